Source: an optimization exercise on an open RTL-to-GDS flow (aim: small area and a short achievable clock period). Production flows keep margins and buffers that such runs may drop. At most, simulation tests tie the RTL to the original design; equivalence was not proved. Runs are listed by start time; runs that overlapped did not see each other's results, and the first one shown may already differ from the original design. The series may have gaps, and a smaller design here may also do less where the tests do not look. The RTL of runs 1, 3 to 8, 13 to 19, 27 to 30, 32 to 35 and 37 to 40 was laid out without a check of its function. In runs 24 to 48 the design's own scripts or RTL, not TritonCTS, make the clock network. The flow treats the clock pin as an ideal source. Dropping or thinning the clock tree relies on that and would not hold on a real chip. Power figures rest on the tool's default switching activity, not on a simulated workload.

## run.sh

```bash
#!/bin/bash
# synth_recipe.tcl (not shown) runs the flow's synth.tcl, then flattens the netlist and writes it again
# the make line also repeats each setting of config.mk as NAME=value (left out here)
make -C /OpenROAD-flow-scripts/flow DESIGN_CONFIG=/design/flow/config.mk WORK_HOME=/design/flow/orfs CLKGATE_MAP_FILE= SYNTH_SCRIPT=/design/flow/synth_recipe.tcl finish
```

## constraint.sdc

```tcl
create_clock -name core_clock -period 13.5 [get_ports {clk}]
set_input_delay 2.7000 -clock core_clock [delete_from_list [all_inputs] [get_ports {clk}]]
set_output_delay 2.7000 -clock core_clock [all_outputs]
set_load 0.01 [all_outputs]
```

## design.v

```verilog
module full_adder(input a,b,cin,
                  output sum,co);
assign sum=a^b^cin;
assign co=((a&b)||(b&cin)||(cin&a));                 
endmodule
module half_adder(input a,
                  input b,
                  output sum,
                  output carry);
assign sum=a^b;
assign carry=a&b;
endmodule
module mux2_1(input a,b,sel,
              output y);
assign y=sel?b:a;
endmodule
module adder_4bit(input [3:0]a,b,
                  input cin,
                  output [3:0]sum,
                  output co);
wire s1,c1,s2,c2,s3,c3,s4,s11,s44,c4,c11,s22,c22,s33,c33,c44;
full_adder f1(a[0],b[0],1'b0,s1,c1);
full_adder f2(a[1],b[1],c1,s2,c2);
full_adder f3(a[2],b[2],c2,s3,c3);
full_adder f4(a[3],b[3],c3,s4,c4);
full_adder f5(a[0],b[0],1'b1,s11,c11);
full_adder f6(a[1],b[1],c11,s22,c22);
full_adder f7(a[2],b[2],c22,s33,c33);
full_adder f8(a[3],b[3],c33,s44,c44);
mux2_1 m1(s1,s11,cin,sum[0]);
mux2_1 m2(s2,s22,cin,sum[1]);
mux2_1 m3(s3,s33,cin,sum[2]);
mux2_1 m4(s4,s44,cin,sum[3]);
mux2_1 m5(c4,c44,cin,co);
endmodule
module adder_6bit(input [5:0]a,b,
                  input cin,
                  output [5:0]sum,
                  output co);
wire s1,s2,s3,s4,s5,s6,c1,c2,c3,c4,c5,c6;
wire s11,s22,s33,s44,s55,s66,c11,c22,c33,c44,c55,c66;
full_adder f1(a[0],b[0],1'b0,s1,c1);
full_adder f2(a[1],b[1],c1,s2,c2);
full_adder f3(a[2],b[2],c2,s3,c3);
full_adder f4(a[3],b[3],c3,s4,c4);
full_adder f5(a[4],b[4],c4,s5,c5);
full_adder f6(a[5],b[5],c5,s6,c6);
full_adder f7(a[0],b[0],1'b1,s11,c11);
full_adder f8(a[1],b[1],c11,s22,c22);
full_adder f9(a[2],b[2],c22,s33,c33);
full_adder f10(a[3],b[3],c33,s44,c44);
full_adder f11(a[4],b[4],c44,s55,c55);
full_adder f12(a[5],b[5],c55,s66,c66);
mux2_1 m1(s1,s11,cin,sum[0]);
mux2_1 m2(s2,s22,cin,sum[1]);
mux2_1 m3(s3,s33,cin,sum[2]);
mux2_1 m4(s4,s44,cin,sum[3]);
mux2_1 m5(s5,s55,cin,sum[4]);
mux2_1 m6(s6,s66,cin,sum[5]);
mux2_1 m7(c6,c66,cin,co);
endmodule
module adder_8bit(input [7:0] a,b,
                   input cin,
                   output [7:0] sum,
                   output co);
wire s1,s2,s3,s4,s5,s6,s7,s8,c1,c2,c3,c4,c5,c6,c7,c8;
wire s11,s22,s33,s44,s55,s66,s77,s88,c11,c22,c33,c44,c55,c66,c77,c88;
full_adder f10(a[0],b[0],1'b0,s1,c1);
full_adder f20(a[1],b[1],c1,s2,c2);
full_adder f30(a[2],b[2],c2,s3,c3);
full_adder f40(a[3],b[3],c3,s4,c4);
full_adder f50(a[4],b[4],c4,s5,c5);
full_adder f60(a[5],b[5],c5,s6,c6);
full_adder f70(a[6],b[6],c6,s7,c7);
full_adder f80(a[7],b[7],c7,s8,c8);
full_adder f11(a[0],b[0],1'b1,s11,c11);
full_adder f22(a[1],b[1],c11,s22,c22);
full_adder f33(a[2],b[2],c22,s33,c33);
full_adder f44(a[3],b[3],c33,s44,c44);
full_adder f55(a[4],b[4],c44,s55,c55);
full_adder f66(a[5],b[5],c55,s66,c66);
full_adder f77(a[6],b[6],c66,s77,c77);
full_adder f88(a[7],b[7],c77,s88,c88);
mux2_1 m1(s1,s11,cin,sum[0]);
mux2_1 m2(s2,s22,cin,sum[1]);
mux2_1 m3(s3,s33,cin,sum[2]);
mux2_1 m4(s4,s44,cin,sum[3]);
mux2_1 m5(s5,s55,cin,sum[4]);
mux2_1 m6(s6,s66,cin,sum[5]);
mux2_1 m7(s7,s77,cin,sum[6]);
mux2_1 m8(s8,s88,cin,sum[7]);
mux2_1 m9(c8,c88,cin,co);
endmodule
module adder_12bit(input [11:0] a,b,
                   input cin,
                   output [11:0] sum,
                   output co);
wire s1,s2,s3,s4,s5,s6,s7,s8,s9,s10,s11a,s12,c1,c2,c3,c4,c5,c6,c7,c8,c9,c10,c11a,c12;
wire s11,s22,s33,s44,s55,s66,s77,s88,s99,s1010,s1111,s1212;
wire c11,c22,c33,c44,c55,c66,c77,c88,c99,c1010,c1111,c1212;
full_adder f10(a[0],b[0],1'b0,s1,c1);
full_adder f20(a[1],b[1],c1,s2,c2);
full_adder f30(a[2],b[2],c2,s3,c3);
full_adder f40(a[3],b[3],c3,s4,c4);
full_adder f50(a[4],b[4],c4,s5,c5);
full_adder f60(a[5],b[5],c5,s6,c6);
full_adder f70(a[6],b[6],c6,s7,c7);
full_adder f80(a[7],b[7],c7,s8,c8);
full_adder f90(a[8],b[8],c8,s9,c9);
full_adder f100(a[9],b[9],c9,s10,c10);
full_adder f110(a[10],b[10],c10,s11a,c11a);
full_adder f120(a[11],b[11],c11a,s12,c12);
full_adder f11(a[0],b[0],1'b1,s11,c11);
full_adder f22(a[1],b[1],c11,s22,c22);
full_adder f33(a[2],b[2],c22,s33,c33);
full_adder f44(a[3],b[3],c33,s44,c44);
full_adder f55(a[4],b[4],c44,s55,c55);
full_adder f66(a[5],b[5],c55,s66,c66);
full_adder f77(a[6],b[6],c66,s77,c77);
full_adder f88(a[7],b[7],c77,s88,c88);
full_adder f99(a[8],b[8],c88,s99,c99);
full_adder f1010(a[9],b[9],c99,s1010,c1010);
full_adder f1111(a[10],b[10],c1010,s1111,c1111);
full_adder f1212(a[11],b[11],c1111,s1212,c1212);
mux2_1 m1(s1,s11,cin,sum[0]);
mux2_1 m2(s2,s22,cin,sum[1]);
mux2_1 m3(s3,s33,cin,sum[2]);
mux2_1 m4(s4,s44,cin,sum[3]);
mux2_1 m5(s5,s55,cin,sum[4]);
mux2_1 m6(s6,s66,cin,sum[5]);
mux2_1 m7(s7,s77,cin,sum[6]);
mux2_1 m8(s8,s88,cin,sum[7]);
mux2_1 m9(s9,s99,cin,sum[8]);
mux2_1 m10(s10,s1010,cin,sum[9]);
mux2_1 m11(s11a,s1111,cin,sum[10]);
mux2_1 m12(s12,s1212,cin,sum[11]);
mux2_1 m13(c12,c1212,cin,co);
endmodule
module adder_16bit(input [15:0] a,b,
                   input cin,
                   output [15:0] sum,
                   output co);
wire s1,s2,s3,s4,s5,s6,s7,s8,s9,s10,s11a,s12,s13,s14,s15,s16;
wire c1,c2,c3,c4,c5,c6,c7,c8,c9,c10,c11a,c12,c13,c14,c15,c16;
wire s11,s22,s33,s44,s55,s66,s77,s88,s99,s1010,s1111,s1212,s1313,s1414,s1515,s1616;
wire c11,c22,c33,c44,c55,c66,c77,c88,c99,c1010,c1111,c1212,c1313,c1414,c1515,c1616;
full_adder f10(a[0],b[0],1'b0,s1,c1);
full_adder f20(a[1],b[1],c1,s2,c2);
full_adder f30(a[2],b[2],c2,s3,c3);
full_adder f40(a[3],b[3],c3,s4,c4);
full_adder f50(a[4],b[4],c4,s5,c5);
full_adder f60(a[5],b[5],c5,s6,c6);
full_adder f70(a[6],b[6],c6,s7,c7);
full_adder f80(a[7],b[7],c7,s8,c8);
full_adder f90(a[8],b[8],c8,s9,c9);
full_adder f100(a[9],b[9],c9,s10,c10);
full_adder f110(a[10],b[10],c10,s11a,c11a);
full_adder f120(a[11],b[11],c11a,s12,c12);
full_adder f130(a[12],b[12],c12,s13,c13);
full_adder f140(a[13],b[13],c13,s14,c14);
full_adder f150(a[14],b[14],c14,s15,c15);
full_adder f160(a[15],b[15],c15,s16,c16);
full_adder f11(a[0],b[0],1'b1,s11,c11);
full_adder f22(a[1],b[1],c11,s22,c22);
full_adder f33(a[2],b[2],c22,s33,c33);
full_adder f44(a[3],b[3],c33,s44,c44);
full_adder f55(a[4],b[4],c44,s55,c55);
full_adder f66(a[5],b[5],c55,s66,c66);
full_adder f77(a[6],b[6],c66,s77,c77);
full_adder f88(a[7],b[7],c77,s88,c88);
full_adder f99(a[8],b[8],c88,s99,c99);
full_adder f1010(a[9],b[9],c99,s1010,c1010);
full_adder f1111(a[10],b[10],c1010,s1111,c1111);
full_adder f1212(a[11],b[11],c1111,s1212,c1212);
full_adder f1313(a[12],b[12],c1212,s1313,c1313);
full_adder f1414(a[13],b[13],c1313,s1414,c1414);
full_adder f1515(a[14],b[14],c1414,s1515,c1515);
full_adder f1616(a[15],b[15],c1515,s1616,c1616);
mux2_1 m1(s1,s11,cin,sum[0]);
mux2_1 m2(s2,s22,cin,sum[1]);
mux2_1 m3(s3,s33,cin,sum[2]);
mux2_1 m4(s4,s44,cin,sum[3]);
mux2_1 m5(s5,s55,cin,sum[4]);
mux2_1 m6(s6,s66,cin,sum[5]);
mux2_1 m7(s7,s77,cin,sum[6]);
mux2_1 m8(s8,s88,cin,sum[7]);
mux2_1 m9(s9,s99,cin,sum[8]);
mux2_1 m10(s10,s1010,cin,sum[9]);
mux2_1 m11(s11a,s1111,cin,sum[10]);
mux2_1 m12(s12,s1212,cin,sum[11]);
mux2_1 m13(s13,s1313,cin,sum[12]);
mux2_1 m14(s14,s1414,cin,sum[13]);
mux2_1 m15(s15,s1515,cin,sum[14]);
mux2_1 m16(s16,s1616,cin,sum[15]);
mux2_1 m17(c16,c1616,cin,co);
endmodule
module adder_24bit(input [23:0] a,b,
                   input cin,
                   output [23:0] sum,
                   output co);
wire s1,s2,s3,s4,s5,s6,s7,s8,s9,s10,s11a,s12;
wire s13,s14,s15,s16,s17,s18,s19,s20,s21,s222,s23,s24;
wire c1,c2,c3,c4,c5,c6,c7,c8,c9,c10,c11a,c12;
wire c13,c14,c15,c16,c17,c18,c19,c20,c21,c222,c23,c24;
wire s11,s22,s33,s44,s55,s66,s77,s88,s99,s1010,s1111,s1212;
wire s1313,s1414,s1515,s1616,s1717,s1818,s1919,s2020,s2121,s2222,s2323,s2424;
wire c11,c22,c33,c44,c55,c66,c77,c88,c99,c1010,c1111,c1212;
wire c1313,c1414,c1515,c1616,c1717,c1818,c1919,c2020,c2121,c2222,c2323,c2424;
full_adder f10(a[0],b[0],1'b0,s1,c1);
full_adder f20(a[1],b[1],c1,s2,c2);
full_adder f30(a[2],b[2],c2,s3,c3);
full_adder f40(a[3],b[3],c3,s4,c4);
full_adder f50(a[4],b[4],c4,s5,c5);
full_adder f60(a[5],b[5],c5,s6,c6);
full_adder f70(a[6],b[6],c6,s7,c7);
full_adder f80(a[7],b[7],c7,s8,c8);
full_adder f90(a[8],b[8],c8,s9,c9);
full_adder f100(a[9],b[9],c9,s10,c10);
full_adder f110(a[10],b[10],c10,s11a,c11a);
full_adder f120(a[11],b[11],c11a,s12,c12);
full_adder f130(a[12],b[12],c12,s13,c13);
full_adder f140(a[13],b[13],c13,s14,c14);
full_adder f150(a[14],b[14],c14,s15,c15);
full_adder f160(a[15],b[15],c15,s16,c16);
full_adder f170(a[16],b[16],c16,s17,c17);
full_adder f180(a[17],b[17],c17,s18,c18);
full_adder f190(a[18],b[18],c18,s19,c19);
full_adder f200(a[19],b[19],c19,s20,c20);
full_adder f210(a[20],b[20],c20,s21,c21);
full_adder f220(a[21],b[21],c21,s222,c222);
full_adder f230(a[22],b[22],c222,s23,c23);
full_adder f240(a[23],b[23],c23,s24,c24);
full_adder f11(a[0],b[0],1'b1,s11,c11);
full_adder f22(a[1],b[1],c11,s22,c22);
full_adder f33(a[2],b[2],c22,s33,c33);
full_adder f44(a[3],b[3],c33,s44,c44);
full_adder f55(a[4],b[4],c44,s55,c55);
full_adder f66(a[5],b[5],c55,s66,c66);
full_adder f77(a[6],b[6],c66,s77,c77);
full_adder f88(a[7],b[7],c77,s88,c88);
full_adder f99(a[8],b[8],c88,s99,c99);
full_adder f1010(a[9],b[9],c99,s1010,c1010);
full_adder f1111(a[10],b[10],c1010,s1111,c1111);
full_adder f1212(a[11],b[11],c1111,s1212,c1212);
full_adder f1313(a[12],b[12],c1212,s1313,c1313);
full_adder f1414(a[13],b[13],c1313,s1414,c1414);
full_adder f1515(a[14],b[14],c1414,s1515,c1515);
full_adder f1616(a[15],b[15],c1515,s1616,c1616);
full_adder f1717(a[16],b[16],c1616,s1717,c1717);
full_adder f1818(a[17],b[17],c1717,s1818,c1818);
full_adder f1919(a[18],b[18],c1818,s1919,c1919);
full_adder f2020(a[19],b[19],c1919,s2020,c2020);
full_adder f2121(a[20],b[20],c2020,s2121,c2121);
full_adder f2222(a[21],b[21],c2121,s2222,c2222);
full_adder f2323(a[22],b[22],c2222,s2323,c2323);
full_adder f2424(a[23],b[23],c2323,s2424,c2424);
mux2_1 m1(s1,s11,cin,sum[0]);
mux2_1 m2(s2,s22,cin,sum[1]);
mux2_1 m3(s3,s33,cin,sum[2]);
mux2_1 m4(s4,s44,cin,sum[3]);
mux2_1 m5(s5,s55,cin,sum[4]);
mux2_1 m6(s6,s66,cin,sum[5]);
mux2_1 m7(s7,s77,cin,sum[6]);
mux2_1 m8(s8,s88,cin,sum[7]);
mux2_1 m9(s9,s99,cin,sum[8]);
mux2_1 m10(s10,s1010,cin,sum[9]);
mux2_1 m11(s11a,s1111,cin,sum[10]);
mux2_1 m12(s12,s1212,cin,sum[11]);
mux2_1 m13(s13,s1313,cin,sum[12]);
mux2_1 m14(s14,s1414,cin,sum[13]);
mux2_1 m15(s15,s1515,cin,sum[14]);
mux2_1 m16(s16,s1616,cin,sum[15]);
mux2_1 m17(s17,s1717,cin,sum[16]);
mux2_1 m18(s18,s1818,cin,sum[17]);
mux2_1 m19(s19,s1919,cin,sum[18]);
mux2_1 m20(s20,s2020,cin,sum[19]);
mux2_1 m21(s21,s2121,cin,sum[20]);
mux2_1 m22(s222,s2222,cin,sum[21]);
mux2_1 m23(s23,s2323,cin,sum[22]);
mux2_1 m24(s24,s2424,cin,sum[23]);
mux2_1 m25(c24,c2424,cin,co);
endmodule
module mul_2x2(input clk,
               input [1:0]a,b,
               output [3:0]out);           
reg [1:0]clk_a,clk_b;
wire [3:0]temp;
always @(posedge clk)
 begin
  clk_a<=a;
  clk_b<=b;
 end
assign out[0]=clk_a[0]&clk_b[0];
assign temp[0]=clk_a[0]&clk_b[1];
assign temp[1]=clk_a[1]&clk_b[0];
assign temp[2]=clk_a[1]&clk_b[1];
half_adder h1(temp[0],temp[1],out[1],temp[3]);
half_adder h2(temp[3],temp[2],out[2],out[3]);
endmodule
module mul_4x4(input clk,
               input [3:0]a,
               input [3:0]b,
               output [7:0]c);
wire [3:0]q0,q1,q2,q3,q4;
wire [5:0]q5,q6;		
wire [3:0]temp1;
wire [5:0]temp2,temp3,temp4;
reg [3:0]clk_a,clk_b;
always @(posedge clk)
begin
 clk_a<=a;
 clk_b<=b;
end
mul_2x2 m1(clk,clk_a[1:0],clk_b[1:0],q0[3:0]);
mul_2x2 m2(clk,clk_a[3:2],clk_b[1:0],q1[3:0]);
mul_2x2 m3(clk,clk_a[1:0],clk_b[3:2],q2[3:0]);
mul_2x2 m4(clk,clk_a[3:2],clk_b[3:2],q3[3:0]);
assign temp1 ={2'b00,q0[3:2]};
adder_4bit a1(q1[3:0],temp1,1'b0,q4,);
assign temp2 ={2'b00,q2[3:0]};
assign temp3 ={q3[3:0],2'b00};
adder_6bit a2(temp2,temp3,1'b0,q5,);
assign temp4={2'b00,q4[3:0]};
adder_6bit a3(temp4,q5,1'b0,q6,);
assign c[1:0]=q0[1:0];
assign c[7:2]=q6[5:0];
endmodule
module mul_8x8(input clk,
               input [7:0] a,b,
               output [15:0]c);
wire [7:0]q0,q1,q2,q3,q4;
wire [11:0]q5,q6;	
wire [7:0]temp1;
wire [11:0]temp2,temp3,temp4;
reg [7:0]clk_a,clk_b;
always @(posedge clk)
begin
 clk_a<=a;
 clk_b<=b;
end
mul_4x4 mu1(clk,clk_a[3:0],clk_b[3:0],q0[7:0]);
mul_4x4 mu2(clk,clk_a[7:4],clk_b[3:0],q1[7:0]);
mul_4x4 mu3(clk,clk_a[3:0],clk_b[7:4],q2[7:0]);
mul_4x4 mu4(clk,clk_a[7:4],clk_b[7:4],q3[7:0]);
assign temp1 ={4'b0000,q0[7:4]};
adder_8bit a1(q1[7:0],temp1,1'b0,q4,);
assign temp2 ={4'b0000,q2[7:0]};
assign temp3 ={q3[7:0],4'b0000};
adder_12bit a2(temp2,temp3,1'b0,q5,);
assign temp4={4'b0000,q4[7:0]};
adder_12bit a3(temp4,q5,1'b0,q6,);
assign c[3:0]=q0[3:0];
assign c[15:4]=q6[11:0];
endmodule    
module mul_16x16(input clk,
                 input [15:0]a,
                 input [15:0]b,
                 output [31:0]c);
reg [15:0]clk_a,clk_b;
reg [31:0]p1,p2,p3;
always @(posedge clk)
 begin
  clk_a<=a;
  clk_b<=b;
  p1<=clk_a*clk_b;
  p2<=p1;
  p3<=p2;
 end
assign c=p3;
endmodule
module accumulator(input clk,en,clr,
                   input [31:0]a,
                   output [39:0]c);
reg [39:0]acc;
always @(posedge clk)
 begin
  if (clr)
   acc <= 40'b0;
  else if (en)
  begin 
   acc <= acc + {8'b0,a};
  end
 end
assign c = acc;
endmodule
module mac_unit(input clk,en,clr,
                input [15:0]a,b,
                output [39:0]c);
wire [31:0]temp1;
mul_16x16 m1(clk,a,b,temp1);
accumulator a1(clk,en,clr,temp1,c);
endmodule
```

## config.mk

```make
export PLATFORM = sky130hd
export DESIGN_NAME = mac_unit
export DESIGN_NICKNAME = mac_unit
export VERILOG_FILES = /design/flow/design.v
export SDC_FILE = /design/flow/constraint.sdc
export NUM_CORES = 4
export LEC_CHECK = 0
export CAP_MARGIN = 20
export CORE_MARGIN = 2
export CORE_UTILIZATION = 40
export SLEW_MARGIN = 20
```

==> flow_metrics.env, run 1 <==
export IMPL_io_pins=75
export IMPL_drc=0
export IMPL_cp_slowest_stage_delay_ps=730
export IMPL_critPathMaxFanout=16
export IMPL_gp_congestion=0.876
export IMPL_ys_warn_count=2
export IMPL_synthCells=1500
export IMPL_max_slew_margin_pct=49.1
export IMPL_synth_distinct_cells=64
export IMPL_dr_pass1_iters=5
export IMPL_power_total_mw=4.46
export IMPL_cpLargestDelayFamily="adder cells"
export IMPL_synthArstFlopShare_pct=0
export IMPL_status="timing/DRC/antenna clean"
export IMPL_cts_setup_buffers=0
export IMPL_grt_max_degree=45
export IMPL_path_buf_inv=3
export IMPL_worstMarginPinSlew_ps=763
export IMPL_dp_hpwl_um=24300
export IMPL_clkSinkCount=168
export IMPL_die_w_um=192
export IMPL_via_count=9800
export IMPL_cp_end_kind="flip-flop"
export IMPL_fin_ws_ps=7270
export IMPL_place_ws_ps=7270
export IMPL_port_buffers=74
export IMPL_crit_slowest_cell="dfxtp_1"
export IMPL_coreArea_um2=35300
export IMPL_cts_inserted_buffers=17
export IMPL_clk_path_buf_depth=2
export IMPL_rows=69
export IMPL_cpMostUsedCell="fa_1"
export IMPL_fin_util_pct=45.2
export IMPL_hold_path_class="flip-flop to flip-flop"
export IMPL_critPathLaunchType="flip-flop"
export IMPL_finalClockSkew_ps=17.1
export IMPL_worstSkewPairLatency_ps=450
export IMPL_met3_usage_pct=2.35
export IMPL_max_freq_ghz=0.161
export IMPL_synthFlopType="dfxtp_1"
export IMPL_report_final_slew_viol_count=0
export IMPL_cap_violations=0
export IMPL_clk_pin_slew_ps=90
export IMPL_htreeDepth=4
export IMPL_ant_nets=0
export IMPL_grtUsageTotal_pct=17.6
export IMPL_totalWireLength_um=30800
export IMPL_start_util_pct=40.3
export IMPL_antenna_found_initial=0
export IMPL_p_leak_nw=7.62
export IMPL_nets=1909
export IMPL_cellPowerDensity_nw_per_um2=280
export IMPL_root_buffer="clkbuf_16"
export IMPL_use_met1_pct=24.9
export IMPL_rsz0062_at_grt="false"
export IMPL_grt_overflow=0
export IMPL_worst_ep_required_time_ps=13870
export IMPL_cts_hold_fix_buffers=0
export IMPL_cts_tree="done"
export IMPL_n_antenna_cell=0
export IMPL_grt_pass1_wl_um=51300
export IMPL_fin_crit_sh_pct=46.1
export IMPL_die_y_um=192
export IMPL_synthesis_area_um2=14200
export IMPL_drt_iter0_drc=471
export IMPL_hold_viol=0
export IMPL_wl_per_cell_um=15.3
export IMPL_grt_util_met2_pct=28.1
export IMPL_cp_data_arrival_time_ps=6600
export IMPL_synth_edff_count=0
export IMPL_setup_tns_ps=0
export IMPL_synth_seq_area_share_pct=23.7
export IMPL_die_area_um2=37100
export IMPL_ir_drop_v=0.000220
export IMPL_setup_violations=0
export IMPL_via_per_inst=4.86
export IMPL_reg2reg_slack_ps=7270
export IMPL_cts_resized=0
export IMPL_drive_gt1_share_pct=3.21
export IMPL_first_global_vias=10200
export IMPL_syn_area_per_cell_um2=9.47
export IMPL_grt_busiest_layer="met2"
export IMPL_critPathKind="flip-flop to flip-flop"
export IMPL_synth_seq_cells=168
export IMPL_syn_to_final_growth_pct=12.2
export IMPL_path_cells="nand2_1 > fa_1 > fa_1 > fa_1 > inv_1 > fa_1 > fa_1 > inv_1 > fa_1 > inv_1 > ha_1 > a21o_1 > a21oi_1 > o21ai_0 > a41o_1 > a21oi_2 > o211ai_1 > a311o_1 > a21oi_1 > xnor2_1"
export IMPL_timing_final_crit_period_ps=6230
-- per-stage QoR --
step | hold WS [ps] | area, um^2 | cells
after floorplan | 310 | 14200 | 1500
after global placement | 310 | 15300 | 1985
after detailed placement | 312 | 15300 | 1985
after CTS | 317 | 15900 | 2017
after global routing | 325 | 15900 | 2017
final | 316 | 15900 | 2017
-- registers in the layout, summed over array words and instances, names as in the netlist --
signal and cells:
a1.acc 40, m1.p1 32, m1.p2 32, m1.p3 32, m1.clk_a 16, m1.clk_b 16
-- path summary, 6_finish.rpt --
| kind | from | to | cells after the start |
|---|---|---|---|
| max | m1.clk_a[12] | m1.p1[30] | 20 |
| min | m1.p2[14] | m1.p3[14] | 0 |
| max reg2reg | m1.clk_a[12] | m1.p1[30] | 20 |
| min reg2reg | m1.p2[14] | m1.p3[14] | 0 |
-- worst register-to-register path: stages (launching register included) --
cell      delay, ps
dfxtp_1         730
nand2_1         170
fa_1            550
fa_1            530
fa_1            520
inv_1            50
fa_1            490
fa_1            500
inv_1            50
fa_1            470
inv_1            40
ha_1            360
a21o_1          210
a21oi_1         120
o21ai_0          90
a41o_1          250
a21oi_2         230
o211ai_1        190
a311o_1         300
a21oi_1         170
xnor2_1         130
-- synthesized netlist by cell type, types with 16 or more instances --
cell type,count,area [um^2]
nor2_1,81,304
fa_1,195,3900
inv_1,242,908
a21o_1,26,195
nand2_1,157,589
a21oi_1,62,310
o21ai_1,16,80.1
dfxtp_1,168,3360
xnor2_1,45,394
xor2_1,17,149
ha_1,136,1700
clkbuf_1,41,154
and2_1,132,826
-- routing by layer --
layer  share of wire [%]  wire [um]
met1                  49      15100
met3                 4.1       1270
met5                   0          0
met2                  45      13800
met4                 1.8        561
-- area by class of cell --
class                           count  area (um^2)
Fill cell                        3399        19400
Multi-Input combinational cell   1036         9700
Sequential cell                   168         3360
Inverter                          243          926
Timing Repair Buffer               77          763
Tap cell                          461          577
Clock buffer                       17          425
Clock inverter                     15          199
-- cell usage in the layout (no fill, tap or decap), types with 4 or more instances in the layout --
| master | count |
|---|---|
| nand2b_1 | 8 |
| nor3_1 | 14 |
| mux2i_1 | 14 |
| clkdlybuf4s50_1 | 74 |
| inv_6 | 4 |
| nand3_1 | 14 |
| o211ai_1 | 7 |
| xor2_1 | 17 |
| xnor2_1 | 45 |
| nand2_1 | 157 |
| dfxtp_1 | 168 |
| inv_8 | 5 |
| clkbuf_16 | 17 |
| nor2b_1 | 7 |
| o21ai_0 | 14 |
| a21o_1 | 26 |
| a21oi_1 | 62 |
| and2_1 | 132 |
| and3_1 | 5 |
| a211oi_1 | 11 |
| nor2_1 | 81 |
| ha_1 | 136 |
| o21a_1 | 5 |
| nand4_1 | 8 |
| o21ai_1 | 16 |
| inv_1 | 242 |
| o21bai_1 | 11 |
| or3_1 | 4 |
| fa_1 | 195 |
-- kinds of logic (layout without fill, tap and decap cells) --
group	count (synthesis)	in the layout	share of synthesized area, %
xor gates and xnor gates	62	62	3.82
and+or+nand+nor	438	438	15.0
adders and majority gates	331	331	39.4
DFF	168	168	23.7
muxes	14	14	0.986
AOI/OAI and AO/OA	191	191	8.98
buffers and inverters	296	352	8.12
-- power breakdown --
group | switching (mW) | internal [mW]
combinational | 1.72 | 1.42
sequential | 0.0904 | 0.713
clock | 0.234 | 0.284
total | 2.05 | 2.41
==> run 2, diff against run 1 <==
--- a/design.v
+++ b/design.v
@@ -358,11 +358,13 @@
                  output [31:0]c);
 reg [15:0]clk_a,clk_b;
-reg [31:0]p1,p2,p3;
+reg [23:0]pl,ph;
+reg [31:0]p2,p3;
 always @(posedge clk)
  begin
   clk_a<=a;
   clk_b<=b;
-  p1<=clk_a*clk_b;
-  p2<=p1;
+  pl<=clk_a*clk_b[7:0];
+  ph<=clk_a*clk_b[15:8];
+  p2<={8'b0,pl}+{ph,8'b0};
   p3<=p2;
  end
==> run 2 against run 1 <==
Maximum frequency rose by 20%. Via count increased by 4.9%. Global-route usage fell by 0.63 points. Critical endpoint is now m1.ph[20]. Total power shrank 21%. Clock power up 3%. Still clean on timing, DRC and antenna. Combinational power is 32% lower. Clock skew down 6.2 ps. Sequential power rose by 8.1%. Final area increased by 4.0%.
==> flow_metrics.env, run 2 <==
export IMPL_grt_max_degree=43
export IMPL_largest_register="a1.acc"
export IMPL_cts_resized=0
export IMPL_whs_ps=321
export IMPL_ant_nets=0
export IMPL_synth_seq_area_share_pct=24.9
export IMPL_n_antenna_cell=0
export IMPL_root_buffer="clkbuf_16"
export IMPL_start_util_pct=40.5
export IMPL_port_buffers=74
export IMPL_via_count=10300
export IMPL_cts_inserted_buffers=17
export IMPL_nets=1951
export IMPL_synth_area_top_cells="dfxtp_1, fa_1, ha_1, and2_1, inv_1"
export IMPL_final_cell_mix="and2_1, inv_1, dfxtp_1"
export IMPL_die_w_um=196
export IMPL_clkSinkCount=184
export IMPL_r2r_cells=17
export IMPL_first_global_vias=10700
export IMPL_via_per_inst=4.92
export IMPL_crit_slowest_cell="dfxtp_1"
export IMPL_path_cells="and2_1 > fa_1 > fa_1 > fa_1 > inv_1 > fa_1 > inv_1 > ha_1 > a21oi_1 > o21ai_0 > nand2_1 > o31a_1 > o21ai_1 > o311ai_0 > nand2b_1 > a21oi_1 > xnor2_1"
export IMPL_critPathLaunch="m1.clk_a[6]"
export IMPL_max_slew_margin_pct=38.6
export IMPL_yosysMostFrequentCell="and2_1"
export IMPL_layout_commonest_cell="and2_1"
export IMPL_grt_overflow=0
export IMPL_worstMarginPinSlew_ps=922
export IMPL_finalClockSkew_ps=10.9
export IMPL_dp_hpwl_um=25200
export IMPL_cts_setup_buffers=0
export IMPL_syn_to_final_growth_pct=12.0
export IMPL_wl_per_cell_um=14.9
export IMPL_io_pins=75
export IMPL_timing_final_crit_period_ps=5170
export IMPL_r2r_start="m1.clk_a[6]"
export IMPL_critPathLaunchType="flip-flop"
export IMPL_totalWireLength_um=31200
export IMPL_synth_distinct_cells=62
export IMPL_final_area_um2=16600
export IMPL_clk_path_buf_depth=2
export IMPL_placed_cells=2059
export IMPL_synth_common_cells="and2_1, inv_1, dfxtp_1"
export IMPL_cts_hold_fix_buffers=0
export IMPL_synthArstFlopShare_pct=0
export IMPL_cp_end_kind="flip-flop"
export IMPL_reg2reg_slack_ps=8330
export IMPL_cellPowerDensity_nw_per_um2=214
export IMPL_die_area_um2=38600
export IMPL_r2r_end="m1.ph[20]"
export IMPL_rows=70
export IMPL_worstSkewPairLatency_ps=460
export IMPL_cp_slowest_stage_delay_ps=650
export IMPL_syn_area_per_cell_um2=9.46
export IMPL_htreeDepth=4
export IMPL_drive_gt1_share_pct=3.45
export IMPL_n_fill_cell=3514
export IMPL_cts_tree="done"
export IMPL_antenna_found_initial=0
export IMPL_die_y_um=196
export IMPL_rsz0062_at_grt="false"
export IMPL_critPathMaxFanout=16
export IMPL_fin_cells=2091
export IMPL_synthesis_area_um2=14800
export IMPL_synthFlopType="dfxtp_1"
export IMPL_synth_top_cell_by_area="dfxtp_1"
export IMPL_max_freq_ghz=0.193
export IMPL_hold_viol=0
export IMPL_largest_reg_flops=40
export IMPL_setup_violations=0
export IMPL_drt_iter0_drc=297
export IMPL_cpMostUsedCell="fa_1"
export IMPL_cp_data_arrival_time_ps=5560
export IMPL_endpoint="m1.ph[20]"
export IMPL_worst_ep_required_time_ps=13890
export IMPL_hold_path_class="flip-flop to flip-flop"
export IMPL_clk_pin_slew_ps=80
export IMPL_largestRegisters="a1.acc x40, m1.p2 x32, m1.p3 x32"
export IMPL_synth_seq_cells=184
export IMPL_ir_drop_v=0.000116
export IMPL_synthCells=1564
export IMPL_setup_tns_ps=0
export IMPL_cap_violations=0
export IMPL_fin_crit_sh_pct=38.3
export IMPL_status="timing/DRC/antenna clean"
export IMPL_gp_congestion=0.846
export IMPL_report_final_slew_viol_count=0
export IMPL_critPathKind="flip-flop to flip-flop"
export IMPL_fin_ws_ps=8330
export IMPL_synth_top_area_share_pct=24.9
export IMPL_placed_area_um2=15900
export IMPL_coreArea_um2=36500
export IMPL_grtUsageTotal_pct=16.9
export IMPL_place_ws_ps=8360
export IMPL_synth_edff_count=0
export IMPL_drc=0
export IMPL_p_leak_nw=7.79
export IMPL_ys_warn_count=2
export IMPL_dr_pass1_iters=5
export IMPL_grt_pass1_wl_um=52500
==> run 2: worst min-delay path by stage <==
stage / from / to / depth (start not counted)
floorplan: m1.pl[0] / m1.p2[0] / 0
global placement: m1.p2[15] / m1.p3[15] / 0
detailed placement: m1.pl[3] / m1.p2[3] / 0
CTS: m1.p2[6] / m1.p3[6] / 0
global route: m1.pl[1] / m1.p2[1] / 0
finish: m1.p2[10] / m1.p3[10] / 0
==> run 2: cells by family after synthesis <==
| group | share of synthesized area, % |
|---|---|
| and+or+nand+nor | 17.1 |
| buffers and inverters | 6.70 |
| xor gates and xnor gates | 4.85 |
| muxes | 1.56 |
| adders and majority gates | 34.5 |
| DFF | 24.9 |
| AOI/OAI and AO/OA | 10.4 |
==> run 2: critical path: cells and delay by family, from the launching register on <==
kind | cells | cell delay (ps)
xor+xnor | 1 | 130
fa+ha+maj | 5 | 2250
simple gates | 3 | 480
flops | 1 | 650
buf+inv | 2 | 90
compound gates | 6 | 1520
==> run 2: metal layers <==
| layer | up-vias | track usage, % | share of wire (%) |
|---|---|---|---|
| li1 | 5125 | - | - |
| met1 | 4967 | 21.7 | 47 |
| met2 | 162 | 29.7 | 48 |
| met3 | 29 | 2.70 | 3.5 |
| met4 | 0 | 4.52 | 1.6 |
| met5 | - | 0 | 0 |
==> run 2: cell type report <==
| type | instances | area, um^2 | share of cell area (%) |
|---|---|---|---|
| Clock buffer | 17 | 425 | 2.57 |
| Clock inverter | 15 | 216 | 1.31 |
| Inverter | 213 | 800 | 4.82 |
| Multi-Input combinational cell | 1119 | 10100 | 61.1 |
| Sequential cell | 184 | 3680 | 22.2 |
| Tap cell | 468 | 586 | 3.53 |
| Timing Repair Buffer | 75 | 743 | 4.48 |
==> run 2: where the power goes <==
group	total, mW	switching [mW]	internal, mW
logic	2.14	1.19	0.955
clock network	0.533	0.270	0.263
registers	0.868	0.107	0.761
==> run 2: per-stage QoR <==
step	total power [mW]	utilization, %
2_1_floorplan	2.49	-
3_3_place_gp	2.98	43.6
3_5_place_dp	3.03	43.6
4_1_cts	3.58	45.4
5_1_grt	3.88	45.4
6_report	3.55	45.4
## Run 3: large edit since run 2, in outline
design.v: 394 -> 1087 lines; modules unchanged: 14
  mul_16x16: edited, 18 -> 711 lines, not shown
==> run 3 against run 2 <==
Critical path type is now primary input to flip-flop. Maximum frequency grew 20%. Largest cell class unchanged. Cell count shrank 3.5%. Register-to-register slack better by 1200 ps. Final area down 2.7%. Critical path depth shrank 13. Highest routed layer unchanged. First-iteration DRC count increased by 97%. Total power shrank 11%. Clock power up 0.8%. Routed wire length grew 3.3%.
==> flow_metrics.env, run 3 <==
export IMPL_status="timing/DRC/antenna clean"
export IMPL_synth_area_top_cells="dfxtp_1, fa_1, and2_1, ha_1, inv_1"
export IMPL_grt_pass1_wl_um=54100
export IMPL_crit_slowest_cell="or4_1"
export IMPL_multiInputGateArea_um2=9380
export IMPL_grt_util_met2_pct=28.7
export IMPL_worstSkewPairLatency_ps=450
export IMPL_syn_to_final_growth_pct=12.2
export IMPL_antenna_found_initial=0
export IMPL_rsz0062_at_grt="false"
export IMPL_hold_viol=0
export IMPL_grt_busiest_layer="met2"
export IMPL_worstMarginPinSlew_ps=943
export IMPL_syn_area_per_cell_um2=9.57
export IMPL_cts_inserted_buffers=17
export IMPL_grtUsageTotal_pct=17.9
export IMPL_timing_final_crit_period_ps=4320
export IMPL_cts_tree="done"
export IMPL_report_final_slew_viol_count=0
export IMPL_die_y_um=194
export IMPL_wl_per_cell_um=15.9
export IMPL_use_met1_pct=25.1
export IMPL_hp_start="m1.s2[0]"
export IMPL_htreeDepth=4
export IMPL_met3_usage_pct=3.03
export IMPL_die_w_um=194
export IMPL_synthCells=1502
export IMPL_hold_path_class="flip-flop to flip-flop"
export IMPL_drt_iter0_drc=585
export IMPL_clock_power_share_pct=17.1
export IMPL_worst_ep_required_time_ps=13880
export IMPL_gp_congestion=0.852
export IMPL_synth_edff_count=0
export IMPL_cts_setup_buffers=0
export IMPL_finalClockSkew_ps=11.7
export IMPL_layout_commonest_cell="inv_1"
export IMPL_rows=69
export IMPL_ir_drop_v=0.000111
export IMPL_synth_distinct_cells=67
export IMPL_cts_hold_fix_buffers=0
export IMPL_largest_reg_flops=61
export IMPL_regArea_um2=3940
export IMPL_synth_top_cell_by_area="dfxtp_1"
export IMPL_grt_overflow=0
export IMPL_ys_warn_count=2
export IMPL_synthesis_area_um2=14400
export IMPL_synth_common_cells="inv_1, dfxtp_1, fa_1"
export IMPL_clkSinkCount=197
export IMPL_power_switching_mw=1.34
export IMPL_via_per_inst=4.97
export IMPL_clk_pin_slew_ps=90
export IMPL_clk_path_buf_depth=2
export IMPL_whs_ps=324
export IMPL_cp_slowest_stage_delay_ps=650
export IMPL_io_pins=75
export IMPL_share_seq_of_total_power_pct=29.1
export IMPL_setup_violations=0
export IMPL_critPathLaunch="en"
export IMPL_root_buffer="clkbuf_16"
export IMPL_drc=0
export IMPL_dp_hpwl_um=24300
export IMPL_drive_gt1_share_pct=2.83
export IMPL_power_frac_comb_pct=53.8
export IMPL_r2r_start="m1.rb[15]"
export IMPL_critPathKind="primary input to flip-flop"
export IMPL_dr_pass1_iters=5
export IMPL_cp_data_arrival_time_ps=4700
export IMPL_p_leak_nw=7.44
export IMPL_synth_seq_area_share_pct=27.4
export IMPL_largestRegisters="m1.s2 x61, a1.acc x40"
export IMPL_critPathMaxFanout=38
export IMPL_start_util_pct=40.5
export IMPL_die_area_um2=37500
export IMPL_grt_max_degree=53
export IMPL_largest_register="m1.s2"
export IMPL_cellPowerDensity_nw_per_um2=195
export IMPL_first_global_vias=10500
export IMPL_synth_seq_cells=197
export IMPL_cap_violations=0
export IMPL_critPathLaunchType="primary input"
export IMPL_max_freq_ghz=0.231
export IMPL_ant_nets=0
export IMPL_nets=1853
export IMPL_cts_resized=0
export IMPL_n_antenna_cell=0
export IMPL_setup_tns_ps=0
export IMPL_synthArstFlopShare_pct=0
export IMPL_internal_power_mw=1.81
export IMPL_path_cells="buf_2 > inv_1 > or4_1 > a21oi_1"
export IMPL_swShare_pct=42.6
export IMPL_port_buffers=74
export IMPL_totalWireLength_um=32200
export IMPL_synth_top_area_share_pct=27.4
export IMPL_fin_crit_sh_pct=32.0
export IMPL_coreArea_um2=35500
export IMPL_via_count=10000
export IMPL_n_fill_cell=3345
export IMPL_max_slew_margin_pct=37.1
export IMPL_cp_end_kind="flip-flop"
export IMPL_yosysMostFrequentCell="inv_1"
export IMPL_synthFlopType="dfxtp_1"
export IMPL_final_cell_mix="inv_1, fa_1, dfxtp_1"
[run 3: cell types whose count changed after synthesis, moves of 6 or more]
cell | previous run | this run
fa_1 | 170 | 197
or2_2 | 7 | 1
a21oi_1 | 87 | 65
dfxtp_1 | 184 | 197
xnor2_1 | 57 | 29
xor2_1 | 25 | 13
nand2b_1 | 10 | 4
o21bai_1 | 12 | 6
inv_1 | 213 | 230
nand2_1 | 84 | 147
ha_1 | 136 | 77
and2_1 | 218 | 162
a211oi_1 | 7 | 13
[run 3: routing by layer]
layer | up-vias | share of wire, % | wire (um)
met5 | - | 0 | 0
met4 | 0 | 1.4 | 437
met3 | 27 | 4.1 | 1330
met2 | 212 | 45 | 14500
met1 | 4934 | 49 | 15900
li1 | 4865 | - | -
[run 3: path summary, 6_finish.rpt]
path	slack, ps	cells after the start	end
setup / recovery	9180	4	a1.acc[32]
hold reg to reg	320	0	m1.p3[0]
setup reg to reg	9520	10	m1.s2[32]
hold / removal	320	0	m1.p3[0]
[run 3: metrics by stage]
stage	cell area [um^2]	utilization (%)	std cells	total power, mW	worst slack, ps
4_1_cts	16100	45.5	2018	3.18	9200
6_report	16100	45.5	2018	3.15	9180
5_1_grt	16100	45.5	2018	3.45	9040
2_1_floorplan	14400	-	1502	2.17	9660
3_3_place_gp	15500	43.7	1986	2.60	8690
3_5_place_dp	15500	43.7	1986	2.63	8720
[run 3: area by class of cell]
| type | instances | area share (%) |
|---|---|---|
| repair buffers | 74 | 4.53 |
| clock buffers | 17 | 2.64 |
| flip-flops and latches | 197 | 24.4 |
| multi-input cells | 1023 | 58.1 |
| inverters | 231 | 5.38 |
| well taps | 461 | 3.58 |
| clock inverters | 15 | 1.30 |
[run 3: critical path, delay by kind of cell]
kind | cells | cell delay [ps]
AOI/OAI and AO/OA | 1 | 140
and+or+nand+nor | 1 | 650
buffers and inverters | 2 | 1200
[run 3: logic make-up (layout without fill, tap and decap cells)]
logic type / Yosys count / count (layout) / synth area share, %
buffers and inverters: 282 / 337 / 7.37
flip-flops: 197 / 197 / 27.4
AO/OA/AOI/OAI: 217 / 217 / 10.3
multiplexers: 22 / 22 / 1.57
XOR/XNOR: 42 / 42 / 2.56
AND/OR/NAND/NOR: 468 / 468 / 16.6
adder cells (fa/ha/maj): 274 / 274 / 34.1
[run 3: power groups by stage]
| stage | Combinational (mW) | Clock, mW | Sequential, mW |
|---|---|---|---|
| 2_1_floorplan | 1.28 | 0 | 0.891 |
| 3_3_place_gp | 1.66 | 0 | 0.933 |
| 3_5_place_dp | 1.70 | 0 | 0.933 |
| 4_1_cts | 1.71 | 0.553 | 0.919 |
| 5_1_grt | 1.93 | 0.576 | 0.939 |
| 6_report | 1.69 | 0.537 | 0.916 |
==> run 4, diff against run 3 <==
--- a/design.v
+++ b/design.v
@@ -358,5 +358,5 @@
                  output [31:0]c);
 reg [15:0]ra,rb;
-reg [60:0]s2;
+reg [87:0]s2;
 reg [31:0]p3,p4;
 wire s1, c2;
@@ -906,152 +906,179 @@
 assign s363 = (ra[13] & rb[15]) ^ (ra[14] & rb[14]) ^ (ra[15] & rb[13]);
 assign c364 = ((ra[13] & rb[15]) & (ra[14] & rb[14])) | ((ra[13] & rb[15]) & (ra[15] & rb[13])) | ((ra[14] & rb[14]) & (ra[15] & rb[13]));
+wire [87:0]s2_d;
+assign s2_d[0] = (ra[0] & rb[0]);
+assign s2_d[1] = (ra[0] & rb[1]);
+assign s2_d[2] = (ra[1] & rb[0]);
+assign s2_d[3] = (ra[0] & rb[2]);
+assign s2_d[4] = (ra[1] & rb[1]);
+assign s2_d[5] = (ra[2] & rb[0]);
+assign s2_d[6] = s313;
+assign s2_d[7] = (ra[2] & rb[1]);
+assign s2_d[8] = (ra[3] & rb[0]);
+assign s2_d[9] = c314;
+assign s2_d[10] = s315;
+assign s2_d[11] = s221;
+assign s2_d[12] = c316;
+assign s2_d[13] = s317;
+assign s2_d[14] = s223;
+assign s2_d[15] = c318;
+assign s2_d[16] = s319;
+assign s2_d[17] = s229;
+assign s2_d[18] = c320;
+assign s2_d[19] = s321;
+assign s2_d[20] = s233;
+assign s2_d[21] = c322;
+assign s2_d[22] = s323;
+assign s2_d[23] = s237;
+assign s2_d[24] = c324;
+assign s2_d[25] = s325;
+assign s2_d[26] = s241;
+assign s2_d[27] = c326;
+assign s2_d[28] = s327;
+assign s2_d[29] = s245;
+assign s2_d[30] = c328;
+assign s2_d[31] = s329;
+assign s2_d[32] = s249;
+assign s2_d[33] = c330;
+assign s2_d[34] = s331;
+assign s2_d[35] = s253;
+assign s2_d[36] = c332;
+assign s2_d[37] = s333;
+assign s2_d[38] = s257;
+assign s2_d[39] = c334;
+assign s2_d[40] = s335;
+assign s2_d[41] = s261;
+assign s2_d[42] = c336;
+assign s2_d[43] = s337;
+assign s2_d[44] = s265;
+assign s2_d[45] = c338;
+assign s2_d[46] = s339;
+assign s2_d[47] = s269;
+assign s2_d[48] = c340;
+assign s2_d[49] = s341;
+assign s2_d[50] = s273;
+assign s2_d[51] = c342;
+assign s2_d[52] = s343;
+assign s2_d[53] = s277;
+assign s2_d[54] = c344;
+assign s2_d[55] = s345;
+assign s2_d[56] = s281;
+assign s2_d[57] = c346;
+assign s2_d[58] = s347;
+assign s2_d[59] = s285;
+assign s2_d[60] = c348;
+assign s2_d[61] = s349;
+assign s2_d[62] = c286;
+assign s2_d[63] = c350;
+assign s2_d[64] = s351;
+assign s2_d[65] = s293;
+assign s2_d[66] = c352;
+assign s2_d[67] = s353;
+assign s2_d[68] = s297;
+assign s2_d[69] = c354;
+assign s2_d[70] = s355;
+assign s2_d[71] = s301;
+assign s2_d[72] = c356;
+assign s2_d[73] = s357;
+assign s2_d[74] = c302;
+assign s2_d[75] = c358;
+assign s2_d[76] = s359;
+assign s2_d[77] = s309;
+assign s2_d[78] = c360;
+assign s2_d[79] = s361;
+assign s2_d[80] = c310;
+assign s2_d[81] = c362;
+assign s2_d[82] = s363;
+assign s2_d[83] = c312;
+assign s2_d[84] = c364;
+assign s2_d[85] = (ra[14] & rb[15]);
+assign s2_d[86] = (ra[15] & rb[14]);
+assign s2_d[87] = (ra[15] & rb[15]);
 wire s365, c366;
-assign s365 = (ra[0] & rb[2]) ^ (ra[1] & rb[1]);
-assign c366 = (ra[0] & rb[2]) & (ra[1] & rb[1]);
+assign s365 = s2[3] ^ s2[4];
+assign c366 = s2[3] & s2[4];
 wire s367, c368;
-assign s367 = (ra[2] & rb[1]) ^ (ra[3] & rb[0]) ^ s313;
-assign c368 = ((ra[2] & rb[1]) & (ra[3] & rb[0])) | ((ra[2] & rb[1]) & s313) | ((ra[3] & rb[0]) & s313);
+assign s367 = s2[6] ^ s2[7] ^ s2[8];
+assign c368 = (s2[6] & s2[7]) | (s2[6] & s2[8]) | (s2[7] & s2[8]);
 wire s369, c370;
-assign s369 = c314 ^ s221 ^ s315;
-assign c370 = (c314 & s221) | (c314 & s315) | (s221 & s315);
+assign s369 = s2[9] ^ s2[10] ^ s2[11];
+assign c370 = (s2[9] & s2[10]) | (s2[9] & s2[11]) | (s2[10] & s2[11]);
 wire s371, c372;
-assign s371 = c316 ^ s223 ^ s317;
-assign c372 = (c316 & s223) | (c316 & s317) | (s223 & s317);
+assign s371 = s2[12] ^ s2[13] ^ s2[14];
+assign c372 = (s2[12] & s2[13]) | (s2[12] & s2[14]) | (s2[13] & s2[14]);
 wire s373, c374;
-assign s373 = c318 ^ s229 ^ s319;
-assign c374 = (c318 & s229) | (c318 & s319) | (s229 & s319);
+assign s373 = s2[15] ^ s2[16] ^ s2[17];
+assign c374 = (s2[15] & s2[16]) | (s2[15] & s2[17]) | (s2[16] & s2[17]);
 wire s375, c376;
-assign s375 = c320 ^ s233 ^ s321;
-assign c376 = (c320 & s233) | (c320 & s321) | (s233 & s321);
+assign s375 = s2[18] ^ s2[19] ^ s2[20];
+assign c376 = (s2[18] & s2[19]) | (s2[18] & s2[20]) | (s2[19] & s2[20]);
 wire s377, c378;
-assign s377 = s237 ^ c322 ^ s323;
-assign c378 = (s237 & c322) | (s237 & s323) | (c322 & s323);
+assign s377 = s2[21] ^ s2[22] ^ s2[23];
+assign c378 = (s2[21] & s2[22]) | (s2[21] & s2[23]) | (s2[22] & s2[23]);
 wire s379, c380;
-assign s379 = s241 ^ c324 ^ s325;
-assign c380 = (s241 & c324) | (s241 & s325) | (c324 & s325);
+assign s379 = s2[24] ^ s2[25] ^ s2[26];
+assign c380 = (s2[24] & s2[25]) | (s2[24] & s2[26]) | (s2[25] & s2[26]);
 wire s381, c382;
-assign s381 = c326 ^ s245 ^ s327;
-assign c382 = (c326 & s245) | (c326 & s327) | (s245 & s327);
+assign s381 = s2[27] ^ s2[28] ^ s2[29];
+assign c382 = (s2[27] & s2[28]) | (s2[27] & s2[29]) | (s2[28] & s2[29]);
 wire s383, c384;
-assign s383 = s249 ^ c328 ^ s329;
-assign c384 = (s249 & c328) | (s249 & s329) | (c328 & s329);
+assign s383 = s2[30] ^ s2[31] ^ s2[32];
+assign c384 = (s2[30] & s2[31]) | (s2[30] & s2[32]) | (s2[31] & s2[32]);
 wire s385, c386;
-assign s385 = s253 ^ c330 ^ s331;
-assign c386 = (s253 & c330) | (s253 & s331) | (c330 & s331);
+assign s385 = s2[33] ^ s2[34] ^ s2[35];
+assign c386 = (s2[33] & s2[34]) | (s2[33] & s2[35]) | (s2[34] & s2[35]);
 wire s387, c388;
-assign s387 = s257 ^ c332 ^ s333;
-assign c388 = (s257 & c332) | (s257 & s333) | (c332 & s333);
+assign s387 = s2[36] ^ s2[37] ^ s2[38];
+assign c388 = (s2[36] & s2[37]) | (s2[36] & s2[38]) | (s2[37] & s2[38]);
 wire s389, c390;
-assign s389 = s261 ^ c334 ^ s335;
-assign c390 = (s261 & c334) | (s261 & s335) | (c334 & s335);
+assign s389 = s2[39] ^ s2[40] ^ s2[41];
+assign c390 = (s2[39] & s2[40]) | (s2[39] & s2[41]) | (s2[40] & s2[41]);
 wire s391, c392;
-assign s391 = c336 ^ s265 ^ s337;
-assign c392 = (c336 & s265) | (c336 & s337) | (s265 & s337);
+assign s391 = s2[42] ^ s2[43] ^ s2[44];
+assign c392 = (s2[42] & s2[43]) | (s2[42] & s2[44]) | (s2[43] & s2[44]);
 wire s393, c394;
-assign s393 = s269 ^ c338 ^ s339;
-assign c394 = (s269 & c338) | (s269 & s339) | (c338 & s339);
+assign s393 = s2[45] ^ s2[46] ^ s2[47];
+assign c394 = (s2[45] & s2[46]) | (s2[45] & s2[47]) | (s2[46] & s2[47]);
 wire s395, c396;
-assign s395 = s273 ^ c340 ^ s341;
-assign c396 = (s273 & c340) | (s273 & s341) | (c340 & s341);
+assign s395 = s2[48] ^ s2[49] ^ s2[50];
+assign c396 = (s2[48] & s2[49]) | (s2[48] & s2[50]) | (s2[49] & s2[50]);
 wire s397, c398;
-assign s397 = s277 ^ c342 ^ s343;
-assign c398 = (s277 & c342) | (s277 & s343) | (c342 & s343);
+assign s397 = s2[51] ^ s2[52] ^ s2[53];
+assign c398 = (s2[51] & s2[52]) | (s2[51] & s2[53]) | (s2[52] & s2[53]);
 wire s399, c400;
-assign s399 = s281 ^ c344 ^ s345;
-assign c400 = (s281 & c344) | (s281 & s345) | (c344 & s345);
+assign s399 = s2[54] ^ s2[55] ^ s2[56];
+assign c400 = (s2[54] & s2[55]) | (s2[54] & s2[56]) | (s2[55] & s2[56]);
 wire s401, c402;
-assign s401 = s285 ^ c346 ^ s347;
-assign c402 = (s285 & c346) | (s285 & s347) | (c346 & s347);
+assign s401 = s2[57] ^ s2[58] ^ s2[59];
+assign c402 = (s2[57] & s2[58]) | (s2[57] & s2[59]) | (s2[58] & s2[59]);
 wire s403, c404;
-assign s403 = s349 ^ c286 ^ c348;
-assign c404 = (s349 & c286) | (s349 & c348) | (c286 & c348);
+assign s403 = s2[60] ^ s2[61] ^ s2[62];
+assign c404 = (s2[60] & s2[61]) | (s2[60] & s2[62]) | (s2[61] & s2[62]);
 wire s405, c406;
-assign s405 = s293 ^ c350 ^ s351;
-assign c406 = (s293 & c350) | (s293 & s351) | (c350 & s351);
+assign s405 = s2[63] ^ s2[64] ^ s2[65];
+assign c406 = (s2[63] & s2[64]) | (s2[63] & s2[65]) | (s2[64] & s2[65]);
 wire s407, c408;
-assign s407 = s297 ^ c352 ^ s353;
-assign c408 = (s297 & c352) | (s297 & s353) | (c352 & s353);
+assign s407 = s2[66] ^ s2[67] ^ s2[68];
+assign c408 = (s2[66] & s2[67]) | (s2[66] & s2[68]) | (s2[67] & s2[68]);
 wire s409, c410;
-assign s409 = s301 ^ c354 ^ s355;
-assign c410 = (s301 & c354) | (s301 & s355) | (c354 & s355);
+assign s409 = s2[69] ^ s2[70] ^ s2[71];
+assign c410 = (s2[69] & s2[70]) | (s2[69] & s2[71]) | (s2[70] & s2[71]);
 wire s411, c412;
-assign s411 = s357 ^ c302 ^ c356;
-assign c412 = (s357 & c302) | (s357 & c356) | (c302 & c356);
+assign s411 = s2[72] ^ s2[73] ^ s2[74];
+assign c412 = (s2[72] & s2[73]) | (s2[72] & s2[74]) | (s2[73] & s2[74]);
 wire s413, c414;
-assign s413 = s309 ^ c358 ^ s359;
-assign c414 = (s309 & c358) | (s309 & s359) | (c358 & s359);
+assign s413 = s2[75] ^ s2[76] ^ s2[77];
+assign c414 = (s2[75] & s2[76]) | (s2[75] & s2[77]) | (s2[76] & s2[77]);
 wire s415, c416;
-assign s415 = s361 ^ c310 ^ c360;
-assign c416 = (s361 & c310) | (s361 & c360) | (c310 & c360);
+assign s415 = s2[78] ^ s2[79] ^ s2[80];
+assign c416 = (s2[78] & s2[79]) | (s2[78] & s2[80]) | (s2[79] & s2[80]);
 wire s417, c418;
-assign s417 = s363 ^ c312 ^ c362;
-assign c418 = (s363 & c312) | (s363 & c362) | (c312 & c362);
+assign s417 = s2[81] ^ s2[82] ^ s2[83];
+assign c418 = (s2[81] & s2[82]) | (s2[81] & s2[83]) | (s2[82] & s2[83]);
 wire s419, c420;
-assign s419 = (ra[14] & rb[15]) ^ (ra[15] & rb[14]) ^ c364;
-assign c420 = ((ra[14] & rb[15]) & (ra[15] & rb[14])) | ((ra[14] & rb[15]) & c364) | ((ra[15] & rb[14]) & c364);
-wire [60:0]s2_d;
-assign s2_d[0] = (ra[0] & rb[0]);
-assign s2_d[1] = (ra[0] & rb[1]);
-assign s2_d[2] = (ra[1] & rb[0]);
-assign s2_d[3] = s365;
-assign s2_d[4] = (ra[2] & rb[0]);
-assign s2_d[5] = c366;
-assign s2_d[6] = s367;
-assign s2_d[7] = c368;
-assign s2_d[8] = s369;
-assign s2_d[9] = c370;
-assign s2_d[10] = s371;
-assign s2_d[11] = c372;
-assign s2_d[12] = s373;
-assign s2_d[13] = c374;
-assign s2_d[14] = s375;
-assign s2_d[15] = c376;
-assign s2_d[16] = s377;
-assign s2_d[17] = c378;
-assign s2_d[18] = s379;
-assign s2_d[19] = c380;
-assign s2_d[20] = s381;
-assign s2_d[21] = c382;
-assign s2_d[22] = s383;
-assign s2_d[23] = c384;
-assign s2_d[24] = s385;
-assign s2_d[25] = c386;
-assign s2_d[26] = s387;
-assign s2_d[27] = c388;
-assign s2_d[28] = s389;
-assign s2_d[29] = c390;
-assign s2_d[30] = s391;
-assign s2_d[31] = c392;
-assign s2_d[32] = s393;
-assign s2_d[33] = c394;
-assign s2_d[34] = s395;
-assign s2_d[35] = c396;
-assign s2_d[36] = s397;
-assign s2_d[37] = c398;
-assign s2_d[38] = s399;
-assign s2_d[39] = c400;
-assign s2_d[40] = s401;
-assign s2_d[41] = c402;
-assign s2_d[42] = s403;
-assign s2_d[43] = c404;
-assign s2_d[44] = s405;
-assign s2_d[45] = c406;
-assign s2_d[46] = s407;
-assign s2_d[47] = c408;
-assign s2_d[48] = s409;
-assign s2_d[49] = c410;
-assign s2_d[50] = s411;
-assign s2_d[51] = c412;
-assign s2_d[52] = s413;
-assign s2_d[53] = c414;
-assign s2_d[54] = s415;
-assign s2_d[55] = c416;
-assign s2_d[56] = s417;
-assign s2_d[57] = c418;
-assign s2_d[58] = s419;
-assign s2_d[59] = c420;
-assign s2_d[60] = (ra[15] & rb[15]);
-wire [31:0]x3 = {1'b0, s2[59], s2[57], s2[55], s2[53], s2[51], s2[49], s2[47], s2[45], s2[43], s2[41], s2[39], s2[37], s2[35], s2[33], s2[31], s2[29], s2[27], s2[25], s2[23], s2[21], s2[19], s2[17], s2[15], s2[13], s2[11], s2[9], s2[7], s2[5], s2[3], s2[1], s2[0]};
-wire [31:0]y3 = {1'b0, s2[60], s2[58], s2[56], s2[54], s2[52], s2[50], s2[48], s2[46], s2[44], s2[42], s2[40], s2[38], s2[36], s2[34], s2[32], s2[30], s2[28], s2[26], s2[24], s2[22], s2[20], s2[18], s2[16], s2[14], s2[12], s2[10], s2[8], s2[6], s2[4], s2[2], 1'b0};
+assign s419 = s2[84] ^ s2[85] ^ s2[86];
+assign c420 = (s2[84] & s2[85]) | (s2[84] & s2[86]) | (s2[85] & s2[86]);
+wire [31:0]x3 = {c420, c418, c416, c414, c412, c410, c408, c406, c404, c402, c400, c398, c396, c394, c392, c390, c388, c386, c384, c382, c380, c378, c376, c374, c372, c370, c368, c366, s365, s2[1], s2[0]};
+wire [31:0]y3 = {s2[87], s419, s417, s415, s413, s411, s409, s407, s405, s403, s401, s399, s397, s395, s393, s391, s389, s387, s385, s383, s381, s379, s377, s375, s373, s371, s369, s367, s2[5], s2[2], 1'b0};
 always @(posedge clk)
  begin
==> run 4 against run 3 <==
Clock skew grew 7.5 ps. First-iteration DRC count shrank 5.5%. Die area grew 2.3%. Non-clock buffer count grew 3. Clock power grew 38%. Critical path type is now flip-flop to primary output. Area after synthesis grew 2.4%. Combinational power grew 16%. Clock-buffer cell count grew 17. Final area grew 3.9%. Critical endpoint is now c[32].
==> flow_metrics.env, run 4 <==
export IMPL_first_global_vias=10300
export IMPL_final_cell_mix="dfxtp_1, fa_1, inv_1"
export IMPL_multiInputGateArea_um2=9300
export IMPL_power_switching_mw=1.50
export IMPL_rows=70
export IMPL_drive_gt1_share_pct=4.61
export IMPL_yosysMostFrequentCell="dfxtp_1"
export IMPL_max_slew_margin_pct=45.5
export IMPL_grt_max_degree=58
export IMPL_clock_power_share_pct=19.9
export IMPL_die_y_um=196
export IMPL_worstSkewPairLatency_ps=560
export IMPL_cp_end_kind="primary output"
export IMPL_wl_per_cell_um=16.2
export IMPL_die_w_um=196
export IMPL_drc=0
export IMPL_swShare_pct=40.2
export IMPL_fin_crit_sh_pct=32.0
export IMPL_synthCells=1488
export IMPL_ant_nets=0
export IMPL_critPathMaxFanout=9
export IMPL_cap_violations=0
export IMPL_hold_path_class="flip-flop to flip-flop"
export IMPL_clk_pin_slew_ps=60
export IMPL_syn_area_per_cell_um2=9.89
export IMPL_n_fill_cell=3457
export IMPL_via_count=10100
export IMPL_setup_violations=0
export IMPL_drt_iter0_drc=553
export IMPL_synth_edff_count=0
export IMPL_internal_power_mw=2.23
export IMPL_final_area_um2=16800
export IMPL_critPathKind="flip-flop to primary output"
export IMPL_synth_common_cells="dfxtp_1, fa_1, inv_1"
export IMPL_cts_setup_buffers=0
export IMPL_path_buf_inv=1
export IMPL_setup_tns_ps=0
export IMPL_status="timing/DRC/antenna clean"
export IMPL_hold_viol=0
export IMPL_synth_seq_area_share_pct=30.5
export IMPL_n_antenna_cell=0
export IMPL_worstMarginPinSlew_ps=816
export IMPL_largestRegisters="m1.s2 x88, a1.acc x40"
export IMPL_cp_slowest_stage_delay_ps=590
export IMPL_cpLargestDelayFamily="buffers and inverters"
export IMPL_dp_hpwl_um=23800
export IMPL_cts_inserted_buffers=27
export IMPL_grtUsageTotal_pct=17.6
export IMPL_worst_ep_required_time_ps=10800
export IMPL_p_leak_nw=7.62
export IMPL_grt_overflow=0
export IMPL_cts_tree="done"
export IMPL_clk_path_buf_depth=3
export IMPL_layout_commonest_cell="dfxtp_1"
export IMPL_synthArstFlopShare_pct=0
export IMPL_synthFlopType="dfxtp_1"
export IMPL_synthesis_area_um2=14700
export IMPL_regArea_um2=4480
export IMPL_cellPowerDensity_nw_per_um2=223
export IMPL_path_cells="clkdlybuf4s50_1"
export IMPL_finalClockSkew_ps=19.2
export IMPL_synth_distinct_cells=64
export IMPL_clkSinkCount=224
export IMPL_synth_area_top_cells="dfxtp_1, fa_1, and2_1, ha_1, inv_1"
export IMPL_io_pins=75
export IMPL_grt_pass1_wl_um=54300
export IMPL_largest_register="m1.s2"
export IMPL_ys_warn_count=2
export IMPL_placed_area_um2=15800
export IMPL_syn_to_final_growth_pct=13.9
export IMPL_via_per_inst=4.96
export IMPL_nets=1849
export IMPL_synth_seq_cells=224
export IMPL_totalWireLength_um=32900
export IMPL_report_final_slew_viol_count=0
export IMPL_antenna_found_initial=0
export IMPL_synth_top_area_share_pct=30.5
export IMPL_htreeDepth=1
export IMPL_root_buffer="clkbuf_16"
export IMPL_die_area_um2=38400
export IMPL_rsz0062_at_grt="false"
export IMPL_fin_util_pct=46.0
export IMPL_power_frac_comb_pct=52.5
export IMPL_critPathLaunchType="flip-flop"
export IMPL_gp_congestion=0.840
export IMPL_share_seq_of_total_power_pct=27.6
export IMPL_crit_slowest_cell="clkdlybuf4s50_1"
export IMPL_ir_drop_v=0.000121
export IMPL_largest_reg_flops=88
export IMPL_dr_pass1_iters=5
export IMPL_power_total_mw=3.73
export IMPL_timing_final_crit_period_ps=4320
export IMPL_cts_hold_fix_buffers=0
export IMPL_cp_data_arrival_time_ps=1620
export IMPL_cts_resized=0
export IMPL_max_freq_ghz=0.231
export IMPL_port_buffers=74
export IMPL_start_util_pct=40.4
export IMPL_synth_top_cell_by_area="dfxtp_1"
export IMPL_coreArea_um2=36400
run 4: cell type report:
type / count / area share [%]
Timing Repair Buffer: 77 / 4.49
Clock buffer: 34 / 4.43
Clock inverter: 16 / 1.07
Sequential cell: 224 / 26.7
Multi-Input combinational cell: 1016 / 55.4
Inverter: 194 / 4.34
Tap cell: 468 / 3.49
run 4: kinds of logic (layout without fill, tap and decap cells):
group / Yosys count / after routing / synth area share [%]
AO/OA/AOI/OAI: 206 / 206 / 9.03
adder cells (fa/ha/maj): 274 / 274 / 33.3
multiplexers: 26 / 26 / 1.81
AND/OR/NAND/NOR: 463 / 463 / 16.2
flip-flops: 224 / 224 / 30.5
buffers and inverters: 248 / 321 / 6.41
XOR/XNOR: 47 / 47 / 2.80
run 4: worst paths after layout:
check | depth (start not counted) | from | slack, ps | to
worst max-delay path | 1 | a1.acc[32] | 9180 | c[32]
worst min-delay path | 0 | m1.p3[19] | 320 | m1.p4[19]
worst max register to register | 7 | m1.rb[14] | 9880 | m1.s2[46]
worst min register to register | 0 | m1.p3[19] | 320 | m1.p4[19]
run 4: routing by layer:
layer | global-route usage, % | vias to the layer above | part of all wire, %
met5 | 0 | - | 0
met4 | 4.99 | 0 | 2.2
met3 | 3.09 | 55 | 5.9
met2 | 28.0 | 250 | 45
met1 | 24.7 | 4907 | 47
li1 | - | 4852 | -
run 4: metrics by stage:
step           hold WS [ps]  cells  setup slack, ps
3_5_place_dp            312   1979             8930
3_3_place_gp            310   1979             8920
6_report                318   2029             9180
5_1_grt                 328   2029             9130
2_1_floorplan           310   1488             9700
4_1_cts                 320   2029             9160
run 4: power groups by stage:
stage	Clock [mW]	Sequential (mW)	Combinational (mW)
after floorplan	0	1.01	1.50
after global placement	0	1.04	1.93
after detailed placement	0	1.05	1.95
after CTS	0.766	1.03	1.97
after global routing	0.793	1.06	2.23
final	0.743	1.03	1.96
==> run 5: too many edits to list; what changed since run 4 <==
design.v: 1114 -> 877 lines; modules unchanged: 14
  mul_16x16: edited, 738 -> 501 lines, not shown
--- a/config.mk
+++ b/config.mk
@@ -10,2 +10,4 @@
 export CORE_UTILIZATION = 40
 export SLEW_MARGIN = 20
+export SYNTH_HIERARCHICAL = 1
+export SYNTH_MINIMUM_KEEP_SIZE = 0
==> run 5 against run 4 <==
Final area shrank 7.0%. Via count is 6.2% lower. Critical path type is now primary input to flip-flop. Area after synthesis down 5.6%.
==> flow_metrics.env, run 5 <==
export IMPL_status="timing/DRC/antenna clean"
export IMPL_largestRegisters="m1.s2 x61, a1.acc x40"
export IMPL_cp_end_kind="flip-flop"
export IMPL_fin_crit_sh_pct=31.7
export IMPL_synth_area_top_cells="dfxtp_1, fa_1, and2_1, ha_1, a21oi_1"
export IMPL_syn_to_final_growth_pct=12.2
export IMPL_hold_path_class="flip-flop to flip-flop"
export IMPL_n_antenna_cell=0
export IMPL_whs_ps=329
export IMPL_drc=0
export IMPL_synth_seq_area_share_pct=28.4
export IMPL_cp_slowest_stage_delay_ps=460
export IMPL_synth_compound_area_share_pct=10.3
export IMPL_first_global_vias=10100
export IMPL_io_pins=75
export IMPL_grt_max_degree=43
export IMPL_max_slew_margin_pct=45.3
export IMPL_clk_pin_slew_ps=70
export IMPL_critPathKind="primary input to flip-flop"
export IMPL_synthCells=1307
export IMPL_synth_top_area_share_pct=28.4
export IMPL_largest_register="m1.s2"
export IMPL_synth_top_family_by_area="adder cells"
export IMPL_clkSinkCount=197
export IMPL_crit_slowest_cell="clkdlybuf4s50_1"
export IMPL_drt_iter0_drc=564
export IMPL_finalClockSkew_ps=15.1
export IMPL_port_buffers=74
export IMPL_dr_pass1_iters=5
export IMPL_synth_seq_cells=197
export IMPL_synth_top_cell_by_area="dfxtp_1"
export IMPL_worstMarginPinSlew_ps=820
export IMPL_totalWireLength_um=31800
export IMPL_synth_simple_area_share_pct=19.0
export IMPL_worstSkewPairLatency_ps=460
export IMPL_cellPowerDensity_nw_per_um2=208
export IMPL_cpLargestDelayFamily="buffers and inverters"
export IMPL_cp_data_arrival_time_ps=4620
export IMPL_synthesis_area_um2=13900
export IMPL_timing_final_crit_period_ps=4290
export IMPL_synthAdderAreaFrac_pct=35.3
export IMPL_antenna_found_initial=0
export IMPL_p_leak_nw=6.61
export IMPL_max_freq_ghz=0.233
export IMPL_die_y_um=190
export IMPL_yosysMostFrequentCell="and2_1"
export IMPL_grtUsageTotal_pct=18.7
export IMPL_rows=68
export IMPL_ir_drop_v=0.000131
export IMPL_coreArea_um2=34400
export IMPL_drive_gt1_share_pct=3.89
export IMPL_via_count=9436
export IMPL_synth_common_cells="and2_1, dfxtp_1, fa_1"
export IMPL_synth_mux_area_share_pct=1.75
export IMPL_gp_congestion=0.860
export IMPL_wl_per_cell_um=17.5
export IMPL_die_area_um2=36300
export IMPL_cts_inserted_buffers=17
export IMPL_cts_hold_fix_buffers=0
export IMPL_power_total_mw=3.24
export IMPL_path_cells="clkdlybuf4s50_1 > buf_4 > nand3_1 > nor4_1 > mux2_1"
export IMPL_dp_hpwl_um=23900
export IMPL_setup_tns_ps=0
export IMPL_cts_setup_buffers=0
export IMPL_nets=1657
export IMPL_grt_overflow=0
export IMPL_worst_ep_required_time_ps=13840
export IMPL_critPathLaunchType="primary input"
export IMPL_syn_area_per_cell_um2=10.6
export IMPL_start_util_pct=40.4
export IMPL_via_per_inst=5.20
export IMPL_clk_path_buf_depth=2
export IMPL_synthFlopType="dfxtp_1"
export IMPL_cts_resized=0
export IMPL_synthArstFlopShare_pct=0
export IMPL_die_w_um=190
export IMPL_rsz0062_at_grt="false"
export IMPL_cap_violations=0
export IMPL_htreeDepth=4
export IMPL_ant_nets=0
export IMPL_fin_util_pct=45.4
export IMPL_largest_reg_flops=61
export IMPL_layout_commonest_cell="and2_1"
export IMPL_setup_violations=0
export IMPL_synth_distinct_cells=66
export IMPL_synth_xor_area_share_pct=3.28
export IMPL_report_final_slew_viol_count=0
export IMPL_path_buf_inv=2
export IMPL_root_buffer="clkbuf_16"
export IMPL_critPathMaxFanout=33
export IMPL_grt_pass1_wl_um=52800
export IMPL_final_cell_mix="and2_1, fa_1, dfxtp_1"
export IMPL_ys_warn_count=8
export IMPL_synth_edff_count=0
export IMPL_hold_viol=0
export IMPL_cts_tree="done"
[run 5: cell types whose count changed in the layout (fill, tap and decap cells not counted), sizes merged, moves of 5 or more]
cell and change:
inv -172, and2 +99, nand2 -70, dfxtp -27
clkbuf -17, a21o -8, nor2 -8, o21a -6
xor2 +6, a31oi +5, nand2b -5, o22ai +5
[run 5: metrics by stage]
step / worst slack (ps) / instances / cell area (um^2)
after global placement: 8800 / 1784 / 15000
final: 9210 / 1816 / 15600
after floorplan: 9590 / 1307 / 13900
after CTS: 9240 / 1816 / 15600
after detailed placement: 8770 / 1784 / 15000
after global routing: 9110 / 1816 / 15600
[run 5: final cells by class]
class / count / area, um^2
clock buffer: 17 / 425
sequential: 197 / 3940
tap: 455 / 569
inverter: 15 / 56.3
multi-input combinational: 1041 / 9680
timing repair buffer: 76 / 756
clock inverter: 15 / 158
fill: 3221 / 18800
[run 5: worst register-to-register path, cell delays in order, from the launching register on]
cell	delay [ps]
dfxtp_1	740
and2_1	260
fa_1	420
fa_1	530
fa_1	460
fa_1	400
fa_1	530
fa_1	450
[run 5: final timing paths]
path / from / slack [ps] / end / cells after the start
worst max register to register: m1.rb[15] / 9580 / m1.s2[32] / 7
worst min-delay path: m1.p3[16] / 330 / m1.p4[16] / 0
worst min register to register: m1.p3[16] / 330 / m1.p4[16] / 0
worst max-delay path: en / 9210 / a1.acc[39] / 5
[run 5: power breakdown]
group          leakage [nW]  switching [mW]  internal [mW]  total [mW]
Sequential             1.65           0.110          0.801       0.911
Combinational          4.67            1.02          0.789        1.81
Clock                 0.293           0.252          0.264       0.516
Total                  6.61            1.38           1.85        3.24
[run 5: per-module statistics from Yosys (local to each module, per instance), a selection]
module,area (um^2),cells inside,flip-flops and latches,copies in the design
full_adder,20.0,1,0,195
accumulator,3110,384,40,1
half_adder,12.5,1,0,15
mul_16x16,6700,713,157,1
[run 5: logic make-up after synthesis]
logic type	Yosys count
simple gates	477
flops	197
mux	24
xor+xnor	52
compound gates	214
fa+ha+maj	274
buf+inv	69
[run 5: per-layer routing]
metal	track usage, %	part of all wire [%]	up-vias
met2	30.9	47	202
met3	2.96	3.9	39
met5	0	0	-
met4	6.44	2.1	0
met1	24.9	47	4709
li1	-	-	4486
==> run 6, diff against run 5 <==
--- a/design.v
+++ b/design.v
@@ -358,5 +358,5 @@
                  output [31:0]c);
 reg [15:0]ra,rb;
-reg [60:0]s2;
+reg [87:0]s2;
 reg [31:0]p3,p4;
 wire s1, c2;
@@ -724,124 +724,151 @@
 wire s363, c364;
 full_adder fa364((ra[13] & rb[15]), (ra[14] & rb[14]), (ra[15] & rb[13]), s363, c364);
+wire [87:0]s2_d;
+assign s2_d[0] = (ra[0] & rb[0]);
+assign s2_d[1] = (ra[0] & rb[1]);
+assign s2_d[2] = (ra[1] & rb[0]);
+assign s2_d[3] = (ra[0] & rb[2]);
+assign s2_d[4] = (ra[1] & rb[1]);
+assign s2_d[5] = (ra[2] & rb[0]);
+assign s2_d[6] = s313;
+assign s2_d[7] = (ra[2] & rb[1]);
+assign s2_d[8] = (ra[3] & rb[0]);
+assign s2_d[9] = c314;
+assign s2_d[10] = s315;
+assign s2_d[11] = s221;
+assign s2_d[12] = c316;
+assign s2_d[13] = s317;
+assign s2_d[14] = s223;
+assign s2_d[15] = c318;
+assign s2_d[16] = s319;
+assign s2_d[17] = s229;
+assign s2_d[18] = c320;
+assign s2_d[19] = s321;
+assign s2_d[20] = s233;
+assign s2_d[21] = c322;
+assign s2_d[22] = s323;
+assign s2_d[23] = s237;
+assign s2_d[24] = c324;
+assign s2_d[25] = s325;
+assign s2_d[26] = s241;
+assign s2_d[27] = c326;
+assign s2_d[28] = s327;
+assign s2_d[29] = s245;
+assign s2_d[30] = c328;
+assign s2_d[31] = s329;
+assign s2_d[32] = s249;
+assign s2_d[33] = c330;
+assign s2_d[34] = s331;
+assign s2_d[35] = s253;
+assign s2_d[36] = c332;
+assign s2_d[37] = s333;
+assign s2_d[38] = s257;
+assign s2_d[39] = c334;
+assign s2_d[40] = s335;
+assign s2_d[41] = s261;
+assign s2_d[42] = c336;
+assign s2_d[43] = s337;
+assign s2_d[44] = s265;
+assign s2_d[45] = c338;
+assign s2_d[46] = s339;
+assign s2_d[47] = s269;
+assign s2_d[48] = c340;
+assign s2_d[49] = s341;
+assign s2_d[50] = s273;
+assign s2_d[51] = c342;
+assign s2_d[52] = s343;
+assign s2_d[53] = s277;
+assign s2_d[54] = c344;
+assign s2_d[55] = s345;
+assign s2_d[56] = s281;
+assign s2_d[57] = c346;
+assign s2_d[58] = s347;
+assign s2_d[59] = s285;
+assign s2_d[60] = c348;
+assign s2_d[61] = s349;
+assign s2_d[62] = c286;
+assign s2_d[63] = c350;
+assign s2_d[64] = s351;
+assign s2_d[65] = s293;
+assign s2_d[66] = c352;
+assign s2_d[67] = s353;
+assign s2_d[68] = s297;
+assign s2_d[69] = c354;
+assign s2_d[70] = s355;
+assign s2_d[71] = s301;
+assign s2_d[72] = c356;
+assign s2_d[73] = s357;
+assign s2_d[74] = c302;
+assign s2_d[75] = c358;
+assign s2_d[76] = s359;
+assign s2_d[77] = s309;
+assign s2_d[78] = c360;
+assign s2_d[79] = s361;
+assign s2_d[80] = c310;
+assign s2_d[81] = c362;
+assign s2_d[82] = s363;
+assign s2_d[83] = c312;
+assign s2_d[84] = c364;
+assign s2_d[85] = (ra[14] & rb[15]);
+assign s2_d[86] = (ra[15] & rb[14]);
+assign s2_d[87] = (ra[15] & rb[15]);
 wire s365, c366;
-half_adder ha366((ra[0] & rb[2]), (ra[1] & rb[1]), s365, c366);
+half_adder ha366(s2[3], s2[4], s365, c366);
 wire s367, c368;
-full_adder fa368((ra[2] & rb[1]), (ra[3] & rb[0]), s313, s367, c368);
+full_adder fa368(s2[6], s2[7], s2[8], s367, c368);
 wire s369, c370;
-full_adder fa370(c314, s221, s315, s369, c370);
+full_adder fa370(s2[9], s2[10], s2[11], s369, c370);
 wire s371, c372;
-full_adder fa372(c316, s223, s317, s371, c372);
+full_adder fa372(s2[12], s2[13], s2[14], s371, c372);
 wire s373, c374;
-full_adder fa374(c318, s229, s319, s373, c374);
+full_adder fa374(s2[15], s2[16], s2[17], s373, c374);
 wire s375, c376;
-full_adder fa376(c320, s233, s321, s375, c376);
+full_adder fa376(s2[18], s2[19], s2[20], s375, c376);
 wire s377, c378;
-full_adder fa378(s237, c322, s323, s377, c378);
+full_adder fa378(s2[21], s2[22], s2[23], s377, c378);
 wire s379, c380;
-full_adder fa380(s241, c324, s325, s379, c380);
+full_adder fa380(s2[24], s2[25], s2[26], s379, c380);
 wire s381, c382;
-full_adder fa382(c326, s245, s327, s381, c382);
+full_adder fa382(s2[27], s2[28], s2[29], s381, c382);
 wire s383, c384;
-full_adder fa384(s249, c328, s329, s383, c384);
+full_adder fa384(s2[30], s2[31], s2[32], s383, c384);
 wire s385, c386;
-full_adder fa386(s253, c330, s331, s385, c386);
+full_adder fa386(s2[33], s2[34], s2[35], s385, c386);
 wire s387, c388;
-full_adder fa388(s257, c332, s333, s387, c388);
+full_adder fa388(s2[36], s2[37], s2[38], s387, c388);
 wire s389, c390;
-full_adder fa390(s261, c334, s335, s389, c390);
+full_adder fa390(s2[39], s2[40], s2[41], s389, c390);
 wire s391, c392;
-full_adder fa392(c336, s265, s337, s391, c392);
+full_adder fa392(s2[42], s2[43], s2[44], s391, c392);
 wire s393, c394;
-full_adder fa394(s269, c338, s339, s393, c394);
+full_adder fa394(s2[45], s2[46], s2[47], s393, c394);
 wire s395, c396;
-full_adder fa396(s273, c340, s341, s395, c396);
+full_adder fa396(s2[48], s2[49], s2[50], s395, c396);
 wire s397, c398;
-full_adder fa398(s277, c342, s343, s397, c398);
+full_adder fa398(s2[51], s2[52], s2[53], s397, c398);
 wire s399, c400;
-full_adder fa400(s281, c344, s345, s399, c400);
+full_adder fa400(s2[54], s2[55], s2[56], s399, c400);
 wire s401, c402;
-full_adder fa402(s285, c346, s347, s401, c402);
+full_adder fa402(s2[57], s2[58], s2[59], s401, c402);
 wire s403, c404;
-full_adder fa404(s349, c286, c348, s403, c404);
+full_adder fa404(s2[60], s2[61], s2[62], s403, c404);
 wire s405, c406;
-full_adder fa406(s293, c350, s351, s405, c406);
+full_adder fa406(s2[63], s2[64], s2[65], s405, c406);
 wire s407, c408;
-full_adder fa408(s297, c352, s353, s407, c408);
+full_adder fa408(s2[66], s2[67], s2[68], s407, c408);
 wire s409, c410;
-full_adder fa410(s301, c354, s355, s409, c410);
+full_adder fa410(s2[69], s2[70], s2[71], s409, c410);
 wire s411, c412;
-full_adder fa412(s357, c302, c356, s411, c412);
+full_adder fa412(s2[72], s2[73], s2[74], s411, c412);
 wire s413, c414;
-full_adder fa414(s309, c358, s359, s413, c414);
+full_adder fa414(s2[75], s2[76], s2[77], s413, c414);
 wire s415, c416;
-full_adder fa416(s361, c310, c360, s415, c416);
+full_adder fa416(s2[78], s2[79], s2[80], s415, c416);
 wire s417, c418;
-full_adder fa418(s363, c312, c362, s417, c418);
+full_adder fa418(s2[81], s2[82], s2[83], s417, c418);
 wire s419, c420;
-full_adder fa420((ra[14] & rb[15]), (ra[15] & rb[14]), c364, s419, c420);
-wire [60:0]s2_d;
-assign s2_d[0] = (ra[0] & rb[0]);
-assign s2_d[1] = (ra[0] & rb[1]);
-assign s2_d[2] = (ra[1] & rb[0]);
-assign s2_d[3] = s365;
-assign s2_d[4] = (ra[2] & rb[0]);
-assign s2_d[5] = c366;
-assign s2_d[6] = s367;
-assign s2_d[7] = c368;
-assign s2_d[8] = s369;
-assign s2_d[9] = c370;
-assign s2_d[10] = s371;
-assign s2_d[11] = c372;
-assign s2_d[12] = s373;
-assign s2_d[13] = c374;
-assign s2_d[14] = s375;
-assign s2_d[15] = c376;
-assign s2_d[16] = s377;
-assign s2_d[17] = c378;
-assign s2_d[18] = s379;
-assign s2_d[19] = c380;
-assign s2_d[20] = s381;
-assign s2_d[21] = c382;
-assign s2_d[22] = s383;
-assign s2_d[23] = c384;
-assign s2_d[24] = s385;
-assign s2_d[25] = c386;
-assign s2_d[26] = s387;
-assign s2_d[27] = c388;
-assign s2_d[28] = s389;
-assign s2_d[29] = c390;
-assign s2_d[30] = s391;
-assign s2_d[31] = c392;
-assign s2_d[32] = s393;
-assign s2_d[33] = c394;
-assign s2_d[34] = s395;
-assign s2_d[35] = c396;
-assign s2_d[36] = s397;
-assign s2_d[37] = c398;
-assign s2_d[38] = s399;
-assign s2_d[39] = c400;
-assign s2_d[40] = s401;
-assign s2_d[41] = c402;
-assign s2_d[42] = s403;
-assign s2_d[43] = c404;
-assign s2_d[44] = s405;
-assign s2_d[45] = c406;
-assign s2_d[46] = s407;
-assign s2_d[47] = c408;
-assign s2_d[48] = s409;
-assign s2_d[49] = c410;
-assign s2_d[50] = s411;
-assign s2_d[51] = c412;
-assign s2_d[52] = s413;
-assign s2_d[53] = c414;
-assign s2_d[54] = s415;
-assign s2_d[55] = c416;
-assign s2_d[56] = s417;
-assign s2_d[57] = c418;
-assign s2_d[58] = s419;
-assign s2_d[59] = c420;
-assign s2_d[60] = (ra[15] & rb[15]);
-wire [31:0]x3 = {1'b0, s2[59], s2[57], s2[55], s2[53], s2[51], s2[49], s2[47], s2[45], s2[43], s2[41], s2[39], s2[37], s2[35], s2[33], s2[31], s2[29], s2[27], s2[25], s2[23], s2[21], s2[19], s2[17], s2[15], s2[13], s2[11], s2[9], s2[7], s2[5], s2[3], s2[1], s2[0]};
-wire [31:0]y3 = {1'b0, s2[60], s2[58], s2[56], s2[54], s2[52], s2[50], s2[48], s2[46], s2[44], s2[42], s2[40], s2[38], s2[36], s2[34], s2[32], s2[30], s2[28], s2[26], s2[24], s2[22], s2[20], s2[18], s2[16], s2[14], s2[12], s2[10], s2[8], s2[6], s2[4], s2[2], 1'b0};
+full_adder fa420(s2[84], s2[85], s2[86], s419, c420);
+wire [31:0]x3 = {c420, c418, c416, c414, c412, c410, c408, c406, c404, c402, c400, c398, c396, c394, c392, c390, c388, c386, c384, c382, c380, c378, c376, c374, c372, c370, c368, c366, s365, s2[1], s2[0]};
+wire [31:0]y3 = {s2[87], s419, s417, s415, s413, s411, s409, s407, s405, s403, s401, s399, s397, s395, s393, s391, s389, s387, s385, s383, s381, s379, s377, s375, s373, s371, s369, s367, s2[5], s2[2], 1'b0};
 always @(posedge clk)
  begin
==> run 6 against run 5 <==
Sequential share of layout area is 2.1 points higher. First-iteration DRC count shrank 20%. Die area up 3.8%. Via count rose by 2.1%. Clock power grew 26%. Sequential cell count rose by 27. Largest power group unchanged. Total power rose by 22%. Maximum frequency is 1.0% higher. Cell count increased by 2.6%.
==> flow_metrics.env, run 6 <==
export IMPL_n_antenna_cell=0
export IMPL_via_per_inst=5.17
export IMPL_reg2reg_slack_ps=10060
export IMPL_syn_to_final_growth_pct=13.3
export IMPL_wl_per_cell_um=17.9
export IMPL_path_depth=1
export IMPL_synth_area_top_cells="dfxtp_1, fa_1, and2_1, ha_1, a21oi_1"
export IMPL_htreeDepth=1
export IMPL_ant_nets=0
export IMPL_endpoint="c[34]"
export IMPL_fin_cells=1864
export IMPL_critPathLaunch="a1.acc[34]"
export IMPL_setup_violations=0
export IMPL_finalClockSkew_ps=19.9
export IMPL_drt_iter0_drc=451
export IMPL_totalWireLength_um=33300
export IMPL_grt_util_met2_pct=30.1
export IMPL_clkSinkCount=224
export IMPL_worstSkewPairLatency_ps=530
export IMPL_ys_warn_count=8
export IMPL_cap_violations=0
export IMPL_synth_seq_area_share_pct=31.1
export IMPL_synth_seq_cells=224
export IMPL_placed_cells=1818
export IMPL_final_cell_mix="and2_1, dfxtp_1, fa_1"
export IMPL_critPathKind="flip-flop to primary output"
export IMPL_synth_distinct_cells=66
export IMPL_grtUsageTotal_pct=17.9
export IMPL_r2r_start="m1.rb[13]"
export IMPL_cts_inserted_buffers=25
export IMPL_first_global_vias=10300
export IMPL_critPathMaxFanout=7
export IMPL_synth_edff_count=0
export IMPL_cp_slowest_stage_delay_ps=580
export IMPL_cts_resized=0
export IMPL_synthesis_area_um2=14400
export IMPL_clk_path_buf_depth=3
export IMPL_coreArea_um2=35600
export IMPL_via_count=9630
export IMPL_setup_tns_ps=0
export IMPL_synthFlopType="dfxtp_1"
export IMPL_cpLargestDelayFamily="buffers and inverters"
export IMPL_drive_gt1_share_pct=4.70
export IMPL_status="timing/DRC/antenna clean"
export IMPL_die_y_um=194
export IMPL_r2r_end="m1.s2[46]"
export IMPL_path_buf_inv=1
export IMPL_rows=69
export IMPL_worst_ep_required_time_ps=10800
export IMPL_io_pins=75
export IMPL_hold_viol=0
export IMPL_max_freq_ghz=0.236
export IMPL_layout_commonest_cell="and2_1"
export IMPL_largest_register="m1.s2"
export IMPL_clk_pin_slew_ps=60
export IMPL_worstMarginPinSlew_ps=814
export IMPL_synth_top_cell_by_area="dfxtp_1"
export IMPL_die_w_um=194
export IMPL_crit_slowest_cell="clkdlybuf4s50_1"
export IMPL_placed_area_um2=15600
export IMPL_critPathLaunchType="flip-flop"
export IMPL_syn_area_per_cell_um2=10.8
export IMPL_largest_reg_flops=88
export IMPL_p_leak_nw=6.93
export IMPL_synth_top_area_share_pct=31.1
export IMPL_grt_max_degree=43
export IMPL_timing_final_crit_period_ps=4240
export IMPL_synth_common_cells="and2_1, dfxtp_1, fa_1"
export IMPL_dp_hpwl_um=25000
export IMPL_drc=0
export IMPL_ir_drop_v=0.000148
export IMPL_cts_hold_fix_buffers=0
export IMPL_path_cells="clkdlybuf4s50_1"
export IMPL_nets=1693
export IMPL_grt_pass1_wl_um=54600
export IMPL_die_area_um2=37600
export IMPL_cts_setup_buffers=0
export IMPL_yosysMostFrequentCell="and2_1"
export IMPL_port_buffers=74
export IMPL_final_area_um2=16400
export IMPL_cp_end_kind="primary output"
export IMPL_cellPowerDensity_nw_per_um2=242
export IMPL_rsz0062_at_grt="false"
export IMPL_met3_usage_pct=2.35
export IMPL_hold_path_class="flip-flop to flip-flop"
export IMPL_root_buffer="clkbuf_16"
export IMPL_dr_pass1_iters=5
export IMPL_cp_data_arrival_time_ps=1540
export IMPL_r2r_cells=6
export IMPL_start_util_pct=40.6
export IMPL_synthArstFlopShare_pct=0
export IMPL_power_total_mw=3.95
export IMPL_max_slew_margin_pct=45.3
export IMPL_fin_crit_sh_pct=31.4
export IMPL_gp_congestion=0.836
export IMPL_grt_busiest_layer="met2"
export IMPL_report_final_slew_viol_count=0
export IMPL_grt_overflow=0
export IMPL_largestRegisters="m1.s2 x88, a1.acc x40"
export IMPL_synthCells=1334
export IMPL_use_met1_pct=24.1
export IMPL_antenna_found_initial=0
export IMPL_cts_tree="done"
## run 6: changes by cell type in the layout (fill, tap and decap cells not counted)
cell / change
inv_6: -4
clkinv_2: +6
clkbuf_16: +8
clkbuf_8: +2
dfxtp_1: +27
clkbuf_1: +2
inv_8: -5
buf_4: +1
clkinvlp_4: +5
## run 6: worst min-delay path by stage
stage	start	endpoint	slack, ps	cells after the start
floorplan	m1.s2[0]	m1.p3[0]	310	0
global route	m1.p3[7]	m1.p4[7]	330	0
finish	m1.p3[5]	m1.p4[5]	320	0
detailed placement	m1.p3[14]	m1.p4[14]	310	0
global placement	m1.p3[21]	m1.p4[21]	310	0
CTS	m1.p3[5]	m1.p4[5]	320	0
## run 6: where the power goes
group | internal, mW | switching (mW)
Sequential | 0.901 | 0.132
Combinational | 0.954 | 1.32
Clock | 0.372 | 0.279
Total | 2.23 | 1.73
## run 6: per-module statistics from Yosys, one instance, submodules excluded, excerpt
| module | flip-flops and latches | cells | area (um^2) |
|---|---|---|---|
| accumulator | 40 | 384 | 3110 |
| full_adder | 0 | 1 | 20.0 |
| half_adder | 0 | 1 | 12.5 |
| mul_16x16 | 184 | 740 | 7240 |
## run 6: per-stage QoR
step	worst slack (ps)	util [%]	hold slack, ps
3_5_place_dp	8740	43.8	312
4_1_cts	9230	46.0	324
5_1_grt	9180	46.0	328
3_3_place_gp	8790	43.8	310
2_1_floorplan	9590	-	310
6_report	9260	46.0	317
## run 6: cell families after synthesis
group	Yosys count	share of synthesized area [%]
XOR/XNOR	52	3.15
multiplexers	24	1.68
adder cells (fa/ha/maj)	274	34.0
AO/OA/AOI/OAI	214	9.96
buffers and inverters	69	1.88
flip-flops	224	31.1
AND/OR/NAND/NOR	477	18.3
## run 6: per-layer routing
layer | wire, um | vias up
li1 | - | 4598
met1 | 15700 | 4801
met2 | 15700 | 182
met3 | 1110 | 49
met4 | 740 | 0
met5 | 0 | -
## run 6: area by class of cell
class / count / area [um^2]
clock buffers: 29 / 661
clock inverters: 17 / 134
fillers: 3369 / 19200
inverters: 15 / 56.3
multi-input cells: 1041 / 9680
flip-flops and latches: 224 / 4480
well taps: 461 / 577
repair buffers: 77 / 763
==> run 7, diff against run 6 <==
==> design.v: back to that of run 5 <==
==> flow/run.sh (new file) <==
#!/bin/bash
# Standard layout with plain buf_1 port buffers; ORFS keeps each step's log under orfs/logs.
export BUFFER_PORTS_ARGS="-buffer_cell sky130_fd_sc_hd__buf_1"
bash standard.sh > standard.log 2>&1
==> standard.sh (new file) <==
#!/bin/bash
# synth_recipe.tcl (not shown) runs the flow's synth.tcl, then flattens the netlist and writes it again
# the make line also repeats each setting of config.mk as NAME=value (left out here)
make -C /OpenROAD-flow-scripts/flow DESIGN_CONFIG=/design/flow/config.mk WORK_HOME=/design/flow/orfs CLKGATE_MAP_FILE= SYNTH_SCRIPT=/design/flow/synth_recipe.tcl "${@:-finish}"
removed: run.sh
==> run 7 against run 6 <==
Still clean. Clock skew decreased by 7.0 ps. Critical path depth increased by 3. Cell count decreased by 2.6%. Non-clock buffer count fell by 2. Worst hold slack improved by 9.9 ps. Sequential cell count down 27. Critical endpoint is now a1.acc[39]. Largest power group unchanged. Highest routed layer unchanged.
==> flow_metrics.env, run 7 <==
export IMPL_whs_endpoint="m1.p4[7]"
export IMPL_power_total_mw=3.17
export IMPL_port_buffers=74
export IMPL_cts_tree="done"
export IMPL_root_buffer="clkbuf_16"
export IMPL_syn_to_final_growth_pct=8.83
export IMPL_r2r_start="m1.rb[14]"
export IMPL_ir_drop_v=0.000120
export IMPL_die_y_um=190
export IMPL_final_cell_mix="and2_1, fa_1, dfxtp_1"
export IMPL_synth_distinct_cells=66
export IMPL_synthFlopType="dfxtp_1"
export IMPL_antenna_found_initial=0
export IMPL_synthCells=1307
export IMPL_setup_violations=0
export IMPL_cts_inserted_buffers=17
export IMPL_cts_setup_buffers=0
export IMPL_largest_register="m1.s2"
export IMPL_critPathLaunchType="primary input"
export IMPL_clkSinkCount=197
export IMPL_rsz0062_at_grt="false"
export IMPL_htreeDepth=4
export IMPL_cp_slowest_stage_delay_ps=670
export IMPL_rows=68
export IMPL_cp_data_arrival_time_ps=4570
export IMPL_drt_iter0_drc=576
export IMPL_synth_area_top_cells="dfxtp_1, fa_1, and2_1, ha_1, a21oi_1"
export IMPL_layout_commonest_cell="and2_1"
export IMPL_critPathKind="primary input to flip-flop"
export IMPL_cpLargestDelayFamily="simple AND/OR/NAND/NOR gates"
export IMPL_hold_path_class="flip-flop to flip-flop"
export IMPL_via_per_inst=5.17
export IMPL_clk_pin_slew_ps=70
export IMPL_coreArea_um2=34400
export IMPL_fin_crit_sh_pct=31.3
export IMPL_dp_hpwl_um=23900
export IMPL_start_util_pct=40.4
export IMPL_die_w_um=190
export IMPL_max_freq_ghz=0.237
export IMPL_n_antenna_cell=0
export IMPL_multiInputGateArea_um2=9680
export IMPL_path_buf_inv=1
export IMPL_gp_congestion=0.850
export IMPL_synth_top_area_share_pct=28.4
export IMPL_synth_edff_count=0
export IMPL_largest_reg_flops=61
export IMPL_ant_nets=0
export IMPL_hold_depth=0
export IMPL_totalWireLength_um=31400
export IMPL_nets=1656
export IMPL_worstMarginPinSlew_ps=900
export IMPL_synthesis_area_um2=13900
export IMPL_crit_slowest_cell="clkbuf_2"
export IMPL_synth_seq_cells=197
export IMPL_hp_start="m1.p3[7]"
export IMPL_yosysMostFrequentCell="and2_1"
export IMPL_grt_max_degree=43
export IMPL_synthArstFlopShare_pct=0
export IMPL_wl_per_cell_um=17.3
export IMPL_synth_seq_area_share_pct=28.4
export IMPL_via_count=9385
export IMPL_r2r_end="m1.s2[32]"
export IMPL_dr_pass1_iters=5
export IMPL_cp_end_kind="flip-flop"
export IMPL_worst_ep_required_time_ps=13840
export IMPL_report_final_slew_viol_count=0
export IMPL_syn_area_per_cell_um2=10.6
export IMPL_cap_violations=0
export IMPL_regArea_um2=3940
export IMPL_first_global_vias=9969
export IMPL_grt_overflow=0
export IMPL_r2r_cells=7
export IMPL_p_leak_nw=6.41
export IMPL_grtUsageTotal_pct=18.4
export IMPL_path_cells="clkbuf_2 > nand3_1 > nor4_1 > mux2_1"
export IMPL_drive_gt1_share_pct=3.90
export IMPL_cts_resized=0
export IMPL_hold_viol=0
export IMPL_largestRegisters="m1.s2 x61, a1.acc x40"
export IMPL_synth_common_cells="and2_1, dfxtp_1, fa_1"
export IMPL_grt_pass1_wl_um=52300
export IMPL_cts_hold_fix_buffers=0
export IMPL_setup_tns_ps=0
export IMPL_status="timing/DRC/antenna clean"
export IMPL_critPathMaxFanout=33
export IMPL_ys_warn_count=8
export IMPL_n_fill_cell=3322
export IMPL_worstSkewPairLatency_ps=460
export IMPL_die_area_um2=36300
export IMPL_finalClockSkew_ps=12.9
export IMPL_io_pins=75
export IMPL_synth_top_cell_by_area="dfxtp_1"
export IMPL_cellPowerDensity_nw_per_um2=209
export IMPL_reg2reg_slack_ps=9670
export IMPL_clk_path_buf_depth=2
export IMPL_timing_final_crit_period_ps=4220
export IMPL_drc=0
export IMPL_max_slew_margin_pct=40.0
[run 7: metrics by stage]
stage / cells / instance area [um^2] / worst slack (ps) / util [%] / hold WS, ps
final: 1815 / 15100 / 9280 / 44.0 / 327
after global routing: 1815 / 15100 / 9150 / 44.0 / 332
after CTS: 1815 / 15100 / 9280 / 44.0 / 329
after detailed placement: 1783 / 14500 / 8800 / 42.3 / 312
after global placement: 1783 / 14500 / 8860 / 42.3 / 310
after floorplan: 1307 / 13900 / 9590 / - / 310
[run 7: logic make-up after synthesis]
family          after synthesis  synth area share [%]
compound gates              214                  10.3
xor+xnor                     52                  3.28
fa+ha+maj                   274                  35.3
buf+inv                      69                  1.95
flops                       197                  28.4
mux                          24                  1.75
simple gates                477                  19.0
[run 7: routing by layer]
layer	vias up	GRT usage (%)	wire, um
met5	-	0	0
met4	0	6.74	715
met3	49	2.76	1290
met2	206	30.0	14500
met1	4654	24.8	14900
li1	4476	-	-
[run 7: modules after synthesis, one instance, submodules excluded, a selection]
| module | cells | cell area, um^2 |
|---|---|---|
| half_adder | 1 | 12.5 |
| full_adder | 1 | 20.0 |
| mul_16x16 | 713 | 6700 |
| accumulator | 384 | 3110 |
[run 7: how the worst max path moves through the flow]
stage          from          to  slack [ps]  cells after the start
2_1_floorplan    en  a1.acc[10]        9590                      4
3_3_place_gp     en  a1.acc[39]        8860                      4
3_5_place_dp     en  a1.acc[39]        8800                      4
4_1_cts          en  a1.acc[39]        9280                      4
5_1_grt          en  a1.acc[39]        9150                      4
6_report         en  a1.acc[39]        9280                      4
[run 7: layout make-up]
class | instances | share of cell area (%)
timing repair buffer | 75 | 1.89
sequential | 197 | 26.1
tap | 455 | 3.76
clock buffer | 17 | 2.81
multi-input combinational | 1041 | 64.0
inverter | 15 | 0.372
clock inverter | 15 | 1.07
[run 7: report_power, final]
part           internal (mW)  switching, mW  total [mW]
clock                  0.263          0.248       0.512
combinational          0.737           1.01        1.75
sequential             0.801          0.108       0.910
total                   1.80           1.37        3.17
==> run 8, diff against run 7 <==
==> flow/run.sh (replaced) <==
#!/bin/bash
# Standard layout with plain buf_1 port buffers and a setup repair margin; ORFS keeps each step's log under orfs/logs.
export BUFFER_PORTS_ARGS="-buffer_cell sky130_fd_sc_hd__buf_1"
export SETUP_SLACK_MARGIN=9.7
bash standard.sh > standard.log 2>&1
==> run 8 against run 7 <==
Combinational power is essentially flat. First-iteration DRC count grew 4.0%. Clock power shrank 4.1%. Total power shrank 0.67%. Die area is the same. Largest cell class unchanged. Final area is essentially flat. Setup slack gained 480 ps. Routed wire length grew 0.12%. Critical path type is now flip-flop to primary output. Sequential cell count is the same. Non-clock buffer count is the same. Area after synthesis is the same. Critical path depth shrank 3.
==> flow_metrics.env, run 8 <==
export IMPL_synth_top_area_share_pct=28.4
export IMPL_die_y_um=190
export IMPL_worst_ep_required_time_ps=10800
export IMPL_critPathLaunchType="flip-flop"
export IMPL_synth_seq_area_share_pct=28.4
export IMPL_drc=0
export IMPL_gp_congestion=0.854
export IMPL_dr_pass1_iters=5
export IMPL_nets=1656
export IMPL_fin_ws_ps=9750
export IMPL_grt_util_met2_pct=29.8
export IMPL_setup_tns_ps=0
export IMPL_largest_register="m1.s2"
export IMPL_htreeDepth=4
export IMPL_synth_edff_count=0
export IMPL_n_fill_cell=3335
export IMPL_grt_overflow=0
export IMPL_synthesis_area_um2=13900
export IMPL_max_freq_ghz=0.267
export IMPL_die_area_um2=36300
export IMPL_clk_path_buf_depth=2
export IMPL_ant_nets=0
export IMPL_place_ws_ps=8790
export IMPL_yosysMostFrequentCell="and2_1"
export IMPL_critPathMaxFanout=3
export IMPL_fin_crit_sh_pct=27.8
export IMPL_p_leak_nw=6.40
export IMPL_synth_common_cells="and2_1, dfxtp_1, fa_1"
export IMPL_grtUsageTotal_pct=18.3
export IMPL_cts_inserted_buffers=17
export IMPL_power_total_mw=3.15
export IMPL_grt_busiest_layer="met2"
export IMPL_dp_hpwl_um=23900
export IMPL_cp_slowest_stage_delay_ps=430
export IMPL_cap_violations=0
export IMPL_path_buf_inv=1
export IMPL_syn_to_final_growth_pct=8.88
export IMPL_io_pins=75
export IMPL_cpLargestDelayFamily="flip-flops"
export IMPL_wl_per_cell_um=17.3
export IMPL_worstMarginPinSlew_ps=762
export IMPL_cp_end_kind="primary output"
export IMPL_first_global_vias=9976
export IMPL_synthCells=1307
export IMPL_met3_usage_pct=2.54
export IMPL_largest_reg_flops=61
export IMPL_finalClockSkew_ps=14.3
export IMPL_cts_setup_buffers=0
export IMPL_final_cell_mix="and2_1, fa_1, dfxtp_1"
export IMPL_via_per_inst=5.14
export IMPL_status="timing/DRC/antenna clean"
export IMPL_hold_path_class="flip-flop to flip-flop"
export IMPL_start_util_pct=40.4
export IMPL_critPathKind="flip-flop to primary output"
export IMPL_die_w_um=190
export IMPL_use_met1_pct=24.8
export IMPL_max_slew_margin_pct=48.8
export IMPL_setup_violations=0
export IMPL_grt_pass1_wl_um=51900
export IMPL_hold_viol=0
export IMPL_synthArstFlopShare_pct=0
export IMPL_cellPowerDensity_nw_per_um2=208
export IMPL_clkSinkCount=197
export IMPL_cts_tree="done"
export IMPL_antenna_found_initial=0
export IMPL_rsz0062_at_grt="true"
export IMPL_cp_data_arrival_time_ps=1050
export IMPL_ir_drop_v=0.000129
export IMPL_totalWireLength_um=31400
export IMPL_grt_max_degree=43
export IMPL_synth_seq_cells=197
export IMPL_coreArea_um2=34400
export IMPL_synth_area_top_cells="dfxtp_1, fa_1, and2_1, ha_1, a21oi_1"
export IMPL_n_antenna_cell=0
export IMPL_timing_final_crit_period_ps=3750
export IMPL_worstSkewPairLatency_ps=460
export IMPL_ys_warn_count=8
export IMPL_synth_distinct_cells=66
export IMPL_crit_slowest_cell="dfxtp_1"
export IMPL_synth_top_cell_by_area="dfxtp_1"
export IMPL_rows=68
export IMPL_drive_gt1_share_pct=4.93
export IMPL_root_buffer="clkbuf_16"
export IMPL_largestRegisters="m1.s2 x61, a1.acc x40"
export IMPL_via_count=9334
export IMPL_syn_area_per_cell_um2=10.6
export IMPL_drt_iter0_drc=599
export IMPL_layout_commonest_cell="and2_1"
export IMPL_clk_pin_slew_ps=70
export IMPL_synthFlopType="dfxtp_1"
export IMPL_port_buffers=74
export IMPL_path_cells="buf_1"
export IMPL_report_final_slew_viol_count=0
run 8: changes by cell type in the layout (fill, tap and decap cells not counted):
cell,delta
dfxtp_1,-14
dfxtp_2,+14
clkbuf_8,+3
inv_8,-3
bufinv_16,-1
clkbuf_2,-1
clkinvlp_4,+1
inv_6,+1
run 8: kinds of logic (layout without fill, tap and decap cells):
family / Yosys count / after routing / share of synthesized area, %
AND/OR/NAND/NOR: 477 / 477 / 19.0
AO/OA/AOI/OAI: 214 / 214 / 10.3
buffers and inverters: 69 / 122 / 1.95
XOR/XNOR: 52 / 52 / 3.28
flip-flops: 197 / 197 / 28.4
adder cells (fa/ha/maj): 274 / 274 / 35.3
multiplexers: 24 / 24 / 1.75
run 8: power by group:
part | switching, mW | total [mW] | internal [mW]
registers | 0.110 | 0.912 | 0.802
logic | 1.01 | 1.74 | 0.737
clock network | 0.240 | 0.491 | 0.251
run 8: through the flow:
stage                     area, um^2  util [%]  hold slack, ps  cells
after floorplan                13900         -             310   1307
after global placement         14500      42.3             310   1783
after detailed placement       14500      42.3             312   1783
after CTS                      15100      44.0             328   1815
after global routing           15100      44.0             333   1815
final                          15100      44.0             327   1815
run 8: Yosys stat by module (local to each module, per instance), excerpt:
| module | cells | area (um^2) | flip-flops and latches |
|---|---|---|---|
| mul_16x16 | 713 | 6700 | 157 |
| accumulator | 384 | 3110 | 40 |
| full_adder | 1 | 20.0 | 0 |
| half_adder | 1 | 12.5 | 0 |
run 8: cell type report:
class	instances	area [um^2]	share of cell area, %
Multi-Input combinational cell	1041	9680	64.0
Sequential cell	197	3960	26.2
Tap cell	455	569	3.76
Clock buffer	19	453	2.99
Timing Repair Buffer	75	295	1.95
Clock inverter	13	114	0.752
Inverter	15	56.3	0.372
run 8: final timing paths:
kind	slack, ps	to	start	cells after the start
hold reg to reg	330	m1.p4[23]	m1.p3[23]	0
hold / removal	330	m1.p4[23]	m1.p3[23]	0
setup reg to reg	9760	m1.s2[32]	m1.rb[8]	7
setup / recovery	9750	c[22]	a1.acc[22]	1
run 8: routing by layer:
| metal | vias to the layer above | routed length [um] |
|---|---|---|
| li1 | 4479 | - |
| met1 | 4594 | 14800 |
| met2 | 215 | 14600 |
| met3 | 46 | 1210 |
| met4 | 0 | 862 |
| met5 | - | 0 |
run 8: timing repair:
item / 4_1_cts / 5_1_grt
endpoints found under the setup margin: 8 / 9
gates resized for setup: 6 / 10
hold buffers: 0 / 0
--- run 9: outline of the changes from run 8 ---
design.v: 877 -> 797 lines; modules unchanged: 2
  full_adder: edited, 5 -> 5 lines
  mux2_1: edited, 4 -> 4 lines
  mul_16x16: edited, 501 -> 757 lines, not shown
  accumulator: edited, 15 -> 17 lines, not shown
  removed: adder_4bit, adder_6bit, adder_8bit, adder_12bit, adder_16bit, adder_24bit, mul_2x2, mul_4x4, mul_8x8
==> module full_adder as of run 9 <==
module full_adder(input a,b,cin,
                  output sum,co);
assign sum=a^b^cin;
assign co=(a&b)|(b&cin)|(cin&a);
endmodule
==> module mux2_1 as of run 9 <==
module mux2_1(input h,s,en,clr,
              output d);
assign d=~clr&(en?s:h);
endmodule
==> flow/run.sh (replaced) <==
#!/bin/bash
# The standard layout (standard.sh), with two changes:
#  - the port buffers are plain buf_1 cells;
#  - setup repair aims for 9.7 ns of slack at the design's clock period.
# ORFS writes each step's full log under orfs/logs/; make's own output goes to standard.log.
export BUFFER_PORTS_ARGS="-buffer_cell sky130_fd_sc_hd__buf_1"
export SETUP_SLACK_MARGIN=9.7
bash standard.sh > standard.log 2>&1
==> run 9 against run 8 <==
Largest power group unchanged. Utilization hardly changed. Non-clock buffer count up 2. Sequential power hardly changed. Cell count up 1.8%. Setup slack gained 19 ps. Via count increased by 2.9%. Highest routed layer unchanged. Die area shrank 1.5%. Sequential cell count stayed put. Still clean on timing, DRC and antenna.
==> flow_metrics.env, run 9 <==
export IMPL_timing_final_crit_period_ps=3730
export IMPL_dr_pass1_iters=5
export IMPL_synth_distinct_cells=74
export IMPL_synth_compound_area_share_pct=10.5
export IMPL_io_pins=75
export IMPL_setup_tns_ps=0
export IMPL_n_antenna_cell=0
export IMPL_via_per_inst=5.20
export IMPL_synthArstFlopShare_pct=0
export IMPL_gp_congestion=0.868
export IMPL_fin_crit_sh_pct=27.6
export IMPL_synthFlopType="dfxtp_1"
export IMPL_grtUsageTotal_pct=18.5
export IMPL_cap_violations=0
export IMPL_critPathMaxFanout=5
export IMPL_totalWireLength_um=31300
export IMPL_synth_top_family_by_area="adder cells"
export IMPL_fin_cells=1847
export IMPL_synth_edff_count=0
export IMPL_root_buffer="clkbuf_16"
export IMPL_r2r_start="m1.ra_n[9]"
export IMPL_power_switching_mw=1.37
export IMPL_max_freq_ghz=0.268
export IMPL_hold_viol=0
export IMPL_path_cells="buf_1"
export IMPL_hold_path_class="flip-flop to flip-flop"
export IMPL_clock_power_share_pct=15.6
export IMPL_r2r_cells=6
export IMPL_synth_top_cell_by_area="dfxtp_1"
export IMPL_htreeDepth=4
export IMPL_synthCells=1370
export IMPL_worstSkewPairLatency_ps=450
export IMPL_syn_area_per_cell_um2=9.99
export IMPL_clk_pin_slew_ps=80
export IMPL_hp_start="m1.p3[5]"
export IMPL_cts_hold_fix_buffers=0
export IMPL_worstMarginPinSlew_ps=893
export IMPL_antenna_found_initial=0
export IMPL_synth_common_cells="nor2_1, dfxtp_1, fa_1"
export IMPL_yosysMostFrequentCell="nor2_1"
export IMPL_max_slew_margin_pct=40.4
export IMPL_fin_util_pct=44.0
export IMPL_placed_area_um2=14200
export IMPL_port_buffers=74
export IMPL_first_global_vias=10000
export IMPL_critPathKind="flip-flop to primary output"
export IMPL_p_leak_nw=6.61
export IMPL_n_fill_cell=3209
export IMPL_synth_seq_cells=197
export IMPL_power_frac_comb_pct=55.6
export IMPL_grt_overflow=0
export IMPL_power_total_mw=3.16
export IMPL_dp_hpwl_um=23400
export IMPL_drive_gt1_share_pct=5.86
export IMPL_status="timing/DRC/antenna clean"
export IMPL_reg2reg_slack_ps=9830
export IMPL_r2r_end="m1.s2[36]"
export IMPL_multiInputGateArea_um2=9220
export IMPL_path_buf_inv=1
export IMPL_final_cell_mix="nor2_1, fa_1, dfxtp_1"
export IMPL_synth_top_area_share_pct=28.8
export IMPL_drt_iter0_drc=855
export IMPL_share_seq_of_total_power_pct=28.8
export IMPL_synth_simple_area_share_pct=14.2
export IMPL_swShare_pct=43.4
export IMPL_die_w_um=189
export IMPL_grt_pass1_wl_um=52300
export IMPL_ant_nets=0
export IMPL_placed_cells=1815
export IMPL_coreArea_um2=33600
export IMPL_internal_power_mw=1.79
export IMPL_finalClockSkew_ps=10.2
export IMPL_syn_to_final_growth_pct=8.12
export IMPL_cts_setup_buffers=0
export IMPL_cts_tree="done"
export IMPL_cellPowerDensity_nw_per_um2=213
export IMPL_endpoint="c[33]"
export IMPL_final_area_um2=14800
export IMPL_rsz0062_at_grt="true"
export IMPL_cp_data_arrival_time_ps=1030
export IMPL_cts_inserted_buffers=17
export IMPL_worst_ep_required_time_ps=10800
export IMPL_largestRegisters="m1.s2 x61, a1.acc x40"
export IMPL_path_depth=1
export IMPL_setup_violations=0
export IMPL_largest_register="m1.s2"
export IMPL_grt_max_degree=41
export IMPL_rows=67
export IMPL_synthesis_area_um2=13700
export IMPL_critPathLaunchType="flip-flop"
export IMPL_clkSinkCount=197
export IMPL_synth_mux_area_share_pct=3.15
export IMPL_cpLargestDelayFamily="flip-flops"
export IMPL_synthAdderAreaFrac_pct=35.9
export IMPL_ys_warn_count=8
export IMPL_layout_commonest_cell="nor2_1"
export IMPL_critPathLaunch="a1.acc[33]"
export IMPL_wl_per_cell_um=17.0
export IMPL_die_y_um=189
export IMPL_die_area_um2=35700
export IMPL_cp_end_kind="primary output"
export IMPL_crit_slowest_cell="dfxtp_1"
export IMPL_synth_area_top_cells="dfxtp_1, fa_1, nor2_1, ha_1, mux2i_1"
export IMPL_report_final_slew_viol_count=0
export IMPL_clk_path_buf_depth=2
export IMPL_largest_reg_flops=61
export IMPL_synth_seq_area_share_pct=28.8
export IMPL_via_count=9601
export IMPL_regArea_um2=3970
export IMPL_start_util_pct=40.7
export IMPL_nets=1695
export IMPL_cp_slowest_stage_delay_ps=410
export IMPL_synth_xor_area_share_pct=3.65
export IMPL_drc=0
export IMPL_ir_drop_v=0.000126
-- run 9: worst min path at each step --
stage	depth (start not counted)	endpoint	slack, ps
detailed placement	0	m1.p4[20]	310
global route	0	m1.p4[7]	330
CTS	0	m1.p4[6]	320
global placement	0	m1.p4[24]	310
floorplan	0	m1.p3[0]	310
finish	0	m1.p4[5]	320
-- run 9: cell type report --
type                       instances  share of cell area (%)
clock buffer                      18                    2.90
clock inverter                    14                   0.938
inverter                          50                    1.27
multi-input combinational       1043                    62.3
sequential                       197                    26.8
tap                              448                    3.79
timing repair buffer              77                    2.05
-- run 9: logic make-up after synthesis --
| family | after synthesis |
|---|---|
| buffers and inverters | 130 |
| AO/OA/AOI/OAI | 204 |
| XOR/XNOR | 57 |
| adder cells (fa/ha/maj) | 274 |
| flip-flops | 197 |
| multiplexers | 43 |
| AND/OR/NAND/NOR | 465 |
-- run 9: Yosys stat by module (local to each module, per instance), excerpt --
module,cells,times used
accumulator,303,1
full_adder,1,195
half_adder,1,15
mul_16x16,777,1
mux2_1,2,40
-- run 9: per-stage QoR --
stage / hold slack, ps / setup WS [ps]
after floorplan: 310 / 9830
after global placement: 310 / 9660
after detailed placement: 312 / 9650
after CTS: 317 / 9720
after global routing: 330 / 9690
final: 318 / 9770
-- run 9: layer usage --
| layer | track usage, % | part of all wire [%] |
|---|---|---|
| met3 | 3.93 | 6.0 |
| met4 | 5.26 | 1.9 |
| met2 | 29.5 | 46 |
| met1 | 25.3 | 46 |
| met5 | 0 | 0 |
-- run 9: power by group through the flow --
stage	logic (mW)	registers (mW)	clock network [mW]
after floorplan	1.39	0.880	0
after global placement	1.71	0.920	0
after detailed placement	1.75	0.923	0
after CTS	1.76	0.911	0.508
after global routing	1.99	0.932	0.534
final	1.76	0.911	0.491
-- run 9: worst register-to-register path, stage by stage (launching register included) --
cell and delay [ps]:
dfxtp_1 870, nor2_1 150, fa_1 540, fa_1 560, fa_1 470, fa_1 570, fa_1 400
-- run 9: repair_timing --
action | in CTS | in global routing
setup endpoints to repair | 4 | 12
pin swaps | 0 | 0
gates resized for setup | 9 | 8
==> run 10, diff against run 9 <==
==> flow/run.sh (replaced) <==
#!/bin/bash
# The standard layout (standard.sh), with two changes:
#  - the port buffers are plain buf_1 cells;
#  - setup repair aims for 10.0 ns of slack at the design's clock period.
# ORFS writes each step's full log under orfs/logs/; make's own output goes to standard.log.
export BUFFER_PORTS_ARGS="-buffer_cell sky130_fd_sc_hd__buf_1"
export SETUP_SLACK_MARGIN=10.0
bash standard.sh > standard.log 2>&1
==> run 10 against run 9 <==
Cell count up 3.4%. Via count rose by 4.0%. Combinational power grew 6%. Synthesized cell count is the same. Die area unchanged. Sequential power decreased by 0.8%. Worst hold slack improved by 9.9 ps. Clock skew up 8.7 ps. Maximum frequency is 3.0% higher. Non-clock buffer count grew 63. Final area grew 6.7%. First-iteration DRC count increased by 2.8%.
==> flow_metrics.env, run 10 <==
export IMPL_critPathLaunch="a1.acc[24]"
export IMPL_drive_gt1_share_pct=16.6
export IMPL_io_pins=75
export IMPL_path_cells="buf_6"
export IMPL_grt_overflow=0
export IMPL_n_antenna_cell=0
export IMPL_met3_usage_pct=3.86
export IMPL_hold_path_class="flip-flop to flip-flop"
export IMPL_totalWireLength_um=31900
export IMPL_use_met1_pct=24.3
export IMPL_crit_slowest_cell="dfxtp_2"
export IMPL_whs_endpoint="m1.p4[7]"
export IMPL_synth_seq_area_share_pct=28.8
export IMPL_hold_viol=0
export IMPL_via_per_inst=5.23
export IMPL_synth_mux_area_share_pct=3.15
export IMPL_critPathKind="flip-flop to primary output"
export IMPL_synth_edff_count=0
export IMPL_setup_tns_ps=0
export IMPL_cts_tree="done"
export IMPL_grt_max_degree=41
export IMPL_cp_data_arrival_time_ps=920
export IMPL_synthCells=1370
export IMPL_critPathLaunchType="flip-flop"
export IMPL_synthAdderAreaFrac_pct=35.9
export IMPL_synthArstFlopShare_pct=0
export IMPL_htreeDepth=4
export IMPL_port_buffers=74
export IMPL_worstMarginPinSlew_ps=904
export IMPL_cellPowerDensity_nw_per_um2=210
export IMPL_largestRegisters="m1.s2 x61, a1.acc x40"
export IMPL_final_area_um2=15800
export IMPL_largest_register="m1.s2"
export IMPL_wl_per_cell_um=16.7
export IMPL_synth_common_cells="nor2_1, dfxtp_1, fa_1"
export IMPL_nets=1758
export IMPL_path_buf_inv=1
export IMPL_r2r_cells=7
export IMPL_synthFlopType="dfxtp_1"
export IMPL_coreArea_um2=33600
export IMPL_synth_area_top_cells="dfxtp_1, fa_1, nor2_1, ha_1, mux2i_1"
export IMPL_max_slew_margin_pct=39.8
export IMPL_grtUsageTotal_pct=18.4
export IMPL_start_util_pct=40.7
export IMPL_ys_warn_count=8
export IMPL_rows=67
export IMPL_ant_nets=0
export IMPL_via_count=9989
export IMPL_cap_violations=0
export IMPL_first_global_vias=10400
export IMPL_drc=0
export IMPL_cp_slowest_stage_delay_ps=370
export IMPL_dp_hpwl_um=23100
export IMPL_max_freq_ghz=0.276
export IMPL_syn_to_final_growth_pct=15.3
export IMPL_synth_top_cell_by_area="dfxtp_1"
export IMPL_critPathMaxFanout=2
export IMPL_rsz0062_at_grt="true"
export IMPL_hold_depth=0
export IMPL_final_cell_mix="nor2_1, fa_1, dfxtp_1"
export IMPL_worst_ep_required_time_ps=10800
export IMPL_clk_pin_slew_ps=90
export IMPL_ir_drop_v=0.000123
export IMPL_fin_crit_sh_pct=26.8
export IMPL_timing_final_crit_period_ps=3620
export IMPL_p_leak_nw=7.19
export IMPL_largest_reg_flops=61
export IMPL_drt_iter0_drc=879
export IMPL_die_y_um=189
export IMPL_cp_end_kind="primary output"
export IMPL_die_w_um=189
export IMPL_synth_seq_cells=197
export IMPL_cpLargestDelayFamily="flip-flops"
export IMPL_grt_busiest_layer="met2"
export IMPL_dr_pass1_iters=5
export IMPL_reg2reg_slack_ps=10080
export IMPL_layout_commonest_cell="nor2_1"
export IMPL_synth_compound_area_share_pct=10.5
export IMPL_grt_util_met2_pct=30.5
export IMPL_status="timing/DRC/antenna clean"
export IMPL_clkSinkCount=197
export IMPL_synth_xor_area_share_pct=3.65
export IMPL_r2r_start="m1.ra_n[6]"
export IMPL_clk_path_buf_depth=2
export IMPL_worstSkewPairLatency_ps=450
export IMPL_r2r_end="m1.s2[38]"
export IMPL_synth_distinct_cells=74
export IMPL_synthesis_area_um2=13700
export IMPL_synth_top_family_by_area="adder cells"
export IMPL_hp_start="m1.p3[7]"
export IMPL_grt_pass1_wl_um=52500
export IMPL_report_final_slew_viol_count=0
export IMPL_cts_hold_fix_buffers=0
export IMPL_synth_top_area_share_pct=28.8
export IMPL_cts_inserted_buffers=17
export IMPL_finalClockSkew_ps=18.9
export IMPL_root_buffer="clkbuf_16"
export IMPL_gp_congestion=0.871
export IMPL_syn_area_per_cell_um2=9.99
export IMPL_yosysMostFrequentCell="nor2_1"
export IMPL_power_total_mw=3.32
export IMPL_synth_simple_area_share_pct=14.2
export IMPL_setup_violations=0
export IMPL_placed_area_um2=14200
export IMPL_die_area_um2=35700
export IMPL_antenna_found_initial=0
-- run 10: cell counts after synthesis --
No cell type changed its count.
-- run 10: cell families after synthesis --
kind of cell,count (synthesis)
adder cells (fa/ha/maj),274
AO/OA/AOI/OAI,204
XOR/XNOR,57
buffers and inverters,130
AND/OR/NAND/NOR,465
flip-flops,197
multiplexers,43
-- run 10: per-layer routing --
layer	vias to the layer above	wire [um]
li1	4676	-
met1	4885	14300
met2	384	14700
met3	44	2250
met4	0	586
met5	-	0
-- run 10: worst max path at each step --
stage | end | slack [ps] | depth (start not counted)
CTS | c[24] | 9860 | 1
finish | c[24] | 9880 | 1
global placement | a1.acc[30] | 9660 | 4
detailed placement | a1.acc[27] | 9630 | 4
floorplan | m1.s2[36] | 10000 | 9
global route | c[24] | 9850 | 1
-- run 10: where the power goes --
part           leakage [nW]  internal, mW  total (mW)  switching, mW
clock network         0.317         0.278       0.552          0.274
logic                  5.20         0.821        1.86           1.04
registers              1.67         0.805       0.904         0.0991
-- run 10: timing repair --
action                                  CTS  global route
resized for setup                       166            10
buffers inserted                         39            26
endpoints found under the setup margin   59            50
hold endpoints to repair                  0             0
-- run 10: area by class of cell --
class / instances / area [um^2]
fill: 3138 / 17800
multi-input combinational: 1043 / 9220
sequential: 197 / 4090
timing repair buffer: 140 / 1080
tap: 448 / 561
clock buffer: 17 / 425
clock inverter: 15 / 228
inverter: 50 / 188
-- run 10: per-module statistics from Yosys, one instance, submodules excluded, a selection --
module	area, um^2	flip-flops and latches	cells
half_adder	12.5	0	1
full_adder	20.0	0	1
mux2_1	13.8	0	2
accumulator	2680	40	303
mul_16x16	6360	157	777
-- run 10: stage by stage --
| stage | util (%) | hold WS, ps | instances | setup slack (ps) |
|---|---|---|---|---|
| finish | 47.0 | 328 | 1910 | 9880 |
| global route | 47.0 | 333 | 1910 | 9850 |
| CTS | 46.3 | 329 | 1884 | 9860 |
| detailed placement | 42.2 | 312 | 1813 | 9630 |
| global placement | 42.2 | 310 | 1813 | 9660 |
| floorplan | - | 310 | 1370 | 10000 |
==> run 11, diff against run 10 <==
==> flow/run.sh (replaced) <==
#!/bin/bash
# The standard layout (standard.sh), with two changes:
#  - the port buffers are plain buf_1 cells;
#  - setup repair aims for 9.80 ns of slack at the design's clock period.
# ORFS writes each step's full log under orfs/logs/; make's own output goes to standard.log.
export BUFFER_PORTS_ARGS="-buffer_cell sky130_fd_sc_hd__buf_1"
export SETUP_SLACK_MARGIN=9.80
bash standard.sh > standard.log 2>&1
--- a/config.mk
+++ b/config.mk
@@ -9,4 +9,5 @@
 export CORE_MARGIN = 2
 export CORE_UTILIZATION = 40
+export CTS_BUF_LIST = sky130_fd_sc_hd__clkbuf_8
 export SLEW_MARGIN = 20
 export SYNTH_HIERARCHICAL = 1
==> run 11 against run 10 <==
Clock-buffer cell count stayed put. Largest cell class unchanged. Routed wire length decreased by 0.88%. Still clean on timing, DRC and antenna. Register-to-register slack got worse by 230 ps. Worst hold slack worse by 8.7 ps.
==> flow_metrics.env, run 11 <==
export IMPL_status="timing/DRC/antenna clean"
export IMPL_cts_inserted_buffers=17
export IMPL_fin_cells=1888
export IMPL_layout_commonest_cell="nor2_1"
export IMPL_place_ws_ps=9650
export IMPL_clk_pin_slew_ps=110
export IMPL_synth_top_area_share_pct=28.8
export IMPL_die_area_um2=35700
export IMPL_synthCells=1370
export IMPL_finalClockSkew_ps=14.3
export IMPL_cp_end_kind="primary output"
export IMPL_fin_crit_sh_pct=27.2
export IMPL_largest_register="m1.s2"
export IMPL_cp_slowest_stage_delay_ps=370
export IMPL_grtUsageTotal_pct=18.6
export IMPL_drive_gt1_share_pct=14.2
export IMPL_start_util_pct=40.7
export IMPL_worstSkewPairLatency_ps=490
export IMPL_rsz0062_at_grt="true"
export IMPL_largest_reg_flops=61
export IMPL_reg2reg_slack_ps=9850
export IMPL_rows=67
export IMPL_n_fill_cell=3163
export IMPL_path_depth=1
export IMPL_ir_drop_v=0.0000943
export IMPL_synthesis_area_um2=13700
export IMPL_r2r_cells=6
export IMPL_p_leak_nw=6.95
export IMPL_largestRegisters="m1.s2 x61, a1.acc x40"
export IMPL_report_final_slew_viol_count=0
export IMPL_grt_max_degree=41
export IMPL_clk_path_buf_depth=2
export IMPL_fin_util_pct=45.3
export IMPL_dp_hpwl_um=23400
export IMPL_die_w_um=189
export IMPL_n_antenna_cell=0
export IMPL_worst_ep_required_time_ps=10800
export IMPL_synth_distinct_cells=74
export IMPL_fin_ws_ps=9830
export IMPL_setup_tns_ps=0
export IMPL_port_buffers=74
export IMPL_hold_path_class="flip-flop to flip-flop"
export IMPL_r2r_start="m1.rb_n[5]"
export IMPL_synth_common_cells="nor2_1, dfxtp_1, fa_1"
export IMPL_totalWireLength_um=31600
export IMPL_power_total_mw=3.13
export IMPL_synthFlopType="dfxtp_1"
export IMPL_path_cells="buf_6"
export IMPL_hold_viol=0
export IMPL_wl_per_cell_um=16.8
export IMPL_max_slew_margin_pct=39.7
export IMPL_synth_seq_cells=197
export IMPL_critPathLaunch="a1.acc[35]"
export IMPL_synth_area_top_cells="dfxtp_1, fa_1, nor2_1, ha_1, mux2i_1"
export IMPL_cp_data_arrival_time_ps=970
export IMPL_synth_seq_area_share_pct=28.8
export IMPL_die_y_um=189
export IMPL_cellPowerDensity_nw_per_um2=205
export IMPL_root_buffer="clkbuf_8"
export IMPL_timing_final_crit_period_ps=3670
export IMPL_cpLargestDelayFamily="flip-flops"
export IMPL_nets=1736
export IMPL_crit_slowest_cell="dfxtp_4"
export IMPL_coreArea_um2=33600
export IMPL_htreeDepth=4
export IMPL_dr_pass1_iters=5
export IMPL_cap_violations=0
export IMPL_gp_congestion=0.868
export IMPL_yosysMostFrequentCell="nor2_1"
export IMPL_ant_nets=0
export IMPL_via_per_inst=5.18
export IMPL_critPathLaunchType="flip-flop"
export IMPL_synth_edff_count=0
export IMPL_worstMarginPinSlew_ps=904
export IMPL_synthArstFlopShare_pct=0
export IMPL_r2r_end="m1.s2[36]"
export IMPL_critPathMaxFanout=4
export IMPL_hold_depth=0
export IMPL_via_count=9774
export IMPL_grt_pass1_wl_um=52900
export IMPL_syn_to_final_growth_pct=11.4
export IMPL_antenna_found_initial=0
export IMPL_setup_violations=0
export IMPL_cts_hold_fix_buffers=0
export IMPL_path_buf_inv=1
export IMPL_grt_overflow=0
export IMPL_critPathKind="flip-flop to primary output"
export IMPL_first_global_vias=10300
export IMPL_placed_cells=1815
export IMPL_io_pins=75
export IMPL_clkSinkCount=197
export IMPL_synth_top_cell_by_area="dfxtp_1"
export IMPL_ys_warn_count=8
export IMPL_endpoint="c[35]"
export IMPL_max_freq_ghz=0.273
export IMPL_final_cell_mix="nor2_1, fa_1, dfxtp_1"
export IMPL_syn_area_per_cell_um2=9.99
export IMPL_drt_iter0_drc=860
export IMPL_cts_tree="done"
export IMPL_drc=0
run 11: per-layer routing:
| layer | vias up | wire (um) | global-route usage (%) |
|---|---|---|---|
| met4 | 0 | 482 | 4.87 |
| met5 | - | 0 | 0 |
| met3 | 34 | 1830 | 3.47 |
| met2 | 319 | 14600 | 30.3 |
| met1 | 4796 | 14700 | 25.5 |
| li1 | 4625 | - | - |
run 11: worst min-delay path by stage:
stage | start | to | slack (ps)
after floorplan | m1.s2[0] | m1.p3[0] | 310
after global placement | m1.p3[24] | m1.p4[24] | 310
after detailed placement | m1.p3[20] | m1.p4[20] | 310
after CTS | m1.p3[7] | m1.p4[7] | 320
after global routing | m1.p3[7] | m1.p4[7] | 330
final | m1.p3[4] | m1.p4[4] | 320
run 11: what timing repair did:
item                                    4_1_cts  5_1_grt
endpoints found under the setup margin       51       42
buffers inserted                             39        2
gates resized for setup                     112       27
run 11: cell families (layout without fill, tap and decap cells):
logic type               count (synthesis)  after routing  synth area share (%)
adder cells (fa/ha/maj)                274            274                  35.9
AO/OA/AOI/OAI                          204            204                  10.5
AND/OR/NAND/NOR                        465            465                  14.2
multiplexers                            43             43                  3.15
buffers and inverters                  130            200                  3.87
XOR/XNOR                                57             57                  3.65
flip-flops                             197            197                  28.8
run 11: worst register-to-register path, stage by stage, from the launching register on:
cell and delay [ps]:
dfxtp_1 880, nor2_1 180, fa_1 510, fa_1 530, fa_1 470, fa_1 570, fa_1 400
run 11: cell type report:
cell class	count	area, um^2	area share (%)
repair buffers	118	867	5.69
clock buffers	17	234	1.54
flip-flops and latches	197	4040	26.5
inverters	50	188	1.23
clock inverters	15	143	0.936
well taps	448	561	3.68
multi-input cells	1043	9220	60.5
run 11: Yosys stat by module, one instance, submodules excluded, excerpt:
| module | area, um^2 | flip-flops and latches | times used | cells inside |
|---|---|---|---|---|
| full_adder | 20.0 | 0 | 195 | 1 |
| mul_16x16 | 6360 | 157 | 1 | 777 |
| mux2_1 | 13.8 | 0 | 40 | 2 |
| half_adder | 12.5 | 0 | 15 | 1 |
| accumulator | 2680 | 40 | 1 | 303 |
run 11: where the power goes:
| part | switching [mW] | total [mW] | internal (mW) |
|---|---|---|---|
| clock network | 0.232 | 0.368 | 0.136 |
| registers | 0.104 | 0.910 | 0.806 |
| logic | 1.04 | 1.85 | 0.813 |
run 11: through the flow:
stage	hold slack (ps)	cell area [um^2]
global placement	310	14200
global route	327	15200
finish	320	15200
CTS	321	15100
floorplan	310	13700
detailed placement	312	14200
==> run 12, diff against run 11 <==
==> flow/run.sh (replaced) <==
#!/bin/bash
# The standard layout (standard.sh), with two changes:
#  - the port buffers are plain buf_1 cells;
#  - setup repair aims for 9.7 ns of slack at the design's clock period.
# ORFS writes each step's full log under orfs/logs/; make's own output goes to standard.log.
export BUFFER_PORTS_ARGS="-buffer_cell sky130_fd_sc_hd__buf_1"
export SETUP_SLACK_MARGIN=9.7
bash standard.sh > standard.log 2>&1
==> run 12 against run 11 <==
Still clean on timing, DRC and antenna. Final area down 3.8%. Total power down 2.8%. Area after synthesis is the same. Combinational power decreased by 5%. Clock-buffer cell count did not move. Utilization down 1.7 points. Global-route usage is 0.18 points lower. Clock skew shrank 1.2 ps. Sequential power is 0.4% higher. Routed wire length fell by 1.2%.
==> flow_metrics.env, run 12 <==
export IMPL_status="timing/DRC/antenna clean"
export IMPL_grt_pass1_wl_um=52200
export IMPL_totalWireLength_um=31200
export IMPL_critPathLaunchType="flip-flop"
export IMPL_cp_end_kind="primary output"
export IMPL_m1WireLength_um=14500
export IMPL_dr_wl_met2_um=14200
export IMPL_fin_cells=1847
export IMPL_cts_inserted_buffers=17
export IMPL_clkSinkCount=197
export IMPL_setup_violations=0
export IMPL_worstSkewPairLatency_ps=480
export IMPL_final_cell_mix="nor2_1, fa_1, dfxtp_1"
export IMPL_power_total_mw=3.04
export IMPL_hold_path_class="flip-flop to flip-flop"
export IMPL_via_per_inst=5.20
export IMPL_worstMarginPinSlew_ps=889
export IMPL_placed_area_um2=14200
export IMPL_port_buffers=74
export IMPL_synth_common_cells="nor2_1, dfxtp_1, fa_1"
export IMPL_root_buffer="clkbuf_8"
export IMPL_drc=0
export IMPL_layout_commonest_cell="nor2_1"
export IMPL_synth_top_area_share_pct=28.8
export IMPL_setup_tns_ps=0
export IMPL_place_ws_ps=9650
export IMPL_worst_ep_required_time_ps=10800
export IMPL_multiInputGateArea_um2=9220
export IMPL_cellPowerDensity_nw_per_um2=207
export IMPL_whs_ps=322
export IMPL_io_pins=75
export IMPL_synth_edff_count=0
export IMPL_timing_final_crit_period_ps=3730
export IMPL_wl_per_cell_um=16.9
export IMPL_grt_max_degree=41
export IMPL_cp_data_arrival_time_ps=1030
export IMPL_n_fill_cell=3228
export IMPL_critPathKind="flip-flop to primary output"
export IMPL_via_count=9598
export IMPL_synth_distinct_cells=74
export IMPL_syn_to_final_growth_pct=7.13
export IMPL_synthFlopType="dfxtp_1"
export IMPL_synthesis_area_um2=13700
export IMPL_synth_top_cell_by_area="dfxtp_1"
export IMPL_cp_slowest_stage_delay_ps=390
export IMPL_placed_cells=1815
export IMPL_final_area_um2=14700
export IMPL_dr_pass1_iters=8
export IMPL_cts_hold_fix_buffers=0
export IMPL_p_leak_nw=6.60
export IMPL_fin_ws_ps=9770
export IMPL_rows=67
export IMPL_max_freq_ghz=0.268
export IMPL_die_w_um=189
export IMPL_critPathMaxFanout=3
export IMPL_max_slew_margin_pct=40.7
export IMPL_ant_nets=0
export IMPL_die_y_um=189
export IMPL_start_util_pct=40.7
export IMPL_drive_gt1_share_pct=8.93
export IMPL_syn_area_per_cell_um2=9.99
export IMPL_synthArstFlopShare_pct=0
export IMPL_fin_crit_sh_pct=27.7
export IMPL_nets=1695
export IMPL_hold_viol=0
export IMPL_synth_area_top_cells="dfxtp_1, fa_1, nor2_1, ha_1, mux2i_1"
export IMPL_yosysMostFrequentCell="nor2_1"
export IMPL_dp_hpwl_um=23400
export IMPL_report_final_slew_viol_count=0
export IMPL_path_cells="buf_1"
export IMPL_largest_reg_flops=61
export IMPL_largestRegisters="m1.s2 x61, a1.acc x40"
export IMPL_wl_met3_um=2040
export IMPL_first_global_vias=10000
export IMPL_n_antenna_cell=0
export IMPL_fin_util_pct=43.6
export IMPL_antenna_found_initial=0
export IMPL_cpLargestDelayFamily="flip-flops"
export IMPL_path_buf_inv=1
export IMPL_regArea_um2=4000
export IMPL_ys_warn_count=8
export IMPL_maxUsedRoutingLayer="met4"
export IMPL_grt_overflow=0
export IMPL_clk_pin_slew_ps=110
export IMPL_coreArea_um2=33600
export IMPL_cts_tree="done"
export IMPL_finalClockSkew_ps=13.1
export IMPL_crit_slowest_cell="dfxtp_1"
export IMPL_synth_seq_cells=197
export IMPL_largest_register="m1.s2"
export IMPL_synthCells=1370
export IMPL_htreeDepth=4
export IMPL_cap_violations=0
export IMPL_gp_congestion=0.868
export IMPL_clk_path_buf_depth=2
export IMPL_ir_drop_v=0.0000942
export IMPL_rsz0062_at_grt="true"
export IMPL_grtUsageTotal_pct=18.4
export IMPL_synth_seq_area_share_pct=28.8
export IMPL_drt_iter0_drc=879
export IMPL_die_area_um2=35700
## run 12: cell counts after synthesis
No cell type changed its count.
## run 12: metal layers
layer,track usage [%],up-vias
li1,-,4544
met1,25.5,4689
met2,29.6,332
met3,3.54,33
met4,4.90,0
met5,0,-
## run 12: power breakdown
part	total [mW]	internal, mW	switching [mW]
clock	0.365	0.136	0.229
sequential	0.914	0.804	0.110
combinational	1.76	0.746	1.02
## run 12: final timing paths
path	startpoint	end	slack [ps]	cells past startpoint
worst max-delay path	a1.acc[18]	c[18]	9770	1
worst min-delay path	m1.p3[5]	m1.p4[5]	320	0
worst min register to register	m1.p3[5]	m1.p4[5]	320	0
worst max register to register	m1.rb_n[6]	m1.s2[36]	9830	6
## run 12: cell families (layout without fill, tap and decap cells)
family / Yosys count / after routing / synth area share [%]
buffers and inverters: 130 / 159 / 3.87
multiplexers: 43 / 43 / 3.15
adder cells (fa/ha/maj): 274 / 274 / 35.9
flip-flops: 197 / 197 / 28.8
AND/OR/NAND/NOR: 465 / 465 / 14.2
XOR/XNOR: 57 / 57 / 3.65
AO/OA/AOI/OAI: 204 / 204 / 10.5
## run 12: layout make-up
type / instances / area share [%]
multi-input combinational: 1043 / 62.8
sequential: 197 / 27.3
tap: 448 / 3.82
timing repair buffer: 77 / 2.23
clock buffer: 17 / 1.60
inverter: 50 / 1.28
clock inverter: 15 / 0.973
## run 12: repair_timing
action,4_1_cts,5_1_grt
gates cloned,0,0
endpoints found under the setup margin,19,36
gates resized for setup,24,37
setup buffers,0,0
pin swaps,0,0
## run 12: modules after synthesis, one instance, submodules excluded, excerpt
module / flip-flops and latches / copies in the design / cells / cell area [um^2]
mux2_1: 0 / 40 / 2 / 13.8
full_adder: 0 / 195 / 1 / 20.0
accumulator: 40 / 1 / 303 / 2680
mul_16x16: 157 / 1 / 777 / 6360
half_adder: 0 / 15 / 1 / 12.5
==> run 13: too many edits to list; what changed since run 12 <==
design.v: 797 -> 714 lines; modules unchanged: 5
  booth_enc: new, 6 lines, not shown
  booth_sel: new, 4 lines
  mul_16x16: edited, 757 -> 664 lines, shown in part
==> module booth_sel as of run 13 <==
module booth_sel(input xj,xj1,one,two,
                 output p);
assign p=(one&xj)|(two&xj1);
endmodule
==> module mul_16x16 as of run 13, first 10 of 664 lines <==
module mul_16x16(input clk,
                 input [15:0]a,
                 input [15:0]b,
                 output [31:0]c);
reg [15:0]ra,rb;
reg [62:0]s2;      
reg [31:0]p3,p4;
wire [17:-1]bx = {2'b00, rb, 1'b0};
wire one0, two0, neg0;
booth_enc be0(bx[1], bx[0], bx[-1], one0, two0, neg0);
==> flow/run.sh (replaced) <==
#!/bin/bash
# The standard layout (standard.sh), with these changes:
#  - the port buffers are chosen here (flow/ports.tcl, run before global placement):
#    buf_1 on the inputs, buf_2 on the outputs, and the accumulator flip-flops
#    that drive the outputs sized to dfxtp_2;
#  - setup repair aims for 9.7 ns of slack at the design's clock period.
# ORFS writes each step's full log under orfs/logs/; make's own output goes to standard.log.
export DONT_BUFFER_PORTS=1
export PRE_GLOBAL_PLACE_TCL=$PWD/flow/ports.tcl
export SETUP_SLACK_MARGIN=9.7
bash standard.sh > standard.log 2>&1
==> flow/ports.tcl (new file) <==
# Port buffers (in place of ORFS's buffer_ports call), and the output flip-flops' size.
buffer_ports -inputs -buffer_cell sky130_fd_sc_hd__buf_1
buffer_ports -outputs -buffer_cell sky130_fd_sc_hd__buf_2
foreach inst [get_cells {a1.acc*}] {
  replace_cell $inst sky130_fd_sc_hd__dfxtp_2
}
==> run 13 against run 12 <==
Clock skew is 4.2 ps higher. Via count is 0.20% higher. Sequential cell count is 2 higher. Total power is 6.0% higher. Die area is 0.72% higher. Routed wire length is 1.1% higher. Maximum frequency is 2.1% higher. Setup slack better by 78 ps. Worst hold slack better by 14 ps. Non-clock buffer count is 69 lower. Critical path type unchanged. Critical endpoint is now c[32]. Largest cell class unchanged.
==> flow_metrics.env, run 13 <==
export IMPL_critPathLaunch="a1.acc[32]"
export IMPL_gp_congestion=0.880
export IMPL_finalClockSkew_ps=17.4
export IMPL_synthCells=1334
export IMPL_synthArstFlopShare_pct=0
export IMPL_cp_end_kind="primary output"
export IMPL_endpoint="c[32]"
export IMPL_clk_path_buf_depth=2
export IMPL_port_buffers=74
export IMPL_grt_overflow=0
export IMPL_synth_seq_area_share_pct=28.9
export IMPL_root_buffer="clkbuf_8"
export IMPL_synth_common_cells="dfxtp_1, xor2_1, a22o_1"
export IMPL_placed_area_um2=14300
export IMPL_synth_area_top_cells="dfxtp_1, fa_1, xor2_1, ha_1, a22o_1"
export IMPL_die_y_um=190
export IMPL_status="timing/DRC/antenna clean"
export IMPL_synth_edff_count=0
export IMPL_ir_drop_v=0.0000991
export IMPL_largest_register="m1.s2"
export IMPL_die_area_um2=36000
export IMPL_critPathKind="flip-flop to primary output"
export IMPL_via_count=9617
export IMPL_swShare_pct=44.2
export IMPL_cts_tree="done"
export IMPL_start_util_pct=40.9
export IMPL_final_cell_mix="dfxtp_1, xor2_1, a22o_1"
export IMPL_worstSkewPairLatency_ps=500
export IMPL_nets=1553
export IMPL_fin_cells=1773
export IMPL_r2r_start="m1.rb[3]"
export IMPL_whs_ps=336
export IMPL_synth_seq_cells=199
export IMPL_power_switching_mw=1.43
export IMPL_cts_inserted_buffers=17
export IMPL_setup_tns_ps=0
export IMPL_cellPowerDensity_nw_per_um2=220
export IMPL_synth_top_cell_by_area="dfxtp_1"
export IMPL_totalWireLength_um=31600
export IMPL_max_freq_ghz=0.274
export IMPL_io_pins=75
export IMPL_drive_gt1_share_pct=8.68
export IMPL_fin_util_pct=43.6
export IMPL_rows=67
export IMPL_grtUsageTotal_pct=18.1
export IMPL_report_final_slew_viol_count=0
export IMPL_die_w_um=190
export IMPL_wl_per_cell_um=17.8
export IMPL_timing_final_crit_period_ps=3660
export IMPL_grt_max_degree=41
export IMPL_n_fill_cell=3228
export IMPL_n_antenna_cell=0
export IMPL_clock_power_share_pct=12.0
export IMPL_r2r_end="m1.s2[38]"
export IMPL_ys_warn_count=8
export IMPL_via_per_inst=5.42
export IMPL_largest_reg_flops=63
export IMPL_reg2reg_slack_ps=9950
export IMPL_path_depth=0
export IMPL_antenna_found_initial=0
export IMPL_dp_hpwl_um=24300
export IMPL_fin_crit_sh_pct=27.1
export IMPL_synthFlopType="dfxtp_1"
export IMPL_syn_area_per_cell_um2=10.3
export IMPL_worstMarginPinSlew_ps=840
export IMPL_place_ws_ps=9440
export IMPL_placed_cells=1740
export IMPL_setup_violations=0
export IMPL_fin_ws_ps=9840
export IMPL_grt_pass1_wl_um=51700
export IMPL_critPathLaunchType="flip-flop"
export IMPL_first_global_vias=9655
export IMPL_r2r_cells=9
export IMPL_share_seq_of_total_power_pct=30.1
export IMPL_drc=0
export IMPL_hold_path_class="flip-flop to flip-flop"
export IMPL_layout_commonest_cell="dfxtp_1"
export IMPL_final_area_um2=14700
export IMPL_clk_pin_slew_ps=120
export IMPL_synth_top_area_share_pct=28.9
export IMPL_hold_viol=0
export IMPL_coreArea_um2=33700
export IMPL_power_frac_comb_pct=57.9
export IMPL_max_slew_margin_pct=44.0
export IMPL_dr_pass1_iters=4
export IMPL_htreeDepth=4
export IMPL_clkSinkCount=199
export IMPL_internal_power_mw=1.80
export IMPL_worst_ep_required_time_ps=10800
export IMPL_cap_violations=0
export IMPL_critPathMaxFanout=8
export IMPL_yosysMostFrequentCell="dfxtp_1"
export IMPL_drt_iter0_drc=550
export IMPL_p_leak_nw=6.57
export IMPL_synth_distinct_cells=70
export IMPL_largestRegisters="m1.s2 x63, a1.acc x40"
export IMPL_ant_nets=0
export IMPL_power_total_mw=3.22
export IMPL_syn_to_final_growth_pct=6.47
export IMPL_synthesis_area_um2=13800
export IMPL_cp_data_arrival_time_ps=960
export IMPL_rsz0062_at_grt="false"
==> run 13: changes by cell type in the layout (fill, tap and decap cells not counted), moves of 19 or more <==
cell / before / now
fa_1: 197 / 113
and2_1: 1 / 20
nor2_1: 340 / 76
o21ai_0: 22 / 42
buf_1: 53 / 0
inv_1: 51 / 29
a22o_1: 1 / 128
xor2_1: 23 / 154
==> run 13: final cells by class <==
type / instances / area (um^2) / area share [%]
clock buffers: 18 / 248 / 1.69
clock inverters: 14 / 153 / 1.04
inverters: 28 / 105 / 0.716
multi-input cells: 1058 / 9520 / 64.8
flip-flops and latches: 199 / 4040 / 27.5
well taps: 448 / 561 / 3.82
repair buffers: 8 / 60.1 / 0.409
==> run 13: worst min path at each step <==
stage,startpoint,endpoint,slack [ps],cells after the start
floorplan,m1.p3[0],m1.p4[0],310,0
global placement,m1.p3[3],m1.p4[3],310,0
detailed placement,m1.p3[12],m1.p4[12],310,0
CTS,m1.p3[6],m1.p4[6],330,0
global route,m1.p3[4],m1.p4[4],330,0
finish,m1.p3[19],m1.p4[19],340,0
==> run 13: power by group through the flow <==
| stage | clock (mW) | combinational (mW) | sequential, mW |
|---|---|---|---|
| global route | 0.428 | 2.13 | 0.995 |
| CTS | 0.404 | 1.87 | 0.973 |
| finish | 0.386 | 1.87 | 0.970 |
| detailed placement | 0 | 1.86 | 0.986 |
| floorplan | 0 | 1.51 | 0.923 |
| global placement | 0 | 1.83 | 0.987 |
==> run 13: layer usage <==
metal | wire length [um] | global-route usage, % | part of all wire [%]
met5 | 0 | 0 | 0
met4 | 423 | 4.68 | 1.3
met2 | 14100 | 28.3 | 45
met3 | 1520 | 3.56 | 4.8
met1 | 15600 | 25.7 | 49
==> run 13: repair_timing <==
| item | CTS | global route |
|---|---|---|
| gates cloned | 0 | 1 |
| setup endpoints to repair | 21 | 9 |
| buffers inserted | 0 | 0 |
| hold buffers | 0 | 0 |
| gates resized for setup | 1 | 1 |
==> run 13: per-module statistics from Yosys (local to each module, per instance), a selection <==
module	flip-flops and latches	cells inside
mux2_1	0	2
accumulator	40	334
full_adder	0	1
half_adder	0	1
booth_sel	0	1
booth_enc	0	5
==> run 13: cell families after synthesis <==
group	after synthesis	synth area share (%)
compound gates	369	20.2
xor+xnor	188	11.9
fa+ha+maj	206	24.8
buf+inv	87	2.56
flops	199	28.9
mux	41	2.98
other cells	2	0.0545
simple gates	242	8.49
## Run 14: large edit since run 13, in outline
design.v: 714 -> 810 lines; modules unchanged: 5
  half_adder_n: new, 7 lines
  xnor2: new, 3 lines
  or2: new, 3 lines
  mul_16x16: edited, 664 -> 757 lines, shown in part
  removed: booth_enc, booth_sel
==> module half_adder_n as of run 14 <==
module half_adder_n(input a_n,
                    input b_n,
                    output sum_n,
                    output carry_n);
xnor2 x(a_n,b_n,sum_n);
or2 o(a_n,b_n,carry_n);
endmodule
==> module xnor2 as of run 14 <==
module xnor2(input a,b, output y);
assign y=~(a^b);
endmodule
==> module or2 as of run 14 <==
module or2(input a,b, output y);
assign y=a|b;
endmodule
==> module mul_16x16 as of run 14, first 11 of 757 lines <==
module mul_16x16(input clk,
                 input [15:0]a,
                 input [15:0]b,
                 output [31:0]c);
reg [15:0]ra,rb;
reg [60:0]s2;      
reg [31:0]p3,p4;
wire pn0_0 = ~(ra[0] & rb[0]);    
wire pn0_1 = ~(ra[0] & rb[1]);    
wire pn0_2 = ~(ra[0] & rb[2]);    
wire pn0_3 = ~(ra[0] & rb[3]);    
==> flow/run.sh (replaced) <==
#!/bin/bash
# The standard layout (standard.sh), with these changes:
#  - the port buffers are chosen here (flow/ports.tcl, run before global placement):
#    buf_1 on the inputs, buf_2 on the outputs, and the accumulator flip-flops
#    that drive the outputs sized to dfxtp_2;
#  - setup repair aims for 9.85 ns of slack at the design's clock period.
# ORFS writes each step's full log under orfs/logs/; make's own output goes to standard.log.
export DONT_BUFFER_PORTS=1
export PRE_GLOBAL_PLACE_TCL=$PWD/flow/ports.tcl
export SETUP_SLACK_MARGIN=9.85
bash standard.sh > standard.log 2>&1
==> run 14 against run 13 <==
Sequential share of layout area grew 1.2 points. Utilization decreased by 0.67 points. Still clean. Cell count decreased by 2.0%. Die area decreased by 2.5%. Sequential cell count down 2. Critical path depth stayed put. Area after synthesis shrank 2.5%.
==> flow_metrics.env, run 14 <==
export IMPL_synth_area_top_cells="dfxtp_1, fa_1, nand2_1, ha_1, xnor2_1"
export IMPL_largest_register="m1.s2"
export IMPL_nets=1570
export IMPL_clk_path_buf_depth=2
export IMPL_coreArea_um2=33300
export IMPL_finalClockSkew_ps=21.3
export IMPL_hold_path_class="flip-flop to flip-flop"
export IMPL_multiInputGateArea_um2=9110
export IMPL_fin_crit_sh_pct=26.7
export IMPL_status="timing/DRC/antenna clean"
export IMPL_setup_violations=0
export IMPL_dr_pass1_iters=6
export IMPL_cts_tree="done"
export IMPL_setup_tns_ps=0
export IMPL_ir_drop_v=0.0000853
export IMPL_r2r_end="m1.s2[38]"
export IMPL_report_final_slew_viol_count=0
export IMPL_die_y_um=187
export IMPL_fin_cells=1737
export IMPL_gp_congestion=0.859
export IMPL_layout_commonest_cell="nand2_1"
export IMPL_wl_per_cell_um=17.7
export IMPL_rsz0062_at_grt="true"
export IMPL_htreeDepth=4
export IMPL_critPathLaunchType="flip-flop"
export IMPL_reg2reg_slack_ps=9980
export IMPL_synth_top_area_share_pct=29.3
export IMPL_syn_area_per_cell_um2=10.1
export IMPL_drc=0
export IMPL_grtUsageTotal_pct=18.4
export IMPL_largest_reg_flops=61
export IMPL_largestRegisters="m1.s2 x61, a1.acc x40"
export IMPL_synth_seq_cells=197
export IMPL_max_freq_ghz=0.277
export IMPL_io_pins=75
export IMPL_synth_common_cells="nand2_1, dfxtp_1, fa_1"
export IMPL_via_count=9127
export IMPL_totalWireLength_um=30700
export IMPL_r2r_start="m1.ra[5]"
export IMPL_placed_cells=1705
export IMPL_cts_inserted_buffers=17
export IMPL_synth_seq_area_share_pct=29.3
export IMPL_hold_depth=0
export IMPL_ant_nets=0
export IMPL_port_buffers=74
export IMPL_synth_edff_count=0
export IMPL_die_area_um2=35100
export IMPL_r2r_cells=7
export IMPL_grt_pass1_wl_um=50900
export IMPL_p_leak_nw=5.54
export IMPL_regArea_um2=4100
export IMPL_critPathKind="flip-flop to primary output"
export IMPL_hp_start="m1.p3[8]"
export IMPL_critPathMaxFanout=6
export IMPL_cp_end_kind="primary output"
export IMPL_cellPowerDensity_nw_per_um2=219
export IMPL_synth_top_cell_by_area="dfxtp_1"
export IMPL_rows=67
export IMPL_dp_hpwl_um=22800
export IMPL_via_per_inst=5.25
export IMPL_final_cell_mix="nand2_1, fa_1, dfxtp_1"
export IMPL_cap_violations=0
export IMPL_die_w_um=187
export IMPL_clk_pin_slew_ps=120
export IMPL_drt_iter0_drc=622
export IMPL_clkSinkCount=197
export IMPL_first_global_vias=9553
export IMPL_ys_warn_count=8
export IMPL_max_slew_margin_pct=48.8
export IMPL_synthesis_area_um2=13400
export IMPL_root_buffer="clkbuf_8"
export IMPL_syn_to_final_growth_pct=6.24
export IMPL_grt_overflow=0
export IMPL_yosysMostFrequentCell="nand2_1"
export IMPL_cp_data_arrival_time_ps=910
export IMPL_synthArstFlopShare_pct=0
export IMPL_hold_viol=0
export IMPL_timing_final_crit_period_ps=3610
export IMPL_worstMarginPinSlew_ps=759
export IMPL_n_fill_cell=3152
export IMPL_worstSkewPairLatency_ps=500
export IMPL_synthFlopType="dfxtp_1"
export IMPL_cts_hold_fix_buffers=0
export IMPL_whs_endpoint="m1.p4[8]"
export IMPL_start_util_pct=40.4
export IMPL_synthCells=1335
export IMPL_n_antenna_cell=0
export IMPL_synth_distinct_cells=68
export IMPL_drive_gt1_share_pct=9.00
export IMPL_grt_max_degree=41
export IMPL_antenna_found_initial=0
export IMPL_worst_ep_required_time_ps=10800
-- run 14: cell types whose count changed after synthesis, sizes merged, moves of 18 or more --
cell | previous run | this run
ha | 93 | 62
xor2 | 154 | 24
fa | 113 | 197
nand2 | 56 | 301
clkbuf | 39 | 76
buf | 20 | 2
and2 | 20 | 2
a22o | 128 | 1
-- run 14: layout make-up --
cell class	instances	share of cell area, %
inverter	21	0.552
multi-input combinational	1039	63.8
clock inverter	14	1.26
tap	448	3.93
clock buffer	18	1.74
sequential	197	28.7
-- run 14: per-layer routing --
layer,part of all wire (%),track usage (%)
met1,46,24.6
met2,46,29.7
met3,7.0,4.65
met4,1.4,4.88
met5,0,0
-- run 14: modules after synthesis, one instance, submodules excluded, excerpt --
module / cells inside / times used / cell area (um^2) / flops+latches
full_adder: 1 / 195 / 20.0 / 0
xnor2: 1 / 15 / 8.76 / 0
accumulator: 303 / 1 / 2680 / 40
mul_16x16: 727 / 1 / 6080 / 157
or2: 1 / 15 / 6.26 / 0
mux2_1: 2 / 40 / 13.8 / 0
-- run 14: stage by stage --
step / total power, mW / hold slack (ps) / util (%) / worst slack, ps / cell area, um^2
floorplan: 2.33 / 310 / - / 9870 / 13400
global placement: 2.70 / 312 / 41.3 / 9710 / 13700
detailed placement: 2.74 / 312 / 41.3 / 9630 / 13700
finish: 3.13 / 332 / 42.9 / 9890 / 14300
CTS: 3.15 / 330 / 42.7 / 9850 / 14200
global route: 3.44 / 327 / 42.9 / 9830 / 14300
-- run 14: worst max-delay path by stage --
stage,start,end,slack (ps),depth (start not counted)
floorplan,m1.rb[11],m1.s2[36],9870,9
global placement,m1.rb[14],m1.s2[36],9710,7
detailed placement,m1.rb[15],m1.s2[36],9630,7
CTS,a1.acc[32],c[32],9850,0
global route,a1.acc[32],c[32],9830,0
finish,a1.acc[32],c[32],9890,0
-- run 14: repair_timing --
item	4_1_cts	5_1_grt
buffers inserted	0	0
resized for setup	30	25
endpoints found under the setup margin	19	29
-- run 14: power breakdown --
group	internal, mW	switching, mW
Combinational	0.775	1.01
Sequential	0.814	0.136
Clock	0.148	0.248
Total	1.74	1.40
-- run 14: cells by family after synthesis --
kind of cell             synth area share, %
flip-flops                              29.3
multiplexers                            3.06
adder cells (fa/ha/maj)                 35.1
XOR/XNOR                                4.82
AND/OR/NAND/NOR                         14.1
AO/OA/AOI/OAI                           10.7
buffers and inverters                   2.83
==> run 15, diff against run 14 <==
==> flow/run.sh (replaced) <==
#!/bin/bash
# The standard layout (standard.sh), with these changes:
#  - every port gets a buf_1 buffer (ORFS's buffer_ports with -buffer_cell);
#  - before the resize step (flow/sizes.tcl) the output buffers become buf_2 and the
#    accumulator flip-flops that drive them dfxtp_2;
#  - setup repair aims for 9.70 ns of slack at the design's clock period, and
#    does not remove buffers (so every port keeps its buffer).
# ORFS writes each step's full log under orfs/logs/; make's own output goes to standard.log.
export BUFFER_PORTS_ARGS="-buffer_cell sky130_fd_sc_hd__buf_1"
export PRE_RESIZE_TCL=$PWD/flow/sizes.tcl
export SETUP_SLACK_MARGIN=9.70
export SKIP_BUFFER_REMOVAL=1
bash standard.sh > standard.log 2>&1
==> flow/sizes.tcl (new file) <==
# Sizes of the output buffers (made by buffer_ports, named output*) and of the
# accumulator flip-flops that drive them.
foreach inst [get_cells {output*}] {
  replace_cell $inst sky130_fd_sc_hd__buf_2
}
foreach inst [get_cells {a1.acc*}] {
  replace_cell $inst sky130_fd_sc_hd__dfxtp_2
}
--- a/config.mk
+++ b/config.mk
@@ -9,5 +9,7 @@
 export CORE_MARGIN = 2
 export CORE_UTILIZATION = 40
-export CTS_BUF_LIST = sky130_fd_sc_hd__clkbuf_8
+export CTS_BUF_LIST = sky130_fd_sc_hd__clkbuf_16
+export CTS_CLUSTER_DIAMETER = 200
+export CTS_CLUSTER_SIZE = 40
 export SLEW_MARGIN = 20
 export SYNTH_HIERARCHICAL = 1
removed: flow/ports.tcl
==> run 15 against run 14 <==
Final area up 3.4%. Sequential power is 2.7% lower. Register-to-register slack worse by 190 ps. Die area did not move. Still clean. Critical path type is now flip-flop to flip-flop. Area after synthesis unchanged.
==> flow_metrics.env, run 15 <==
export IMPL_max_freq_ghz=0.270
export IMPL_place_ws_ps=9570
export IMPL_die_y_um=187
export IMPL_dp_hpwl_um=22700
export IMPL_synth_top_area_share_pct=29.3
export IMPL_timing_final_crit_period_ps=3710
export IMPL_final_area_um2=14800
export IMPL_via_count=9455
export IMPL_worstMarginPinSlew_ps=913
export IMPL_synthCells=1335
export IMPL_synth_seq_cells=197
export IMPL_p_leak_nw=5.89
export IMPL_synth_distinct_cells=68
export IMPL_layout_commonest_cell="nand2_1"
export IMPL_hold_viol=0
export IMPL_setup_violations=0
export IMPL_syn_to_final_growth_pct=9.83
export IMPL_worst_ep_required_time_ps=13820
export IMPL_ant_nets=0
export IMPL_cellPowerDensity_nw_per_um2=226
export IMPL_grt_pass1_wl_um=51600
export IMPL_fin_cells=1812
export IMPL_n_antenna_cell=0
export IMPL_io_pins=75
export IMPL_rsz0062_at_grt="false"
export IMPL_whs_ps=329
export IMPL_fin_crit_sh_pct=27.5
export IMPL_synthesis_area_um2=13400
export IMPL_largest_reg_flops=61
export IMPL_die_w_um=187
export IMPL_placed_cells=1780
export IMPL_critPathKind="flip-flop to flip-flop"
export IMPL_synth_seq_area_share_pct=29.3
export IMPL_synthFlopType="dfxtp_1"
export IMPL_critPathMaxFanout=16
export IMPL_worstSkewPairLatency_ps=450
export IMPL_reg2reg_slack_ps=9790
export IMPL_rows=67
export IMPL_status="timing/DRC/antenna clean"
export IMPL_fin_ws_ps=9790
export IMPL_dr_pass1_iters=5
export IMPL_port_buffers=74
export IMPL_clk_pin_slew_ps=80
export IMPL_synth_edff_count=0
export IMPL_grt_max_degree=41
export IMPL_coreArea_um2=33300
export IMPL_cp_end_kind="flip-flop"
export IMPL_first_global_vias=9969
export IMPL_grtUsageTotal_pct=18.4
export IMPL_clk_path_buf_depth=2
export IMPL_largest_register="m1.s2"
export IMPL_r2r_start="m1.rb[6]"
export IMPL_hp_start="m1.p3[14]"
export IMPL_critPathLaunchType="flip-flop"
export IMPL_drive_gt1_share_pct=10.9
export IMPL_wl_per_cell_um=17.0
export IMPL_cts_inserted_buffers=17
export IMPL_synth_common_cells="nand2_1, dfxtp_1, fa_1"
export IMPL_ys_warn_count=8
export IMPL_drc=0
export IMPL_yosysMostFrequentCell="nand2_1"
export IMPL_n_fill_cell=3159
export IMPL_clkSinkCount=197
export IMPL_report_final_slew_viol_count=0
export IMPL_syn_area_per_cell_um2=10.1
export IMPL_cp_data_arrival_time_ps=4030
export IMPL_placed_area_um2=14100
export IMPL_ir_drop_v=0.000114
export IMPL_finalClockSkew_ps=12.3
export IMPL_grt_overflow=0
export IMPL_synthArstFlopShare_pct=0
export IMPL_drt_iter0_drc=664
export IMPL_root_buffer="clkbuf_16"
export IMPL_hold_path_class="flip-flop to flip-flop"
export IMPL_synth_top_cell_by_area="dfxtp_1"
export IMPL_largestRegisters="m1.s2 x61, a1.acc x40"
export IMPL_setup_tns_ps=0
export IMPL_via_per_inst=5.22
export IMPL_critPathLaunch="m1.rb[6]"
export IMPL_max_slew_margin_pct=39.1
export IMPL_nets=1645
export IMPL_final_cell_mix="nand2_1, fa_1, dfxtp_1"
export IMPL_synth_area_top_cells="dfxtp_1, fa_1, nand2_1, ha_1, xnor2_1"
export IMPL_cts_tree="done"
export IMPL_start_util_pct=40.4
export IMPL_totalWireLength_um=30800
export IMPL_htreeDepth=4
export IMPL_cap_violations=0
export IMPL_antenna_found_initial=0
export IMPL_die_area_um2=35100
export IMPL_gp_congestion=0.874
## run 15: cell counts after synthesis
Identical to the previous run, type by type.
## run 15: cell type report
cell class	count	area, um^2	share of cell area (%)
timing repair buffer	75	338	2.29
tap	448	561	3.80
multi-input combinational	1039	9110	61.7
sequential	197	4020	27.2
clock inverter	15	225	1.53
clock buffer	17	425	2.88
inverter	21	78.8	0.534
## run 15: layer usage
layer  wire [um]  share of wire [%]  vias to the layer above  GRT usage, %
li1            -                  -                     4437             -
met1       14000                 45                     4666          25.1
met2       14100                 46                      306          29.1
met3        1970                6.4                       46          4.60
met4         699                2.3                        0          5.37
met5           0                  0                        -             0
## run 15: kinds of logic (layout without fill, tap and decap cells)
| logic type | after synthesis | in the layout | synth area share (%) |
|---|---|---|---|
| XOR/XNOR | 74 | 74 | 4.82 |
| flip-flops | 197 | 197 | 29.3 |
| buffers and inverters | 99 | 128 | 2.83 |
| multiplexers | 41 | 41 | 3.06 |
| adder cells (fa/ha/maj) | 259 | 259 | 35.1 |
| AO/OA/AOI/OAI | 211 | 211 | 10.7 |
| AND/OR/NAND/NOR | 454 | 454 | 14.1 |
## run 15: critical path: stages (launching register included)
cell	delay, ps
dfxtp_1	820
nand2_1	190
fa_1	560
fa_1	570
fa_1	470
fa_1	570
fa_1	400
## run 15: through the flow
| stage | power (mW) | util (%) |
|---|---|---|
| 4_1_cts | 3.36 | 44.3 |
| 3_3_place_gp | 2.74 | 42.0 |
| 2_1_floorplan | 2.33 | - |
| 3_5_place_dp | 2.78 | 42.3 |
| 6_report | 3.33 | 44.3 |
| 5_1_grt | 3.65 | 44.3 |
## run 15: repair_timing
item	in CTS	in global routing
hold buffers	0	0
buffers inserted	0	0
endpoints found under the setup margin	12	14
resized for setup	7	12
cloned	0	0
## run 15: per-module statistics from Yosys (local to each module, per instance), excerpt
module / times used / flops+latches
accumulator: 1 / 40
full_adder: 195 / 0
mul_16x16: 1 / 157
mux2_1: 40 / 0
or2: 15 / 0
xnor2: 15 / 0
## run 15: power by group
group,switching (mW),internal [mW],total [mW]
combinational,1.06,0.805,1.86
sequential,0.111,0.813,0.924
clock,0.285,0.264,0.549
## run 15: final timing paths
kind | endpoint | cells after the start
max | m1.s2[36] | 6
min | m1.p4[14] | 0
max reg2reg | m1.s2[36] | 6
min reg2reg | m1.p4[14] | 0
==> run 16, diff against run 15 <==
--- a/config.mk
+++ b/config.mk
@@ -10,6 +10,4 @@
 export CORE_UTILIZATION = 40
 export CTS_BUF_LIST = sky130_fd_sc_hd__clkbuf_16
-export CTS_CLUSTER_DIAMETER = 200
-export CTS_CLUSTER_SIZE = 40
 export SLEW_MARGIN = 20
 export SYNTH_HIERARCHICAL = 1
==> run 16 against run 15 <==
Sequential cell count unchanged. Clock skew unchanged. Routed wire length unchanged. Clock power about the same. Via count unchanged. Maximum frequency unchanged. Sequential share of layout area unchanged. Area after synthesis unchanged. Final area unchanged. Non-clock buffer count unchanged.
==> flow_metrics.env, run 16 <==
export IMPL_finalClockSkew_ps=12.3
export IMPL_synthesis_area_um2=13400
export IMPL_start_util_pct=40.4
export IMPL_hold_path_class="flip-flop to flip-flop"
export IMPL_gp_congestion=0.874
export IMPL_first_global_vias=9969
export IMPL_grtUsageTotal_pct=18.4
export IMPL_clkSinkCount=197
export IMPL_synthArstFlopShare_pct=0
export IMPL_cts_tree="done"
export IMPL_hold_depth=0
export IMPL_synth_distinct_cells=68
export IMPL_cap_violations=0
export IMPL_largest_reg_flops=61
export IMPL_worst_ep_required_time_ps=13820
export IMPL_rsz0062_at_grt="false"
export IMPL_cp_end_kind="flip-flop"
export IMPL_p_leak_nw=5.89
export IMPL_totalWireLength_um=30800
export IMPL_worstSkewPairLatency_ps=450
export IMPL_report_final_slew_viol_count=0
export IMPL_final_cell_mix="nand2_1, fa_1, dfxtp_1"
export IMPL_cts_hold_fix_buffers=0
export IMPL_r2r_cells=6
export IMPL_port_buffers=74
export IMPL_grt_overflow=0
export IMPL_clk_pin_slew_ps=80
export IMPL_htreeDepth=4
export IMPL_placed_area_um2=14100
export IMPL_worstMarginPinSlew_ps=913
export IMPL_n_fill_cell=3159
export IMPL_max_freq_ghz=0.270
export IMPL_critPathKind="flip-flop to flip-flop"
export IMPL_largest_register="m1.s2"
export IMPL_ir_drop_v=0.000114
export IMPL_clk_path_buf_depth=2
export IMPL_drive_gt1_share_pct=10.9
export IMPL_antenna_found_initial=0
export IMPL_io_pins=75
export IMPL_critPathMaxFanout=16
export IMPL_yosysMostFrequentCell="nand2_1"
export IMPL_rows=67
export IMPL_ys_warn_count=8
export IMPL_grt_max_degree=41
export IMPL_status="timing/DRC/antenna clean"
export IMPL_syn_to_final_growth_pct=9.83
export IMPL_timing_final_crit_period_ps=3710
export IMPL_cts_inserted_buffers=17
export IMPL_fin_crit_sh_pct=27.5
export IMPL_coreArea_um2=33300
export IMPL_synthCells=1335
export IMPL_die_w_um=187
export IMPL_syn_area_per_cell_um2=10.1
export IMPL_ant_nets=0
export IMPL_via_count=9455
export IMPL_whs_ps=329
export IMPL_synth_seq_cells=197
export IMPL_dr_pass1_iters=5
export IMPL_layout_commonest_cell="nand2_1"
export IMPL_synth_top_cell_by_area="dfxtp_1"
export IMPL_grt_pass1_wl_um=51600
export IMPL_synthFlopType="dfxtp_1"
export IMPL_drc=0
export IMPL_n_antenna_cell=0
export IMPL_fin_util_pct=44.3
export IMPL_setup_violations=0
export IMPL_synth_seq_area_share_pct=29.3
export IMPL_die_area_um2=35100
export IMPL_largestRegisters="m1.s2 x61, a1.acc x40"
export IMPL_via_per_inst=5.22
export IMPL_dp_hpwl_um=22700
export IMPL_nets=1645
export IMPL_wl_per_cell_um=17.0
export IMPL_max_slew_margin_pct=39.1
export IMPL_root_buffer="clkbuf_16"
export IMPL_synth_edff_count=0
export IMPL_drt_iter0_drc=664
export IMPL_cp_data_arrival_time_ps=4030
export IMPL_critPathLaunchType="flip-flop"
export IMPL_hold_viol=0
export IMPL_cellPowerDensity_nw_per_um2=226
export IMPL_setup_tns_ps=0
export IMPL_synth_area_top_cells="dfxtp_1, fa_1, nand2_1, ha_1, xnor2_1"
export IMPL_synth_common_cells="nand2_1, dfxtp_1, fa_1"
export IMPL_final_area_um2=14800
export IMPL_synth_top_area_share_pct=29.3
export IMPL_die_y_um=187
run 16: worst paths after layout:
| check | start | to | slack (ps) |
|---|---|---|---|
| min reg2reg | m1.p3[14] | m1.p4[14] | 330 |
| max reg2reg | m1.rb[6] | m1.s2[36] | 9790 |
| min | m1.p3[14] | m1.p4[14] | 330 |
| max | m1.rb[6] | m1.s2[36] | 9790 |
run 16: metal layers:
| layer | vias to the layer above | global-route usage [%] | wire length [um] |
|---|---|---|---|
| li1 | 4437 | - | - |
| met4 | 0 | 5.37 | 699 |
| met3 | 46 | 4.60 | 1970 |
| met1 | 4666 | 25.1 | 14000 |
| met5 | - | 0 | 0 |
| met2 | 306 | 29.1 | 14100 |
run 16: modules after synthesis, one instance, submodules excluded, excerpt:
module,cells inside,flip-flops and latches
accumulator,303,40
or2,1,0
full_adder,1,0
mul_16x16,727,157
mux2_1,2,0
xnor2,1,0
run 16: power by group:
part / switching (mW) / internal, mW / total [mW]
combinational: 1.06 / 0.805 / 1.86
sequential: 0.111 / 0.813 / 0.924
clock: 0.285 / 0.264 / 0.549
run 16: final cells by class:
| class | count | area, um^2 | area share (%) |
|---|---|---|---|
| multi-input combinational | 1039 | 9110 | 61.7 |
| sequential | 197 | 4020 | 27.2 |
| tap | 448 | 561 | 3.80 |
| clock buffer | 17 | 425 | 2.88 |
| timing repair buffer | 75 | 338 | 2.29 |
| clock inverter | 15 | 225 | 1.53 |
| inverter | 21 | 78.8 | 0.534 |
run 16: worst max-delay path: stages, from the launching register on:
cell,delay (ps)
dfxtp_1,820
nand2_1,190
fa_1,560
fa_1,570
fa_1,470
fa_1,570
fa_1,400
run 16: logic make-up after synthesis:
| logic type | Yosys count | synth area share [%] |
|---|---|---|
| adders and majority gates | 259 | 35.1 |
| muxes | 41 | 3.06 |
| and+or+nand+nor | 454 | 14.1 |
| buffers and inverters | 99 | 2.83 |
| xor gates and xnor gates | 74 | 4.82 |
| AOI/OAI and AO/OA | 211 | 10.7 |
| DFF | 197 | 29.3 |
run 16: repair_timing:
item / CTS / global route
setup buffers: 0 / 0
resized for setup: 7 / 12
setup endpoints to repair: 12 / 14
run 16: through the flow:
stage                     power (mW)  std cells  setup slack [ps]
after detailed placement        2.78       1780              9570
after global routing            3.65       1812              9700
after global placement          2.74       1780              9660
after CTS                       3.36       1812              9680
final                           3.33       1812              9790
after floorplan                 2.33       1335              9870
--- run 17: outline of the changes from run 16 ---
design.v: 810 -> 1101 lines; modules unchanged: 7
  mul_16x16: edited, 757 -> 900 lines, shown in part
  accumulator: edited, 17 -> 165 lines, not shown
==> module mul_16x16, changes in run 17, first 30 of 289 lines <==
@@ -4,5 +4,5 @@
                  output [31:0]c);
 reg [15:0]ra,rb;
-reg [60:0]s2;      
+reg [55:0]s2;      
 reg [31:0]p3,p4;
 wire pn0_0 = ~(ra[0] & rb[0]);    
@@ -682,68 +682,211 @@
 wire s419, c420;
 full_adder fa420(pn14_15, pn15_14, c364, s419, c420);
-wire [60:0]s2_d;
+wire s421, c422;
+half_adder_n ha422(pn0_1, pn1_0, s421, c422);
+wire s423, c424;
+full_adder fa424(pn2_0, s365, c422, s423, c424);
+wire s425, c426;
+full_adder fa426(c366, s367, c424, s425, c426);
+wire s427, c428;
+full_adder fa428(c368, s369, c426, s427, c428);
+wire s429, c430;
+full_adder fa430(c370, s371, c428, s429, c430);
+wire s431, c432;
+full_adder fa432(c372, s373, c430, s431, c432);
+wire [55:0]s2_d;
 assign s2_d[0] = pn0_0;    
-assign s2_d[1] = pn0_1;    
-assign s2_d[2] = pn1_0;    
-assign s2_d[3] = s365;    
-assign s2_d[4] = pn2_0;    
-assign s2_d[5] = c366;    
--- a/config.mk
+++ b/config.mk
@@ -9,5 +9,5 @@
 export CORE_MARGIN = 2
 export CORE_UTILIZATION = 40
-export CTS_BUF_LIST = sky130_fd_sc_hd__clkbuf_16
+export CTS_BUF_LIST = sky130_fd_sc_hd__clkbuf_8
 export SLEW_MARGIN = 20
 export SYNTH_HIERARCHICAL = 1
==> run 17 against run 16 <==
Clock power down 31%. Critical endpoint is now c[20]. Non-clock buffer count stayed put. Die area decreased by 7.3%. Still clean on timing, DRC and antenna. Combinational power is about 30% lower. Largest cell class unchanged. Critical path type is now flip-flop to primary output. Sequential power up 2.7%. Utilization fell by 0.38 points. Register-to-register slack better by 30 ps.
==> flow_metrics.env, run 17 <==
export IMPL_status="timing/DRC/antenna clean"
export IMPL_grt_max_degree=41
export IMPL_final_cell_mix="nand2_1, fa_1, dfxtp_1"
export IMPL_first_global_vias=8534
export IMPL_drc=0
export IMPL_critPathMaxFanout=4
export IMPL_fin_crit_sh_pct=27.4
export IMPL_totalWireLength_um=26300
export IMPL_yosysMostFrequentCell="nand2_1"
export IMPL_r2r_cells=7
export IMPL_largestRegisters="m1.s2 x56, a1.acc x40"
export IMPL_hold_path_class="flip-flop to flip-flop"
export IMPL_nets=1482
export IMPL_dp_hpwl_um=19100
export IMPL_finalClockSkew_ps=17.0
export IMPL_root_buffer="clkbuf_8"
export IMPL_drive_gt1_share_pct=12.8
export IMPL_r2r_end="m1.s2[29]"
export IMPL_r2r_start="m1.ra[0]"
export IMPL_setup_violations=0
export IMPL_p_leak_nw=5.44
export IMPL_synth_common_cells="nand2_1, fa_1, dfxtp_1"
export IMPL_synth_top_cell_by_area="fa_1"
export IMPL_io_pins=75
export IMPL_cap_violations=0
export IMPL_via_per_inst=4.95
export IMPL_via_count=7772
export IMPL_critPathLaunch="a1.acc[20]"
export IMPL_synth_seq_cells=192
export IMPL_die_y_um=180
export IMPL_rsz0062_at_grt="true"
export IMPL_grt_pass1_wl_um=44700
export IMPL_ys_warn_count=8
export IMPL_synth_top_area_share_pct=36.9
export IMPL_max_slew_margin_pct=36.8
export IMPL_grtUsageTotal_pct=17.4
export IMPL_timing_final_crit_period_ps=3700
export IMPL_cts_hold_fix_buffers=0
export IMPL_synth_edff_count=0
export IMPL_largest_register="m1.s2"
export IMPL_port_buffers=74
export IMPL_drt_iter0_drc=477
export IMPL_syn_to_final_growth_pct=8.12
export IMPL_path_depth=1
export IMPL_worstSkewPairLatency_ps=470
export IMPL_endpoint="c[20]"
export IMPL_reg2reg_slack_ps=9820
export IMPL_cpLargestDelayFamily="flip-flops"
export IMPL_report_final_slew_viol_count=0
export IMPL_synth_seq_area_share_pct=30.9
export IMPL_cts_inserted_buffers=17
export IMPL_ant_nets=0
export IMPL_n_fill_cell=2897
export IMPL_synth_area_top_cells="fa_1, dfxtp_1, nand2_1, ha_1, mux2i_1"
export IMPL_setup_tns_ps=0
export IMPL_cp_slowest_stage_delay_ps=390
export IMPL_hold_viol=0
export IMPL_synthesis_area_um2=12400
export IMPL_start_util_pct=40.7
export IMPL_clkSinkCount=192
export IMPL_path_buf_inv=1
export IMPL_synth_distinct_cells=45
export IMPL_hold_depth=0
export IMPL_clk_pin_slew_ps=120
export IMPL_cp_end_kind="primary output"
export IMPL_crit_slowest_cell="dfxtp_2"
export IMPL_synthArstFlopShare_pct=0
export IMPL_critPathLaunchType="flip-flop"
export IMPL_synthFlopType="dfxtp_1"
export IMPL_critPathKind="flip-flop to primary output"
export IMPL_final_area_um2=13400
export IMPL_rows=64
export IMPL_cts_tree="done"
export IMPL_n_antenna_cell=0
export IMPL_grt_overflow=0
export IMPL_placed_area_um2=13000
export IMPL_htreeDepth=4
export IMPL_syn_area_per_cell_um2=10.9
export IMPL_max_freq_ghz=0.270
export IMPL_wl_per_cell_um=16.8
export IMPL_gp_congestion=0.838
export IMPL_cp_data_arrival_time_ps=1000
export IMPL_path_cells="buf_2"
export IMPL_die_area_um2=32500
export IMPL_worstMarginPinSlew_ps=948
export IMPL_dr_pass1_iters=5
export IMPL_layout_commonest_cell="nand2_1"
export IMPL_clk_path_buf_depth=2
export IMPL_cts_setup_buffers=0
export IMPL_cellPowerDensity_nw_per_um2=196
export IMPL_ir_drop_v=0.0000688
export IMPL_synthCells=1139
export IMPL_worst_ep_required_time_ps=10800
export IMPL_largest_reg_flops=56
export IMPL_antenna_found_initial=0
export IMPL_die_w_um=180
export IMPL_coreArea_um2=30600
-- run 17: cell count changes after synthesis, moves of 7 or more --
cell / before / now
nand2_1: 301 / 279
clkbuf_1: 76 / 64
buf_4: 0 / 8
xor2_1: 24 / 17
o21bai_1: 8 / 1
a21oi_1: 62 / 27
fa_1: 197 / 229
a21o_1: 36 / 1
nand3_1: 15 / 4
nor2_1: 75 / 49
a31oi_1: 12 / 1
o21ai_0: 26 / 10
xnor2_1: 50 / 29
inv_1: 21 / 60
-- run 17: kinds of logic (layout without fill, tap and decap cells) --
logic type | count (synthesis) | after routing | synth area share [%]
mux | 40 | 40 | 3.22
buf+inv | 132 | 167 | 4.22
xor+xnor | 46 | 46 | 3.24
fa+ha+maj | 286 | 286 | 42.6
flops | 192 | 192 | 30.9
compound gates | 69 | 69 | 3.50
simple gates | 374 | 374 | 12.3
-- run 17: area by class of cell --
class	count	area, um^2	share of cell area [%]
multi-input cells	815	8070	60.0
flip-flops and latches	192	3930	29.2
well taps	396	495	3.68
repair buffers	75	338	2.51
clock buffers	17	234	1.74
inverters	60	225	1.67
clock inverters	15	159	1.18
-- run 17: worst min-delay path by stage --
stage / from / endpoint / slack, ps
after floorplan: m1.p3[0] / m1.p4[0] / 310
after global placement: m1.p3[23] / m1.p4[23] / 310
after detailed placement: m1.p3[16] / m1.p4[16] / 310
after CTS: m1.p3[27] / m1.p4[27] / 330
after global routing: m1.p3[31] / m1.p4[31] / 320
final: m1.p3[26] / m1.p4[26] / 330
-- run 17: layer usage --
layer  GRT usage, %  wire, um  vias to the layer above
met3           5.34      2040                       45
li1               -         -                     3583
met4           4.55       519                        0
met5              0         0                        -
met1           23.1     11900                     3885
met2           27.7     11900                      259
-- run 17: what timing repair did --
| item | in CTS | in global routing |
|---|---|---|
| resized for setup | 12 | 13 |
| endpoints found under the setup margin | 9 | 15 |
| endpoints found under the hold margin | 0 | 0 |
-- run 17: Yosys stat by module, one instance, submodules excluded, a selection --
module,flip-flops and latches,cell area [um^2],cells
mux2_1,0,13.8,2
or2,0,6.26,1
mul_16x16,152,5270,596
xnor2,0,8.76,1
full_adder,0,20.0,1
accumulator,40,2380,231
-- run 17: through the flow --
stage	util, %	setup WS (ps)	power [mW]	std cells	hold slack, ps
after floorplan	-	9870	1.91	1139	310
after global placement	42.2	9630	2.21	1538	310
after detailed placement	42.6	9590	2.29	1538	312
after CTS	43.9	9700	2.67	1570	330
after global routing	44.0	9670	2.94	1570	324
final	44.0	9800	2.63	1570	326
-- run 17: power breakdown --
group / internal, mW / switching (mW) / total [mW]
combinational: 0.602 / 0.707 / 1.31
clock: 0.141 / 0.236 / 0.377
sequential: 0.809 / 0.140 / 0.949
total: 1.55 / 1.08 / 2.63
==> run 18, diff against run 17 <==
--- a/flow/run.sh
+++ b/flow/run.sh
@@ -2,6 +2,4 @@
 # The standard layout (standard.sh), with these changes:
 #  - every port gets a buf_1 buffer (ORFS's buffer_ports with -buffer_cell);
-#  - before the resize step (flow/sizes.tcl) the output buffers become buf_2 and the
-#    accumulator flip-flops that drive them dfxtp_2;
 #  - setup repair aims for 9.70 ns of slack at the design's clock period, and
 #    does not remove buffers (so every port keeps its buffer).
==> flow/sizes.tcl (replaced) <==
# Sizes of the output buffers (made by buffer_ports, named output*), of the
# accumulator flip-flops that drive them, and of the operand flip-flops.
foreach inst [get_cells {output*}] {
  replace_cell $inst sky130_fd_sc_hd__buf_2
}
foreach inst [get_cells {a1.acc*}] {
  replace_cell $inst sky130_fd_sc_hd__dfxtp_2
}
foreach inst [get_cells {m1.ra* m1.rb*}] {
  replace_cell $inst sky130_fd_sc_hd__dfxtp_4
}
==> run 18 against run 17 <==
Critical path depth unchanged. Total power is 0.35% lower. Sequential share of layout area increased by 0.47 points. Still clean on timing, DRC and antenna. Clock power fell by 1%. Area after synthesis unchanged. Sequential power is 0.4% lower. Non-clock buffer count unchanged. Maximum frequency down 0.34%. Critical path type unchanged. Clock-buffer cell count up 1. Via count shrank 0.62%. Clock skew up 4.4 ps. Largest power group unchanged.
==> flow_metrics.env, run 18 <==
export IMPL_crit_slowest_cell="dfxtp_2"
export IMPL_critPathMaxFanout=4
export IMPL_hold_path_class="flip-flop to flip-flop"
export IMPL_share_seq_of_total_power_pct=36.0
export IMPL_whs_ps=325
export IMPL_largest_register="m1.s2"
export IMPL_cap_violations=0
export IMPL_cp_end_kind="primary output"
export IMPL_drive_gt1_share_pct=13.5
export IMPL_swShare_pct=40.9
export IMPL_synth_area_top_cells="fa_1, dfxtp_1, nand2_1, ha_1, mux2i_1"
export IMPL_final_area_um2=13500
export IMPL_power_switching_mw=1.07
export IMPL_place_ws_ps=9620
export IMPL_synth_top_area_share_pct=36.9
export IMPL_power_frac_comb_pct=49.8
export IMPL_synth_seq_cells=192
export IMPL_final_cell_mix="nand2_1, fa_1, dfxtp_1"
export IMPL_synth_distinct_cells=45
export IMPL_start_util_pct=40.7
export IMPL_r2r_start="m1.ra[0]"
export IMPL_die_w_um=180
export IMPL_r2r_cells=7
export IMPL_first_global_vias=8472
export IMPL_synthArstFlopShare_pct=0
export IMPL_syn_area_per_cell_um2=10.9
export IMPL_hold_viol=0
export IMPL_synthFlopType="dfxtp_1"
export IMPL_cellPowerDensity_nw_per_um2=194
export IMPL_reg2reg_slack_ps=9940
export IMPL_antenna_found_initial=0
export IMPL_setup_tns_ps=0
export IMPL_synth_common_cells="nand2_1, fa_1, dfxtp_1"
export IMPL_port_buffers=74
export IMPL_clk_path_buf_depth=2
export IMPL_largestRegisters="m1.s2 x56, a1.acc x40"
export IMPL_hold_depth=0
export IMPL_max_freq_ghz=0.269
export IMPL_synth_seq_area_share_pct=30.9
export IMPL_grt_max_degree=41
export IMPL_htreeDepth=4
export IMPL_critPathKind="flip-flop to primary output"
export IMPL_grt_pass1_wl_um=44400
export IMPL_cpLargestDelayFamily="flip-flops"
export IMPL_wl_per_cell_um=16.7
export IMPL_via_count=7724
export IMPL_worstSkewPairLatency_ps=480
export IMPL_setup_violations=0
export IMPL_dp_hpwl_um=19100
export IMPL_n_fill_cell=2863
export IMPL_die_area_um2=32500
export IMPL_worst_ep_required_time_ps=10800
export IMPL_grtUsageTotal_pct=17.3
export IMPL_ys_warn_count=8
export IMPL_finalClockSkew_ps=21.4
export IMPL_largest_reg_flops=56
export IMPL_io_pins=75
export IMPL_n_antenna_cell=0
export IMPL_cp_data_arrival_time_ps=1020
export IMPL_path_cells="buf_2"
export IMPL_fin_util_pct=44.3
export IMPL_max_slew_margin_pct=37.8
export IMPL_grt_overflow=0
export IMPL_internal_power_mw=1.55
export IMPL_rows=64
export IMPL_gp_congestion=0.838
export IMPL_status="timing/DRC/antenna clean"
export IMPL_clk_pin_slew_ps=120
export IMPL_synthCells=1139
export IMPL_via_per_inst=4.92
export IMPL_cts_inserted_buffers=17
export IMPL_timing_final_crit_period_ps=3720
export IMPL_drt_iter0_drc=433
export IMPL_clkSinkCount=192
export IMPL_critPathLaunchType="flip-flop"
export IMPL_fin_crit_sh_pct=27.5
export IMPL_synth_edff_count=0
export IMPL_synth_top_cell_by_area="fa_1"
export IMPL_cp_slowest_stage_delay_ps=380
export IMPL_synthesis_area_um2=12400
export IMPL_placed_area_um2=13100
export IMPL_root_buffer="clkbuf_8"
export IMPL_whs_endpoint="m1.p4[30]"
export IMPL_path_buf_inv=1
export IMPL_drc=0
export IMPL_cts_tree="done"
export IMPL_coreArea_um2=30600
export IMPL_yosysMostFrequentCell="nand2_1"
export IMPL_hp_start="m1.p3[30]"
export IMPL_syn_to_final_growth_pct=8.86
export IMPL_ant_nets=0
export IMPL_layout_commonest_cell="nand2_1"
export IMPL_r2r_end="m1.s2[29]"
export IMPL_p_leak_nw=5.45
export IMPL_fin_ws_ps=9780
export IMPL_rsz0062_at_grt="false"
export IMPL_clock_power_share_pct=14.2
export IMPL_totalWireLength_um=26200
export IMPL_ir_drop_v=0.0000688
export IMPL_dr_pass1_iters=5
export IMPL_nets=1482
export IMPL_report_final_slew_viol_count=0
export IMPL_die_y_um=180
export IMPL_worstMarginPinSlew_ps=933
-- run 18: cell types whose count changed in the layout (fill, tap and decap cells not counted), sizes merged --
cell	change
inv	-2
clkinvlp	+1
clkbuf	+1
-- run 18: layout make-up --
class	count	area, um^2	share of cell area [%]
clock inverters	14	146	1.08
clock buffers	18	248	1.83
multi-input cells	815	8070	59.6
inverters	60	225	1.66
repair buffers	75	338	2.49
well taps	396	495	3.66
flip-flops and latches	192	4020	29.7
-- run 18: timing repair --
action | CTS | global route
hold buffers | 0 | 0
resized for setup | 0 | 2
buffers inserted | 0 | 0
setup endpoints to repair | 0 | 2
endpoints found under the hold margin | 0 | 0
-- run 18: worst max-delay path by stage --
stage,from,end,slack (ps),cells after the start
6_report,a1.acc[24],c[24],9780,1
5_1_grt,a1.acc[24],c[24],9700,1
4_1_cts,a1.acc[24],c[24],9720,1
3_5_place_dp,en,a1.acc[29],9620,4
3_3_place_gp,en,a1.acc[35],9630,4
2_1_floorplan,m1.rb[11],m1.s2[31],9870,9
-- run 18: through the flow --
stage               std cells  total power [mW]
global placement         1538              2.21
floorplan                1139              1.91
CTS                      1570              2.67
finish                   1570              2.63
detailed placement       1538              2.29
global route             1570              2.93
-- run 18: power by group through the flow --
stage	combinational (mW)	clock, mW	sequential, mW
6_report	1.31	0.373	0.945
5_1_grt	1.54	0.414	0.976
4_1_cts	1.33	0.392	0.947
3_5_place_dp	1.33	0	0.960
3_3_place_gp	1.26	0	0.950
2_1_floorplan	1.00	0	0.910
-- run 18: cell families (layout without fill, tap and decap cells) --
kind of cell / Yosys count / after routing / share of synthesized area [%]
adders and majority gates: 286 / 286 / 42.6
and+or+nand+nor: 374 / 374 / 12.3
xor gates and xnor gates: 46 / 46 / 3.24
AOI/OAI and AO/OA: 69 / 69 / 3.50
muxes: 40 / 40 / 3.22
buffers and inverters: 132 / 167 / 4.22
DFF: 192 / 192 / 30.9
-- run 18: per-layer routing --
layer | vias up | GRT usage, % | share of wire [%]
li1 | 3577 | - | -
met1 | 3823 | 22.7 | 44
met2 | 279 | 27.7 | 46
met3 | 45 | 5.09 | 8.0
met4 | 0 | 5.29 | 2.0
met5 | - | 0 | 0
-- run 18: Yosys stat by module (local to each module, per instance), a selection --
module / cell area [um^2] / flip-flops and latches / times used / cells
mul_16x16: 5270 / 152 / 1 / 596
xnor2: 8.76 / 0 / 16 / 1
accumulator: 2380 / 40 / 1 / 231
full_adder: 20.0 / 0 / 200 / 1
or2: 6.26 / 0 / 16 / 1
mux2_1: 13.8 / 0 / 40 / 2
==> run 19, diff against run 18 <==
--- a/flow/sizes.tcl
+++ b/flow/sizes.tcl
@@ -8,4 +8,4 @@
 }
 foreach inst [get_cells {m1.ra* m1.rb*}] {
-  replace_cell $inst sky130_fd_sc_hd__dfxtp_4
+  replace_cell $inst sky130_fd_sc_hd__dfxtp_2
 }
==> run 19 against run 18 <==
Still clean on timing, DRC and antenna. Final area is 0.36% lower. Sequential power hardly changed. Worst hold slack gained 11 ps. Cell count stayed put. Utilization shrank 0.16 points. Largest cell class unchanged. Highest routed layer unchanged.
==> flow_metrics.env, run 19 <==
export IMPL_hold_depth=0
export IMPL_synth_common_cells="nand2_1, fa_1, dfxtp_1"
export IMPL_layout_commonest_cell="nand2_1"
export IMPL_synth_seq_cells=192
export IMPL_placed_cells=1538
export IMPL_setup_violations=0
export IMPL_n_fill_cell=2883
export IMPL_setup_tns_ps=0
export IMPL_placed_area_um2=13100
export IMPL_hold_path_class="flip-flop to flip-flop"
export IMPL_fin_crit_sh_pct=27.5
export IMPL_status="timing/DRC/antenna clean"
export IMPL_fin_cells=1570
export IMPL_antenna_found_initial=0
export IMPL_start_util_pct=40.7
export IMPL_nets=1482
export IMPL_gp_congestion=0.838
export IMPL_largest_register="m1.s2"
export IMPL_totalWireLength_um=26500
export IMPL_drc=0
export IMPL_report_final_slew_viol_count=0
export IMPL_synth_seq_area_share_pct=30.9
export IMPL_dr_pass1_iters=5
export IMPL_largest_reg_flops=56
export IMPL_dp_hpwl_um=19200
export IMPL_max_freq_ghz=0.269
export IMPL_die_w_um=180
export IMPL_rsz0062_at_grt="false"
export IMPL_cts_resized=0
export IMPL_ys_warn_count=8
export IMPL_via_per_inst=4.95
export IMPL_final_cell_mix="nand2_1, fa_1, dfxtp_1"
export IMPL_cellPowerDensity_nw_per_um2=197
export IMPL_timing_final_crit_period_ps=3710
export IMPL_grtUsageTotal_pct=17.6
export IMPL_ir_drop_v=0.0000815
export IMPL_path_buf_inv=1
export IMPL_synth_top_area_share_pct=36.9
export IMPL_die_area_um2=32500
export IMPL_synth_distinct_cells=45
export IMPL_synth_area_top_cells="fa_1, dfxtp_1, nand2_1, ha_1, mux2i_1"
export IMPL_r2r_end="m1.s2[31]"
export IMPL_finalClockSkew_ps=27.6
export IMPL_power_total_mw=2.66
export IMPL_io_pins=75
export IMPL_cp_end_kind="primary output"
export IMPL_ant_nets=0
export IMPL_worstSkewPairLatency_ps=490
export IMPL_cts_tree="done"
export IMPL_synth_edff_count=0
export IMPL_whs_endpoint="m1.p4[17]"
export IMPL_root_buffer="clkbuf_8"
export IMPL_htreeDepth=4
export IMPL_synth_top_cell_by_area="fa_1"
export IMPL_rows=64
export IMPL_drive_gt1_share_pct=13.5
export IMPL_critPathMaxFanout=4
export IMPL_clkSinkCount=192
export IMPL_crit_slowest_cell="dfxtp_2"
export IMPL_r2r_cells=7
export IMPL_grt_overflow=0
export IMPL_first_global_vias=8582
export IMPL_worst_ep_required_time_ps=10800
export IMPL_drt_iter0_drc=394
export IMPL_clk_pin_slew_ps=110
export IMPL_hold_viol=0
export IMPL_p_leak_nw=5.45
export IMPL_cts_hold_fix_buffers=0
export IMPL_grt_pass1_wl_um=45200
export IMPL_synthesis_area_um2=12400
export IMPL_cap_violations=0
export IMPL_worstMarginPinSlew_ps=947
export IMPL_yosysMostFrequentCell="nand2_1"
export IMPL_synthArstFlopShare_pct=0
export IMPL_reg2reg_slack_ps=9830
export IMPL_wl_per_cell_um=16.9
export IMPL_coreArea_um2=30600
export IMPL_cts_inserted_buffers=17
export IMPL_cts_setup_buffers=0
export IMPL_syn_area_per_cell_um2=10.9
export IMPL_die_y_um=180
export IMPL_cpLargestDelayFamily="flip-flops"
export IMPL_synthFlopType="dfxtp_1"
export IMPL_critPathLaunchType="flip-flop"
export IMPL_cp_data_arrival_time_ps=1010
export IMPL_path_cells="buf_2"
export IMPL_final_area_um2=13500
export IMPL_synthCells=1139
export IMPL_syn_to_final_growth_pct=8.47
export IMPL_critPathKind="flip-flop to primary output"
export IMPL_n_antenna_cell=0
export IMPL_cp_slowest_stage_delay_ps=380
export IMPL_largestRegisters="m1.s2 x56, a1.acc x40"
export IMPL_grt_max_degree=41
export IMPL_hp_start="m1.p3[17]"
export IMPL_clk_path_buf_depth=2
export IMPL_via_count=7764
export IMPL_port_buffers=74
export IMPL_max_slew_margin_pct=36.9
export IMPL_r2r_start="m1.rb[15]"
## run 19: cell counts after synthesis
Identical to the previous run, type by type.
## run 19: final cells by class
type | count | area [um^2] | share of cell area, %
timing repair buffer | 75 | 338 | 2.50
clock inverter | 14 | 183 | 1.35
clock buffer | 18 | 248 | 1.84
tap | 396 | 495 | 3.67
sequential | 192 | 3930 | 29.2
multi-input combinational | 815 | 8070 | 59.8
inverter | 60 | 225 | 1.67
## run 19: metal layers
layer,up-vias,global-route usage [%],share of wire (%),wire length (um)
met5,-,0,0,0
met4,0,4.87,1.8,483
met3,42,4.95,7.5,1990
met2,266,28.2,46,12100
met1,3881,23.4,45,11900
li1,3575,-,-,-
## run 19: worst max-delay path by stage
stage / startpoint / endpoint / cells past startpoint
after floorplan: m1.rb[11] / m1.s2[31] / 9
after global placement: en / a1.acc[35] / 4
after detailed placement: en / a1.acc[29] / 4
after CTS: a1.acc[24] / c[24] / 1
after global routing: a1.acc[26] / c[26] / 1
final: a1.acc[26] / c[26] / 1
## run 19: stage by stage
step	utilization, %	hold slack [ps]	setup slack, ps
after floorplan	-	310	9870
after global placement	42.2	310	9630
after detailed placement	42.7	312	9620
after CTS	44.1	338	9730
after global routing	44.1	332	9700
final	44.1	335	9790
## run 19: kinds of logic after synthesis
family | count (synthesis) | share of synthesized area (%)
AOI/OAI and AO/OA | 69 | 3.50
xor gates and xnor gates | 46 | 3.24
adders and majority gates | 286 | 42.6
buffers and inverters | 132 | 4.22
DFF | 192 | 30.9
muxes | 40 | 3.22
and+or+nand+nor | 374 | 12.3
## run 19: power by group
part	internal (mW)	switching, mW	total (mW)
Combinational	0.602	0.707	1.31
Clock	0.150	0.251	0.401
Sequential	0.808	0.140	0.948
## run 19: modules after synthesis (local to each module, per instance), a selection
module	flops+latches	cell area (um^2)	copies in the design
mul_16x16	152	5270	1
accumulator	40	2380	1
full_adder	0	20.0	200
mux2_1	0	13.8	40
xnor2	0	8.76	16
or2	0	6.26	16
==> run 20, diff against run 19 <==
--- a/design.v
+++ b/design.v
@@ -24,7 +24,7 @@
 assign y=a|b;
 endmodule
-module mux2_1(input h,s,en,clr,
+module mux2_1(input h,s,e1,e0,
               output d);
-assign d=~clr&(en?s:h);
+assign d=(e1&s)|(e0&h);
 endmodule
 module mul_16x16(input clk,
@@ -1082,9 +1082,11 @@
 wire [39:0]sum=p0^cy;
 wire [39:0]d;
+wire e1=en&~clr;     
+wire e0=~(en|clr);   
 genvar i;
 generate
  for (i=0;i<40;i=i+1)
   begin : sel
-   mux2_1 m(acc[i],sum[i],en,clr,d[i]);
+   mux2_1 m(acc[i],sum[i],e1,e0,d[i]);
   end
 endgenerate
--- a/flow/run.sh
+++ b/flow/run.sh
@@ -2,4 +2,6 @@
 # The standard layout (standard.sh), with these changes:
 #  - every port gets a buf_1 buffer (ORFS's buffer_ports with -buffer_cell);
+#  - before the resize step (flow/sizes.tcl) the output buffers become buf_2 and the
+#    accumulator flip-flops that drive them dfxtp_2;
 #  - setup repair aims for 9.70 ns of slack at the design's clock period, and
 #    does not remove buffers (so every port keeps its buffer).
==> flow/sizes.tcl (replaced) <==
# Sizes of the output buffers (made by buffer_ports, named output*) and of the
# accumulator flip-flops that drive them.
foreach inst [get_cells {output*}] {
  replace_cell $inst sky130_fd_sc_hd__buf_2
}
foreach inst [get_cells {a1.acc*}] {
  replace_cell $inst sky130_fd_sc_hd__dfxtp_2
}
==> run 20 against run 19 <==
Still clean. Via count down 2.1%. Synthesized cell count down 3.3%. Utilization down 0.37 points. Worst hold slack worse by 17 ps. Maximum frequency down 0.34%. Largest cell class unchanged. Largest power group unchanged.
==> flow_metrics.env, run 20 <==
export IMPL_status="timing/DRC/antenna clean"
export IMPL_grt_max_degree=41
export IMPL_placed_area_um2=12800
export IMPL_ys_warn_count=8
export IMPL_port_buffers=74
export IMPL_synth_simple_area_share_pct=11.4
export IMPL_synthFlopType="dfxtp_1"
export IMPL_finalClockSkew_ps=22.2
export IMPL_cpLargestDelayFamily="flip-flops"
export IMPL_coreArea_um2=30300
export IMPL_p_leak_nw=5.28
export IMPL_ant_nets=0
export IMPL_critPathMaxFanout=4
export IMPL_via_count=7599
export IMPL_max_freq_ghz=0.269
export IMPL_path_buf_inv=1
export IMPL_synth_top_area_share_pct=37.4
export IMPL_via_per_inst=4.96
export IMPL_dr_pass1_iters=5
export IMPL_synthArstFlopShare_pct=0
export IMPL_totalWireLength_um=25800
export IMPL_hp_start="m1.p3[19]"
export IMPL_max_slew_margin_pct=32.2
export IMPL_whs_endpoint="m1.p4[19]"
export IMPL_die_y_um=179
export IMPL_synth_seq_area_share_pct=31.4
export IMPL_drt_iter0_drc=487
export IMPL_synth_edff_count=0
export IMPL_n_fill_cell=2834
export IMPL_clk_pin_slew_ps=110
export IMPL_synth_mux_area_share_pct=0
export IMPL_cts_inserted_buffers=17
export IMPL_start_util_pct=40.4
export IMPL_timing_final_crit_period_ps=3720
export IMPL_cellPowerDensity_nw_per_um2=191
export IMPL_drive_gt1_share_pct=13.1
export IMPL_crit_slowest_cell="dfxtp_2"
export IMPL_htreeDepth=4
export IMPL_report_final_slew_viol_count=0
export IMPL_synth_area_top_cells="fa_1, dfxtp_1, nand2_1, ha_1, a22o_1"
export IMPL_hold_depth=0
export IMPL_layout_commonest_cell="nand2_1"
export IMPL_reg2reg_slack_ps=9820
export IMPL_drc=0
export IMPL_grt_overflow=0
export IMPL_final_cell_mix="nand2_1, fa_1, dfxtp_1"
export IMPL_rsz0062_at_grt="false"
export IMPL_synth_top_family_by_area="adder cells"
export IMPL_largest_reg_flops=56
export IMPL_cts_setup_buffers=0
export IMPL_cts_resized=15
export IMPL_synth_compound_area_share_pct=6.41
export IMPL_path_cells="buf_2"
export IMPL_rows=64
export IMPL_nets=1444
export IMPL_wl_per_cell_um=16.8
export IMPL_synth_distinct_cells=45
export IMPL_n_antenna_cell=0
export IMPL_fin_crit_sh_pct=27.6
export IMPL_r2r_start="m1.rb[7]"
export IMPL_worstSkewPairLatency_ps=490
export IMPL_clk_path_buf_depth=2
export IMPL_hold_path_class="flip-flop to flip-flop"
export IMPL_final_area_um2=13300
export IMPL_r2r_end="m1.s2[31]"
export IMPL_synth_common_cells="nand2_1, fa_1, dfxtp_1"
export IMPL_worst_ep_required_time_ps=10800
export IMPL_critPathLaunch="a1.acc[22]"
export IMPL_r2r_cells=6
export IMPL_cp_data_arrival_time_ps=1020
export IMPL_antenna_found_initial=0
export IMPL_ir_drop_v=0.0000761
export IMPL_clkSinkCount=192
export IMPL_gp_congestion=0.825
export IMPL_synthCells=1101
export IMPL_cts_hold_fix_buffers=0
export IMPL_power_total_mw=2.54
export IMPL_worstMarginPinSlew_ps=1020
export IMPL_largest_register="m1.s2"
export IMPL_setup_violations=0
export IMPL_hold_viol=0
export IMPL_syn_to_final_growth_pct=8.38
export IMPL_cp_end_kind="primary output"
export IMPL_grt_pass1_wl_um=42900
export IMPL_largestRegisters="m1.s2 x56, a1.acc x40"
export IMPL_setup_tns_ps=0
export IMPL_dp_hpwl_um=18700
export IMPL_syn_area_per_cell_um2=11.1
export IMPL_synth_xor_area_share_pct=3.29
export IMPL_critPathKind="flip-flop to primary output"
export IMPL_yosysMostFrequentCell="nand2_1"
export IMPL_root_buffer="clkbuf_8"
export IMPL_grtUsageTotal_pct=17.5
export IMPL_synthesis_area_um2=12200
export IMPL_io_pins=75
export IMPL_critPathLaunchType="flip-flop"
export IMPL_die_w_um=179
export IMPL_synth_seq_cells=192
export IMPL_synth_top_cell_by_area="fa_1"
export IMPL_die_area_um2=32000
export IMPL_synthAdderAreaFrac_pct=43.2
export IMPL_first_global_vias=8231
export IMPL_cap_violations=0
export IMPL_cts_tree="done"
export IMPL_cp_slowest_stage_delay_ps=380
run 20: cell count changes in the layout (fill, tap and decap cells not counted), sizes merged:
| cell | before | now |
|---|---|---|
| a22o | 0 | 40 |
| buf | 73 | 75 |
| bufinv | 0 | 1 |
| clkbuf | 20 | 21 |
| clkinv | 7 | 3 |
| mux2i | 40 | 0 |
| nor2 | 50 | 11 |
| nor2b | 1 | 2 |
run 20: layout make-up:
type / count / area [um^2] / area share [%]
multi-input cells: 777 / 7890 / 59.4
flip-flops and latches: 192 / 3920 / 29.5
well taps: 396 / 495 / 3.73
repair buffers: 75 / 335 / 2.53
clock buffers: 21 / 289 / 2.18
inverters: 60 / 225 / 1.70
clock inverters: 11 / 118 / 0.886
run 20: cells by family (layout without fill, tap and decap cells):
family	after synthesis	after routing
compound gates	109	109
fa+ha+maj	286	286
simple gates	336	336
buf+inv	132	167
xor+xnor	46	46
flops	192	192
run 20: Yosys stat by module, one instance, submodules excluded, a selection:
module	cells	area, um^2	copies in the design	flops+latches
mux2_1	1	8.76	40	0
or2	1	6.26	16	0
mul_16x16	596	5270	1	152
full_adder	1	20.0	200	0
xnor2	1	8.76	16	0
accumulator	233	2390	1	40
run 20: per-layer routing:
layer / vias up / routed length [um] / share of wire, % / global-route usage [%]
li1: 3499 / - / - / -
met1: 3837 / 11600 / 45 / 23.6
met2: 227 / 12100 / 47 / 29.1
met3: 36 / 1630 / 6.3 / 3.24
met4: 0 / 444 / 1.7 / 4.95
met5: - / 0 / 0 / 0
run 20: worst max path at each step:
stage | endpoint | slack [ps] | cells after the start
2_1_floorplan | a1.acc[0] | 9730 | 2
6_report | c[22] | 9780 | 1
5_1_grt | m1.s2[31] | 9700 | 6
3_3_place_gp | a1.acc[28] | 9490 | 3
4_1_cts | m1.s2[29] | 9700 | 7
3_5_place_dp | a1.acc[0] | 9470 | 3
run 20: power by group:
part	switching (mW)	internal (mW)
logic	0.651	0.568
registers	0.135	0.802
clock network	0.213	0.171
run 20: metrics by stage:
step           hold slack [ps]  utilization, %  worst slack [ps]  cells
2_1_floorplan              310               -              9730   1101
3_3_place_gp               310            42.0              9490   1500
3_5_place_dp               312            42.3              9470   1500
4_1_cts                    329            43.7              9700   1532
5_1_grt                    321            43.7              9700   1532
6_report                   319            43.7              9780   1532
==> run 21, diff against run 20 <==
==> flow/run.sh (replaced) <==
#!/bin/bash
# The standard layout (standard.sh), with these changes:
#  - every port gets a buf_1 buffer (ORFS's buffer_ports with -buffer_cell);
#  - before the resize step (flow/sizes.tcl) the output buffers become buf_2 and
#    the accumulator flip-flops that drive them dfxtp_2;
#  - after CTS (flow/clocktree.tcl) the clock tree is rebuilt as two balanced
#    levels of clkbuf_16 buffers (4 on the clock port, 8 driving the flip-flops);
#  - setup repair aims for 9.70 ns of slack at the design's clock period, and
#    does not remove buffers (so every port keeps its buffer).
# ORFS writes each step's full log under orfs/logs/; make's own output goes to standard.log.
export BUFFER_PORTS_ARGS="-buffer_cell sky130_fd_sc_hd__buf_1"
export PRE_RESIZE_TCL=$PWD/flow/sizes.tcl
export POST_CTS_TCL=$PWD/flow/clocktree.tcl
export SETUP_SLACK_MARGIN=9.70
export SKIP_BUFFER_REMOVAL=1
bash standard.sh > standard.log 2>&1
==> flow/clocktree.tcl (new file) <==
# Two-level clock tree in place of the one CTS builds: the clock port drives four
# clkbuf_16 buffers, one per quadrant of the flip-flops, and each of these drives
# two clkbuf_16 buffers, one per half of its quadrant, which drive the flip-flops'
# clock pins. The groups are cut at median coordinates, so every flip-flop's clock
# goes through two equal buffers.
set block [ord::get_db_block]
set db [ord::get_db]
set bufm [$db findMaster sky130_fd_sc_hd__clkbuf_16]
set clk_net [$block findNet clk]

set ffs {}
foreach inst [$block getInsts] {
  if {[string match "sky130_fd_sc_hd__df*" [[$inst getMaster] getName]]} {
    lappend ffs $inst
  }
}
# remove the CTS buffers and their nets
set old_nets {}
foreach inst [$block getInsts] {
  if {[string match "clkbuf_*_clk" [$inst getName]]} {
    set onet [[$inst findITerm X] getNet]
    if {$onet != "NULL"} { lappend old_nets $onet }
    odb::dbInst_destroy $inst
  }
}
foreach ff $ffs {
  set it [$ff findITerm CLK]
  set n [$it getNet]
  if {$n != "NULL" && [$n getName] != "clk"} { $it disconnect }
}
foreach n $old_nets {
  if {[llength [$n getITerms]] == 0} { odb::dbNet_destroy $n }
}
if {[llength [$clk_net getITerms]] != 0} { error "clock port still drives cells" }

proc ffx {ff} { return [lindex [$ff getLocation] 0] }
proc ffy {ff} { return [lindex [$ff getLocation] 1] }
proc split2 {l axis} {
  set s [lsort -command [list apply {{axis a b} {expr {[ff$axis $a] - [ff$axis $b]}}} $axis] $l]
  set h [expr {[llength $s] / 2}]
  return [list [lrange $s 0 [expr {$h - 1}]] [lrange $s $h end]]
}
proc centroid {l} {
  set sx 0; set sy 0
  foreach ff $l { set sx [expr {$sx + [ffx $ff]}]; set sy [expr {$sy + [ffy $ff]}] }
  return [list [expr {$sx / [llength $l]}] [expr {$sy / [llength $l]}]]
}
proc add_buf {name loc in_net out_name} {
  global block bufm
  set buf [odb::dbInst_create $block $bufm $name]
  $buf setLocation {*}$loc
  $buf setPlacementStatus PLACED
  [$buf findITerm A] connect $in_net
  set net [odb::dbNet_create $block $out_name]
  $net setSigType CLOCK
  [$buf findITerm X] connect $net
  return $net
}
set quads {}
foreach half [split2 $ffs x] { lappend quads {*}[split2 $half y] }
set k 0
foreach q $quads {
  set rnet [add_buf "clkroot_$k" [centroid $q] $clk_net "clknet_root_$k"]
  set j 0
  foreach part [split2 $q x] {
    set lnet [add_buf "clkleaf_${k}_$j" [centroid $part] $rnet "clknet_leaf_${k}_$j"]
    foreach ff $part { [$ff findITerm CLK] connect $lnet }
    puts "clock buffer clkleaf_${k}_$j drives [llength $part] flip-flops"
    incr j
  }
  incr k
}

detailed_placement
check_placement -verbose
estimate_parasitics -placement
report_clock_skew
--- a/config.mk
+++ b/config.mk
@@ -9,5 +9,4 @@
 export CORE_MARGIN = 2
 export CORE_UTILIZATION = 40
-export CTS_BUF_LIST = sky130_fd_sc_hd__clkbuf_8
 export SLEW_MARGIN = 20
 export SYNTH_HIERARCHICAL = 1
==> run 21 against run 20 <==
The flow now stops in 4_1_cts. Synthesized cell count did not move. Area after synthesis stayed put.
==> flow_metrics.env, run 21 <==
export IMPL_status="stopped before the end"
export IMPL_haltStage="4_1_cts"
export IMPL_error="Error: cts.tcl, 90 can't read \"block\": no such variable"
export IMPL_die_y_um=179
export IMPL_clkSinkCount=192
export IMPL_rows=64
export IMPL_gp_congestion=0.825
export IMPL_synth_common_cells="nand2_1, fa_1, dfxtp_1"
export IMPL_synthFlopType="dfxtp_1"
export IMPL_synth_top_cell_by_area="fa_1"
export IMPL_synth_distinct_cells=45
export IMPL_yosysMostFrequentCell="nand2_1"
export IMPL_die_w_um=179
export IMPL_port_buffers=74
export IMPL_io_pins=75
export IMPL_placed_area_um2=12800
export IMPL_synth_seq_area_share_pct=31.4
export IMPL_place_ws_ps=9470
export IMPL_synth_area_top_cells="fa_1, dfxtp_1, nand2_1, ha_1, a22o_1"
export IMPL_ys_warn_count=8
export IMPL_syn_area_per_cell_um2=11.1
export IMPL_start_util_pct=40.4
export IMPL_synthArstFlopShare_pct=0
export IMPL_synth_top_area_share_pct=37.4
export IMPL_dp_hpwl_um=18700
export IMPL_synth_edff_count=0
export IMPL_synthesis_area_um2=12200
export IMPL_synthCells=1101
export IMPL_synth_seq_cells=192
-- run 21: kinds of logic after synthesis --
| family | count (synthesis) | synth area share (%) |
|---|---|---|
| flops | 192 | 31.4 |
| fa+ha+maj | 286 | 43.2 |
| xor+xnor | 46 | 3.29 |
| simple gates | 336 | 11.4 |
| buf+inv | 132 | 4.29 |
| compound gates | 109 | 6.41 |
-- run 21: per-stage QoR --
stage,std cells,total power [mW]
global placement,1500,2.12
detailed placement,1500,2.19
floorplan,1101,1.85
-- run 21: worst min path at each step --
stage | startpoint | to | slack (ps) | cells past startpoint
2_1_floorplan | m1.p3[0] | m1.p4[0] | 310 | 0
3_3_place_gp | m1.p3[11] | m1.p4[11] | 310 | 0
3_5_place_dp | m1.p3[10] | m1.p4[10] | 310 | 0
-- run 21: modules after synthesis (local to each module, per instance), excerpt --
| module | flip-flops and latches | times used | cells |
|---|---|---|---|
| full_adder | 0 | 200 | 1 |
| mul_16x16 | 152 | 1 | 596 |
| mux2_1 | 0 | 40 | 1 |
| or2 | 0 | 16 | 1 |
| accumulator | 40 | 1 | 233 |
| xnor2 | 0 | 16 | 1 |
-- run 21: power groups by stage --
| stage | logic, mW | clock network, mW | registers, mW |
|---|---|---|---|
| 3_5_place_dp | 1.24 | 0 | 0.949 |
| 3_3_place_gp | 1.18 | 0 | 0.940 |
| 2_1_floorplan | 0.951 | 0 | 0.898 |
==> run 22, diff against run 21 <==
--- a/flow/run.sh
+++ b/flow/run.sh
@@ -6,5 +6,5 @@
 #  - after CTS (flow/clocktree.tcl) the clock tree is rebuilt as two balanced
 #    levels of clkbuf_16 buffers (4 on the clock port, 8 driving the flip-flops);
-#  - setup repair aims for 9.70 ns of slack at the design's clock period, and
+#  - setup repair aims for 9.90 ns of slack at the design's clock period, and
 #    does not remove buffers (so every port keeps its buffer).
 # ORFS writes each step's full log under orfs/logs/; make's own output goes to standard.log.
@@ -12,5 +12,5 @@
 export PRE_RESIZE_TCL=$PWD/flow/sizes.tcl
 export POST_CTS_TCL=$PWD/flow/clocktree.tcl
-export SETUP_SLACK_MARGIN=9.70
+export SETUP_SLACK_MARGIN=9.90
 export SKIP_BUFFER_REMOVAL=1
 bash standard.sh > standard.log 2>&1
==> run 22 against run 21 <==
The flow again stops in 4_1_cts. Synthesized cell count is the same. Area after synthesis unchanged.
==> flow_metrics.env, run 22 <==
export IMPL_synth_seq_cells=192
export IMPL_ys_warn_count=8
export IMPL_dp_hpwl_um=18700
export IMPL_synth_seq_area_share_pct=31.4
export IMPL_synth_top_cell_by_area="fa_1"
export IMPL_placed_cells=1499
export IMPL_place_ws_ps=9440
export IMPL_port_buffers=74
export IMPL_die_y_um=179
export IMPL_synth_area_top_cells="fa_1, dfxtp_1, nand2_1, ha_1, a22o_1"
export IMPL_synthesis_area_um2=12200
export IMPL_error="Error: cts.tcl, 90 can't read \"block\": no such variable"
export IMPL_io_pins=75
export IMPL_syn_area_per_cell_um2=11.1
export IMPL_synthCells=1101
export IMPL_start_util_pct=40.4
export IMPL_synthArstFlopShare_pct=0
export IMPL_synth_common_cells="nand2_1, fa_1, dfxtp_1"
export IMPL_synth_distinct_cells=45
export IMPL_clkSinkCount=192
export IMPL_synthFlopType="dfxtp_1"
export IMPL_status="stopped before the end"
export IMPL_rows=64
export IMPL_synth_top_area_share_pct=37.4
export IMPL_gp_congestion=0.830
export IMPL_die_w_um=179
export IMPL_synth_edff_count=0
export IMPL_yosysMostFrequentCell="nand2_1"
export IMPL_haltStage="4_1_cts"
## run 22: worst min-delay path by stage
| stage | start | end | slack (ps) | cells after the start |
|---|---|---|---|---|
| 2_1_floorplan | m1.p3[0] | m1.p4[0] | 310 | 0 |
| 3_3_place_gp | m1.p3[23] | m1.p4[23] | 310 | 0 |
| 3_5_place_dp | m1.p3[0] | m1.p4[0] | 310 | 0 |
## run 22: per-stage QoR
step                area (um^2)  hold slack (ps)
floorplan                 12300              310
global placement          12700              310
detailed placement        12800              312
## run 22: power by group through the flow
| stage | combinational, mW | sequential, mW | clock, mW |
|---|---|---|---|
| 3_5_place_dp | 1.25 | 0.948 | 0 |
| 3_3_place_gp | 1.20 | 0.938 | 0 |
| 2_1_floorplan | 0.951 | 0.898 | 0 |
## run 22: cell families after synthesis
kind of cell | after synthesis | synth area share [%]
buffers and inverters | 132 | 4.29
AOI/OAI and AO/OA | 109 | 6.41
and+or+nand+nor | 336 | 11.4
DFF | 192 | 31.4
adders and majority gates | 286 | 43.2
xor gates and xnor gates | 46 | 3.29
## run 22: per-module statistics from Yosys (local to each module, per instance), a selection
| module | cell area (um^2) | flip-flops and latches |
|---|---|---|
| or2 | 6.26 | 0 |
| xnor2 | 8.76 | 0 |
| accumulator | 2390 | 40 |
| full_adder | 20.0 | 0 |
| mul_16x16 | 5270 | 152 |
| mux2_1 | 8.76 | 0 |
==> run 23, diff against run 22 <==
==> flow/run.sh (replaced) <==
#!/bin/bash
# The standard layout (standard.sh), with these changes:
#  - every port gets a buf_1 buffer (ORFS's buffer_ports with -buffer_cell);
#  - setup repair aims for 9.70 ns of slack at the design's clock period, and
#    does not remove buffers (so every port keeps its buffer).
# ORFS writes each step's full log under orfs/logs/; make's own output goes to standard.log.
export BUFFER_PORTS_ARGS="-buffer_cell sky130_fd_sc_hd__buf_1"
export PRE_RESIZE_TCL=$PWD/flow/sizes.tcl
export SETUP_SLACK_MARGIN=9.70
export SKIP_BUFFER_REMOVAL=1
bash standard.sh > standard.log 2>&1
==> flow/sizes.tcl (replaced) <==
# Sizes of the output buffers (made by buffer_ports, named output*), of the
# accumulator flip-flops that drive them, and of the operand flip-flops.
foreach inst [get_cells {output*}] {
  replace_cell $inst sky130_fd_sc_hd__buf_2
}
foreach inst [get_cells {a1.acc*}] {
  replace_cell $inst sky130_fd_sc_hd__dfxtp_2
}
foreach inst [get_cells {m1.ra* m1.rb*}] {
  replace_cell $inst sky130_fd_sc_hd__dfxtp_2
}
--- a/config.mk
+++ b/config.mk
@@ -9,4 +9,5 @@
 export CORE_MARGIN = 2
 export CORE_UTILIZATION = 40
+export CTS_BUF_LIST = sky130_fd_sc_hd__clkbuf_8
 export SLEW_MARGIN = 20
 export SYNTH_HIERARCHICAL = 1
removed: flow/clocktree.tcl
==> run 23 against run 22 <==
Now clean on timing, DRC and antenna. Area after synthesis unchanged. Synthesized cell count unchanged.
==> flow_metrics.env, run 23 <==
export IMPL_status="timing/DRC/antenna clean"
export IMPL_nets=1444
export IMPL_start_util_pct=40.4
export IMPL_die_area_um2=32000
export IMPL_ir_drop_v=0.0000607
export IMPL_via_count=7563
export IMPL_ant_nets=0
export IMPL_p_leak_nw=5.27
export IMPL_antenna_found_initial=0
export IMPL_synthFlopType="dfxtp_1"
export IMPL_cpLargestDelayFamily="flip-flops"
export IMPL_critPathKind="flip-flop to primary output"
export IMPL_largest_register="m1.s2"
export IMPL_io_pins=75
export IMPL_grtUsageTotal_pct=17.5
export IMPL_crit_slowest_cell="dfxtp_2"
export IMPL_rows=64
export IMPL_cts_setup_buffers=0
export IMPL_clkSinkCount=192
export IMPL_coreArea_um2=30300
export IMPL_synth_seq_area_share_pct=31.4
export IMPL_grt_pass1_wl_um=43000
export IMPL_die_y_um=179
export IMPL_synthesis_area_um2=12200
export IMPL_max_slew_margin_pct=33.5
export IMPL_worstMarginPinSlew_ps=996
export IMPL_port_buffers=74
export IMPL_syn_to_final_growth_pct=8.18
export IMPL_drt_iter0_drc=478
export IMPL_finalClockSkew_ps=20.4
export IMPL_report_final_slew_viol_count=0
export IMPL_cts_resized=0
export IMPL_dr_pass1_iters=4
export IMPL_setup_tns_ps=0
export IMPL_cp_slowest_stage_delay_ps=380
export IMPL_largestRegisters="m1.s2 x56, a1.acc x40"
export IMPL_grt_max_degree=41
export IMPL_htreeDepth=4
export IMPL_n_fill_cell=2799
export IMPL_path_cells="buf_2"
export IMPL_fin_ws_ps=9790
export IMPL_cellPowerDensity_nw_per_um2=190
export IMPL_clk_path_buf_depth=2
export IMPL_synth_area_top_cells="fa_1, dfxtp_1, nand2_1, ha_1, a22o_1"
export IMPL_totalWireLength_um=25600
export IMPL_synth_distinct_cells=45
export IMPL_max_freq_ghz=0.270
export IMPL_drive_gt1_share_pct=13.8
export IMPL_critPathLaunchType="flip-flop"
export IMPL_synth_common_cells="nand2_1, fa_1, dfxtp_1"
export IMPL_hold_viol=0
export IMPL_synthCells=1101
export IMPL_final_cell_mix="nand2_1, fa_1, dfxtp_1"
export IMPL_synthArstFlopShare_pct=0
export IMPL_clk_pin_slew_ps=100
export IMPL_setup_violations=0
export IMPL_synth_top_cell_by_area="fa_1"
export IMPL_worst_ep_required_time_ps=10800
export IMPL_drc=0
export IMPL_n_antenna_cell=0
export IMPL_fin_crit_sh_pct=27.5
export IMPL_dp_hpwl_um=18600
export IMPL_syn_area_per_cell_um2=11.1
export IMPL_synth_top_area_share_pct=37.4
export IMPL_critPathMaxFanout=4
export IMPL_hold_path_class="flip-flop to flip-flop"
export IMPL_via_per_inst=4.94
export IMPL_ys_warn_count=8
export IMPL_place_ws_ps=9460
export IMPL_cp_end_kind="primary output"
export IMPL_die_w_um=179
export IMPL_rsz0062_at_grt="false"
export IMPL_yosysMostFrequentCell="nand2_1"
export IMPL_layout_commonest_cell="nand2_1"
export IMPL_cp_data_arrival_time_ps=1010
export IMPL_path_buf_inv=1
export IMPL_cts_hold_fix_buffers=0
export IMPL_cts_tree="done"
export IMPL_timing_final_crit_period_ps=3710
export IMPL_worstSkewPairLatency_ps=470
export IMPL_synth_edff_count=0
export IMPL_synth_seq_cells=192
export IMPL_cts_inserted_buffers=17
export IMPL_cap_violations=0
export IMPL_first_global_vias=8258
export IMPL_grt_overflow=0
export IMPL_wl_per_cell_um=16.7
export IMPL_largest_reg_flops=56
export IMPL_gp_congestion=0.825
export IMPL_root_buffer="clkbuf_8"
-- run 23: worst paths after layout --
kind              start        end  slack (ps)  depth (start not counted)
max          a1.acc[12]      c[12]        9790                          1
max reg2reg   m1.rb[15]  m1.s2[31]        9840                          7
min           m1.p3[10]  m1.p4[10]         320                          0
min reg2reg   m1.p3[10]  m1.p4[10]         320                          0
-- run 23: kinds of logic (layout without fill, tap and decap cells) --
family / count (synthesis) / count (layout) / synth area share, %
adders and majority gates: 286 / 286 / 43.2
DFF: 192 / 192 / 31.4
and+or+nand+nor: 336 / 336 / 11.4
xor gates and xnor gates: 46 / 46 / 3.29
buffers and inverters: 132 / 167 / 4.29
AOI/OAI and AO/OA: 109 / 109 / 6.41
-- run 23: report_power, final --
group          switching [mW]  internal [mW]
clock                   0.210          0.147
combinational           0.653          0.568
sequential              0.135          0.802
-- run 23: layout make-up --
cell class / count / area [um^2] / share of cell area, %
Sequential cell: 192 / 3930 / 29.7
Clock buffer: 20 / 275 / 2.08
Clock inverter: 12 / 96.3 / 0.727
Multi-Input combinational cell: 777 / 7890 / 59.5
Inverter: 60 / 225 / 1.70
Tap cell: 396 / 495 / 3.74
Timing Repair Buffer: 75 / 335 / 2.53
-- run 23: per-layer routing --
layer  part of all wire [%]  track usage, %
met4                    1.7            4.71
met1                     45            23.5
met2                     47            28.7
met5                      0               0
met3                    7.0            3.77
-- run 23: per-stage QoR --
step / instances / util (%) / hold slack (ps) / power [mW] / area, um^2
floorplan: 1101 / - / 310 / 1.85 / 12300
global placement: 1500 / 42.0 / 310 / 2.12 / 12700
detailed placement: 1500 / 42.4 / 312 / 2.19 / 12900
CTS: 1532 / 43.7 / 324 / 2.55 / 13300
global route: 1532 / 43.7 / 319 / 2.80 / 13300
finish: 1532 / 43.7 / 323 / 2.52 / 13300
-- run 23: modules after synthesis (local to each module, per instance), excerpt --
module	area, um^2	copies in the design	flip-flops and latches
mul_16x16	5270	1	152
full_adder	20.0	200	0
or2	6.26	16	0
mux2_1	8.76	40	0
accumulator	2390	1	40
xnor2	8.76	16	0
==> run 24, diff against run 23 <==
--- a/flow/run.sh
+++ b/flow/run.sh
@@ -2,4 +2,8 @@
 # The standard layout (standard.sh), with these changes:
 #  - every port gets a buf_1 buffer (ORFS's buffer_ports with -buffer_cell);
+#  - before the resize step (flow/sizes.tcl) the output buffers become buf_2 and
+#    the accumulator flip-flops that drive them dfxtp_2;
+#  - after CTS (flow/clocktree.tcl) the clock tree is rebuilt as two balanced
+#    levels of clkbuf_16 buffers (4 on the clock port, 8 driving the flip-flops);
 #  - setup repair aims for 9.70 ns of slack at the design's clock period, and
 #    does not remove buffers (so every port keeps its buffer).
@@ -7,4 +11,5 @@
 export BUFFER_PORTS_ARGS="-buffer_cell sky130_fd_sc_hd__buf_1"
 export PRE_RESIZE_TCL=$PWD/flow/sizes.tcl
+export POST_CTS_TCL=$PWD/flow/clocktree.tcl
 export SETUP_SLACK_MARGIN=9.70
 export SKIP_BUFFER_REMOVAL=1
==> flow/clocktree.tcl (new file) <==
# Two-level clock tree in place of the one CTS builds: the clock port drives four
# clkbuf_16 buffers, one per quadrant of the flip-flops, and each of these drives
# two clkbuf_16 buffers, one per half of its quadrant, which drive the flip-flops'
# clock pins. The groups are cut at median coordinates, so every flip-flop's clock
# goes through two equal buffers.
set block [ord::get_db_block]
set db [ord::get_db]
set bufm [$db findMaster sky130_fd_sc_hd__clkbuf_16]
set clk_net [$block findNet clk]

set ffs {}
foreach inst [$block getInsts] {
  if {[string match "sky130_fd_sc_hd__df*" [[$inst getMaster] getName]]} {
    lappend ffs $inst
  }
}
# remove the CTS buffers, its dummy loads, and its nets
set old_nets {}
foreach inst [$block getInsts] {
  if {[string match "clkload*" [$inst getName]]} {
    odb::dbInst_destroy $inst
  } elseif {[string match "clkbuf_*_clk" [$inst getName]]} {
    set onet [[$inst findITerm X] getNet]
    if {$onet != "NULL"} { lappend old_nets $onet }
    odb::dbInst_destroy $inst
  }
}
foreach ff $ffs {
  set it [$ff findITerm CLK]
  set n [$it getNet]
  if {$n != "NULL" && [$n getName] != "clk"} { $it disconnect }
}
foreach n $old_nets {
  if {[llength [$n getITerms]] == 0} { odb::dbNet_destroy $n }
}
if {[llength [$clk_net getITerms]] != 0} { error "clock port still drives cells" }

proc ffx {ff} { return [lindex [$ff getLocation] 0] }
proc ffy {ff} { return [lindex [$ff getLocation] 1] }
proc split2 {l axis} {
  set s [lsort -command [list apply {{axis a b} {expr {[ff$axis $a] - [ff$axis $b]}}} $axis] $l]
  set h [expr {[llength $s] / 2}]
  return [list [lrange $s 0 [expr {$h - 1}]] [lrange $s $h end]]
}
proc centroid {l} {
  set sx 0; set sy 0
  foreach ff $l { set sx [expr {$sx + [ffx $ff]}]; set sy [expr {$sy + [ffy $ff]}] }
  return [list [expr {$sx / [llength $l]}] [expr {$sy / [llength $l]}]]
}
proc add_buf {block bufm name loc in_net out_name} {
  set buf [odb::dbInst_create $block $bufm $name]
  $buf setLocation {*}$loc
  $buf setPlacementStatus PLACED
  [$buf findITerm A] connect $in_net
  set net [odb::dbNet_create $block $out_name]
  $net setSigType CLOCK
  [$buf findITerm X] connect $net
  return $net
}
set quads {}
foreach half [split2 $ffs x] { lappend quads {*}[split2 $half y] }
set k 0
foreach q $quads {
  set rnet [add_buf $block $bufm "clkroot_$k" [centroid $q] $clk_net "clknet_root_$k"]
  set j 0
  foreach part [split2 $q x] {
    set lnet [add_buf $block $bufm "clkleaf_${k}_$j" [centroid $part] $rnet "clknet_leaf_${k}_$j"]
    foreach ff $part { [$ff findITerm CLK] connect $lnet }
    puts "clock buffer clkleaf_${k}_$j drives [llength $part] flip-flops"
    incr j
  }
  incr k
}

detailed_placement
check_placement -verbose
estimate_parasitics -placement
report_clock_skew
==> flow/sizes.tcl (replaced) <==
# Sizes of the output buffers (made by buffer_ports, named output*) and of the
# accumulator flip-flops that drive them.
foreach inst [get_cells {output*}] {
  replace_cell $inst sky130_fd_sc_hd__buf_2
}
foreach inst [get_cells {a1.acc*}] {
  replace_cell $inst sky130_fd_sc_hd__dfxtp_2
}
--- a/config.mk
+++ b/config.mk
@@ -9,5 +9,4 @@
 export CORE_MARGIN = 2
 export CORE_UTILIZATION = 40
-export CTS_BUF_LIST = sky130_fd_sc_hd__clkbuf_8
 export SLEW_MARGIN = 20
 export SYNTH_HIERARCHICAL = 1
==> run 24 against run 23 <==
Global-route usage down 0.27 points. Critical endpoint is now m1.s2[31]. Register-to-register slack worse by 50 ps. Cell count down 1.2%. Sequential cell count unchanged. Critical path depth up 5. First-iteration DRC count up 4.4%. Largest power group unchanged. Total power down 1.3%. Setup slack worse by 7.1 ps.
==> flow_metrics.env, run 24 <==
export IMPL_status="timing/DRC/antenna clean"
export IMPL_via_count=7558
export IMPL_critPathLaunchType="flip-flop"
export IMPL_synth_top_cell_by_area="fa_1"
export IMPL_r2r_start="m1.rb[7]"
export IMPL_critPathKind="flip-flop to flip-flop"
export IMPL_totalWireLength_um=26200
export IMPL_syn_to_final_growth_pct=7.63
export IMPL_synthesis_area_um2=12200
export IMPL_hp_start="m1.p3[18]"
export IMPL_worstSkewPairLatency_ps=300
export IMPL_cellPowerDensity_nw_per_um2=188
export IMPL_synth_area_top_cells="fa_1, dfxtp_1, nand2_1, ha_1, a22o_1"
export IMPL_path_buf_inv=0
export IMPL_whs_endpoint="m1.p4[18]"
export IMPL_met3_usage_pct=2.88
export IMPL_setup_tns_ps=0
export IMPL_die_w_um=179
export IMPL_grt_pass1_wl_um=43000
export IMPL_whs_ps=317
export IMPL_worst_ep_required_time_ps=13680
export IMPL_synth_edff_count=0
export IMPL_power_frac_comb_pct=49.2
export IMPL_grtUsageTotal_pct=17.2
export IMPL_power_total_mw=2.48
export IMPL_cp_slowest_stage_delay_ps=900
export IMPL_layout_commonest_cell="nand2_1"
export IMPL_setup_violations=0
export IMPL_clkSinkCount=192
export IMPL_largest_reg_flops=56
export IMPL_die_area_um2=32000
export IMPL_synthCells=1101
export IMPL_drc=0
export IMPL_dp_hpwl_um=18700
export IMPL_antenna_found_initial=0
export IMPL_hold_viol=0
export IMPL_yosysMostFrequentCell="nand2_1"
export IMPL_swShare_pct=38.4
export IMPL_fin_ws_ps=9790
export IMPL_max_freq_ghz=0.269
export IMPL_clk_pin_slew_ps=100
export IMPL_p_leak_nw=5.23
export IMPL_timing_final_crit_period_ps=3710
export IMPL_hold_depth=0
export IMPL_first_global_vias=8209
export IMPL_cap_violations=0
export IMPL_synthFlopType="dfxtp_1"
export IMPL_placed_cells=1500
export IMPL_start_util_pct=40.4
export IMPL_wl_per_cell_um=17.3
export IMPL_cp_end_kind="flip-flop"
export IMPL_critPathMaxFanout=16
export IMPL_synth_distinct_cells=45
export IMPL_ys_warn_count=8
export IMPL_grt_max_degree=41
export IMPL_die_y_um=179
export IMPL_use_met1_pct=23.2
export IMPL_drt_iter0_drc=499
export IMPL_r2r_end="m1.s2[31]"
export IMPL_hold_path_class="flip-flop to flip-flop"
export IMPL_cpMostUsedCell="fa_1"
export IMPL_ir_drop_v=0.0000800
export IMPL_crit_slowest_cell="dfxtp_1"
export IMPL_largest_register="m1.s2"
export IMPL_max_slew_margin_pct=41.4
export IMPL_synth_seq_area_share_pct=31.4
export IMPL_via_per_inst=5.00
export IMPL_internal_power_mw=1.53
export IMPL_n_antenna_cell=0
export IMPL_grt_util_met2_pct=29.4
export IMPL_fin_cells=1513
export IMPL_port_buffers=74
export IMPL_clock_power_share_pct=13.1
export IMPL_cp_data_arrival_time_ps=3890
export IMPL_report_final_slew_viol_count=0
export IMPL_dr_pass1_iters=5
export IMPL_path_cells="nand2_1 > fa_1 > fa_1 > fa_1 > fa_1 > fa_1"
export IMPL_share_seq_of_total_power_pct=37.7
export IMPL_rows=64
export IMPL_reg2reg_slack_ps=9790
export IMPL_fin_crit_sh_pct=27.5
export IMPL_ant_nets=0
export IMPL_io_pins=75
export IMPL_synthArstFlopShare_pct=0
export IMPL_rsz0062_at_grt="false"
export IMPL_r2r_cells=6
export IMPL_grt_overflow=0
export IMPL_nets=1440
export IMPL_power_switching_mw=0.955
export IMPL_synth_seq_cells=192
export IMPL_largestRegisters="m1.s2 x56, a1.acc x40"
export IMPL_grt_busiest_layer="met2"
export IMPL_synth_common_cells="nand2_1, fa_1, dfxtp_1"
export IMPL_syn_area_per_cell_um2=11.1
export IMPL_finalClockSkew_ps=26.4
export IMPL_drive_gt1_share_pct=11.8
export IMPL_gp_congestion=0.825
export IMPL_coreArea_um2=30300
export IMPL_place_ws_ps=9470
export IMPL_cpLargestDelayFamily="adder cells"
export IMPL_final_cell_mix="nand2_1, fa_1, dfxtp_1"
export IMPL_worstMarginPinSlew_ps=877
export IMPL_synth_top_area_share_pct=37.4
-- run 24: cell types whose count changed in the layout (fill, tap and decap cells not counted) --
cell	delta
inv_6	-5
nor2b_4	+1
dfxtp_2	-8
clkinv_2	-1
inv_1	-2
dfxtp_1	+8
inv_8	-2
clkbuf_16	+12
clkbuf_8	-20
clkinv_4	-2
-- run 24: modules after synthesis (local to each module, per instance), excerpt --
| module | flops+latches | copies in the design | cell area [um^2] |
|---|---|---|---|
| full_adder | 0 | 200 | 20.0 |
| accumulator | 40 | 1 | 2390 |
| xnor2 | 0 | 16 | 8.76 |
| mux2_1 | 0 | 40 | 8.76 |
| mul_16x16 | 152 | 1 | 5270 |
| or2 | 0 | 16 | 6.26 |
-- run 24: stage by stage --
step | util (%) | area, um^2
global route | 43.4 | 13200
detailed placement | 42.3 | 12800
finish | 43.4 | 13200
floorplan | - | 12300
global placement | 42.0 | 12700
-- run 24: per-layer routing --
| metal | part of all wire (%) | vias up |
|---|---|---|
| met3 | 6.4 | 22 |
| met5 | 0 | - |
| met4 | 1.1 | 0 |
| met2 | 48 | 227 |
| met1 | 45 | 3825 |
| li1 | - | 3484 |
-- run 24: cell type report --
type / instances / area [um^2]
buffer: 12 / 300
fill: 2818 / 17200
inverter: 60 / 225
multi-input combinational: 778 / 7900
sequential: 192 / 3920
tap: 396 / 495
timing repair buffer: 75 / 335
-- run 24: kinds of logic (layout without fill, tap and decap cells) --
kind of cell               Yosys count  after routing  share of synthesized area (%)
AOI/OAI and AO/OA                  109            109                           6.41
xor gates and xnor gates            46             46                           3.29
adders and majority gates          286            286                           43.2
buffers and inverters              132            147                           4.29
DFF                                192            192                           31.4
and+or+nand+nor                    336            337                           11.4
-- run 24: how the worst max path moves through the flow --
stage	from	slack (ps)	endpoint	cells past startpoint
after floorplan	en	9730	a1.acc[0]	2
after global placement	en	9490	a1.acc[28]	3
after detailed placement	en	9470	a1.acc[0]	3
after global routing	m1.rb[15]	9720	m1.s2[29]	7
final	m1.rb[7]	9790	m1.s2[31]	6
-- run 24: power groups by stage --
stage / combinational (mW) / sequential, mW / clock [mW]
after floorplan: 0.951 / 0.898 / 0
after global placement: 1.18 / 0.940 / 0
after detailed placement: 1.24 / 0.949 / 0
after global routing: 1.44 / 0.963 / 0.360
final: 1.22 / 0.937 / 0.326
==> run 25, diff against run 24 <==
--- a/flow/run.sh
+++ b/flow/run.sh
@@ -6,5 +6,5 @@
 #  - after CTS (flow/clocktree.tcl) the clock tree is rebuilt as two balanced
 #    levels of clkbuf_16 buffers (4 on the clock port, 8 driving the flip-flops);
-#  - setup repair aims for 9.70 ns of slack at the design's clock period, and
+#  - setup repair aims for 9.90 ns of slack at the design's clock period, and
 #    does not remove buffers (so every port keeps its buffer).
 # ORFS writes each step's full log under orfs/logs/; make's own output goes to standard.log.
@@ -12,5 +12,5 @@
 export PRE_RESIZE_TCL=$PWD/flow/sizes.tcl
 export POST_CTS_TCL=$PWD/flow/clocktree.tcl
-export SETUP_SLACK_MARGIN=9.70
+export SETUP_SLACK_MARGIN=9.90
 export SKIP_BUFFER_REMOVAL=1
 bash standard.sh > standard.log 2>&1
==> run 25 against run 24 <==
Cell count rose by 4.6%. Global-route usage is 0.46 points higher. Clock skew up 1.7 ps. Sequential cell count unchanged. Still clean. Sequential power is 2% lower. Clock power about the same. Worst hold slack got worse by 1.8 ps. Maximum frequency increased by 6.4%.
==> flow_metrics.env, run 25 <==
export IMPL_p_leak_nw=5.64
export IMPL_dp_hpwl_um=18700
export IMPL_syn_to_final_growth_pct=14.8
export IMPL_largest_reg_flops=56
export IMPL_coreArea_um2=30300
export IMPL_critPathLaunchType="flip-flop"
export IMPL_synth_top_cell_by_area="fa_1"
export IMPL_synth_seq_cells=192
export IMPL_path_buf_inv=0
export IMPL_drive_gt1_share_pct=17.6
export IMPL_ys_warn_count=8
export IMPL_wl_per_cell_um=17.5
export IMPL_critPathKind="flip-flop to flip-flop"
export IMPL_hp_start="m1.p3[18]"
export IMPL_synth_top_area_share_pct=37.4
export IMPL_critPathLaunch="m1.ra[8]"
export IMPL_max_freq_ghz=0.286
export IMPL_die_area_um2=32000
export IMPL_setup_tns_ps=0
export IMPL_r2r_start="m1.ra[8]"
export IMPL_fin_util_pct=46.3
export IMPL_finalClockSkew_ps=28.1
export IMPL_cp_slowest_stage_delay_ps=630
export IMPL_synth_edff_count=0
export IMPL_layout_commonest_cell="nand2_1"
export IMPL_start_util_pct=40.4
export IMPL_port_buffers=74
export IMPL_grt_overflow=0
export IMPL_max_slew_margin_pct=54.7
export IMPL_worstSkewPairLatency_ps=300
export IMPL_cp_data_arrival_time_ps=3670
export IMPL_fin_crit_sh_pct=25.9
export IMPL_final_area_um2=14100
export IMPL_gp_congestion=0.830
export IMPL_synth_seq_area_share_pct=31.4
export IMPL_via_count=7926
export IMPL_ant_nets=0
export IMPL_drt_iter0_drc=390
export IMPL_drc=0
export IMPL_placed_area_um2=12800
export IMPL_grt_pass1_wl_um=44000
export IMPL_synth_area_top_cells="fa_1, dfxtp_1, nand2_1, ha_1, a22o_1"
export IMPL_dr_pass1_iters=5
export IMPL_die_y_um=179
export IMPL_synthesis_area_um2=12200
export IMPL_final_cell_mix="nand2_1, fa_1, dfxtp_1"
export IMPL_antenna_found_initial=0
export IMPL_clkSinkCount=192
export IMPL_worstMarginPinSlew_ps=678
export IMPL_cpMostUsedCell="fa_1"
export IMPL_synth_common_cells="nand2_1, fa_1, dfxtp_1"
export IMPL_timing_final_crit_period_ps=3490
export IMPL_largest_register="m1.s2"
export IMPL_syn_area_per_cell_um2=11.1
export IMPL_report_final_slew_viol_count=0
export IMPL_whs_ps=316
export IMPL_io_pins=75
export IMPL_first_global_vias=8483
export IMPL_hold_path_class="flip-flop to flip-flop"
export IMPL_totalWireLength_um=27600
export IMPL_status="timing/DRC/antenna clean"
export IMPL_synthFlopType="dfxtp_1"
export IMPL_cellPowerDensity_nw_per_um2=186
export IMPL_clk_pin_slew_ps=110
export IMPL_largestRegisters="m1.s2 x56, a1.acc x40"
export IMPL_rsz0062_at_grt="false"
export IMPL_n_antenna_cell=0
export IMPL_hold_viol=0
export IMPL_worst_ep_required_time_ps=13680
export IMPL_ir_drop_v=0.0000735
export IMPL_yosysMostFrequentCell="nand2_1"
export IMPL_grtUsageTotal_pct=17.7
export IMPL_critPathMaxFanout=16
export IMPL_via_per_inst=5.01
export IMPL_synthCells=1101
export IMPL_synth_distinct_cells=45
export IMPL_rows=64
export IMPL_setup_violations=0
export IMPL_cap_violations=0
export IMPL_grt_max_degree=41
export IMPL_crit_slowest_cell="dfxtp_2"
export IMPL_path_cells="nand2_1 > or2_1 > fa_1 > fa_1 > fa_1 > fa_1 > fa_1"
export IMPL_synthArstFlopShare_pct=0
export IMPL_cpLargestDelayFamily="adder cells"
export IMPL_die_w_um=179
export IMPL_cp_end_kind="flip-flop"
export IMPL_nets=1509
==> run 25: cell counts after synthesis <==
No cell type changed its count.
==> run 25: cell families (layout without fill, tap and decap cells) <==
family,Yosys count,in the layout,synth area share [%]
AO/OA/AOI/OAI,109,109,6.41
flip-flops,192,192,31.4
buffers and inverters,132,211,4.29
adder cells (fa/ha/maj),286,286,43.2
XOR/XNOR,46,46,3.29
AND/OR/NAND/NOR,336,342,11.4
==> run 25: path summary, 6_finish.rpt <==
| kind | cells after the start | slack [ps] | endpoint |
|---|---|---|---|
| hold reg to reg | 0 | 320 | m1.p4[18] |
| setup reg to reg | 7 | 10010 | m1.s2[31] |
| setup / recovery | 7 | 10010 | m1.s2[31] |
| hold / removal | 0 | 320 | m1.p4[18] |
==> run 25: per-module statistics from Yosys (local to each module, per instance), excerpt <==
module       flip-flops and latches  times used
accumulator                      40           1
xnor2                             0          16
mux2_1                            0          40
or2                               0          16
full_adder                        0         200
mul_16x16                       152           1
==> run 25: area by class of cell <==
cell class / instances / area (um^2)
multi-input combinational: 783 / 7970
tap: 396 / 495
inverter: 60 / 225
timing repair buffer: 139 / 1110
buffer: 12 / 300
sequential: 192 / 3970
fill: 2815 / 16300
==> run 25: where the power goes <==
group / internal (mW) / switching (mW) / total [mW] / leakage [nW]
Sequential: 0.800 / 0.120 / 0.920 / 1.63
Clock: 0.160 / 0.167 / 0.327 / 0.148
Combinational: 0.657 / 0.706 / 1.36 / 3.86
==> run 25: per-layer routing <==
| layer | vias up | share of wire (%) | GRT usage [%] |
|---|---|---|---|
| li1 | 3621 | - | - |
| met1 | 4036 | 44 | 23.5 |
| met2 | 232 | 48 | 30.1 |
| met3 | 37 | 6.2 | 3.37 |
| met4 | 0 | 1.7 | 3.96 |
| met5 | - | 0 | 0 |
==> run 25: worst reg2reg max path: stages (launching register included) <==
cell and delay, ps:
dfxtp_2 630, nand2_1 150, or2_1 260, fa_1 480, fa_1 510, fa_1 400, fa_1 520, fa_1 410
==> run 25: per-stage QoR <==
stage / std cells / worst slack (ps) / power, mW
floorplan: 1101 / 9910 / 1.85
global placement: 1499 / 9460 / 2.13
detailed placement: 1499 / 9440 / 2.20
global route: 1582 / 9900 / 2.89
finish: 1582 / 10010 / 2.61
==> run 26, diff against run 25 <==
==> flow/run.sh (replaced) <==
#!/bin/bash
# The standard layout (standard.sh), with these changes:
#  - every port gets a buf_1 buffer (ORFS's buffer_ports with -buffer_cell);
#  - after CTS (flow/clocktree.tcl) the clock tree is rebuilt as two balanced
#    levels of clkbuf_16 buffers (4 on the clock port, 8 driving the flip-flops);
#  - setup repair aims for 9.80 ns of slack at the design's clock period, and
#    does not remove buffers (so every port keeps its buffer).
# ORFS writes each step's full log under orfs/logs/; make's own output goes to standard.log.
export BUFFER_PORTS_ARGS="-buffer_cell sky130_fd_sc_hd__buf_1"
export PRE_RESIZE_TCL=$PWD/flow/sizes.tcl
export POST_CTS_TCL=$PWD/flow/clocktree.tcl
export SETUP_SLACK_MARGIN=9.80
export SKIP_BUFFER_REMOVAL=1
bash standard.sh > standard.log 2>&1
--- a/flow/sizes.tcl
+++ b/flow/sizes.tcl
@@ -7,2 +7,5 @@
   replace_cell $inst sky130_fd_sc_hd__dfxtp_2
 }
+foreach inst [get_cells {m1.ra* m1.rb*}] {
+  replace_cell $inst sky130_fd_sc_hd__dfxtp_4
+}
==> run 26 against run 25 <==
Die area is the same. Maximum frequency shrank 4.9%. Clock power shrank 1%. Synthesized cell count is the same. Critical path depth shrank 4. Combinational power shrank 9%. Sequential share of layout area grew 2.0 points. First-iteration DRC count grew 14%. Critical path type is now primary input to flip-flop. Largest power group unchanged. Sequential cell count is the same. Global-route usage shrank 0.27 points.
==> flow_metrics.env, run 26 <==
export IMPL_grt_pass1_wl_um=43500
export IMPL_yosysMostFrequentCell="nand2_1"
export IMPL_largestRegisters="m1.s2 x56, a1.acc x40"
export IMPL_cellPowerDensity_nw_per_um2=188
export IMPL_start_util_pct=40.4
export IMPL_ant_nets=0
export IMPL_hold_depth=0
export IMPL_grtUsageTotal_pct=17.4
export IMPL_p_leak_nw=5.24
export IMPL_timing_final_crit_period_ps=3670
export IMPL_rsz0062_at_grt="true"
export IMPL_synth_top_area_share_pct=37.4
export IMPL_reg2reg_slack_ps=9920
export IMPL_whs_endpoint="m1.p4[17]"
export IMPL_drive_gt1_share_pct=12.6
export IMPL_first_global_vias=8446
export IMPL_worstMarginPinSlew_ps=643
export IMPL_report_final_slew_viol_count=0
export IMPL_critPathMaxFanout=20
export IMPL_cp_end_kind="flip-flop"
export IMPL_dr_pass1_iters=5
export IMPL_cp_slowest_stage_delay_ps=630
export IMPL_ir_drop_v=0.0000712
export IMPL_die_w_um=179
export IMPL_grt_max_degree=41
export IMPL_layout_commonest_cell="nand2_1"
export IMPL_hp_start="m1.p3[17]"
export IMPL_io_pins=75
export IMPL_r2r_start="m1.rb[15]"
export IMPL_final_area_um2=13300
export IMPL_crit_slowest_cell="nor2b_4"
export IMPL_r2r_cells=7
export IMPL_via_count=7555
export IMPL_port_buffers=74
export IMPL_synth_seq_cells=192
export IMPL_r2r_end="m1.s2[29]"
export IMPL_path_cells="buf_1 > nor2b_4 > a22o_1"
export IMPL_hold_path_class="flip-flop to flip-flop"
export IMPL_cp_data_arrival_time_ps=3900
export IMPL_critPathKind="primary input to flip-flop"
export IMPL_n_antenna_cell=0
export IMPL_synthCells=1101
export IMPL_critPathLaunch="en"
export IMPL_setup_violations=0
export IMPL_grt_overflow=0
export IMPL_largest_reg_flops=56
export IMPL_nets=1441
export IMPL_coreArea_um2=30300
export IMPL_largest_register="m1.s2"
export IMPL_synth_top_cell_by_area="fa_1"
export IMPL_cap_violations=0
export IMPL_worst_ep_required_time_ps=13720
export IMPL_fin_crit_sh_pct=27.2
export IMPL_synth_area_top_cells="fa_1, dfxtp_1, nand2_1, ha_1, a22o_1"
export IMPL_synth_distinct_cells=45
export IMPL_ys_warn_count=8
export IMPL_synthesis_area_um2=12200
export IMPL_syn_area_per_cell_um2=11.1
export IMPL_clkSinkCount=192
export IMPL_die_area_um2=32000
export IMPL_synthFlopType="dfxtp_1"
export IMPL_wl_per_cell_um=17.3
export IMPL_synthArstFlopShare_pct=0
export IMPL_path_buf_inv=1
export IMPL_max_freq_ghz=0.272
export IMPL_hold_viol=0
export IMPL_finalClockSkew_ps=22.9
export IMPL_cpLargestDelayFamily="simple AND/OR/NAND/NOR gates"
export IMPL_die_y_um=179
export IMPL_final_cell_mix="nand2_1, fa_1, dfxtp_1"
export IMPL_max_slew_margin_pct=57.0
export IMPL_synth_edff_count=0
export IMPL_totalWireLength_um=26200
export IMPL_gp_congestion=0.832
export IMPL_n_fill_cell=2835
export IMPL_setup_tns_ps=0
export IMPL_antenna_found_initial=0
export IMPL_synth_common_cells="nand2_1, fa_1, dfxtp_1"
export IMPL_critPathLaunchType="primary input"
export IMPL_path_depth=3
export IMPL_synth_seq_area_share_pct=31.4
export IMPL_rows=64
export IMPL_clk_pin_slew_ps=100
export IMPL_dp_hpwl_um=18700
export IMPL_placed_area_um2=13000
export IMPL_drt_iter0_drc=445
export IMPL_endpoint="a1.acc[25]"
export IMPL_status="timing/DRC/antenna clean"
export IMPL_syn_to_final_growth_pct=8.54
export IMPL_via_per_inst=4.99
export IMPL_drc=0
export IMPL_worstSkewPairLatency_ps=300
## run 26: cell count changes in the layout (fill, tap and decap cells not counted)
cell	change
buf_4	-60
buf_6	-40
buf_2	+39
dfxtp_4	+18
dfxtp_2	-16
buf_12	-3
buf_1	+2
clkbuf_2	-2
dfxtp_1	-2
nor2_4	-2
nor2b_4	-2
## run 26: cell type report
| type | count | area (um^2) | area share [%] |
|---|---|---|---|
| multi-input cells | 779 | 7920 | 59.6 |
| inverters | 60 | 225 | 1.69 |
| well taps | 396 | 495 | 3.73 |
| flip-flops and latches | 192 | 4020 | 30.2 |
| repair buffers | 75 | 338 | 2.54 |
| plain buffers | 12 | 300 | 2.26 |
## run 26: metal layers
metal | vias to the layer above | global-route usage, % | wire length (um)
li1 | 3479 | - | -
met5 | - | 0 | 0
met2 | 234 | 28.8 | 12300
met3 | 33 | 2.99 | 1700
met1 | 3809 | 24.0 | 11700
met4 | 0 | 3.96 | 392
## run 26: logic make-up (layout without fill, tap and decap cells)
family | Yosys count | count (layout) | synth area share, %
AOI/OAI and AO/OA | 109 | 109 | 6.41
xor gates and xnor gates | 46 | 46 | 3.29
adders and majority gates | 286 | 286 | 43.2
buffers and inverters | 132 | 147 | 4.29
DFF | 192 | 192 | 31.4
and+or+nand+nor | 336 | 338 | 11.4
## run 26: stage by stage
| stage | power, mW | hold WS (ps) | setup slack, ps | util [%] | instances |
|---|---|---|---|---|---|
| 3_3_place_gp | 2.13 | 310 | 9450 | 42.0 | 1499 |
| 3_5_place_dp | 2.20 | 312 | 9440 | 42.7 | 1499 |
| 5_1_grt | 2.78 | 324 | 9750 | 43.8 | 1514 |
| 2_1_floorplan | 1.85 | 310 | 9870 | - | 1101 |
| 6_report | 2.50 | 318 | 9830 | 43.8 | 1514 |
## run 26: Yosys stat by module (local to each module, per instance), a selection
| module | flip-flops and latches | times used | area [um^2] |
|---|---|---|---|
| or2 | 0 | 16 | 6.26 |
| accumulator | 40 | 1 | 2390 |
| mul_16x16 | 152 | 1 | 5270 |
| xnor2 | 0 | 16 | 8.76 |
| mux2_1 | 0 | 40 | 8.76 |
| full_adder | 0 | 200 | 20.0 |
## run 26: worst reg2reg max path, cell delays in order (launching register included)
cell,delay [ps]
dfxtp_4,510
nand2_1,120
fa_1,480
fa_1,570
fa_1,440
fa_1,410
fa_1,510
fa_1,410
## run 26: power breakdown
group          total [mW]  switching, mW  internal [mW]
Sequential          0.933          0.134          0.799
Clock               0.323          0.164          0.160
Combinational        1.24          0.668          0.577
Total                2.50          0.965           1.54
==> run 27, diff against run 26 <==
--- a/design.v
+++ b/design.v
@@ -28,4 +28,9 @@
 assign d=(e1&s)|(e0&h);
 endmodule
+module acc_ctl(input en,clr,
+               output e1,e0);
+assign e1=en&~clr;
+assign e0=~(en|clr);
+endmodule
 module mul_16x16(input clk,
                  input [15:0]a,
@@ -1082,11 +1087,16 @@
 wire [39:0]sum=p0^cy;
 wire [39:0]d;
-wire e1=en&~clr;     
-wire e0=~(en|clr);   
+wire [3:0]e1,e0;     
 genvar i;
 generate
+ for (i=0;i<4;i=i+1)
+  begin : ctl
+   acc_ctl k(en,clr,e1[i],e0[i]);
+  end
+endgenerate
+generate
  for (i=0;i<40;i=i+1)
   begin : sel
-   mux2_1 m(acc[i],sum[i],e1,e0,d[i]);
+   mux2_1 m(acc[i],sum[i],e1[i/10],e0[i/10],d[i]);
   end
 endgenerate
--- a/flow/run.sh
+++ b/flow/run.sh
@@ -4,5 +4,5 @@
 #  - after CTS (flow/clocktree.tcl) the clock tree is rebuilt as two balanced
 #    levels of clkbuf_16 buffers (4 on the clock port, 8 driving the flip-flops);
-#  - setup repair aims for 9.80 ns of slack at the design's clock period, and
+#  - setup repair aims for 9.70 ns of slack at the design's clock period, and
 #    does not remove buffers (so every port keeps its buffer).
 # ORFS writes each step's full log under orfs/logs/; make's own output goes to standard.log.
@@ -10,5 +10,5 @@
 export PRE_RESIZE_TCL=$PWD/flow/sizes.tcl
 export POST_CTS_TCL=$PWD/flow/clocktree.tcl
-export SETUP_SLACK_MARGIN=9.80
+export SETUP_SLACK_MARGIN=9.70
 export SKIP_BUFFER_REMOVAL=1
 bash standard.sh > standard.log 2>&1
--- a/flow/sizes.tcl
+++ b/flow/sizes.tcl
@@ -7,4 +7,10 @@
   replace_cell $inst sky130_fd_sc_hd__dfxtp_2
 }
+# the input buffers of en and clr, which drive the accumulator's control gates
+foreach port {en clr} {
+  foreach inst [get_cells -of_objects [get_nets $port]] {
+    replace_cell $inst sky130_fd_sc_hd__buf_2
+  }
+}
 foreach inst [get_cells {m1.ra* m1.rb*}] {
   replace_cell $inst sky130_fd_sc_hd__dfxtp_4
==> run 27 against run 26 <==
First-iteration DRC count down 13%. Final area is essentially flat. Still clean. Register-to-register slack better by 30 ps. Utilization decreased by 0.082 points. Largest power group unchanged. Critical path depth increased by 4. Via count fell by 0.65%. Maximum frequency up 3.4%. Cell count grew 0.20%.
==> flow_metrics.env, run 27 <==
export IMPL_setup_violations=0
export IMPL_power_total_mw=2.48
export IMPL_antenna_found_initial=0
export IMPL_critPathLaunch="m1.ra[1]"
export IMPL_synth_distinct_cells=47
export IMPL_worst_ep_required_time_ps=13660
export IMPL_cp_data_arrival_time_ps=3720
export IMPL_synth_top_cell_by_area="fa_1"
export IMPL_report_final_slew_viol_count=0
export IMPL_fin_crit_sh_pct=26.3
export IMPL_drt_iter0_drc=388
export IMPL_yosysMostFrequentCell="nand2_1"
export IMPL_synth_seq_area_share_pct=31.2
export IMPL_dr_pass1_iters=5
export IMPL_cellPowerDensity_nw_per_um2=187
export IMPL_synth_common_cells="nand2_1, fa_1, dfxtp_1"
export IMPL_layout_commonest_cell="nand2_1"
export IMPL_hold_viol=0
export IMPL_grt_pass1_wl_um=43400
export IMPL_finalClockSkew_ps=28.0
export IMPL_n_antenna_cell=0
export IMPL_hold_path_class="flip-flop to flip-flop"
export IMPL_largestRegisters="m1.s2 x56, a1.acc x40"
export IMPL_largest_reg_flops=56
export IMPL_syn_area_per_cell_um2=11.1
export IMPL_first_global_vias=8284
export IMPL_dp_hpwl_um=19100
export IMPL_totalWireLength_um=25800
export IMPL_syn_to_final_growth_pct=8.09
export IMPL_synth_area_top_cells="fa_1, dfxtp_1, nand2_1, ha_1, a22o_1"
export IMPL_placed_cells=1505
export IMPL_die_w_um=179
export IMPL_whs_ps=324
export IMPL_endpoint="m1.s2[29]"
export IMPL_via_per_inst=4.95
export IMPL_io_pins=75
export IMPL_nets=1444
export IMPL_port_buffers=74
export IMPL_largest_register="m1.s2"
export IMPL_critPathKind="flip-flop to flip-flop"
export IMPL_cp_end_kind="flip-flop"
export IMPL_coreArea_um2=30400
export IMPL_status="timing/DRC/antenna clean"
export IMPL_start_util_pct=40.5
export IMPL_timing_final_crit_period_ps=3550
export IMPL_synth_top_area_share_pct=37.2
export IMPL_reg2reg_slack_ps=9950
export IMPL_max_freq_ghz=0.282
export IMPL_drc=0
export IMPL_max_slew_margin_pct=57.3
export IMPL_rows=64
export IMPL_final_cell_mix="nand2_1, fa_1, dfxtp_1"
export IMPL_n_fill_cell=2869
export IMPL_fin_util_pct=43.7
export IMPL_synth_seq_cells=192
export IMPL_worstSkewPairLatency_ps=300
export IMPL_gp_congestion=0.872
export IMPL_ir_drop_v=0.0000693
export IMPL_cap_violations=0
export IMPL_synth_edff_count=0
export IMPL_path_cells="nand2_1 > fa_1 > fa_1 > fa_1 > fa_1 > fa_1 > fa_1"
export IMPL_drive_gt1_share_pct=12.7
export IMPL_synthesis_area_um2=12300
export IMPL_cpMostUsedCell="fa_1"
export IMPL_critPathLaunchType="flip-flop"
export IMPL_critPathMaxFanout=16
export IMPL_grtUsageTotal_pct=16.7
export IMPL_wl_per_cell_um=17.0
export IMPL_synthArstFlopShare_pct=0
export IMPL_ant_nets=0
export IMPL_cp_slowest_stage_delay_ps=560
export IMPL_synthFlopType="dfxtp_1"
export IMPL_rsz0062_at_grt="false"
export IMPL_die_y_um=179
export IMPL_setup_tns_ps=0
export IMPL_grt_max_degree=25
export IMPL_via_count=7506
export IMPL_crit_slowest_cell="fa_1"
export IMPL_clkSinkCount=192
export IMPL_r2r_end="m1.s2[29]"
export IMPL_die_area_um2=32200
export IMPL_r2r_cells=7
export IMPL_worstMarginPinSlew_ps=638
export IMPL_synthCells=1107
export IMPL_fin_cells=1517
export IMPL_ys_warn_count=8
export IMPL_grt_overflow=0
export IMPL_r2r_start="m1.ra[1]"
export IMPL_p_leak_nw=5.26
export IMPL_clk_pin_slew_ps=110
==> run 27: changes by cell type after synthesis <==
cell	before	now
buf_1	0	5
clkbuf_1	64	59
nor2b_4	0	4
nor2_1	10	13
nor2b_1	2	1
==> run 27: worst max-delay path: cells and delay by family, from the launching register on <==
family | cells | cell delay, ps
adders and majority gates | 6 | 2800
and+or+nand+nor | 1 | 110
DFF | 1 | 490
==> run 27: final cells by class <==
type,count,area [um^2],share of cell area (%)
Multi-Input combinational cell,783,7940,59.7
Timing Repair Buffer,74,330,2.48
Buffer,12,300,2.26
Tap cell,396,495,3.72
Inverter,60,225,1.69
Sequential cell,192,4010,30.2
==> run 27: Yosys stat by module (local to each module, per instance), a selection <==
module	times used	cell area, um^2
acc_ctl	4	17.5
accumulator	1	2380
full_adder	200	20.0
mul_16x16	1	5270
mux2_1	40	8.76
or2	16	6.26
xnor2	16	8.76
==> run 27: per-layer routing <==
layer,global-route usage [%],routed length (um),vias up
met5,0,0,-
met4,4.03,407,0
met3,3.00,1640,31
met2,28.0,12000,217
met1,22.6,11700,3766
li1,-,-,3492
==> run 27: logic make-up after synthesis <==
logic type / Yosys count / share of synthesized area [%]
adder cells (fa/ha/maj): 286 / 43.0
flip-flops: 192 / 31.2
AO/OA/AOI/OAI: 109 / 6.38
buffers and inverters: 132 / 4.27
XOR/XNOR: 46 / 3.27
AND/OR/NAND/NOR: 342 / 11.8
==> run 27: worst min path at each step <==
stage                     startpoint         to  slack [ps]  cells after the start
after floorplan             m1.p3[0]   m1.p4[0]         310                      0
after global placement     m1.p3[25]  m1.p4[25]         310                      0
after detailed placement   m1.p3[13]  m1.p4[13]         310                      0
after global routing       m1.p3[19]  m1.p4[19]         340                      0
final                      m1.p3[17]  m1.p4[17]         320                      0
==> run 27: stage by stage <==
stage	setup slack, ps	area, um^2
detailed placement	9730	13000
finish	9950	13300
floorplan	9830	12300
global route	9860	13300
global placement	9440	12800
==> run 27: report_power, final <==
part	switching, mW	internal [mW]	leakage [nW]
clock	0.164	0.160	0.148
combinational	0.656	0.568	3.47
sequential	0.136	0.799	1.64
total	0.956	1.53	5.26
==> run 28, diff against run 27 <==
--- a/flow/run.sh
+++ b/flow/run.sh
@@ -4,5 +4,5 @@
 #  - after CTS (flow/clocktree.tcl) the clock tree is rebuilt as two balanced
 #    levels of clkbuf_16 buffers (4 on the clock port, 8 driving the flip-flops);
-#  - setup repair aims for 9.70 ns of slack at the design's clock period, and
+#  - setup repair aims for 9.50 ns of slack at the design's clock period, and
 #    does not remove buffers (so every port keeps its buffer).
 # ORFS writes each step's full log under orfs/logs/; make's own output goes to standard.log.
@@ -10,5 +10,5 @@
 export PRE_RESIZE_TCL=$PWD/flow/sizes.tcl
 export POST_CTS_TCL=$PWD/flow/clocktree.tcl
-export SETUP_SLACK_MARGIN=9.70
+export SETUP_SLACK_MARGIN=9.50
 export SKIP_BUFFER_REMOVAL=1
 bash standard.sh > standard.log 2>&1
==> run 28 against run 27 <==
Synthesized cell count stayed put. Sequential power hardly changed. Sequential share of layout area stayed put.
==> flow_metrics.env, run 28 <==
export IMPL_die_w_um=179
export IMPL_synth_seq_area_share_pct=31.2
export IMPL_rsz0062_at_grt="false"
export IMPL_final_cell_mix="nand2_1, fa_1, dfxtp_1"
export IMPL_p_leak_nw=5.26
export IMPL_synth_edff_count=0
export IMPL_placed_cells=1505
export IMPL_power_total_mw=2.48
export IMPL_via_count=7506
export IMPL_synthArstFlopShare_pct=0
export IMPL_synth_top_area_share_pct=37.2
export IMPL_report_final_slew_viol_count=0
export IMPL_placed_area_um2=13000
export IMPL_grtUsageTotal_pct=16.7
export IMPL_via_per_inst=4.95
export IMPL_r2r_cells=7
export IMPL_critPathKind="flip-flop to flip-flop"
export IMPL_die_area_um2=32200
export IMPL_hold_depth=0
export IMPL_grt_pass1_wl_um=43400
export IMPL_synth_common_cells="nand2_1, fa_1, dfxtp_1"
export IMPL_rows=64
export IMPL_grt_max_degree=25
export IMPL_port_buffers=74
export IMPL_timing_final_crit_period_ps=3550
export IMPL_n_fill_cell=2869
export IMPL_hold_path_class="flip-flop to flip-flop"
export IMPL_reg2reg_slack_ps=9950
export IMPL_antenna_found_initial=0
export IMPL_synth_area_top_cells="fa_1, dfxtp_1, nand2_1, ha_1, a22o_1"
export IMPL_layout_commonest_cell="nand2_1"
export IMPL_nets=1444
export IMPL_max_slew_margin_pct=57.3
export IMPL_cap_violations=0
export IMPL_setup_violations=0
export IMPL_syn_area_per_cell_um2=11.1
export IMPL_yosysMostFrequentCell="nand2_1"
export IMPL_ant_nets=0
export IMPL_hold_viol=0
export IMPL_synth_distinct_cells=47
export IMPL_totalWireLength_um=25800
export IMPL_drt_iter0_drc=388
export IMPL_final_area_um2=13300
export IMPL_cellPowerDensity_nw_per_um2=187
export IMPL_ir_drop_v=0.0000693
export IMPL_synth_seq_cells=192
export IMPL_drc=0
export IMPL_worstSkewPairLatency_ps=300
export IMPL_finalClockSkew_ps=28.0
export IMPL_wl_per_cell_um=17.0
export IMPL_synth_top_cell_by_area="fa_1"
export IMPL_largest_register="m1.s2"
export IMPL_io_pins=75
export IMPL_clk_pin_slew_ps=110
export IMPL_ys_warn_count=8
export IMPL_worst_ep_required_time_ps=13660
export IMPL_start_util_pct=40.5
export IMPL_whs_ps=324
export IMPL_die_y_um=179
export IMPL_synthFlopType="dfxtp_1"
export IMPL_setup_tns_ps=0
export IMPL_clkSinkCount=192
export IMPL_n_antenna_cell=0
export IMPL_worstMarginPinSlew_ps=638
export IMPL_coreArea_um2=30400
export IMPL_dr_pass1_iters=5
export IMPL_fin_cells=1517
export IMPL_max_freq_ghz=0.282
export IMPL_status="timing/DRC/antenna clean"
export IMPL_grt_overflow=0
export IMPL_critPathLaunchType="flip-flop"
export IMPL_drive_gt1_share_pct=12.7
export IMPL_fin_crit_sh_pct=26.3
export IMPL_largest_reg_flops=56
export IMPL_cp_end_kind="flip-flop"
export IMPL_syn_to_final_growth_pct=8.09
export IMPL_synthesis_area_um2=12300
export IMPL_cp_data_arrival_time_ps=3720
export IMPL_dp_hpwl_um=19100
export IMPL_critPathMaxFanout=16
export IMPL_gp_congestion=0.872
export IMPL_first_global_vias=8284
export IMPL_synthCells=1107
export IMPL_largestRegisters="m1.s2 x56, a1.acc x40"
[run 28: cell counts after synthesis]
Identical to the previous run, type by type.
[run 28: routing by layer]
metal  track usage [%]  share of wire [%]  up-vias
met3              3.00                6.4       31
li1                  -                  -     3492
met4              4.03                1.6        0
met2              28.0                 46      217
met1              22.6                 46     3766
met5                 0                  0        -
[run 28: kinds of logic (layout without fill, tap and decap cells)]
kind of cell               after synthesis  after routing  share of synthesized area [%]
DFF                                    192            192                           31.2
buffers and inverters                  132            146                           4.27
adders and majority gates              286            286                           43.0
and+or+nand+nor                        342            342                           11.8
AOI/OAI and AO/OA                      109            109                           6.38
xor gates and xnor gates                46             46                           3.27
[run 28: layout make-up]
class	count	area, um^2	share of cell area [%]
Sequential cell	192	4010	30.2
Buffer	12	300	2.26
Inverter	60	225	1.69
Timing Repair Buffer	74	330	2.48
Tap cell	396	495	3.72
Multi-Input combinational cell	783	7940	59.7
[run 28: modules after synthesis (local to each module, per instance), excerpt]
module | area, um^2 | cells | times used
acc_ctl | 17.5 | 2 | 4
or2 | 6.26 | 1 | 16
mux2_1 | 8.76 | 1 | 40
accumulator | 2380 | 231 | 1
xnor2 | 8.76 | 1 | 16
full_adder | 20.0 | 1 | 200
mul_16x16 | 5270 | 596 | 1
[run 28: power breakdown]
group          internal (mW)  total (mW)  switching, mW
clock network          0.160       0.324          0.164
registers              0.799       0.935          0.136
logic                  0.568        1.22          0.656
[run 28: through the flow]
step / setup slack [ps] / util (%)
after global routing: 9860 / 43.7
after floorplan: 9830 / -
after global placement: 9440 / 42.0
final: 9950 / 43.7
after detailed placement: 9730 / 42.7
[run 28: final timing paths]
path                   from   endpoint
setup / recovery   m1.ra[1]  m1.s2[29]
hold / removal    m1.p3[17]  m1.p4[17]
setup reg to reg   m1.ra[1]  m1.s2[29]
hold reg to reg   m1.p3[17]  m1.p4[17]
[run 28: worst max-delay path: stages (launching register included)]
cell and delay [ps]:
dfxtp_4 490, nand2_1 110, fa_1 560, fa_1 440, fa_1 470, fa_1 400
fa_1 510, fa_1 420
==> run 29, diff against run 28 <==
--- a/flow/run.sh
+++ b/flow/run.sh
@@ -4,5 +4,5 @@
 #  - after CTS (flow/clocktree.tcl) the clock tree is rebuilt as two balanced
 #    levels of clkbuf_16 buffers (4 on the clock port, 8 driving the flip-flops);
-#  - setup repair aims for 9.50 ns of slack at the design's clock period, and
+#  - setup repair aims for 9.85 ns of slack at the design's clock period, and
 #    does not remove buffers (so every port keeps its buffer).
 # ORFS writes each step's full log under orfs/logs/; make's own output goes to standard.log.
@@ -10,5 +10,5 @@
 export PRE_RESIZE_TCL=$PWD/flow/sizes.tcl
 export POST_CTS_TCL=$PWD/flow/clocktree.tcl
-export SETUP_SLACK_MARGIN=9.50
+export SETUP_SLACK_MARGIN=9.85
 export SKIP_BUFFER_REMOVAL=1
 bash standard.sh > standard.log 2>&1
--- a/flow/sizes.tcl
+++ b/flow/sizes.tcl
@@ -2,8 +2,8 @@
 # accumulator flip-flops that drive them.
 foreach inst [get_cells {output*}] {
-  replace_cell $inst sky130_fd_sc_hd__buf_2
+  replace_cell $inst sky130_fd_sc_hd__buf_4
 }
 foreach inst [get_cells {a1.acc*}] {
-  replace_cell $inst sky130_fd_sc_hd__dfxtp_2
+  replace_cell $inst sky130_fd_sc_hd__dfxtp_4
 }
 # the input buffers of en and clr, which drive the accumulator's control gates
==> run 29 against run 28 <==
Maximum frequency increased by 0.30%. Synthesized cell count unchanged. Still clean. Sequential power barely moved. Setup slack improved by 10 ps. Area after synthesis unchanged. Die area is the same. Global-route usage is 0.29 points higher. First-iteration DRC count grew 13%. Sequential share of layout area down 0.41 points. Clock power is essentially flat.
==> flow_metrics.env, run 29 <==
export IMPL_status="timing/DRC/antenna clean"
export IMPL_dr_pass1_iters=5
export IMPL_clk_pin_slew_ps=100
export IMPL_synth_top_area_share_pct=37.2
export IMPL_timing_final_crit_period_ps=3540
export IMPL_critPathMaxFanout=16
export IMPL_syn_to_final_growth_pct=12.3
export IMPL_cap_violations=0
export IMPL_totalWireLength_um=26200
export IMPL_hold_depth=0
export IMPL_yosysMostFrequentCell="nand2_1"
export IMPL_synth_seq_cells=192
export IMPL_report_final_slew_viol_count=0
export IMPL_m1WireLength_um=11800
export IMPL_synth_top_cell_by_area="fa_1"
export IMPL_synthArstFlopShare_pct=0
export IMPL_synthCells=1107
export IMPL_share_seq_of_total_power_pct=36.2
export IMPL_setup_violations=0
export IMPL_cp_slowest_stage_delay_ps=580
export IMPL_max_freq_ghz=0.282
export IMPL_grt_max_degree=25
export IMPL_worstSkewPairLatency_ps=300
export IMPL_cellPowerDensity_nw_per_um2=186
export IMPL_p_leak_nw=5.48
export IMPL_cp_data_arrival_time_ps=3730
export IMPL_cp_end_kind="flip-flop"
export IMPL_ant_nets=0
export IMPL_drive_gt1_share_pct=15.5
export IMPL_grt_overflow=0
export IMPL_path_depth=7
export IMPL_hold_viol=0
export IMPL_drt_iter0_drc=440
export IMPL_synth_seq_area_share_pct=31.2
export IMPL_via_per_inst=4.97
export IMPL_power_switching_mw=0.979
export IMPL_drc=0
export IMPL_max_slew_margin_pct=55.7
export IMPL_dp_hpwl_um=19300
export IMPL_synthFlopType="dfxtp_1"
export IMPL_maxUsedRoutingLayer="met4"
export IMPL_port_buffers=74
export IMPL_r2r_cells=7
export IMPL_rows=64
export IMPL_finalClockSkew_ps=19.9
export IMPL_synthesis_area_um2=12300
export IMPL_wl_met3_um=1580
export IMPL_first_global_vias=8323
export IMPL_path_buf_inv=0
export IMPL_critPathLaunchType="flip-flop"
export IMPL_dr_wl_met2_um=12400
export IMPL_placed_cells=1505
export IMPL_n_antenna_cell=0
export IMPL_power_frac_comb_pct=51.1
export IMPL_grtUsageTotal_pct=17.0
export IMPL_rsz0062_at_grt="false"
export IMPL_nets=1481
export IMPL_grt_pass1_wl_um=44200
export IMPL_ir_drop_v=0.0000676
export IMPL_via_count=7716
export IMPL_start_util_pct=40.5
export IMPL_cpMostUsedCell="fa_1"
export IMPL_reg2reg_slack_ps=9960
export IMPL_worstMarginPinSlew_ps=662
export IMPL_layout_commonest_cell="nand2_1"
export IMPL_cpLargestDelayFamily="adder cells"
export IMPL_synth_area_top_cells="fa_1, dfxtp_1, nand2_1, ha_1, a22o_1"
export IMPL_setup_tns_ps=0
export IMPL_largest_reg_flops=56
export IMPL_io_pins=75
export IMPL_coreArea_um2=30400
export IMPL_internal_power_mw=1.59
export IMPL_syn_area_per_cell_um2=11.1
export IMPL_clkSinkCount=192
export IMPL_die_area_um2=32200
export IMPL_synth_distinct_cells=47
export IMPL_final_cell_mix="nand2_1, fa_1, dfxtp_1"
export IMPL_die_y_um=179
export IMPL_crit_slowest_cell="fa_1"
export IMPL_hold_path_class="flip-flop to flip-flop"
export IMPL_swShare_pct=38.0
export IMPL_path_cells="nand2_1 > fa_1 > fa_1 > fa_1 > fa_1 > fa_1 > fa_1"
export IMPL_fin_crit_sh_pct=26.2
export IMPL_largest_register="m1.s2"
export IMPL_die_w_um=179
export IMPL_wl_per_cell_um=16.9
export IMPL_worst_ep_required_time_ps=13680
export IMPL_synth_edff_count=0
export IMPL_clock_power_share_pct=12.7
export IMPL_ys_warn_count=8
export IMPL_antenna_found_initial=0
export IMPL_fin_cells=1554
export IMPL_critPathKind="flip-flop to flip-flop"
export IMPL_gp_congestion=0.854
export IMPL_largestRegisters="m1.s2 x56, a1.acc x40"
export IMPL_synth_common_cells="nand2_1, fa_1, dfxtp_1"
==> run 29: per-module statistics from Yosys (local to each module, per instance), a selection <==
module       flops+latches  cells  times used
mux2_1                   0      1          40
full_adder               0      1         200
xnor2                    0      1          16
acc_ctl                  0      2           4
or2                      0      1          16
accumulator             40    231           1
mul_16x16              152    596           1
==> run 29: layout make-up <==
| class | instances | area [um^2] |
|---|---|---|
| buffer | 12 | 300 |
| fill | 2781 | 16600 |
| inverter | 60 | 225 |
| multi-input combinational | 783 | 7940 |
| sequential | 192 | 4110 |
| tap | 396 | 495 |
| timing repair buffer | 111 | 749 |
==> run 29: power groups by stage <==
| stage | Combinational [mW] | Sequential (mW) | Clock (mW) |
|---|---|---|---|
| after floorplan | 0.952 | 0.898 | 0 |
| after global placement | 1.19 | 0.942 | 0 |
| after detailed placement | 1.27 | 0.960 | 0 |
| after global routing | 1.53 | 0.959 | 0.365 |
| final | 1.32 | 0.932 | 0.327 |
==> run 29: final timing paths <==
path	start	to
setup / recovery	m1.ra[1]	m1.s2[31]
hold / removal	m1.p3[17]	m1.p4[17]
setup reg to reg	m1.ra[1]	m1.s2[31]
hold reg to reg	m1.p3[17]	m1.p4[17]
==> run 29: metal layers <==
layer | up-vias | track usage [%]
li1 | 3567 | -
met2 | 214 | 28.3
met4 | 0 | 3.64
met3 | 36 | 3.18
met5 | - | 0
met1 | 3899 | 23.3
==> run 29: worst reg2reg max path, cell delays in order (launching register included) <==
cell	delay, ps
dfxtp_4	490
nand2_1	120
fa_1	460
fa_1	580
fa_1	430
fa_1	390
fa_1	540
fa_1	420
==> run 29: cells by family (layout without fill, tap and decap cells) <==
kind of cell | count (synthesis) | count (layout) | synth area share [%]
fa+ha+maj | 286 | 286 | 43.0
xor+xnor | 46 | 46 | 3.27
compound gates | 109 | 109 | 6.38
buf+inv | 132 | 183 | 4.27
simple gates | 342 | 342 | 11.8
flops | 192 | 192 | 31.2
==> run 29: stage by stage <==
| stage | hold slack (ps) | setup WS [ps] | area, um^2 | power (mW) | utilization (%) |
|---|---|---|---|---|---|
| floorplan | 310 | 9870 | 12300 | 1.85 | - |
| global placement | 310 | 9430 | 12800 | 2.14 | 42.0 |
| detailed placement | 312 | 9740 | 13200 | 2.23 | 43.4 |
| global route | 338 | 9860 | 13800 | 2.85 | 45.4 |
| finish | 329 | 9960 | 13800 | 2.57 | 45.4 |
==> run 30, diff against run 29 <==
--- a/flow/run.sh
+++ b/flow/run.sh
@@ -4,5 +4,5 @@
 #  - after CTS (flow/clocktree.tcl) the clock tree is rebuilt as two balanced
 #    levels of clkbuf_16 buffers (4 on the clock port, 8 driving the flip-flops);
-#  - setup repair aims for 9.85 ns of slack at the design's clock period, and
+#  - setup repair aims for 9.95 ns of slack at the design's clock period, and
 #    does not remove buffers (so every port keeps its buffer).
 # ORFS writes each step's full log under orfs/logs/; make's own output goes to standard.log.
@@ -10,5 +10,5 @@
 export PRE_RESIZE_TCL=$PWD/flow/sizes.tcl
 export POST_CTS_TCL=$PWD/flow/clocktree.tcl
-export SETUP_SLACK_MARGIN=9.85
+export SETUP_SLACK_MARGIN=9.95
 export SKIP_BUFFER_REMOVAL=1
 bash standard.sh > standard.log 2>&1
==> run 30 against run 29 <==
Still clean on timing, DRC and antenna. Global-route usage up 0.30 points. Sequential power down 0.6%. Clock power down 2%. Setup slack better by 72 ps. Die area unchanged. Total power up 0.98%. Cell count up 1.9%. Register-to-register slack better by 120 ps. Via count up 1.4%. Critical path depth down 6. Final area up 2.6%. Sequential cell count unchanged. Critical endpoint is now c[23].
==> flow_metrics.env, run 30 <==
export IMPL_synth_edff_count=0
export IMPL_hold_viol=0
export IMPL_drive_gt1_share_pct=17.8
export IMPL_cpLargestDelayFamily="flip-flops"
export IMPL_power_switching_mw=0.980
export IMPL_totalWireLength_um=26600
export IMPL_cp_slowest_stage_delay_ps=360
export IMPL_internal_power_mw=1.62
export IMPL_cp_end_kind="primary output"
export IMPL_via_per_inst=4.94
export IMPL_grt_overflow=0
export IMPL_path_buf_inv=1
export IMPL_die_area_um2=32200
export IMPL_status="timing/DRC/antenna clean"
export IMPL_max_freq_ghz=0.288
export IMPL_syn_to_final_growth_pct=15.2
export IMPL_dr_pass1_iters=5
export IMPL_syn_area_per_cell_um2=11.1
export IMPL_synth_distinct_cells=47
export IMPL_ir_drop_v=0.0000751
export IMPL_grtUsageTotal_pct=17.3
export IMPL_worstMarginPinSlew_ps=661
export IMPL_final_cell_mix="nand2_1, fa_1, dfxtp_1"
export IMPL_via_count=7821
export IMPL_crit_slowest_cell="dfxtp_4"
export IMPL_synth_seq_cells=192
export IMPL_critPathMaxFanout=2
export IMPL_io_pins=75
export IMPL_drt_iter0_drc=397
export IMPL_fin_ws_ps=10030
export IMPL_swShare_pct=37.7
export IMPL_drc=0
export IMPL_share_seq_of_total_power_pct=35.6
export IMPL_synth_seq_area_share_pct=31.2
export IMPL_setup_tns_ps=0
export IMPL_placed_cells=1505
export IMPL_clk_pin_slew_ps=90
export IMPL_clkSinkCount=192
export IMPL_wl_per_cell_um=16.8
export IMPL_coreArea_um2=30400
export IMPL_rsz0062_at_grt="false"
export IMPL_ys_warn_count=8
export IMPL_n_antenna_cell=0
export IMPL_grt_pass1_wl_um=45000
export IMPL_first_global_vias=8643
export IMPL_largest_reg_flops=56
export IMPL_synthFlopType="dfxtp_1"
export IMPL_rows=64
export IMPL_ant_nets=0
export IMPL_synth_area_top_cells="fa_1, dfxtp_1, nand2_1, ha_1, a22o_1"
export IMPL_antenna_found_initial=0
export IMPL_cellPowerDensity_nw_per_um2=183
export IMPL_synthArstFlopShare_pct=0
export IMPL_clock_power_share_pct=12.4
export IMPL_power_frac_comb_pct=52.0
export IMPL_port_buffers=74
export IMPL_start_util_pct=40.5
export IMPL_finalClockSkew_ps=22.5
export IMPL_place_ws_ps=9740
export IMPL_hold_path_class="flip-flop to flip-flop"
export IMPL_largest_register="m1.s2"
export IMPL_critPathLaunchType="flip-flop"
export IMPL_synth_common_cells="nand2_1, fa_1, dfxtp_1"
export IMPL_synthesis_area_um2=12300
export IMPL_report_final_slew_viol_count=0
export IMPL_max_slew_margin_pct=55.8
export IMPL_layout_commonest_cell="nand2_1"
export IMPL_p_leak_nw=5.65
export IMPL_cp_data_arrival_time_ps=770
export IMPL_fin_cells=1584
export IMPL_die_y_um=179
export IMPL_largestRegisters="m1.s2 x56, a1.acc x40"
export IMPL_timing_final_crit_period_ps=3470
export IMPL_fin_crit_sh_pct=25.7
export IMPL_path_cells="buf_6"
export IMPL_grt_max_degree=25
export IMPL_synthCells=1107
export IMPL_die_w_um=179
export IMPL_critPathKind="flip-flop to primary output"
export IMPL_gp_congestion=0.835
export IMPL_n_fill_cell=2845
export IMPL_setup_violations=0
export IMPL_worst_ep_required_time_ps=10800
export IMPL_cap_violations=0
export IMPL_worstSkewPairLatency_ps=300
export IMPL_synth_top_area_share_pct=37.2
export IMPL_yosysMostFrequentCell="nand2_1"
export IMPL_synth_top_cell_by_area="fa_1"
export IMPL_dp_hpwl_um=19600
export IMPL_nets=1511
## run 30: changes by cell type in the layout (fill, tap and decap cells not counted)
| cell | before | now |
|---|---|---|
| a31oi_1 | 1 | 0 |
| a211oi_2 | 0 | 1 |
| buf_6 | 11 | 40 |
| a211oi_1 | 3 | 2 |
| buf_4 | 66 | 67 |
| a31oi_4 | 0 | 1 |
## run 30: metal layers
| layer | track usage (%) | wire, um | vias to the layer above |
|---|---|---|---|
| met5 | 0 | 0 | - |
| met4 | 4.13 | 477 | 0 |
| met1 | 23.8 | 12100 | 3925 |
| met2 | 28.9 | 12500 | 233 |
| li1 | - | - | 3631 |
| met3 | 2.78 | 1530 | 32 |
## run 30: Yosys stat by module, one instance, submodules excluded, excerpt
| module | flops+latches | cells | times used | area (um^2) |
|---|---|---|---|---|
| accumulator | 40 | 231 | 1 | 2380 |
| mul_16x16 | 152 | 596 | 1 | 5270 |
| xnor2 | 0 | 1 | 16 | 8.76 |
| mux2_1 | 0 | 1 | 40 | 8.76 |
| full_adder | 0 | 1 | 200 | 20.0 |
| or2 | 0 | 1 | 16 | 6.26 |
| acc_ctl | 0 | 2 | 4 | 17.5 |
## run 30: power by group through the flow
stage | logic (mW) | clock network (mW) | registers [mW]
finish | 1.35 | 0.322 | 0.926
global route | 1.58 | 0.358 | 0.952
detailed placement | 1.26 | 0 | 0.961
global placement | 1.20 | 0 | 0.943
floorplan | 0.952 | 0 | 0.898
## run 30: kinds of logic after synthesis
kind of cell / after synthesis / share of synthesized area, %
compound gates: 109 / 6.38
xor+xnor: 46 / 3.27
buf+inv: 132 / 4.27
flops: 192 / 31.2
fa+ha+maj: 286 / 43.0
simple gates: 342 / 11.8
## run 30: path summary, 6_finish.rpt
| kind | slack [ps] | start | depth (start not counted) | endpoint |
|---|---|---|---|---|
| worst max-delay path | 10030 | a1.acc[23] | 1 | c[23] |
| worst min-delay path | 330 | m1.p3[16] | 0 | m1.p4[16] |
| worst max register to register | 10080 | m1.rb[15] | 7 | m1.s2[29] |
| worst min register to register | 330 | m1.p3[16] | 0 | m1.p4[16] |
## run 30: area by class of cell
type,count,area (um^2),area share (%)
multi-input combinational,783,7960,56.1
sequential,192,4110,29.0
timing repair buffer,141,1080,7.64
tap,396,495,3.49
buffer,12,300,2.12
inverter,60,225,1.59
## run 30: through the flow
step / cell area, um^2 / utilization [%] / total power, mW / hold WS (ps)
2_1_floorplan: 12300 / - / 1.85 / 310
3_3_place_gp: 12800 / 42.0 / 2.14 / 310
3_5_place_dp: 13200 / 43.4 / 2.22 / 312
5_1_grt: 14200 / 46.6 / 2.89 / 338
6_report: 14200 / 46.6 / 2.60 / 328
==> run 31, diff against run 30 <==
--- a/design.v
+++ b/design.v
@@ -28,9 +28,4 @@
 assign d=(e1&s)|(e0&h);
 endmodule
-module acc_ctl(input en,clr,
-               output e1,e0);
-assign e1=en&~clr;
-assign e0=~(en|clr);
-endmodule
 module mul_16x16(input clk,
                  input [15:0]a,
@@ -1087,16 +1082,11 @@
 wire [39:0]sum=p0^cy;
 wire [39:0]d;
-wire [3:0]e1,e0;     
+wire e1=en&~clr;     
+wire e0=~(en|clr);   
 genvar i;
 generate
- for (i=0;i<4;i=i+1)
-  begin : ctl
-   acc_ctl k(en,clr,e1[i],e0[i]);
-  end
-endgenerate
-generate
  for (i=0;i<40;i=i+1)
   begin : sel
-   mux2_1 m(acc[i],sum[i],e1[i/10],e0[i/10],d[i]);
+   mux2_1 m(acc[i],sum[i],e1,e0,d[i]);
   end
 endgenerate
--- a/flow/run.sh
+++ b/flow/run.sh
@@ -4,5 +4,5 @@
 #  - after CTS (flow/clocktree.tcl) the clock tree is rebuilt as two balanced
 #    levels of clkbuf_16 buffers (4 on the clock port, 8 driving the flip-flops);
-#  - setup repair aims for 9.95 ns of slack at the design's clock period, and
+#  - setup repair aims for 9.70 ns of slack at the design's clock period, and
 #    does not remove buffers (so every port keeps its buffer).
 # ORFS writes each step's full log under orfs/logs/; make's own output goes to standard.log.
@@ -10,5 +10,5 @@
 export PRE_RESIZE_TCL=$PWD/flow/sizes.tcl
 export POST_CTS_TCL=$PWD/flow/clocktree.tcl
-export SETUP_SLACK_MARGIN=9.95
+export SETUP_SLACK_MARGIN=9.70
 export SKIP_BUFFER_REMOVAL=1
 bash standard.sh > standard.log 2>&1
==> flow/sizes.tcl (replaced) <==
# Sizes of the output buffers (made by buffer_ports, named output*) and of the
# accumulator flip-flops that drive them.
foreach inst [get_cells {output*}] {
  replace_cell $inst sky130_fd_sc_hd__buf_2
}
foreach inst [get_cells {a1.acc*}] {
  replace_cell $inst sky130_fd_sc_hd__dfxtp_2
}
foreach inst [get_cells {m1.ra* m1.rb*}] {
  replace_cell $inst sky130_fd_sc_hd__dfxtp_4
}
==> run 31 against run 30 <==
Synthesized cell count decreased by 0.54%. Global-route usage increased by 0.12 points. First-iteration DRC count increased by 5.5%. Critical endpoint is now a1.acc[19]. Worst hold slack got worse by 7.7 ps. Maximum frequency decreased by 1.7%. Sequential share of layout area increased by 1.2 points. Still clean on timing, DRC and antenna. Sequential cell count unchanged. Utilization decreased by 2.9 points. Register-to-register slack got worse by 110 ps. Die area decreased by 0.48%.
==> flow_metrics.env, run 31 <==
export IMPL_critPathLaunchType="primary input"
export IMPL_max_slew_margin_pct=58.0
export IMPL_power_frac_comb_pct=49.3
export IMPL_status="timing/DRC/antenna clean"
export IMPL_r2r_end="m1.s2[31]"
export IMPL_final_cell_mix="nand2_1, fa_1, dfxtp_1"
export IMPL_setup_violations=0
export IMPL_drc=0
export IMPL_antenna_found_initial=0
export IMPL_critPathMaxFanout=20
export IMPL_critPathKind="primary input to flip-flop"
export IMPL_synth_top_area_share_pct=37.4
export IMPL_max_freq_ghz=0.283
export IMPL_internal_power_mw=1.53
export IMPL_synthCells=1101
export IMPL_largest_reg_flops=56
export IMPL_reg2reg_slack_ps=9970
export IMPL_die_w_um=179
export IMPL_power_total_mw=2.48
export IMPL_fin_crit_sh_pct=26.1
export IMPL_synth_top_cell_by_area="fa_1"
export IMPL_hold_viol=0
export IMPL_die_area_um2=32000
export IMPL_crit_slowest_cell="nor2b_4"
export IMPL_worstMarginPinSlew_ps=628
export IMPL_cp_data_arrival_time_ps=3760
export IMPL_synthFlopType="dfxtp_1"
export IMPL_synth_edff_count=0
export IMPL_ant_nets=0
export IMPL_first_global_vias=8329
export IMPL_coreArea_um2=30300
export IMPL_grt_pass1_wl_um=43400
export IMPL_synth_seq_area_share_pct=31.4
export IMPL_share_seq_of_total_power_pct=37.6
export IMPL_largestRegisters="m1.s2 x56, a1.acc x40"
export IMPL_drive_gt1_share_pct=12.5
export IMPL_ys_warn_count=8
export IMPL_finalClockSkew_ps=24.2
export IMPL_r2r_cells=7
export IMPL_whs_ps=321
export IMPL_cellPowerDensity_nw_per_um2=187
export IMPL_syn_area_per_cell_um2=11.1
export IMPL_yosysMostFrequentCell="nand2_1"
export IMPL_final_area_um2=13300
export IMPL_dp_hpwl_um=18800
export IMPL_clk_pin_slew_ps=90
export IMPL_nets=1440
export IMPL_placed_area_um2=13000
export IMPL_largest_register="m1.s2"
export IMPL_synth_seq_cells=192
export IMPL_timing_final_crit_period_ps=3530
export IMPL_cp_slowest_stage_delay_ps=600
export IMPL_ir_drop_v=0.0000737
export IMPL_swShare_pct=38.5
export IMPL_worstSkewPairLatency_ps=300
export IMPL_synth_distinct_cells=45
export IMPL_wl_per_cell_um=17.2
export IMPL_hold_path_class="flip-flop to flip-flop"
export IMPL_critPathLaunch="en"
export IMPL_synth_common_cells="nand2_1, fa_1, dfxtp_1"
export IMPL_cp_end_kind="flip-flop"
export IMPL_via_per_inst=4.95
export IMPL_synth_area_top_cells="fa_1, dfxtp_1, nand2_1, ha_1, a22o_1"
export IMPL_endpoint="a1.acc[19]"
export IMPL_setup_tns_ps=0
export IMPL_io_pins=75
export IMPL_n_antenna_cell=0
export IMPL_grtUsageTotal_pct=17.4
export IMPL_die_y_um=179
export IMPL_synthArstFlopShare_pct=0
export IMPL_start_util_pct=40.4
export IMPL_rsz0062_at_grt="false"
export IMPL_cap_violations=0
export IMPL_worst_ep_required_time_ps=13730
export IMPL_report_final_slew_viol_count=0
export IMPL_grt_overflow=0
export IMPL_layout_commonest_cell="nand2_1"
export IMPL_syn_to_final_growth_pct=8.37
export IMPL_n_fill_cell=2820
export IMPL_clock_power_share_pct=13.1
export IMPL_drt_iter0_drc=419
export IMPL_clkSinkCount=192
export IMPL_gp_congestion=0.825
export IMPL_dr_pass1_iters=4
export IMPL_synthesis_area_um2=12200
export IMPL_r2r_start="m1.rb[15]"
export IMPL_rows=64
export IMPL_via_count=7482
export IMPL_path_cells="buf_1 > nor2b_4 > a22o_1"
export IMPL_port_buffers=74
export IMPL_power_switching_mw=0.957
export IMPL_fin_util_pct=43.7
export IMPL_grt_max_degree=41
export IMPL_totalWireLength_um=26000
export IMPL_p_leak_nw=5.24
-- run 31: changes by cell type after synthesis, sizes merged --
cell,delta
nor2,-3
buf,-5
clkbuf,+5
nor2b,-3
-- run 31: worst min path at each step --
stage                     startpoint   endpoint  depth (start not counted)
after floorplan             m1.p3[0]   m1.p4[0]                          0
after global placement     m1.p3[11]  m1.p4[11]                          0
after detailed placement   m1.p3[10]  m1.p4[10]                          0
after global routing        m1.p3[4]   m1.p4[4]                          0
final                      m1.p3[19]  m1.p4[19]                          0
-- run 31: power by group through the flow --
| stage | Clock [mW] | Combinational [mW] | Sequential (mW) |
|---|---|---|---|
| after floorplan | 0 | 0.951 | 0.898 |
| after global placement | 0 | 1.18 | 0.940 |
| after detailed placement | 0 | 1.24 | 0.948 |
| after global routing | 0.360 | 1.44 | 0.959 |
| final | 0.327 | 1.22 | 0.934 |
-- run 31: kinds of logic (layout without fill, tap and decap cells) --
kind of cell | Yosys count | in the layout | synth area share, %
flip-flops | 192 | 192 | 31.4
buffers and inverters | 132 | 147 | 4.29
AND/OR/NAND/NOR | 336 | 337 | 11.4
adder cells (fa/ha/maj) | 286 | 286 | 43.2
AO/OA/AOI/OAI | 109 | 109 | 6.41
XOR/XNOR | 46 | 46 | 3.29
-- run 31: layer usage --
metal	global-route usage, %	vias up	wire, um	part of all wire, %
li1	-	3477	-	-
met1	23.8	3732	11500	44
met2	28.9	232	12300	47
met3	3.12	41	1700	6.6
met4	4.34	0	557	2.1
met5	0	-	0	0
-- run 31: critical path, delay by kind of cell --
| kind | cells | cell delay (ps) |
|---|---|---|
| simple gates | 1 | 600 |
| compound gates | 1 | 240 |
| buf+inv | 1 | 210 |
-- run 31: final cells by class --
class                      count  area (um^2)  share of cell area (%)
multi-input combinational    778         7900                    59.5
inverter                      60          225                    1.70
timing repair buffer          75          335                    2.53
buffer                        12          300                    2.26
tap                          396          495                    3.73
sequential                   192         4010                    30.2
-- run 31: Yosys stat by module, one instance, submodules excluded, excerpt --
module	times used	flops+latches	cells	cell area, um^2
accumulator	1	40	233	2390
full_adder	200	0	1	20.0
mul_16x16	1	152	596	5270
mux2_1	40	0	1	8.76
or2	16	0	1	6.26
xnor2	16	0	1	8.76
-- run 31: stage by stage --
step	cells	setup slack, ps
final	1513	9970
after global routing	1513	9830
after detailed placement	1500	9470
after global placement	1500	9490
after floorplan	1101	9730
==> run 32, diff against run 31 <==
--- a/design.v
+++ b/design.v
@@ -28,4 +28,9 @@
 assign d=(e1&s)|(e0&h);
 endmodule
+module acc_ctl(input en,clr,
+               output e1,e0);
+assign e1=en&~clr;
+assign e0=~(en|clr);
+endmodule
 module mul_16x16(input clk,
                  input [15:0]a,
@@ -1082,11 +1087,16 @@
 wire [39:0]sum=p0^cy;
 wire [39:0]d;
-wire e1=en&~clr;     
-wire e0=~(en|clr);   
+wire [3:0]e1,e0;     
 genvar i;
 generate
+ for (i=0;i<4;i=i+1)
+  begin : ctl
+   acc_ctl k(en,clr,e1[i],e0[i]);
+  end
+endgenerate
+generate
  for (i=0;i<40;i=i+1)
   begin : sel
-   mux2_1 m(acc[i],sum[i],e1,e0,d[i]);
+   mux2_1 m(acc[i],sum[i],e1[i/10],e0[i/10],d[i]);
   end
 endgenerate
==> flow/run.sh (replaced) <==
#!/bin/bash
# The standard layout (standard.sh), with these changes:
#  - every port gets a buf_1 buffer (ORFS's buffer_ports with -buffer_cell);
#  - after CTS (flow/clocktree.tcl) the clock tree is rebuilt as two balanced
#    levels of clkbuf_16 buffers (4 on the clock port, 8 driving the flip-flops);
#  - setup repair aims for 9.85 ns of slack at the design's clock period, and
#    does not remove buffers (so every port keeps its buffer); it may resize a
#    cell to one of another footprint (MATCH_CELL_FOOTPRINT=0).
# ORFS writes each step's full log under orfs/logs/; make's own output goes to standard.log.
export BUFFER_PORTS_ARGS="-buffer_cell sky130_fd_sc_hd__buf_1"
export PRE_RESIZE_TCL=$PWD/flow/sizes.tcl
export POST_CTS_TCL=$PWD/flow/clocktree.tcl
export SETUP_SLACK_MARGIN=9.85
export SKIP_BUFFER_REMOVAL=1
export MATCH_CELL_FOOTPRINT=0
bash standard.sh > standard.log 2>&1
==> flow/sizes.tcl (replaced) <==
# Sizes of the output buffers (made by buffer_ports, named output*) and of the
# accumulator flip-flops that drive them.
foreach inst [get_cells {output*}] {
  replace_cell $inst sky130_fd_sc_hd__buf_4
}
foreach inst [get_cells {a1.acc*}] {
  replace_cell $inst sky130_fd_sc_hd__dfxtp_4
}
# the input buffers of en and clr, which drive the accumulator's control gates
foreach port {en clr} {
  foreach inst [get_cells -of_objects [get_nets $port]] {
    replace_cell $inst sky130_fd_sc_hd__buf_2
  }
}
foreach inst [get_cells {m1.ra* m1.rb*}] {
  replace_cell $inst sky130_fd_sc_hd__dfxtp_4
}
==> run 32 against run 31 <==
Still clean. Setup slack lost 12 ps. Die area rose by 0.48%. Sequential power about the same. Routed wire length increased by 0.91%. Total power grew 3.7%. First-iteration DRC count increased by 5.0%. Sequential cell count did not move. Clock skew fell by 4.3 ps. Register-to-register slack barely moved. Cell count is 2.7% higher. Final area rose by 4.1%. Largest power group unchanged.
==> flow_metrics.env, run 32 <==
export IMPL_cp_end_kind="flip-flop"
export IMPL_synthCells=1107
export IMPL_n_fill_cell=2781
export IMPL_largest_register="m1.s2"
export IMPL_ys_warn_count=8
export IMPL_worstMarginPinSlew_ps=662
export IMPL_r2r_start="m1.ra[1]"
export IMPL_cellPowerDensity_nw_per_um2=186
export IMPL_max_slew_margin_pct=55.7
export IMPL_placed_area_um2=13200
export IMPL_via_count=7716
export IMPL_nets=1481
export IMPL_setup_tns_ps=0
export IMPL_max_freq_ghz=0.282
export IMPL_ant_nets=0
export IMPL_critPathKind="flip-flop to flip-flop"
export IMPL_final_area_um2=13800
export IMPL_grt_overflow=0
export IMPL_synth_edff_count=0
export IMPL_yosysMostFrequentCell="nand2_1"
export IMPL_largest_reg_flops=56
export IMPL_power_total_mw=2.57
export IMPL_synth_top_cell_by_area="fa_1"
export IMPL_use_met1_pct=23.3
export IMPL_dr_pass1_iters=5
export IMPL_coreArea_um2=30400
export IMPL_synth_area_top_cells="fa_1, dfxtp_1, nand2_1, ha_1, a22o_1"
export IMPL_worstSkewPairLatency_ps=300
export IMPL_syn_to_final_growth_pct=12.3
export IMPL_drc=0
export IMPL_path_cells="nand2_1 > fa_1 > fa_1 > fa_1 > fa_1 > fa_1 > fa_1"
export IMPL_path_depth=7
export IMPL_n_antenna_cell=0
export IMPL_report_final_slew_viol_count=0
export IMPL_port_buffers=74
export IMPL_multiInputGateArea_um2=7940
export IMPL_place_ws_ps=9740
export IMPL_crit_slowest_cell="fa_1"
export IMPL_layout_commonest_cell="nand2_1"
export IMPL_timing_final_crit_period_ps=3540
export IMPL_cap_violations=0
export IMPL_syn_area_per_cell_um2=11.1
export IMPL_setup_violations=0
export IMPL_synth_seq_cells=192
export IMPL_synthArstFlopShare_pct=0
export IMPL_synth_top_area_share_pct=37.2
export IMPL_status="timing/DRC/antenna clean"
export IMPL_met3_usage_pct=3.18
export IMPL_antenna_found_initial=0
export IMPL_via_per_inst=4.97
export IMPL_die_w_um=179
export IMPL_cpMostUsedCell="fa_1"
export IMPL_path_buf_inv=0
export IMPL_hp_start="m1.p3[17]"
export IMPL_grtUsageTotal_pct=17.0
export IMPL_synthFlopType="dfxtp_1"
export IMPL_synth_distinct_cells=47
export IMPL_grt_pass1_wl_um=44200
export IMPL_wl_per_cell_um=16.9
export IMPL_final_cell_mix="nand2_1, fa_1, dfxtp_1"
export IMPL_drt_iter0_drc=440
export IMPL_drive_gt1_share_pct=15.5
export IMPL_critPathLaunchType="flip-flop"
export IMPL_clkSinkCount=192
export IMPL_hold_path_class="flip-flop to flip-flop"
export IMPL_cpLargestDelayFamily="adder cells"
export IMPL_largestRegisters="m1.s2 x56, a1.acc x40"
export IMPL_start_util_pct=40.5
export IMPL_synth_common_cells="nand2_1, fa_1, dfxtp_1"
export IMPL_p_leak_nw=5.48
export IMPL_hold_depth=0
export IMPL_rsz0062_at_grt="false"
export IMPL_synth_seq_area_share_pct=31.2
export IMPL_grt_busiest_layer="met2"
export IMPL_ir_drop_v=0.0000676
export IMPL_cp_slowest_stage_delay_ps=580
export IMPL_first_global_vias=8323
export IMPL_dp_hpwl_um=19300
export IMPL_worst_ep_required_time_ps=13680
export IMPL_die_y_um=179
export IMPL_gp_congestion=0.854
export IMPL_rows=64
export IMPL_fin_ws_ps=9960
export IMPL_r2r_cells=7
export IMPL_synthesis_area_um2=12300
export IMPL_io_pins=75
export IMPL_grt_max_degree=25
export IMPL_regArea_um2=4110
export IMPL_fin_crit_sh_pct=26.2
export IMPL_finalClockSkew_ps=19.9
export IMPL_clk_pin_slew_ps=100
export IMPL_grt_util_met2_pct=28.3
export IMPL_cp_data_arrival_time_ps=3730
export IMPL_critPathLaunch="m1.ra[1]"
export IMPL_totalWireLength_um=26200
export IMPL_die_area_um2=32200
export IMPL_hold_viol=0
export IMPL_critPathMaxFanout=16
run 32: logic make-up after synthesis:
kind of cell    share of synthesized area [%]
simple gates                             11.8
fa+ha+maj                                43.0
flops                                    31.2
buf+inv                                  4.27
compound gates                           6.38
xor+xnor                                 3.27
run 32: report_power, final:
group	leakage, nW	internal, mW	switching (mW)	total, mW
combinational	3.68	0.628	0.688	1.32
clock	0.148	0.160	0.167	0.327
sequential	1.65	0.807	0.125	0.932
run 32: final timing paths:
kind          endpoint  slack (ps)
min reg2reg  m1.p4[17]         330
max          m1.s2[31]        9960
min          m1.p4[17]         330
max reg2reg  m1.s2[31]        9960
run 32: metrics by stage:
step           hold WS [ps]  cells  util [%]
2_1_floorplan           310   1107         -
3_3_place_gp            310   1505      42.0
3_5_place_dp            312   1505      43.4
5_1_grt                 338   1554      45.4
6_report                329   1554      45.4
run 32: Yosys stat by module, one instance, submodules excluded, excerpt:
module,flops+latches,cells,copies in the design
mux2_1,0,1,40
xnor2,0,1,16
mul_16x16,152,596,1
or2,0,1,16
accumulator,40,231,1
full_adder,0,1,200
acc_ctl,0,2,4
run 32: final cells by class:
| class | instances | area share [%] |
|---|---|---|
| repair buffers | 111 | 5.42 |
| multi-input cells | 783 | 57.4 |
| inverters | 60 | 1.63 |
| flip-flops and latches | 192 | 29.8 |
| plain buffers | 12 | 2.17 |
| well taps | 396 | 3.58 |
run 32: metal layers:
layer,part of all wire [%],wire length [um]
met5,0,0
met4,1.6,410
met3,6.0,1580
met2,47,12400
met1,45,11800
==> run 33, diff against run 32 <==
--- a/design.v
+++ b/design.v
@@ -461,5 +461,5 @@
 full_adder fa164(s61, s63, s9, s163, c164);
 wire s165, c166;
-full_adder fa166(c60, s65, s67, s165, c166);
+full_adder fa166(s65, c60, s67, s165, c166);
 wire s167, c168;
 full_adder fa168(c62, c64, s69, s167, c168);
@@ -471,7 +471,7 @@
 full_adder fa174(c70, c72, s77, s173, c174);
 wire s175, c176;
-full_adder fa176(s79, s21, c74, s175, c176);
+full_adder fa176(s79, s21, s81, s175, c176);
 wire s177, c178;
-full_adder fa178(s81, c76, s83, s177, c178);
+full_adder fa178(c74, c76, s83, s177, c178);
 wire s179, c180;
 full_adder fa180(c78, c80, s85, s179, c180);
@@ -483,7 +483,7 @@
 full_adder fa186(c86, c88, c90, s185, c186);
 wire s187, c188;
-full_adder fa188(s93, s95, s97, s187, c188);
+full_adder fa188(c24, s93, s95, s187, c188);
 wire s189, c190;
-full_adder fa190(s99, c24, c92, s189, c190);
+full_adder fa190(s97, s99, c92, s189, c190);
 wire s191, c192;
 full_adder fa192(pn14_6, pn15_5, c94, s191, c192);
@@ -547,11 +547,11 @@
 full_adder fa250(s139, c136, s141, s249, c250);
 wire s251, c252;
-full_adder fa252(c138, c140, s143, s251, c252);
+full_adder fa252(c138, s143, c140, s251, c252);
 wire s253, c254;
 full_adder fa254(c142, s145, s147, s253, c254);
 wire s255, c256;
-full_adder fa256(c144, c146, c148, s255, c256);
+full_adder fa256(c144, s149, c146, s255, c256);
 wire s257, c258;
-full_adder fa258(s149, s151, s153, s257, c258);
+full_adder fa258(c148, s151, s153, s257, c258);
 wire s259, c260;
 full_adder fa260(c150, c152, c154, s259, c260);
@@ -577,7 +577,7 @@
 full_adder fa280(c180, c182, s185, s279, c280);
 wire s281, c282;
-full_adder fa282(s187, c184, s189, s281, c282);
+full_adder fa282(s187, s189, c184, s281, c282);
 wire s283, c284;
-full_adder fa284(c186, c188, s191, s283, c284);
+full_adder fa284(s191, c186, c188, s283, c284);
 wire s285, c286;
 full_adder fa286(s193, s195, c190, s285, c286);
@@ -593,5 +593,5 @@
 full_adder fa296(c204, c206, s209, s295, c296);
 wire s297, c298;
-full_adder fa298(s211, c208, s213, s297, c298);
+full_adder fa298(s211, s213, c208, s297, c298);
 wire s299, c300;
 full_adder fa300(pn15_9, c210, c212, s299, c300);
@@ -629,7 +629,7 @@
 full_adder fa332(c248, s251, c250, s331, c332);
 wire s333, c334;
-full_adder fa334(c252, c254, s255, s333, c334);
+full_adder fa334(c252, s255, c254, s333, c334);
 wire s335, c336;
-full_adder fa336(c256, c258, s259, s335, c336);
+full_adder fa336(c256, s259, c258, s335, c336);
 wire s337, c338;
 full_adder fa338(c260, s263, c262, s337, c338);
@@ -639,9 +639,9 @@
 full_adder fa342(c268, s271, c270, s341, c342);
 wire s343, c344;
-full_adder fa344(s275, c272, c274, s343, c344);
+full_adder fa344(c272, s275, c274, s343, c344);
 wire s345, c346;
 full_adder fa346(c276, s279, c278, s345, c346);
 wire s347, c348;
-full_adder fa348(c280, s283, c282, s347, c348);
+full_adder fa348(c280, s283, s285, s347, c348);
 wire s349, c350;
 full_adder fa350(c284, s287, s289, s349, c350);
@@ -649,11 +649,11 @@
 full_adder fa352(s291, c288, c290, s351, c352);
 wire s353, c354;
-full_adder fa354(c292, s295, c294, s353, c354);
+full_adder fa354(c292, s295, s297, s353, c354);
 wire s355, c356;
-full_adder fa356(c296, s299, c298, s355, c356);
+full_adder fa356(c296, s299, s301, s355, c356);
 wire s357, c358;
 full_adder fa358(s303, c300, s305, s357, c358);
 wire s359, c360;
-full_adder fa360(c304, s307, c306, s359, c360);
+full_adder fa360(c304, s307, s309, s359, c360);
 wire s361, c362;
 full_adder fa362(pn15_12, c308, s311, s361, c362);
@@ -669,15 +669,15 @@
 full_adder fa372(c316, s223, s317, s371, c372);
 wire s373, c374;
-full_adder fa374(c318, s229, s319, s373, c374);
+full_adder fa374(s229, c318, s319, s373, c374);
 wire s375, c376;
 full_adder fa376(c320, s233, s321, s375, c376);
 wire s377, c378;
-full_adder fa378(s237, c322, s323, s377, c378);
+full_adder fa378(c322, s237, s323, s377, c378);
 wire s379, c380;
 full_adder fa380(s241, c324, s325, s379, c380);
 wire s381, c382;
-full_adder fa382(c326, s245, s327, s381, c382);
+full_adder fa382(s245, c326, s327, s381, c382);
 wire s383, c384;
-full_adder fa384(s249, c328, s329, s383, c384);
+full_adder fa384(c328, s249, s329, s383, c384);
 wire s385, c386;
 full_adder fa386(s253, c330, s331, s385, c386);
@@ -687,5 +687,5 @@
 full_adder fa390(s261, c334, s335, s389, c390);
 wire s391, c392;
-full_adder fa392(c336, s265, s337, s391, c392);
+full_adder fa392(s265, c336, s337, s391, c392);
 wire s393, c394;
 full_adder fa394(s269, c338, s339, s393, c394);
@@ -697,21 +697,21 @@
 full_adder fa400(s281, c344, s345, s399, c400);
 wire s401, c402;
-full_adder fa402(s285, c346, s347, s401, c402);
+full_adder fa402(c282, s347, c346, s401, c402);
 wire s403, c404;
-full_adder fa404(s349, c286, c348, s403, c404);
+full_adder fa404(c286, s349, c348, s403, c404);
 wire s405, c406;
-full_adder fa406(s293, c350, s351, s405, c406);
+full_adder fa406(s293, s351, c350, s405, c406);
 wire s407, c408;
-full_adder fa408(s297, c352, s353, s407, c408);
+full_adder fa408(c294, c352, s353, s407, c408);
 wire s409, c410;
-full_adder fa410(s301, c354, s355, s409, c410);
+full_adder fa410(c298, s355, c354, s409, c410);
 wire s411, c412;
-full_adder fa412(s357, c302, c356, s411, c412);
+full_adder fa412(c302, s357, c356, s411, c412);
 wire s413, c414;
-full_adder fa414(s309, c358, s359, s413, c414);
+full_adder fa414(c306, s359, c358, s413, c414);
 wire s415, c416;
-full_adder fa416(s361, c310, c360, s415, c416);
+full_adder fa416(c310, s361, c360, s415, c416);
 wire s417, c418;
-full_adder fa418(s363, c312, c362, s417, c418);
+full_adder fa418(c312, s363, c362, s417, c418);
 wire s419, c420;
 full_adder fa420(pn14_15, pn15_14, c364, s419, c420);
==> flow/run.sh (replaced) <==
#!/bin/bash
# The standard layout (standard.sh), with these changes:
#  - every port gets a buf_1 buffer (ORFS's buffer_ports with -buffer_cell);
#  - after CTS (flow/clocktree.tcl) the clock tree is rebuilt as two balanced
#    levels of clkbuf_16 buffers (4 on the clock port, 8 driving the flip-flops);
#  - setup repair aims for 9.70 ns of slack at the design's clock period, and
#    does not remove buffers (so every port keeps its buffer).
# ORFS writes each step's full log under orfs/logs/; make's own output goes to standard.log.
export BUFFER_PORTS_ARGS="-buffer_cell sky130_fd_sc_hd__buf_1"
export PRE_RESIZE_TCL=$PWD/flow/sizes.tcl
export POST_CTS_TCL=$PWD/flow/clocktree.tcl
export SETUP_SLACK_MARGIN=9.70
export SKIP_BUFFER_REMOVAL=1
bash standard.sh > standard.log 2>&1
--- a/flow/sizes.tcl
+++ b/flow/sizes.tcl
@@ -2,8 +2,8 @@
 # accumulator flip-flops that drive them.
 foreach inst [get_cells {output*}] {
-  replace_cell $inst sky130_fd_sc_hd__buf_4
+  replace_cell $inst sky130_fd_sc_hd__buf_2
 }
 foreach inst [get_cells {a1.acc*}] {
-  replace_cell $inst sky130_fd_sc_hd__dfxtp_4
+  replace_cell $inst sky130_fd_sc_hd__dfxtp_2
 }
 # the input buffers of en and clr, which drive the accumulator's control gates
==> run 33 against run 32 <==
Still clean. Clock skew up 2.9 ps. Final area down 3.8%. Sequential cell count unchanged. Synthesized cell count is the same. Sequential power is essentially flat. Routed wire length decreased by 3.6%. Total power decreased by 2.7%. Critical path depth unchanged. Worst hold slack lost 4.3 ps. Utilization down 1.7 points. Register-to-register slack about the same.
==> flow_metrics.env, run 33 <==
export IMPL_synth_top_cell_by_area="fa_1"
export IMPL_die_y_um=179
export IMPL_grtUsageTotal_pct=16.5
export IMPL_synth_area_top_cells="fa_1, dfxtp_1, nand2_1, ha_1, a22o_1"
export IMPL_p_leak_nw=5.26
export IMPL_dp_hpwl_um=19100
export IMPL_fin_crit_sh_pct=26.2
export IMPL_dr_pass1_iters=4
export IMPL_max_freq_ghz=0.282
export IMPL_synth_simple_area_share_pct=11.8
export IMPL_setup_tns_ps=0
export IMPL_io_pins=75
export IMPL_nets=1444
export IMPL_ir_drop_v=0.0000698
export IMPL_largestRegisters="m1.s2 x56, a1.acc x40"
export IMPL_synth_mux_area_share_pct=0
export IMPL_synthAdderAreaFrac_pct=43.0
export IMPL_cap_violations=0
export IMPL_synthArstFlopShare_pct=0
export IMPL_first_global_vias=8162
export IMPL_ant_nets=0
export IMPL_n_fill_cell=2876
export IMPL_whs_ps=325
export IMPL_fin_cells=1517
export IMPL_report_final_slew_viol_count=0
export IMPL_die_w_um=179
export IMPL_gp_congestion=0.835
export IMPL_drt_iter0_drc=322
export IMPL_critPathLaunchType="flip-flop"
export IMPL_via_count=7496
export IMPL_syn_area_per_cell_um2=11.1
export IMPL_start_util_pct=40.5
export IMPL_die_area_um2=32200
export IMPL_via_per_inst=4.94
export IMPL_yosysMostFrequentCell="nand2_1"
export IMPL_coreArea_um2=30400
export IMPL_synth_edff_count=0
export IMPL_drc=0
export IMPL_fin_util_pct=43.7
export IMPL_n_antenna_cell=0
export IMPL_grt_max_degree=25
export IMPL_placed_cells=1505
export IMPL_setup_violations=0
export IMPL_critPathMaxFanout=16
export IMPL_critPathKind="flip-flop to flip-flop"
export IMPL_synth_top_area_share_pct=37.2
export IMPL_synthCells=1107
export IMPL_worstMarginPinSlew_ps=659
export IMPL_cellPowerDensity_nw_per_um2=188
export IMPL_grt_pass1_wl_um=42700
export IMPL_worstSkewPairLatency_ps=300
export IMPL_synth_common_cells="nand2_1, fa_1, dfxtp_1"
export IMPL_ys_warn_count=8
export IMPL_synthFlopType="dfxtp_1"
export IMPL_cp_data_arrival_time_ps=3710
export IMPL_syn_to_final_growth_pct=8.09
export IMPL_clk_pin_slew_ps=100
export IMPL_timing_final_crit_period_ps=3540
export IMPL_multiInputGateArea_um2=7940
export IMPL_final_area_um2=13300
export IMPL_clkSinkCount=192
export IMPL_status="timing/DRC/antenna clean"
export IMPL_rows=64
export IMPL_finalClockSkew_ps=22.8
export IMPL_wl_per_cell_um=16.7
export IMPL_synth_top_family_by_area="adder cells"
export IMPL_hold_path_class="flip-flop to flip-flop"
export IMPL_max_slew_margin_pct=55.9
export IMPL_antenna_found_initial=0
export IMPL_synth_seq_area_share_pct=31.2
export IMPL_final_cell_mix="nand2_1, fa_1, dfxtp_1"
export IMPL_totalWireLength_um=25300
export IMPL_worst_ep_required_time_ps=13670
export IMPL_port_buffers=74
export IMPL_synth_seq_cells=192
export IMPL_synth_xor_area_share_pct=3.27
export IMPL_largest_reg_flops=56
export IMPL_drive_gt1_share_pct=12.7
export IMPL_placed_area_um2=13000
export IMPL_synthesis_area_um2=12300
export IMPL_layout_commonest_cell="nand2_1"
export IMPL_regArea_um2=4010
export IMPL_cp_end_kind="flip-flop"
export IMPL_largest_register="m1.s2"
export IMPL_synth_compound_area_share_pct=6.38
export IMPL_rsz0062_at_grt="false"
export IMPL_hold_viol=0
export IMPL_synth_distinct_cells=47
export IMPL_grt_overflow=0
## run 33: area by class of cell
cell class                      instances  share of cell area [%]
Sequential cell                       192                    30.2
Buffer                                 12                    2.26
Timing Repair Buffer                   74                    2.48
Tap cell                              396                    3.72
Multi-Input combinational cell        783                    59.7
Inverter                               60                    1.69
## run 33: cell families (layout without fill, tap and decap cells)
logic type	count (synthesis)	count (layout)
AND/OR/NAND/NOR	342	342
adder cells (fa/ha/maj)	286	286
flip-flops	192	192
buffers and inverters	132	146
AO/OA/AOI/OAI	109	109
XOR/XNOR	46	46
## run 33: final timing paths
path,start,to,slack (ps),cells past startpoint
hold reg to reg,m1.p3[12],m1.p4[12],330,0
setup reg to reg,m1.rb[15],m1.s2[29],9960,7
hold / removal,m1.p3[12],m1.p4[12],330,0
setup / recovery,m1.rb[15],m1.s2[29],9960,7
## run 33: per-stage QoR
step | setup WS, ps | power (mW)
2_1_floorplan | 9830 | 1.85
3_3_place_gp | 9450 | 2.16
3_5_place_dp | 9730 | 2.22
5_1_grt | 9850 | 2.78
6_report | 9960 | 2.51
## run 33: routing by layer
layer	GRT usage, %	up-vias	part of all wire, %
met5	0	-	0
met4	3.12	0	1.2
met3	2.98	20	6.2
met2	27.7	203	47
met1	22.5	3774	46
li1	-	3499	-
## run 33: critical path: stages (launching register included)
cell	delay (ps)
dfxtp_4	480
nand2_1	110
fa_1	470
fa_1	580
fa_1	440
fa_1	400
fa_1	510
fa_1	410
## run 33: report_power, final
part           switching (mW)  internal (mW)  leakage (nW)
clock                   0.161          0.160         0.148
combinational           0.671          0.579          3.48
sequential              0.136          0.799          1.64
total                   0.968           1.54          5.26
## run 33: per-module statistics from Yosys (local to each module, per instance), a selection
| module | cells | copies in the design |
|---|---|---|
| mul_16x16 | 596 | 1 |
| accumulator | 231 | 1 |
| full_adder | 1 | 200 |
| acc_ctl | 2 | 4 |
| mux2_1 | 1 | 40 |
| xnor2 | 1 | 16 |
| or2 | 1 | 16 |
==> run 34, diff against run 33 <==
--- a/flow/sizes.tcl
+++ b/flow/sizes.tcl
@@ -14,4 +14,4 @@
 }
 foreach inst [get_cells {m1.ra* m1.rb*}] {
-  replace_cell $inst sky130_fd_sc_hd__dfxtp_4
+  replace_cell $inst sky130_fd_sc_hd__dfxtp_2
 }
==> run 34 against run 33 <==
Still clean on timing, DRC and antenna. Cell count did not move. Utilization fell by 0.26 points. Global-route usage barely moved. Maximum frequency fell by 2.6%. Critical path depth did not move. Sequential power barely moved.
==> flow_metrics.env, run 34 <==
export IMPL_status="timing/DRC/antenna clean"
export IMPL_power_total_mw=2.51
export IMPL_ir_drop_v=0.0000790
export IMPL_die_y_um=179
export IMPL_power_frac_comb_pct=49.9
export IMPL_grt_pass1_wl_um=42700
export IMPL_critPathMaxFanout=16
export IMPL_drt_iter0_drc=349
export IMPL_drive_gt1_share_pct=12.7
export IMPL_path_buf_inv=0
export IMPL_die_area_um2=32200
export IMPL_share_seq_of_total_power_pct=37.3
export IMPL_cp_data_arrival_time_ps=3810
export IMPL_clk_pin_slew_ps=90
export IMPL_cellPowerDensity_nw_per_um2=190
export IMPL_cpLargestDelayFamily="adder cells"
export IMPL_synth_distinct_cells=47
export IMPL_n_fill_cell=2867
export IMPL_largest_register="m1.s2"
export IMPL_rows=64
export IMPL_synth_seq_cells=192
export IMPL_synth_seq_area_share_pct=31.2
export IMPL_grt_max_degree=25
export IMPL_synthesis_area_um2=12300
export IMPL_critPathKind="flip-flop to flip-flop"
export IMPL_clkSinkCount=192
export IMPL_synthCells=1107
export IMPL_synth_common_cells="nand2_1, fa_1, dfxtp_1"
export IMPL_via_count=7529
export IMPL_dr_pass1_iters=6
export IMPL_syn_to_final_growth_pct=7.44
export IMPL_cap_violations=0
export IMPL_gp_congestion=0.835
export IMPL_max_freq_ghz=0.275
export IMPL_layout_commonest_cell="nand2_1"
export IMPL_cp_end_kind="flip-flop"
export IMPL_drc=0
export IMPL_port_buffers=74
export IMPL_synth_area_top_cells="fa_1, dfxtp_1, nand2_1, ha_1, a22o_1"
export IMPL_fin_ws_ps=9860
export IMPL_fin_crit_sh_pct=26.9
export IMPL_worst_ep_required_time_ps=13670
export IMPL_clock_power_share_pct=12.8
export IMPL_synth_top_cell_by_area="fa_1"
export IMPL_worstSkewPairLatency_ps=300
export IMPL_synth_edff_count=0
export IMPL_start_util_pct=40.5
export IMPL_syn_area_per_cell_um2=11.1
export IMPL_worstMarginPinSlew_ps=662
export IMPL_n_antenna_cell=0
export IMPL_final_cell_mix="nand2_1, fa_1, dfxtp_1"
export IMPL_dp_hpwl_um=19100
export IMPL_coreArea_um2=30400
export IMPL_largestRegisters="m1.s2 x56, a1.acc x40"
export IMPL_internal_power_mw=1.54
export IMPL_power_switching_mw=0.971
export IMPL_die_w_um=179
export IMPL_synthArstFlopShare_pct=0
export IMPL_hold_viol=0
export IMPL_p_leak_nw=5.25
export IMPL_grt_overflow=0
export IMPL_rsz0062_at_grt="false"
export IMPL_critPathLaunchType="flip-flop"
export IMPL_cpMostUsedCell="fa_1"
export IMPL_path_cells="nand2_1 > fa_1 > fa_1 > fa_1 > fa_1 > fa_1 > fa_1"
export IMPL_max_slew_margin_pct=55.7
export IMPL_hold_path_class="flip-flop to flip-flop"
export IMPL_largest_reg_flops=56
export IMPL_finalClockSkew_ps=19.7
export IMPL_crit_slowest_cell="dfxtp_2"
export IMPL_synth_top_area_share_pct=37.2
export IMPL_grtUsageTotal_pct=16.5
export IMPL_setup_violations=0
export IMPL_timing_final_crit_period_ps=3640
export IMPL_nets=1444
export IMPL_synthFlopType="dfxtp_1"
export IMPL_whs_ps=328
export IMPL_swShare_pct=38.6
export IMPL_via_per_inst=4.96
export IMPL_cp_slowest_stage_delay_ps=570
export IMPL_yosysMostFrequentCell="nand2_1"
export IMPL_wl_per_cell_um=16.7
export IMPL_report_final_slew_viol_count=0
export IMPL_first_global_vias=8066
export IMPL_totalWireLength_um=25300
export IMPL_antenna_found_initial=0
export IMPL_ys_warn_count=8
export IMPL_io_pins=75
export IMPL_setup_tns_ps=0
export IMPL_ant_nets=0
export IMPL_place_ws_ps=9740
## run 34: cell counts after synthesis
Identical to the previous run, type by type.
## run 34: final timing paths
| path | start | endpoint | slack, ps | cells past startpoint |
|---|---|---|---|---|
| hold reg to reg | m1.p3[18] | m1.p4[18] | 330 | 0 |
| setup reg to reg | m1.ra[0] | m1.s2[27] | 9860 | 7 |
| setup / recovery | m1.ra[0] | m1.s2[27] | 9860 | 7 |
| hold / removal | m1.p3[18] | m1.p4[18] | 330 | 0 |
## run 34: worst reg2reg max path: stages (launching register included)
cell     delay [ps]
dfxtp_2         570
nand2_1         140
fa_1            570
fa_1            440
fa_1            460
fa_1            410
fa_1            520
fa_1            410
## run 34: routing by layer
| metal | share of wire, % | track usage, % | vias to the layer above |
|---|---|---|---|
| li1 | - | - | 3489 |
| met1 | 47 | 22.8 | 3785 |
| met2 | 46 | 27.4 | 236 |
| met3 | 5.9 | 2.88 | 19 |
| met4 | 1.2 | 3.19 | 0 |
| met5 | 0 | 0 | - |
## run 34: area by class of cell
cell class / count / area [um^2] / share of cell area, %
sequential: 192 / 3930 / 29.7
timing repair buffer: 74 / 330 / 2.50
multi-input combinational: 783 / 7940 / 60.0
tap: 396 / 495 / 3.75
inverter: 60 / 225 / 1.70
buffer: 12 / 300 / 2.27
## run 34: modules after synthesis, one instance, submodules excluded, excerpt
module | flip-flops and latches | times used | cells | area, um^2
mul_16x16 | 152 | 1 | 596 | 5270
accumulator | 40 | 1 | 231 | 2380
full_adder | 0 | 200 | 1 | 20.0
acc_ctl | 0 | 4 | 2 | 17.5
mux2_1 | 0 | 40 | 1 | 8.76
xnor2 | 0 | 16 | 1 | 8.76
or2 | 0 | 16 | 1 | 6.26
## run 34: through the flow
| stage | cell area, um^2 | cells | util (%) |
|---|---|---|---|
| floorplan | 12300 | 1107 | - |
| global placement | 12800 | 1505 | 42.0 |
| detailed placement | 12900 | 1505 | 42.5 |
| global route | 13200 | 1517 | 43.5 |
| finish | 13200 | 1517 | 43.5 |
## run 34: cells by family after synthesis
group           after synthesis  synth area share [%]
flops                       192                  31.2
compound gates              109                  6.38
buf+inv                     132                  4.27
simple gates                342                  11.8
xor+xnor                     46                  3.27
fa+ha+maj                   286                  43.0
## run 34: power by group through the flow
stage | logic (mW) | registers (mW) | clock network, mW
2_1_floorplan | 0.956 | 0.899 | 0
3_3_place_gp | 1.22 | 0.943 | 0
3_5_place_dp | 1.27 | 0.952 | 0
5_1_grt | 1.47 | 0.965 | 0.354
6_report | 1.25 | 0.938 | 0.321
==> run 35, diff against run 34 <==
==> design.v: back to that of run 27 <==
--- a/flow/run.sh
+++ b/flow/run.sh
@@ -3,5 +3,5 @@
 #  - every port gets a buf_1 buffer (ORFS's buffer_ports with -buffer_cell);
 #  - after CTS (flow/clocktree.tcl) the clock tree is rebuilt as two balanced
-#    levels of clkbuf_16 buffers (4 on the clock port, 8 driving the flip-flops);
+#    levels of inverters (4 inv_8 on the clock port, 8 inv_16 driving the flip-flops);
 #  - setup repair aims for 9.70 ns of slack at the design's clock period, and
 #    does not remove buffers (so every port keeps its buffer).
--- a/flow/clocktree.tcl
+++ b/flow/clocktree.tcl
@@ -1,10 +1,6 @@
-# Two-level clock tree in place of the one CTS builds: the clock port drives four
-# clkbuf_16 buffers, one per quadrant of the flip-flops, and each of these drives
-# two clkbuf_16 buffers, one per half of its quadrant, which drive the flip-flops'
-# clock pins. The groups are cut at median coordinates, so every flip-flop's clock
-# goes through two equal buffers.
 set block [ord::get_db_block]
 set db [ord::get_db]
-set bufm [$db findMaster sky130_fd_sc_hd__clkbuf_16]
+set leafm [$db findMaster sky130_fd_sc_hd__inv_16]
+set rootm [$db findMaster sky130_fd_sc_hd__inv_8]
 set clk_net [$block findNet clk]
 
@@ -48,6 +44,6 @@
   return [list [expr {$sx / [llength $l]}] [expr {$sy / [llength $l]}]]
 }
-proc add_buf {block bufm name loc in_net out_name} {
-  set buf [odb::dbInst_create $block $bufm $name]
+proc add_buf {block master name loc in_net out_name} {
+  set buf [odb::dbInst_create $block $master $name]
   $buf setLocation {*}$loc
   $buf setPlacementStatus PLACED
@@ -55,5 +51,5 @@
   set net [odb::dbNet_create $block $out_name]
   $net setSigType CLOCK
-  [$buf findITerm X] connect $net
+  [$buf findITerm Y] connect $net
   return $net
 }
@@ -62,10 +58,10 @@
 set k 0
 foreach q $quads {
-  set rnet [add_buf $block $bufm "clkroot_$k" [centroid $q] $clk_net "clknet_root_$k"]
+  set rnet [add_buf $block $rootm "clkroot_$k" [centroid $q] $clk_net "clknet_root_$k"]
   set j 0
   foreach part [split2 $q x] {
-    set lnet [add_buf $block $bufm "clkleaf_${k}_$j" [centroid $part] $rnet "clknet_leaf_${k}_$j"]
+    set lnet [add_buf $block $leafm "clkleaf_${k}_$j" [centroid $part] $rnet "clknet_leaf_${k}_$j"]
     foreach ff $part { [$ff findITerm CLK] connect $lnet }
-    puts "clock buffer clkleaf_${k}_$j drives [llength $part] flip-flops"
+    puts "clock inverter clkleaf_${k}_$j drives [llength $part] flip-flops"
     incr j
   }
--- a/flow/sizes.tcl
+++ b/flow/sizes.tcl
@@ -14,4 +14,4 @@
 }
 foreach inst [get_cells {m1.ra* m1.rb*}] {
-  replace_cell $inst sky130_fd_sc_hd__dfxtp_2
+  replace_cell $inst sky130_fd_sc_hd__dfxtp_4
 }
==> run 35 against run 34 <==
Still clean. Global-route usage grew 0.28 points. Cell count is the same. Sequential power about the same. Largest cell class unchanged.
==> flow_metrics.env, run 35 <==
export IMPL_status="timing/DRC/antenna clean"
export IMPL_report_final_slew_viol_count=0
export IMPL_synth_seq_cells=192
export IMPL_syn_area_per_cell_um2=11.1
export IMPL_setup_tns_ps=0
export IMPL_clk_pin_slew_ps=80
export IMPL_clkSinkCount=192
export IMPL_grt_pass1_wl_um=43300
export IMPL_cp_data_arrival_time_ps=3650
export IMPL_fin_util_pct=43.4
export IMPL_hold_viol=0
export IMPL_drc=0
export IMPL_rsz0062_at_grt="false"
export IMPL_r2r_start="m1.rb[15]"
export IMPL_largest_register="m1.s2"
export IMPL_n_fill_cell=2884
export IMPL_drive_gt1_share_pct=12.7
export IMPL_grt_overflow=0
export IMPL_syn_to_final_growth_pct=7.32
export IMPL_r2r_cells=7
export IMPL_die_area_um2=32200
export IMPL_hp_start="m1.p3[15]"
export IMPL_max_freq_ghz=0.280
export IMPL_p_leak_nw=5.21
export IMPL_via_count=7504
export IMPL_start_util_pct=40.5
export IMPL_ys_warn_count=8
export IMPL_fin_crit_sh_pct=26.5
export IMPL_largest_reg_flops=56
export IMPL_power_total_mw=2.43
export IMPL_synth_distinct_cells=47
export IMPL_synthArstFlopShare_pct=0
export IMPL_n_antenna_cell=0
export IMPL_synth_top_cell_by_area="fa_1"
export IMPL_hold_path_class="flip-flop to flip-flop"
export IMPL_synthesis_area_um2=12300
export IMPL_final_cell_mix="nand2_1, fa_1, dfxtp_1"
export IMPL_nets=1444
export IMPL_ant_nets=0
export IMPL_synthCells=1107
export IMPL_max_slew_margin_pct=57.1
export IMPL_largestRegisters="m1.s2 x56, a1.acc x40"
export IMPL_totalWireLength_um=25700
export IMPL_whs_endpoint="m1.p4[15]"
export IMPL_critPathLaunchType="primary input"
export IMPL_die_y_um=179
export IMPL_cap_violations=0
export IMPL_worstMarginPinSlew_ps=641
export IMPL_grtUsageTotal_pct=16.7
export IMPL_port_buffers=74
export IMPL_antenna_found_initial=0
export IMPL_cp_end_kind="flip-flop"
export IMPL_layout_commonest_cell="nand2_1"
export IMPL_cellPowerDensity_nw_per_um2=184
export IMPL_synth_seq_area_share_pct=31.2
export IMPL_critPathKind="primary input to flip-flop"
export IMPL_hold_depth=0
export IMPL_synth_edff_count=0
export IMPL_synth_common_cells="nand2_1, fa_1, dfxtp_1"
export IMPL_wl_per_cell_um=16.9
export IMPL_coreArea_um2=30400
export IMPL_whs_ps=323
export IMPL_synthFlopType="dfxtp_1"
export IMPL_rows=64
export IMPL_synth_area_top_cells="fa_1, dfxtp_1, nand2_1, ha_1, a22o_1"
export IMPL_dr_pass1_iters=5
export IMPL_io_pins=75
export IMPL_critPathMaxFanout=10
export IMPL_first_global_vias=8286
export IMPL_grt_max_degree=25
export IMPL_reg2reg_slack_ps=9950
export IMPL_worstSkewPairLatency_ps=150
export IMPL_gp_congestion=0.872
export IMPL_finalClockSkew_ps=20.7
export IMPL_setup_violations=0
export IMPL_dp_hpwl_um=19100
export IMPL_die_w_um=179
export IMPL_r2r_end="m1.s2[29]"
export IMPL_via_per_inst=4.95
export IMPL_timing_final_crit_period_ps=3580
export IMPL_worst_ep_required_time_ps=13580
export IMPL_yosysMostFrequentCell="nand2_1"
export IMPL_ir_drop_v=0.0000625
export IMPL_synth_top_area_share_pct=37.2
export IMPL_drt_iter0_drc=404
-- run 35: cell counts after synthesis --
Identical to the previous run, type by type.
-- run 35: modules after synthesis, one instance, submodules excluded, excerpt --
module | cells | flip-flops and latches | area, um^2
mul_16x16 | 596 | 152 | 5270
accumulator | 231 | 40 | 2380
full_adder | 1 | 0 | 20.0
acc_ctl | 2 | 0 | 17.5
mux2_1 | 1 | 0 | 8.76
xnor2 | 1 | 0 | 8.76
or2 | 1 | 0 | 6.26
-- run 35: report_power, final --
part	switching, mW	leakage, nW	total [mW]	internal [mW]
sequential	0.136	1.64	0.936	0.800
combinational	0.656	3.47	1.22	0.568
clock	0.217	0.102	0.270	0.0529
-- run 35: area by class of cell --
cell class | instances | area (um^2) | area share, %
sequential | 192 | 4010 | 30.4
tap | 396 | 495 | 3.75
multi-input combinational | 783 | 7940 | 60.1
timing repair buffer | 74 | 330 | 2.50
inverter | 72 | 430 | 3.26
-- run 35: metal layers --
metal | global-route usage, % | vias to the layer above | wire length (um)
met3 | 3.12 | 17 | 1560
li1 | - | 3498 | -
met5 | 0 | - | 0
met1 | 22.6 | 3773 | 11700
met2 | 28.0 | 216 | 12100
met4 | 3.87 | 0 | 293
-- run 35: worst max-delay path, stage by stage --
cell	delay (ps)
buf_2	200
nor2_1	530
a22o_1	220
-- run 35: worst max-delay path by stage --
| stage | startpoint | end | slack [ps] |
|---|---|---|---|
| final | clr | a1.acc[5] | 9920 |
| after global routing | clr | a1.acc[10] | 9840 |
| after detailed placement | clr | a1.acc[31] | 9730 |
| after global placement | clr | a1.acc[33] | 9440 |
| after floorplan | m1.ra[3] | m1.s2[29] | 9830 |
-- run 35: stage by stage --
stage | setup slack, ps | cells | instance area (um^2)
after detailed placement | 9730 | 1505 | 13000
after global placement | 9440 | 1505 | 12800
after floorplan | 9830 | 1107 | 12300
after global routing | 9840 | 1517 | 13200
final | 9920 | 1517 | 13200
-- run 35: cells by family after synthesis --
kind of cell               share of synthesized area [%]
xor gates and xnor gates                            3.27
buffers and inverters                               4.27
adders and majority gates                           43.0
DFF                                                 31.2
AOI/OAI and AO/OA                                   6.38
and+or+nand+nor                                     11.8
==> run 36, diff against run 35 <==
--- a/design.v
+++ b/design.v
@@ -28,9 +28,4 @@
 assign d=(e1&s)|(e0&h);
 endmodule
-module acc_ctl(input en,clr,
-               output e1,e0);
-assign e1=en&~clr;
-assign e0=~(en|clr);
-endmodule
 module mul_16x16(input clk,
                  input [15:0]a,
@@ -1087,16 +1082,11 @@
 wire [39:0]sum=p0^cy;
 wire [39:0]d;
-wire [3:0]e1,e0;     
+wire e1=en&~clr;     
+wire e0=~(en|clr);   
 genvar i;
 generate
- for (i=0;i<4;i=i+1)
-  begin : ctl
-   acc_ctl k(en,clr,e1[i],e0[i]);
-  end
-endgenerate
-generate
  for (i=0;i<40;i=i+1)
   begin : sel
-   mux2_1 m(acc[i],sum[i],e1[i/10],e0[i/10],d[i]);
+   mux2_1 m(acc[i],sum[i],e1,e0,d[i]);
   end
 endgenerate
==> run 36 against run 35 <==
Synthesized cell count shrank 0.54%. Maximum frequency rose by 0.10%. Setup slack better by 3.6 ps. Still clean. First-iteration DRC count is 13% higher. Combinational power about the same. Sequential power about the same. Die area is 0.48% lower. Clock skew fell by 5.9 ps. Utilization hardly changed. Largest power group unchanged. Sequential cell count stayed put. Register-to-register slack gained 20 ps. Critical path depth unchanged.
==> flow_metrics.env, run 36 <==
export IMPL_start_util_pct=40.4
export IMPL_worst_ep_required_time_ps=13580
export IMPL_grt_max_degree=41
export IMPL_critPathLaunch="en"
export IMPL_synth_mux_area_share_pct=0
export IMPL_die_area_um2=32000
export IMPL_synth_top_family_by_area="adder cells"
export IMPL_syn_to_final_growth_pct=7.61
export IMPL_nets=1440
export IMPL_fin_util_pct=43.4
export IMPL_grt_overflow=0
export IMPL_finalClockSkew_ps=14.7
export IMPL_fin_crit_sh_pct=26.5
export IMPL_synthAdderAreaFrac_pct=43.2
export IMPL_die_w_um=179
export IMPL_hp_start="m1.p3[19]"
export IMPL_rows=64
export IMPL_synth_seq_cells=192
export IMPL_drive_gt1_share_pct=12.7
export IMPL_layout_commonest_cell="nand2_1"
export IMPL_totalWireLength_um=26100
export IMPL_cap_violations=0
export IMPL_first_global_vias=8330
export IMPL_via_per_inst=4.98
export IMPL_ir_drop_v=0.0000683
export IMPL_syn_area_per_cell_um2=11.1
export IMPL_clkSinkCount=192
export IMPL_grtUsageTotal_pct=17.4
export IMPL_max_slew_margin_pct=57.4
export IMPL_ys_warn_count=8
export IMPL_timing_final_crit_period_ps=3570
export IMPL_report_final_slew_viol_count=0
export IMPL_synth_compound_area_share_pct=6.41
export IMPL_status="timing/DRC/antenna clean"
export IMPL_synthesis_area_um2=12200
export IMPL_fin_cells=1513
export IMPL_wl_per_cell_um=17.2
export IMPL_worstMarginPinSlew_ps=638
export IMPL_synth_top_cell_by_area="fa_1"
export IMPL_reg2reg_slack_ps=9970
export IMPL_synthArstFlopShare_pct=0
export IMPL_critPathMaxFanout=20
export IMPL_synth_top_area_share_pct=37.4
export IMPL_synth_common_cells="nand2_1, fa_1, dfxtp_1"
export IMPL_hold_viol=0
export IMPL_synth_seq_area_share_pct=31.4
export IMPL_die_y_um=179
export IMPL_io_pins=75
export IMPL_max_freq_ghz=0.280
export IMPL_setup_violations=0
export IMPL_largest_reg_flops=56
export IMPL_port_buffers=74
export IMPL_worstSkewPairLatency_ps=140
export IMPL_synth_xor_area_share_pct=3.29
export IMPL_r2r_start="m1.rb[15]"
export IMPL_largest_register="m1.s2"
export IMPL_p_leak_nw=5.20
export IMPL_ant_nets=0
export IMPL_dr_pass1_iters=4
export IMPL_drt_iter0_drc=456
export IMPL_synthFlopType="dfxtp_1"
export IMPL_synth_edff_count=0
export IMPL_setup_tns_ps=0
export IMPL_n_fill_cell=2833
export IMPL_gp_congestion=0.825
export IMPL_critPathKind="primary input to flip-flop"
export IMPL_hold_path_class="flip-flop to flip-flop"
export IMPL_drc=0
export IMPL_placed_cells=1500
export IMPL_critPathLaunchType="primary input"
export IMPL_dp_hpwl_um=18800
export IMPL_yosysMostFrequentCell="nand2_1"
export IMPL_grt_pass1_wl_um=43500
export IMPL_cp_data_arrival_time_ps=3650
export IMPL_cp_end_kind="flip-flop"
export IMPL_n_antenna_cell=0
export IMPL_coreArea_um2=30300
export IMPL_clk_pin_slew_ps=80
export IMPL_synth_area_top_cells="fa_1, dfxtp_1, nand2_1, ha_1, a22o_1"
export IMPL_synth_simple_area_share_pct=11.4
export IMPL_largestRegisters="m1.s2 x56, a1.acc x40"
export IMPL_antenna_found_initial=0
export IMPL_final_area_um2=13200
export IMPL_placed_area_um2=13000
export IMPL_synthCells=1101
export IMPL_cellPowerDensity_nw_per_um2=184
export IMPL_final_cell_mix="nand2_1, fa_1, dfxtp_1"
export IMPL_rsz0062_at_grt="false"
export IMPL_synth_distinct_cells=45
export IMPL_via_count=7528
-- run 36: cell types whose count changed in the layout (fill, tap and decap cells not counted) --
cell and delta:
nor2_1 -4, buf_4 +1, nor2b_4 -2, nor2_2 +1
-- run 36: path summary, 6_finish.rpt --
kind,to,cells past startpoint
hold reg to reg,m1.p4[19],0
hold / removal,m1.p4[19],0
setup / recovery,a1.acc[19],3
setup reg to reg,m1.s2[29],7
-- run 36: stage by stage --
step	setup WS [ps]	hold WS (ps)	power [mW]
floorplan	9730	310	1.85
global route	9840	334	2.70
global placement	9490	310	2.12
detailed placement	9500	312	2.19
finish	9930	319	2.43
-- run 36: per-module statistics from Yosys (local to each module, per instance), a selection --
module,times used,flip-flops and latches
mul_16x16,1,152
mux2_1,40,0
full_adder,200,0
or2,16,0
xnor2,16,0
accumulator,1,40
-- run 36: worst max-delay path: stages --
cell and delay [ps]:
buf_2 130, nor2b_4 570, a22o_1 240
-- run 36: metal layers --
metal  vias to the layer above  GRT usage, %  share of wire, %
met2                       210          29.5                48
met3                        28          3.27               6.1
met5                         -             0                 0
met1                      3805          23.5                45
met4                         0          3.56               1.5
li1                       3485             -                 -
-- run 36: kinds of logic after synthesis --
group	count (synthesis)
simple gates	336
fa+ha+maj	286
flops	192
buf+inv	132
compound gates	109
xor+xnor	46
-- run 36: cell type report --
type	instances	area, um^2	share of cell area (%)
Inverter	72	430	3.27
Sequential cell	192	4010	30.5
Tap cell	396	495	3.76
Multi-Input combinational cell	778	7900	60.0
Timing Repair Buffer	75	338	2.56
-- run 36: report_power, final --
part / switching (mW) / internal [mW] / total [mW]
logic: 0.655 / 0.569 / 1.22
registers: 0.135 / 0.800 / 0.934
clock network: 0.215 / 0.0529 / 0.268
total: 1.00 / 1.42 / 2.43
--- run 37: outline of the changes from run 36 ---
design.v: 1103 -> 1024 lines; modules unchanged: 4
  acc_ctl: new, 5 lines
  booth_enc: new, 6 lines
  booth_sel: new, 4 lines
  mul_16x16: edited, 900 -> 814 lines, shown in part
  accumulator: edited, 167 -> 172 lines, not shown
  removed: half_adder_n, xnor2, or2
==> module acc_ctl as of run 37 <==
module acc_ctl(input en,clr,
               output e1,e0);
assign e1=en&~clr;
assign e0=~(en|clr);
endmodule
==> module booth_enc as of run 37 <==
module booth_enc(input b2,b1,b0,
                 output one,two,neg);
assign one=b1^b0;
assign two=(b2&~b1&~b0)|(~b2&b1&b0);
assign neg=b2&~(b1&b0);
endmodule
==> module booth_sel as of run 37 <==
module booth_sel(input xj,xj1,one,two,
                 output p);
assign p=(one&xj)|(two&xj1);
endmodule
==> module mul_16x16 as of run 37, first 13 of 814 lines <==
module mul_16x16(input clk,
                 input [15:0]a,
                 input [15:0]b,
                 output [31:0]c);
reg [15:0]ra,rb;
reg [58:0]s2;      
reg [31:0]p3,p4;
wire [17:-1]bx = {2'b00, rb, 1'b0};
wire one0, two0, neg0;
booth_enc be0(bx[1], bx[0], bx[-1], one0, two0, neg0);
wire [16:-1]bx0 = {neg0, ra ^ {16{neg0}}, neg0};
wire bp0_0 = (one0 & bx0[0]) | (two0 & neg0);
wire bp0_1;
--- a/flow/sizes.tcl
+++ b/flow/sizes.tcl
@@ -14,4 +14,4 @@
 }
 foreach inst [get_cells {m1.ra* m1.rb*}] {
-  replace_cell $inst sky130_fd_sc_hd__dfxtp_4
+  replace_cell $inst sky130_fd_sc_hd__dfxtp_2
 }
==> run 37 against run 36 <==
Critical endpoint is now m1.s2[30]. Cell count rose by 2.6%. Clock power barely moved. Utilization rose by 0.28 points. Highest routed layer unchanged. Global-route usage fell by 1.1 points. Die area rose by 3.1%.
==> flow_metrics.env, run 37 <==
export IMPL_hold_depth=0
export IMPL_ant_nets=0
export IMPL_clock_power_share_pct=10.3
export IMPL_n_antenna_cell=0
export IMPL_r2r_start="m1.rb[9]"
export IMPL_synthArstFlopShare_pct=0
export IMPL_clkSinkCount=195
export IMPL_die_w_um=182
export IMPL_synth_seq_cells=195
export IMPL_timing_final_crit_period_ps=3660
export IMPL_finalClockSkew_ps=17.9
export IMPL_synthFlopType="dfxtp_1"
export IMPL_p_leak_nw=6.14
export IMPL_synth_area_top_cells="dfxtp_1, fa_1, a22o_1, xor2_1, ha_1"
export IMPL_internal_power_mw=1.52
export IMPL_cp_slowest_stage_delay_ps=600
export IMPL_share_seq_of_total_power_pct=36.9
export IMPL_synth_top_cell_by_area="dfxtp_1"
export IMPL_layout_commonest_cell="a22o_1"
export IMPL_grtUsageTotal_pct=16.3
export IMPL_fin_cells=1553
export IMPL_largest_register="m1.s2"
export IMPL_clk_pin_slew_ps=80
export IMPL_port_buffers=74
export IMPL_grt_pass1_wl_um=43000
export IMPL_coreArea_um2=31300
export IMPL_setup_tns_ps=0
export IMPL_cpLargestDelayFamily="adder cells"
export IMPL_ys_warn_count=8
export IMPL_cp_data_arrival_time_ps=3680
export IMPL_worst_ep_required_time_ps=13520
export IMPL_wl_per_cell_um=16.8
export IMPL_syn_to_final_growth_pct=8.28
export IMPL_crit_slowest_cell="nor2b_4"
export IMPL_reg2reg_slack_ps=9840
export IMPL_die_area_um2=33000
export IMPL_cellPowerDensity_nw_per_um2=190
export IMPL_rsz0062_at_grt="false"
export IMPL_critPathMaxFanout=21
export IMPL_synth_distinct_cells=49
export IMPL_nets=1423
export IMPL_largestRegisters="m1.s2 x59, a1.acc x40"
export IMPL_r2r_cells=8
export IMPL_start_util_pct=40.4
export IMPL_cp_end_kind="flip-flop"
export IMPL_synthCells=1089
export IMPL_final_cell_mix="a22o_1, fa_1, xor2_1"
export IMPL_r2r_end="m1.s2[30]"
export IMPL_critPathLaunchType="flip-flop"
export IMPL_dr_pass1_iters=5
export IMPL_synth_top_area_share_pct=30.9
export IMPL_drt_iter0_drc=431
export IMPL_syn_area_per_cell_um2=11.6
export IMPL_synth_seq_area_share_pct=30.9
export IMPL_die_y_um=182
export IMPL_cpMostUsedCell="fa_1"
export IMPL_max_slew_margin_pct=43.6
export IMPL_max_freq_ghz=0.273
export IMPL_power_switching_mw=1.08
export IMPL_grt_overflow=0
export IMPL_grt_max_degree=26
export IMPL_cap_violations=0
export IMPL_whs_endpoint="m1.p4[19]"
export IMPL_totalWireLength_um=26100
export IMPL_status="timing/DRC/antenna clean"
export IMPL_path_buf_inv=0
export IMPL_worstMarginPinSlew_ps=846
export IMPL_critPathKind="flip-flop to flip-flop"
export IMPL_path_cells="ha_1 > nor2b_4 > xor2_1 > a22o_1 > fa_1 > fa_1 > fa_1 > fa_1"
export IMPL_via_count=7982
export IMPL_antenna_found_initial=0
export IMPL_placed_cells=1541
export IMPL_dp_hpwl_um=20500
export IMPL_drive_gt1_share_pct=14.8
export IMPL_hp_start="m1.p3[19]"
export IMPL_synthesis_area_um2=12600
export IMPL_first_global_vias=8056
export IMPL_report_final_slew_viol_count=0
export IMPL_fin_crit_sh_pct=27.1
export IMPL_via_per_inst=5.14
export IMPL_worstSkewPairLatency_ps=150
export IMPL_io_pins=75
export IMPL_yosysMostFrequentCell="dfxtp_1"
export IMPL_synth_common_cells="dfxtp_1, a22o_1, fa_1"
export IMPL_power_frac_comb_pct=52.8
export IMPL_synth_edff_count=0
export IMPL_setup_violations=0
export IMPL_swShare_pct=41.6
export IMPL_ir_drop_v=0.0000705
export IMPL_drc=0
export IMPL_hold_path_class="flip-flop to flip-flop"
export IMPL_hold_viol=0
export IMPL_largest_reg_flops=59
export IMPL_rows=65
export IMPL_gp_congestion=0.856
[run 37: changes by cell type after synthesis, moves of 10 or more]
cell      previous run  this run
o21ai_0             10        25
nor2b_1              2        17
xnor2_1             29        15
buf_2                0        17
fa_1               229       146
ha_1                57        89
and2_1               2        17
a22o_1              40       168
or2_1               16         1
nand2b_1             4        14
xor2_1              17       145
clkbuf_1            64        17
nand2_1            279        39
[run 37: area by class of cell]
cell class                      instances  area [um^2]
Fill cell                            2912        17600
Multi-Input combinational cell        802         8360
Sequential cell                       195         3990
Tap cell                              402          503
Inverter                               71          427
Timing Repair Buffer                   83          398
[run 37: logic make-up after synthesis]
kind of cell / count (synthesis) / synth area share (%)
buf+inv: 101 / 3.41
other cells: 2 / 0.0594
fa+ha+maj: 235 / 31.9
flops: 195 / 30.9
simple gates: 137 / 6.24
compound gates: 259 / 16.4
xor+xnor: 160 / 11.1
[run 37: how the worst max path moves through the flow]
stage	slack, ps	start	depth (start not counted)	to
floorplan	9960	m1.rb[7]	10	m1.s2[30]
global placement	9500	m1.rb[11]	7	m1.s2[32]
detailed placement	9860	clr	4	a1.acc[25]
global route	9710	m1.rb[9]	8	m1.s2[32]
finish	9840	m1.rb[9]	8	m1.s2[30]
[run 37: per-layer routing]
layer	wire length [um]	track usage [%]	part of all wire [%]	vias to the layer above
li1	-	-	-	3878
met1	12800	23.8	49	3905
met2	11600	25.7	45	173
met3	1400	2.47	5.4	26
met4	290	3.35	1.1	0
met5	0	0	0	-
[run 37: power by group through the flow]
stage | sequential, mW | combinational, mW | clock [mW]
after global routing | 0.988 | 1.60 | 0.306
after floorplan | 0.936 | 1.04 | 0
after detailed placement | 0.977 | 1.39 | 0
final | 0.960 | 1.38 | 0.270
after global placement | 0.966 | 1.33 | 0
[run 37: per-stage QoR]
stage                     util [%]  hold slack, ps  setup WS [ps]  area [um^2]  power [mW]
final                         43.7             316           9840        13700        2.61
after detailed placement      43.1             312           9860        13500        2.36
after global routing          43.7             325           9710        13700        2.90
after global placement        42.6             311           9500        13300        2.29
after floorplan                  -             310           9960        12700        1.98
[run 37: Yosys stat by module (local to each module, per instance), excerpt]
module / cells inside / copies in the design / area, um^2
mul_16x16: 494 / 1 / 5700
accumulator: 231 / 1 / 2380
booth_enc: 5 / 8 / 41.3
full_adder: 1 / 116 / 20.0
acc_ctl: 2 / 8 / 17.5
half_adder: 1 / 24 / 12.5
booth_sel: 1 / 128 / 8.76
mux2_1: 1 / 40 / 8.76
==> run 38: too many edits to list; what changed since run 37 <==
design.v: 1024 -> 1113 lines; modules unchanged: 6
  half_adder_n: new, 7 lines
  xnor2: new, 3 lines
  or2: new, 3 lines
  mul_16x16: edited, 814 -> 900 lines, shown in part
  removed: booth_enc, booth_sel
==> module half_adder_n as of run 38 <==
module half_adder_n(input a_n,
                    input b_n,
                    output sum_n,
                    output carry_n);
xnor2 x(a_n,b_n,sum_n);
or2 o(a_n,b_n,carry_n);
endmodule
==> module xnor2 as of run 38 <==
module xnor2(input a,b, output y);
assign y=~(a^b);
endmodule
==> module or2 as of run 38 <==
module or2(input a,b, output y);
assign y=a|b;
endmodule
==> module mul_16x16 as of run 38, first 17 of 900 lines <==
module mul_16x16(input clk,
                 input [15:0]a,
                 input [15:0]b,
                 output [31:0]c);
reg [15:0]ra,rb;
reg [55:0]s2;      
reg [31:0]p3,p4;
wire pn0_0 = ~(ra[0] & rb[0]);    
wire pn0_1 = ~(ra[0] & rb[1]);    
wire pn0_2 = ~(ra[0] & rb[2]);    
wire pn0_3 = ~(ra[0] & rb[3]);    
wire pn0_4 = ~(ra[0] & rb[4]);    
wire pn0_5 = ~(ra[0] & rb[5]);    
wire pn0_6 = ~(ra[0] & rb[6]);    
wire pn0_7 = ~(ra[0] & rb[7]);    
wire pn0_8 = ~(ra[0] & rb[8]);    
wire pn0_9 = ~(ra[0] & rb[9]);    
--- a/flow/sizes.tcl
+++ b/flow/sizes.tcl
@@ -14,4 +14,4 @@
 }
 foreach inst [get_cells {m1.ra* m1.rb*}] {
-  replace_cell $inst sky130_fd_sc_hd__dfxtp_2
+  replace_cell $inst sky130_fd_sc_hd__dfxtp_4
 }
==> run 38 against run 37 <==
Clock skew down 1.3 ps. Cell count fell by 1.7%. Routed wire length shrank 2.5%. Maximum frequency grew 3.6%. Worst hold slack better by 4.1 ps. Largest power group unchanged. Setup slack better by 130 ps. Still clean. Critical path type unchanged.
==> flow_metrics.env, run 38 <==
export IMPL_setup_violations=0
export IMPL_coreArea_um2=30500
export IMPL_wl_met3_um=1720
export IMPL_p_leak_nw=5.25
export IMPL_port_buffers=74
export IMPL_yosysMostFrequentCell="nand2_1"
export IMPL_grt_max_degree=25
export IMPL_hp_start="m1.p3[17]"
export IMPL_power_total_mw=2.43
export IMPL_synth_top_cell_by_area="fa_1"
export IMPL_wl_per_cell_um=16.7
export IMPL_r2r_cells=7
export IMPL_rows=64
export IMPL_worstMarginPinSlew_ps=401
export IMPL_max_freq_ghz=0.283
export IMPL_grt_pass1_wl_um=43600
export IMPL_dr_pass1_iters=5
export IMPL_synth_common_cells="nand2_1, fa_1, dfxtp_1"
export IMPL_syn_area_per_cell_um2=11.1
export IMPL_clk_pin_slew_ps=80
export IMPL_largestRegisters="m1.s2 x56, a1.acc x40"
export IMPL_cap_violations=0
export IMPL_final_cell_mix="nand2_1, fa_1, dfxtp_1"
export IMPL_crit_slowest_cell="fa_1"
export IMPL_finalClockSkew_ps=16.6
export IMPL_m1WireLength_um=11600
export IMPL_clock_power_share_pct=10.8
export IMPL_synth_seq_area_share_pct=31.0
export IMPL_worstSkewPairLatency_ps=140
export IMPL_synth_seq_cells=192
export IMPL_internal_power_mw=1.42
export IMPL_die_y_um=180
export IMPL_io_pins=75
export IMPL_layout_commonest_cell="nand2_1"
export IMPL_rsz0062_at_grt="false"
export IMPL_nets=1453
export IMPL_ant_nets=0
export IMPL_share_seq_of_total_power_pct=38.4
export IMPL_swShare_pct=41.5
export IMPL_cpMostUsedCell="fa_1"
export IMPL_synthesis_area_um2=12400
export IMPL_drive_gt1_share_pct=13.0
export IMPL_synth_top_area_share_pct=37.0
export IMPL_critPathLaunchType="flip-flop"
export IMPL_reg2reg_slack_ps=9970
export IMPL_dr_wl_met2_um=11700
export IMPL_grtUsageTotal_pct=16.7
export IMPL_die_w_um=180
export IMPL_r2r_end="m1.s2[33]"
export IMPL_first_global_vias=8179
export IMPL_n_antenna_cell=0
export IMPL_largest_reg_flops=56
export IMPL_die_area_um2=32400
export IMPL_power_frac_comb_pct=50.8
export IMPL_critPathMaxFanout=16
export IMPL_largest_register="m1.s2"
export IMPL_antenna_found_initial=0
export IMPL_synth_edff_count=0
export IMPL_r2r_start="m1.ra[2]"
export IMPL_power_switching_mw=1.01
export IMPL_dp_hpwl_um=19600
export IMPL_cp_data_arrival_time_ps=3550
export IMPL_synthFlopType="dfxtp_1"
export IMPL_drt_iter0_drc=406
export IMPL_synth_distinct_cells=47
export IMPL_report_final_slew_viol_count=0
export IMPL_hold_viol=0
export IMPL_ir_drop_v=0.0000712
export IMPL_grt_overflow=0
export IMPL_status="timing/DRC/antenna clean"
export IMPL_setup_tns_ps=0
export IMPL_synthCells=1115
export IMPL_via_per_inst=4.98
export IMPL_critPathKind="flip-flop to flip-flop"
export IMPL_hold_depth=0
export IMPL_cp_slowest_stage_delay_ps=570
export IMPL_cellPowerDensity_nw_per_um2=183
export IMPL_cp_end_kind="flip-flop"
export IMPL_clkSinkCount=192
export IMPL_whs_endpoint="m1.p4[17]"
export IMPL_drc=0
export IMPL_maxUsedRoutingLayer="met4"
export IMPL_gp_congestion=0.848
export IMPL_via_count=7606
export IMPL_synth_area_top_cells="fa_1, dfxtp_1, nand2_1, ha_1, a22o_1"
export IMPL_timing_final_crit_period_ps=3530
export IMPL_hold_path_class="flip-flop to flip-flop"
export IMPL_totalWireLength_um=25400
export IMPL_synthArstFlopShare_pct=0
export IMPL_worst_ep_required_time_ps=13510
export IMPL_fin_crit_sh_pct=26.2
export IMPL_ys_warn_count=8
export IMPL_syn_to_final_growth_pct=7.34
export IMPL_start_util_pct=40.6
export IMPL_path_cells="nand2_1 > fa_1 > fa_1 > fa_1 > fa_1 > fa_1 > fa_1"
export IMPL_max_slew_margin_pct=73.1
-- run 38: cell families after synthesis --
family | count (synthesis) | share of synthesized area (%)
and+or+nand+nor | 350 | 12.3
adders and majority gates | 286 | 42.8
DFF | 192 | 31.0
buffers and inverters | 132 | 4.25
AOI/OAI and AO/OA | 109 | 6.35
xor gates and xnor gates | 46 | 3.25
-- run 38: power by group through the flow --
| stage | registers, mW | clock network (mW) | logic (mW) |
|---|---|---|---|
| finish | 0.934 | 0.264 | 1.24 |
| global route | 0.960 | 0.298 | 1.46 |
| detailed placement | 0.949 | 0 | 1.25 |
| global placement | 0.941 | 0 | 1.20 |
| floorplan | 0.898 | 0 | 0.953 |
-- run 38: stage by stage --
| step | setup slack (ps) | instances | util [%] | cell area, um^2 | hold WS, ps |
|---|---|---|---|---|---|
| floorplan | 9830 | 1115 | - | 12400 | 310 |
| global placement | 9480 | 1514 | 42.2 | 12900 | 310 |
| detailed placement | 9820 | 1514 | 42.9 | 13100 | 312 |
| global route | 9840 | 1526 | 43.6 | 13300 | 326 |
| finish | 9970 | 1526 | 43.6 | 13300 | 320 |
-- run 38: worst max path at each step --
stage | start | end | slack [ps] | cells after the start
after global routing | m1.ra[1] | m1.s2[31] | 9840 | 7
final | m1.ra[2] | m1.s2[33] | 9970 | 7
after floorplan | m1.ra[3] | m1.s2[29] | 9830 | 9
after detailed placement | clr | a1.acc[5] | 9820 | 4
after global placement | en | a1.acc[28] | 9480 | 3
-- run 38: Yosys stat by module, one instance, submodules excluded, a selection --
module	cells inside	times used	flip-flops and latches	area (um^2)
mul_16x16	596	1	152	5270
accumulator	231	1	40	2380
full_adder	1	200	0	20.0
acc_ctl	2	8	0	17.5
mux2_1	1	40	0	8.76
xnor2	1	16	0	8.76
or2	1	16	0	6.26
-- run 38: metal layers --
metal	GRT usage (%)	vias up
met5	0	-
met4	3.61	0
met3	3.20	31
met2	26.9	231
met1	23.4	3818
li1	-	3526
-- run 38: cell type report --
cell class | count | area, um^2
inverters | 72 | 430
flip-flops and latches | 192 | 4010
fillers | 2876 | 17200
multi-input cells | 791 | 8010
well taps | 396 | 495
repair buffers | 75 | 338
-- run 38: worst max-delay path, delay by kind of cell, from the launching register on --
kind          cells  cell delay [ps]
fa+ha+maj         6             2800
flops             1              480
simple gates      1              110
==> run 39, diff against run 38 <==
--- a/flow/sizes.tcl
+++ b/flow/sizes.tcl
@@ -10,5 +10,5 @@
 foreach port {en clr} {
   foreach inst [get_cells -of_objects [get_nets $port]] {
-    replace_cell $inst sky130_fd_sc_hd__buf_2
+    replace_cell $inst sky130_fd_sc_hd__buf_8
   }
 }
==> run 39 against run 38 <==
Setup slack got worse by 12 ps. Worst hold slack worse by 0.64 ps. Register-to-register slack hardly changed. Global-route usage up 0.079 points. Sequential share of layout area hardly changed. Clock power about the same. Combinational power is essentially flat. Maximum frequency decreased by 0.34%. Synthesized cell count stayed put. Utilization increased by 0.066 points. Routed wire length increased by 0.84%. Area after synthesis is the same. Critical endpoint unchanged. Largest cell class unchanged. Highest routed layer unchanged.
==> flow_metrics.env, run 39 <==
export IMPL_grt_pass1_wl_um=43800
export IMPL_setup_violations=0
export IMPL_worstMarginPinSlew_ps=409
export IMPL_gp_congestion=0.848
export IMPL_nets=1453
export IMPL_power_switching_mw=1.01
export IMPL_synthCells=1115
export IMPL_critPathLaunchType="flip-flop"
export IMPL_grtUsageTotal_pct=16.7
export IMPL_whs_ps=319
export IMPL_port_buffers=74
export IMPL_crit_slowest_cell="fa_1"
export IMPL_synthesis_area_um2=12400
export IMPL_cellPowerDensity_nw_per_um2=183
export IMPL_yosysMostFrequentCell="nand2_1"
export IMPL_final_cell_mix="nand2_1, fa_1, dfxtp_1"
export IMPL_cp_data_arrival_time_ps=3560
export IMPL_die_area_um2=32400
export IMPL_multiInputGateArea_um2=8010
export IMPL_cpMostUsedCell="fa_1"
export IMPL_synth_top_area_share_pct=37.0
export IMPL_coreArea_um2=30500
export IMPL_ir_drop_v=0.0000703
export IMPL_syn_to_final_growth_pct=7.50
export IMPL_synth_distinct_cells=47
export IMPL_regArea_um2=4010
export IMPL_synthArstFlopShare_pct=0
export IMPL_dp_hpwl_um=19500
export IMPL_report_final_slew_viol_count=0
export IMPL_swShare_pct=41.5
export IMPL_synth_seq_cells=192
export IMPL_synth_top_cell_by_area="fa_1"
export IMPL_cp_slowest_stage_delay_ps=570
export IMPL_synth_common_cells="nand2_1, fa_1, dfxtp_1"
export IMPL_drt_iter0_drc=388
export IMPL_synthFlopType="dfxtp_1"
export IMPL_max_slew_margin_pct=72.6
export IMPL_rsz0062_at_grt="false"
export IMPL_via_count=7592
export IMPL_start_util_pct=40.6
export IMPL_path_cells="nand2_1 > fa_1 > fa_1 > fa_1 > fa_1 > fa_1 > fa_1"
export IMPL_clkSinkCount=192
export IMPL_cp_end_kind="flip-flop"
export IMPL_worstSkewPairLatency_ps=140
export IMPL_largestRegisters="m1.s2 x56, a1.acc x40"
export IMPL_die_w_um=180
export IMPL_placed_area_um2=13100
export IMPL_fin_crit_sh_pct=26.3
export IMPL_n_fill_cell=2861
export IMPL_place_ws_ps=9850
export IMPL_fin_util_pct=43.6
export IMPL_setup_tns_ps=0
export IMPL_worst_ep_required_time_ps=13520
export IMPL_finalClockSkew_ps=15.1
export IMPL_hold_viol=0
export IMPL_synth_edff_count=0
export IMPL_max_freq_ghz=0.282
export IMPL_die_y_um=180
export IMPL_grt_max_degree=25
export IMPL_timing_final_crit_period_ps=3540
export IMPL_largest_register="m1.s2"
export IMPL_drive_gt1_share_pct=13.0
export IMPL_grt_overflow=0
export IMPL_clk_pin_slew_ps=80
export IMPL_p_leak_nw=5.26
export IMPL_critPathMaxFanout=16
export IMPL_power_total_mw=2.43
export IMPL_final_area_um2=13300
export IMPL_status="timing/DRC/antenna clean"
export IMPL_hold_path_class="flip-flop to flip-flop"
export IMPL_dr_pass1_iters=5
export IMPL_first_global_vias=8329
export IMPL_totalWireLength_um=25700
export IMPL_layout_commonest_cell="nand2_1"
export IMPL_largest_reg_flops=56
export IMPL_syn_area_per_cell_um2=11.1
export IMPL_antenna_found_initial=0
export IMPL_critPathKind="flip-flop to flip-flop"
export IMPL_io_pins=75
export IMPL_wl_per_cell_um=16.8
export IMPL_placed_cells=1514
export IMPL_rows=64
export IMPL_via_per_inst=4.98
export IMPL_share_seq_of_total_power_pct=38.4
export IMPL_power_frac_comb_pct=50.7
export IMPL_fin_ws_ps=9960
export IMPL_ys_warn_count=8
export IMPL_synth_area_top_cells="fa_1, dfxtp_1, nand2_1, ha_1, a22o_1"
export IMPL_drc=0
export IMPL_clock_power_share_pct=10.9
export IMPL_cap_violations=0
export IMPL_synth_seq_area_share_pct=31.0
export IMPL_internal_power_mw=1.42
export IMPL_n_antenna_cell=0
export IMPL_ant_nets=0
export IMPL_fin_cells=1526
## run 39: kinds of logic after synthesis
group | Yosys count | synth area share [%]
buf+inv | 132 | 4.25
simple gates | 350 | 12.3
fa+ha+maj | 286 | 42.8
flops | 192 | 31.0
compound gates | 109 | 6.35
xor+xnor | 46 | 3.25
## run 39: Yosys stat by module, one instance, submodules excluded, excerpt
module	copies in the design	cells inside	area, um^2	flops+latches
mux2_1	40	1	8.76	0
accumulator	1	231	2380	40
full_adder	200	1	20.0	0
mul_16x16	1	596	5270	152
acc_ctl	8	2	17.5	0
or2	16	1	6.26	0
xnor2	16	1	8.76	0
## run 39: layout make-up
class | instances | area share [%]
Multi-Input combinational cell | 791 | 60.2
Tap cell | 396 | 3.72
Inverter | 72 | 3.23
Timing Repair Buffer | 75 | 2.69
Sequential cell | 192 | 30.2
## run 39: power by group through the flow
stage / logic (mW) / clock network [mW] / registers [mW]
6_report: 1.23 / 0.266 / 0.934
2_1_floorplan: 0.953 / 0 / 0.898
3_5_place_dp: 1.25 / 0 / 0.948
5_1_grt: 1.45 / 0.302 / 0.959
3_3_place_gp: 1.20 / 0 / 0.941
## run 39: final timing paths
check | cells past startpoint | end | startpoint | slack, ps
max | 7 | m1.s2[33] | m1.ra[2] | 9960
min | 0 | m1.p4[18] | m1.p3[18] | 320
max reg2reg | 7 | m1.s2[33] | m1.ra[2] | 9960
min reg2reg | 0 | m1.p4[18] | m1.p3[18] | 320
## run 39: routing by layer
layer,vias up,track usage [%],wire length [um]
met5,-,0,0
met4,0,3.58,358
met3,29,3.30,1720
met2,228,27.0,11900
met1,3808,23.5,11700
li1,3527,-,-
## run 39: worst max-delay path, delay by kind of cell, from the launching register on
family,cells,cell delay (ps)
fa+ha+maj,6,2810
simple gates,1,110
flops,1,490
==> run 40: too many edits to list; what changed since run 39 <==
design.v: 1113 -> 1158 lines; modules unchanged: 9
  mul_16x16: edited, 900 -> 945 lines, shown in part
==> module mul_16x16, changes in run 40, first 34 of 429 lines <==
@@ -4,5 +4,5 @@
                  output [31:0]c);
 reg [15:0]ra,rb;
-reg [55:0]s2;      
+reg [64:0]s2;      
 reg [31:0]p3,p4;
 wire pn0_0 = ~(ra[0] & rb[0]);    
@@ -653,19 +653,19 @@
 full_adder fa390(s261, c334, s335, s389, c390);
 wire s391, c392;
-full_adder fa392(c336, s265, s337, s391, c392);
+half_adder_n ha392(c336, s265, s391, c392);
 wire s393, c394;
-full_adder fa394(s269, c338, s339, s393, c394);
+half_adder_n ha394(s269, c338, s393, c394);
 wire s395, c396;
-full_adder fa396(s273, c340, s341, s395, c396);
+half_adder_n ha396(s273, c340, s395, c396);
 wire s397, c398;
-full_adder fa398(s277, c342, s343, s397, c398);
+half_adder_n ha398(s277, c342, s397, c398);
 wire s399, c400;
-full_adder fa400(s281, c344, s345, s399, c400);
+half_adder_n ha400(s281, c344, s399, c400);
 wire s401, c402;
-full_adder fa402(s285, c346, s347, s401, c402);
+half_adder_n ha402(s285, c346, s401, c402);
 wire s403, c404;
-full_adder fa404(s349, c286, c348, s403, c404);
+half_adder_n ha404(s349, c286, s403, c404);
 wire s405, c406;
-full_adder fa406(s293, c350, s351, s405, c406);
+half_adder_n ha406(s293, c350, s405, c406);
 wire s407, c408;
==> run 40 against run 39 <==
Cell count grew 3.3%. Highest routed layer unchanged. Register-to-register slack gained 260 ps. Setup slack gained 71 ps. Global-route usage shrank 0.36 points. Area after synthesis grew 3.4%. Via count grew 3.2%. Sequential share of layout area grew 0.37 points. Sequential power grew 5.6%. Clock power grew 2%. Final area grew 3.3%. First-iteration DRC count grew 11%.
==> flow_metrics.env, run 40 <==
export IMPL_start_util_pct=40.6
export IMPL_cap_violations=0
export IMPL_clkSinkCount=201
export IMPL_antenna_found_initial=0
export IMPL_synth_edff_count=0
export IMPL_synth_area_top_cells="fa_1, dfxtp_1, nand2_1, ha_1, xnor2_1"
export IMPL_ir_drop_v=0.0000831
export IMPL_regArea_um2=4200
export IMPL_crit_slowest_cell="buf_4"
export IMPL_gp_congestion=0.833
export IMPL_synthFlopType="dfxtp_1"
export IMPL_synth_simple_area_share_pct=12.8
export IMPL_grtUsageTotal_pct=16.4
export IMPL_synth_seq_area_share_pct=31.4
export IMPL_synth_compound_area_share_pct=6.08
export IMPL_synth_xor_area_share_pct=4.38
export IMPL_totalWireLength_um=26000
export IMPL_io_pins=75
export IMPL_die_area_um2=33500
export IMPL_path_cells="buf_8 > buf_4 > nor2_1 > a22o_1"
export IMPL_critPathKind="primary input to flip-flop"
export IMPL_cp_slowest_stage_delay_ps=320
export IMPL_syn_to_final_growth_pct=7.33
export IMPL_dp_hpwl_um=19700
export IMPL_dr_pass1_iters=5
export IMPL_synth_seq_cells=201
export IMPL_first_global_vias=8429
export IMPL_synth_top_cell_by_area="fa_1"
export IMPL_synthesis_area_um2=12800
export IMPL_rsz0062_at_grt="false"
export IMPL_largestRegisters="m1.s2 x65, a1.acc x40"
export IMPL_die_w_um=183
export IMPL_die_y_um=183
export IMPL_via_per_inst=4.97
export IMPL_r2r_cells=7
export IMPL_grt_max_degree=27
export IMPL_drc=0
export IMPL_whs_endpoint="m1.p4[17]"
export IMPL_report_final_slew_viol_count=0
export IMPL_ys_warn_count=8
export IMPL_hold_path_class="flip-flop to flip-flop"
export IMPL_multiInputGateArea_um2=8250
export IMPL_wl_per_cell_um=16.5
export IMPL_grt_pass1_wl_um=43300
export IMPL_setup_violations=0
export IMPL_synth_common_cells="nand2_1, fa_1, dfxtp_1"
export IMPL_synthAdderAreaFrac_pct=41.2
export IMPL_timing_final_crit_period_ps=3470
export IMPL_rows=65
export IMPL_final_cell_mix="nand2_1, fa_1, dfxtp_1"
export IMPL_finalClockSkew_ps=15.0
export IMPL_fin_cells=1576
export IMPL_n_fill_cell=2967
export IMPL_via_count=7832
export IMPL_cellPowerDensity_nw_per_um2=199
export IMPL_grt_overflow=0
export IMPL_worstSkewPairLatency_ps=140
export IMPL_coreArea_um2=31600
export IMPL_synth_top_area_share_pct=35.6
export IMPL_worst_ep_required_time_ps=13520
export IMPL_reg2reg_slack_ps=10220
export IMPL_fin_crit_sh_pct=25.7
export IMPL_worstMarginPinSlew_ps=427
export IMPL_synthArstFlopShare_pct=0
export IMPL_largest_reg_flops=65
export IMPL_setup_tns_ps=0
export IMPL_cp_data_arrival_time_ps=3500
export IMPL_ant_nets=0
export IMPL_critPathMaxFanout=16
export IMPL_placed_cells=1564
export IMPL_port_buffers=74
export IMPL_drt_iter0_drc=432
export IMPL_p_leak_nw=5.41
export IMPL_synth_top_family_by_area="adder cells"
export IMPL_r2r_start="m1.ra[1]"
export IMPL_fin_util_pct=43.6
export IMPL_max_freq_ghz=0.288
export IMPL_layout_commonest_cell="nand2_1"
export IMPL_n_antenna_cell=0
export IMPL_nets=1496
export IMPL_drive_gt1_share_pct=12.5
export IMPL_max_slew_margin_pct=71.4
export IMPL_synthCells=1159
export IMPL_r2r_end="m1.s2[40]"
export IMPL_hold_depth=0
export IMPL_syn_area_per_cell_um2=11.0
export IMPL_yosysMostFrequentCell="nand2_1"
export IMPL_synth_distinct_cells=46
export IMPL_cp_end_kind="flip-flop"
export IMPL_clk_pin_slew_ps=90
export IMPL_synth_mux_area_share_pct=0
export IMPL_critPathLaunchType="primary input"
export IMPL_hold_viol=0
export IMPL_status="timing/DRC/antenna clean"
export IMPL_hp_start="m1.p3[17]"
export IMPL_largest_register="m1.s2"
run 40: cell families after synthesis:
| kind of cell | Yosys count |
|---|---|
| AO/OA/AOI/OAI | 109 |
| XOR/XNOR | 64 |
| adder cells (fa/ha/maj) | 285 |
| buffers and inverters | 133 |
| flip-flops | 201 |
| AND/OR/NAND/NOR | 367 |
run 40: Yosys stat by module (local to each module, per instance), a selection:
module       cells inside  area (um^2)  flip-flops and latches
acc_ctl                 2         17.5                       0
accumulator           231         2380                      40
full_adder              1         20.0                       0
mul_16x16             608         5480                     161
mux2_1                  1         8.76                       0
or2                     1         6.26                       0
xnor2                   1         8.76                       0
run 40: critical path, delay by kind of cell:
| family | cells | cell delay, ps |
|---|---|---|
| simple gates | 1 | 170 |
| buf+inv | 2 | 380 |
| compound gates | 1 | 230 |
run 40: worst max path at each step:
| stage | start | endpoint | slack (ps) | cells past startpoint |
|---|---|---|---|---|
| final | clr | a1.acc[27] | 10030 | 4 |
| after detailed placement | clr | a1.acc[24] | 9870 | 4 |
| after global placement | en | a1.acc[0] | 9510 | 3 |
| after global routing | clr | a1.acc[27] | 9960 | 4 |
| after floorplan | m1.ra[3] | m1.s2[37] | 10120 | 9 |
run 40: area by class of cell:
type,count,share of cell area [%]
Tap cell,402,3.66
Inverter,73,3.16
Timing Repair Buffer,75,2.60
Sequential cell,201,30.5
Multi-Input combinational cell,825,60.0
run 40: metrics by stage:
stage | hold slack (ps) | area (um^2) | setup WS (ps) | total power, mW
2_1_floorplan | 310 | 12800 | 10120 | 2.11
3_3_place_gp | 310 | 13300 | 9510 | 2.44
3_5_place_dp | 312 | 13500 | 9870 | 2.50
5_1_grt | 335 | 13700 | 9960 | 3.07
6_report | 315 | 13700 | 10030 | 2.74
run 40: where the power goes:
part           leakage (nW)  switching (mW)  internal [mW]
sequential             1.71           0.142          0.843
clock                 0.102           0.220         0.0529
combinational          3.59           0.787          0.696
total                  5.41            1.15           1.59
run 40: layer usage:
layer  part of all wire [%]  global-route usage, %  vias up
met2                     46                   26.6      218
met3                    6.7                   3.69       19
li1                       -                      -     3653
met4                    1.1                   3.46        0
met1                     46                   22.5     3942
met5                      0                      0        -
==> run 41, diff against run 40 <==
==> design.v: back to that of run 20 <==
==> run 41 against run 40 <==
Still clean. Synthesized cell count fell by 5.0%. Maximum frequency down 1.8%. Final area is 4.0% lower. Combinational power is 17% lower. Die area shrank 4.3%. Routed wire length up 0.49%. Total power fell by 11%. Sequential cell count fell by 9. Sequential share of layout area fell by 0.13 points. Cell count down 4.0%. Critical endpoint is now m1.s2[31].
==> flow_metrics.env, run 41 <==
export IMPL_synthesis_area_um2=12200
export IMPL_via_per_inst=5.02
export IMPL_yosysMostFrequentCell="nand2_1"
export IMPL_final_cell_mix="nand2_1, fa_1, dfxtp_1"
export IMPL_grt_pass1_wl_um=43300
export IMPL_whs_ps=316
export IMPL_cp_data_arrival_time_ps=3560
export IMPL_cpLargestDelayFamily="adder cells"
export IMPL_io_pins=75
export IMPL_gp_congestion=0.825
export IMPL_report_final_slew_viol_count=0
export IMPL_synthFlopType="dfxtp_1"
export IMPL_max_freq_ghz=0.283
export IMPL_rsz0062_at_grt="false"
export IMPL_start_util_pct=40.4
export IMPL_cp_end_kind="flip-flop"
export IMPL_ys_warn_count=8
export IMPL_coreArea_um2=30300
export IMPL_synth_top_cell_by_area="fa_1"
export IMPL_antenna_found_initial=0
export IMPL_met3_usage_pct=2.95
export IMPL_dp_hpwl_um=18800
export IMPL_synth_seq_area_share_pct=31.4
export IMPL_path_cells="nand2_1 > fa_1 > fa_1 > fa_1 > fa_1 > fa_1 > fa_1"
export IMPL_setup_tns_ps=0
export IMPL_cp_slowest_stage_delay_ps=560
export IMPL_critPathMaxFanout=16
export IMPL_synthCells=1101
export IMPL_layout_commonest_cell="nand2_1"
export IMPL_finalClockSkew_ps=16.3
export IMPL_status="timing/DRC/antenna clean"
export IMPL_wl_per_cell_um=17.3
export IMPL_rows=64
export IMPL_grt_util_met2_pct=29.5
export IMPL_p_leak_nw=5.20
export IMPL_clk_pin_slew_ps=80
export IMPL_ir_drop_v=0.0000645
export IMPL_timing_final_crit_period_ps=3540
export IMPL_crit_slowest_cell="fa_1"
export IMPL_cpMostUsedCell="fa_1"
export IMPL_grtUsageTotal_pct=17.4
export IMPL_port_buffers=74
export IMPL_synth_area_top_cells="fa_1, dfxtp_1, nand2_1, ha_1, a22o_1"
export IMPL_totalWireLength_um=26200
export IMPL_ant_nets=0
export IMPL_first_global_vias=8262
export IMPL_max_slew_margin_pct=58.8
export IMPL_die_w_um=179
export IMPL_setup_violations=0
export IMPL_largest_reg_flops=56
export IMPL_cellPowerDensity_nw_per_um2=184
export IMPL_worstSkewPairLatency_ps=140
export IMPL_drive_gt1_share_pct=12.7
export IMPL_critPathLaunchType="flip-flop"
export IMPL_die_y_um=179
export IMPL_synth_seq_cells=192
export IMPL_nets=1440
export IMPL_use_met1_pct=23.3
export IMPL_syn_area_per_cell_um2=11.1
export IMPL_fin_crit_sh_pct=26.2
export IMPL_drt_iter0_drc=460
export IMPL_synth_distinct_cells=45
export IMPL_path_buf_inv=0
export IMPL_grt_max_degree=41
export IMPL_largestRegisters="m1.s2 x56, a1.acc x40"
export IMPL_synthArstFlopShare_pct=0
export IMPL_syn_to_final_growth_pct=7.77
export IMPL_n_antenna_cell=0
export IMPL_critPathKind="flip-flop to flip-flop"
export IMPL_worstMarginPinSlew_ps=616
export IMPL_dr_pass1_iters=5
export IMPL_synth_common_cells="nand2_1, fa_1, dfxtp_1"
export IMPL_clkSinkCount=192
export IMPL_synth_top_area_share_pct=37.4
export IMPL_grt_busiest_layer="met2"
export IMPL_drc=0
export IMPL_die_area_um2=32000
export IMPL_via_count=7593
export IMPL_grt_overflow=0
export IMPL_largest_register="m1.s2"
export IMPL_hold_path_class="flip-flop to flip-flop"
export IMPL_cap_violations=0
export IMPL_hold_viol=0
export IMPL_synth_edff_count=0
export IMPL_fin_util_pct=43.5
export IMPL_worst_ep_required_time_ps=13520
==> run 41: cell count changes in the layout (fill, tap and decap cells not counted), sizes merged, moves of 2 or more <==
cell and change:
or2 -17, xnor2 -16, dfxtp -9, nor2 -7
nor2b -5, xor2 -2
==> run 41: where the power goes <==
group,total (mW),switching [mW],internal [mW]
clock network,0.270,0.217,0.0529
logic,1.23,0.659,0.572
registers,0.935,0.135,0.800
total,2.44,1.01,1.42
==> run 41: cells by family after synthesis <==
kind of cell / synth area share [%]
and+or+nand+nor: 11.4
adders and majority gates: 43.2
DFF: 31.4
buffers and inverters: 4.29
AOI/OAI and AO/OA: 6.41
xor gates and xnor gates: 3.29
==> run 41: per-module statistics from Yosys (local to each module, per instance), excerpt <==
| module | copies in the design | cell area [um^2] |
|---|---|---|
| mul_16x16 | 1 | 5270 |
| accumulator | 1 | 2390 |
| full_adder | 200 | 20.0 |
| mux2_1 | 40 | 8.76 |
| xnor2 | 16 | 8.76 |
| or2 | 16 | 6.26 |
==> run 41: final cells by class <==
class                           count  area [um^2]
Fill cell                        2830        17100
Multi-Input combinational cell    778         7900
Sequential cell                   192         4010
Tap cell                          396          495
Inverter                           72          430
Timing Repair Buffer               75          358
==> run 41: metal layers <==
metal	up-vias	share of wire, %
li1	3481	-
met5	-	0
met4	0	1.8
met3	34	7.0
met2	274	47
met1	3804	44
==> run 41: worst paths after layout <==
path	startpoint	endpoint	slack (ps)	cells past startpoint
max reg2reg	m1.rb[15]	m1.s2[31]	9960	7
max	m1.rb[15]	m1.s2[31]	9960	7
min	m1.p3[19]	m1.p4[19]	320	0
min reg2reg	m1.p3[19]	m1.p4[19]	320	0
==> run 41: per-stage QoR <==
step	setup slack, ps	total power [mW]	area, um^2	std cells
2_1_floorplan	9730	1.85	12300	1101
3_3_place_gp	9490	2.12	12700	1500
3_5_place_dp	9530	2.19	13000	1500
5_1_grt	9840	2.71	13200	1513
6_report	9960	2.44	13200	1513
==> run 42, diff against run 41 <==
--- a/flow/sizes.tcl
+++ b/flow/sizes.tcl
@@ -2,5 +2,5 @@
 # accumulator flip-flops that drive them.
 foreach inst [get_cells {output*}] {
-  replace_cell $inst sky130_fd_sc_hd__buf_2
+  replace_cell $inst sky130_fd_sc_hd__buf_1
 }
 foreach inst [get_cells {a1.acc*}] {
==> run 42 against run 41 <==
Global-route usage about the same. Highest routed layer unchanged. Critical path depth unchanged. Setup slack got worse by 9.2 ps. Maximum frequency decreased by 0.26%. Largest cell class unchanged. Sequential cell count unchanged. Clock power about the same. Via count decreased by 0.17%. Total power decreased by 0.42%. Utilization decreased by 0.16 points. Largest power group unchanged.
==> flow_metrics.env, run 42 <==
export IMPL_wl_per_cell_um=17.3
export IMPL_report_final_slew_viol_count=0
export IMPL_critPathLaunchType="flip-flop"
export IMPL_met3_usage_pct=3.50
export IMPL_via_per_inst=5.01
export IMPL_synth_distinct_cells=45
export IMPL_worst_ep_required_time_ps=13520
export IMPL_yosysMostFrequentCell="nand2_1"
export IMPL_synthArstFlopShare_pct=0
export IMPL_antenna_found_initial=0
export IMPL_die_y_um=179
export IMPL_grt_overflow=0
export IMPL_clk_pin_slew_ps=80
export IMPL_synthCells=1101
export IMPL_die_area_um2=32000
export IMPL_cap_violations=0
export IMPL_critPathKind="flip-flop to flip-flop"
export IMPL_rows=64
export IMPL_first_global_vias=8290
export IMPL_grt_max_degree=41
export IMPL_synth_seq_area_share_pct=31.4
export IMPL_synthesis_area_um2=12200
export IMPL_grt_util_met2_pct=29.1
export IMPL_critPathMaxFanout=16
export IMPL_synth_seq_cells=192
export IMPL_fin_crit_sh_pct=26.3
export IMPL_power_total_mw=2.43
export IMPL_ir_drop_v=0.0000714
export IMPL_grtUsageTotal_pct=17.4
export IMPL_coreArea_um2=30300
export IMPL_setup_tns_ps=0
export IMPL_grt_busiest_layer="met2"
export IMPL_hold_viol=0
export IMPL_largestRegisters="m1.s2 x56, a1.acc x40"
export IMPL_hold_path_class="flip-flop to flip-flop"
export IMPL_worstSkewPairLatency_ps=140
export IMPL_die_w_um=179
export IMPL_drc=0
export IMPL_synth_area_top_cells="fa_1, dfxtp_1, nand2_1, ha_1, a22o_1"
export IMPL_syn_area_per_cell_um2=11.1
export IMPL_largest_reg_flops=56
export IMPL_dr_pass1_iters=5
export IMPL_drive_gt1_share_pct=9.13
export IMPL_syn_to_final_growth_pct=7.36
export IMPL_whs_ps=314
export IMPL_max_slew_margin_pct=59.4
export IMPL_synthFlopType="dfxtp_1"
export IMPL_cp_end_kind="flip-flop"
export IMPL_p_leak_nw=5.04
export IMPL_n_antenna_cell=0
export IMPL_port_buffers=74
export IMPL_largest_register="m1.s2"
export IMPL_status="timing/DRC/antenna clean"
export IMPL_setup_violations=0
export IMPL_r2r_start="m1.rb[15]"
export IMPL_totalWireLength_um=26100
export IMPL_drt_iter0_drc=427
export IMPL_io_pins=75
export IMPL_cp_data_arrival_time_ps=3560
export IMPL_synth_edff_count=0
export IMPL_start_util_pct=40.4
export IMPL_ys_warn_count=8
export IMPL_timing_final_crit_period_ps=3550
export IMPL_final_cell_mix="nand2_1, fa_1, dfxtp_1"
export IMPL_n_fill_cell=2814
export IMPL_synth_common_cells="nand2_1, fa_1, dfxtp_1"
export IMPL_worstMarginPinSlew_ps=608
export IMPL_gp_congestion=0.825
export IMPL_max_freq_ghz=0.282
export IMPL_nets=1440
export IMPL_hp_start="m1.p3[19]"
export IMPL_layout_commonest_cell="nand2_1"
export IMPL_fin_util_pct=43.3
export IMPL_rsz0062_at_grt="false"
export IMPL_use_met1_pct=23.3
export IMPL_finalClockSkew_ps=17.2
export IMPL_via_count=7580
export IMPL_synth_top_area_share_pct=37.4
export IMPL_critPathLaunch="m1.rb[15]"
export IMPL_dp_hpwl_um=18700
export IMPL_grt_pass1_wl_um=43400
export IMPL_cellPowerDensity_nw_per_um2=184
export IMPL_clkSinkCount=192
export IMPL_ant_nets=0
export IMPL_synth_top_cell_by_area="fa_1"
==> run 42: cell types whose count changed in the layout (fill, tap and decap cells not counted) <==
cell / change
buf_1: +40
buf_2: -40
==> run 42: layer usage <==
metal,vias to the layer above,wire length (um)
met5,-,0
met4,0,477
met3,38,1870
met2,277,12400
met1,3787,11300
li1,3478,-
==> run 42: power by group <==
group | total [mW] | switching [mW] | internal, mW
combinational | 1.22 | 0.656 | 0.562
clock | 0.269 | 0.216 | 0.0529
sequential | 0.937 | 0.137 | 0.800
total | 2.43 | 1.01 | 1.42
==> run 42: final timing paths <==
path | end | slack [ps] | depth (start not counted)
max | m1.s2[31] | 9950 | 7
min reg2reg | m1.p4[19] | 310 | 0
min | m1.p4[19] | 310 | 0
max reg2reg | m1.s2[31] | 9950 | 7
==> run 42: Yosys stat by module (local to each module, per instance), a selection <==
module	cells inside	flip-flops and latches	cell area, um^2	times used
accumulator	233	40	2390	1
full_adder	1	0	20.0	200
mux2_1	1	0	8.76	40
or2	1	0	6.26	16
xnor2	1	0	8.76	16
mul_16x16	596	152	5270	1
==> run 42: kinds of logic after synthesis <==
group | count (synthesis) | share of synthesized area, %
adders and majority gates | 286 | 43.2
and+or+nand+nor | 336 | 11.4
buffers and inverters | 132 | 4.29
AOI/OAI and AO/OA | 109 | 6.41
xor gates and xnor gates | 46 | 3.29
DFF | 192 | 31.4
==> run 42: worst max-delay path, stage by stage, from the launching register on <==
cell,delay (ps)
dfxtp_4,490
nand2_1,110
fa_1,460
fa_1,580
fa_1,440
fa_1,390
fa_1,520
fa_1,420
==> run 42: area by class of cell <==
cell class / count / area [um^2] / share of cell area (%)
Sequential cell: 192 / 4010 / 30.5
Multi-Input combinational cell: 778 / 7900 / 60.1
Timing Repair Buffer: 75 / 308 / 2.34
Tap cell: 396 / 495 / 3.77
Inverter: 72 / 430 / 3.27
==> run 42: through the flow <==
| step | area, um^2 | cells | setup WS [ps] |
|---|---|---|---|
| after global routing | 13200 | 1513 | 9830 |
| after floorplan | 12300 | 1101 | 9730 |
| final | 13200 | 1513 | 9950 |
| after global placement | 12700 | 1500 | 9490 |
| after detailed placement | 12900 | 1500 | 9530 |
==> run 43, diff against run 42 <==
--- a/flow/sizes.tcl
+++ b/flow/sizes.tcl
@@ -5,5 +5,5 @@
 }
 foreach inst [get_cells {a1.acc*}] {
-  replace_cell $inst sky130_fd_sc_hd__dfxtp_2
+  replace_cell $inst sky130_fd_sc_hd__dfxtp_1
 }
 # the input buffers of en and clr, which drive the accumulator's control gates
==> run 43 against run 42 <==
Routed wire length up 0.66%. Combinational power about the same. Largest cell class unchanged. Cell count unchanged. Critical endpoint is now m1.s2[29]. Worst hold slack better by 0.84 ps. Sequential share of layout area down 0.27 points. Register-to-register slack about the same.
==> flow_metrics.env, run 43 <==
export IMPL_cpMostUsedCell="fa_1"
export IMPL_r2r_cells=7
export IMPL_multiInputGateArea_um2=7900
export IMPL_worst_ep_required_time_ps=13520
export IMPL_r2r_end="m1.s2[29]"
export IMPL_endpoint="m1.s2[29]"
export IMPL_path_cells="nand2_1 > fa_1 > fa_1 > fa_1 > fa_1 > fa_1 > fa_1"
export IMPL_n_fill_cell=2837
export IMPL_hold_path_class="flip-flop to flip-flop"
export IMPL_final_area_um2=13100
export IMPL_power_total_mw=2.42
export IMPL_dr_pass1_iters=5
export IMPL_rows=64
export IMPL_critPathLaunchType="flip-flop"
export IMPL_crit_slowest_cell="fa_1"
export IMPL_synth_edff_count=0
export IMPL_cpLargestDelayFamily="adder cells"
export IMPL_synth_seq_area_share_pct=31.4
export IMPL_critPathMaxFanout=16
export IMPL_setup_violations=0
export IMPL_max_freq_ghz=0.283
export IMPL_syn_area_per_cell_um2=11.1
export IMPL_ir_drop_v=0.0000672
export IMPL_grt_pass1_wl_um=43600
export IMPL_grtUsageTotal_pct=17.5
export IMPL_worstMarginPinSlew_ps=628
export IMPL_path_buf_inv=0
export IMPL_drt_iter0_drc=369
export IMPL_final_cell_mix="nand2_1, fa_1, dfxtp_1"
export IMPL_cp_end_kind="flip-flop"
export IMPL_synthArstFlopShare_pct=0
export IMPL_hold_viol=0
export IMPL_drive_gt1_share_pct=5.55
export IMPL_drc=0
export IMPL_die_w_um=179
export IMPL_synthFlopType="dfxtp_1"
export IMPL_status="timing/DRC/antenna clean"
export IMPL_p_leak_nw=5.03
export IMPL_r2r_start="m1.rb[15]"
export IMPL_fin_crit_sh_pct=26.2
export IMPL_reg2reg_slack_ps=9960
export IMPL_place_ws_ps=9550
export IMPL_first_global_vias=8318
export IMPL_cellPowerDensity_nw_per_um2=184
export IMPL_critPathKind="flip-flop to flip-flop"
export IMPL_cap_violations=0
export IMPL_synth_top_area_share_pct=37.4
export IMPL_setup_tns_ps=0
export IMPL_synthCells=1101
export IMPL_yosysMostFrequentCell="nand2_1"
export IMPL_timing_final_crit_period_ps=3540
export IMPL_ys_warn_count=8
export IMPL_synth_area_top_cells="fa_1, dfxtp_1, nand2_1, ha_1, a22o_1"
export IMPL_via_count=7537
export IMPL_critPathLaunch="m1.rb[15]"
export IMPL_port_buffers=74
export IMPL_gp_congestion=0.825
export IMPL_synth_distinct_cells=45
export IMPL_largest_register="m1.s2"
export IMPL_via_per_inst=4.98
export IMPL_path_depth=7
export IMPL_coreArea_um2=30300
export IMPL_largest_reg_flops=56
export IMPL_worstSkewPairLatency_ps=140
export IMPL_max_slew_margin_pct=58.1
export IMPL_antenna_found_initial=0
export IMPL_grt_overflow=0
export IMPL_ant_nets=0
export IMPL_nets=1440
export IMPL_clk_pin_slew_ps=80
export IMPL_synth_seq_cells=192
export IMPL_wl_per_cell_um=17.4
export IMPL_report_final_slew_viol_count=0
export IMPL_cp_slowest_stage_delay_ps=560
export IMPL_grt_max_degree=41
export IMPL_io_pins=75
export IMPL_synthesis_area_um2=12200
export IMPL_clkSinkCount=192
export IMPL_placed_cells=1500
export IMPL_synth_top_cell_by_area="fa_1"
export IMPL_die_y_um=179
export IMPL_fin_cells=1513
export IMPL_rsz0062_at_grt="false"
export IMPL_largestRegisters="m1.s2 x56, a1.acc x40"
export IMPL_regArea_um2=3960
export IMPL_fin_ws_ps=9960
export IMPL_placed_area_um2=12900
export IMPL_cp_data_arrival_time_ps=3550
export IMPL_die_area_um2=32000
export IMPL_n_antenna_cell=0
export IMPL_dp_hpwl_um=18700
export IMPL_start_util_pct=40.4
export IMPL_totalWireLength_um=26300
export IMPL_finalClockSkew_ps=15.8
export IMPL_syn_to_final_growth_pct=6.96
export IMPL_layout_commonest_cell="nand2_1"
export IMPL_synth_common_cells="nand2_1, fa_1, dfxtp_1"
run 43: layout make-up:
class | count | area share, %
well taps | 396 | 3.78
inverters | 72 | 3.29
multi-input cells | 778 | 60.3
repair buffers | 75 | 2.35
flip-flops and latches | 192 | 30.3
run 43: kinds of logic after synthesis:
family / after synthesis / share of synthesized area, %
AOI/OAI and AO/OA: 109 / 6.41
xor gates and xnor gates: 46 / 3.29
and+or+nand+nor: 336 / 11.4
buffers and inverters: 132 / 4.29
adders and majority gates: 286 / 43.2
DFF: 192 / 31.4
run 43: layer usage:
| layer | GRT usage (%) | part of all wire (%) | vias up |
|---|---|---|---|
| met4 | 4.17 | 1.8 | 0 |
| met2 | 29.4 | 48 | 220 |
| li1 | - | - | 3484 |
| met5 | 0 | 0 | - |
| met3 | 2.74 | 5.6 | 37 |
| met1 | 23.8 | 44 | 3796 |
run 43: how the worst min path moves through the flow:
stage | depth (start not counted) | startpoint | endpoint
after global placement | 0 | m1.p3[11] | m1.p4[11]
after global routing | 0 | m1.p3[7] | m1.p4[7]
after detailed placement | 0 | m1.p3[10] | m1.p4[10]
after floorplan | 0 | m1.p3[0] | m1.p4[0]
final | 0 | m1.p3[18] | m1.p4[18]
run 43: Yosys stat by module (local to each module, per instance), excerpt:
module       flops+latches  area, um^2  times used  cells inside
accumulator             40        2390           1           233
xnor2                    0        8.76          16             1
full_adder               0        20.0         200             1
mux2_1                   0        8.76          40             1
mul_16x16              152        5270           1           596
or2                      0        6.26          16             1
run 43: power by group:
group,total [mW],switching (mW),internal [mW]
logic,1.22,0.656,0.562
registers,0.929,0.137,0.792
clock network,0.270,0.217,0.0530
total,2.42,1.01,1.41
run 43: per-stage QoR:
stage / util (%) / hold WS (ps)
finish: 43.2 / 315
global placement: 42.0 / 310
global route: 43.2 / 334
detailed placement: 42.4 / 312
floorplan: - / 310
==> run 44, diff against run 43 <==
--- a/flow/run.sh
+++ b/flow/run.sh
@@ -3,5 +3,5 @@
 #  - every port gets a buf_1 buffer (ORFS's buffer_ports with -buffer_cell);
 #  - after CTS (flow/clocktree.tcl) the clock tree is rebuilt as two balanced
-#    levels of inverters (4 inv_8 on the clock port, 8 inv_16 driving the flip-flops);
+#    levels of inverters (4 inv_6 on the clock port, 8 inv_12 driving the flip-flops);
 #  - setup repair aims for 9.70 ns of slack at the design's clock period, and
 #    does not remove buffers (so every port keeps its buffer).
--- a/flow/clocktree.tcl
+++ b/flow/clocktree.tcl
@@ -1,6 +1,6 @@
 set block [ord::get_db_block]
 set db [ord::get_db]
-set leafm [$db findMaster sky130_fd_sc_hd__inv_16]
-set rootm [$db findMaster sky130_fd_sc_hd__inv_8]
+set leafm [$db findMaster sky130_fd_sc_hd__inv_12]
+set rootm [$db findMaster sky130_fd_sc_hd__inv_6]
 set clk_net [$block findNet clk]
 
==> run 44 against run 43 <==
Sequential share of layout area grew 0.093 points. Clock skew increased by 1.4 ps. Combinational power about the same. Worst hold slack is essentially flat. First-iteration DRC count shrank 1.4%. Register-to-register slack about the same. Utilization fell by 0.13 points. Setup slack improved by 4.4 ps. Cell count is the same. Die area is the same. Via count is 0.16% higher.
==> flow_metrics.env, run 44 <==
export IMPL_internal_power_mw=1.39
export IMPL_ys_warn_count=8
export IMPL_setup_violations=0
export IMPL_dp_hpwl_um=18700
export IMPL_synth_simple_area_share_pct=11.4
export IMPL_port_buffers=74
export IMPL_critPathMaxFanout=16
export IMPL_syn_to_final_growth_pct=6.63
export IMPL_synthAdderAreaFrac_pct=43.2
export IMPL_power_switching_mw=0.993
export IMPL_ant_nets=0
export IMPL_worstSkewPairLatency_ps=150
export IMPL_largest_reg_flops=56
export IMPL_synth_top_family_by_area="adder cells"
export IMPL_via_count=7549
export IMPL_p_leak_nw=5.00
export IMPL_synth_edff_count=0
export IMPL_synth_top_cell_by_area="fa_1"
export IMPL_synth_seq_cells=192
export IMPL_via_per_inst=4.99
export IMPL_status="timing/DRC/antenna clean"
export IMPL_rsz0062_at_grt="false"
export IMPL_syn_area_per_cell_um2=11.1
export IMPL_finalClockSkew_ps=17.2
export IMPL_n_fill_cell=2833
export IMPL_cp_end_kind="flip-flop"
export IMPL_max_freq_ghz=0.283
export IMPL_hold_path_class="flip-flop to flip-flop"
export IMPL_drt_iter0_drc=364
export IMPL_coreArea_um2=30300
export IMPL_clk_pin_slew_ps=100
export IMPL_share_seq_of_total_power_pct=38.9
export IMPL_ir_drop_v=0.0000637
export IMPL_gp_congestion=0.825
export IMPL_grtUsageTotal_pct=17.5
export IMPL_n_antenna_cell=0
export IMPL_synth_top_area_share_pct=37.4
export IMPL_fin_util_pct=43.0
export IMPL_die_area_um2=32000
export IMPL_start_util_pct=40.4
export IMPL_report_final_slew_viol_count=0
export IMPL_critPathKind="flip-flop to flip-flop"
export IMPL_swShare_pct=41.6
export IMPL_synthFlopType="dfxtp_1"
export IMPL_dr_pass1_iters=4
export IMPL_drive_gt1_share_pct=5.55
export IMPL_io_pins=75
export IMPL_grt_pass1_wl_um=43600
export IMPL_final_cell_mix="nand2_1, fa_1, dfxtp_1"
export IMPL_worst_ep_required_time_ps=13530
export IMPL_cap_violations=0
export IMPL_cp_data_arrival_time_ps=3560
export IMPL_die_w_um=179
export IMPL_power_frac_comb_pct=50.9
export IMPL_worstMarginPinSlew_ps=619
export IMPL_grt_max_degree=41
export IMPL_clkSinkCount=192
export IMPL_die_y_um=179
export IMPL_first_global_vias=8335
export IMPL_totalWireLength_um=26100
export IMPL_synth_distinct_cells=45
export IMPL_setup_tns_ps=0
export IMPL_synth_xor_area_share_pct=3.29
export IMPL_critPathLaunchType="flip-flop"
export IMPL_placed_area_um2=12900
export IMPL_max_slew_margin_pct=58.6
export IMPL_drc=0
export IMPL_synth_seq_area_share_pct=31.4
export IMPL_synth_compound_area_share_pct=6.41
export IMPL_antenna_found_initial=0
export IMPL_timing_final_crit_period_ps=3530
export IMPL_final_area_um2=13100
export IMPL_synth_area_top_cells="fa_1, dfxtp_1, nand2_1, ha_1, a22o_1"
export IMPL_grt_overflow=0
export IMPL_synthesis_area_um2=12200
export IMPL_nets=1440
export IMPL_largestRegisters="m1.s2 x56, a1.acc x40"
export IMPL_synth_mux_area_share_pct=0
export IMPL_cellPowerDensity_nw_per_um2=183
export IMPL_synth_common_cells="nand2_1, fa_1, dfxtp_1"
export IMPL_clock_power_share_pct=10.2
export IMPL_synthArstFlopShare_pct=0
export IMPL_hold_viol=0
export IMPL_largest_register="m1.s2"
export IMPL_rows=64
export IMPL_synthCells=1101
export IMPL_yosysMostFrequentCell="nand2_1"
export IMPL_fin_crit_sh_pct=26.2
export IMPL_wl_per_cell_um=17.3
export IMPL_layout_commonest_cell="nand2_1"
## run 44: cell counts after synthesis
No cell type changed its count.
## run 44: metrics by stage
stage                     worst slack (ps)  std cells  hold WS (ps)  total power [mW]
after floorplan                       9730       1101           310              1.85
after global placement                9490       1500           310              2.12
after detailed placement              9550       1500           312              2.17
after global routing                  9830       1513           336              2.67
final                                 9970       1513           315              2.39
## run 44: per-layer routing
metal  wire length, um  track usage (%)
met5                 0                0
met4               587             4.27
met3              1830             2.93
met2             12300             29.3
met1             11400             23.7
## run 44: kinds of logic (layout without fill, tap and decap cells)
logic type,Yosys count,count (layout)
and+or+nand+nor,336,337
adders and majority gates,286,286
DFF,192,192
buffers and inverters,132,147
AOI/OAI and AO/OA,109,109
xor gates and xnor gates,46,46
## run 44: worst paths after layout
path | slack (ps) | cells after the start | endpoint | from
hold reg to reg | 310 | 0 | m1.p4[19] | m1.p3[19]
setup / recovery | 9970 | 7 | m1.s2[29] | m1.rb[15]
hold / removal | 310 | 0 | m1.p4[19] | m1.p3[19]
setup reg to reg | 9970 | 7 | m1.s2[29] | m1.rb[15]
## run 44: cell type report
class                   instances  area (um^2)  share of cell area (%)
multi-input cells             778         7900                    60.5
repair buffers                 75          308                    2.36
well taps                     396          495                    3.79
inverters                      72          390                    2.99
flip-flops and latches        192         3960                    30.3
## run 44: power by group through the flow
stage,clock (mW),combinational (mW),sequential [mW]
floorplan,0,0.951,0.898
global placement,0,1.18,0.940
detailed placement,0,1.23,0.941
global route,0.277,1.44,0.955
finish,0.243,1.22,0.928
## run 44: modules after synthesis, one instance, submodules excluded, a selection
module / cell area [um^2] / cells / copies in the design
xnor2: 8.76 / 1 / 16
or2: 6.26 / 1 / 16
mul_16x16: 5270 / 596 / 1
mux2_1: 8.76 / 1 / 40
full_adder: 20.0 / 1 / 200
accumulator: 2390 / 233 / 1
## run 44: critical path, stage by stage (launching register included)
cell	delay [ps]
dfxtp_4	490
nand2_1	120
fa_1	470
fa_1	560
fa_1	430
fa_1	410
fa_1	510
fa_1	410
==> run 45, diff against run 44 <==
--- a/flow/run.sh
+++ b/flow/run.sh
@@ -4,5 +4,5 @@
 #  - after CTS (flow/clocktree.tcl) the clock tree is rebuilt as two balanced
 #    levels of inverters (4 inv_6 on the clock port, 8 inv_12 driving the flip-flops);
-#  - setup repair aims for 9.70 ns of slack at the design's clock period, and
+#  - setup repair aims for 9.80 ns of slack at the design's clock period, and
 #    does not remove buffers (so every port keeps its buffer).
 # ORFS writes each step's full log under orfs/logs/; make's own output goes to standard.log.
@@ -10,5 +10,5 @@
 export PRE_RESIZE_TCL=$PWD/flow/sizes.tcl
 export POST_CTS_TCL=$PWD/flow/clocktree.tcl
-export SETUP_SLACK_MARGIN=9.70
+export SETUP_SLACK_MARGIN=9.80
 export SKIP_BUFFER_REMOVAL=1
 bash standard.sh > standard.log 2>&1
==> run 45 against run 44 <==
Still clean. Synthesized cell count stayed put. Register-to-register slack worse by 60 ps. Sequential power hardly changed. Global-route usage is 0.11 points lower. Via count is 1.6% higher. First-iteration DRC count is 17% higher. Worst hold slack worse by 3.5 ps. Combinational power hardly changed. Clock skew is 9.5 ps higher. Total power is 0.99% higher. Critical path type unchanged. Largest power group unchanged.
==> flow_metrics.env, run 45 <==
export IMPL_grt_overflow=0
export IMPL_reg2reg_slack_ps=9910
export IMPL_fin_crit_sh_pct=26.6
export IMPL_m1WireLength_um=11600
export IMPL_final_cell_mix="nand2_1, fa_1, dfxtp_1"
export IMPL_yosysMostFrequentCell="nand2_1"
export IMPL_n_fill_cell=2829
export IMPL_cp_data_arrival_time_ps=3620
export IMPL_whs_ps=311
export IMPL_hp_start="m1.p3[20]"
export IMPL_power_total_mw=2.41
export IMPL_drt_iter0_drc=426
export IMPL_n_antenna_cell=0
export IMPL_synth_common_cells="nand2_1, fa_1, dfxtp_1"
export IMPL_largest_register="m1.s2"
export IMPL_r2r_end="m1.s2[29]"
export IMPL_cellPowerDensity_nw_per_um2=183
export IMPL_synth_seq_area_share_pct=31.4
export IMPL_grt_pass1_wl_um=43300
export IMPL_power_switching_mw=0.999
export IMPL_die_y_um=179
export IMPL_r2r_cells=7
export IMPL_synth_area_top_cells="fa_1, dfxtp_1, nand2_1, ha_1, a22o_1"
export IMPL_synth_edff_count=0
export IMPL_synthArstFlopShare_pct=0
export IMPL_rsz0062_at_grt="false"
export IMPL_setup_violations=0
export IMPL_syn_to_final_growth_pct=7.35
export IMPL_synthFlopType="dfxtp_1"
export IMPL_wl_per_cell_um=17.3
export IMPL_final_area_um2=13200
export IMPL_largest_reg_flops=56
export IMPL_synth_seq_cells=192
export IMPL_worstSkewPairLatency_ps=160
export IMPL_critPathLaunchType="flip-flop"
export IMPL_dr_pass1_iters=5
export IMPL_syn_area_per_cell_um2=11.1
export IMPL_share_seq_of_total_power_pct=38.6
export IMPL_dr_wl_met2_um=12300
export IMPL_antenna_found_initial=0
export IMPL_die_w_um=179
export IMPL_via_per_inst=5.06
export IMPL_nets=1441
export IMPL_cap_violations=0
export IMPL_via_count=7668
export IMPL_gp_congestion=0.832
export IMPL_start_util_pct=40.4
export IMPL_drc=0
export IMPL_port_buffers=74
export IMPL_wl_met3_um=1820
export IMPL_synth_top_cell_by_area="fa_1"
export IMPL_max_freq_ghz=0.278
export IMPL_hold_viol=0
export IMPL_power_frac_comb_pct=51.4
export IMPL_worst_ep_required_time_ps=13530
export IMPL_clkSinkCount=192
export IMPL_r2r_start="m1.rb[15]"
export IMPL_placed_area_um2=12900
export IMPL_critPathMaxFanout=16
export IMPL_synthesis_area_um2=12200
export IMPL_totalWireLength_um=26100
export IMPL_grt_max_degree=41
export IMPL_coreArea_um2=30300
export IMPL_p_leak_nw=5.15
export IMPL_synthCells=1101
export IMPL_critPathKind="flip-flop to flip-flop"
export IMPL_layout_commonest_cell="nand2_1"
export IMPL_maxUsedRoutingLayer="met4"
export IMPL_timing_final_crit_period_ps=3590
export IMPL_die_area_um2=32000
export IMPL_dp_hpwl_um=18800
export IMPL_clk_pin_slew_ps=100
export IMPL_clock_power_share_pct=10.0
export IMPL_worstMarginPinSlew_ps=606
export IMPL_grtUsageTotal_pct=17.4
export IMPL_internal_power_mw=1.41
export IMPL_synth_top_area_share_pct=37.4
export IMPL_report_final_slew_viol_count=0
export IMPL_first_global_vias=8435
export IMPL_hold_path_class="flip-flop to flip-flop"
export IMPL_largestRegisters="m1.s2 x56, a1.acc x40"
export IMPL_setup_tns_ps=0
export IMPL_drive_gt1_share_pct=10.6
export IMPL_io_pins=75
export IMPL_ir_drop_v=0.0000750
export IMPL_hold_depth=0
export IMPL_finalClockSkew_ps=26.7
export IMPL_swShare_pct=41.4
export IMPL_synth_distinct_cells=45
export IMPL_max_slew_margin_pct=59.5
export IMPL_ant_nets=0
export IMPL_ys_warn_count=8
export IMPL_status="timing/DRC/antenna clean"
export IMPL_whs_endpoint="m1.p4[20]"
export IMPL_rows=64
export IMPL_cp_end_kind="flip-flop"
## run 45: power by group through the flow
stage / clock network [mW] / logic [mW] / registers [mW]
5_1_grt: 0.277 / 1.46 / 0.957
6_report: 0.241 / 1.24 / 0.930
3_3_place_gp: 0 / 1.19 / 0.940
3_5_place_dp: 0 / 1.24 / 0.940
2_1_floorplan: 0 / 0.951 / 0.898
## run 45: logic make-up (layout without fill, tap and decap cells)
family          count (synthesis)  in the layout  share of synthesized area (%)
buf+inv                       132            147                           4.29
compound gates                109            109                           6.41
fa+ha+maj                     286            286                           43.2
flops                         192            192                           31.4
xor+xnor                       46             46                           3.29
simple gates                  336            338                           11.4
## run 45: area by class of cell
class | count | area (um^2) | share of cell area [%]
sequential | 192 | 4000 | 30.4
timing repair buffer | 75 | 349 | 2.65
inverter | 72 | 390 | 2.97
multi-input combinational | 779 | 7920 | 60.2
tap | 396 | 495 | 3.77
## run 45: worst max-delay path: stages (launching register included)
cell,delay [ps]
dfxtp_4,510
nand2_1,130
fa_1,480
fa_1,570
fa_1,440
fa_1,410
fa_1,520
fa_1,410
## run 45: per-stage QoR
step,worst slack [ps],utilization (%),std cells
6_report,9910,43.3,1514
5_1_grt,9810,43.3,1514
3_5_place_dp,9540,42.4,1499
3_3_place_gp,9450,42.0,1499
2_1_floorplan,9870,-,1101
## run 45: per-module statistics from Yosys, one instance, submodules excluded, excerpt
module,copies in the design,cell area [um^2]
full_adder,200,20.0
xnor2,16,8.76
accumulator,1,2390
mux2_1,40,8.76
or2,16,6.26
mul_16x16,1,5270
## run 45: metal layers
layer / vias up / GRT usage, %
li1: 3492 / -
met1: 3869 / 24.0
met2: 271 / 28.6
met3: 36 / 2.99
met4: 0 / 3.90
met5: - / 0
## run 45: worst max path at each step
stage,slack (ps),endpoint,cells past startpoint,from
floorplan,9870,m1.s2[31],9,m1.rb[11]
global placement,9450,a1.acc[29],3,en
detailed placement,9540,a1.acc[26],3,en
global route,9810,m1.s2[29],7,m1.rb[15]
finish,9910,m1.s2[29],7,m1.rb[15]
==> run 46, diff against run 45 <==
--- a/flow/run.sh
+++ b/flow/run.sh
@@ -4,5 +4,5 @@
 #  - after CTS (flow/clocktree.tcl) the clock tree is rebuilt as two balanced
 #    levels of inverters (4 inv_6 on the clock port, 8 inv_12 driving the flip-flops);
-#  - setup repair aims for 9.80 ns of slack at the design's clock period, and
+#  - setup repair keeps the standard target (0 ns of slack), and
 #    does not remove buffers (so every port keeps its buffer).
 # ORFS writes each step's full log under orfs/logs/; make's own output goes to standard.log.
@@ -10,5 +10,5 @@
 export PRE_RESIZE_TCL=$PWD/flow/sizes.tcl
 export POST_CTS_TCL=$PWD/flow/clocktree.tcl
-export SETUP_SLACK_MARGIN=9.80
+export SETUP_SLACK_MARGIN=0
 export SKIP_BUFFER_REMOVAL=1
 bash standard.sh > standard.log 2>&1
==> run 46 against run 45 <==
Still clean. Sequential cell count unchanged. Routed wire length decreased by 4.2%. Sequential share of layout area about the same. Area after synthesis did not move. Total power decreased by 0.99%. Cell count hardly changed. Register-to-register slack improved by 80 ps. Critical endpoint is now m1.s2[31].
==> flow_metrics.env, run 46 <==
export IMPL_status="timing/DRC/antenna clean"
export IMPL_multiInputGateArea_um2=7890
export IMPL_p_leak_nw=5.00
export IMPL_cp_end_kind="flip-flop"
export IMPL_dp_hpwl_um=19400
export IMPL_synth_seq_area_share_pct=31.4
export IMPL_drc=0
export IMPL_ir_drop_v=0.0000683
export IMPL_first_global_vias=7934
export IMPL_placed_area_um2=12900
export IMPL_synth_xor_area_share_pct=3.29
export IMPL_port_buffers=74
export IMPL_grtUsageTotal_pct=16.9
export IMPL_gp_congestion=0.839
export IMPL_yosysMostFrequentCell="nand2_1"
export IMPL_final_area_um2=13100
export IMPL_syn_to_final_growth_pct=6.54
export IMPL_worst_ep_required_time_ps=13540
export IMPL_synth_area_top_cells="fa_1, dfxtp_1, nand2_1, ha_1, a22o_1"
export IMPL_hold_viol=0
export IMPL_cpMostUsedCell="fa_1"
export IMPL_cp_slowest_stage_delay_ps=580
export IMPL_ys_warn_count=8
export IMPL_grt_max_degree=41
export IMPL_path_cells="nand2_1 > fa_1 > fa_1 > fa_1 > fa_1 > fa_1 > fa_1"
export IMPL_synth_edff_count=0
export IMPL_setup_tns_ps=0
export IMPL_clkSinkCount=192
export IMPL_synth_compound_area_share_pct=6.41
export IMPL_wl_per_cell_um=16.6
export IMPL_max_slew_margin_pct=67.3
export IMPL_rsz0062_at_grt="false"
export IMPL_die_y_um=179
export IMPL_largestRegisters="m1.s2 x56, a1.acc x40"
export IMPL_grt_pass1_wl_um=42300
export IMPL_dr_pass1_iters=6
export IMPL_synth_top_area_share_pct=37.4
export IMPL_nets=1440
export IMPL_synth_top_family_by_area="adder cells"
export IMPL_die_area_um2=32000
export IMPL_via_count=7518
export IMPL_final_cell_mix="nand2_1, fa_1, dfxtp_1"
export IMPL_totalWireLength_um=25100
export IMPL_synth_simple_area_share_pct=11.4
export IMPL_cellPowerDensity_nw_per_um2=183
export IMPL_cp_data_arrival_time_ps=3540
export IMPL_regArea_um2=3960
export IMPL_worstMarginPinSlew_ps=490
export IMPL_fin_cells=1513
export IMPL_setup_violations=0
export IMPL_timing_final_crit_period_ps=3510
export IMPL_cap_violations=0
export IMPL_fin_util_pct=43.0
export IMPL_fin_crit_sh_pct=26.0
export IMPL_syn_area_per_cell_um2=11.1
export IMPL_antenna_found_initial=0
export IMPL_die_w_um=179
export IMPL_finalClockSkew_ps=24.8
export IMPL_critPathLaunchType="flip-flop"
export IMPL_coreArea_um2=30300
export IMPL_via_per_inst=4.97
export IMPL_rows=64
export IMPL_n_fill_cell=2814
export IMPL_synth_distinct_cells=45
export IMPL_critPathMaxFanout=16
export IMPL_synth_top_cell_by_area="fa_1"
export IMPL_synth_seq_cells=192
export IMPL_placed_cells=1501
export IMPL_layout_commonest_cell="nand2_1"
export IMPL_drt_iter0_drc=594
export IMPL_synthesis_area_um2=12200
export IMPL_synthArstFlopShare_pct=0
export IMPL_crit_slowest_cell="fa_1"
export IMPL_max_freq_ghz=0.285
export IMPL_drive_gt1_share_pct=5.55
export IMPL_start_util_pct=40.4
export IMPL_synth_common_cells="nand2_1, fa_1, dfxtp_1"
export IMPL_ant_nets=0
export IMPL_grt_overflow=0
export IMPL_io_pins=75
export IMPL_whs_ps=324
export IMPL_largest_reg_flops=56
export IMPL_hold_path_class="flip-flop to flip-flop"
export IMPL_synth_mux_area_share_pct=0
export IMPL_synthCells=1101
export IMPL_critPathKind="flip-flop to flip-flop"
export IMPL_synthFlopType="dfxtp_1"
export IMPL_report_final_slew_viol_count=0
export IMPL_synthAdderAreaFrac_pct=43.2
export IMPL_n_antenna_cell=0
export IMPL_clk_pin_slew_ps=100
export IMPL_largest_register="m1.s2"
export IMPL_worstSkewPairLatency_ps=160
==> run 46: changes by cell type in the layout (fill, tap and decap cells not counted), moves of 2 or more <==
cell	delta
buf_2	-33
dfxtp_1	+23
nor2_4	-2
dfxtp_2	-22
buf_1	+33
nor2b_4	-2
==> run 46: metrics by stage <==
| step | total power, mW | worst slack [ps] |
|---|---|---|
| after global placement | 2.14 | 9760 |
| after detailed placement | 2.18 | 9870 |
| after global routing | 2.67 | 9840 |
| final | 2.39 | 9990 |
| after floorplan | 1.85 | 9080 |
==> run 46: cell families (layout without fill, tap and decap cells) <==
kind of cell,Yosys count,after routing
flip-flops,192,192
XOR/XNOR,46,46
AO/OA/AOI/OAI,109,109
buffers and inverters,132,148
AND/OR/NAND/NOR,336,336
adder cells (fa/ha/maj),286,286
==> run 46: layout make-up <==
| cell class | count | share of cell area, % |
|---|---|---|
| tap | 396 | 3.80 |
| inverter | 72 | 2.99 |
| sequential | 192 | 30.4 |
| multi-input combinational | 777 | 60.4 |
| timing repair buffer | 76 | 2.42 |
==> run 46: worst max-delay path: cells and delay by family (launching register included) <==
kind	cells	cell delay [ps]
flops	1	480
fa+ha+maj	6	2800
simple gates	1	110
==> run 46: per-module statistics from Yosys, one instance, submodules excluded, excerpt <==
module / cells / cell area, um^2 / flops+latches
mul_16x16: 596 / 5270 / 152
accumulator: 233 / 2390 / 40
full_adder: 1 / 20.0 / 0
mux2_1: 1 / 8.76 / 0
xnor2: 1 / 8.76 / 0
or2: 1 / 6.26 / 0
==> run 46: path summary, 6_finish.rpt <==
check	start	to	slack (ps)	cells after the start
min reg2reg	m1.p3[18]	m1.p4[18]	320	0
min	m1.p3[18]	m1.p4[18]	320	0
max	m1.rb[15]	m1.s2[31]	9990	7
max reg2reg	m1.rb[15]	m1.s2[31]	9990	7
==> run 46: metal layers <==
metal | part of all wire (%) | global-route usage (%)
met1 | 46 | 24.1
met2 | 46 | 27.0
met5 | 0 | 0
met3 | 6.1 | 2.78
met4 | 1.6 | 3.93
==> run 46: power breakdown <==
group	internal, mW	leakage (nW)	switching, mW
clock network	0.0411	0.0765	0.200
registers	0.792	1.62	0.135
logic	0.562	3.30	0.657
==> run 47, diff against run 46 <==
--- a/config.mk
+++ b/config.mk
@@ -8,5 +8,5 @@
 export CAP_MARGIN = 20
 export CORE_MARGIN = 2
-export CORE_UTILIZATION = 40
+export CORE_UTILIZATION = 60
 export SLEW_MARGIN = 20
 export SYNTH_HIERARCHICAL = 1
==> run 47 against run 46 <==
Still clean. Routed wire length is 5.5% lower. Sequential share of layout area up 0.35 points. Via count is 0.48% lower. Critical path type unchanged.
==> flow_metrics.env, run 47 <==
export IMPL_status="timing/DRC/antenna clean"
export IMPL_syn_to_final_growth_pct=5.31
export IMPL_finalClockSkew_ps=18.4
export IMPL_synth_top_cell_by_area="fa_1"
export IMPL_wl_met3_um=1590
export IMPL_synthArstFlopShare_pct=0
export IMPL_grt_max_degree=41
export IMPL_synthFlopType="dfxtp_1"
export IMPL_grt_overflow=0
export IMPL_share_seq_of_total_power_pct=38.8
export IMPL_placed_cells=1376
export IMPL_start_util_pct=60.9
export IMPL_ir_drop_v=0.000112
export IMPL_syn_area_per_cell_um2=11.1
export IMPL_dp_hpwl_um=18300
export IMPL_ys_warn_count=8
export IMPL_critPathLaunchType="flip-flop"
export IMPL_m1WireLength_um=10800
export IMPL_cap_violations=0
export IMPL_coreArea_um2=20100
export IMPL_cellPowerDensity_nw_per_um2=185
export IMPL_drt_iter0_drc=312
export IMPL_maxUsedRoutingLayer="met4"
export IMPL_wl_per_cell_um=17.1
export IMPL_largest_reg_flops=56
export IMPL_synth_distinct_cells=45
export IMPL_die_y_um=147
export IMPL_synth_top_area_share_pct=37.4
export IMPL_report_final_slew_viol_count=0
export IMPL_first_global_vias=7907
export IMPL_max_slew_margin_pct=69.7
export IMPL_worst_ep_required_time_ps=13530
export IMPL_fin_cells=1388
export IMPL_r2r_cells=7
export IMPL_synth_common_cells="nand2_1, fa_1, dfxtp_1"
export IMPL_dr_wl_met2_um=10900
export IMPL_largest_register="m1.s2"
export IMPL_io_pins=75
export IMPL_cp_end_kind="flip-flop"
export IMPL_power_total_mw=2.39
export IMPL_dr_pass1_iters=5
export IMPL_setup_violations=0
export IMPL_drc=0
export IMPL_synth_edff_count=0
export IMPL_critPathKind="flip-flop to flip-flop"
export IMPL_clk_pin_slew_ps=100
export IMPL_max_freq_ghz=0.285
export IMPL_r2r_start="m1.rb[15]"
export IMPL_critPathMaxFanout=16
export IMPL_clock_power_share_pct=10.1
export IMPL_timing_final_crit_period_ps=3510
export IMPL_fin_crit_sh_pct=26.0
export IMPL_power_frac_comb_pct=51.2
export IMPL_setup_tns_ps=0
export IMPL_port_buffers=74
export IMPL_hp_start="m1.p3[18]"
export IMPL_reg2reg_slack_ps=9990
export IMPL_nets=1441
export IMPL_final_cell_mix="nand2_1, fa_1, dfxtp_1"
export IMPL_n_fill_cell=1644
export IMPL_hold_depth=0
export IMPL_swShare_pct=41.5
export IMPL_synthCells=1101
export IMPL_grtUsageTotal_pct=23.8
export IMPL_synth_seq_area_share_pct=31.4
export IMPL_via_per_inst=5.39
export IMPL_die_area_um2=21600
export IMPL_synth_seq_cells=192
export IMPL_totalWireLength_um=23700
export IMPL_gp_congestion=0.850
export IMPL_worstMarginPinSlew_ps=453
export IMPL_via_count=7482
export IMPL_hold_viol=0
export IMPL_hold_path_class="flip-flop to flip-flop"
export IMPL_p_leak_nw=5.00
export IMPL_synth_area_top_cells="fa_1, dfxtp_1, nand2_1, ha_1, a22o_1"
export IMPL_antenna_found_initial=0
export IMPL_ant_nets=0
export IMPL_worstSkewPairLatency_ps=150
export IMPL_clkSinkCount=192
export IMPL_die_w_um=147
export IMPL_rsz0062_at_grt="false"
export IMPL_rows=52
export IMPL_layout_commonest_cell="nand2_1"
export IMPL_internal_power_mw=1.40
export IMPL_r2r_end="m1.s2[31]"
export IMPL_n_antenna_cell=0
export IMPL_grt_pass1_wl_um=40500
export IMPL_cp_data_arrival_time_ps=3540
export IMPL_yosysMostFrequentCell="nand2_1"
export IMPL_fin_ws_ps=9990
export IMPL_whs_endpoint="m1.p4[18]"
export IMPL_power_switching_mw=0.990
export IMPL_place_ws_ps=9860
export IMPL_largestRegisters="m1.s2 x56, a1.acc x40"
export IMPL_drive_gt1_share_pct=5.64
export IMPL_synthesis_area_um2=12200
[run 47: cell types whose count changed in the layout (fill, tap and decap cells not counted)]
cell,change
buf_4,+1
[run 47: kinds of logic (layout without fill, tap and decap cells)]
| logic type | count (synthesis) | in the layout | synth area share [%] |
|---|---|---|---|
| flops | 192 | 192 | 31.4 |
| buf+inv | 132 | 149 | 4.29 |
| fa+ha+maj | 286 | 286 | 43.2 |
| simple gates | 336 | 336 | 11.4 |
| xor+xnor | 46 | 46 | 3.29 |
| compound gates | 109 | 109 | 6.41 |
[run 47: power groups by stage]
stage	Sequential, mW	Clock [mW]	Combinational (mW)
3_3_place_gp	0.937	0	1.20
5_1_grt	0.951	0.269	1.44
2_1_floorplan	0.898	0	0.950
3_5_place_dp	0.941	0	1.24
6_report	0.926	0.240	1.22
[run 47: cell type report]
cell class	instances	area [um^2]	share of cell area, %
Timing Repair Buffer	77	323	2.50
Tap cell	270	338	2.62
Inverter	72	390	3.03
Multi-Input combinational cell	777	7890	61.1
Sequential cell	192	3960	30.7
[run 47: worst max-delay path by stage]
| stage | start | end | slack, ps |
|---|---|---|---|
| after floorplan | clr | a1.acc[0] | 9080 |
| after global routing | m1.rb[15] | m1.s2[29] | 9860 |
| after global placement | m1.rb[15] | m1.s2[29] | 9730 |
| after detailed placement | en | a1.acc[25] | 9860 |
| final | m1.rb[15] | m1.s2[31] | 9990 |
[run 47: layer usage]
| metal | GRT usage, % | vias to the layer above |
|---|---|---|
| met5 | 0 | - |
| met4 | 4.61 | 0 |
| met3 | 5.59 | 25 |
| met2 | 37.7 | 219 |
| met1 | 34.4 | 3754 |
| li1 | - | 3484 |
[run 47: metrics by stage]
step	instance area, um^2	util [%]	hold slack, ps
2_1_floorplan	12200	-	310
3_3_place_gp	12600	62.6	310
3_5_place_dp	12700	63.3	312
5_1_grt	12900	64.2	338
6_report	12900	64.2	328
[run 47: per-module statistics from Yosys, one instance, submodules excluded, a selection]
module,times used,flops+latches,cell area (um^2),cells
mul_16x16,1,152,5270,596
accumulator,1,40,2390,233
full_adder,200,0,20.0,1
mux2_1,40,0,8.76,1
xnor2,16,0,8.76,1
or2,16,0,6.26,1
[run 47: critical path, cell delays in order, from the launching register on]
cell and delay, ps:
dfxtp_4 480, nand2_1 110, fa_1 460, fa_1 580
fa_1 440, fa_1 400, fa_1 510, fa_1 400
==> run 48, diff against run 47 <==
--- a/config.mk
+++ b/config.mk
@@ -8,5 +8,5 @@
 export CAP_MARGIN = 20
 export CORE_MARGIN = 2
-export CORE_UTILIZATION = 60
+export CORE_UTILIZATION = 70
 export SLEW_MARGIN = 20
 export SYNTH_HIERARCHICAL = 1
==> run 48 against run 47 <==
Register-to-register slack worse by 20 ps. Synthesized cell count unchanged. Clock power about the same. Final area decreased by 0.49%. Worst hold slack got worse by 8.8 ps. Still clean. Setup slack worse by 18 ps. First-iteration DRC count up 48%. Largest power group unchanged. Via count is 2.6% higher.
==> flow_metrics.env, run 48 <==
export IMPL_status="timing/DRC/antenna clean"
export IMPL_grt_overflow=0
export IMPL_rows=48
export IMPL_final_cell_mix="nand2_1, fa_1, dfxtp_1"
export IMPL_wl_per_cell_um=18.0
export IMPL_syn_area_per_cell_um2=11.1
export IMPL_critPathKind="flip-flop to flip-flop"
export IMPL_synthCells=1101
export IMPL_coreArea_um2=17200
export IMPL_via_count=7679
export IMPL_via_per_inst=5.72
export IMPL_synth_area_top_cells="fa_1, dfxtp_1, nand2_1, ha_1, a22o_1"
export IMPL_ir_drop_v=0.000119
export IMPL_max_freq_ghz=0.284
export IMPL_grtUsageTotal_pct=28.4
export IMPL_internal_power_mw=1.40
export IMPL_timing_final_crit_period_ps=3530
export IMPL_cp_data_arrival_time_ps=3560
export IMPL_placed_area_um2=12700
export IMPL_n_fill_cell=1226
export IMPL_grt_pass1_wl_um=40300
export IMPL_use_met1_pct=37.9
export IMPL_max_slew_margin_pct=70.8
export IMPL_power_frac_comb_pct=51.3
export IMPL_multiInputGateArea_um2=7890
export IMPL_hp_start="m1.p3[16]"
export IMPL_die_w_um=136
export IMPL_syn_to_final_growth_pct=4.79
export IMPL_totalWireLength_um=24100
export IMPL_met3_usage_pct=6.11
export IMPL_cap_violations=0
export IMPL_n_antenna_cell=0
export IMPL_share_seq_of_total_power_pct=38.7
export IMPL_synthesis_area_um2=12200
export IMPL_r2r_cells=7
export IMPL_largest_register="m1.s2"
export IMPL_largest_reg_flops=56
export IMPL_power_switching_mw=1.00
export IMPL_synth_common_cells="nand2_1, fa_1, dfxtp_1"
export IMPL_cpLargestDelayFamily="adder cells"
export IMPL_synth_top_area_share_pct=37.4
export IMPL_clock_power_share_pct=10.0
export IMPL_port_buffers=74
export IMPL_path_cells="nand2_1 > fa_1 > fa_1 > fa_1 > fa_1 > fa_1 > fa_1"
export IMPL_fin_crit_sh_pct=26.1
export IMPL_synth_top_cell_by_area="fa_1"
export IMPL_regArea_um2=3960
export IMPL_worstMarginPinSlew_ps=439
export IMPL_grt_max_degree=41
export IMPL_p_leak_nw=5.00
export IMPL_path_buf_inv=0
export IMPL_synth_distinct_cells=45
export IMPL_drive_gt1_share_pct=5.55
export IMPL_cpMostUsedCell="fa_1"
export IMPL_report_final_slew_viol_count=0
export IMPL_r2r_end="m1.s2[31]"
export IMPL_first_global_vias=8161
export IMPL_rsz0062_at_grt="false"
export IMPL_ys_warn_count=8
export IMPL_setup_tns_ps=0
export IMPL_yosysMostFrequentCell="nand2_1"
export IMPL_path_depth=7
export IMPL_cp_slowest_stage_delay_ps=590
export IMPL_hold_viol=0
export IMPL_synthArstFlopShare_pct=0
export IMPL_placed_cells=1330
export IMPL_setup_violations=0
export IMPL_worst_ep_required_time_ps=13530
export IMPL_cp_end_kind="flip-flop"
export IMPL_whs_endpoint="m1.p4[16]"
export IMPL_fin_util_pct=74.7
export IMPL_final_area_um2=12800
export IMPL_worstSkewPairLatency_ps=150
export IMPL_reg2reg_slack_ps=9970
export IMPL_clk_pin_slew_ps=100
export IMPL_dp_hpwl_um=18300
export IMPL_critPathLaunchType="flip-flop"
export IMPL_r2r_start="m1.rb[15]"
export IMPL_grt_util_met2_pct=47.1
export IMPL_drc=0
export IMPL_critPathMaxFanout=16
export IMPL_synthFlopType="dfxtp_1"
export IMPL_drt_iter0_drc=463
export IMPL_power_total_mw=2.40
export IMPL_synth_edff_count=0
export IMPL_ant_nets=0
export IMPL_start_util_pct=71.3
export IMPL_gp_congestion=0.891
export IMPL_grt_busiest_layer="met2"
export IMPL_swShare_pct=41.7
export IMPL_antenna_found_initial=0
export IMPL_synth_seq_area_share_pct=31.4
export IMPL_die_area_um2=18600
export IMPL_largestRegisters="m1.s2 x56, a1.acc x40"
export IMPL_fin_cells=1342
export IMPL_hold_path_class="flip-flop to flip-flop"
export IMPL_synth_seq_cells=192
export IMPL_cellPowerDensity_nw_per_um2=187
export IMPL_die_y_um=136
export IMPL_finalClockSkew_ps=17.6
export IMPL_clkSinkCount=192
export IMPL_layout_commonest_cell="nand2_1"
export IMPL_io_pins=75
export IMPL_nets=1440
export IMPL_dr_pass1_iters=5
export IMPL_crit_slowest_cell="fa_1"
export IMPL_hold_depth=0
[run 48: cell count changes in the layout (fill, tap and decap cells not counted)]
cell	before	now
buf_4	3	2
[run 48: per-layer routing]
metal,vias to the layer above,part of all wire [%]
li1,3485,-
met1,3801,41
met2,334,49
met3,59,8.3
met4,0,2.4
met5,-,0
[run 48: worst max path at each step]
stage,from,endpoint,slack [ps]
detailed placement,en,a1.acc[10],9880
finish,m1.rb[15],m1.s2[31],9970
floorplan,clr,a1.acc[0],9080
global placement,m1.rb[15],m1.s2[29],9790
global route,m1.rb[15],m1.s2[31],9870
[run 48: Yosys stat by module, one instance, submodules excluded, a selection]
module | times used | cells inside
or2 | 16 | 1
full_adder | 200 | 1
accumulator | 1 | 233
mux2_1 | 40 | 1
mul_16x16 | 1 | 596
xnor2 | 16 | 1
[run 48: kinds of logic after synthesis]
family / count (synthesis) / share of synthesized area (%)
fa+ha+maj: 286 / 43.2
buf+inv: 132 / 4.29
xor+xnor: 46 / 3.29
simple gates: 336 / 11.4
flops: 192 / 31.4
compound gates: 109 / 6.41
[run 48: worst reg2reg max path: cells and delay by family, from the launching register on]
family / cells / cell delay, ps
adders and majority gates: 6 / 2800
DFF: 1 / 480
and+or+nand+nor: 1 / 130
[run 48: stage by stage]
step	worst slack, ps	hold slack, ps
after floorplan	9080	310
after global routing	9870	336
after detailed placement	9880	312
after global placement	9790	310
final	9970	319
[run 48: cell type report]
type | count | area share, %
inverters | 72 | 3.04
multi-input cells | 777 | 61.4
flip-flops and latches | 192 | 30.9
well taps | 225 | 2.19
repair buffers | 76 | 2.46
[run 48: power by group through the flow]
stage	Clock, mW	Combinational [mW]	Sequential (mW)
after detailed placement	0	1.24	0.941
after floorplan	0	0.950	0.898
after global placement	0	1.17	0.937
after global routing	0.268	1.44	0.954
final	0.240	1.23	0.929

-- afterwards: timing with drivers on the ports --
No port has a modelled driver above. Below, the same layouts with a new extraction and two added sets of constraints. Step 1 (the two cells are an assumption about what drives the block):
set clk [get_ports {clk}]
set_driving_cell -lib_cell sky130_fd_sc_hd__clkbuf_16 $clk
set_driving_cell -lib_cell sky130_fd_sc_hd__buf_2 [delete_from_list [all_inputs] $clk]
Step 2, shift: input delay + t, output delay - t, t = (earliest + latest rising clock arrival at the registers) / 2. This alone moves slack from input paths to output paths. a / b / c = no drivers / after step 1 / after step 2; a / b = the first two.
run	t, ns	setup WS [ns]	hold WS [ns]	clock arrival spread, ns
run 1	0.485	7.274 / 7.274 / 7.274	0.316 / 0.316 / 0.316	0.021 / 0.020
run 2	0.500	8.325 / 8.325 / 8.325	0.321 / 0.321 / 0.321	0.014 / 0.014
run 3	0.492	9.178 / 9.194 / 8.702	0.324 / 0.324 / 0.324	0.013 / 0.013
run 4	0.599	9.179 / 9.131 / 8.905	0.318 / 0.318 / 0.318	0.020 / 0.020
run 5	0.498	9.214 / 9.226 / 8.727	0.329 / 0.329 / 0.329	0.017 / 0.017
run 6	0.569	9.259 / 9.212 / 8.759	0.317 / 0.317 / 0.317	0.020 / 0.020
run 7	0.497	9.276 / 9.301 / 8.803	0.327 / 0.327 / 0.327	0.014 / 0.013
run 8	0.499	9.751 / 9.700 / 9.377	0.327 / 0.327 / 0.327	0.016 / 0.016
run 9	0.488	9.770 / 9.721 / 9.652	0.318 / 0.318 / 0.318	0.011 / 0.011
run 10	0.488	9.878 / 9.833 / 9.771	0.328 / 0.328 / 0.328	0.022 / 0.022
run 11	0.530	9.831 / 9.783 / 9.643	0.320 / 0.320 / 0.320	0.017 / 0.017
run 12	0.527	9.767 / 9.719 / 9.649	0.322 / 0.322 / 0.322	0.016 / 0.016
run 13	0.537	9.844 / 9.802 / 9.461	0.336 / 0.336 / 0.336	0.019 / 0.018
run 14	0.530	9.892 / 9.847 / 9.467	0.332 / 0.332 / 0.332	0.023 / 0.023
run 15	0.488	9.791 / 9.779 / 9.626	0.329 / 0.329 / 0.329	0.013 / 0.013
run 16	0.488	9.791 / 9.779 / 9.626	0.329 / 0.329 / 0.329	0.013 / 0.013
run 17	0.506	9.797 / 9.757 / 9.615	0.326 / 0.326 / 0.326	0.020 / 0.020
run 18	0.514	9.784 / 9.737 / 9.640	0.325 / 0.325 / 0.325	0.027 / 0.027
run 19	0.520	9.789 / 9.747 / 9.641	0.335 / 0.335 / 0.335	0.028 / 0.027
run 20	0.518	9.777 / 9.733 / 9.495	0.319 / 0.319 / 0.319	0.023 / 0.023
run 23	0.506	9.794 / 9.750 / 9.501	0.323 / 0.323 / 0.323	0.023 / 0.024
run 24	0.381	9.787 / 9.787 / 9.688	0.317 / 0.317 / 0.317	0.029 / 0.028
run 25	0.388	10.009 / 9.943 / 9.753	0.316 / 0.316 / 0.316	0.029 / 0.030
run 26	0.388	9.827 / 9.889 / 9.506	0.318 / 0.318 / 0.318	0.026 / 0.025
run 27	0.384	9.948 / 9.880 / 9.760	0.324 / 0.324 / 0.324	0.031 / 0.031
run 28	0.384	9.948 / 9.880 / 9.760	0.324 / 0.324 / 0.324	0.031 / 0.031
run 29	0.385	9.958 / 9.916 / 9.731	0.329 / 0.329 / 0.329	0.023 / 0.023
run 30	0.381	10.030 / 9.935 / 9.736	0.328 / 0.328 / 0.328	0.023 / 0.022
run 31	0.380	9.970 / 9.889 / 9.661	0.321 / 0.321 / 0.321	0.025 / 0.025
run 32	0.385	9.958 / 9.916 / 9.731	0.329 / 0.329 / 0.329	0.023 / 0.023
run 33	0.379	9.958 / 9.885 / 9.737	0.325 / 0.325 / 0.325	0.024 / 0.024
run 34	0.382	9.863 / 9.863 / 9.736	0.328 / 0.328 / 0.328	0.020 / 0.020
run 35	0.279	9.923 / 9.952 / 9.759	0.323 / 0.323 / 0.323	0.022 / 0.024
run 36	0.272	9.927 / 9.974 / 9.776	0.319 / 0.319 / 0.319	0.017 / 0.018
run 37	0.279	9.841 / 9.841 / 9.841	0.316 / 0.316 / 0.316	0.020 / 0.021
run 38	0.275	9.967 / 9.966 / 9.847	0.320 / 0.320 / 0.320	0.017 / 0.019
run 39	0.274	9.955 / 9.954 / 9.838	0.319 / 0.319 / 0.319	0.016 / 0.018
run 40	0.283	10.026 / 9.964 / 9.832	0.315 / 0.315 / 0.315	0.015 / 0.016
run 41	0.277	9.961 / 9.961 / 9.817	0.316 / 0.316 / 0.316	0.018 / 0.018
run 42	0.274	9.952 / 9.952 / 9.817	0.314 / 0.314 / 0.314	0.019 / 0.021
run 43	0.272	9.963 / 9.907 / 9.812	0.315 / 0.315 / 0.315	0.017 / 0.019
run 44	0.266	9.967 / 9.908 / 9.820	0.315 / 0.315 / 0.315	0.019 / 0.019
run 45	0.272	9.909 / 9.909 / 9.800	0.311 / 0.311 / 0.311	0.027 / 0.029
run 46	0.271	9.991 / 9.915 / 9.837	0.324 / 0.325 / 0.325	0.025 / 0.026
run 47	0.274	9.993 / 9.934 / 9.832	0.328 / 0.328 / 0.328	0.022 / 0.023
run 48	0.268	9.974 / 9.929 / 9.860	0.319 / 0.318 / 0.318	0.021 / 0.022
After both steps setup and hold are still met in every run listed. The setup slack of run 6, which loses most, moves by -0.047 ns with the drivers and by -0.500 ns with both steps.
